This is an optimization exercise on Yosys and OpenROAD, whose aim is small area, a short achievable clock period and few clock cycles, not a production implementation. Where RTL was checked, it was by simulation tests only, not by an equivalence proof against the original. Order is by start time. A run may have started before the one above it ended, and the first run may already hold edits. Not every run is shown, and edits may drop behaviour that the tests do not exercise. Function not checked in runs 1 to 8, 14, 24 and 30: the RTL went through the layout flow alone. Power and IR drop assume default switching activity.

$ cat flow/design.v
module DivCore(	 
  input         clock,	 
                reset,	 
                io_in_v,	 
  input  [32:0] io_a,	 
                io_b,	 
  output [32:0] io_quot,	 
                io_rem,	 
  output        io_out_v	 
);
  reg  [5:0]  compute_cnt;	 
  reg  [1:0]  state;	 
  reg  [1:0]  casez_tmp;	 
  always_comb begin	 
    casez (state)	 
      2'b00:
        casez_tmp = io_in_v ? 2'h1 : state;	 
      2'b01:
        casez_tmp = compute_cnt == 6'h0 ? 2'h2 : state;	 
      2'b10:
        casez_tmp = 2'h0;	 
      default:
        casez_tmp = state;	 
    endcase	 
  end  
  wire [32:0] a = io_a[32] ? ~io_a + 33'h1 : io_a;	 
  wire [32:0] b = io_b[32] ? ~io_b + 33'h1 : io_b;	 
  wire [32:0] _neg_b_T_1 = ~b + 33'h1;	 
  wire [33:0] neg_b = {_neg_b_T_1[32], _neg_b_T_1};	 
  reg  [32:0] quot_r;	 
  reg  [33:0] rem_r;	 
  wire [33:0] sub_res = rem_r + neg_b;	 
  wire        _GEN = state == 2'h1;	 
  wire        _GEN_0 = state == 2'h0 & io_in_v;	 
  always @(posedge clock) begin	 
    if (reset) begin	 
      compute_cnt <= 6'h0;	 
      state <= 2'h0;	 
    end
    else begin	 
      if (_GEN_0)	 
        compute_cnt <= 6'h21;	 
      else if (_GEN)	 
        compute_cnt <= compute_cnt - 6'h1;	 
      state <= casez_tmp;	 
    end
    if (_GEN) begin	 
      quot_r <= sub_res[33] ? {quot_r[31:0], 1'h0} : {quot_r[31:0], 1'h1};	 
      rem_r <= {sub_res[33] ? rem_r[32:0] : sub_res[32:0], quot_r[32]};	 
    end
    else if (_GEN_0) begin	 
      quot_r <= a;	 
      rem_r <= 34'h0;	 
    end
  end  
  assign io_quot = (io_a[32] ^ io_b[32]) & (|io_b) ? ~quot_r + 33'h1 : quot_r;	 
  assign io_rem = io_a[32] ? ~(rem_r[33:1]) + 33'h1 : rem_r[33:1];	 
  assign io_out_v = state == 2'h2;	 
endmodule
module DivDebug(	 
  input         clock,	 
                reset,	 
                io_v,	 
  input  [31:0] io_a,	 
                io_b,	 
  input  [1:0]  io_op,	 
  output [31:0] io_res,	 
  output        io_res_valid	 
);
  wire [32:0] _div_inst_io_quot;	 
  wire [32:0] _div_inst_io_rem;	 
  DivCore div_inst (	 
    .clock    (clock),
    .reset    (reset),
    .io_in_v  (io_v),
    .io_a     ({~(io_op[0]) & io_a[31], io_a}),	 
    .io_b     ({~(io_op[0]) & io_b[31], io_b}),	 
    .io_quot  (_div_inst_io_quot),
    .io_rem   (_div_inst_io_rem),
    .io_out_v (io_res_valid)
  );	 
  assign io_res = io_op[1] ? _div_inst_io_rem[31:0] : _div_inst_io_quot[31:0];	 
endmodule
$ cat flow/run.sh
#!/bin/bash
# synth_recipe.tcl (not shown) runs the flow's synth.tcl, then flattens the netlist and writes it again
# the make line also repeats each setting of config.mk as NAME=value (left out here)
make -C /OpenROAD-flow-scripts/flow DESIGN_CONFIG=/design/flow/config.mk WORK_HOME=/design/flow/orfs CLKGATE_MAP_FILE= SYNTH_SCRIPT=/design/flow/synth_recipe.tcl finish
$ cat flow/config.mk
export PLATFORM = sky130hd
export DESIGN_NAME = DivDebug
export DESIGN_NICKNAME = DivDebug
export VERILOG_FILES = /design/flow/design.v
export SDC_FILE = /design/flow/constraint.sdc
export NUM_CORES = 4
export LEC_CHECK = 0
export CAP_MARGIN = 20
export CORE_MARGIN = 2
export CORE_UTILIZATION = 40
export SLEW_MARGIN = 20
$ cat flow/constraint.sdc
create_clock -name core_clock -period 6.0 [get_ports {clock}]
set_input_delay 1.2000 -clock core_clock [delete_from_list [all_inputs] [get_ports {clock}]]
set_output_delay 1.2000 -clock core_clock [all_outputs]
set_load 0.01 [all_outputs]
==> results of run 1 <==
==> per-layer routing <==
| layer | wire, um | global-route usage (%) | vias up |
|---|---|---|---|
| li1 | - | - | 4576 |
| met2 | 11100 | 31.9 | 209 |
| met3 | 1090 | 1.70 | 15 |
| met4 | 206 | 4.01 | 0 |
| met1 | 12600 | 30.9 | 4089 |
| met5 | 0 | 0 | - |
==> synth_stat cells (5+ instances only) <==
cell type / instances / area [um^2]
nor4_1: 23 / 144
xnor2_1: 109 / 955
a21oi_1: 90 / 450
o21bai_1: 6 / 45.0
mux2i_1: 31 / 310
a211oi_1: 9 / 67.6
a21o_1: 15 / 113
dfxtp_1: 8 / 160
o31ai_1: 10 / 75.1
o41ai_1: 11 / 96.3
ha_1: 43 / 538
clkbuf_1: 39 / 146
nand3_1: 20 / 100
a311oi_1: 6 / 52.6
edfxtp_1: 67 / 2010
nand3b_1: 5 / 37.5
or3_1: 7 / 43.8
nand2_1: 153 / 574
nor2b_1: 10 / 62.6
o21ai_0: 84 / 420
nor2_1: 108 / 405
buf_2: 10 / 50.1
or2_2: 9 / 56.3
nand4_1: 6 / 37.5
nor3_1: 46 / 230
xor2_1: 67 / 587
and3_1: 11 / 68.8
nand2b_1: 20 / 125
or4_1: 12 / 90.1
a31oi_1: 13 / 81.3
inv_1: 31 / 116
==> how the worst max path moves through the flow <==
| stage | start | to | slack [ns] | cells past startpoint |
|---|---|---|---|---|
| floorplan | io_b[0] | div_inst.rem_r[31]$_SDFFCE_PN0P_ | 0.03 | 22 |
| CTS | io_b[1] | div_inst.rem_r[28]$_SDFFCE_PN0P_ | 0.01 | 25 |
| global route | io_b[3] | div_inst.rem_r[32]$_SDFFCE_PN0P_ | -0.03 | 22 |
| detailed placement | io_b[1] | div_inst.rem_r[31]$_SDFFCE_PN0P_ | -0.43 | 21 |
| finish | io_b[5] | div_inst.rem_r[32]$_SDFFCE_PN0P_ | 0.18 | 23 |
| global placement | io_b[1] | div_inst.rem_r[31]$_SDFFCE_PN0P_ | -0.33 | 21 |
==> state kept, by name, indices dropped and copies added (netlist names) <==
signal and cells:
div_inst.state 2, div_inst.quot_r 33, div_inst.compute_cnt 6, div_inst.rem_r 34
==> area by class of cell <==
type | instances | area [um^2]
Fill cell | 2099 | 9900
Clock inverter | 4 | 26.3
Tap cell | 280 | 350
Inverter | 31 | 116
Clock buffer | 12 | 289
Multi-Input combinational cell | 987 | 6670
Timing Repair Buffer | 265 | 2300
Sequential cell | 75 | 2170
==> stage by stage <==
step           instance area (um^2)  worst slack [ns]  util [%]  hold slack (ns)
6_report                      11900             0.178      54.6            0.511
5_1_grt                       11900           -0.0253      54.6            0.546
4_1_cts                       11600            0.0144      53.0            0.508
3_5_place_dp                  11200            -0.429      51.5            0.502
3_3_place_gp                  11200            -0.333      51.5            0.498
2_1_floorplan                  8910            0.0323         -            0.448
==> power by group through the flow <==
stage | combinational [mW] | clock, mW | sequential (mW)
floorplan | 2.05 | 0 | 1.21
global placement | 2.98 | 0 | 1.33
detailed placement | 3.01 | 0 | 1.34
CTS | 3.03 | 0.563 | 1.34
global route | 3.52 | 0.585 | 1.39
finish | 3.19 | 0.557 | 1.34
==> cell families (layout without fill, tap and decap cells) <==
logic type	Yosys count	in the layout	synth area share [%]
fa+ha+maj	44	44	6.26
compound gates	282	282	19.6
xor+xnor	176	176	17.3
buf+inv	87	312	4.13
simple gates	452	452	24.6
flops	75	75	24.4
mux	33	33	3.74
==> placed cells by master, fill, tap and decap left out, drive strengths merged, types with 5 or more instances in the layout <==
cell type,instances
buf,164
nand2,154
xnor2,109
nor2,109
clkdlybuf4s50,96
a21oi,90
o21ai,84
xor2,67
edfxtp,67
nor3,49
ha,43
inv,33
mux2i,31
nor4,25
nand3,21
nand2b,20
a21o,15
o41ai,14
a31oi,13
clkbuf,13
or4,13
and3,11
or2,10
nor2b,10
o31ai,10
a211oi,9
dfxtp,8
or3,7
nand4,6
a311oi,6
o21bai,6
nand3b,5
and2,5
==> worst min-delay path, delay by kind of cell (launching register included) <==
kind,cells,cell delay (ns)
AO/OA/AOI/OAI,1,0.06
AND/OR/NAND/NOR,1,0.07
flip-flops,1,0.34
==> what timing repair did <==
item | in CTS | in global routing
cloned | 0 | 1
gates resized for setup | 5 | 57
pin swaps | 2 | 16
setup buffers | 0 | 7
endpoints found under the setup margin | 33 | 60
hold endpoints to repair | 0 | 0
==> summary.txt, run 1 <==
- Number of synthesized flops with an enable pin: 67
- Placer Congestion: 0.945
- I/O Buffers: 101
- Post-DP HPWL: slightly below 20 mm
- CP most frequent cell: buf_4
- Mapped Area: 8910 um^2
- First-iteration detailed-routing DRC count: between 300 and 400
- Vias per inst: 5.37
- Final Skew: 0.00749 ns
- Critical path peak fanout: 4
- Outcome: finished clean
- First-pass DRT Iterations: 5
- Static leakage: between 4 and 5 nW
- Fin Setup TNS: 0 ns
- First-pass GRT wire length: roughly 40 mm
- Gr usage total: 20.4%
- Hold crit path type: reg2reg
- Clock buffer depth: 2
- Worst path required time: just over 6 ns
- Slew Viols, Final: 0
- Total Routed Length: 25.0 mm
- Syn_nets: 1262
- Worst-case reg-to-reg path depth: 12
- Antenna-violating nets left: 0
- Critical path arrival: ~6 ns
- Pwr Total: 5.09 mW
- Fin cells: 1654
- CTS Sinks: 75
- # IOs: 102
- Initial Util: 40.8%
- Launching point of the worst reg2reg path: div_inst.rem_r[1]$_SDFFCE_PN0P_
- Clock root cell: clkbuf_16
- Synth-to-Final Area Change: 33.8%
- Hold depth: 2
- Sw Share: 44.0%
- Initial antenna violation count: 0
- Yosys cell types: 68
- Cts bufs inserted: 9
- Reg power frac: 26.4%
- WHS Endpoint: div_inst.state[0]$_SDFFE_PP0P_
- CP Launch Type: primary input
- Reg-to-reg slack, setup: between 2 and 3 ns
- Pint: 2.85 mW
- Ant diodes: 0
- Fin crit share: 97.0%
- Net Sw Power: 2.24 mW
- CTS H-Tree Depth: 3
- Yosys warning count: 1
- GR Overflow Total: 0
- Sequential share of the synthesized area: 24.4%
- Cells after Synth: 1149
- Row count: 54
- Fin nets: 1482
- Largest stage delay, worst path: 0.45 ns
- CTS tree: done
- Max_slew headroom: 36.2%
- Final hold violations: 0
- Largest net degree at the start of global routing: 71
- Final Critical Period: roughly 5.8 ns
- WP buf/inv: 6
- Final setup fails: 0
- Combinational power share: 62.6%
- Core area: 21800 um^2
- Number of global-route vias before repair: 8196
- Slowest CP cell: clkdlybuf4s50_1
- Clock transition at path regs: 0.06 ns
- Post-placement cell count: 1630
- Worst Path Class, Setup: in2reg
- CP endpoint kind: register
- Die area: between 20000 and 25000 um^2
- DRC violations left: 0
- Fraction of layout instances using a drive strength above 1: 18.3%
- Worst slew pin tran: 0.957 ns
- Die X: 153 um
- Die Y: 153 um
- Cell Pwr Density: around 430 nW/um^2
- Fmax: 172 MHz
- Largest delay contributor family on the critical path: simple AND/OR/NAND/NOR gates
- Syn Area/Cell: a little under 8 um^2
- Post-detailed-route wirelength per cell: 15.1 um
- Worst-Skew Late Latency: 0.33 ns
- Synth Register Bits: 75
- Predominant post-synthesis flop cell: edfxtp_1
- Hold_sp: div_inst.state[0]$_SDFFE_PP0P_
- Vias: approximately 8900
- Asr flop ratio synth: 0%
- RR Endpoint: div_inst.rem_r[32]$_SDFFCE_PN0P_
- Cts hold-fix bufs: 0
- Max-cap viol count: 0
- Maximum VDD drop: a little over 0.2 mV
- Crit-path cells: clkdlybuf4s50_1 > buf_6 > or3_4 > o41ai_4 > xnor2_1 > or2_1 > buf_4 > nor4_4 > buf_4 > buf_4 > nand3_2 > nor3_2 > xor2_1 > ha_1 > or2_2 > o31ai_2 > a211oi_2 > nor2_2 > o2bb2ai_2 > a21o_1 > nand2_4 > buf_4 > o41ai_4
- Clock Power Share: between 10% and 20%
==> run 2: changes to the inputs <==
==> flow/design.v (replaced) <==
module DivDebug(
  input         clock,
                reset,
                io_v,
  input  [31:0] io_a,
                io_b,
  input  [1:0]  io_op,
  output [31:0] io_res,
  output        io_res_valid
);
  localparam [2:0] S_IDLE = 3'd0, S_BIAS = 3'd1, S_ALIGN = 3'd2, S_DIV = 3'd3,
                   S_FIX = 3'd4, S_DONE = 3'd5;
  reg [2:0]  state;
  reg [32:0] R;       
  reg [32:0] D;       
  reg [31:0] Q;       
  reg [5:0]  cnt;
  reg        sa;      
  reg        sub;     
  reg        rq;      
  reg        fix;     
  reg        selq;    
  reg        valid;
  wire signd = ~io_op[0];
  wire in_sa = signd & io_a[31];
  wire in_sb = signd & io_b[31];
  wire in_bz = ~|io_b;
  wire [32:0] X = selq ? {1'b1, ~Q} : R;
  wire [32:0] T = X + (D ^ {33{sub}}) + {32'd0, sub};
  wire        acc = T[32] ~^ sa;
  wire        grow = acc & (D[32] ~^ D[31]);
  wire        last = (cnt == 6'd0);
  always @(posedge clock) begin
    if (reset) begin
      state <= S_IDLE;
      valid <= 1'b0;
    end else begin
      valid <= 1'b0;
      case (state)
        S_IDLE: if (io_v) begin
          state <= in_bz ? S_DONE : (in_sa ? S_BIAS : S_ALIGN);
          valid <= in_bz;
        end
        S_BIAS: state <= S_ALIGN;
        S_ALIGN: if (!grow) begin
          if (last) begin
            state <= fix ? S_FIX : S_DONE;
            valid <= ~fix;
          end else state <= S_DIV;
        end
        S_DIV: if (last) begin
          state <= fix ? S_FIX : S_DONE;
          valid <= ~fix;
        end
        S_FIX: begin state <= S_DONE; valid <= 1'b1; end
        default: state <= S_IDLE;
      endcase
    end
  end
  always @(posedge clock) begin
    case (state)
      S_IDLE: begin
        R    <= {in_sa, io_a};
        D    <= in_sa ? {33{1'b1}} : {in_sb, io_b};
        Q    <= {32{in_bz}};
        cnt  <= 6'd0;
        sa   <= in_sa & ~in_bz;
        sub  <= ~in_sa & ~in_sb;
        rq   <= io_op[1];
        fix  <= io_op[1] ? in_sa : (in_sa ^ in_sb);
        selq <= 1'b0;
      end
      S_BIAS: begin
        R   <= T;
        D   <= {in_sb, io_b};
        sub <= in_sb;
      end
      S_ALIGN, S_DIV: begin
        if (grow && state == S_ALIGN) begin
          D   <= {D[31:0], 1'b0};
          cnt <= cnt + 6'd1;
        end else begin
          if (acc) R <= T;
          Q <= {Q[30:0], acc};
          cnt <= cnt - 6'd1;
          if (last && fix) begin
            D    <= {33{1'b1}};
            sub  <= 1'b1;
            selq <= ~rq;
          end else
            D <= {D[32], D[32:1]};
        end
      end
      S_FIX: begin
        if (rq) R <= T; else Q <= T[31:0];
      end
      default: ;
    endcase
  end
  assign io_res = rq ? R[31:0] : Q;
  assign io_res_valid = valid;
endmodule
==> run 2 against run 1 <==
Effect of this change: global-route usage increased by 1.6 points; via count decreased by 17%; synthesized cell count decreased by 21%; register-to-register slack got worse by 2.2 ns; clock skew increased by 0.0017 ns; synthesized area decreased by 5.6%; count of clock-buffer cells in the layout increased by 8; largest cell class unchanged; highest routed layer unchanged.
==> summary.txt, run 2 <==
- RR Endpoint: cnt[4]$_SDFFCE_PP0N_ (was div_inst.rem_r[32]$_SDFFCE_PN0P_)
- Worst-Skew Late Latency: 0.42 ns (was 0.33 ns)
- Max-cap viol count: 0 (unchanged)
- Area contributors post-synth: edfxtp_1 (39%), nand2_1 (5.8%), mux2_2 (5.5%), ha_1 (5.4%), xor2_1 (4.7%) (was edfxtp_1 (23%), xnor2_1 (11%), xor2_1 (6.6%), nand2_1 (6.4%), ha_1 (6.0%))
- Syn Area/Cell: 9.23 um^2 (was 7.75 um^2)
- Met1 GRT Util: 31.7% (was 30.9%)
- WP buf/inv: 3 (was 6)
- Post-synth top cells: nand2_1 (131), edfxtp_1 (109), nor2_1 (92) (was nand2_1 (153), xnor2_1 (109), nor2_1 (108))
- Number of global-route vias before repair: 7157 (was 8196)
- Vias per inst: 5.79 (was 5.37)
- Fin Setup TNS: 0 ns (unchanged)
- Post-CTS setup buffer count: 0 (unchanged)
- Met3 GRT Util: 3.06% (was 1.70%)
- Critical path peak fanout: 38 (was 4)
- Largest net degree at the start of global routing: 67 (was 71)
- Cts hold-fix bufs: 0 (unchanged)
- Launching point of the worst reg2reg path: sub$_DFFE_PP_ (was div_inst.rem_r[1]$_SDFFCE_PN0P_)
- Post-CTS Resized: 0 (was 5)
- Worst path required time: 6.26 ns (was 6.16 ns)
- Gr usage total: 22.1% (was 20.4%)
- Share of the synthesized area in the top cell type: 38.9% (was 22.6%)
- Max_slew headroom: 37.9% (was 36.2%)
- Row count: 53 (was 54)
- Yosys warning count: 1 (unchanged)
- Largest stage delay, worst path: 0.92 ns (was 0.45 ns)
- Ant diodes: 0 (unchanged)
- I/O Buffers: 101 (unchanged)
- Largest registers: D (33), R (33), Q (32) (was div_inst.rem_r (34), div_inst.quot_r (33), div_inst.compute_cnt (6))
- CP endpoint kind: register (unchanged)
- Vias: 7374 (was 8889)
- Fillers: 1985 (was 2099)
- Hold crit path type: reg2reg (unchanged)
- Post-DP HPWL: 16.8 mm (was 19.3 mm)
- CTS Sinks: 113 (was 75)
- Fmax: 188 MHz (was 172 MHz)
- Fraction of layout instances using a drive strength above 1: 10.8% (was 18.3%)
- Cells after Synth: 911 (was 1149)
- Dominant cell type by area after synthesis: edfxtp_1 (unchanged)
- # IOs: 102 (unchanged)
- Placer Congestion: 0.925 (was 0.945)
- GRT busiest layer: met2 (unchanged)
- Final Critical Period: 5.33 ns (was 5.82 ns)
- Predominant post-synthesis flop cell: edfxtp_1 (unchanged)
- Number of synthesized flops with an enable pin: 109 (was 67)
- Most frequent cell after synthesis: nand2_1 (unchanged)
- Final hold violations: 0 (unchanged)
- Synth Register Bits: 113 (was 75)
- Initial antenna violation count: 0 (unchanged)
- Sequential share of the synthesized area: 39.9% (was 24.4%)
- Post-detailed-route wirelength per cell: 18.8 um (was 15.1 um)
- CP Launch Type: register (was primary input)
- Cts bufs inserted: 17 (was 9)
- Clock buffer depth: 2 (unchanged)
- Critical Path Stages: 17 (was 23)
- Die Y: 149 um (was 153 um)
- Antenna-violating nets left: 0 (unchanged)
- Die area: 22200 um^2 (was 23500 um^2)
- PnR worst setup slack: 0.669 ns (was 0.178 ns)
- Synth-to-Final Area Change: 21.9% (was 33.8%)
- Commonest non-fill, non-tap cell in the layout: nand2_1 (was buf_4)
- First-pass DRT Iterations: 5 (unchanged)
- Asr flop ratio synth: 0% (unchanged)
- Largest delay contributor family on the critical path: compound AO/OA/AOI/OAI gates (was simple AND/OR/NAND/NOR gates)
- First-pass GRT wire length: 38.2 mm (was 40.4 mm)
- Mapped Area: 8410 um^2 (was 8910 um^2)
- Met2 usage: 34.6% (was 31.9%)
- DRC violations left: 0 (unchanged)
- CTS tree: done (unchanged)
- Fin crit share: 88.9% (was 97.0%)
- Reg-to-reg slack, setup: 0.67 ns (was 2.86 ns)
- Worst Path Class, Setup: reg2reg (was in2reg)
- First-iteration detailed-routing DRC count: 521 (was 378)
- Yosys cell types: 66 (was 68)
- Final setup fails: 0 (unchanged)
- Worst slew pin tran: 0.928 ns (was 0.957 ns)
- Critical path startpoint: sub$_DFFE_PP_ (was io_b[5])
- Crit-path cells: buf_4 > xor2_1 > ha_1 > a21o_1 > or3_1 > o21ai_2 > a21oi_1 > o21a_1 > a41oi_4 > mux2_4 > inv_2 > ha_1 > inv_1 > or3_1 > nor3_1 > a311oi_1 > o211ai_1 (was clkdlybuf4s50_1 > buf_6 > or3_4 > o41ai_4 > xnor2_1 > or2_1 > buf_4 > nor4_4 > buf_4 > buf_4 > nand3_2 > nor3_2 > xor2_1 > ha_1 > or2_2 > o31ai_2 > a211oi_2 > nor2_2 > o2bb2ai_2 > a21o_1 > nand2_4 > buf_4 > o41ai_4)
- Slowest CP cell: edfxtp_1 (was clkdlybuf4s50_1)
- Pre-CTS WS: 0.690 ns (was -0.429 ns)
- Most frequent cells in the layout: nand2_1 (131), edfxtp_1 (109), clkdlybuf4s50_1 (101), nor2_1 (91), a21oi_1 (75) (was buf_4 (159), nand2_1 (151), xnor2_1 (109), nor2_1 (103), clkdlybuf4s50_1 (96))
- Slew Viols, Final: 0 (unchanged)
- Clock root cell: clkbuf_16 (unchanged)
- Initial Util: 40.4% (was 40.8%)
- Fin nets: 1092 (was 1482)
- Final Skew: 0.00921 ns (was 0.00749 ns)
- GR Overflow Total: 0 (unchanged)
- CTS H-Tree Depth: 4 (was 3)
- RSZ-0062 raised after global routing: false
- Critical path arrival: 5.59 ns (was 5.98 ns)
- Core area: 20800 um^2 (was 21800 um^2)
- Crit path to: cnt[4]$_SDFFCE_PP0N_ (was div_inst.rem_r[32]$_SDFFCE_PN0P_)
- Util after Layout: 49.2% (was 54.6%)
- Die X: 149 um (was 153 um)
- Syn_nets: 1017 (was 1262)
- Outcome: finished clean (unchanged)
- Worst-case reg-to-reg path depth: 17 (was 12)
- Total Routed Length: 23.9 mm (was 25.0 mm)
- Clock transition at path regs: 0.06 ns (about the same)
run 2: layout make-up:
cell class                 count  area [um^2]  share of cell area [%]
tap                          275          344                    3.36
sequential                   113         3350                    32.7
timing repair buffer         118         1150                    11.2
inverter                      14         52.6                   0.513
clock buffer                  20          457                    4.46
clock inverter                12          110                    1.07
multi-input combinational    722         4780                    46.7
run 2: stage by stage:
step                std cells  cell area (um^2)  hold slack, ns
floorplan                 911              8410           0.534
global placement         1242              9680           0.590
detailed placement       1242              9680           0.596
CTS                      1274             10300           0.611
global route             1274             10300           0.633
finish                   1274             10300           0.608
run 2: cell families (layout without fill, tap and decap cells):
kind of cell / count (synthesis) / count (layout) / share of synthesized area [%]
compound gates: 238 / 238 / 19.5
buf+inv: 76 / 164 / 3.91
mux: 47 / 47 / 6.32
flops: 113 / 113 / 39.9
simple gates: 329 / 329 / 17.4
xor+xnor: 71 / 71 / 7.39
fa+ha+maj: 37 / 37 / 5.59
run 2: how the worst min path moves through the flow:
stage,depth (start not counted),to,start
3_5_place_dp,1,Q[15]$_DFFE_PP_,Q[14]$_DFFE_PP_
4_1_cts,1,Q[12]$_DFFE_PP_,Q[11]$_DFFE_PP_
3_3_place_gp,1,Q[12]$_DFFE_PP_,Q[11]$_DFFE_PP_
2_1_floorplan,2,valid$_SDFF_PP0_,fix$_DFFE_PP_
5_1_grt,1,Q[1]$_DFFE_PP_,Q[0]$_DFFE_PP_
6_report,1,Q[15]$_DFFE_PP_,Q[14]$_DFFE_PP_
run 2: layer usage:
layer / routed length [um] / vias to the layer above
met5: 0 / -
met4: 452 / 0
met3: 1460 / 36
met2: 10800 / 251
met1: 11200 / 3530
li1: - / 3557
Power of run 2 is not shown: default switching activity piles up to over one toggle a cycle in this logic, so the estimate is an artifact.
==> run 3: changes to the inputs <==
==> flow/design.v (replaced) <==
module DivDebug(
  input         clock,
                reset,
                io_v,
  input  [31:0] io_a,
                io_b,
  input  [1:0]  io_op,
  output [31:0] io_res,
  output        io_res_valid
);
  localparam [2:0] S_IDLE = 3'd0, S_BIAS = 3'd1, S_ALIGN = 3'd2, S_DIV = 3'd3,
                   S_FIX = 3'd4, S_DONE = 3'd5;
  reg [2:0]  state;
  reg [32:0] R;       
  reg [32:0] Dx;      
  reg [31:0] Q;       
  reg [5:0]  cnt;
  reg        sa;      
  reg        cin;     
  reg        rq;      
  reg        fix;     
  reg        nq;      
  reg        valid;
  wire signd = ~io_op[0];
  wire in_sa = signd & io_a[31];
  wire in_sb = signd & io_b[31];
  wire in_bz = ~|io_b;
  wire in_fix = io_op[1] ? in_sa : (in_sa ^ in_sb);
  wire [32:0] T = R + Dx + {32'd0, cin};
  wire        acc = T[32] ~^ sa;
  wire        grow = acc & (Dx[32] ~^ Dx[31]);
  wire        last = (cnt == 6'd0);
  wire        step = (state == S_DIV) | ((state == S_ALIGN) & ~grow);
  wire [31:0] Qn = {Q[30:0], (acc & step) ^ nq};
  always @(posedge clock) begin
    if (reset) begin
      state <= S_IDLE;
      valid <= 1'b0;
    end else begin
      valid <= 1'b0;
      case (state)
        S_IDLE: if (io_v) begin
          state <= in_bz ? S_DONE : (in_sa ? S_BIAS : S_ALIGN);
          valid <= in_bz;
        end
        S_BIAS: state <= S_ALIGN;
        S_ALIGN, S_DIV: if (step & last) begin
          state <= fix ? S_FIX : S_DONE;
          valid <= ~fix;
        end else if (step) state <= S_DIV;
        S_FIX: begin state <= S_DONE; valid <= 1'b1; end
        default: state <= S_IDLE;
      endcase
    end
  end
  always @(posedge clock) begin
    Q <= Qn;
    case (state)
      S_IDLE: begin
        R   <= {in_sa & ~in_bz, io_a | {32{in_bz & ~io_op[1]}}};
        Dx  <= in_sa ? {33{1'b1}} : ({in_sb, io_b} ^ {33{~in_sb}});
        Q   <= {32{in_fix & ~io_op[1]}};
        cnt <= 6'd0;
        sa  <= in_sa;
        cin <= ~in_sa & ~in_sb;
        rq  <= io_op[1];
        fix <= in_fix;
        nq  <= in_fix & ~io_op[1];
      end
      S_BIAS: begin
        R   <= T;
        Dx  <= {in_sb, io_b} ^ {33{in_sb}};
        cin <= in_sb;
      end
      S_ALIGN, S_DIV: begin
        if (!step) begin
          Dx  <= {Dx[31:0], cin};
          cnt <= cnt + 6'd1;
        end else begin
          cnt <= cnt - 6'd1;
          if (last) begin
            if (rq) begin if (acc) R <= T; end
            else R <= {1'b0, Qn};
            Dx  <= 33'd0;
            cin <= 1'b1;
          end else begin
            if (acc) R <= T;
            Dx <= {Dx[32], Dx[32:1]};
          end
        end
      end
      S_FIX: R <= T;
      default: ;
    endcase
  end
  assign io_res = R[31:0];
  assign io_res_valid = valid;
endmodule
==> run 3 against run 2 <==
Effect of this change: wire length down 6.5%; die area is 6.3% lower; still clean on timing, DRC and antenna; synthesized area shrank 6.5%; synthesized cell count decreased by 7.9%; final cell count down 9.5%; setup slack improved by 1.0 ns; sequential share of layout area increased by 0.19 points; cell area down 11%; register-to-register slack better by 1.0 ns; first-iteration DRC count up 32%; highest routed layer unchanged; global-route usage decreased by 0.63 points.
==> summary.txt, run 3 <==
- Clock buffer depth: 2 (unchanged)
- Critical path peak fanout: 26 (was 38)
- Die X: 144 um (was 149 um)
- Cts hold-fix bufs: 0 (unchanged)
- Sequential share of the synthesized area: 38.3% (was 39.9%)
- Max_slew headroom: 34.0% (was 37.9%)
- DRC violations left: 0 (unchanged)
- CTS tree: done (unchanged)
- Final Critical Period: 4.33 ns (was 5.33 ns)
- Cells after Synth: 839 (was 911)
- Fin nets: 989 (was 1092)
- Worst-case reg-to-reg path depth: 13 (was 17)
- Worst-Skew Late Latency: 0.36 ns (was 0.42 ns)
- Fmax: 231 MHz (was 188 MHz)
- Hold crit path type: reg2reg (unchanged)
- Share of the synthesized area in the top cell type: 29.4% (was 38.9%)
- CP most frequent cell: fa_1
- Cts bufs inserted: 9 (was 17)
- Most frequent cells in the layout: o21ai_0 (111), clkdlybuf4s50_1 (101), nand2_1 (91), edfxtp_1 (77), xnor2_1 (45) (was nand2_1 (131), edfxtp_1 (109), clkdlybuf4s50_1 (101), nor2_1 (91), a21oi_1 (75))
- Clock root cell: clkbuf_16 (unchanged)
- Row count: 51 (was 53)
- Number of synthesized flops with an enable pin: 77 (was 109)
- Worst slew pin tran: 0.990 ns (was 0.928 ns)
- Vias: 6716 (was 7374)
- CP endpoint kind: register (unchanged)
- Antenna-violating nets left: 0 (unchanged)
- Post-placement cell count: 1136 (was 1242)
- Final Skew: 0.00914 ns (was 0.00921 ns)
- # IOs: 102 (unchanged)
- CTS Sinks: 112 (was 113)
- Initial antenna violation count: 0 (unchanged)
- Critical path arrival: 4.57 ns (was 5.59 ns)
- Util after Layout: 47.2% (was 49.2%)
- Synth-to-Final Area Change: 16.4% (was 21.9%)
- Pre-CTS WS: 1.56 ns (was 0.690 ns)
- RSZ-0062 raised after global routing: false (unchanged)
- Slew Viols, Final: 0 (unchanged)
- Seq. cell area: 3010 um^2 (was 3350 um^2)
- PnR worst setup slack: 1.67 ns (was 0.669 ns)
- Post-detailed-route wirelength per cell: 19.4 um (was 18.8 um)
- Final hold violations: 0 (unchanged)
- Commonest non-fill, non-tap cell in the layout: o21ai_0 (was nand2_1)
- Hold depth: 1 (unchanged)
- Placer Congestion: 0.870 (was 0.925)
- First-pass DRT Iterations: 5 (unchanged)
- Number of global-route vias before repair: 6201 (was 7157)
- CP Launch Type: register (unchanged)
- WP buf/inv: 2 (was 3)
- Worst path required time: 6.24 ns (was 6.26 ns)
- Vias per inst: 5.82 (was 5.79)
- CTS H-Tree Depth: 3 (was 4)
- Final setup fails: 0 (unchanged)
- Post-CTS Resized: 0 (unchanged)
- Synth Register Bits: 112 (was 113)
- Total Routed Length: 22.4 mm (was 23.9 mm)
- Largest delay contributor family on the critical path: compound AO/OA/AOI/OAI gates (unchanged)
- Outcome: finished clean (unchanged)
- Post-DP HPWL: 16.4 mm (was 16.8 mm)
- Largest stage delay, worst path: 0.85 ns (was 0.92 ns)
- Fin Setup TNS: 0 ns (unchanged)
- I/O Buffers: 101 (unchanged)
- First-iteration detailed-routing DRC count: 690 (was 521)
- Syn Area/Cell: 9.38 um^2 (was 9.23 um^2)
- Critical Path Stages: 13 (was 17)
- Clock transition at path regs: 0.07 ns (was 0.06 ns)
- Die Y: 144 um (was 149 um)
- Yosys warning count: 1 (unchanged)
- Multi-input gate area in the final layout: 4360 um^2 (was 4780 um^2)
- Predominant post-synthesis flop cell: edfxtp_1 (unchanged)
- Fin cells: 1153 (was 1274)
- Fin crit share: 72.1% (was 88.9%)
- Worst Path Class, Setup: reg2reg (unchanged)
- Largest net degree at the start of global routing: 41 (was 67)
- Largest registers: Dx (33), R (33), Q (31) (was D (33), R (33), Q (32))
- Post-CTS setup buffer count: 0 (unchanged)
- Core area: 19400 um^2 (was 20800 um^2)
- Area contributors post-synth: edfxtp_1 (29%), dfxtp_1 (8.9%), o21ai_0 (7.1%), ha_1 (5.6%), xnor2_1 (5.0%) (was edfxtp_1 (39%), nand2_1 (5.8%), mux2_2 (5.5%), ha_1 (5.4%), xor2_1 (4.7%))
- Yosys cell types: 72 (was 66)
- Die area: 20800 um^2 (was 22200 um^2)
- Asr flop ratio synth: 0% (unchanged)
- Ant diodes: 0 (unchanged)
- Initial Util: 40.6% (was 40.4%)
- Most frequent cell after synthesis: o21ai_0 (was nand2_1)
- First-pass GRT wire length: 34.1 mm (was 38.2 mm)
- Fillers: 1870 (was 1985)
- Post-synth top cells: o21ai_0 (111), nand2_1 (91), edfxtp_1 (77) (was nand2_1 (131), edfxtp_1 (109), nor2_1 (92))
- Gr usage total: 21.4% (was 22.1%)
- Mapped Area: 7870 um^2 (was 8410 um^2)
- Max-cap viol count: 0 (unchanged)
- Slowest CP cell: and2_1 (was edfxtp_1)
- GR Overflow Total: 0 (unchanged)
- Crit-path cells: fa_1 > inv_1 > fa_1 > nor2b_4 > o31a_4 > a221oi_4 > o21ai_4 > a311o_1 > a31oi_4 > and2_1 > buf_4 > a2111o_1 > a21oi_1 (was buf_4 > xor2_1 > ha_1 > a21o_1 > or3_1 > o21ai_2 > a21oi_1 > o21a_1 > a41oi_4 > mux2_4 > inv_2 > ha_1 > inv_1 > or3_1 > nor3_1 > a311oi_1 > o211ai_1)
- Dominant cell type by area after synthesis: edfxtp_1 (unchanged)
- Fraction of layout instances using a drive strength above 1: 6.53% (was 10.8%)
- Syn_nets: 945 (was 1017)
run 3: final timing paths:
kind                                startpoint                    end  slack (ns)
worst max-delay path            R[0]$_DFFE_PP_  state[0]$_SDFFE_PP0P_        1.67
worst min-delay path              Q[4]$_DFF_P_           Q[5]$_DFF_P_        0.45
worst max register to register  R[0]$_DFFE_PP_  state[0]$_SDFFE_PP0P_        1.67
worst min register to register    Q[4]$_DFF_P_           Q[5]$_DFF_P_        0.45
run 3: cell families after synthesis:
logic type / count (synthesis) / synth area share (%)
adders and majority gates: 37 / 6.08
muxes: 7 / 0.922
and+or+nand+nor: 201 / 12.1
AOI/OAI and AO/OA: 319 / 28.0
buffers and inverters: 96 / 6.71
xor gates and xnor gates: 67 / 7.89
DFF: 112 / 38.3
run 3: final cells by class:
type	count	area share [%]
clock buffer	12	2.80
multi-input combinational	631	47.6
clock inverter	4	0.219
tap	265	3.62
sequential	112	32.9
timing repair buffer	116	12.4
inverter	13	0.533
run 3: through the flow:
step	instance area [um^2]	hold slack [ns]
after floorplan	7870	0.426
after global placement	8850	0.439
after detailed placement	8860	0.433
after CTS	9140	0.454
after global routing	9160	0.474
final	9160	0.451
run 3: metal layers:
metal | routed length, um | part of all wire, % | vias to the layer above | track usage, %
met1 | 10500 | 47 | 3216 | 30.7
met3 | 1340 | 6.0 | 17 | 2.32
met5 | 0 | 0 | - | 0
li1 | - | - | 3245 | -
met4 | 248 | 1.1 | 0 | 5.31
met2 | 10300 | 46 | 238 | 34.8
Power of run 3 is not shown: the default activity estimate is doubtful for this run.
==> run 4: changes to the inputs <==
--- a/flow/config.mk
+++ b/flow/config.mk
@@ -8,4 +8,5 @@
 export CAP_MARGIN = 20
 export CORE_MARGIN = 2
 export CORE_UTILIZATION = 40
+export SETUP_SLACK_MARGIN = 3.0
 export SLEW_MARGIN = 20
==> run 4 against run 3 <==
Effect of this change: wire length grew 8.8%; register-to-register slack improved by 0.51 ns; synthesized area unchanged; still clean on timing, DRC and antenna; highest routed layer unchanged; fmax is 14% higher; core utilization is 4.1 points higher.
==> summary.txt, run 4 <==
- Sequential share of the synthesized area: 38.3% (unchanged)
- First-pass GRT wire length: 37.5 mm (was 34.1 mm)
- Core area: 19400 um^2 (unchanged)
- Cells after Synth: 839 (unchanged)
- Worst-Skew Late Latency: 0.37 ns (was 0.36 ns)
- Uppermost layer routed: met4 (unchanged)
- Largest net degree at the start of global routing: 36 (was 41)
- Mapped Area: 7870 um^2 (unchanged)
- Total Routed Length: 24.3 mm (was 22.4 mm)
- M1 wire length: 11.4 mm (was 10.5 mm)
- # IOs: 102 (unchanged)
- Post-DP HPWL: 16.4 mm (about the same)
- Initial antenna violation count: 0 (unchanged)
- Placer Congestion: 0.873 (was 0.870)
- Worst Path Class, Setup: reg2reg (unchanged)
- Final Skew: 0.00943 ns (was 0.00914 ns)
- Fin Setup TNS: 0 ns (unchanged)
- Initial Util: 40.6% (unchanged)
- Critical path arrival: 3.92 ns (was 4.57 ns)
- Final hold violations: 0 (unchanged)
- CTS tree: done (unchanged)
- Clock transition at path regs: 0.08 ns (was 0.07 ns)
- Number of global-route vias before repair: 6588 (was 6201)
- Post-synth top cells: o21ai_0 (111), nand2_1 (91), edfxtp_1 (77) (unchanged)
- Worst path required time: 6.11 ns (was 6.24 ns)
- Synth Register Bits: 112 (unchanged)
- Largest registers: Dx (33), R (33), Q (31) (unchanged)
- I/O Buffers: 101 (unchanged)
- Clock buffer depth: 2 (unchanged)
- First-iteration detailed-routing DRC count: 614 (was 690)
- Gr usage total: 23.7% (was 21.4%)
- Most frequent cells in the layout: o21ai_0 (111), clkdlybuf4s50_1 (101), nand2_1 (88), edfxtp_1 (77), xnor2_1 (44) (was o21ai_0 (111), clkdlybuf4s50_1 (101), nand2_1 (91), edfxtp_1 (77), xnor2_1 (45))
- Clock root cell: clkbuf_16 (unchanged)
- Final Critical Period: 3.81 ns (was 4.33 ns)
- Yosys cell types: 72 (unchanged)
- Die Y: 144 um (unchanged)
- Row count: 51 (unchanged)
- Critical path peak fanout: 6 (was 26)
- CTS H-Tree Depth: 3 (unchanged)
- Die area: 20800 um^2 (unchanged)
- GR Overflow Total: 0 (unchanged)
- Fmax: 262 MHz (was 231 MHz)
- Die X: 144 um (unchanged)
- Antenna-violating nets left: 0 (unchanged)
- Final setup fails: 0 (unchanged)
- CP endpoint kind: register (unchanged)
- DRC violations left: 0 (unchanged)
- Commonest non-fill, non-tap cell in the layout: o21ai_0 (unchanged)
- Outcome: finished clean (unchanged)
- Max-cap viol count: 0 (unchanged)
- Yosys warning count: 1 (unchanged)
- Dominant cell type by area after synthesis: edfxtp_1 (unchanged)
- Fraction of layout instances using a drive strength above 1: 15.0% (was 6.53%)
- Fin crit share: 63.5% (was 72.1%)
- Metal2 WL: 11.0 mm (was 10.3 mm)
- Fin nets: 1035 (was 989)
- CP Launch Type: register (unchanged)
- Worst slew pin tran: 0.978 ns (was 0.990 ns)
- Post-detailed-route wirelength per cell: 20.3 um (was 19.4 um)
- Area contributors post-synth: edfxtp_1 (29%), dfxtp_1 (8.9%), o21ai_0 (7.1%), ha_1 (5.6%), xnor2_1 (5.0%) (unchanged)
- Slew Viols, Final: 0 (unchanged)
- Vias: 6886 (was 6716)
- Predominant post-synthesis flop cell: edfxtp_1 (unchanged)
- First-pass DRT Iterations: 4 (was 5)
- Ant diodes: 0 (unchanged)
- Most frequent cell after synthesis: o21ai_0 (unchanged)
- Metal3 WL: 1.29 mm (was 1.34 mm)
- Share of the synthesized area in the top cell type: 29.4% (unchanged)
- Cts bufs inserted: 9 (unchanged)
- Asr flop ratio synth: 0% (unchanged)
- Synth-to-Final Area Change: 26.6% (was 16.4%)
- Syn Area/Cell: 9.38 um^2 (unchanged)
- Vias per inst: 5.74 (was 5.82)
- Max_slew headroom: 34.6% (was 34.0%)
- Cts hold-fix bufs: 0 (unchanged)
- RSZ-0062 raised after global routing: true (was false)
- Syn_nets: 945 (unchanged)
- Number of synthesized flops with an enable pin: 77 (unchanged)
- Hold crit path type: reg2reg (unchanged)
- CTS Sinks: 112 (unchanged)
==> run 4: changes by cell type in the layout (fill, tap and decap cells not counted), sizes merged <==
| cell | delta |
|---|---|
| bufinv | +1 |
| clkinvlp | +2 |
| inv | +1 |
| clkinv | -2 |
| nor2 | +2 |
| buf | +43 |
| clkbuf | -1 |
==> run 4: logic make-up (layout without fill, tap and decap cells) <==
| kind of cell | count (synthesis) | after routing | synth area share [%] |
|---|---|---|---|
| flip-flops | 112 | 112 | 38.3 |
| AO/OA/AOI/OAI | 319 | 319 | 28.0 |
| AND/OR/NAND/NOR | 201 | 203 | 12.1 |
| XOR/XNOR | 67 | 67 | 7.89 |
| multiplexers | 7 | 7 | 0.922 |
| buffers and inverters | 96 | 189 | 6.71 |
| adder cells (fa/ha/maj) | 37 | 37 | 6.08 |
==> run 4: timing repair <==
item / 4_1_cts / 5_1_grt
pin swaps: 19 / 13
resized for setup: 37 / 27
endpoints found under the setup margin: 141 / 145
gates cloned: 4 / 1
buffers inserted: 37 / 6
==> run 4: area by class of cell <==
cell class              count  area (um^2)
fillers                  1841         9440
multi-input cells         633         4590
well taps                 265          332
inverters                  13         52.6
flip-flops and latches    112         3010
repair buffers            160         1680
clock inverters             6         58.8
clock buffers              10          229
==> run 4: metal layers <==
metal | up-vias | track usage (%)
met3 | 36 | 2.91
met5 | - | 0
met1 | 3287 | 33.9
met4 | 0 | 7.36
met2 | 233 | 37.5
li1 | 3330 | -
==> run 4: critical path: stages, from the launching register on <==
cell and delay (ns):
edfxtp_1 0.43, fa_2 0.43, inv_2 0.06, fa_2 0.23, nor2b_4 0.05, o31a_4 0.30, a221oi_4 0.34, o21ai_4 0.14
buf_4 0.15, buf_6 0.10, buf_6 0.12, a31oi_4 0.19, xnor2_4 0.17, xnor2_4 0.18, buf_6 0.13, buf_6 0.09
buf_12 0.10, nor2_4 0.05, buf_6 0.13, nand2_1 0.07, o2111ai_2 0.09
==> run 4: path summary, 6_finish.rpt <==
path	end	depth (start not counted)	slack, ns	startpoint
setup / recovery	R[24]$_DFFE_PP_	20	2.19	Dx[0]$_DFFE_PP_
hold / removal	Q[24]$_DFF_P_	1	0.45	Q[23]$_DFF_P_
setup reg to reg	R[24]$_DFFE_PP_	20	2.19	Dx[0]$_DFFE_PP_
hold reg to reg	Q[24]$_DFF_P_	1	0.45	Q[23]$_DFF_P_
==> run 4: stage by stage <==
step                      util (%)  hold slack [ns]  cells  setup WS [ns]  cell area (um^2)
after CTS                     50.3            0.455   1192           2.16              9770
after global routing          51.3            0.471   1199           2.01              9960
after detailed placement      45.9            0.436   1135           1.54              8900
final                         51.3            0.449   1199           2.19              9960
after global placement        45.8            0.437   1134           1.64              8890
after floorplan                  -            0.426    839           2.25              7940
Power of run 4 is not shown: the default activity estimate is doubtful for this run.
==> run 5: changes to the inputs <==
==> flow/design.v (replaced) <==
module DivDebug(
  input         clock,
                reset,
                io_v,
  input  [31:0] io_a,
                io_b,
  input  [1:0]  io_op,
  output [31:0] io_res,
  output        io_res_valid
);
  localparam [2:0] S_IDLE = 3'd0, S_ALIGN = 3'd1, S_DIV = 3'd2,
                   S_FIX = 3'd3, S_DONE = 3'd4;
  function automatic [5:0] bitlen(input [31:0] x);
    reg [15:0] y16; reg [7:0] y8; reg [3:0] y4; reg [1:0] y2;
    reg v16, v8, v4, v2;
    begin
      v16 = |x[31:16];  y16 = v16 ? x[31:16] : x[15:0];
      v8  = |y16[15:8]; y8  = v8  ? y16[15:8] : y16[7:0];
      v4  = |y8[7:4];   y4  = v4  ? y8[7:4]   : y8[3:0];
      v2  = |y4[3:2];   y2  = v2  ? y4[3:2]   : y4[1:0];
      bitlen = (|y2) ? {1'b0, v16, v8, v4, v2, y2[1]} + 6'd1 : 6'd0;
    end
  endfunction
  reg [2:0]  state;
  reg [32:0] R;       
  reg [32:0] Dx;      
  reg [31:0] Q;       
  reg [5:0]  cnt;
  reg        sa;      
  reg        cin;     
  reg        rq;      
  reg        fix;     
  reg        nq;      
  reg        valid;
  wire signd = ~io_op[0];
  wire in_sa = signd & io_a[31];
  wire in_sb = signd & io_b[31];
  wire in_bz = ~|io_b;
  wire in_fix = io_op[1] ? in_sa : (in_sa ^ in_sb);
  wire [5:0] la = bitlen(io_a ^ {32{in_sa}}) + {5'd0, in_sa};
  wire [5:0] lb = bitlen(io_b ^ {32{in_sb}});
  wire [6:0] kd = {1'b0, la} - {1'b0, lb};
  wire [5:0] k  = kd[6] ? 6'd0 : kd[5:0];
  wire        sub = ~(sa ^ in_sb);
  wire [32:0] Dsh = {in_sb, io_b} << cnt;
  wire [32:0] T = R + Dx + {32'd0, cin};
  wire        acc = T[32] ~^ sa;
  wire        last = (cnt == 6'd0);
  wire        step = (state == S_DIV);
  wire [31:0] Qn = {Q[30:0], (acc & step) ^ nq};
  always @(posedge clock) begin
    if (reset) begin
      state <= S_IDLE;
      valid <= 1'b0;
    end else begin
      valid <= 1'b0;
      case (state)
        S_IDLE: if (io_v) begin
          state <= in_bz ? S_DONE : S_ALIGN;
          valid <= in_bz;
        end
        S_ALIGN: state <= S_DIV;
        S_DIV: if (last) begin
          state <= fix ? S_FIX : S_DONE;
          valid <= ~fix;
        end
        S_FIX: begin state <= S_DONE; valid <= 1'b1; end
        default: state <= S_IDLE;
      endcase
    end
  end
  always @(posedge clock) begin
    Q <= Qn;
    case (state)
      S_IDLE: begin
        R   <= {in_sa & ~in_bz, io_a | {32{in_bz & ~io_op[1]}}};
        Dx  <= {33{1'b1}};
        Q   <= {32{in_fix & ~io_op[1]}};
        cnt <= k;
        sa  <= in_sa;
        cin <= 1'b0;
        rq  <= io_op[1];
        fix <= in_fix;
        nq  <= in_fix & ~io_op[1];
      end
      S_ALIGN: begin
        if (sa) R <= T;
        Dx  <= Dsh ^ {33{sub}};
        cin <= sub;
      end
      S_DIV: begin
        cnt <= cnt - 6'd1;
        if (last) begin
          if (rq) begin if (acc) R <= T; end
          else R <= {1'b0, Qn};
          Dx  <= 33'd0;
          cin <= 1'b1;
        end else begin
          if (acc) R <= T;
          Dx <= {Dx[32], Dx[32:1]};
        end
      end
      S_FIX: R <= T;
      default: ;
    endcase
  end
  assign io_res = R[31:0];
  assign io_res_valid = valid;
endmodule
--- a/flow/config.mk
+++ b/flow/config.mk
@@ -8,5 +8,4 @@
 export CAP_MARGIN = 20
 export CORE_MARGIN = 2
 export CORE_UTILIZATION = 40
-export SETUP_SLACK_MARGIN = 3.0
 export SLEW_MARGIN = 20
==> run 5 against run 4 <==
Effect of this change: clock skew rose by 0.0011 ns; critical endpoint is now cnt[4]$_DFFE_PP_; count of clock-buffer cells in the layout did not move; setup slack got worse by 1.8 ns; wire length rose by 53%; critical path depth rose by 1; sequential share of layout area fell by 7.2 points.
==> summary.txt, run 5 <==
- Outcome: finished clean (unchanged)
- Cells after Synth: 1349 (was 839)
- Share of the synthesized area in the top cell type: 20.7% (was 29.4%)
- Pre-CTS WS: -0.105 ns (was 1.54 ns)
- Static leakage: approximately 5.2 nW
- Crit-path cells: clkdlybuf4s50_1 > buf_4 > or4_1 > o22ai_1 > o21ai_0 > mux2_2 > o21ai_0 > o21ai_0 > a21boi_0 > ha_1 > inv_1 > o311a_1 > a31o_1 > ha_1 > o21ai_0 > nand2b_1 > a21oi_1 > nor2b_1 > o21ai_1 > buf_4 > o22ai_1 (was fa_2 > inv_2 > fa_2 > nor2b_4 > o31a_4 > a221oi_4 > o21ai_4 > buf_4 > buf_6 > buf_6 > a31oi_4 > xnor2_4 > xnor2_4 > buf_6 > buf_6 > buf_12 > nor2_4 > buf_6 > nand2_1 > o2111ai_2)
- CTS Sinks: 112 (unchanged)
- Antenna-violating nets left: 0 (unchanged)
- Final setup fails: 0 (unchanged)
- Final Skew: 0.0106 ns (was 0.00943 ns)
- Number of global-route vias before repair: 9942 (was 6588)
- Commonest non-fill, non-tap cell in the layout: nand2_1 (was o21ai_0)
- Post-Synth XOR/XNOR Area: 7.88% (was 7.89%)
- Row count: 61 (was 51)
- Final Critical Period: 5.62 ns (was 3.81 ns)
- PnR worst setup slack: 0.378 ns (was 2.19 ns)
- Max_slew headroom: 34.5% (was 34.6%)
- Placer Congestion: 0.971 (was 0.873)
- Fmax: 178 MHz (was 262 MHz)
- Yosys cell types: 92 (was 72)
- Mux cell area share after synthesis: 10.7% (was 0.922%)
- Syn_nets: 1461 (was 945)
- Worst-Skew Late Latency: 0.37 ns (about the same)
- Cts bufs inserted: 9 (unchanged)
- Initial antenna violation count: 0 (unchanged)
- Post-DP HPWL: 28.5 mm (was 16.4 mm)
- Post-synth top cells: nand2_1 (152), o21ai_0 (110), a21oi_1 (106) (was o21ai_0 (111), nand2_1 (91), edfxtp_1 (77))
- CP most frequent cell: o21ai_0 (was buf_6)
- Largest registers: Dx (33), R (33), Q (31) (unchanged)
- Post-synthesis simple-gate area fraction: 16.6% (was 12.1%)
- Cell Pwr Density: 548 nW/um^2
- Hold crit path type: reg2reg (unchanged)
- Mapped Area: 11200 um^2 (was 7870 um^2)
- Worst-case reg-to-reg path depth: 14 (was 20)
- Slew Viols, Final: 0 (unchanged)
- Ant diodes: 0 (unchanged)
- GR Overflow Total: 0 (unchanged)
- CTS H-Tree Depth: 3 (unchanged)
- Sequential share of the synthesized area: 26.9% (was 38.3%)
- Synth Register Bits: 112 (unchanged)
- Die Y: 171 um (was 144 um)
- Maximum VDD drop: 0.447 mV
- Synth-to-Final Area Change: 17.1% (was 26.6%)
- Launching point of the worst reg2reg path: R[0]$_DFFE_PP_ (was Dx[0]$_DFFE_PP_)
- Compound-Gate Fraction of Synth Area: 26.2% (was 28.0%)
- Worst slew pin tran: 0.982 ns (was 0.978 ns)
- Number of synthesized flops with an enable pin: 77 (unchanged)
- Clock transition at path regs: 0.08 ns (about the same)
- Fraction of layout instances using a drive strength above 1: 11.8% (was 15.0%)
- Worst path required time: 6.10 ns (was 6.11 ns)
- CTS tree: done (unchanged)
- Vias per inst: 5.92 (was 5.74)
- Die X: 171 um (was 144 um)
- Largest family of logic cells by synthesized area: compound AO/OA/AOI/OAI gates (unchanged)
- CP endpoint kind: register (unchanged)
- Initial Util: 40.5% (was 40.6%)
- DRC violations left: 0 (unchanged)
- Reg-to-reg slack, setup: 1.29 ns (was 2.19 ns)
- Post-detailed-route wirelength per cell: 20.6 um (was 20.3 um)
- Syn Area/Cell: 8.29 um^2 (was 9.38 um^2)
- Post-synthesis adder-cell area fraction: 5.01% (was 6.08%)
- RR Endpoint: R[31]$_DFFE_PP_ (was R[24]$_DFFE_PP_)
- Area contributors post-synth: edfxtp_1 (21%), dfxtp_1 (6.3%), mux2i_1 (6.2%), xnor2_1 (5.8%), nand2_1 (5.1%) (was edfxtp_1 (29%), dfxtp_1 (8.9%), o21ai_0 (7.1%), ha_1 (5.6%), xnor2_1 (5.0%))
- Final hold violations: 0 (unchanged)
- Most frequent cells in the layout: nand2_1 (152), o21ai_0 (110), a21oi_1 (104), clkdlybuf4s50_1 (100), nor2_1 (93) (was o21ai_0 (111), clkdlybuf4s50_1 (101), nand2_1 (88), edfxtp_1 (77), xnor2_1 (44))
- Pwr Total: 7.18 mW
- Critical path peak fanout: 8 (was 6)
- Hold_sp: Q[12]$_DFF_P_ (was Q[23]$_DFF_P_)
- Total Routed Length: 37.2 mm (was 24.3 mm)
- # IOs: 102 (unchanged)
- Dominant cell type by area after synthesis: edfxtp_1 (unchanged)
- Die area: 29300 um^2 (was 20800 um^2)
- Worst Path Class, Setup: in2reg (was reg2reg)
- Critical path arrival: 5.72 ns (was 3.92 ns)
- Vias: 10700 (was 6886)
- Clock buffer depth: 2 (unchanged)
- Critical path startpoint: io_a[27] (was Dx[0]$_DFFE_PP_)
- Asr flop ratio synth: 0% (unchanged)
- RSZ-0062 raised after global routing: false (was true)
- Largest stage delay, worst path: 0.53 ns (was 0.43 ns)
- Core area: 27600 um^2 (was 19400 um^2)
- Largest net degree at the start of global routing: 43 (was 36)
- First-pass GRT wire length: 57.2 mm (was 37.5 mm)
- Most frequent cell after synthesis: nand2_1 (was o21ai_0)
- First-pass DRT Iterations: 6 (was 4)
- CP Launch Type: primary input (was register)
- Gr usage total: 25.2% (was 23.7%)
- Fin crit share: 93.7% (was 63.5%)
- Hold depth: 1 (unchanged)
- WHS Endpoint: Q[13]$_DFF_P_ (was Q[24]$_DFF_P_)
- Slowest CP cell: clkdlybuf4s50_1 (was edfxtp_1)
- Max-cap viol count: 0 (unchanged)
- First-iteration detailed-routing DRC count: 924 (was 614)
- I/O Buffers: 101 (unchanged)
- Clock root cell: clkbuf_16 (unchanged)
- Predominant post-synthesis flop cell: edfxtp_1 (unchanged)
- Post-CTS setup buffer count: 0 (was 37)
- Yosys warning count: 1 (unchanged)
- Fin nets: 1532 (was 1035)
## run 5: changes by cell type in the layout (fill, tap and decap cells not counted), sizes merged, moves of 13 or more
| cell | delta |
|---|---|
| nand3 | +16 |
| mux2i | +64 |
| mux4 | +15 |
| a21o | +17 |
| xnor2 | +27 |
| buf | +28 |
| a221o | -28 |
| inv | +17 |
| a21oi | +66 |
| nand2 | +61 |
| mux2 | +13 |
| nor2 | +56 |
| a211oi | +19 |
## run 5: final cells by class
type,instances,area [um^2]
Clock buffer,10,229
Clock inverter,6,92.6
Fill cell,2751,14500
Inverter,29,109
Multi-Input combinational cell,1081,7500
Sequential cell,112,3010
Tap cell,378,473
Timing Repair Buffer,187,1670
## run 5: worst max-delay path by stage
| stage | slack, ns | to | cells after the start |
|---|---|---|---|
| after floorplan | 0.29 | cnt[2]$_DFFE_PP_ | 24 |
| after global placement | 0.03 | cnt[5]$_DFFE_PP_ | 23 |
| after detailed placement | -0.11 | cnt[4]$_DFFE_PP_ | 25 |
| after CTS | 0.28 | cnt[4]$_DFFE_PP_ | 25 |
| after global routing | 0.02 | cnt[3]$_DFFE_PP_ | 25 |
| final | 0.38 | cnt[4]$_DFFE_PP_ | 21 |
## run 5: cells by family (layout without fill, tap and decap cells)
kind of cell | count (synthesis) | in the layout
buffers and inverters | 156 | 232
AND/OR/NAND/NOR | 397 | 397
AO/OA/AOI/OAI | 443 | 443
flip-flops | 112 | 112
adder cells (fa/ha/maj) | 43 | 43
XOR/XNOR | 99 | 99
multiplexers | 99 | 99
## run 5: worst max-delay path: cells and delay by family
family / cells / cell delay, ns
AOI/OAI and AO/OA: 11 / 2.05
adders and majority gates: 2 / 0.55
buffers and inverters: 4 / 0.97
muxes: 1 / 0.40
and+or+nand+nor: 3 / 0.55
## run 5: timing repair
item	in CTS	in global routing
resized for setup	0	8
hold endpoints to repair	0	0
setup endpoints to repair	0	6
hold buffers	0	0
## run 5: layer usage
layer  global-route usage, %  routed length [um]  up-vias
li1                        -                   -     5114
met1                    35.7               17100     5167
met2                    40.1               17000      348
met3                    3.91                2200       44
met4                    6.67                 814        0
met5                       0                   0        -
## run 5: per-stage QoR
step / utilization (%) / hold WS, ns / instances / setup TNS, ns / area (um^2)
floorplan: - / 0.421 / 1349 / 0 / 11200
global placement: 46.0 / 0.434 / 1786 / 0 / 12700
detailed placement: 46.0 / 0.437 / 1786 / -0.484 / 12700
CTS: 47.2 / 0.458 / 1802 / 0 / 13000
global route: 47.4 / 0.473 / 1803 / 0 / 13100
finish: 47.4 / 0.456 / 1803 / 0 / 13100
## run 5: where the power goes
group	internal [mW]	switching (mW)	leakage [nW]
clock	0.369	0.304	0.149
sequential	1.18	0.305	1.05
combinational	2.15	2.87	3.97
total	3.70	3.48	5.17
==> run 6: changes to the inputs <==
==> flow/design.v (replaced) <==
module DivDebug(
  input         clock,
                reset,
                io_v,
  input  [31:0] io_a,
                io_b,
  input  [1:0]  io_op,
  output [31:0] io_res,
  output        io_res_valid
);
  localparam [2:0] S_IDLE = 3'd0, S_BIAS = 3'd1, S_ALIGN = 3'd2, S_DIV = 3'd3,
                   S_FIX = 3'd4, S_DONE = 3'd5;
  reg [2:0]  state;
  reg [32:0] R;       
  reg [32:0] Dx;      
  reg [31:0] Q;       
  reg [5:0]  cnt;
  reg        sa;      
  reg        cin;     
  reg        rq;      
  reg        fix;     
  reg        nq;      
  reg        valid;
  wire signd = ~io_op[0];
  wire in_sa = signd & io_a[31];
  wire in_sb = signd & io_b[31];
  wire in_bz = ~|io_b;
  wire in_fix = io_op[1] ? in_sa : (in_sa ^ in_sb);
  wire [32:0] T;
  PrefixAdd33 add_u (.a(R), .b(Dx), .ci(cin), .s(T));
  wire        acc = T[32] ~^ sa;
  wire        grow = acc & (Dx[32] ~^ Dx[31]);
  wire        last = (cnt == 6'd0);
  wire        step = (state == S_DIV) | ((state == S_ALIGN) & ~grow);
  wire [31:0] Qn = {Q[30:0], (acc & step) ^ nq};
  always @(posedge clock) begin
    if (reset) begin
      state <= S_IDLE;
      valid <= 1'b0;
    end else begin
      valid <= 1'b0;
      case (state)
        S_IDLE: if (io_v) begin
          state <= in_bz ? S_DONE : (in_sa ? S_BIAS : S_ALIGN);
          valid <= in_bz;
        end
        S_BIAS: state <= S_ALIGN;
        S_ALIGN, S_DIV: if (step & last) begin
          state <= fix ? S_FIX : S_DONE;
          valid <= ~fix;
        end else if (step) state <= S_DIV;
        S_FIX: begin state <= S_DONE; valid <= 1'b1; end
        default: state <= S_IDLE;
      endcase
    end
  end
  always @(posedge clock) begin
    Q <= Qn;
    case (state)
      S_IDLE: begin
        R   <= {in_sa & ~in_bz, io_a | {32{in_bz & ~io_op[1]}}};
        Dx  <= in_sa ? {33{1'b1}} : ({in_sb, io_b} ^ {33{~in_sb}});
        Q   <= {32{in_fix & ~io_op[1]}};
        cnt <= 6'd0;
        sa  <= in_sa;
        cin <= ~in_sa & ~in_sb;
        rq  <= io_op[1];
        fix <= in_fix;
        nq  <= in_fix & ~io_op[1];
      end
      S_BIAS: begin
        R   <= T;
        Dx  <= {in_sb, io_b} ^ {33{in_sb}};
        cin <= in_sb;
      end
      S_ALIGN, S_DIV: begin
        if (!step) begin
          Dx  <= {Dx[31:0], cin};
          cnt <= cnt + 6'd1;
        end else begin
          cnt <= cnt - 6'd1;
          if (last) begin
            if (rq) begin if (acc) R <= T; end
            else R <= {1'b0, Qn};
            Dx  <= 33'd0;
            cin <= 1'b1;
          end else begin
            if (acc) R <= T;
            Dx <= {Dx[32], Dx[32:1]};
          end
        end
      end
      S_FIX: R <= T;
      default: ;
    endcase
  end
  assign io_res = R[31:0];
  assign io_res_valid = valid;
endmodule
module PrefixAdd33(
  input  [32:0] a,
                b,
  input         ci,
  output [32:0] s
);
  localparam N = 34;    
  wire [N-1:0] p0 = {a ^ b, 1'b0};
  wire [N-1:0] g0 = {a & b, ci};
  wire [N-1:0] g [0:6];
  wire [N-1:0] p [0:6];
  assign g[0] = g0;
  assign p[0] = p0;
  genvar l, i;
  generate
    for (l = 0; l < 6; l = l + 1) begin : lvl
      for (i = 0; i < N; i = i + 1) begin : bit_
        if ((i >> l) & 1) begin : op
          localparam integer J = ((i >> l) << l) - 1;
          assign g[l+1][i] = g[l][i] | (p[l][i] & g[l][J]);
          assign p[l+1][i] = p[l][i] & p[l][J];
        end else begin : pass
          assign g[l+1][i] = g[l][i];
          assign p[l+1][i] = p[l][i];
        end
      end
    end
  endgenerate
  assign s = p0[N-1:1] ^ g[6][N-2:0];
endmodule
--- a/flow/config.mk
+++ b/flow/config.mk
@@ -8,4 +8,5 @@
 export CAP_MARGIN = 20
 export CORE_MARGIN = 2
 export CORE_UTILIZATION = 40
+export SETUP_SLACK_MARGIN = 3.0
 export SLEW_MARGIN = 20
==> run 6 against run 5 <==
Effect of this change: still clean on timing, DRC and antenna; sequential share of layout area up 4.5 points; clock skew up 0.0014 ns; global-route usage up 0.73 points; wire length down 23%; core utilization up 11 points; critical path depth down 2; highest routed layer unchanged.
==> summary.txt, run 6 <==
- Post-synth top cells: o21ai_0 (107), edfxtp_1 (77), xnor2_1 (44) (was nand2_1 (152), o21ai_0 (110), a21oi_1 (106))
- Fmax: 222 MHz (was 178 MHz)
- Critical Path Stages: 19 (was 21)
- Slew Viols, Final: 0 (unchanged)
- Fillers: 1521 (was 2751)
- Worst-Skew Late Latency: 0.37 ns (about the same)
- Vias: 7558 (was 10700)
- First-pass DRT Iterations: 7 (was 6)
- Final setup fails: 0 (unchanged)
- Gr usage total: 26.0% (was 25.2%)
- Fin Setup TNS: 0 ns (unchanged)
- Ant diodes: 0 (unchanged)
- Yosys warning count: 2 (was 1)
- WP buf/inv: 0 (was 4)
- Synth-to-Final Area Change: 43.3% (was 17.1%)
- Launching point of the worst reg2reg path: Dx[4]$_DFFE_PP_ (was R[0]$_DFFE_PP_)
- Util after Layout: 58.5% (was 47.4%)
- Placer Congestion: 0.888 (was 0.971)
- Clock buffer depth: 2 (unchanged)
- Sequential share of the synthesized area: 39.4% (was 26.9%)
- Worst Path Class, Setup: reg2reg (was in2reg)
- # IOs: 102 (unchanged)
- Final Critical Period: 4.50 ns (was 5.62 ns)
- Cts bufs inserted: 9 (unchanged)
- Critical path arrival: 4.59 ns (was 5.72 ns)
- Hold depth: 1 (unchanged)
- Core area: 18700 um^2 (was 27600 um^2)
- Worst-case reg-to-reg path depth: 19 (was 14)
- Syn_nets: 903 (was 1461)
- Worst slew pin tran: 1.24 ns (was 0.982 ns)
- Asr flop ratio synth: 0% (unchanged)
- RR Endpoint: cnt[4]$_SDFFCE_PN0P_ (was R[31]$_DFFE_PP_)
- First-pass GRT wire length: 40.1 mm (was 57.2 mm)
- Total Routed Length: 28.5 mm (was 37.2 mm)
- Outcome: finished clean (unchanged)
- Hold_sp: Q[4]$_DFF_P_ (was Q[12]$_DFF_P_)
- Worst path required time: 6.09 ns (was 6.10 ns)
- Dominant cell type by area after synthesis: edfxtp_1 (unchanged)
- Cells after Synth: 794 (was 1349)
- Hold crit path type: reg2reg (unchanged)
- Final hold violations: 0 (unchanged)
- DRC violations left: 0 (unchanged)
- I/O Buffers: 101 (unchanged)
- First-iteration detailed-routing DRC count: 631 (was 924)
- WHS Endpoint: Q[5]$_DFF_P_ (was Q[13]$_DFF_P_)
- Cts hold-fix bufs: 0 (unchanged)
- Reg-to-reg slack, setup: 1.50 ns (was 1.29 ns)
- Most frequent cells in the layout: clkdlybuf4s50_1 (101), o21ai_0 (100), edfxtp_1 (77), buf_4 (70), buf_6 (45) (was nand2_1 (152), o21ai_0 (110), a21oi_1 (104), clkdlybuf4s50_1 (100), nor2_1 (93))
- Clock transition at path regs: 0.08 ns (about the same)
- Clock root cell: clkbuf_16 (unchanged)
- RSZ-0062 raised after global routing: true (was false)
- Predominant post-synthesis flop cell: edfxtp_1 (unchanged)
- Share of the synthesized area in the top cell type: 30.3% (was 20.7%)
- Initial Util: 40.8% (was 40.5%)
- Fraction of layout instances using a drive strength above 1: 26.4% (was 11.8%)
- Critical path peak fanout: 3 (was 8)
- CTS tree: done (unchanged)
- Number of synthesized flops with an enable pin: 77 (unchanged)
- Post-DP HPWL: 16.9 mm (was 28.5 mm)
- Largest net degree at the start of global routing: 39 (was 43)
- Area contributors post-synth: edfxtp_1 (30%), dfxtp_1 (9.2%), o21ai_0 (7.0%), ha_1 (5.6%), xnor2_1 (5.0%) (was edfxtp_1 (21%), dfxtp_1 (6.3%), mux2i_1 (6.2%), xnor2_1 (5.8%), nand2_1 (5.1%))
- Crit-path cells: ha_4 > o211ai_1 > o211ai_1 > nand3_2 > a21oi_4 > nor2_4 > o311ai_4 > a21oi_2 > fa_2 > xnor3_1 > mux2i_4 > a21oi_4 > xor2_2 > ha_4 > or2_4 > a21oi_2 > o21bai_1 > xnor2_1 > nor2_1 (was clkdlybuf4s50_1 > buf_4 > or4_1 > o22ai_1 > o21ai_0 > mux2_2 > o21ai_0 > o21ai_0 > a21boi_0 > ha_1 > inv_1 > o311a_1 > a31o_1 > ha_1 > o21ai_0 > nand2b_1 > a21oi_1 > nor2b_1 > o21ai_1 > buf_4 > o22ai_1)
- Post-detailed-route wirelength per cell: 23.7 um (was 20.6 um)
- Largest registers: Dx (33), R (33), Q (31) (unchanged)
- Mapped Area: 7640 um^2 (was 11200 um^2)
- Row count: 50 (was 61)
- Die Y: 142 um (was 171 um)
- Vias per inst: 6.29 (was 5.92)
- GR Overflow Total: 0 (unchanged)
- Die X: 142 um (was 171 um)
- CTS H-Tree Depth: 3 (unchanged)
- Largest delay contributor family on the critical path: compound AO/OA/AOI/OAI gates (unchanged)
- CP Launch Type: register (was primary input)
- Max_slew headroom: 16.7% (was 34.5%)
- Most frequent cell after synthesis: o21ai_0 (was nand2_1)
- CP endpoint kind: register (unchanged)
- Slowest CP cell: edfxtp_1 (was clkdlybuf4s50_1)
- Die area: 20200 um^2 (was 29300 um^2)
- Final Skew: 0.0119 ns (was 0.0106 ns)
- Fin nets: 1072 (was 1532)
- Initial antenna violation count: 0 (unchanged)
- CTS Sinks: 112 (unchanged)
- Synth Register Bits: 112 (unchanged)
- Max-cap viol count: 0 (unchanged)
- Antenna-violating nets left: 0 (unchanged)
- Number of global-route vias before repair: 7173 (was 9942)
- Yosys cell types: 70 (was 92)
- Commonest non-fill, non-tap cell in the layout: clkdlybuf4s50_1 (was nand2_1)
- Fin crit share: 75.0% (was 93.7%)
- Largest stage delay, worst path: 0.44 ns (was 0.53 ns)
- Syn Area/Cell: 9.62 um^2 (was 8.29 um^2)
-- run 6: changes by cell type in the layout (fill, tap and decap cells not counted), moves of 16 or more --
cell / delta
nor2_1: -68
nand3_1: -20
o21a_1: -16
a21o_1: -18
a221o_1: +22
mux2i_1: -61
xnor2_1: -31
a211oi_1: -21
a21oi_1: -75
buf_6: +45
nand2_1: -119
ha_1: -17
-- run 6: final cells by class --
cell class / instances / area (um^2) / area share [%]
sequential: 112 / 3010 / 27.5
clock buffer: 10 / 250 / 2.29
clock inverter: 6 / 48.8 / 0.446
timing repair buffer: 238 / 2500 / 22.8
inverter: 21 / 78.8 / 0.720
multi-input combinational: 581 / 4770 / 43.5
tap: 234 / 293 / 2.67
-- run 6: per-stage QoR --
stage,instance area (um^2),cells,setup slack (ns),hold slack (ns)
CTS,10200,1170,1.56,0.464
global placement,8780,1069,1.05,0.441
floorplan,7770,794,1.77,0.426
finish,10900,1202,1.50,0.462
global route,10900,1202,1.34,0.485
detailed placement,8780,1069,0.981,0.442
-- run 6: what timing repair did --
| item | 4_1_cts | 5_1_grt |
|---|---|---|
| pin swaps | 42 | 41 |
| setup endpoints to repair | 144 | 141 |
| buffers inserted | 81 | 24 |
| cloned | 4 | 8 |
| resized for setup | 93 | 78 |
-- run 6: logic make-up after synthesis --
logic type,share of synthesized area (%)
AO/OA/AOI/OAI,28.2
XOR/XNOR,7.06
adder cells (fa/ha/maj),7.14
buffers and inverters,6.89
flip-flops,39.4
multiplexers,1.34
AND/OR/NAND/NOR,9.91
-- run 6: worst max path at each step --
| stage | startpoint | endpoint | slack (ns) |
|---|---|---|---|
| after floorplan | Dx[4]$_DFFE_PP_ | cnt[4]$_SDFFCE_PN0P_ | 1.77 |
| after global placement | Dx[4]$_DFFE_PP_ | cnt[4]$_SDFFCE_PN0P_ | 1.05 |
| after detailed placement | R[4]$_DFFE_PP_ | cnt[4]$_SDFFCE_PN0P_ | 0.98 |
| after CTS | R[15]$_DFFE_PP_ | cnt[4]$_SDFFCE_PN0P_ | 1.56 |
| after global routing | R[4]$_DFFE_PP_ | cnt[4]$_SDFFCE_PN0P_ | 1.34 |
| final | Dx[4]$_DFFE_PP_ | cnt[4]$_SDFFCE_PN0P_ | 1.50 |
-- run 6: per-layer routing --
layer | GRT usage [%] | wire, um
met4 | 8.42 | 810
met5 | 0 | 0
met3 | 4.61 | 2450
met2 | 43.4 | 13800
met1 | 34.2 | 11500
Power of run 6 is not shown: the default activity estimate is doubtful for this run.
==> run 7: changes to the inputs <==
--- a/flow/config.mk
+++ b/flow/config.mk
@@ -8,5 +8,7 @@
 export CAP_MARGIN = 20
 export CORE_MARGIN = 2
 export CORE_UTILIZATION = 40
+export CTS_BUF_LIST = sky130_fd_sc_hd__clkbuf_4 sky130_fd_sc_hd__clkbuf_8
+export CTS_CLUSTER_SIZE = 30
 export SETUP_SLACK_MARGIN = 3.0
 export SLEW_MARGIN = 20
==> run 7 against run 6 <==
Effect of this change: fmax decreased by 1.8%; wire length decreased by 4.9%; global-route usage rose by 0.26 points; largest cell class unchanged; setup slack worse by 0.083 ns; die area did not move; highest routed layer unchanged; sequential share of layout area is 0.19 points higher; critical path type unchanged.
==> summary.txt, run 7 <==
- Antenna-violating nets left: 0 (unchanged)
- Post-synth top cells: o21ai_0 (107), edfxtp_1 (77), xnor2_1 (44) (unchanged)
- Met3 GRT Util: 5.11% (was 4.61%)
- Core area: 18700 um^2 (unchanged)
- CP Launch Type: register (unchanged)
- Initial antenna violation count: 0 (unchanged)
- First-pass GRT wire length: 40.4 mm (was 40.1 mm)
- CP endpoint kind: register (unchanged)
- Yosys cell types: 70 (unchanged)
- Most frequent cells in the layout: clkdlybuf4s50_1 (101), o21ai_0 (100), edfxtp_1 (77), buf_4 (65), buf_6 (57) (was clkdlybuf4s50_1 (101), o21ai_0 (100), edfxtp_1 (77), buf_4 (70), buf_6 (45))
- Sequential share of the synthesized area: 39.4% (unchanged)
- Clock buffer depth: 2 (unchanged)
- Commonest non-fill, non-tap cell in the layout: clkdlybuf4s50_1 (unchanged)
- Die area: 20200 um^2 (unchanged)
- Post-DP HPWL: 16.9 mm (unchanged)
- GRT busiest layer: met2 (unchanged)
- Met2 usage: 43.3% (was 43.4%)
- Worst slew pin tran: 1.21 ns (was 1.24 ns)
- CTS tree: done (unchanged)
- Seq. cell area: 3010 um^2 (unchanged)
- Largest net degree at the start of global routing: 39 (unchanged)
- Final Skew: 0.0139 ns (was 0.0119 ns)
- Dominant cell type by area after synthesis: edfxtp_1 (unchanged)
- Hold crit path type: reg2reg (unchanged)
- Final hold violations: 0 (unchanged)
- Die Y: 142 um (unchanged)
- Most frequent cell after synthesis: o21ai_0 (unchanged)
- Fin nets: 1075 (was 1072)
- Final Critical Period: 4.58 ns (was 4.50 ns)
- Max_slew headroom: 18.4% (was 16.7%)
- Cts bufs inserted: 9 (unchanged)
- Fillers: 1523 (was 1521)
- Gr usage total: 26.2% (was 26.0%)
- Cells after Synth: 794 (unchanged)
- Syn_nets: 903 (unchanged)
- Cts hold-fix bufs: 0 (unchanged)
- Clock transition at path regs: 0.12 ns (was 0.08 ns)
- Fraction of layout instances using a drive strength above 1: 26.3% (was 26.4%)
- Clock root cell: clkbuf_8 (was clkbuf_16)
- Area contributors post-synth: edfxtp_1 (30%), dfxtp_1 (9.2%), o21ai_0 (7.0%), ha_1 (5.6%), xnor2_1 (5.0%) (unchanged)
- Fin Setup TNS: 0 ns (unchanged)
- Mapped Area: 7640 um^2 (unchanged)
- GR Overflow Total: 0 (unchanged)
- Fin crit share: 76.4% (was 75.0%)
- Largest registers: Dx (33), R (33), Q (31) (unchanged)
- Critical path peak fanout: 5 (was 3)
- Max-cap viol count: 0 (unchanged)
- Row count: 50 (unchanged)
- I/O Buffers: 101 (unchanged)
- Asr flop ratio synth: 0% (unchanged)
- Synth-to-Final Area Change: 42.3% (was 43.3%)
- Ant diodes: 0 (unchanged)
- Worst path required time: 6.16 ns (was 6.09 ns)
- RSZ-0062 raised after global routing: true (unchanged)
- Vias: 7463 (was 7558)
- Yosys warning count: 2 (unchanged)
- Number of global-route vias before repair: 7272 (was 7173)
- Critical path arrival: 4.74 ns (was 4.59 ns)
- Outcome: finished clean (unchanged)
- Share of the synthesized area in the top cell type: 30.3% (unchanged)
- First-iteration detailed-routing DRC count: 613 (was 631)
- CTS H-Tree Depth: 3 (unchanged)
- Fmax: 218 MHz (was 222 MHz)
- CTS Sinks: 112 (unchanged)
- Number of synthesized flops with an enable pin: 77 (unchanged)
- Post-detailed-route wirelength per cell: 22.5 um (was 23.7 um)
- Predominant post-synthesis flop cell: edfxtp_1 (unchanged)
- Initial Util: 40.8% (unchanged)
- Final setup fails: 0 (unchanged)
- Placer Congestion: 0.888 (unchanged)
- Slew Viols, Final: 0 (unchanged)
- Syn Area/Cell: 9.62 um^2 (unchanged)
- # IOs: 102 (unchanged)
- Vias per inst: 6.19 (was 6.29)
- Met1 GRT Util: 34.4% (was 34.2%)
- First-pass DRT Iterations: 6 (was 7)
- Synth Register Bits: 112 (unchanged)
- Total Routed Length: 27.1 mm (was 28.5 mm)
- Multi-input gate area in the final layout: 4760 um^2 (was 4770 um^2)
- Die X: 142 um (unchanged)
- Worst Path Class, Setup: reg2reg (unchanged)
- DRC violations left: 0 (unchanged)
- Final Hold Slack: 0.470 ns (was 0.462 ns)
- Worst-Skew Late Latency: 0.41 ns (was 0.37 ns)
-- run 7: cells by family after synthesis --
family / share of synthesized area, %
compound gates: 28.2
xor+xnor: 7.06
fa+ha+maj: 7.14
buf+inv: 6.89
flops: 39.4
mux: 1.34
simple gates: 9.91
-- run 7: worst paths after layout --
check                  startpoint  cells past startpoint          endpoint  slack [ns]
hold reg to reg      Q[4]$_DFF_P_                      1      Q[5]$_DFF_P_        0.47
setup reg to reg  Dx[4]$_DFFE_PP_                     19  Dx[29]$_DFFE_PP_        1.42
setup / recovery  Dx[4]$_DFFE_PP_                     19  Dx[29]$_DFFE_PP_        1.42
hold / removal       Q[4]$_DFF_P_                      1      Q[5]$_DFF_P_        0.47
-- run 7: stage by stage --
stage	cell area [um^2]	std cells	setup WS (ns)	utilization, %
finish	10900	1205	1.42	58.1
global route	10900	1205	1.32	58.1
CTS	10300	1182	1.55	55.2
detailed placement	8780	1069	0.981	46.9
global placement	8780	1069	1.05	46.9
floorplan	7770	794	1.77	-
-- run 7: critical path: stages (launching register included) --
cell	delay [ns]
edfxtp_1	0.46
ha_4	0.31
o211ai_1	0.11
o211ai_1	0.42
nand3_2	0.21
a21oi_4	0.21
nor2_4	0.07
o311ai_4	0.24
a21oi_2	0.10
fa_2	0.37
xnor3_1	0.30
mux2i_4	0.33
buf_6	0.15
and2_4	0.16
buf_6	0.09
buf_6	0.08
nor3_4	0.04
buf_12	0.20
buf_12	0.14
a221o_1	0.34
-- run 7: final cells by class --
class                      instances  share of cell area (%)
clock buffer                       9                    1.14
clock inverter                     7                   0.725
inverter                          21                   0.725
multi-input combinational        581                    43.8
sequential                       112                    27.7
tap                              234                    2.69
timing repair buffer             241                    23.3
-- run 7: metal layers --
metal / vias up / part of all wire, %
met1: 3602 / 41
met4: 0 / 3.0
li1: 3363 / -
met5: - / 0
met3: 70 / 8.0
met2: 428 / 48
-- run 7: what timing repair did --
item                                    CTS  global route
gates resized for setup                 104            75
buffers inserted                         90            23
endpoints found under the setup margin  144           141
cloned                                    7             0
pin swaps                                53            38
Power of run 7 is not shown: the default activity estimate is doubtful for this run.
==> run 8: changes to the inputs <==
--- a/flow/design.v
+++ b/flow/design.v
@@ -30,8 +30,19 @@
   PrefixAdd33 add_u (.a(R), .b(Dx), .ci(cin), .s(T));
   wire        acc = T[32] ~^ sa;
   wire        grow = acc & (Dx[32] ~^ Dx[31]);
-  wire        last = (cnt == 6'd0);
-  wire        step = (state == S_DIV) | ((state == S_ALIGN) & ~grow);
+  wire [7:0]  nzR, nzD;
+  wire [7:0]  zDup;     
+  genvar n;
+  generate
+    for (n = 0; n < 8; n = n + 1) begin : nib
+      assign nzR[n] = R[4*n+3:4*n] != {4{R[32]}};
+      assign nzD[n] = Dx[4*n+3:4*n] != {4{Dx[32]}};
+      assign zDup[n] = ~|nzD[7:n];
+    end
+  endgenerate
+  wire        big = |(nzR[7:1] & zDup[6:0]);
+  wire        last = (state == S_DIV) ? (cnt == 6'd1) : (cnt == 6'd0);
+  wire        step = (state == S_DIV) | ((state == S_ALIGN) & ~grow & ~big);
   wire [31:0] Qn = {Q[30:0], (acc & step) ^ nq};
   always @(posedge clock) begin
     if (reset) begin
@@ -75,10 +86,15 @@
       end
       S_ALIGN, S_DIV: begin
         if (!step) begin
-          Dx  <= {Dx[31:0], cin};
-          cnt <= cnt + 6'd1;
+          if (big) begin
+            Dx  <= {Dx[28:0], {4{cin}}};
+            cnt <= cnt + 6'd4;
+          end else begin
+            Dx  <= {Dx[31:0], cin};
+            cnt <= cnt + 6'd1;
+          end
         end else begin
-          cnt <= cnt - 6'd1;
+          if (state == S_DIV) cnt <= cnt - 6'd1;
           if (last) begin
             if (rq) begin if (acc) R <= T; end
             else R <= {1'b0, Qn};
--- a/flow/config.mk
+++ b/flow/config.mk
@@ -8,7 +8,5 @@
 export CAP_MARGIN = 20
 export CORE_MARGIN = 2
 export CORE_UTILIZATION = 40
-export CTS_BUF_LIST = sky130_fd_sc_hd__clkbuf_4 sky130_fd_sc_hd__clkbuf_8
-export CTS_CLUSTER_SIZE = 30
 export SETUP_SLACK_MARGIN = 3.0
 export SLEW_MARGIN = 20
==> run 8 against run 7 <==
Effect of this change: highest routed layer unchanged; critical endpoint is now Dx[21]$_DFFE_PP_; first-iteration DRC count is 23% higher; register-to-register slack improved by 0.09 ns; critical path type unchanged; die area is 12% higher; critical path depth increased by 1; cell area up 6.1%; fmax is 2.0% higher; synthesized cell count increased by 22%.
==> summary.txt, run 8 <==
- Fin crit share: 74.9% (was 76.4%)
- RSZ-0062 raised after global routing: true (unchanged)
- Fmax: 223 MHz (was 218 MHz)
- Worst path required time: 6.11 ns (was 6.16 ns)
- # IOs: 102 (unchanged)
- Syn Area/Cell: 8.88 um^2 (was 9.62 um^2)
- Hold_sp: Q[8]$_DFF_P_ (was Q[4]$_DFF_P_)
- Max-cap viol count: 0 (unchanged)
- Largest net degree at the start of global routing: 44 (was 39)
- Cells after Synth: 966 (was 794)
- Antenna-violating nets left: 0 (unchanged)
- Cts bufs inserted: 9 (unchanged)
- CTS H-Tree Depth: 3 (unchanged)
- Mapped Area: 8580 um^2 (was 7640 um^2)
- Ant diodes: 0 (unchanged)
- Synth Register Bits: 112 (unchanged)
- Asr flop ratio synth: 0% (unchanged)
- Fillers: 1885 (was 1523)
- Clock root cell: clkbuf_16 (was clkbuf_8)
- CTS Sinks: 112 (unchanged)
- Critical path peak fanout: 8 (was 5)
- Clock buffer depth: 2 (unchanged)
- Post-synth top cells: o21ai_0 (104), nand2_1 (92), edfxtp_1 (77) (was o21ai_0 (107), edfxtp_1 (77), xnor2_1 (44))
- GR Overflow Total: 0 (unchanged)
- Worst-Skew Late Latency: 0.37 ns (was 0.41 ns)
- Post-DP HPWL: 18.9 mm (was 16.9 mm)
- CP endpoint kind: register (unchanged)
- Die area: 22600 um^2 (was 20200 um^2)
- Gr usage total: 26.6% (was 26.2%)
- Total Routed Length: 30.4 mm (was 27.1 mm)
- First-pass GRT wire length: 45.9 mm (was 40.4 mm)
- Final Skew: 0.0119 ns (was 0.0139 ns)
- Core area: 21000 um^2 (was 18700 um^2)
- Outcome: finished clean (unchanged)
- Final Critical Period: 4.49 ns (was 4.58 ns)
- WHS Endpoint: Q[9]$_DFF_P_ (was Q[5]$_DFF_P_)
- Area contributors post-synth: edfxtp_1 (27%), dfxtp_1 (8.2%), o21ai_0 (6.1%), ha_1 (5.3%), xnor2_1 (4.3%) (was edfxtp_1 (30%), dfxtp_1 (9.2%), o21ai_0 (7.0%), ha_1 (5.6%), xnor2_1 (5.0%))
- Vias per inst: 6.05 (was 6.19)
- Worst slew pin tran: 1.06 ns (was 1.21 ns)
- Cts hold-fix bufs: 0 (unchanged)
- Worst-case reg-to-reg path depth: 20 (was 19)
- Vias: 8374 (was 7463)
- Syn_nets: 1077 (was 903)
- Sequential share of the synthesized area: 35.1% (was 39.4%)
- Initial Util: 40.8% (about the same)
- Hold depth: 1 (unchanged)
- CTS tree: done (unchanged)
- Hold crit path type: reg2reg (unchanged)
- Critical path arrival: 4.61 ns (was 4.74 ns)
- Final hold violations: 0 (unchanged)
- I/O Buffers: 101 (unchanged)
- Most frequent cell after synthesis: o21ai_0 (unchanged)
- Reg-to-reg slack, setup: 1.51 ns (was 1.42 ns)
- Metal2 WL: 15.0 mm (was 13.1 mm)
- Dominant cell type by area after synthesis: edfxtp_1 (unchanged)
- Largest registers: Dx (33), R (33), Q (31) (unchanged)
- Max_slew headroom: 28.9% (was 18.4%)
- Synth-to-Final Area Change: 34.6% (was 42.3%)
- Fin Setup TNS: 0 ns (unchanged)
- Initial antenna violation count: 0 (unchanged)
- Die X: 150 um (was 142 um)
- Launching point of the worst reg2reg path: R[2]$_DFFE_PP_ (was Dx[4]$_DFFE_PP_)
- Slew Viols, Final: 0 (unchanged)
- Yosys warning count: 2 (unchanged)
- Most frequent cells in the layout: clkdlybuf4s50_1 (101), o21ai_0 (97), nand2_1 (88), buf_4 (82), edfxtp_1 (77) (was clkdlybuf4s50_1 (101), o21ai_0 (100), edfxtp_1 (77), buf_4 (65), buf_6 (57))
- Metal3 WL: 1.90 mm (was 2.17 mm)
- Die Y: 150 um (was 142 um)
- Predominant post-synthesis flop cell: edfxtp_1 (unchanged)
- First-iteration detailed-routing DRC count: 752 (was 613)
- CP Launch Type: register (unchanged)
- Fin nets: 1214 (was 1075)
- Yosys cell types: 68 (was 70)
- Number of synthesized flops with an enable pin: 77 (unchanged)
- Number of global-route vias before repair: 7981 (was 7272)
- Share of the synthesized area in the top cell type: 27.0% (was 30.3%)
- Final setup fails: 0 (unchanged)
- Commonest non-fill, non-tap cell in the layout: clkdlybuf4s50_1 (unchanged)
- Clock transition at path regs: 0.07 ns (was 0.12 ns)
- M1 wire length: 12.6 mm (was 11.0 mm)
- DRC violations left: 0 (unchanged)
- Fraction of layout instances using a drive strength above 1: 21.0% (was 26.3%)
- Placer Congestion: 0.893 (was 0.888)
- RR Endpoint: Dx[21]$_DFFE_PP_ (was Dx[29]$_DFFE_PP_)
- Post-detailed-route wirelength per cell: 22.0 um (was 22.5 um)
- Uppermost layer routed: met4 (unchanged)
- Row count: 53 (was 50)
- Worst Path Class, Setup: reg2reg (unchanged)
- First-pass DRT Iterations: 6 (unchanged)
-- run 8: what timing repair did --
item / in CTS / in global routing
setup endpoints to repair: 148 / 148
buffers inserted: 72 / 21
hold endpoints to repair: 0 / 0
resized for setup: 87 / 41
pin swaps: 43 / 36
gates cloned: 10 / 1
-- run 8: how the worst max path moves through the flow --
stage	startpoint	end	slack, ns
after floorplan	Dx[12]$_DFFE_PP_	Dx[30]$_DFFE_PP_	1.80
after global placement	Dx[21]$_DFFE_PP_	Dx[31]$_DFFE_PP_	0.96
after detailed placement	Dx[4]$_DFFE_PP_	Dx[30]$_DFFE_PP_	0.88
after CTS	Dx[14]$_DFFE_PP_	Dx[0]$_DFFE_PP_	1.63
after global routing	R[2]$_DFFE_PP_	cnt[5]$_SDFFCE_PN0P_	1.34
final	R[2]$_DFFE_PP_	Dx[21]$_DFFE_PP_	1.51
-- run 8: area by class of cell --
class,count,area (um^2),area share [%]
Multi-Input combinational cell,738,5690,49.3
Sequential cell,112,3010,26.1
Timing Repair Buffer,213,2110,18.3
Tap cell,275,344,2.98
Clock buffer,14,265,2.30
Inverter,29,109,0.943
Clock inverter,2,13.8,0.119
-- run 8: critical path: stages (launching register included) --
cell and delay (ns):
edfxtp_1 0.47, ha_4 0.31, o211ai_1 0.12, o211ai_1 0.25, nand3b_1 0.16, a21bo_2 0.28
a21oi_4 0.18, nor2_4 0.05, a21oi_2 0.18, a21oi_2 0.08, fa_2 0.36, xnor3_2 0.29
xor2_4 0.19, buf_6 0.15, or2_4 0.24, o2111ai_4 0.10, and2_4 0.22, buf_12 0.11
nor2_4 0.04, clkbuf_16 0.21, a211o_1 0.25
-- run 8: through the flow --
stage	std cells	util, %	cell area (um^2)	setup WS (ns)	hold WS (ns)
after floorplan	966	-	8760	1.80	0.426
after global placement	1263	46.2	9700	0.960	0.433
after detailed placement	1263	46.2	9700	0.877	0.438
after CTS	1361	53.1	11200	1.63	0.456
after global routing	1383	54.9	11500	1.34	0.473
final	1383	54.9	11500	1.51	0.455
-- run 8: routing by layer --
| layer | global-route usage (%) | vias to the layer above |
|---|---|---|
| met4 | 8.96 | 0 |
| met1 | 34.4 | 4088 |
| met2 | 45.3 | 329 |
| met5 | 0 | - |
| met3 | 4.33 | 63 |
| li1 | - | 3894 |
-- run 8: kinds of logic after synthesis --
kind of cell / Yosys count / share of synthesized area (%)
AOI/OAI and AO/OA: 349 / 26.7
xor gates and xnor gates: 56 / 5.88
adders and majority gates: 42 / 6.65
buffers and inverters: 122 / 7.12
DFF: 112 / 35.1
muxes: 21 / 2.60
and+or+nand+nor: 264 / 15.9
Power of run 8 is not shown: the default activity estimate is doubtful for this run.
==> run 9: changes to the inputs <==
--- a/flow/design.v
+++ b/flow/design.v
@@ -26,8 +26,8 @@
   wire in_sb = signd & io_b[31];
   wire in_bz = ~|io_b;
   wire in_fix = io_op[1] ? in_sa : (in_sa ^ in_sb);
-  wire [32:0] T;
-  PrefixAdd33 add_u (.a(R), .b(Dx), .ci(cin), .s(T));
+  wire [33:0] T1 = {R, 1'b1} + {Dx, cin};
+  wire [32:0] T = T1[33:1];
   wire        acc = T[32] ~^ sa;
   wire        grow = acc & (Dx[32] ~^ Dx[31]);
   wire [7:0]  nzR, nzD;
@@ -113,33 +113,3 @@
   assign io_res = R[31:0];
   assign io_res_valid = valid;
 endmodule
-module PrefixAdd33(
-  input  [32:0] a,
-                b,
-  input         ci,
-  output [32:0] s
-);
-  localparam N = 34;    
-  wire [N-1:0] p0 = {a ^ b, 1'b0};
-  wire [N-1:0] g0 = {a & b, ci};
-  wire [N-1:0] g [0:6];
-  wire [N-1:0] p [0:6];
-  assign g[0] = g0;
-  assign p[0] = p0;
-  genvar l, i;
-  generate
-    for (l = 0; l < 6; l = l + 1) begin : lvl
-      for (i = 0; i < N; i = i + 1) begin : bit_
-        if ((i >> l) & 1) begin : op
-          localparam integer J = ((i >> l) << l) - 1;
-          assign g[l+1][i] = g[l][i] | (p[l][i] & g[l][J]);
-          assign p[l+1][i] = p[l][i] & p[l][J];
-        end else begin : pass
-          assign g[l+1][i] = g[l][i];
-          assign p[l+1][i] = p[l][i];
-        end
-      end
-    end
-  endgenerate
-  assign s = p0[N-1:1] ^ g[6][N-2:0];
-endmodule
==> run 9 against run 8 <==
Effect of this change: still clean; synthesized area increased by 0.57%; sequential cell count unchanged; sequential share of layout area decreased by 1.4 points; register-to-register slack improved by 1.0 ns; non-clock buffer count increased by 34.
==> summary.txt, run 9 <==
- Placer Congestion: 0.869 (was 0.893)
- Core area: 21100 um^2 (was 21000 um^2)
- Clock buffer depth: 2 (unchanged)
- Largest stage delay, worst path: 0.51 ns (was 0.47 ns)
- Post-synth top cells: edfxtp_1 (77), nand2_1 (76), o21ai_0 (62) (was o21ai_0 (104), nand2_1 (92), edfxtp_1 (77))
- Final Skew: 0.0111 ns (was 0.0119 ns)
- Ant diodes: 0 (unchanged)
- Sequential share of the synthesized area: 34.9% (was 35.1%)
- Die Y: 151 um (was 150 um)
- Worst slew pin tran: 0.982 ns (was 1.06 ns)
- # IOs: 102 (unchanged)
- RSZ-0062 raised after global routing: true (unchanged)
- Slowest CP cell: edfxtp_1 (unchanged)
- Vias per inst: 6.23 (was 6.05)
- Worst path required time: 6.12 ns (was 6.11 ns)
- Met3 GRT Util: 4.40% (was 4.33%)
- Fillers: 1763 (was 1885)
- First-iteration detailed-routing DRC count: 780 (was 752)
- CP most frequent cell: buf_4
- Worst-Skew Late Latency: 0.37 ns (about the same)
- Critical path arrival: 3.57 ns (was 4.61 ns)
- DRC violations left: 0 (unchanged)
- Final setup fails: 0 (unchanged)
- Number of global-route vias before repair: 8012 (was 7981)
- Die area: 22800 um^2 (was 22600 um^2)
- Yosys warning count: 1 (was 2)
- Fmax: 290 MHz (was 223 MHz)
- Worst Path Class, Setup: reg2reg (unchanged)
- Fin crit share: 57.5% (was 74.9%)
- Share of the synthesized area in the top cell type: 26.8% (was 27.0%)
- Syn_nets: 1043 (was 1077)
- Row count: 53 (unchanged)
- GRT busiest layer: met2 (unchanged)
- Final hold violations: 0 (unchanged)
- Synth-to-Final Area Change: 41.6% (was 34.6%)
- CP endpoint kind: register (unchanged)
- WP buf/inv: 3 (unchanged)
- Max_slew headroom: 34.4% (was 28.9%)
- Largest net degree at the start of global routing: 37 (was 44)
- Post-DP HPWL: 18.2 mm (was 18.9 mm)
- GR Overflow Total: 0 (unchanged)
- Util after Layout: 57.9% (was 54.9%)
- Post-detailed-route wirelength per cell: 22.8 um (was 22.0 um)
- Largest registers: Dx (33), R (33), Q (31) (unchanged)
- Predominant post-synthesis flop cell: edfxtp_1 (unchanged)
- Synth Register Bits: 112 (unchanged)
- Clock root cell: clkbuf_16 (unchanged)
- Crit-path cells: ha_4 > and3_4 > nand4_1 > buf_4 > a31o_4 > o211ai_1 > buf_4 > o211ai_4 > o21ai_4 > nor2_4 > clkbuf_16 > a221o_1 (was ha_4 > o211ai_1 > o211ai_1 > nand3b_1 > a21bo_2 > a21oi_4 > nor2_4 > a21oi_2 > a21oi_2 > fa_2 > xnor3_2 > xor2_4 > buf_6 > or2_4 > o2111ai_4 > and2_4 > buf_12 > nor2_4 > clkbuf_16 > a211o_1)
- Yosys cell types: 69 (was 68)
- Critical path peak fanout: 7 (was 8)
- Initial Util: 40.9% (was 40.8%)
- Hold crit path type: reg2reg (unchanged)
- Clock transition at path regs: 0.08 ns (was 0.07 ns)
- Max-cap viol count: 0 (unchanged)
- Fin Setup TNS: 0 ns (unchanged)
- Met2 usage: 42.7% (was 45.3%)
- Mapped Area: 8620 um^2 (was 8580 um^2)
- CP Launch Type: register (unchanged)
- Number of synthesized flops with an enable pin: 77 (unchanged)
- Initial antenna violation count: 0 (unchanged)
- Vias: 8677 (was 8374)
- Met1 GRT Util: 35.4% (was 34.4%)
- Commonest non-fill, non-tap cell in the layout: buf_4 (was clkdlybuf4s50_1)
- Cts bufs inserted: 9 (unchanged)
- CTS tree: done (unchanged)
- CTS Sinks: 112 (unchanged)
- Slew Viols, Final: 0 (unchanged)
- Cells after Synth: 935 (was 966)
- Fin nets: 1221 (was 1214)
- Asr flop ratio synth: 0% (unchanged)
- Fraction of layout instances using a drive strength above 1: 28.2% (was 21.0%)
- Most frequent cell after synthesis: edfxtp_1 (was o21ai_0)
- Most frequent cells in the layout: buf_4 (104), clkdlybuf4s50_1 (101), edfxtp_1 (77), nand2_1 (74), o21ai_0 (56) (was clkdlybuf4s50_1 (101), o21ai_0 (97), nand2_1 (88), buf_4 (82), edfxtp_1 (77))
- Dominant cell type by area after synthesis: edfxtp_1 (unchanged)
- Cts hold-fix bufs: 0 (unchanged)
- Area contributors post-synth: edfxtp_1 (27%), dfxtp_1 (8.1%), ha_1 (5.5%), xnor2_1 (5.5%), a21o_1 (4.4%) (was edfxtp_1 (27%), dfxtp_1 (8.2%), o21ai_0 (6.1%), ha_1 (5.3%), xnor2_1 (4.3%))
- CTS H-Tree Depth: 3 (unchanged)
- I/O Buffers: 101 (unchanged)
- Die X: 151 um (was 150 um)
- Outcome: finished clean (unchanged)
- First-pass DRT Iterations: 6 (unchanged)
- Final Critical Period: 3.45 ns (was 4.49 ns)
- First-pass GRT wire length: 46.0 mm (was 45.9 mm)
- Gr usage total: 26.6% (about the same)
- Total Routed Length: 31.7 mm (was 30.4 mm)
- Syn Area/Cell: 9.22 um^2 (was 8.88 um^2)
- Largest delay contributor family on the critical path: compound AO/OA/AOI/OAI gates (unchanged)
- Antenna-violating nets left: 0 (unchanged)
run 9: through the flow:
step / setup WS (ns) / hold WS, ns / cell area (um^2) / instances
2_1_floorplan: 2.83 / 0.426 / 8720 / 935
3_3_place_gp: 1.94 / 0.434 / 9670 / 1234
3_5_place_dp: 1.91 / 0.434 / 9670 / 1234
4_1_cts: 2.76 / 0.456 / 11500 / 1352
5_1_grt: 2.49 / 0.460 / 12200 / 1393
6_report: 2.55 / 0.453 / 12200 / 1393
run 9: routing by layer:
metal  share of wire [%]  vias up
li1                    -     3950
met1                  41     4233
met3                 7.7       77
met4                 3.5        0
met5                   0        -
met2                  48      417
run 9: worst reg2reg max path, cell delays in order, from the launching register on:
cell and delay [ns]:
edfxtp_1 0.51, ha_4 0.34, and3_4 0.23, nand4_1 0.26
buf_4 0.24, a31o_4 0.24, o211ai_1 0.10, buf_4 0.18
o211ai_4 0.11, o21ai_4 0.29, nor2_4 0.15, clkbuf_16 0.24
a221o_1 0.32
run 9: what timing repair did:
item	CTS	global route
setup endpoints to repair	119	117
gates resized for setup	123	55
pin swaps	59	70
buffers inserted	90	35
gates cloned	12	6
run 9: final timing paths:
check        slack, ns          endpoint  depth (start not counted)              from
min reg2reg       0.45     Q[29]$_DFF_P_                          1     Q[28]$_DFF_P_
max reg2reg       2.55  Dx[29]$_DFFE_PP_                         12  Dx[14]$_DFFE_PP_
min               0.45     Q[29]$_DFF_P_                          1     Q[28]$_DFF_P_
max               2.55  Dx[29]$_DFFE_PP_                         12  Dx[14]$_DFFE_PP_
run 9: cell families (layout without fill, tap and decap cells):
group	after synthesis	after routing	synth area share (%)
and+or+nand+nor	252	260	14.4
AOI/OAI and AO/OA	316	316	25.9
buffers and inverters	103	278	6.51
adders and majority gates	39	39	5.75
xor gates and xnor gates	69	69	7.01
DFF	112	112	34.9
muxes	44	44	5.51
run 9: final cells by class:
cell class	instances	area [um^2]	share of cell area, %
multi-input cells	728	6050	49.5
flip-flops and latches	112	3010	24.7
repair buffers	247	2420	19.9
well taps	275	344	2.82
clock buffers	11	243	1.99
clock inverters	5	78.8	0.646
inverters	15	57.6	0.471
Testbench counts for the RTL of run 9, summed over its fixed seeds: cycles 35,474.
Power of run 9 is not shown: the default activity estimate is doubtful for this run.
==> run 10: changes to the inputs <==
--- a/flow/config.mk
+++ b/flow/config.mk
@@ -5,6 +5,7 @@
 export SDC_FILE = /design/flow/constraint.sdc
 export NUM_CORES = 4
 export LEC_CHECK = 0
+export ABC_AREA = 1
 export CAP_MARGIN = 20
 export CORE_MARGIN = 2
 export CORE_UTILIZATION = 40
==> run 10 against run 9 <==
Effect of this change: setup slack improved by 0.47 ns; clock skew is 0.0044 ns lower; synthesized area is 5.8% higher; hold slack worse by 0.0064 ns; cell area up 0.46%; critical path depth down 1; non-clock buffer count shrank 22; wire length increased by 3.3%; register-to-register slack improved by 0.49 ns; sequential share of layout area down 0.10 points; critical path type is now in2reg; critical endpoint is now Q[5]$_DFF_P_; largest cell class unchanged.
==> summary.txt, run 10 <==
- Placer Congestion: 0.910 (was 0.869)
- Core area: 22500 um^2 (was 21100 um^2)
- GR Overflow Total: 0 (unchanged)
- Most frequent cell after synthesis: nand2_1 (was edfxtp_1)
- Final hold violations: 0 (unchanged)
- Die X: 155 um (was 151 um)
- Predominant post-synthesis flop cell: edfxtp_1 (unchanged)
- Row count: 55 (was 53)
- Worst path required time: 6.24 ns (was 6.12 ns)
- Most frequent cells in the layout: nand2_1 (269), o21ai_0 (121), buf_4 (109), inv_1 (98), nor2_1 (83) (was buf_4 (104), clkdlybuf4s50_1 (101), edfxtp_1 (77), nand2_1 (74), o21ai_0 (56))
- Dominant cell type by area after synthesis: edfxtp_1 (unchanged)
- Final setup fails: 0 (unchanged)
- Slew Viols, Final: 0 (unchanged)
- CP most frequent cell: inv_1 (was buf_4)
- CTS H-Tree Depth: 3 (unchanged)
- Util after Layout: 54.5% (was 57.9%)
- Syn_nets: 1336 (was 1043)
- Fin cells: 1684 (was 1393)
- Antenna-violating nets left: 0 (unchanged)
- Syn Area/Cell: 7.43 um^2 (was 9.22 um^2)
- Outcome: finished clean (unchanged)
- Sequential share of the synthesized area: 33.0% (was 34.9%)
- Synth Register Bits: 112 (unchanged)
- Largest registers: Dx (33), R (33), Q (31) (unchanged)
- First-pass DRT Iterations: 7 (was 6)
- Fraction of layout instances using a drive strength above 1: 19.7% (was 28.2%)
- # IOs: 102 (unchanged)
- Synth-to-Final Area Change: 34.4% (was 41.6%)
- Area contributors post-synth: edfxtp_1 (25%), nand2_1 (12%), dfxtp_1 (7.7%), o21ai_0 (7.0%), ha_1 (5.2%) (was edfxtp_1 (27%), dfxtp_1 (8.1%), ha_1 (5.5%), xnor2_1 (5.5%), a21o_1 (4.4%))
- Final Skew: 0.00674 ns (was 0.0111 ns)
- CTS Sinks: 112 (unchanged)
- Cts bufs inserted: 9 (unchanged)
- Fin crit share: 49.6% (was 57.5%)
- Critical path startpoint: io_a[31] (was Dx[14]$_DFFE_PP_)
- Clock root cell: clkbuf_16 (unchanged)
- Initial antenna violation count: 0 (unchanged)
- Vias: 9405 (was 8677)
- Crit-path cells: clkdlybuf4s50_1 > inv_1 > nor2_4 > buf_8 > inv_1 > ha_1 > nand2_2 > clkinvlp_4 > nand2_8 > buf_4 > o21ai_0 (was ha_4 > and3_4 > nand4_1 > buf_4 > a31o_4 > o211ai_1 > buf_4 > o211ai_4 > o21ai_4 > nor2_4 > clkbuf_16 > a221o_1)
- Share of the synthesized area in the top cell type: 25.3% (was 26.8%)
- Total Routed Length: 32.8 mm (was 31.7 mm)
- Max-cap viol count: 0 (unchanged)
- Launching point of the worst reg2reg path: Dx[16]$_DFFE_PP_ (was Dx[14]$_DFFE_PP_)
- First-iteration detailed-routing DRC count: 832 (was 780)
- Die area: 24000 um^2 (was 22800 um^2)
- CTS tree: done (unchanged)
- DRC violations left: 0 (unchanged)
- Fmax: 336 MHz (was 290 MHz)
- Post-DP HPWL: 21.0 mm (was 18.2 mm)
- Crit path to: Q[5]$_DFF_P_ (was Dx[29]$_DFFE_PP_)
- Reg-to-reg slack, setup: 3.04 ns (was 2.55 ns)
- Asr flop ratio synth: 0% (unchanged)
- Yosys cell types: 53 (was 69)
- Worst-Skew Late Latency: 0.36 ns (was 0.37 ns)
- RR Endpoint: R[0]$_DFFE_PP_ (was Dx[29]$_DFFE_PP_)
- Cts hold-fix bufs: 0 (unchanged)
- Worst slew pin tran: 0.773 ns (was 0.982 ns)
- CP endpoint kind: register (unchanged)
- Mapped Area: 9130 um^2 (was 8620 um^2)
- Largest net degree at the start of global routing: 37 (unchanged)
- Fillers: 2074 (was 1763)
- Critical path arrival: 3.22 ns (was 3.57 ns)
- Die Y: 155 um (was 151 um)
- Max_slew headroom: 48.4% (was 34.4%)
- Number of synthesized flops with an enable pin: 77 (unchanged)
- Cells after Synth: 1228 (was 935)
- CP Launch Type: primary input (was register)
- Post-placement cell count: 1541 (was 1234)
- First-pass GRT wire length: 46.8 mm (was 46.0 mm)
- Post-detailed-route wirelength per cell: 19.5 um (was 22.8 um)
- Critical path peak fanout: 17 (was 7)
- Worst Path Class, Setup: in2reg (was reg2reg)
- Gr usage total: 25.2% (was 26.6%)
- Vias per inst: 5.58 (was 6.23)
- Clock transition at path regs: 0.08 ns (about the same)
- Number of global-route vias before repair: 8424 (was 8012)
- Initial Util: 40.6% (was 40.9%)
- Post-synth top cells: nand2_1 (283), o21ai_0 (128), inv_1 (104) (was edfxtp_1 (77), nand2_1 (76), o21ai_0 (62))
- I/O Buffers: 101 (unchanged)
- Commonest non-fill, non-tap cell in the layout: nand2_1 (was buf_4)
- Hold crit path type: reg2reg (unchanged)
- Worst-case reg-to-reg path depth: 14 (was 12)
- Largest stage delay, worst path: 0.45 ns (was 0.51 ns)
- RSZ-0062 raised after global routing: false (was true)
- Fin nets: 1502 (was 1221)
- Ant diodes: 0 (unchanged)
- Final Hold Slack: 0.447 ns (was 0.453 ns)
- Fin Setup TNS: 0 ns (unchanged)
- Final Critical Period: 2.97 ns (was 3.45 ns)
- Slowest CP cell: clkdlybuf4s50_1 (was edfxtp_1)
- Clock buffer depth: 2 (unchanged)
- Yosys warning count: 1 (unchanged)
==> run 10: worst min-delay path by stage <==
| stage | from | slack (ns) | endpoint | cells past startpoint |
|---|---|---|---|---|
| global placement | Q[5]$_DFF_P_ | 0.43 | Q[6]$_DFF_P_ | 2 |
| detailed placement | Q[26]$_DFF_P_ | 0.43 | Q[27]$_DFF_P_ | 2 |
| global route | Q[22]$_DFF_P_ | 0.47 | Q[23]$_DFF_P_ | 2 |
| finish | Q[12]$_DFF_P_ | 0.45 | Q[13]$_DFF_P_ | 2 |
| floorplan | Q[9]$_DFF_P_ | 0.42 | Q[10]$_DFF_P_ | 2 |
| CTS | Q[12]$_DFF_P_ | 0.45 | Q[13]$_DFF_P_ | 2 |
==> run 10: layout make-up <==
cell class	count	area [um^2]	share of cell area, %
clock buffer	11	275	2.24
timing repair inverter	3	22.5	0.184
multi-input combinational	929	5920	48.2
clock inverter	5	33.8	0.275
tap	285	357	2.91
inverter	114	499	4.07
timing repair buffer	225	2150	17.5
sequential	112	3010	24.6
==> run 10: through the flow <==
step | cell area, um^2 | setup slack [ns]
final | 12300 | 3.03
after global routing | 12300 | 2.92
after floorplan | 9130 | 3.22
after CTS | 11400 | 2.93
after global placement | 10000 | 1.71
after detailed placement | 10000 | 1.77
==> run 10: critical path, delay by kind of cell <==
kind / cells / cell delay, ns
AOI/OAI and AO/OA: 1 / 0.09
and+or+nand+nor: 3 / 0.42
buffers and inverters: 6 / 1.19
adders and majority gates: 1 / 0.32
==> run 10: cells by family (layout without fill, tap and decap cells) <==
logic type / Yosys count / after routing / synth area share (%)
simple gates: 517 / 520 / 25.1
compound gates: 301 / 302 / 19.7
buf+inv: 191 / 358 / 10.2
flops: 112 / 112 / 33.0
xor+xnor: 68 / 68 / 6.53
fa+ha+maj: 39 / 39 / 5.43
==> run 10: repair_timing <==
action,4_1_cts,5_1_grt
gates cloned,4,5
buffers inserted,66,52
endpoints found under the hold margin,0,0
gates resized for setup,66,107
pin swaps,8,46
endpoints found under the setup margin,147,123
==> run 10: per-layer routing <==
layer	share of wire, %	track usage [%]
met5	0	0
met4	3.7	7.72
met3	6.3	4.15
met2	48	43.4
met1	42	32.3
Power of run 10 is not shown: the default activity estimate is doubtful for this run.
==> run 11: changes to the inputs <==
==> flow/flow/run.sh (new file) <==
#!/bin/bash
# The standard layout (standard.sh, unchanged synthesis and steps), with
# plain sky130_fd_sc_hd__buf_1 cells as the port buffers instead of the default.
set -euo pipefail
export BUFFER_PORTS_ARGS="-buffer_cell sky130_fd_sc_hd__buf_1"
bash standard.sh > standard_sh.log 2>&1
==> flow/standard.sh (new file) <==
#!/bin/bash
# synth_recipe.tcl (not shown) runs the flow's synth.tcl, then flattens the netlist and writes it again
# the make line also repeats each setting of config.mk as NAME=value (left out here)
make -C /OpenROAD-flow-scripts/flow DESIGN_CONFIG=/design/flow/config.mk WORK_HOME=/design/flow/orfs CLKGATE_MAP_FILE= SYNTH_SCRIPT=/design/flow/synth_recipe.tcl "${@:-finish}"
--- a/flow/config.mk
+++ b/flow/config.mk
@@ -5,7 +5,6 @@
 export SDC_FILE = /design/flow/constraint.sdc
 export NUM_CORES = 4
 export LEC_CHECK = 0
-export ABC_AREA = 1
 export CAP_MARGIN = 20
 export CORE_MARGIN = 2
 export CORE_UTILIZATION = 40
removed: flow/run.sh
==> run 11 against run 10 <==
Effect of this change: still clean on timing, DRC and antenna; via count fell by 9.0%; wire length fell by 5.2%; final cell count fell by 18%; synthesized cell count fell by 24%; register-to-register slack got worse by 0.39 ns; fmax fell by 11%; clock skew rose by 0.0064 ns; critical endpoint is now Dx[9]$_DFFE_PP_.
==> summary.txt, run 11 <==
- Number of synthesized flops with an enable pin: 77 (unchanged)
- Synth Register Bits: 112 (unchanged)
- Multi-input gate area in the final layout: 6000 um^2 (was 5920 um^2)
- Initial Util: 40.9% (was 40.6%)
- Die Y: 151 um (was 155 um)
- Hold crit path type: reg2reg (unchanged)
- Share of the synthesized area in the top cell type: 26.8% (was 25.3%)
- Post-synth top cells: edfxtp_1 (77), nand2_1 (76), o21ai_0 (62) (was nand2_1 (283), o21ai_0 (128), inv_1 (104))
- Outcome: finished clean (unchanged)
- Initial antenna violation count: 0 (unchanged)
- Yosys cell types: 69 (was 53)
- Syn Area/Cell: 9.22 um^2 (was 7.43 um^2)
- Number of global-route vias before repair: 7903 (was 8424)
- Cts bufs inserted: 9 (unchanged)
- Cells after Synth: 935 (was 1228)
- Slew Viols, Final: 0 (unchanged)
- Most frequent cells in the layout: buf_4 (108), buf_1 (101), edfxtp_1 (77), nand2_1 (74), o21ai_0 (58) (was nand2_1 (269), o21ai_0 (121), buf_4 (109), inv_1 (98), nor2_1 (83))
- Gr usage total: 26.0% (was 25.2%)
- First-pass GRT wire length: 45.2 mm (was 46.8 mm)
- Antenna-violating nets left: 0 (unchanged)
- Vias per inst: 6.18 (was 5.58)
- Cts hold-fix bufs: 0 (unchanged)
- CTS H-Tree Depth: 3 (unchanged)
- First-pass DRT Iterations: 5 (was 7)
- CTS tree: done (unchanged)
- Worst-Skew Late Latency: 0.38 ns (was 0.36 ns)
- Ant diodes: 0 (unchanged)
- Final hold violations: 0 (unchanged)
- Largest net degree at the start of global routing: 37 (unchanged)
- Post-detailed-route wirelength per cell: 22.4 um (was 19.5 um)
- CP endpoint kind: register (unchanged)
- Die area: 22800 um^2 (was 24000 um^2)
- Dominant cell type by area after synthesis: edfxtp_1 (unchanged)
- Fin Setup TNS: 0 ns (unchanged)
- Clock transition at path regs: 0.08 ns (about the same)
- Area contributors post-synth: edfxtp_1 (27%), dfxtp_1 (8.1%), ha_1 (5.5%), xnor2_1 (5.5%), a21o_1 (4.4%) (was edfxtp_1 (25%), nand2_1 (12%), dfxtp_1 (7.7%), o21ai_0 (7.0%), ha_1 (5.2%))
- Worst slew pin tran: 0.990 ns (was 0.773 ns)
- First-iteration detailed-routing DRC count: 821 (was 832)
- Crit-path cells: ha_4 > and4_4 > a211o_1 > o22ai_2 > nand2b_4 > o211ai_1 > buf_4 > o211ai_4 > o21ai_4 > buf_12 > and3_4 > a221o_1 (was clkdlybuf4s50_1 > inv_1 > nor2_4 > buf_8 > inv_1 > ha_1 > nand2_2 > clkinvlp_4 > nand2_8 > buf_4 > o21ai_0)
- Die X: 151 um (was 155 um)
- Yosys warning count: 1 (unchanged)
- Fin crit share: 55.8% (was 49.6%)
- DRC violations left: 0 (unchanged)
- Fmax: 299 MHz (was 336 MHz)
- Largest stage delay, worst path: 0.52 ns (was 0.45 ns)
- Commonest non-fill, non-tap cell in the layout: buf_4 (was nand2_1)
- Most frequent cell after synthesis: edfxtp_1 (was nand2_1)
- Fillers: 1903 (was 2074)
- Clock buffer depth: 2 (unchanged)
- Placer Congestion: 0.843 (was 0.910)
- Final Critical Period: 3.35 ns (was 2.97 ns)
- RSZ-0062 raised after global routing: true (was false)
- Synth-to-Final Area Change: 32.2% (was 34.4%)
- Clock root cell: clkbuf_16 (unchanged)
- Critical path peak fanout: 8 (was 17)
- Largest delay contributor family on the critical path: compound AO/OA/AOI/OAI gates (was buffers and inverters)
- Syn_nets: 1043 (was 1336)
- Vias: 8554 (was 9405)
- Core area: 21100 um^2 (was 22500 um^2)
- Critical path arrival: 3.47 ns (was 3.22 ns)
- Max_slew headroom: 33.9% (was 48.4%)
- Predominant post-synthesis flop cell: edfxtp_1 (unchanged)
- # IOs: 102 (unchanged)
- CP Launch Type: register (was primary input)
- I/O Buffers: 101 (unchanged)
- Post-DP HPWL: 18.4 mm (was 21.0 mm)
- Fin nets: 1213 (was 1502)
- Largest registers: Dx (33), R (33), Q (31) (unchanged)
- Fraction of layout instances using a drive strength above 1: 26.8% (was 19.7%)
- Worst path required time: 6.12 ns (was 6.24 ns)
- Final Skew: 0.0131 ns (was 0.00674 ns)
- Asr flop ratio synth: 0% (unchanged)
- Total Routed Length: 31.1 mm (was 32.8 mm)
- CTS Sinks: 112 (unchanged)
- Worst Path Class, Setup: reg2reg (was in2reg)
- Final setup fails: 0 (unchanged)
- Sequential share of the synthesized area: 34.9% (was 33.0%)
- GR Overflow Total: 0 (unchanged)
- Mapped Area: 8620 um^2 (was 9130 um^2)
- Row count: 53 (was 55)
- Slowest CP cell: edfxtp_1 (was clkdlybuf4s50_1)
- Max-cap viol count: 0 (unchanged)
- WP buf/inv: 2 (was 6)
- Seq. cell area: 3010 um^2 (unchanged)
-- run 11: cell type report --
cell class                 instances  area share, %
multi-input combinational        729           52.6
sequential                       112           26.4
timing repair buffer             238           14.9
tap                              275           3.02
clock buffer                      10           2.19
inverter                          15          0.505
clock inverter                     6          0.351
-- run 11: metal layers --
| metal | vias up | wire (um) | global-route usage [%] |
|---|---|---|---|
| li1 | 3929 | - | - |
| met1 | 4168 | 12900 | 34.5 |
| met2 | 370 | 14400 | 41.7 |
| met3 | 87 | 2120 | 3.95 |
| met4 | 0 | 1620 | 11.9 |
| met5 | - | 0 | 0 |
-- run 11: final timing paths --
kind / slack (ns) / to / startpoint / cells past startpoint
worst max-delay path: 2.65 / Dx[9]$_DFFE_PP_ / Dx[21]$_DFFE_PP_ / 12
worst min-delay path: 0.46 / Q[1]$_DFF_P_ / Q[0]$_DFF_P_ / 1
worst max register to register: 2.65 / Dx[9]$_DFFE_PP_ / Dx[21]$_DFFE_PP_ / 12
worst min register to register: 0.46 / Q[1]$_DFF_P_ / Q[0]$_DFF_P_ / 1
-- run 11: kinds of logic (layout without fill, tap and decap cells) --
| family | Yosys count | after routing | synth area share, % |
|---|---|---|---|
| flip-flops | 112 | 112 | 34.9 |
| AND/OR/NAND/NOR | 252 | 261 | 14.4 |
| AO/OA/AOI/OAI | 316 | 316 | 25.9 |
| adder cells (fa/ha/maj) | 39 | 39 | 5.75 |
| multiplexers | 44 | 44 | 5.51 |
| XOR/XNOR | 69 | 69 | 7.01 |
| buffers and inverters | 103 | 269 | 6.51 |
-- run 11: metrics by stage --
step | cells | setup WS (ns) | cell area [um^2] | hold slack [ns] | utilization, %
finish | 1385 | 2.65 | 11400 | 0.457 | 54.1
floorplan | 935 | 2.83 | 8720 | 0.426 | -
CTS | 1352 | 2.77 | 10800 | 0.461 | 51.2
global placement | 1234 | 1.84 | 9040 | 0.439 | 42.9
global route | 1385 | 2.59 | 11400 | 0.481 | 54.1
detailed placement | 1234 | 1.87 | 9040 | 0.439 | 42.9
-- run 11: timing repair --
action,CTS,global route
buffers inserted,90,25
setup endpoints to repair,147,116
gates resized for setup,98,65
pin swaps,42,40
cloned,12,8
hold endpoints to repair,0,0
Power of run 11 is not shown: the default activity estimate is doubtful for this run.
==> run 12: changes to the inputs <==
--- a/flow/config.mk
+++ b/flow/config.mk
@@ -5,8 +5,9 @@
 export SDC_FILE = /design/flow/constraint.sdc
 export NUM_CORES = 4
 export LEC_CHECK = 0
+export ABC_AREA = 1
 export CAP_MARGIN = 20
 export CORE_MARGIN = 2
 export CORE_UTILIZATION = 40
-export SETUP_SLACK_MARGIN = 3.0
+export SETUP_SLACK_MARGIN = 3.8
 export SLEW_MARGIN = 20
==> run 12 against run 11 <==
Effect of this change: wire length grew 8.4%; first-iteration DRC count down 17%; synthesized cell count is 31% higher; highest routed layer unchanged; via count is 12% higher.
==> summary.txt, run 12 <==
- Most frequent cell after synthesis: nand2_1 (was edfxtp_1)
- Core area: 22500 um^2 (was 21100 um^2)
- Multi-input gate area in the final layout: 6340 um^2 (was 6000 um^2)
- CTS tree: done (unchanged)
- Yosys cell types: 53 (was 69)
- WHS Endpoint: Q[6]$_DFF_P_ (was Q[1]$_DFF_P_)
- Largest registers: Dx (33), R (33), Q (31) (unchanged)
- Cells after Synth: 1228 (was 935)
- Fillers: 2040 (was 1903)
- Commonest non-fill, non-tap cell in the layout: nand2_1 (was buf_4)
- Post-DP HPWL: 21.5 mm (was 18.4 mm)
- Initial Util: 40.6% (was 40.9%)
- Most frequent cells in the layout: nand2_1 (246), buf_4 (109), o21ai_0 (104), inv_1 (93), buf_1 (87) (was buf_4 (108), buf_1 (101), edfxtp_1 (77), nand2_1 (74), o21ai_0 (58))
- Number of synthesized flops with an enable pin: 77 (unchanged)
- Share of the synthesized area in the top cell type: 25.3% (was 26.8%)
- CP Launch Type: register (unchanged)
- Antenna-violating nets left: 0 (unchanged)
- Area contributors post-synth: edfxtp_1 (25%), nand2_1 (12%), dfxtp_1 (7.7%), o21ai_0 (7.0%), ha_1 (5.2%) (was edfxtp_1 (27%), dfxtp_1 (8.1%), ha_1 (5.5%), xnor2_1 (5.5%), a21o_1 (4.4%))
- Die X: 155 um (was 151 um)
- Ant diodes: 0 (unchanged)
- Post-detailed-route wirelength per cell: 19.6 um (was 22.4 um)
- Reg-to-reg slack, setup: 3.23 ns (was 2.65 ns)
- Clock root cell: clkbuf_16 (unchanged)
- Vias: 9599 (was 8554)
- Hold crit path type: reg2reg (unchanged)
- DRC violations left: 0 (unchanged)
- Max_slew headroom: 48.6% (was 33.9%)
- Synth Register Bits: 112 (unchanged)
- Final setup fails: 0 (unchanged)
- Largest net degree at the start of global routing: 37 (unchanged)
- Die Y: 155 um (was 151 um)
- First-pass GRT wire length: 50.5 mm (was 45.2 mm)
- First-iteration detailed-routing DRC count: 681 (was 821)
- Max-cap viol count: 0 (unchanged)
- Post-synth top cells: nand2_1 (283), o21ai_0 (128), inv_1 (104) (was edfxtp_1 (77), nand2_1 (76), o21ai_0 (62))
- I/O Buffers: 101 (unchanged)
- Total Routed Length: 33.7 mm (was 31.1 mm)
- Placer Congestion: 0.933 (was 0.843)
- Fin nets: 1533 (was 1213)
- Worst-Skew Late Latency: 0.37 ns (was 0.38 ns)
- Die area: 24000 um^2 (was 22800 um^2)
- Fin Setup TNS: 0 ns (unchanged)
- Cts bufs inserted: 9 (unchanged)
- Slew Viols, Final: 0 (unchanged)
- Fraction of layout instances using a drive strength above 1: 26.8% (about the same)
- RR Endpoint: R[6]$_DFFE_PP_ (was Dx[9]$_DFFE_PP_)
- Yosys warning count: 1 (unchanged)
- CP endpoint kind: register (unchanged)
- Vias per inst: 5.60 (was 6.18)
- Critical path peak fanout: 17 (was 8)
- Asr flop ratio synth: 0% (unchanged)
- Initial antenna violation count: 0 (unchanged)
- Dominant cell type by area after synthesis: edfxtp_1 (unchanged)
- Final hold violations: 0 (unchanged)
- Worst Path Class, Setup: reg2reg (unchanged)
- CTS Sinks: 112 (unchanged)
- Outcome: finished clean (unchanged)
- Worst-case reg-to-reg path depth: 16 (was 12)
- Number of global-route vias before repair: 9020 (was 7903)
- CTS H-Tree Depth: 3 (unchanged)
- Worst slew pin tran: 0.770 ns (was 0.990 ns)
- Clock buffer depth: 2 (unchanged)
- Predominant post-synthesis flop cell: edfxtp_1 (unchanged)
- Final Critical Period: 2.77 ns (was 3.35 ns)
- Critical path arrival: 2.84 ns (was 3.47 ns)
- Launching point of the worst reg2reg path: Dx[17]$_DFFE_PP_ (was Dx[21]$_DFFE_PP_)
- Hold depth: 2 (was 1)
- Fin crit share: 46.2% (was 55.8%)
- GR Overflow Total: 0 (unchanged)
- # IOs: 102 (unchanged)
- Row count: 55 (was 53)
- RSZ-0062 raised after global routing: true (unchanged)
- Gr usage total: 27.3% (was 26.0%)
- Seq. cell area: 3020 um^2 (was 3010 um^2)
- Final Skew: 0.0124 ns (was 0.0131 ns)
- Syn_nets: 1336 (was 1043)
- Sequential share of the synthesized area: 33.0% (was 34.9%)
- Hold_sp: Q[5]$_DFF_P_ (was Q[0]$_DFF_P_)
- First-pass DRT Iterations: 5 (unchanged)
- Syn Area/Cell: 7.43 um^2 (was 9.22 um^2)
- Worst path required time: 6.07 ns (was 6.12 ns)
- Mapped Area: 9130 um^2 (was 8620 um^2)
- Synth-to-Final Area Change: 35.9% (was 32.2%)
- Clock transition at path regs: 0.08 ns (about the same)
- Fmax: 361 MHz (was 299 MHz)
-- run 12: cell types whose count changed in the layout (fill, tap and decap cells not counted), moves of 25 or more --
cell	delta
nand2_1	+172
xor2_1	+36
xnor2_1	-36
a221o_1	-32
inv_1	+79
o22ai_1	-28
a21o_1	-46
buf_6	+33
nor2_1	+26
o21ai_0	+46
o211ai_1	+25
o21ai_1	+26
-- run 12: routing by layer --
layer  track usage (%)  routed length, um
met5                 0                  0
met4              10.9               1450
met3              4.43               2170
met2              46.1              16200
met1              35.1              13900
-- run 12: logic make-up (layout without fill, tap and decap cells) --
family,count (synthesis),in the layout,synth area share (%)
buf+inv,191,388,10.2
fa+ha+maj,39,39,5.43
xor+xnor,68,68,6.53
compound gates,301,302,19.7
flops,112,112,33.0
simple gates,517,521,25.1
-- run 12: area by class of cell --
type / count / share of cell area (%)
clock buffers: 10 / 1.85
clock inverters: 6 / 0.353
inverters: 114 / 4.42
multi-input cells: 930 / 51.1
flip-flops and latches: 112 / 24.3
well taps: 285 / 2.88
repair buffers: 253 / 14.7
repair inverters: 5 / 0.383
-- run 12: worst max path at each step --
stage	startpoint	to	cells past startpoint
floorplan	Dx[4]$_DFFE_PP_	Dx[2]$_DFFE_PP_	19
global placement	R[32]$_DFFE_PP_	Dx[23]$_DFFE_PP_	13
detailed placement	state[2]$_SDFFE_PP0P_	R[24]$_DFFE_PP_	10
CTS	Dx[1]$_DFFE_PP_	R[17]$_DFFE_PP_	18
global route	Dx[3]$_DFFE_PP_	Dx[23]$_DFFE_PP_	18
finish	Dx[17]$_DFFE_PP_	R[6]$_DFFE_PP_	16
-- run 12: what timing repair did --
item / 4_1_cts / 5_1_grt
endpoints found under the setup margin: 182 / 176
hold buffers: 0 / 0
gates resized for setup: 168 / 94
gates cloned: 10 / 1
endpoints found under the hold margin: 0 / 0
pin swaps: 56 / 43
buffers inserted: 113 / 37
-- run 12: worst max-delay path, cell delays in order (launching register included) --
cell and delay [ns]:
edfxtp_1 0.52, ha_4 0.29, nand2_1 0.08, nand2_1 0.09
nand2_1 0.08, nand2_2 0.07, nand2_2 0.08, nand3_4 0.08
a21oi_4 0.23, nand2_4 0.10, nand2_4 0.07, nand3_4 0.12
nand3_4 0.13, nand3_4 0.12, buf_4 0.18, nand3_4 0.06
buf_12 0.19
-- run 12: through the flow --
stage	util, %	worst slack (ns)	hold slack, ns	cells	instance area, um^2
final	55.1	3.23	0.450	1715	12400
after detailed placement	43.2	2.44	0.432	1538	9720
after CTS	52.2	3.25	0.451	1677	11800
after global placement	43.2	2.55	0.426	1538	9720
after global routing	55.1	3.12	0.467	1715	12400
after floorplan	-	3.54	0.419	1228	9560
Power of run 12 is not shown: the default activity estimate is doubtful for this run.
==> run 13: changes to the inputs <==
--- a/flow/config.mk
+++ b/flow/config.mk
@@ -9,5 +9,5 @@
 export CAP_MARGIN = 20
 export CORE_MARGIN = 2
 export CORE_UTILIZATION = 40
-export SETUP_SLACK_MARGIN = 3.8
+export SETUP_SLACK_MARGIN = 3.3
 export SLEW_MARGIN = 20
==> run 13 against run 12 <==
Effect of this change: non-clock buffer count is 21 lower; global-route usage is 0.12 points higher; die area stayed put; via count is 2.1% higher; synthesized cell count stayed put; cell area is 3.3% lower; critical path type unchanged.
==> summary.txt, run 13 <==
- Util after Layout: 53.3% (was 55.1%)
- Worst slew pin tran: 0.786 ns (was 0.770 ns)
- RR Endpoint: R[11]$_DFFE_PP_ (was R[6]$_DFFE_PP_)
- Most frequent cells in the layout: nand2_1 (249), o21ai_0 (117), buf_4 (104), buf_1 (100), inv_1 (95) (was nand2_1 (246), buf_4 (109), o21ai_0 (104), inv_1 (93), buf_1 (87))
- Critical path startpoint: R[32]$_DFFE_PP_ (was Dx[17]$_DFFE_PP_)
- Yosys cell types: 53 (unchanged)
- Final Skew: 0.00919 ns (was 0.0124 ns)
- First-pass GRT wire length: 50.9 mm (was 50.5 mm)
- First-pass DRT Iterations: 5 (unchanged)
- Sequential share of the synthesized area: 33.0% (unchanged)
- Predominant post-synthesis flop cell: edfxtp_1 (unchanged)
- Met3 GRT Util: 3.54% (was 4.43%)
- Gr usage total: 27.5% (was 27.3%)
- Number of global-route vias before repair: 9157 (was 9020)
- First-iteration detailed-routing DRC count: 993 (was 681)
- Fin cells: 1695 (was 1715)
- CP endpoint kind: register (unchanged)
- Crit path to: R[11]$_DFFE_PP_ (was R[6]$_DFFE_PP_)
- # IOs: 102 (unchanged)
- Die area: 24000 um^2 (unchanged)
- Synth Register Bits: 112 (unchanged)
- Area contributors post-synth: edfxtp_1 (25%), nand2_1 (12%), dfxtp_1 (7.7%), o21ai_0 (7.0%), ha_1 (5.2%) (unchanged)
- Post-placement cell count: 1541 (was 1538)
- Clock transition at path regs: 0.08 ns (about the same)
- CTS H-Tree Depth: 3 (unchanged)
- Ant diodes: 0 (unchanged)
- CTS Sinks: 112 (unchanged)
- Reg-to-reg slack, setup: 3.17 ns (was 3.23 ns)
- Critical path peak fanout: 32 (was 17)
- Met1 GRT Util: 34.4% (was 35.1%)
- Most frequent cell after synthesis: nand2_1 (unchanged)
- Slew Viols, Final: 0 (unchanged)
- Post-DP HPWL: 21.1 mm (was 21.5 mm)
- Worst-case reg-to-reg path depth: 13 (was 16)
- Pre-CTS WS: 2.12 ns (was 2.44 ns)
- Share of the synthesized area in the top cell type: 25.3% (unchanged)
- Final hold violations: 0 (unchanged)
- Asr flop ratio synth: 0% (unchanged)
- PnR worst setup slack: 3.17 ns (was 3.23 ns)
- Syn Area/Cell: 7.43 um^2 (unchanged)
- Syn_nets: 1336 (unchanged)
- Fin crit share: 47.2% (was 46.2%)
- Die Y: 155 um (unchanged)
- Commonest non-fill, non-tap cell in the layout: nand2_1 (unchanged)
- Clock root cell: clkbuf_16 (unchanged)
- Met2 usage: 45.7% (was 46.1%)
- Yosys warning count: 1 (unchanged)
- Dominant cell type by area after synthesis: edfxtp_1 (unchanged)
- Placer Congestion: 0.923 (was 0.933)
- Post-detailed-route wirelength per cell: 20.1 um (was 19.6 um)
- Core area: 22500 um^2 (unchanged)
- Largest net degree at the start of global routing: 34 (was 37)
- GRT busiest layer: met2 (unchanged)
- Synth-to-Final Area Change: 31.5% (was 35.9%)
- CP Launch Type: register (unchanged)
- Worst-Skew Late Latency: 0.37 ns (about the same)
- Largest registers: Dx (33), R (33), Q (31) (unchanged)
- Row count: 55 (unchanged)
- CTS tree: done (unchanged)
- Fin Setup TNS: 0 ns (unchanged)
- Clock buffer depth: 2 (unchanged)
- Launching point of the worst reg2reg path: R[32]$_DFFE_PP_ (was Dx[17]$_DFFE_PP_)
- Final setup fails: 0 (unchanged)
- Worst path required time: 6.08 ns (was 6.07 ns)
- Outcome: finished clean (unchanged)
- I/O Buffers: 101 (unchanged)
- Mapped Area: 9130 um^2 (unchanged)
- Vias: 9798 (was 9599)
- Vias per inst: 5.78 (was 5.60)
- Final Critical Period: 2.83 ns (was 2.77 ns)
- Cells after Synth: 1228 (unchanged)
- DRC violations left: 0 (unchanged)
- Initial Util: 40.6% (unchanged)
- Critical path arrival: 2.92 ns (was 2.84 ns)
- Max_slew headroom: 47.5% (was 48.6%)
- Cts hold-fix bufs: 0 (unchanged)
- Fmax: 353 MHz (was 361 MHz)
- Max-cap viol count: 0 (unchanged)
- GR Overflow Total: 0 (unchanged)
- Initial antenna violation count: 0 (unchanged)
- Fin nets: 1513 (was 1533)
- Antenna-violating nets left: 0 (unchanged)
- Cts bufs inserted: 9 (unchanged)
- Worst Path Class, Setup: reg2reg (unchanged)
- Hold crit path type: reg2reg (unchanged)
- Number of synthesized flops with an enable pin: 77 (unchanged)
- RSZ-0062 raised after global routing: true (unchanged)
- Total Routed Length: 34.1 mm (was 33.7 mm)
- Die X: 155 um (unchanged)
- Post-synth top cells: nand2_1 (283), o21ai_0 (128), inv_1 (104) (unchanged)
- Fraction of layout instances using a drive strength above 1: 24.5% (was 26.8%)
[run 13: cell counts after synthesis]
No cell type changed its count.
[run 13: worst max-delay path: stages, from the launching register on]
cell and delay [ns]:
edfxtp_1 0.47, clkinvlp_4 0.15, buf_12 0.16, nor3_1 0.23
a31oi_1 0.16, nand3_1 0.15, nand2_1 0.10, nor2_4 0.22
nand2_8 0.10, inv_8 0.21, nand3_4 0.18, buf_6 0.18
nand3_4 0.08, buf_12 0.15
[run 13: timing repair]
item | in CTS | in global routing
setup buffers | 113 | 13
gates resized for setup | 136 | 101
pin swaps | 25 | 35
cloned | 11 | 1
endpoints found under the setup margin | 148 | 126
[run 13: stage by stage]
stage | hold slack, ns | cell area [um^2]
after floorplan | 0.419 | 9140
after global placement | 0.423 | 9410
after detailed placement | 0.431 | 9410
after CTS | 0.449 | 11500
after global routing | 0.472 | 12000
final | 0.447 | 12000
[run 13: per-layer routing]
metal / part of all wire (%) / vias up
met2: 47 / 452
li1: - / 4553
met1: 40 / 4670
met4: 6.4 / 0
met5: 0 / -
met3: 6.9 / 123
[run 13: area by class of cell]
class,instances,area (um^2)
repair buffers,232,1560
clock inverters,4,35.0
multi-input cells,931,6200
flip-flops and latches,112,3020
clock buffers,12,256
well taps,285,357
inverters,114,526
repair inverters,5,42.5
fillers,2064,10500
[run 13: worst min-delay path by stage]
stage,start,endpoint,slack [ns],cells past startpoint
floorplan,Q[9]$_DFF_P_,Q[10]$_DFF_P_,0.42,2
global placement,Q[9]$_DFF_P_,Q[10]$_DFF_P_,0.42,2
detailed placement,Q[16]$_DFF_P_,Q[17]$_DFF_P_,0.43,2
CTS,Q[16]$_DFF_P_,Q[17]$_DFF_P_,0.45,2
global route,Q[12]$_DFF_P_,Q[13]$_DFF_P_,0.47,2
finish,Q[17]$_DFF_P_,Q[18]$_DFF_P_,0.45,2
[run 13: cell families (layout without fill, tap and decap cells)]
| family | Yosys count | count (layout) | share of synthesized area, % |
|---|---|---|---|
| AO/OA/AOI/OAI | 301 | 302 | 19.7 |
| XOR/XNOR | 68 | 68 | 6.53 |
| adder cells (fa/ha/maj) | 39 | 39 | 5.43 |
| buffers and inverters | 191 | 367 | 10.2 |
| flip-flops | 112 | 112 | 33.0 |
| AND/OR/NAND/NOR | 517 | 522 | 25.1 |
Power of run 13 is not shown: the default activity estimate is doubtful for this run.
==> run 14: changes to the inputs <==
--- a/flow/design.v
+++ b/flow/design.v
@@ -15,17 +15,18 @@
   reg [32:0] Dx;      
   reg [31:0] Q;       
   reg [5:0]  cnt;
-  reg        sa;      
   reg        cin;     
-  reg        rq;      
-  reg        fix;     
-  reg        nq;      
   reg        valid;
   wire signd = ~io_op[0];
   wire in_sa = signd & io_a[31];
   wire in_sb = signd & io_b[31];
   wire in_bz = ~|io_b;
   wire in_fix = io_op[1] ? in_sa : (in_sa ^ in_sb);
+  wire sa  = in_sa;                
+  wire rq  = io_op[1];             
+  wire fix = in_fix;               
+  wire nq  = in_fix & ~io_op[1];   
+  wire [32:0] Dld = {in_sb, io_b} ^ {33{in_sb ^ (state == S_IDLE)}};
   wire [33:0] T1 = {R, 1'b1} + {Dx, cin};
   wire [32:0] T = T1[33:1];
   wire        acc = T[32] ~^ sa;
@@ -35,8 +36,8 @@
   genvar n;
   generate
     for (n = 0; n < 8; n = n + 1) begin : nib
-      assign nzR[n] = R[4*n+3:4*n] != {4{R[32]}};
-      assign nzD[n] = Dx[4*n+3:4*n] != {4{Dx[32]}};
+      assign nzR[n] = R[32]  ? ~&R[4*n+3:4*n]  : |R[4*n+3:4*n];
+      assign nzD[n] = Dx[32] ? ~&Dx[4*n+3:4*n] : |Dx[4*n+3:4*n];
       assign zDup[n] = ~|nzD[7:n];
     end
   endgenerate
@@ -70,18 +71,14 @@
     case (state)
       S_IDLE: begin
         R   <= {in_sa & ~in_bz, io_a | {32{in_bz & ~io_op[1]}}};
-        Dx  <= in_sa ? {33{1'b1}} : ({in_sb, io_b} ^ {33{~in_sb}});
+        Dx  <= Dld | {33{in_sa}};
         Q   <= {32{in_fix & ~io_op[1]}};
         cnt <= 6'd0;
-        sa  <= in_sa;
         cin <= ~in_sa & ~in_sb;
-        rq  <= io_op[1];
-        fix <= in_fix;
-        nq  <= in_fix & ~io_op[1];
       end
       S_BIAS: begin
         R   <= T;
-        Dx  <= {in_sb, io_b} ^ {33{in_sb}};
+        Dx  <= Dld;
         cin <= in_sb;
       end
       S_ALIGN, S_DIV: begin
@@ -106,8 +103,11 @@
           end
         end
       end
-      S_FIX: R <= T;
-      default: ;
+      S_FIX: begin
+        R  <= T;
+        Dx <= Dld;
+      end
+      default: Dx <= Dld;
     endcase
   end
   assign io_res = R[31:0];
--- a/flow/config.mk
+++ b/flow/config.mk
@@ -9,5 +9,6 @@
 export CAP_MARGIN = 20
 export CORE_MARGIN = 2
 export CORE_UTILIZATION = 40
+export CTS_BUF_LIST = sky130_fd_sc_hd__clkbuf_4 sky130_fd_sc_hd__clkbuf_8
 export SETUP_SLACK_MARGIN = 3.3
 export SLEW_MARGIN = 20
==> run 14 against run 13 <==
Effect of this change: sequential share of layout area decreased by 3.0 points; sequential cell count decreased by 4; first-iteration DRC count decreased by 7.9%.
==> summary.txt, run 14 <==
- Outcome: finished clean (unchanged)
- CP Launch Type: register (unchanged)
- Largest registers: Dx (33), R (33), Q (31) (unchanged)
- Critical path arrival: 2.92 ns (about the same)
- Fraction of layout instances using a drive strength above 1: 25.2% (was 24.5%)
- CP endpoint kind: register (unchanged)
- Vias per inst: 5.75 (was 5.78)
- Share of the synthesized area in the top cell type: 15.5% (was 25.3%)
- Worst slew pin tran: 0.752 ns (was 0.786 ns)
- Asr flop ratio synth: 0% (unchanged)
- CTS tree: done (unchanged)
- Commonest non-fill, non-tap cell in the layout: nand2_1 (unchanged)
- CTS H-Tree Depth: 3 (unchanged)
- Number of synthesized flops with an enable pin: 41 (was 77)
- Fin Setup TNS: 0 ns (unchanged)
- RSZ-0062 raised after global routing: true (unchanged)
- Worst path required time: 6.11 ns (was 6.08 ns)
- First-pass DRT Iterations: 5 (unchanged)
- Area contributors post-synth: dfxtp_1 (16%), edfxtp_1 (14%), nand2_1 (13%), o21ai_0 (8.8%), nand3_1 (5.8%) (was edfxtp_1 (25%), nand2_1 (12%), dfxtp_1 (7.7%), o21ai_0 (7.0%), ha_1 (5.2%))
- Hold_sp: Q[28]$_DFF_P_ (was Q[17]$_DFF_P_)
- Cts hold-fix bufs: 0 (unchanged)
- Final setup fails: 0 (unchanged)
- Dominant cell type by area after synthesis: dfxtp_1 (was edfxtp_1)
- Most frequent cells in the layout: nand2_1 (259), o21ai_0 (123), inv_1 (101), buf_1 (100), buf_4 (75) (was nand2_1 (249), o21ai_0 (117), buf_4 (104), buf_1 (100), inv_1 (95))
- Post-synth top cells: nand2_1 (308), o21ai_0 (152), inv_1 (106) (was nand2_1 (283), o21ai_0 (128), inv_1 (104))
- Post-detailed-route wirelength per cell: 19.9 um (was 20.1 um)
- Antenna-violating nets left: 0 (unchanged)
- Launching point of the worst reg2reg path: R[2]$_DFFE_PP_ (was R[32]$_DFFE_PP_)
- # IOs: 102 (unchanged)
- Die X: 151 um (was 155 um)
- Largest net degree at the start of global routing: 35 (was 34)
- Yosys warning count: 1 (unchanged)
- Hold crit path type: reg2reg (unchanged)
- Ant diodes: 0 (unchanged)
- Fin crit share: 46.8% (was 47.2%)
- Final hold violations: 0 (unchanged)
- Die area: 22800 um^2 (was 24000 um^2)
- Cells after Synth: 1263 (was 1228)
- Max_slew headroom: 49.8% (was 47.5%)
- Initial antenna violation count: 0 (unchanged)
- Vias: 9691 (was 9798)
- Syn_nets: 1371 (was 1336)
- Worst-Skew Late Latency: 0.41 ns (was 0.37 ns)
- First-pass GRT wire length: 48.5 mm (was 50.9 mm)
- Yosys cell types: 47 (was 53)
- I/O Buffers: 101 (unchanged)
- Final Skew: 0.0191 ns (was 0.00919 ns)
- Initial Util: 41.0% (was 40.6%)
- Post-DP HPWL: 21.0 mm (was 21.1 mm)
- Fmax: 356 MHz (was 353 MHz)
- Critical path startpoint: R[2]$_DFFE_PP_ (was R[32]$_DFFE_PP_)
- Clock transition at path regs: 0.12 ns (was 0.08 ns)
- CTS Sinks: 108 (was 112)
- Syn Area/Cell: 6.85 um^2 (was 7.43 um^2)
- Fillers: 1982 (was 2064)
- Synth-to-Final Area Change: 35.4% (was 31.5%)
- Fin nets: 1514 (was 1513)
- Clock buffer depth: 2 (unchanged)
- Most frequent cell after synthesis: nand2_1 (unchanged)
- Die Y: 151 um (was 155 um)
- Final Critical Period: 2.81 ns (was 2.83 ns)
- Cts bufs inserted: 9 (unchanged)
- Sequential share of the synthesized area: 29.7% (was 33.0%)
- DRC violations left: 0 (unchanged)
- Mapped Area: 8650 um^2 (was 9130 um^2)
- First-iteration detailed-routing DRC count: 915 (was 993)
- Clock root cell: clkbuf_8 (was clkbuf_16)
- Number of global-route vias before repair: 8771 (was 9157)
- Max-cap viol count: 0 (unchanged)
- Synth Register Bits: 108 (was 112)
- Gr usage total: 27.9% (was 27.5%)
- Core area: 21100 um^2 (was 22500 um^2)
- Row count: 53 (was 55)
- Placer Congestion: 0.915 (was 0.923)
- Slew Viols, Final: 0 (unchanged)
- Predominant post-synthesis flop cell: dfxtp_1 (was edfxtp_1)
- GR Overflow Total: 0 (unchanged)
- Worst Path Class, Setup: reg2reg (unchanged)
- Total Routed Length: 33.6 mm (was 34.1 mm)
- Critical path peak fanout: 17 (was 32)
[run 14: cell types whose count changed in the layout (fill, tap and decap cells not counted), sizes merged, moves of 12 or more]
cell	before	now
dfxtp	35	67
nand3	54	104
buf	230	203
o2111ai	5	19
o211ai	38	9
nand2	294	314
edfxtp	77	41
nand3b	19	0
o21ai	141	153
[run 14: critical path: stages, from the launching register on]
cell,delay [ns]
edfxtp_1,0.48
ha_4,0.29
nand2_4,0.08
inv_2,0.03
nand2_1,0.05
nand2_1,0.04
nand2_1,0.07
nand3_2,0.12
nand2_2,0.11
nand2_4,0.08
nand2_4,0.12
nand2_4,0.07
nand2_4,0.10
nand3_2,0.07
nand3_2,0.09
nand3_4,0.08
nand2_4,0.15
inv_8,0.04
buf_12,0.14
nand3_4,0.09
buf_12,0.18
[run 14: cell type report]
class	instances	area (um^2)	share of cell area [%]
clock buffers	11	151	1.29
inverters	113	458	3.91
multi-input cells	961	6390	54.6
well taps	275	344	2.94
repair buffers	213	1680	14.4
flip-flops and latches	108	2600	22.2
clock inverters	5	82.6	0.706
[run 14: logic make-up after synthesis]
logic type,after synthesis,synth area share (%)
compound gates,289,19.0
xor+xnor,67,6.79
fa+ha+maj,39,5.73
buf+inv,197,10.7
flops,108,29.7
mux,1,0.116
simple gates,562,27.9
[run 14: per-stage QoR]
step           util, %  worst slack (ns)  std cells  hold slack [ns]  area, um^2
2_1_floorplan        -              3.33       1263            0.419        8720
3_3_place_gp      42.9              1.73       1568            0.434        9050
3_5_place_dp      43.2              1.88       1570            0.436        9110
4_1_cts           50.2              3.27       1663            0.455       10600
5_1_grt           55.5              3.04       1686            0.465       11700
6_report          55.5              3.19       1686            0.440       11700
[run 14: worst paths after layout]
check	end	slack, ns	cells past startpoint
worst max register to register	R[24]$_DFFE_PP_	3.19	20
worst min register to register	Q[29]$_DFF_P_	0.44	2
worst max-delay path	R[24]$_DFFE_PP_	3.19	20
worst min-delay path	Q[29]$_DFF_P_	0.44	2
[run 14: per-layer routing]
metal / GRT usage (%) / vias to the layer above / share of wire [%]
li1: - / 4569 / -
met1: 37.8 / 4603 / 42
met2: 45.0 / 445 / 46
met3: 3.16 / 74 / 7.4
met4: 12.0 / 0 / 4.1
met5: 0 / - / 0
[run 14: repair_timing]
item	CTS	global route
gates cloned	7	8
pin swaps	30	36
setup endpoints to repair	147	136
resized for setup	92	220
endpoints found under the hold margin	0	0
setup buffers	70	15
Power of run 14 is not shown: the default activity estimate is doubtful for this run.
==> run 15: changes to the inputs <==
--- a/flow/design.v
+++ b/flow/design.v
@@ -14,7 +14,7 @@
   reg [32:0] R;       
   reg [32:0] Dx;      
   reg [31:0] Q;       
-  reg [5:0]  cnt;
+  reg [4:0]  cnt;
   reg        cin;     
   reg        valid;
   wire signd = ~io_op[0];
@@ -30,7 +30,7 @@
   wire [33:0] T1 = {R, 1'b1} + {Dx, cin};
   wire [32:0] T = T1[33:1];
   wire        acc = T[32] ~^ sa;
-  wire        grow = acc & (Dx[32] ~^ Dx[31]);
+  wire        grow = acc & (Dx[32] ~^ Dx[31]) & (~(Dx[32] ^ cin) | (Dx[30] ^ cin));
   wire [7:0]  nzR, nzD;
   wire [7:0]  zDup;     
   genvar n;
@@ -42,7 +42,7 @@
     end
   endgenerate
   wire        big = |(nzR[7:1] & zDup[6:0]);
-  wire        last = (state == S_DIV) ? (cnt == 6'd1) : (cnt == 6'd0);
+  wire        last = (state == S_DIV) ? (cnt == 5'd1) : (cnt == 5'd0);
   wire        step = (state == S_DIV) | ((state == S_ALIGN) & ~grow & ~big);
   wire [31:0] Qn = {Q[30:0], (acc & step) ^ nq};
   always @(posedge clock) begin
@@ -73,7 +73,7 @@
         R   <= {in_sa & ~in_bz, io_a | {32{in_bz & ~io_op[1]}}};
         Dx  <= Dld | {33{in_sa}};
         Q   <= {32{in_fix & ~io_op[1]}};
-        cnt <= 6'd0;
+        cnt <= 5'd0;
         cin <= ~in_sa & ~in_sb;
       end
       S_BIAS: begin
@@ -85,13 +85,13 @@
         if (!step) begin
           if (big) begin
             Dx  <= {Dx[28:0], {4{cin}}};
-            cnt <= cnt + 6'd4;
+            cnt <= cnt + 5'd4;
           end else begin
             Dx  <= {Dx[31:0], cin};
-            cnt <= cnt + 6'd1;
+            cnt <= cnt + 5'd1;
           end
         end else begin
-          if (state == S_DIV) cnt <= cnt - 6'd1;
+          if (state == S_DIV) cnt <= cnt - 5'd1;
           if (last) begin
             if (rq) begin if (acc) R <= T; end
             else R <= {1'b0, Qn};
==> run 15 against run 14 <==
Effect of this change: die area decreased by 3.3%; synthesized cell count fell by 6.7%; non-clock buffer count rose by 14; global-route usage increased by 1.6 points; setup slack got worse by 0.077 ns; synthesized area down 3.4%; count of clock-buffer cells in the layout decreased by 1; hold slack got worse by 0.0054 ns.
==> summary.txt, run 15 <==
- Number of global-route vias before repair: 8681 (was 8771)
- Most frequent cell after synthesis: nand2_1 (unchanged)
- Asr flop ratio synth: 0% (unchanged)
- Post-detailed-route wirelength per cell: 20.3 um (was 19.9 um)
- Dominant cell type by area after synthesis: dfxtp_1 (unchanged)
- Gr usage total: 29.4% (was 27.9%)
- Total Routed Length: 32.9 mm (was 33.6 mm)
- # IOs: 102 (unchanged)
- Post-DP HPWL: 21.3 mm (was 21.0 mm)
- Critical path peak fanout: 6 (was 17)
- Largest registers: Dx (33), R (33), Q (31) (unchanged)
- Die X: 149 um (was 151 um)
- Final setup fails: 0 (unchanged)
- CTS tree: done (unchanged)
- CP Launch Type: register (unchanged)
- Die area: 22100 um^2 (was 22800 um^2)
- Vias: 9145 (was 9691)
- Worst-Skew Late Latency: 0.41 ns (about the same)
- WHS Endpoint: Q[9]$_DFF_P_ (was Q[29]$_DFF_P_)
- GR Overflow Total: 0 (unchanged)
- Worst-case reg-to-reg path depth: 16 (was 20)
- I/O Buffers: 101 (unchanged)
- Antenna-violating nets left: 0 (unchanged)
- RR Endpoint: R[19]$_DFFE_PP_ (was R[24]$_DFFE_PP_)
- Hold depth: 2 (unchanged)
- Clock transition at path regs: 0.12 ns (about the same)
- Worst Path Class, Setup: reg2reg (unchanged)
- Largest stage delay, worst path: 0.50 ns (was 0.48 ns)
- Number of synthesized flops with an enable pin: 40 (was 41)
- Worst slew pin tran: 0.775 ns (was 0.752 ns)
- Hold_sp: Q[8]$_DFF_P_ (was Q[28]$_DFF_P_)
- Worst path required time: 6.15 ns (was 6.11 ns)
- Synth Register Bits: 107 (was 108)
- Cts hold-fix bufs: 0 (unchanged)
- Clock root cell: clkbuf_8 (unchanged)
- Core area: 20400 um^2 (was 21100 um^2)
- Vias per inst: 5.63 (was 5.75)
- First-pass GRT wire length: 49.7 mm (was 48.5 mm)
- CTS Sinks: 107 (was 108)
- Reg-to-reg slack, setup: 3.11 ns (was 3.19 ns)
- Most frequent cells in the layout: nand2_1 (246), o21ai_0 (110), buf_1 (101), buf_4 (94), inv_1 (93) (was nand2_1 (259), o21ai_0 (123), inv_1 (101), buf_1 (100), buf_4 (75))
- Cells after Synth: 1178 (was 1263)
- Mapped Area: 8360 um^2 (was 8650 um^2)
- Critical path arrival: 3.04 ns (was 2.92 ns)
- Die Y: 149 um (was 151 um)
- Placer Congestion: 0.909 (was 0.915)
- Critical path startpoint: R[21]$_DFFE_PP_ (was R[2]$_DFFE_PP_)
- Launching point of the worst reg2reg path: R[21]$_DFFE_PP_ (was R[2]$_DFFE_PP_)
- Largest net degree at the start of global routing: 35 (unchanged)
- Syn_nets: 1286 (was 1371)
- CTS H-Tree Depth: 3 (unchanged)
- Max_slew headroom: 48.3% (was 49.8%)
- Cts bufs inserted: 9 (unchanged)
- Sequential share of the synthesized area: 30.4% (was 29.7%)
- Predominant post-synthesis flop cell: dfxtp_1 (unchanged)
- CP endpoint kind: register (unchanged)
- Area contributors post-synth: dfxtp_1 (16%), edfxtp_1 (14%), nand2_1 (12%), o21ai_0 (7.4%), ha_1 (5.7%) (was dfxtp_1 (16%), edfxtp_1 (14%), nand2_1 (13%), o21ai_0 (8.8%), nand3_1 (5.8%))
- Util after Layout: 54.2% (was 55.5%)
- Yosys cell types: 52 (was 47)
- Final Skew: 0.0199 ns (was 0.0191 ns)
- Syn Area/Cell: 7.09 um^2 (was 6.85 um^2)
- Post-synth top cells: nand2_1 (266), o21ai_0 (124), inv_1 (104) (was nand2_1 (308), o21ai_0 (152), inv_1 (106))
- First-pass DRT Iterations: 7 (was 5)
- Yosys warning count: 1 (unchanged)
- Row count: 52 (was 53)
- DRC violations left: 0 (unchanged)
- Hold crit path type: reg2reg (unchanged)
- Outcome: finished clean (unchanged)
- Fraction of layout instances using a drive strength above 1: 23.4% (was 25.2%)
- Fmax: 346 MHz (was 356 MHz)
- Slowest CP cell: edfxtp_1 (unchanged)
- Fin crit share: 48.1% (was 46.8%)
- Share of the synthesized area in the top cell type: 16.1% (was 15.5%)
- Clock buffer depth: 2 (unchanged)
- Initial Util: 41.0% (about the same)
- Commonest non-fill, non-tap cell in the layout: nand2_1 (unchanged)
- Fin nets: 1456 (was 1514)
- First-iteration detailed-routing DRC count: 899 (was 915)
- Final Critical Period: 2.89 ns (was 2.81 ns)
- Crit-path cells: ha_4 > a21o_1 > a21oi_2 > nand2_2 > a21oi_4 > buf_6 > nand3_4 > nand3_4 > nand2_8 > buf_12 > nand2_8 > inv_12 > nor2_8 > a21oi_1 > o21ai_1 > nand2_1 (was ha_4 > nand2_4 > inv_2 > nand2_1 > nand2_1 > nand2_1 > nand3_2 > nand2_2 > nand2_4 > nand2_4 > nand2_4 > nand2_4 > nand3_2 > nand3_2 > nand3_4 > nand2_4 > inv_8 > buf_12 > nand3_4 > buf_12)
- Max-cap viol count: 0 (unchanged)
- Fin Setup TNS: 0 ns (unchanged)
- Slew Viols, Final: 0 (unchanged)
- Synth-to-Final Area Change: 32.0% (was 35.4%)
- Initial antenna violation count: 0 (unchanged)
- Final Hold Slack: 0.435 ns (was 0.440 ns)
- Final hold violations: 0 (unchanged)
- Ant diodes: 0 (unchanged)
- RSZ-0062 raised after global routing: true (unchanged)
==> run 15: cell types whose count changed after synthesis, sizes merged, moves of 8 or more <==
cell	delta
nand2	-36
nand3b	+12
o22ai	+8
xor2	-15
o21ai	-18
nor2	+12
o2111ai	-8
o211ai	+20
nand3	-52
==> run 15: critical path: cells and delay by family, from the launching register on <==
| family | cells | cell delay (ns) |
|---|---|---|
| AO/OA/AOI/OAI | 5 | 0.81 |
| AND/OR/NAND/NOR | 7 | 0.73 |
| flip-flops | 1 | 0.50 |
| adder cells (fa/ha/maj) | 1 | 0.27 |
| buffers and inverters | 3 | 0.33 |
==> run 15: per-layer routing <==
metal	vias up	global-route usage (%)	wire, um
met2	377	47.4	15200
met5	-	0	0
met1	4353	39.7	14100
li1	4334	-	-
met4	0	11.7	1410
met3	81	4.51	2180
==> run 15: area by class of cell <==
class / count / area [um^2]
multi-input combinational: 887 / 5810
clock buffer: 10 / 138
timing repair buffer: 227 / 1580
timing repair inverter: 1 / 5.00
sequential: 107 / 2560
fill: 1909 / 9330
inverter: 115 / 492
clock inverter: 6 / 111
tap: 270 / 338
==> run 15: cell families after synthesis <==
logic type	after synthesis	synth area share, %
and+or+nand+nor	497	26.4
AOI/OAI and AO/OA	285	20.0
buffers and inverters	189	10.9
DFF	107	30.4
xor gates and xnor gates	59	6.18
adders and majority gates	39	5.93
muxes	2	0.240
==> run 15: how the worst max path moves through the flow <==
stage,to,depth (start not counted)
final,R[19]$_DFFE_PP_,16
after CTS,R[19]$_DFFE_PP_,19
after detailed placement,R[17]$_DFFE_PP_,12
after global placement,R[17]$_DFFE_PP_,12
after global routing,R[19]$_DFFE_PP_,17
after floorplan,R[0]$_DFFE_PP_,17
==> run 15: metrics by stage <==
stage	area (um^2)	setup WS (ns)	instances
detailed placement	8990	2.28	1484
floorplan	8680	3.28	1178
finish	11000	3.11	1623
CTS	10600	3.18	1610
global route	11000	3.03	1623
global placement	8990	2.32	1484
==> run 15: repair_timing <==
action	in CTS	in global routing
buffers inserted	101	12
gates cloned	9	1
setup endpoints to repair	145	144
gates resized for setup	106	82
pin swaps	11	21
Testbench counts for the RTL of run 15, summed over its fixed seeds: cycles 35,308.
Power of run 15 is not shown: the default activity estimate is doubtful for this run.
==> run 16: changes to the inputs <==
--- a/flow/config.mk
+++ b/flow/config.mk
@@ -9,6 +9,7 @@
 export CAP_MARGIN = 20
 export CORE_MARGIN = 2
 export CORE_UTILIZATION = 40
-export CTS_BUF_LIST = sky130_fd_sc_hd__clkbuf_4 sky130_fd_sc_hd__clkbuf_8
+export CTS_BUF_LIST = sky130_fd_sc_hd__clkbuf_8
 export SETUP_SLACK_MARGIN = 3.3
 export SLEW_MARGIN = 20
+export TNS_END_PERCENT = 5
==> run 16 against run 15 <==
Effect of this change: fmax grew 1.6%; synthesized area did not move; critical path type unchanged; die area stayed put; highest routed layer unchanged; setup slack better by 0.045 ns; critical path depth decreased by 1.
==> summary.txt, run 16 <==
- Outcome: finished clean (unchanged)
- CTS tree: done (unchanged)
- Critical path arrival: 3.00 ns (was 3.04 ns)
- CP endpoint kind: register (unchanged)
- Max-cap viol count: 0 (unchanged)
- Final hold violations: 0 (unchanged)
- Hold crit path type: reg2reg (unchanged)
- PnR worst setup slack: 3.16 ns (was 3.11 ns)
- Reg-to-reg slack, setup: 3.16 ns (was 3.11 ns)
- Hold depth: 2 (unchanged)
- Gr usage total: 26.6% (was 29.4%)
- Worst path required time: 6.15 ns (about the same)
- Final Critical Period: 2.84 ns (was 2.89 ns)
- Die X: 149 um (unchanged)
- Share of the synthesized area in the top cell type: 16.1% (unchanged)
- Max_slew headroom: 51.7% (was 48.3%)
- Fin nets: 1440 (was 1456)
- Slew Viols, Final: 0 (unchanged)
- Worst slew pin tran: 0.718 ns (was 0.775 ns)
- Fraction of layout instances using a drive strength above 1: 21.4% (was 23.4%)
- Vias: 8966 (was 9145)
- Yosys cell types: 52 (unchanged)
- Row count: 52 (unchanged)
- Synth Register Bits: 107 (unchanged)
- Synth-to-Final Area Change: 27.1% (was 32.0%)
- Post-synth top cells: nand2_1 (266), o21ai_0 (124), inv_1 (104) (unchanged)
- Final setup fails: 0 (unchanged)
- Die Y: 149 um (unchanged)
- Clock buffer depth: 2 (unchanged)
- Syn Area/Cell: 7.09 um^2 (unchanged)
- Largest net degree at the start of global routing: 51 (was 35)
- Fin Setup TNS: 0 ns (unchanged)
- Cts hold-fix bufs: 0 (unchanged)
- Ant diodes: 0 (unchanged)
- Area contributors post-synth: dfxtp_1 (16%), edfxtp_1 (14%), nand2_1 (12%), o21ai_0 (7.4%), ha_1 (5.7%) (unchanged)
- Vias per inst: 5.58 (was 5.63)
- Syn_nets: 1286 (unchanged)
- Final Skew: 0.0250 ns (was 0.0199 ns)
- Yosys warning count: 1 (unchanged)
- Post-detailed-route wirelength per cell: 19.4 um (was 20.3 um)
- Post-placement cell count: 1483 (was 1484)
- Die area: 22100 um^2 (unchanged)
- Clock transition at path regs: 0.12 ns (about the same)
- Largest registers: Dx (33), R (33), Q (31) (unchanged)
- Dominant cell type by area after synthesis: dfxtp_1 (unchanged)
- Cells after Synth: 1178 (unchanged)
- Fin cells: 1607 (was 1623)
- Number of synthesized flops with an enable pin: 40 (unchanged)
- Number of global-route vias before repair: 8017 (was 8681)
- Initial antenna violation count: 0 (unchanged)
- Core area: 20400 um^2 (unchanged)
- Fin crit share: 47.4% (was 48.1%)
- Asr flop ratio synth: 0% (unchanged)
- CP Launch Type: register (unchanged)
- Most frequent cells in the layout: nand2_1 (252), o21ai_0 (114), buf_1 (100), inv_1 (97), buf_4 (96) (was nand2_1 (246), o21ai_0 (110), buf_1 (101), buf_4 (94), inv_1 (93))
- First-pass GRT wire length: 45.2 mm (was 49.7 mm)
- Initial Util: 41.0% (unchanged)
- Multi-input gate area in the final layout: 5690 um^2 (was 5810 um^2)
- Worst Path Class, Setup: reg2reg (unchanged)
- CTS H-Tree Depth: 3 (unchanged)
- Placer Congestion: 0.924 (was 0.909)
- RR Endpoint: R[9]$_DFFE_PP_ (was R[19]$_DFFE_PP_)
- First-iteration detailed-routing DRC count: 793 (was 899)
- GR Overflow Total: 0 (unchanged)
- Fmax: 352 MHz (was 346 MHz)
- Antenna-violating nets left: 0 (unchanged)
- Cts bufs inserted: 9 (unchanged)
- Worst-Skew Late Latency: 0.41 ns (about the same)
- Sequential share of the synthesized area: 30.4% (unchanged)
- CTS Sinks: 107 (unchanged)
- I/O Buffers: 101 (unchanged)
- Post-DP HPWL: 21.4 mm (was 21.3 mm)
- Commonest non-fill, non-tap cell in the layout: nand2_1 (unchanged)
- Predominant post-synthesis flop cell: dfxtp_1 (unchanged)
- First-pass DRT Iterations: 5 (was 7)
- Critical path peak fanout: 17 (was 6)
- Mapped Area: 8360 um^2 (unchanged)
- WHS Endpoint: Q[15]$_DFF_P_ (was Q[9]$_DFF_P_)
- Pre-CTS WS: 2.26 ns (was 2.28 ns)
- Launching point of the worst reg2reg path: R[23]$_DFFE_PP_ (was R[21]$_DFFE_PP_)
- Hold_sp: Q[14]$_DFF_P_ (was Q[8]$_DFF_P_)
- DRC violations left: 0 (unchanged)
- Worst-case reg-to-reg path depth: 15 (was 16)
- Fillers: 1988 (was 1909)
- RSZ-0062 raised after global routing: true (unchanged)
- # IOs: 102 (unchanged)
- Most frequent cell after synthesis: nand2_1 (unchanged)
- Clock root cell: clkbuf_8 (unchanged)
- Seq. cell area: 2570 um^2 (was 2560 um^2)
- Total Routed Length: 31.1 mm (was 32.9 mm)
-- run 16: how the worst max path moves through the flow --
stage / startpoint / endpoint / slack (ns) / depth (start not counted)
4_1_cts: cin$_DFFE_PP_ / R[19]$_DFFE_PP_ / 2.99 / 12
2_1_floorplan: R[7]$_DFFE_PP_ / R[0]$_DFFE_PP_ / 3.28 / 18
5_1_grt: R[1]$_DFFE_PP_ / R[22]$_DFFE_PP_ / 2.96 / 15
3_3_place_gp: io_b[26] / R[21]$_DFFE_PP_ / 2.32 / 12
6_report: R[23]$_DFFE_PP_ / R[9]$_DFFE_PP_ / 3.16 / 15
3_5_place_dp: io_b[12] / R[12]$_DFFE_PP_ / 2.26 / 11
-- run 16: worst max-delay path: stages (launching register included) --
cell      delay [ns]
edfxtp_1        0.51
ha_4            0.28
a21o_1          0.18
a21oi_2         0.14
nand2_2         0.10
a21oi_4         0.24
nand2_2         0.09
nand2_2         0.11
nand3_4         0.11
nand2_8         0.16
nand2_8         0.08
nand2_8         0.14
nand2_8         0.09
clkinv_8        0.08
nand3_4         0.06
buf_12          0.17
-- run 16: stage by stage --
stage	hold WS, ns	instance area (um^2)	utilization [%]
final	0.446	10600	52.2
after global routing	0.468	10600	52.2
after CTS	0.448	9610	47.2
after detailed placement	0.431	8980	44.1
after global placement	0.428	8980	44.1
after floorplan	0.419	8670	-
-- run 16: kinds of logic after synthesis --
logic type      share of synthesized area, %
flops                                   30.4
buf+inv                                 10.9
mux                                    0.240
fa+ha+maj                               5.93
simple gates                            26.4
xor+xnor                                6.18
compound gates                          20.0
-- run 16: cell type report --
type / count / area share [%]
Multi-Input combinational cell: 887 / 53.6
Sequential cell: 107 / 24.2
Timing Repair Buffer: 211 / 12.4
Inverter: 115 / 4.52
Tap cell: 270 / 3.18
Clock buffer: 9 / 1.17
Clock inverter: 7 / 0.872
Timing Repair inverter: 1 / 0.0471
-- run 16: per-layer routing --
layer  wire [um]  GRT usage (%)  vias to the layer above  share of wire (%)
met1       13300           36.2                     4213                 43
met5           0              0                        -                  0
li1            -              -                     4303                  -
met4        1110           9.19                        0                3.6
met3        2240           3.28                       68                7.2
met2       14500           43.7                      382                 47
-- run 16: repair_timing --
item,CTS,global route
endpoints found under the hold margin,0,0
setup buffers,39,61
resized for setup,23,121
pin swaps,4,35
setup endpoints to repair,146,146
cloned,3,5
Power of run 16 is not shown: the default activity estimate is doubtful for this run.
==> run 17: changes to the inputs <==
--- a/flow/config.mk
+++ b/flow/config.mk
@@ -9,7 +9,6 @@
 export CAP_MARGIN = 20
 export CORE_MARGIN = 2
 export CORE_UTILIZATION = 40
-export CTS_BUF_LIST = sky130_fd_sc_hd__clkbuf_8
 export SETUP_SLACK_MARGIN = 3.3
 export SLEW_MARGIN = 20
-export TNS_END_PERCENT = 5
+export TNS_END_PERCENT = 0
==> run 17 against run 16 <==
Effect of this change: still clean; register-to-register slack lost 0.02 ns; synthesized cell count unchanged; sequential cell count did not move; final cell count up 0.19%; first-iteration DRC count is 11% higher; cell area grew 0.16%; wire length is 0.24% lower; clock skew is 0.0069 ns lower; non-clock buffer count grew 2; hold slack better by 0.0012 ns; critical path type unchanged; critical endpoint is now R[7]$_DFFE_PP_; highest routed layer unchanged.
==> summary.txt, run 17 <==
- Syn_nets: 1286 (unchanged)
- # IOs: 102 (unchanged)
- CTS H-Tree Depth: 3 (unchanged)
- Max-cap viol count: 0 (unchanged)
- Clock transition at path regs: 0.07 ns (was 0.12 ns)
- Number of synthesized flops with an enable pin: 40 (unchanged)
- Launching point of the worst reg2reg path: R[9]$_DFFE_PP_ (was R[23]$_DFFE_PP_)
- Final setup fails: 0 (unchanged)
- Max_slew headroom: 52.4% (was 51.7%)
- Util after Layout: 52.2% (about the same)
- Largest family of logic cells by synthesized area: simple AND/OR/NAND/NOR gates (unchanged)
- RR Endpoint: R[7]$_DFFE_PP_ (was R[9]$_DFFE_PP_)
- Placed inst area: 8980 um^2 (unchanged)
- Largest net degree at the start of global routing: 51 (unchanged)
- First-pass GRT wire length: 44.1 mm (was 45.2 mm)
- Area contributors post-synth: dfxtp_1 (16%), edfxtp_1 (14%), nand2_1 (12%), o21ai_0 (7.4%), ha_1 (5.7%) (unchanged)
- Critical path peak fanout: 9 (was 17)
- Most frequent cells in the layout: nand2_1 (255), o21ai_0 (116), buf_1 (101), buf_4 (100), inv_1 (97) (was nand2_1 (252), o21ai_0 (114), buf_1 (100), inv_1 (97), buf_4 (96))
- Fin Setup TNS: 0 ns (unchanged)
- Post-synthesis adder-cell area fraction: 5.93% (unchanged)
- Die X: 149 um (unchanged)
- Dominant cell type by area after synthesis: dfxtp_1 (unchanged)
- Die area: 22100 um^2 (unchanged)
- Fraction of layout instances using a drive strength above 1: 20.1% (was 21.4%)
- DRC violations left: 0 (unchanged)
- CP Launch Type: register (unchanged)
- I/O Buffers: 101 (unchanged)
- Vias per inst: 5.54 (was 5.58)
- Asr flop ratio synth: 0% (unchanged)
- Die Y: 149 um (unchanged)
- Cells after Synth: 1178 (unchanged)
- First-pass DRT Iterations: 5 (unchanged)
- Core area: 20400 um^2 (unchanged)
- Slew Viols, Final: 0 (unchanged)
- Final Skew: 0.0181 ns (was 0.0250 ns)
- Total Routed Length: 31.0 mm (was 31.1 mm)
- Synth-to-Final Area Change: 27.3% (was 27.1%)
- Yosys cell types: 52 (unchanged)
- Post-DP HPWL: 21.4 mm (unchanged)
- Initial Util: 41.0% (unchanged)
- Post-detailed-route wirelength per cell: 19.3 um (was 19.4 um)
- Antenna-violating nets left: 0 (unchanged)
- Clock buffer depth: 2 (unchanged)
- Worst Path Class, Setup: reg2reg (unchanged)
- Fin cells: 1610 (was 1607)
- WHS Endpoint: Q[14]$_DFF_P_ (was Q[15]$_DFF_P_)
- Hold crit path type: reg2reg (unchanged)
- Hold_sp: Q[13]$_DFF_P_ (was Q[14]$_DFF_P_)
- Share of the synthesized area in the top cell type: 16.1% (unchanged)
- Largest registers: Dx (33), R (33), Q (31) (unchanged)
- Commonest non-fill, non-tap cell in the layout: nand2_1 (unchanged)
- Post-synthesis simple-gate area fraction: 26.4% (unchanged)
- Worst path required time: 6.09 ns (was 6.15 ns)
- Synth Register Bits: 107 (unchanged)
- Clock root cell: clkbuf_16 (was clkbuf_8)
- Gr usage total: 25.8% (was 26.6%)
- Predominant post-synthesis flop cell: dfxtp_1 (unchanged)
- Row count: 52 (unchanged)
- Post-Synth XOR/XNOR Area: 6.18% (unchanged)
- Fin nets: 1443 (was 1440)
- Post-placement cell count: 1483 (unchanged)
- Sequential share of the synthesized area: 30.4% (unchanged)
- Mapped Area: 8360 um^2 (unchanged)
- Hold depth: 2 (unchanged)
- First-iteration detailed-routing DRC count: 879 (was 793)
- Final Instance Area: 10600 um^2 (about the same)
- CTS tree: done (unchanged)
- Fmax: 349 MHz (was 352 MHz)
- Worst-Skew Late Latency: 0.37 ns (was 0.41 ns)
- CP endpoint kind: register (unchanged)
- Yosys warning count: 1 (unchanged)
- Vias: 8926 (was 8966)
- Worst-case reg-to-reg path depth: 17 (was 15)
- Compound-Gate Fraction of Synth Area: 20.0% (unchanged)
- RSZ-0062 raised after global routing: true (unchanged)
- Number of global-route vias before repair: 7938 (was 8017)
- Initial antenna violation count: 0 (unchanged)
- Ant diodes: 0 (unchanged)
- CTS Sinks: 107 (unchanged)
- Cts bufs inserted: 9 (unchanged)
- Most frequent cell after synthesis: nand2_1 (unchanged)
- Syn Area/Cell: 7.09 um^2 (unchanged)
- Placer Congestion: 0.924 (unchanged)
- Post-synth top cells: nand2_1 (266), o21ai_0 (124), inv_1 (104) (unchanged)
- Final hold violations: 0 (unchanged)
- Critical path arrival: 2.96 ns (was 3.00 ns)
- Mux cell area share after synthesis: 0.240% (unchanged)
- Reg-to-reg slack, setup: 3.13 ns (was 3.16 ns)
- Worst slew pin tran: 0.707 ns (was 0.718 ns)
- Fin crit share: 47.8% (was 47.4%)
- GR Overflow Total: 0 (unchanged)
- Outcome: finished clean (unchanged)
- Final Critical Period: 2.87 ns (was 2.84 ns)
-- run 17: cell counts after synthesis --
No cell type changed its count.
-- run 17: logic make-up (layout without fill, tap and decap cells) --
group | after synthesis | count (layout)
and+or+nand+nor | 497 | 503
xor gates and xnor gates | 59 | 59
buffers and inverters | 189 | 345
adders and majority gates | 39 | 39
muxes | 2 | 2
DFF | 107 | 107
AOI/OAI and AO/OA | 285 | 285
-- run 17: cell type report --
class | count | area, um^2
repair inverters | 1 | 5.00
clock inverters | 6 | 88.8
fillers | 1984 | 9730
inverters | 115 | 465
repair buffers | 213 | 1330
multi-input cells | 888 | 5630
clock buffers | 10 | 229
flip-flops and latches | 107 | 2560
well taps | 270 | 338
-- run 17: worst max-delay path: stages, from the launching register on --
cell       delay (ns)
edfxtp_1         0.49
ha_4             0.33
nand2_1          0.07
inv_2            0.07
nand3_2          0.09
nor3_2           0.19
nand2_2          0.09
nand2_4          0.10
nand2_4          0.08
nand2_2          0.09
nand2_2          0.08
nand3_4          0.11
nand2_8          0.10
nand2_4          0.11
inv_4            0.10
nor2_8           0.18
buf_4            0.18
o2111ai_1        0.12
-- run 17: how the worst max path moves through the flow --
stage | from | to | slack [ns] | depth (start not counted)
2_1_floorplan | R[7]$_DFFE_PP_ | R[0]$_DFFE_PP_ | 3.28 | 18
4_1_cts | Dx[3]$_DFF_P_ | R[9]$_DFFE_PP_ | 2.94 | 18
6_report | R[9]$_DFFE_PP_ | R[7]$_DFFE_PP_ | 3.13 | 17
5_1_grt | R[17]$_DFFE_PP_ | R[31]$_DFFE_PP_ | 3.04 | 16
3_3_place_gp | io_b[26] | R[21]$_DFFE_PP_ | 2.32 | 12
3_5_place_dp | io_b[12] | R[12]$_DFFE_PP_ | 2.26 | 11
-- run 17: timing repair --
item                                    4_1_cts  5_1_grt
gates resized for setup                      10      101
pin swaps                                     2       31
setup buffers                                19       83
endpoints found under the hold margin         0        0
hold buffers                                  0        0
endpoints found under the setup margin      146      146
gates cloned                                  2        7
-- run 17: per-stage QoR --
step | hold WS [ns] | worst slack (ns)
floorplan | 0.419 | 3.28
global placement | 0.428 | 2.32
detailed placement | 0.431 | 2.26
CTS | 0.446 | 2.94
global route | 0.464 | 3.04
finish | 0.447 | 3.13
-- run 17: layer usage --
metal | share of wire [%] | vias up | track usage [%]
li1 | - | 4312 | -
met2 | 47 | 355 | 42.6
met5 | 0 | - | 0
met3 | 6.6 | 51 | 3.01
met1 | 43 | 4208 | 35.4
met4 | 2.8 | 0 | 8.24
Power of run 17 is not shown: the default activity estimate is doubtful for this run.
==> run 18: changes to the inputs <==
--- a/flow/config.mk
+++ b/flow/config.mk
@@ -11,4 +11,4 @@
 export CORE_UTILIZATION = 40
 export SETUP_SLACK_MARGIN = 3.3
 export SLEW_MARGIN = 20
-export TNS_END_PERCENT = 0
+export TNS_END_PERCENT = 5
==> run 18 against run 17 <==
Effect of this change: still clean on timing, DRC and antenna; die area is the same; fmax shrank 1.5%; synthesized cell count is the same; count of clock-buffer cells in the layout is the same; critical path depth shrank 5; global-route usage grew 1.8 points; first-iteration DRC count shrank 7.5%; critical endpoint is now R[24]$_DFFE_PP_; largest cell class unchanged.
==> summary.txt, run 18 <==
- Worst-Skew Late Latency: 0.37 ns (about the same)
- Initial antenna violation count: 0 (unchanged)
- First-pass DRT Iterations: 5 (unchanged)
- Yosys warning count: 1 (unchanged)
- Row count: 52 (unchanged)
- RSZ-0062 raised after global routing: true (unchanged)
- Die area: 22100 um^2 (unchanged)
- Placer Congestion: 0.924 (unchanged)
- Die X: 149 um (unchanged)
- Clock root cell: clkbuf_16 (unchanged)
- CP endpoint kind: register (unchanged)
- Synth Register Bits: 107 (unchanged)
- Worst-case reg-to-reg path depth: 12 (was 17)
- Initial Util: 41.0% (unchanged)
- Area contributors post-synth: dfxtp_1 (16%), edfxtp_1 (14%), nand2_1 (12%), o21ai_0 (7.4%), ha_1 (5.7%) (unchanged)
- Syn Area/Cell: 7.09 um^2 (unchanged)
- Number of global-route vias before repair: 8369 (was 7938)
- Die Y: 149 um (unchanged)
- CTS tree: done (unchanged)
- Slew Viols, Final: 0 (unchanged)
- Fin crit share: 48.5% (was 47.8%)
- I/O Buffers: 101 (unchanged)
- Cts bufs inserted: 9 (unchanged)
- CP Launch Type: register (unchanged)
- CTS H-Tree Depth: 3 (unchanged)
- Predominant post-synthesis flop cell: dfxtp_1 (unchanged)
- Antenna-violating nets left: 0 (unchanged)
- Hold crit path type: reg2reg (unchanged)
- Post-detailed-route wirelength per cell: 19.7 um (was 19.3 um)
- Number of synthesized flops with an enable pin: 40 (unchanged)
- Clock buffer depth: 2 (unchanged)
- Final setup fails: 0 (unchanged)
- Core area: 20400 um^2 (unchanged)
- Worst Path Class, Setup: reg2reg (unchanged)
- Most frequent cells in the layout: nand2_1 (252), o21ai_0 (115), buf_1 (101), inv_1 (99), nor2_1 (87) (was nand2_1 (255), o21ai_0 (116), buf_1 (101), buf_4 (100), inv_1 (97))
- Fin Setup TNS: 0 ns (unchanged)
- CTS Sinks: 107 (unchanged)
- Final Skew: 0.0175 ns (was 0.0181 ns)
- Most frequent cell after synthesis: nand2_1 (unchanged)
- Vias per inst: 5.58 (was 5.54)
- Syn_nets: 1286 (unchanged)
- Max-cap viol count: 0 (unchanged)
- Commonest non-fill, non-tap cell in the layout: nand2_1 (unchanged)
- Fmax: 344 MHz (was 349 MHz)
- Gr usage total: 27.6% (was 25.8%)
- Fillers: 1965 (was 1984)
- Asr flop ratio synth: 0% (unchanged)
- Outcome: finished clean (unchanged)
- First-pass GRT wire length: 47.0 mm (was 44.1 mm)
- Ant diodes: 0 (unchanged)
- Mapped Area: 8360 um^2 (unchanged)
- Max_slew headroom: 56.6% (was 52.4%)
- First-iteration detailed-routing DRC count: 813 (was 879)
- Largest net degree at the start of global routing: 34 (was 51)
- Worst slew pin tran: 0.652 ns (was 0.707 ns)
- Largest registers: Dx (33), R (33), Q (31) (unchanged)
- Worst path required time: 6.20 ns (was 6.09 ns)
- Final hold violations: 0 (unchanged)
- Hold depth: 2 (unchanged)
- GR Overflow Total: 0 (unchanged)
- Final Critical Period: 2.91 ns (was 2.87 ns)
- Cells after Synth: 1178 (unchanged)
- Vias: 8916 (was 8926)
- Share of the synthesized area in the top cell type: 16.1% (unchanged)
- Post-DP HPWL: 21.4 mm (unchanged)
- Total Routed Length: 31.5 mm (was 31.0 mm)
- Critical path peak fanout: 10 (was 9)
- Yosys cell types: 52 (unchanged)
- Synth-to-Final Area Change: 26.8% (was 27.3%)
- Dominant cell type by area after synthesis: dfxtp_1 (unchanged)
- # IOs: 102 (unchanged)
- Critical path arrival: 3.11 ns (was 2.96 ns)
- Cts hold-fix bufs: 0 (unchanged)
- Clock transition at path regs: 0.08 ns (was 0.07 ns)
- Post-synth top cells: nand2_1 (266), o21ai_0 (124), inv_1 (104) (unchanged)
- Sequential share of the synthesized area: 30.4% (unchanged)
- Fin nets: 1430 (was 1443)
- Fraction of layout instances using a drive strength above 1: 19.4% (was 20.1%)
- DRC violations left: 0 (unchanged)
run 18: cell count changes in the layout (fill, tap and decap cells not counted), moves of 3 or more:
cell     previous run  this run
dfxtp_1            55        51
buf_4             100        82
nand2_1           255       252
dfxtp_2            12        16
run 18: metal layers:
| metal | global-route usage [%] | wire (um) | share of wire [%] | up-vias |
|---|---|---|---|---|
| met1 | 36.7 | 13300 | 42 | 4179 |
| met5 | 0 | 0 | 0 | - |
| li1 | - | - | - | 4280 |
| met2 | 44.9 | 14500 | 46 | 387 |
| met4 | 11.5 | 1290 | 4.1 | 0 |
| met3 | 4.17 | 2380 | 7.6 | 70 |
run 18: through the flow:
step	cells	util (%)	cell area (um^2)	hold WS, ns	worst slack (ns)
floorplan	1178	-	8670	0.419	3.28
global placement	1483	44.1	8980	0.428	2.32
detailed placement	1483	44.1	8980	0.431	2.26
CTS	1565	49.9	10200	0.446	2.95
global route	1597	52.0	10600	0.464	2.99
finish	1597	52.0	10600	0.440	3.09
run 18: final cells by class:
type	instances	area (um^2)	share of cell area [%]
timing repair buffer	202	1340	12.7
multi-input combinational	886	5560	52.5
inverter	115	464	4.38
clock inverter	6	88.8	0.839
tap	270	338	3.19
timing repair inverter	1	5.00	0.0472
clock buffer	10	229	2.16
sequential	107	2560	24.2
run 18: final timing paths:
| check | start | end | slack, ns |
|---|---|---|---|
| setup / recovery | R[21]$_DFFE_PP_ | R[24]$_DFFE_PP_ | 3.09 |
| hold / removal | Q[14]$_DFF_P_ | Q[15]$_DFF_P_ | 0.44 |
| setup reg to reg | R[21]$_DFFE_PP_ | R[24]$_DFFE_PP_ | 3.09 |
| hold reg to reg | Q[14]$_DFF_P_ | Q[15]$_DFF_P_ | 0.44 |
run 18: kinds of logic (layout without fill, tap and decap cells):
| family | Yosys count | count (layout) | share of synthesized area [%] |
|---|---|---|---|
| AOI/OAI and AO/OA | 285 | 285 | 20.0 |
| xor gates and xnor gates | 59 | 59 | 6.18 |
| adders and majority gates | 39 | 39 | 5.93 |
| buffers and inverters | 189 | 334 | 10.9 |
| DFF | 107 | 107 | 30.4 |
| muxes | 2 | 2 | 0.240 |
| and+or+nand+nor | 497 | 501 | 26.4 |
run 18: worst max-delay path, cell delays in order, from the launching register on:
cell and delay (ns):
edfxtp_1 0.47, ha_4 0.27, a21o_1 0.18, a21oi_2 0.16
nand2_2 0.11, a21oi_4 0.25, nand3_2 0.16, nand3_4 0.16
nand2_8 0.08, buf_4 0.15, nor2_4 0.33, inv_1 0.17
o221ai_1 0.23
run 18: what timing repair did:
item | CTS | global route
endpoints found under the hold margin | 0 | 0
buffers inserted | 61 | 27
setup endpoints to repair | 146 | 146
gates resized for setup | 62 | 49
pin swaps | 15 | 16
gates cloned | 5 | 5
Power of run 18 is not shown: the default activity estimate is doubtful for this run.
==> run 19: changes to the inputs <==
--- a/flow/design.v
+++ b/flow/design.v
@@ -24,8 +24,8 @@
   wire in_fix = io_op[1] ? in_sa : (in_sa ^ in_sb);
   wire sa  = in_sa;                
   wire rq  = io_op[1];             
-  wire fix = in_fix;               
-  wire nq  = in_fix & ~io_op[1];   
+  wire fix = in_fix & ~in_bz;      
+  wire nq  = fix & ~io_op[1];      
   wire [32:0] Dld = {in_sb, io_b} ^ {33{in_sb ^ (state == S_IDLE)}};
   wire [33:0] T1 = {R, 1'b1} + {Dx, cin};
   wire [32:0] T = T1[33:1];
@@ -53,8 +53,7 @@
       valid <= 1'b0;
       case (state)
         S_IDLE: if (io_v) begin
-          state <= in_bz ? S_DONE : (in_sa ? S_BIAS : S_ALIGN);
-          valid <= in_bz;
+          state <= in_bz ? S_DIV : (in_sa ? S_BIAS : S_ALIGN);
         end
         S_BIAS: state <= S_ALIGN;
         S_ALIGN, S_DIV: if (step & last) begin
@@ -70,11 +69,11 @@
     Q <= Qn;
     case (state)
       S_IDLE: begin
-        R   <= {in_sa & ~in_bz, io_a | {32{in_bz & ~io_op[1]}}};
+        R   <= {in_sa, io_a};
         Dx  <= Dld | {33{in_sa}};
-        Q   <= {32{in_fix & ~io_op[1]}};
-        cnt <= 5'd0;
-        cin <= ~in_sa & ~in_sb;
+        Q   <= {32{nq | in_bz}};
+        cnt <= {4'd0, in_bz};
+        cin <= (~in_sa & ~in_sb) | in_bz;
       end
       S_BIAS: begin
         R   <= T;
==> run 19 against run 18 <==
Effect of this change: largest cell class unchanged; via count down 4.8%; highest routed layer unchanged; setup slack better by 0.011 ns; non-clock buffer count rose by 11; critical endpoint is now R[15]$_DFFE_PP_; fmax increased by 0.40%; die area decreased by 2.7%.
==> summary.txt, run 19 <==
- Fraction of layout instances using a drive strength above 1: 22.8% (was 19.4%)
- Area contributors post-synth: dfxtp_1 (17%), edfxtp_1 (15%), nand2_1 (9.2%), o21ai_0 (7.1%), ha_1 (5.9%) (was dfxtp_1 (16%), edfxtp_1 (14%), nand2_1 (12%), o21ai_0 (7.4%), ha_1 (5.7%))
- DRC violations left: 0 (unchanged)
- Slowest CP cell: edfxtp_1 (unchanged)
- Clock transition at path regs: 0.08 ns (about the same)
- Fmax: 345 MHz (was 344 MHz)
- Initial Util: 40.4% (was 41.0%)
- Final Instance Area: 10600 um^2 (about the same)
- CTS Sinks: 107 (unchanged)
- Commonest non-fill, non-tap cell in the layout: nand2_1 (unchanged)
- Sequential share of the synthesized area: 31.3% (was 30.4%)
- Synth-to-Final Area Change: 30.4% (was 26.8%)
- Most frequent cells in the layout: nand2_1 (177), o21ai_0 (112), inv_1 (107), buf_4 (102), buf_1 (101) (was nand2_1 (252), o21ai_0 (115), buf_1 (101), inv_1 (99), nor2_1 (87))
- Launching point of the worst reg2reg path: R[3]$_DFFE_PP_ (was R[21]$_DFFE_PP_)
- Cts bufs inserted: 9 (unchanged)
- Fillers: 1883 (was 1965)
- CP endpoint kind: register (unchanged)
- CP Launch Type: register (unchanged)
- Predominant post-synthesis flop cell: dfxtp_1 (unchanged)
- Crit-path cells: ha_4 > nand2_1 > inv_1 > nand2_2 > nand2_2 > nand2_2 > nand3_2 > nand2_2 > nand2_4 > nand2_4 > nand2_4 > nand2_4 > nand3_4 > nand2_8 > buf_4 > nor2_4 > buf_12 > a221oi_1 > o21ai_0 (was ha_4 > a21o_1 > a21oi_2 > nand2_2 > a21oi_4 > nand3_2 > nand3_4 > nand2_8 > buf_4 > nor2_4 > inv_1 > o221ai_1)
- Final setup fails: 0 (unchanged)
- Synth Register Bits: 107 (unchanged)
- Row count: 52 (unchanged)
- Share of the synthesized area in the top cell type: 16.5% (was 16.1%)
- Max-cap viol count: 0 (unchanged)
- Worst Path Class, Setup: reg2reg (unchanged)
- First-iteration detailed-routing DRC count: 743 (was 813)
- Cts hold-fix bufs: 0 (unchanged)
- RR Endpoint: R[15]$_DFFE_PP_ (was R[24]$_DFFE_PP_)
- Final Critical Period: 2.90 ns (was 2.91 ns)
- Cells after Synth: 1102 (was 1178)
- Dominant cell type by area after synthesis: dfxtp_1 (unchanged)
- Worst-Skew Late Latency: 0.37 ns (about the same)
- Fin crit share: 48.3% (was 48.5%)
- Ant diodes: 0 (unchanged)
- Worst-case reg-to-reg path depth: 19 (was 12)
- Core area: 20100 um^2 (was 20400 um^2)
- Die area: 21500 um^2 (was 22100 um^2)
- Multi-input gate area in the final layout: 5600 um^2 (was 5560 um^2)
- Syn Area/Cell: 7.37 um^2 (was 7.09 um^2)
- Placed inst area: 8620 um^2 (was 8980 um^2)
- Yosys cell types: 56 (was 52)
- Number of global-route vias before repair: 7449 (was 8369)
- Vias per inst: 5.52 (was 5.58)
- Post-synth top cells: nand2_1 (199), o21ai_0 (116), inv_1 (110) (was nand2_1 (266), o21ai_0 (124), inv_1 (104))
- CTS tree: done (unchanged)
- Initial antenna violation count: 0 (unchanged)
- Critical path peak fanout: 11 (was 10)
- WHS Endpoint: Q[9]$_DFF_P_ (was Q[15]$_DFF_P_)
- Gr usage total: 24.3% (was 27.6%)
- Number of synthesized flops with an enable pin: 40 (unchanged)
- Reg-to-reg slack, setup: 3.10 ns (was 3.09 ns)
- Critical path arrival: 2.99 ns (was 3.11 ns)
- Largest stage delay, worst path: 0.45 ns (was 0.47 ns)
- Fin Setup TNS: 0 ns (unchanged)
- Worst path required time: 6.10 ns (was 6.20 ns)
- Post-detailed-route wirelength per cell: 18.5 um (was 19.7 um)
- Clock root cell: clkbuf_16 (unchanged)
- Total Routed Length: 28.5 mm (was 31.5 mm)
- Hold depth: 2 (unchanged)
- Die X: 147 um (was 149 um)
- Fin nets: 1370 (was 1430)
- Outcome: finished clean (unchanged)
- # IOs: 102 (unchanged)
- First-pass DRT Iterations: 6 (was 5)
- Syn_nets: 1210 (was 1286)
- Die Y: 147 um (was 149 um)
- Max_slew headroom: 48.8% (was 56.6%)
- First-pass GRT wire length: 40.7 mm (was 47.0 mm)
- GR Overflow Total: 0 (unchanged)
- RSZ-0062 raised after global routing: true (unchanged)
- Hold_sp: Q[8]$_DFF_P_ (was Q[14]$_DFF_P_)
- Mapped Area: 8130 um^2 (was 8360 um^2)
- Seq. cell area: 2550 um^2 (was 2560 um^2)
- CTS H-Tree Depth: 3 (unchanged)
- Most frequent cell after synthesis: nand2_1 (unchanged)
- Largest registers: Dx (33), R (33), Q (31) (unchanged)
- Slew Viols, Final: 0 (unchanged)
- Asr flop ratio synth: 0% (unchanged)
- Util after Layout: 52.7% (was 52.0%)
- Final Skew: 0.0136 ns (was 0.0175 ns)
- Vias: 8485 (was 8916)
- Placer Congestion: 0.956 (was 0.924)
- Post-DP HPWL: 18.8 mm (was 21.4 mm)
- Worst slew pin tran: 0.767 ns (was 0.652 ns)
- Hold crit path type: reg2reg (unchanged)
- Final hold violations: 0 (unchanged)
- I/O Buffers: 101 (unchanged)
- Yosys warning count: 1 (unchanged)
- Clock buffer depth: 2 (unchanged)
- Largest net degree at the start of global routing: 33 (was 34)
- Antenna-violating nets left: 0 (unchanged)
-- run 19: cell type report --
cell class	count	share of cell area [%]
multi-input combinational	812	52.9
clock inverter	7	0.638
clock buffer	9	2.13
timing repair inverter	1	0.0708
sequential	107	24.1
inverter	118	4.49
tap	270	3.19
timing repair buffer	213	12.5
-- run 19: metrics by stage --
stage,setup slack [ns],hold WS [ns],cells
3_5_place_dp,2.40,0.437,1406
2_1_floorplan,3.31,0.427,1102
4_1_cts,3.11,0.453,1462
5_1_grt,3.01,0.480,1537
6_report,3.10,0.461,1537
3_3_place_gp,2.27,0.439,1406
-- run 19: worst max path at each step --
stage	cells past startpoint	from	slack [ns]	endpoint
2_1_floorplan	11	io_op[0]	3.31	R[0]$_DFFE_PP_
3_3_place_gp	7	io_b[23]	2.27	Q[18]$_DFF_P_
3_5_place_dp	6	io_op[1]	2.40	R[3]$_DFFE_PP_
4_1_cts	10	cnt[0]$_DFFE_PP_	3.11	R[3]$_DFFE_PP_
5_1_grt	20	R[3]$_DFFE_PP_	3.01	R[7]$_DFFE_PP_
6_report	19	R[3]$_DFFE_PP_	3.10	R[15]$_DFFE_PP_
-- run 19: timing repair --
action,in CTS,in global routing
gates resized for setup,28,114
setup buffers,35,70
pin swaps,7,44
endpoints found under the setup margin,144,144
gates cloned,5,5
-- run 19: cells by family after synthesis --
group / count (synthesis) / share of synthesized area [%]
and+or+nand+nor: 416 / 22.9
AOI/OAI and AO/OA: 283 / 21.7
buffers and inverters: 191 / 10.8
DFF: 107 / 31.3
xor gates and xnor gates: 64 / 6.90
adders and majority gates: 39 / 6.10
muxes: 2 / 0.246
-- run 19: worst max-delay path, delay by kind of cell, from the launching register on --
family,cells,cell delay [ns]
DFF,1,0.45
adders and majority gates,1,0.29
and+or+nand+nor,13,1.11
AOI/OAI and AO/OA,2,0.38
buffers and inverters,3,0.35
-- run 19: per-layer routing --
| layer | share of wire (%) | track usage (%) | up-vias |
|---|---|---|---|
| met1 | 43 | 32.0 | 4011 |
| met4 | 3.5 | 10.0 | 0 |
| li1 | - | - | 4122 |
| met3 | 5.6 | 3.75 | 55 |
| met2 | 47 | 39.8 | 297 |
| met5 | 0 | 0 | - |
Testbench counts for the RTL of run 19, summed over its fixed seeds: cycles 35,497.
Power of run 19 is not shown: the default activity estimate is doubtful for this run.
==> run 20: changes to the inputs <==
--- a/flow/design.v
+++ b/flow/design.v
@@ -24,8 +24,8 @@
   wire in_fix = io_op[1] ? in_sa : (in_sa ^ in_sb);
   wire sa  = in_sa;                
   wire rq  = io_op[1];             
-  wire fix = in_fix & ~in_bz;      
-  wire nq  = fix & ~io_op[1];      
+  wire fix = in_fix;               
+  wire nq  = in_fix & ~io_op[1];   
   wire [32:0] Dld = {in_sb, io_b} ^ {33{in_sb ^ (state == S_IDLE)}};
   wire [33:0] T1 = {R, 1'b1} + {Dx, cin};
   wire [32:0] T = T1[33:1];
@@ -53,7 +53,8 @@
       valid <= 1'b0;
       case (state)
         S_IDLE: if (io_v) begin
-          state <= in_bz ? S_DIV : (in_sa ? S_BIAS : S_ALIGN);
+          state <= in_bz ? S_DONE : (in_sa ? S_BIAS : S_ALIGN);
+          valid <= in_bz;
         end
         S_BIAS: state <= S_ALIGN;
         S_ALIGN, S_DIV: if (step & last) begin
@@ -69,11 +70,11 @@
     Q <= Qn;
     case (state)
       S_IDLE: begin
-        R   <= {in_sa, io_a};
+        R   <= {in_sa & ~in_bz, io_a | {32{in_bz & ~io_op[1]}}};
         Dx  <= Dld | {33{in_sa}};
-        Q   <= {32{nq | in_bz}};
-        cnt <= {4'd0, in_bz};
-        cin <= (~in_sa & ~in_sb) | in_bz;
+        Q   <= {32{in_fix & ~io_op[1]}};
+        cnt <= 5'd0;
+        cin <= ~in_sa & ~in_sb;
       end
       S_BIAS: begin
         R   <= T;
--- a/flow/config.mk
+++ b/flow/config.mk
@@ -5,7 +5,7 @@
 export SDC_FILE = /design/flow/constraint.sdc
 export NUM_CORES = 4
 export LEC_CHECK = 0
-export ABC_AREA = 1
+export ABC_AREA = 0
 export CAP_MARGIN = 20
 export CORE_MARGIN = 2
 export CORE_UTILIZATION = 40
==> run 20 against run 19 <==
Effect of this change: wire length decreased by 7.1%; sequential cell count unchanged; fmax decreased by 11%; synthesized area about the same; first-iteration DRC count decreased by 26%; cell area decreased by 7.1%; critical path depth decreased by 5; final cell count decreased by 13%; largest cell class unchanged; highest routed layer unchanged.
==> summary.txt, run 20 <==
- Asr flop ratio synth: 0% (unchanged)
- Seq. cell area: 2550 um^2 (about the same)
- PnR worst setup slack: 2.76 ns (was 3.10 ns)
- Predominant post-synthesis flop cell: dfxtp_1 (unchanged)
- Final Hold Slack: 0.452 ns (was 0.461 ns)
- Critical path peak fanout: 8 (was 11)
- Row count: 52 (unchanged)
- Max-cap viol count: 0 (unchanged)
- Launching point of the worst reg2reg path: R[0]$_DFFE_PP_ (was R[3]$_DFFE_PP_)
- Core area: 20100 um^2 (unchanged)
- Largest net degree at the start of global routing: 40 (was 33)
- Vias per inst: 5.87 (was 5.52)
- Synth-to-Final Area Change: 21.2% (was 30.4%)
- CTS Sinks: 107 (unchanged)
- Cts bufs inserted: 9 (unchanged)
- Pre-CTS WS: 1.75 ns (was 2.40 ns)
- Final Skew: 0.00897 ns (was 0.0136 ns)
- Clock transition at path regs: 0.08 ns (about the same)
- Multi-input gate area in the final layout: 5440 um^2 (was 5600 um^2)
- First-pass DRT Iterations: 5 (was 6)
- DRC violations left: 0 (unchanged)
- CP Launch Type: register (unchanged)
- Post-synth top cells: nand2_1 (109), dfxtp_1 (67), o21ai_0 (61) (was nand2_1 (199), o21ai_0 (116), inv_1 (110))
- Final hold violations: 0 (unchanged)
- RSZ-0062 raised after global routing: true (unchanged)
- CP endpoint kind: register (unchanged)
- WHS Endpoint: Q[23]$_DFF_P_ (was Q[9]$_DFF_P_)
- Yosys cell types: 65 (was 56)
- Total Routed Length: 26.4 mm (was 28.5 mm)
- Hold crit path type: reg2reg (unchanged)
- Clock root cell: clkbuf_16 (unchanged)
- Final Critical Period: 3.24 ns (was 2.90 ns)
- Syn Area/Cell: 8.52 um^2 (was 7.37 um^2)
- Final setup fails: 0 (unchanged)
- Fin cells: 1334 (was 1537)
- I/O Buffers: 101 (unchanged)
- Cells after Synth: 953 (was 1102)
- CTS tree: done (unchanged)
- Outcome: finished clean (unchanged)
- Fraction of layout instances using a drive strength above 1: 18.2% (was 22.8%)
- Worst-case reg-to-reg path depth: 14 (was 19)
- Number of synthesized flops with an enable pin: 40 (unchanged)
- Die area: 21500 um^2 (about the same)
- Post-placement cell count: 1250 (was 1406)
- Hold depth: 1 (was 2)
- Max_slew headroom: 55.8% (was 48.8%)
- Cts hold-fix bufs: 0 (unchanged)
- Most frequent cell after synthesis: nand2_1 (unchanged)
- Share of the synthesized area in the top cell type: 16.5% (about the same)
- Gr usage total: 24.2% (was 24.3%)
- Reg-to-reg slack, setup: 2.76 ns (was 3.10 ns)
- # IOs: 102 (unchanged)
- Critical path arrival: 3.33 ns (was 2.99 ns)
- Fin Setup TNS: 0 ns (unchanged)
- Commonest non-fill, non-tap cell in the layout: nand2_1 (unchanged)
- Hold_sp: Q[22]$_DFF_P_ (was Q[8]$_DFF_P_)
- Initial Util: 40.4% (about the same)
- CTS H-Tree Depth: 3 (unchanged)
- Number of global-route vias before repair: 7393 (was 7449)
- Synth Register Bits: 107 (unchanged)
- First-iteration detailed-routing DRC count: 548 (was 743)
- Die Y: 146 um (was 147 um)
- Dominant cell type by area after synthesis: dfxtp_1 (unchanged)
- Clock buffer depth: 2 (unchanged)
- Placer Congestion: 0.881 (was 0.956)
- Worst Path Class, Setup: reg2reg (unchanged)
- Die X: 146 um (was 147 um)
- Yosys warning count: 1 (unchanged)
- Post-detailed-route wirelength per cell: 19.8 um (was 18.5 um)
- Worst-Skew Late Latency: 0.37 ns (about the same)
- Largest registers: Dx (33), R (33), Q (31) (unchanged)
- Worst slew pin tran: 0.661 ns (was 0.767 ns)
- First-pass GRT wire length: 41.2 mm (was 40.7 mm)
- RR Endpoint: R[16]$_DFFE_PP_ (was R[15]$_DFFE_PP_)
- Mapped Area: 8120 um^2 (was 8130 um^2)
- Vias: 7824 (was 8485)
- Initial antenna violation count: 1 (was 0)
- Slew Viols, Final: 0 (unchanged)
- GR Overflow Total: 0 (unchanged)
- Post-DP HPWL: 17.8 mm (was 18.8 mm)
- Fin crit share: 54.0% (was 48.3%)
- Most frequent cells in the layout: nand2_1 (108), buf_1 (101), buf_4 (67), dfxtp_1 (62), o21ai_0 (58) (was nand2_1 (177), o21ai_0 (112), inv_1 (107), buf_4 (102), buf_1 (101))
- Worst path required time: 6.09 ns (was 6.10 ns)
- Antenna-violating nets left: 0 (unchanged)
- Fin nets: 1167 (was 1370)
- Fillers: 1921 (was 1883)
- Area contributors post-synth: dfxtp_1 (17%), edfxtp_1 (15%), ha_1 (5.9%), nand2_1 (5.0%), a21o_1 (4.2%) (was dfxtp_1 (17%), edfxtp_1 (15%), nand2_1 (9.2%), o21ai_0 (7.1%), ha_1 (5.9%))
- Ant diodes: 0 (unchanged)
- Fmax: 309 MHz (was 345 MHz)
- Syn_nets: 1061 (was 1210)
- Sequential share of the synthesized area: 31.3% (about the same)
run 20: changes by cell type after synthesis, sizes merged, moves of 22 or more:
cell,delta
nand2,-104
inv,-106
a21o,+42
clkbuf,+28
mux2,+29
o2111ai,+22
nor2,-55
o21ai,-54
run 20: cell families after synthesis:
| group | after synthesis | synth area share, % |
|---|---|---|
| muxes | 52 | 7.09 |
| adders and majority gates | 39 | 6.10 |
| buffers and inverters | 104 | 6.53 |
| xor gates and xnor gates | 67 | 7.23 |
| AOI/OAI and AO/OA | 303 | 24.9 |
| and+or+nand+nor | 281 | 16.8 |
| DFF | 107 | 31.3 |
run 20: per-stage QoR:
| stage | utilization [%] | instance area, um^2 |
|---|---|---|
| floorplan | - | 8160 |
| global placement | 42.5 | 8540 |
| detailed placement | 42.5 | 8540 |
| CTS | 47.3 | 9520 |
| global route | 48.9 | 9840 |
| finish | 48.9 | 9840 |
run 20: worst max-delay path by stage:
stage	start	endpoint	depth (start not counted)
after floorplan	R[15]$_DFFE_PP_	R[0]$_DFFE_PP_	12
after global placement	R[32]$_DFFE_PP_	R[27]$_DFFE_PP_	12
after detailed placement	R[32]$_DFFE_PP_	R[27]$_DFFE_PP_	12
after CTS	R[0]$_DFFE_PP_	R[19]$_DFFE_PP_	12
after global routing	R[9]$_DFFE_PP_	R[29]$_DFFE_PP_	12
final	R[0]$_DFFE_PP_	R[16]$_DFFE_PP_	14
run 20: layout make-up:
type	instances	area share (%)
multi-input cells	743	55.2
flip-flops and latches	107	25.9
repair buffers	185	11.9
well taps	270	3.43
clock buffers	10	2.54
inverters	13	0.496
clock inverters	6	0.470
run 20: worst max-delay path, cell delays in order, from the launching register on:
cell and delay, ns:
edfxtp_1 0.46, ha_1 0.33, a21oi_1 0.18, nand4b_1 0.16, a21oi_1 0.11, o21ai_2 0.23, a311oi_2 0.17, buf_4 0.19
o21ai_4 0.20, a21oi_4 0.08, or2_4 0.25, buf_12 0.13, o22ai_4 0.15, buf_6 0.17, buf_16 0.14
run 20: layer usage:
| layer | wire length (um) | track usage, % | part of all wire, % |
|---|---|---|---|
| met5 | 0 | 0 | 0 |
| met2 | 12500 | 39.9 | 47 |
| met4 | 817 | 9.37 | 3.1 |
| met1 | 11900 | 32.1 | 45 |
| met3 | 1300 | 3.66 | 4.9 |
run 20: what timing repair did:
| item | CTS | global route |
|---|---|---|
| resized for setup | 61 | 33 |
| buffers inserted | 41 | 21 |
| endpoints found under the setup margin | 116 | 120 |
| gates cloned | 5 | 0 |
| pin swaps | 20 | 18 |
Testbench counts for the RTL of run 20, summed over its fixed seeds: cycles 35,308.
Power of run 20 is not shown: the default activity estimate is doubtful for this run.
==> run 21: changes to the inputs <==
--- a/flow/config.mk
+++ b/flow/config.mk
@@ -5,10 +5,10 @@
 export SDC_FILE = /design/flow/constraint.sdc
 export NUM_CORES = 4
 export LEC_CHECK = 0
-export ABC_AREA = 0
+export ABC_AREA = 1
 export CAP_MARGIN = 20
 export CORE_MARGIN = 2
 export CORE_UTILIZATION = 40
-export SETUP_SLACK_MARGIN = 3.3
+export SETUP_SLACK_MARGIN = 3.6
 export SLEW_MARGIN = 20
 export TNS_END_PERCENT = 5
==> run 21 against run 20 <==
Effect of this change: final cell count up 19%; hold slack worse by 0.012 ns; sequential share of layout area down 1.4 points; still clean; register-to-register slack better by 0.38 ns.
==> summary.txt, run 21 <==
- Cells after Synth: 1178 (was 953)
- Synth Register Bits: 107 (unchanged)
- Predominant post-synthesis flop cell: dfxtp_1 (unchanged)
- PnR worst setup slack: 3.14 ns (was 2.76 ns)
- Cts bufs inserted: 9 (unchanged)
- GR Overflow Total: 0 (unchanged)
- Placer Congestion: 0.909 (was 0.881)
- Compound-Gate Fraction of Synth Area: 20.0% (was 24.9%)
- Worst Path Class, Setup: reg2reg (unchanged)
- Fraction of layout instances using a drive strength above 1: 18.2% (about the same)
- Max_slew headroom: 55.8% (about the same)
- CP most frequent cell: buf_4 (was a21oi_1)
- First-iteration detailed-routing DRC count: 670 (was 548)
- Initial Util: 41.0% (was 40.4%)
- Total Routed Length: 30.9 mm (was 26.4 mm)
- Row count: 52 (unchanged)
- Asr flop ratio synth: 0% (unchanged)
- CTS Sinks: 107 (unchanged)
- RSZ-0062 raised after global routing: true (unchanged)
- Fin crit share: 47.6% (was 54.0%)
- Post-synthesis adder-cell area fraction: 5.93% (was 6.10%)
- Commonest non-fill, non-tap cell in the layout: nand2_1 (unchanged)
- Post-detailed-route wirelength per cell: 19.5 um (was 19.8 um)
- Mux cell area share after synthesis: 0.240% (was 7.09%)
- Max-cap viol count: 0 (unchanged)
- Util after Layout: 51.3% (was 48.9%)
- Post-Synth XOR/XNOR Area: 6.18% (was 7.23%)
- Final Critical Period: 2.86 ns (was 3.24 ns)
- Die Y: 149 um (was 146 um)
- CP Launch Type: register (unchanged)
- Antenna-violating nets left: 0 (unchanged)
- Clock buffer depth: 2 (unchanged)
- Most frequent cells in the layout: nand2_1 (259), o21ai_0 (113), buf_1 (100), inv_1 (95), nor2_1 (88) (was nand2_1 (108), buf_1 (101), buf_4 (67), dfxtp_1 (62), o21ai_0 (58))
- Post-synth top cells: nand2_1 (266), o21ai_0 (124), inv_1 (104) (was nand2_1 (109), dfxtp_1 (67), o21ai_0 (61))
- Worst slew pin tran: 0.656 ns (was 0.661 ns)
- Number of synthesized flops with an enable pin: 40 (unchanged)
- Core area: 20400 um^2 (was 20100 um^2)
- Yosys warning count: 1 (unchanged)
- Fmax: 350 MHz (was 309 MHz)
- Clock root cell: clkbuf_16 (unchanged)
- Final setup fails: 0 (unchanged)
- Largest family of logic cells by synthesized area: simple AND/OR/NAND/NOR gates (was compound AO/OA/AOI/OAI gates)
- Outcome: finished clean (unchanged)
- Critical path peak fanout: 11 (was 8)
- Mapped Area: 8360 um^2 (was 8120 um^2)
- Fin nets: 1420 (was 1167)
- Hold crit path type: reg2reg (unchanged)
- Syn_nets: 1286 (was 1061)
- Most frequent cell after synthesis: nand2_1 (unchanged)
- CP endpoint kind: register (unchanged)
- Vias per inst: 5.60 (was 5.87)
- Vias: 8899 (was 7824)
- I/O Buffers: 101 (unchanged)
- Largest net degree at the start of global routing: 51 (was 40)
- Post-placement cell count: 1484 (was 1250)
- Worst-Skew Late Latency: 0.36 ns (was 0.37 ns)
- Final hold violations: 0 (unchanged)
- Worst path required time: 6.11 ns (was 6.09 ns)
- # IOs: 102 (unchanged)
- Area contributors post-synth: dfxtp_1 (16%), edfxtp_1 (14%), nand2_1 (12%), o21ai_0 (7.4%), ha_1 (5.7%) (was dfxtp_1 (17%), edfxtp_1 (15%), ha_1 (5.9%), nand2_1 (5.0%), a21o_1 (4.2%))
- Fin cells: 1588 (was 1334)
- Pre-CTS WS: 2.28 ns (was 1.75 ns)
- Largest registers: Dx (33), R (33), Q (31) (unchanged)
- Die area: 22100 um^2 (was 21500 um^2)
- First-pass DRT Iterations: 6 (was 5)
- Slew Viols, Final: 0 (unchanged)
- Post-DP HPWL: 21.3 mm (was 17.8 mm)
- Largest stage delay, worst path: 0.51 ns (was 0.46 ns)
- Yosys cell types: 52 (was 65)
- First-pass GRT wire length: 46.7 mm (was 41.2 mm)
- Sequential share of the synthesized area: 30.4% (was 31.3%)
- Number of global-route vias before repair: 8157 (was 7393)
- WP buf/inv: 3 (was 4)
- Share of the synthesized area in the top cell type: 16.1% (was 16.5%)
- Fin Setup TNS: 0 ns (unchanged)
- DRC violations left: 0 (unchanged)
- Synth-to-Final Area Change: 25.0% (was 21.2%)
- Gr usage total: 27.4% (was 24.2%)
- Fillers: 1975 (was 1921)
- Slowest CP cell: edfxtp_1 (unchanged)
- Syn Area/Cell: 7.09 um^2 (was 8.52 um^2)
- CTS H-Tree Depth: 3 (unchanged)
- Dominant cell type by area after synthesis: dfxtp_1 (unchanged)
- Critical path arrival: 2.97 ns (was 3.33 ns)
- CTS tree: done (unchanged)
- Clock transition at path regs: 0.08 ns (about the same)
- Cts hold-fix bufs: 0 (unchanged)
- Final Skew: 0.0140 ns (was 0.00897 ns)
- Largest delay contributor family on the critical path: compound AO/OA/AOI/OAI gates (unchanged)
- Die X: 149 um (was 146 um)
- Post-synthesis simple-gate area fraction: 26.4% (was 16.8%)
- Crit-path cells: ha_4 > a21o_1 > a21oi_2 > nand2_2 > a21oi_4 > nand2_4 > nand2_1 > nand3_4 > nand2_8 > buf_4 > nor2_4 > buf_12 > buf_4 > a21oi_1 > o21ai_1 (was ha_1 > a21oi_1 > nand4b_1 > a21oi_1 > o21ai_2 > a311oi_2 > buf_4 > o21ai_4 > a21oi_4 > or2_4 > buf_12 > o22ai_4 > buf_6 > buf_16)
- Initial antenna violation count: 1 (unchanged)
## run 21: cell count changes in the layout (fill, tap and decap cells not counted), sizes merged, moves of 15 or more
cell | before | now
o211ai | 9 | 29
a21o | 45 | 3
mux2 | 29 | 0
a32oi | 19 | 0
nor2 | 42 | 107
inv | 14 | 110
nand2 | 109 | 278
nand3 | 37 | 52
and3 | 17 | 0
mux2i | 23 | 2
o21ai | 78 | 135
## run 21: cells by family (layout without fill, tap and decap cells)
family,count (synthesis),after routing
muxes,2,2
AOI/OAI and AO/OA,285,285
adders and majority gates,39,39
DFF,107,107
and+or+nand+nor,497,501
buffers and inverters,189,324
other,0,1
xor gates and xnor gates,59,59
## run 21: final timing paths
kind | depth (start not counted) | startpoint | slack, ns | end
worst min register to register | 2 | Q[8]$_DFF_P_ | 0.44 | Q[9]$_DFF_P_
worst min-delay path | 2 | Q[8]$_DFF_P_ | 0.44 | Q[9]$_DFF_P_
worst max-delay path | 15 | R[21]$_DFFE_PP_ | 3.14 | R[25]$_DFFE_PP_
worst max register to register | 15 | R[21]$_DFFE_PP_ | 3.14 | R[25]$_DFFE_PP_
## run 21: layout make-up
type	count	area, um^2	share of cell area, %
repair inverters	1	5.00	0.0479
flip-flops and latches	107	2560	24.5
inverters	115	472	4.52
multi-input cells	886	5580	53.4
clock inverters	5	81.3	0.779
diodes	1	2.50	0.0240
repair buffers	192	1140	10.9
well taps	270	338	3.23
clock buffers	11	264	2.53
## run 21: metal layers
| metal | GRT usage (%) | wire, um | up-vias |
|---|---|---|---|
| met4 | 9.62 | 1080 | 0 |
| met3 | 4.11 | 1890 | 56 |
| li1 | - | - | 4270 |
| met2 | 44.3 | 14400 | 344 |
| met5 | 0 | 0 | - |
| met1 | 37.5 | 13600 | 4229 |
## run 21: worst register-to-register path, delay by kind of cell (launching register included)
family | cells | cell delay (ns)
flip-flops | 1 | 0.51
AND/OR/NAND/NOR | 6 | 0.56
adder cells (fa/ha/maj) | 1 | 0.28
buffers and inverters | 3 | 0.44
AO/OA/AOI/OAI | 5 | 0.85
## run 21: per-stage QoR
step	hold slack, ns	area [um^2]
2_1_floorplan	0.419	8680
3_3_place_gp	0.425	8990
3_5_place_dp	0.433	8990
4_1_cts	0.443	9970
5_1_grt	0.466	10400
6_report	0.440	10400
## run 21: repair_timing
action,in CTS,in global routing
pin swaps,10,17
setup endpoints to repair,146,152
gates cloned,5,1
gates resized for setup,46,54
setup buffers,51,30
Power of run 21 is not shown: the default activity estimate is doubtful for this run.
==> run 22: changes to the inputs <==
--- a/flow/config.mk
+++ b/flow/config.mk
@@ -5,10 +5,10 @@
 export SDC_FILE = /design/flow/constraint.sdc
 export NUM_CORES = 4
 export LEC_CHECK = 0
-export ABC_AREA = 1
+export ABC_AREA = 0
 export CAP_MARGIN = 20
 export CORE_MARGIN = 2
 export CORE_UTILIZATION = 40
-export SETUP_SLACK_MARGIN = 3.6
+export SETUP_SLACK_MARGIN = 4.0
 export SLEW_MARGIN = 20
 export TNS_END_PERCENT = 5
==> run 22 against run 21 <==
Effect of this change: clock skew down 0.0055 ns; global-route usage fell by 3.2 points; cell area fell by 5.8%; via count fell by 12%; setup slack worse by 0.35 ns; still clean on timing, DRC and antenna; critical path depth decreased by 1; register-to-register slack worse by 0.35 ns; fmax decreased by 11%; synthesized cell count decreased by 19%; final cell count decreased by 16%; first-iteration DRC count decreased by 15%.
==> summary.txt, run 22 <==
- Outcome: finished clean (unchanged)
- Predominant post-synthesis flop cell: dfxtp_1 (unchanged)
- Final Critical Period: 3.21 ns (was 2.86 ns)
- Core area: 20100 um^2 (was 20400 um^2)
- DRC violations left: 0 (unchanged)
- Most frequent cells in the layout: nand2_1 (108), buf_1 (101), buf_4 (67), dfxtp_1 (62), o21ai_0 (58) (was nand2_1 (259), o21ai_0 (113), buf_1 (100), inv_1 (95), nor2_1 (88))
- Final setup fails: 0 (unchanged)
- RR Endpoint: R[16]$_DFFE_PP_ (was R[25]$_DFFE_PP_)
- Number of global-route vias before repair: 7393 (was 8157)
- Yosys warning count: 1 (unchanged)
- Worst slew pin tran: 0.654 ns (was 0.656 ns)
- Launching point of the worst reg2reg path: R[20]$_DFFE_PP_ (was R[21]$_DFFE_PP_)
- Worst path required time: 6.09 ns (was 6.11 ns)
- Largest net degree at the start of global routing: 40 (was 51)
- # IOs: 102 (unchanged)
- Fin crit share: 53.5% (was 47.6%)
- Fin Setup TNS: 0 ns (unchanged)
- Worst-Skew Late Latency: 0.37 ns (was 0.36 ns)
- Share of the synthesized area in the top cell type: 16.5% (was 16.1%)
- Post-detailed-route wirelength per cell: 19.8 um (was 19.5 um)
- Reg-to-reg slack, setup: 2.79 ns (was 3.14 ns)
- Clock buffer depth: 2 (unchanged)
- Post-synthesis adder-cell area fraction: 6.10% (was 5.93%)
- First-iteration detailed-routing DRC count: 570 (was 670)
- Post-synthesis simple-gate area fraction: 16.8% (was 26.4%)
- Yosys cell types: 65 (was 52)
- Post-synth top cells: nand2_1 (109), dfxtp_1 (67), o21ai_0 (61) (was nand2_1 (266), o21ai_0 (124), inv_1 (104))
- Asr flop ratio synth: 0% (unchanged)
- Final hold violations: 0 (unchanged)
- Clock transition at path regs: 0.08 ns (about the same)
- Final Skew: 0.00847 ns (was 0.0140 ns)
- Worst-case reg-to-reg path depth: 14 (was 15)
- Vias per inst: 5.87 (was 5.60)
- I/O Buffers: 101 (unchanged)
- Antenna-violating nets left: 0 (unchanged)
- Cells after Synth: 953 (was 1178)
- First-pass DRT Iterations: 5 (was 6)
- Die Y: 146 um (was 149 um)
- Number of synthesized flops with an enable pin: 40 (unchanged)
- CP Launch Type: register (unchanged)
- Fraction of layout instances using a drive strength above 1: 18.2% (about the same)
- Largest registers: Dx (33), R (33), Q (31) (unchanged)
- Cts bufs inserted: 9 (unchanged)
- Max-cap viol count: 0 (unchanged)
- Vias: 7832 (was 8899)
- CTS H-Tree Depth: 3 (unchanged)
- Most frequent cell after synthesis: nand2_1 (unchanged)
- WHS Endpoint: Q[23]$_DFF_P_ (was Q[9]$_DFF_P_)
- Hold depth: 1 (was 2)
- Synth Register Bits: 107 (unchanged)
- Commonest non-fill, non-tap cell in the layout: nand2_1 (unchanged)
- Critical path arrival: 3.30 ns (was 2.97 ns)
- Worst Path Class, Setup: reg2reg (unchanged)
- Post-DP HPWL: 17.8 mm (was 21.3 mm)
- Initial antenna violation count: 1 (unchanged)
- Initial Util: 40.4% (was 41.0%)
- Gr usage total: 24.2% (was 27.4%)
- Ant diodes: 0 (was 1)
- Sequential share of the synthesized area: 31.3% (was 30.4%)
- Dominant cell type by area after synthesis: dfxtp_1 (unchanged)
- Row count: 52 (unchanged)
- Area contributors post-synth: dfxtp_1 (17%), edfxtp_1 (15%), ha_1 (5.9%), nand2_1 (5.0%), a21o_1 (4.2%) (was dfxtp_1 (16%), edfxtp_1 (14%), nand2_1 (12%), o21ai_0 (7.4%), ha_1 (5.7%))
- Die area: 21500 um^2 (was 22100 um^2)
- Max_slew headroom: 56.2% (was 55.8%)
- Largest family of logic cells by synthesized area: compound AO/OA/AOI/OAI gates (was simple AND/OR/NAND/NOR gates)
- Critical path peak fanout: 8 (was 11)
- CTS tree: done (unchanged)
- Synth-to-Final Area Change: 21.2% (was 25.0%)
- Hold crit path type: reg2reg (unchanged)
- Fin nets: 1167 (was 1420)
- Syn Area/Cell: 8.52 um^2 (was 7.09 um^2)
- Mapped Area: 8120 um^2 (was 8360 um^2)
- Mux cell area share after synthesis: 7.09% (was 0.240%)
- CP endpoint kind: register (unchanged)
- Post-Synth XOR/XNOR Area: 7.23% (was 6.18%)
- Die X: 146 um (was 149 um)
- GR Overflow Total: 0 (unchanged)
- Hold_sp: Q[22]$_DFF_P_ (was Q[8]$_DFF_P_)
- Clock root cell: clkbuf_16 (unchanged)
- Critical path startpoint: R[20]$_DFFE_PP_ (was R[21]$_DFFE_PP_)
- Slew Viols, Final: 0 (unchanged)
- Placer Congestion: 0.881 (was 0.909)
- CTS Sinks: 107 (unchanged)
- Total Routed Length: 26.4 mm (was 30.9 mm)
- Compound-Gate Fraction of Synth Area: 24.9% (was 20.0%)
- Syn_nets: 1061 (was 1286)
- RSZ-0062 raised after global routing: true (unchanged)
- First-pass GRT wire length: 41.2 mm (was 46.7 mm)
- Fmax: 311 MHz (was 350 MHz)
[run 22: cells by family after synthesis]
logic type	Yosys count
AND/OR/NAND/NOR	281
multiplexers	52
adder cells (fa/ha/maj)	39
XOR/XNOR	67
flip-flops	107
buffers and inverters	104
AO/OA/AOI/OAI	303
[run 22: metrics by stage]
| stage | hold WS (ns) | cell area [um^2] | cells | setup slack (ns) | util (%) |
|---|---|---|---|---|---|
| after detailed placement | 0.436 | 8540 | 1250 | 1.75 | 42.5 |
| after global placement | 0.434 | 8540 | 1250 | 1.84 | 42.5 |
| after global routing | 0.465 | 9840 | 1334 | 2.61 | 48.9 |
| final | 0.451 | 9840 | 1334 | 2.79 | 48.9 |
| after floorplan | 0.426 | 8160 | 953 | 2.49 | - |
| after CTS | 0.454 | 9520 | 1312 | 2.78 | 47.3 |
[run 22: worst max path at each step]
stage	end	slack, ns	cells past startpoint
after global routing	R[29]$_DFFE_PP_	2.61	12
after CTS	R[19]$_DFFE_PP_	2.78	12
final	R[16]$_DFFE_PP_	2.79	14
after global placement	R[27]$_DFFE_PP_	1.84	12
after floorplan	R[0]$_DFFE_PP_	2.49	12
after detailed placement	R[27]$_DFFE_PP_	1.75	12
[run 22: final cells by class]
class / count / area (um^2)
Multi-Input combinational cell: 743 / 5440
Clock buffer: 10 / 250
Timing Repair Buffer: 185 / 1170
Tap cell: 270 / 338
Clock inverter: 6 / 46.3
Sequential cell: 107 / 2550
Inverter: 13 / 48.8
Fill cell: 1921 / 10300
[run 22: timing repair]
item	in CTS	in global routing
pin swaps	20	18
endpoints found under the setup margin	180	180
cloned	5	0
hold buffers	0	0
resized for setup	61	33
buffers inserted	41	21
[run 22: routing by layer]
metal  GRT usage [%]  share of wire, %
met1            32.1                44
met2            39.9                47
met3            3.66               5.5
met4            9.37               3.1
met5               0                 0
[run 22: worst max-delay path, cell delays in order (launching register included)]
cell and delay [ns]:
edfxtp_1 0.49, buf_4 0.19, or4_1 0.46, nor2_1 0.14, a31oi_2 0.07, a311oi_2 0.29
nor2_2 0.09, o21ai_4 0.17, buf_12 0.12, nor2_4 0.03, or2_4 0.28, buf_12 0.13
o22ai_4 0.15, buf_6 0.17, buf_16 0.14
Power of run 22 is not shown: the default activity estimate is doubtful for this run.
==> run 23: changes to the inputs <==
==> flow/config.mk (replaced) <==
export PLATFORM = sky130hd
export DESIGN_NAME = DivDebug
export DESIGN_NICKNAME = DivDebug
export VERILOG_FILES = /design/flow/design.v
export SDC_FILE = /design/flow/constraint.sdc
export NUM_CORES = 4
export LEC_CHECK = 0
export ABC_AREA = 1
export CAP_MARGIN = 5
export CORE_MARGIN = 2
export CORE_UTILIZATION = 40
export SETUP_SLACK_MARGIN = 3.6
export SLEW_MARGIN = 5
export TNS_END_PERCENT = 5
==> run 23 against run 22 <==
Effect of this change: final cell count is 19% higher; count of clock-buffer cells in the layout is 1 higher; fmax is 12% higher; sequential cell count stayed put; via count is 14% higher; largest cell class unchanged; setup slack better by 0.35 ns; critical endpoint is now R[25]$_DFFE_PP_; register-to-register slack better by 0.35 ns; critical path depth is 1 higher; hold slack worse by 0.011 ns; sequential share of layout area is 1.4 points lower.
==> summary.txt, run 23 <==
- Final setup fails: 0 (unchanged)
- Critical path peak fanout: 11 (was 8)
- Synth Register Bits: 107 (unchanged)
- CP Launch Type: register (unchanged)
- Critical path arrival: 2.97 ns (was 3.30 ns)
- Yosys warning count: 1 (unchanged)
- Most frequent cell after synthesis: nand2_1 (unchanged)
- Max-cap viol count: 0 (unchanged)
- Dominant cell type by area after synthesis: dfxtp_1 (unchanged)
- Worst-Skew Late Latency: 0.36 ns (was 0.37 ns)
- Predominant post-synthesis flop cell: dfxtp_1 (unchanged)
- Sequential share of the synthesized area: 30.4% (was 31.3%)
- Share of the synthesized area in the top cell type: 16.1% (was 16.5%)
- Slew Viols, Final: 0 (unchanged)
- Mapped Area: 8360 um^2 (was 8120 um^2)
- Fin Setup TNS: 0 ns (unchanged)
- Worst path required time: 6.11 ns (was 6.09 ns)
- First-pass DRT Iterations: 6 (was 5)
- Reg-to-reg slack, setup: 3.14 ns (was 2.79 ns)
- Crit-path cells: ha_4 > a21o_1 > a21oi_2 > nand2_2 > a21oi_4 > nand2_4 > nand2_1 > nand3_4 > nand2_8 > buf_4 > nor2_4 > buf_12 > buf_4 > a21oi_1 > o21ai_1 (was buf_4 > or4_1 > nor2_1 > a31oi_2 > a311oi_2 > nor2_2 > o21ai_4 > buf_12 > nor2_4 > or2_4 > buf_12 > o22ai_4 > buf_6 > buf_16)
- Total Routed Length: 30.9 mm (was 26.4 mm)
- RSZ-0062 raised after global routing: true (unchanged)
- Fin crit share: 47.6% (was 53.5%)
- Most frequent cells in the layout: nand2_1 (259), o21ai_0 (113), buf_1 (100), inv_1 (95), nor2_1 (88) (was nand2_1 (108), buf_1 (101), buf_4 (67), dfxtp_1 (62), o21ai_0 (58))
- Initial antenna violation count: 1 (unchanged)
- Die area: 22100 um^2 (was 21500 um^2)
- Hold depth: 2 (was 1)
- Clock buffer depth: 2 (unchanged)
- Yosys cell types: 52 (was 65)
- Fmax: 350 MHz (was 311 MHz)
- First-iteration detailed-routing DRC count: 670 (was 570)
- Vias: 8899 (was 7832)
- Largest net degree at the start of global routing: 51 (was 40)
- Worst slew pin tran: 0.656 ns (was 0.654 ns)
- CP endpoint kind: register (unchanged)
- CP most frequent cell: buf_4 (was buf_12)
- First-pass GRT wire length: 46.7 mm (was 41.2 mm)
- Clock transition at path regs: 0.08 ns (about the same)
- Die X: 149 um (was 146 um)
- Row count: 52 (unchanged)
- Post-DP HPWL: 21.3 mm (was 17.8 mm)
- Cts hold-fix bufs: 0 (unchanged)
- Max_slew headroom: 55.8% (was 56.2%)
- Cts bufs inserted: 9 (unchanged)
- CTS Sinks: 107 (unchanged)
- Largest stage delay, worst path: 0.51 ns (was 0.49 ns)
- Slowest CP cell: edfxtp_1 (unchanged)
- Vias per inst: 5.60 (was 5.87)
- Outcome: finished clean (unchanged)
- DRC violations left: 0 (unchanged)
- CTS tree: done (unchanged)
- Fraction of layout instances using a drive strength above 1: 18.2% (about the same)
- Post-detailed-route wirelength per cell: 19.5 um (was 19.8 um)
- Gr usage total: 27.4% (was 24.2%)
- Post-synth top cells: nand2_1 (266), o21ai_0 (124), inv_1 (104) (was nand2_1 (109), dfxtp_1 (67), o21ai_0 (61))
- Cells after Synth: 1178 (was 953)
- Final Skew: 0.0140 ns (was 0.00847 ns)
- Fillers: 1975 (was 1921)
- Number of synthesized flops with an enable pin: 40 (unchanged)
- Worst-case reg-to-reg path depth: 15 (was 14)
- Final Critical Period: 2.86 ns (was 3.21 ns)
- CTS H-Tree Depth: 3 (unchanged)
- Placer Congestion: 0.909 (was 0.881)
- Largest delay contributor family on the critical path: compound AO/OA/AOI/OAI gates (was simple AND/OR/NAND/NOR gates)
- Final hold violations: 0 (unchanged)
- Die Y: 149 um (was 146 um)
- Synth-to-Final Area Change: 25.0% (was 21.2%)
- Largest registers: Dx (33), R (33), Q (31) (unchanged)
- # IOs: 102 (unchanged)
- Number of global-route vias before repair: 8157 (was 7393)
- Worst Path Class, Setup: reg2reg (unchanged)
- I/O Buffers: 101 (unchanged)
- Initial Util: 41.0% (was 40.4%)
- WHS Endpoint: Q[9]$_DFF_P_ (was Q[23]$_DFF_P_)
- RR Endpoint: R[25]$_DFFE_PP_ (was R[16]$_DFFE_PP_)
- WP buf/inv: 3 (was 5)
- Launching point of the worst reg2reg path: R[21]$_DFFE_PP_ (was R[20]$_DFFE_PP_)
- Core area: 20400 um^2 (was 20100 um^2)
- Area contributors post-synth: dfxtp_1 (16%), edfxtp_1 (14%), nand2_1 (12%), o21ai_0 (7.4%), ha_1 (5.7%) (was dfxtp_1 (17%), edfxtp_1 (15%), ha_1 (5.9%), nand2_1 (5.0%), a21o_1 (4.2%))
- Asr flop ratio synth: 0% (unchanged)
- GR Overflow Total: 0 (unchanged)
- Clock root cell: clkbuf_16 (unchanged)
- Fin nets: 1420 (was 1167)
- Syn Area/Cell: 7.09 um^2 (was 8.52 um^2)
- Syn_nets: 1286 (was 1061)
- Hold_sp: Q[8]$_DFF_P_ (was Q[22]$_DFF_P_)
- Antenna-violating nets left: 0 (unchanged)
- Commonest non-fill, non-tap cell in the layout: nand2_1 (unchanged)
- Hold crit path type: reg2reg (unchanged)
run 23: changes by cell type after synthesis, moves of 21 or more:
cell	previous run	this run
mux2_2	21	0
o21ai_0	61	124
a21o_1	45	3
clkbuf_1	52	22
mux2i_1	23	2
nand2_1	109	266
nor2_1	39	98
inv_1	12	104
run 23: cells by family (layout without fill, tap and decap cells):
kind of cell	after synthesis	count (layout)	synth area share (%)
and+or+nand+nor	497	501	26.4
AOI/OAI and AO/OA	285	285	20.0
adders and majority gates	39	39	5.93
xor gates and xnor gates	59	59	6.18
other	0	1	0
muxes	2	2	0.240
DFF	107	107	30.4
buffers and inverters	189	324	10.9
run 23: area by class of cell:
| type | instances | area [um^2] | area share, % |
|---|---|---|---|
| clock buffer | 11 | 264 | 2.53 |
| timing repair inverter | 1 | 5.00 | 0.0479 |
| sequential | 107 | 2560 | 24.5 |
| multi-input combinational | 886 | 5580 | 53.4 |
| tap | 270 | 338 | 3.23 |
| inverter | 115 | 472 | 4.52 |
| antenna | 1 | 2.50 | 0.0240 |
| timing repair buffer | 192 | 1140 | 10.9 |
| clock inverter | 5 | 81.3 | 0.779 |
run 23: tightest hold or removal path, stage by stage (launching register included):
cell and delay, ns:
dfxtp_1 0.31, nand2_1 0.06, nand2_1 0.04
run 23: layer usage:
layer	routed length [um]	track usage, %	share of wire (%)	up-vias
met2	14400	44.3	47	344
met3	1890	4.11	6.1	56
li1	-	-	-	4270
met4	1080	9.62	3.5	0
met1	13600	37.5	44	4229
met5	0	0	0	-
run 23: timing repair:
action | CTS | global route
gates resized for setup | 46 | 54
buffers inserted | 51 | 30
pin swaps | 10 | 17
setup endpoints to repair | 146 | 152
gates cloned | 5 | 1
run 23: how the worst max path moves through the flow:
stage,from,endpoint,slack (ns),cells past startpoint
CTS,R[9]$_DFFE_PP_,R[22]$_DFFE_PP_,3.16,18
global route,R[25]$_DFFE_PP_,R[24]$_DFFE_PP_,3.05,16
global placement,io_b[25],R[17]$_DFFE_PP_,2.32,12
finish,R[21]$_DFFE_PP_,R[25]$_DFFE_PP_,3.14,15
detailed placement,io_b[31],R[17]$_DFFE_PP_,2.28,12
floorplan,R[7]$_DFFE_PP_,R[0]$_DFFE_PP_,3.28,17
run 23: per-stage QoR:
stage          utilization, %  hold WS, ns  worst slack, ns  instances  area [um^2]
2_1_floorplan               -        0.419             3.28       1178         8680
3_3_place_gp             44.2        0.425             2.32       1484         8990
3_5_place_dp             44.2        0.433             2.28       1484         8990
4_1_cts                  49.0        0.443             3.16       1556         9970
5_1_grt                  51.3        0.466             3.05       1587        10400
6_report                 51.3        0.440             3.14       1588        10400
Power of run 23 is not shown: the default activity estimate is doubtful for this run.
==> run 24: changes to the inputs <==
==> flow/design.v (replaced) <==
module DivDebug(
  input         clock,
                reset,
                io_v,
  input  [31:0] io_a,
                io_b,
  input  [1:0]  io_op,
  output [31:0] io_res,
  output        io_res_valid
);
  localparam [2:0] S_IDLE = 3'd0, S_BIAS = 3'd1, S_ALIGN = 3'd2, S_DIV = 3'd3,
                   S_FIX = 3'd4, S_DONE = 3'd5;
  reg [2:0]  state;
  reg [31:0] R;       
  reg [31:0] Dx;      
  reg [31:0] Q;       
  reg [4:0]  cnt;
  reg        cin;     
  reg        valid;
  wire sa  = ~io_op[0] & io_a[31];     
  wire sb  = ~io_op[0] & io_b[31];     
  wire bz  = ~|io_b;                   
  wire rq  = io_op[1];                 
  wire fix = rq ? sa : (sa ^ sb);      
  wire nq  = fix & ~rq;                
  wire inloop = (state == S_ALIGN) | (state == S_DIV);
  wire rs = sa;
  wire ds = (state == S_BIAS) | (inloop & ~sa);
  wire [31:0] Dld = io_b ^ {32{sb ^ (state == S_IDLE)}};
  wire [33:0] T1 = {rs, R, 1'b1} + {ds, Dx, cin};
  wire [32:0] T = T1[33:1];
  wire        acc = T[32] ~^ sa;
  wire        grow = acc & (ds ~^ Dx[31]) & (~(ds ^ cin) | (Dx[30] ^ cin));
  wire [7:0]  nzR, nzD;
  wire [7:0]  zDup;     
  genvar n;
  generate
    for (n = 0; n < 8; n = n + 1) begin : nib
      assign nzR[n] = rs ? ~&R[4*n+3:4*n]  : |R[4*n+3:4*n];
      assign nzD[n] = ds ? ~&Dx[4*n+3:4*n] : |Dx[4*n+3:4*n];
      assign zDup[n] = ~|nzD[7:n];
    end
  endgenerate
  wire        big = |(nzR[7:1] & zDup[6:0]);
  wire        last = (state == S_DIV) ? (cnt == 5'd1) : (cnt == 5'd0);
  wire        step = (state == S_DIV) | ((state == S_ALIGN) & ~grow & ~big);
  wire [31:0] Qn = {Q[30:0], (acc & step) ^ nq};
  always @(posedge clock) begin
    if (reset) begin
      state <= S_IDLE;
      valid <= 1'b0;
    end else begin
      valid <= 1'b0;
      case (state)
        S_IDLE: if (io_v) begin
          state <= bz ? S_DONE : (sa ? S_BIAS : S_ALIGN);
          valid <= bz;
        end
        S_BIAS: state <= S_ALIGN;
        S_ALIGN, S_DIV: if (step & last) begin
          state <= fix ? S_FIX : S_DONE;
          valid <= ~fix;
        end else if (step) state <= S_DIV;
        S_FIX: begin state <= S_DONE; valid <= 1'b1; end
        default: state <= S_IDLE;
      endcase
    end
  end
  always @(posedge clock) begin
    Q <= Qn;
    case (state)
      S_IDLE: begin
        R   <= io_a | {32{bz & ~rq}};
        Dx  <= Dld | {32{sa}};
        Q   <= {32{nq}};
        cnt <= 5'd0;
        cin <= ~sa & ~sb;
      end
      S_BIAS: begin
        R   <= T[31:0];
        Dx  <= Dld;
        cin <= sb;
      end
      S_ALIGN, S_DIV: begin
        if (!step) begin
          if (big) begin
            Dx  <= {Dx[27:0], {4{cin}}};
            cnt <= cnt + 5'd4;
          end else begin
            Dx  <= {Dx[30:0], cin};
            cnt <= cnt + 5'd1;
          end
        end else begin
          if (state == S_DIV) cnt <= cnt - 5'd1;
          if (last) begin
            if (rq) begin if (acc) R <= T[31:0]; end
            else R <= Qn;
            Dx  <= 32'd0;
            cin <= 1'b1;
          end else begin
            if (acc) R <= T[31:0];
            Dx <= {ds, Dx[31:1]};
          end
        end
      end
      S_FIX: begin
        R  <= T[31:0];
        Dx <= Dld;
      end
      default: Dx <= Dld;
    endcase
  end
  assign io_res = R;
  assign io_res_valid = valid;
endmodule
--- a/flow/config.mk
+++ b/flow/config.mk
@@ -6,9 +6,9 @@
 export NUM_CORES = 4
 export LEC_CHECK = 0
 export ABC_AREA = 1
-export CAP_MARGIN = 5
+export CAP_MARGIN = 20
 export CORE_MARGIN = 2
 export CORE_UTILIZATION = 40
 export SETUP_SLACK_MARGIN = 3.6
-export SLEW_MARGIN = 5
+export SLEW_MARGIN = 20
 export TNS_END_PERCENT = 5
==> run 24 against run 23 <==
Effect of this change: global-route usage is 1.5 points higher; final cell count grew 8.8%; die area rose by 2.2%; first-iteration DRC count increased by 40%.
==> summary.txt, run 24 <==
- Outcome: finished clean (unchanged)
- # IOs: 102 (unchanged)
- Placer Congestion: 0.926 (was 0.909)
- Syn Area/Cell: 6.61 um^2 (was 7.09 um^2)
- Commonest non-fill, non-tap cell in the layout: nand2_1 (unchanged)
- Critical path peak fanout: 8 (was 11)
- Asr flop ratio synth: 0% (unchanged)
- Slew Viols, Final: 0 (unchanged)
- CTS H-Tree Depth: 3 (unchanged)
- First-pass GRT wire length: 49.7 mm (was 46.7 mm)
- Cts hold-fix bufs: 0 (unchanged)
- Antenna-violating nets left: 0 (unchanged)
- Post-detailed-route wirelength per cell: 19.6 um (was 19.5 um)
- Dominant cell type by area after synthesis: dfxtp_1 (unchanged)
- I/O Buffers: 101 (unchanged)
- Worst slew pin tran: 0.887 ns (was 0.656 ns)
- First-pass DRT Iterations: 5 (was 6)
- Met2 usage: 43.2% (was 44.3%)
- Final setup fails: 0 (unchanged)
- RSZ-0062 raised after global routing: true (unchanged)
- Fillers: 2113 (was 1975)
- Core area: 21000 um^2 (was 20400 um^2)
- CTS Sinks: 105 (was 107)
- Max_slew headroom: 40.9% (was 55.8%)
- Fraction of layout instances using a drive strength above 1: 19.4% (was 18.2%)
- Largest net degree at the start of global routing: 71 (was 51)
- Final Critical Period: 2.99 ns (was 2.86 ns)
- Initial antenna violation count: 0 (was 1)
- Final Skew: 0.0105 ns (was 0.0140 ns)
- Most frequent cell after synthesis: nand2_1 (unchanged)
- Slowest CP cell: nor2_4 (was edfxtp_1)
- Synth Register Bits: 105 (was 107)
- Post-DP HPWL: 22.0 mm (was 21.3 mm)
- Total Routed Length: 33.8 mm (was 30.9 mm)
- CP Launch Type: primary input (was register)
- Critical path arrival: 3.12 ns (was 2.97 ns)
- CP most frequent cell: nand2_4 (was buf_4)
- CTS tree: done (unchanged)
- Yosys warning count: 1 (unchanged)
- Clock buffer depth: 2 (unchanged)
- Die Y: 150 um (was 149 um)
- Worst-Skew Late Latency: 0.37 ns (was 0.36 ns)
- Fin nets: 1555 (was 1420)
- Cts bufs inserted: 9 (unchanged)
- Met1 GRT Util: 42.7% (was 37.5%)
- Sequential share of the synthesized area: 29.1% (was 30.4%)
- Fmax: 335 MHz (was 350 MHz)
- Syn_nets: 1400 (was 1286)
- Number of global-route vias before repair: 8640 (was 8157)
- Clock root cell: clkbuf_16 (unchanged)
- GR Overflow Total: 0 (unchanged)
- Crit-path cells: buf_12 > inv_12 > nand2_8 > nand2_8 > nand2_8 > nand2_4 > nand2_4 > nand2_2 > nor2_4 > nand3_1 > nand2_2 > nor2_4 > nand2_4 > nor2_4 > nand2_4 > nand2_8 > nand2_4 > nand2_4 > nand3_2 > nand3_2 > nand2_1 (was ha_4 > a21o_1 > a21oi_2 > nand2_2 > a21oi_4 > nand2_4 > nand2_1 > nand3_4 > nand2_8 > buf_4 > nor2_4 > buf_12 > buf_4 > a21oi_1 > o21ai_1)
- Met3 GRT Util: 4.45% (was 4.11%)
- Most frequent cells in the layout: nand2_1 (307), o21ai_0 (166), inv_1 (105), buf_1 (99) (was nand2_1 (259), o21ai_0 (113), buf_1 (100), inv_1 (95), nor2_1 (88))
- CP endpoint kind: register (unchanged)
- First-iteration detailed-routing DRC count: 936 (was 670)
- Share of the synthesized area in the top cell type: 15.7% (was 16.1%)
- Clock transition at path regs: 0.08 ns (about the same)
- Row count: 53 (was 52)
- Gr usage total: 29.0% (was 27.4%)
- Fin Setup TNS: 0 ns (unchanged)
- Predominant post-synthesis flop cell: dfxtp_1 (unchanged)
- Post-synth top cells: nand2_1 (348), o21ai_0 (172), inv_1 (108) (was nand2_1 (266), o21ai_0 (124), inv_1 (104))
- Hold crit path type: reg2reg (unchanged)
- Cells after Synth: 1292 (was 1178)
- Util after Layout: 53.5% (was 51.3%)
- Yosys cell types: 43 (was 52)
- GRT busiest layer: met2 (unchanged)
- Final hold violations: 0 (unchanged)
- Number of synthesized flops with an enable pin: 38 (was 40)
- Ant diodes: 0 (was 1)
- Mapped Area: 8540 um^2 (was 8360 um^2)
- Initial Util: 40.6% (was 41.0%)
- Max-cap viol count: 0 (unchanged)
- Largest registers: Dx (32), R (32), Q (31) (was Dx (33), R (33), Q (31))
- Fin crit share: 49.8% (was 47.6%)
- Vias: 9805 (was 8899)
- Worst path required time: 6.13 ns (was 6.11 ns)
- Die X: 150 um (was 149 um)
- Vias per inst: 5.68 (was 5.60)
- DRC violations left: 0 (unchanged)
- Largest stage delay, worst path: 0.17 ns (was 0.51 ns)
- Area contributors post-synth: dfxtp_1 (16%), nand2_1 (15%), edfxtp_1 (13%), o21ai_0 (10%), ha_1 (5.6%) (was dfxtp_1 (16%), edfxtp_1 (14%), nand2_1 (12%), o21ai_0 (7.4%), ha_1 (5.7%))
- Worst Path Class, Setup: in2reg (was reg2reg)
- Synth-to-Final Area Change: 31.6% (was 25.0%)
- Die area: 22500 um^2 (was 22100 um^2)
[run 24: cell types whose count changed after synthesis, moves of 11 or more]
cell,before,now
nand3_1,47,86
o211ai_1,29,40
o21ai_1,10,25
nor2_1,98,81
nand2_1,266,348
clkbuf_1,22,33
o21ai_0,124,172
buf_4,34,5
[run 24: final timing paths]
check	cells after the start	slack (ns)	to	start
min	2	0.46	Q[30]$_DFF_P_	Q[29]$_DFF_P_
min reg2reg	2	0.46	Q[30]$_DFF_P_	Q[29]$_DFF_P_
max reg2reg	14	3.02	R[7]$_DFFE_PP_	R[30]$_DFFE_PP_
max	21	3.01	R[0]$_DFFE_PP_	io_op[0]
[run 24: layout make-up]
cell class	count	area [um^2]	share of cell area (%)
clock buffers	9	225	2.00
clock inverters	7	58.8	0.523
inverters	116	473	4.21
multi-input cells	1018	6350	56.5
flip-flops and latches	105	2490	22.2
well taps	275	344	3.06
repair buffers	193	1260	11.3
repair inverters	4	27.5	0.245
[run 24: cell families (layout without fill, tap and decap cells)]
group | count (synthesis) | in the layout | share of synthesized area, %
mux | 2 | 2 | 0.234
compound gates | 335 | 335 | 21.9
simple gates | 580 | 587 | 29.0
xor+xnor | 55 | 55 | 5.64
fa+ha+maj | 39 | 39 | 5.80
buf+inv | 176 | 329 | 8.32
flops | 105 | 105 | 29.1
[run 24: worst max-delay path, delay by kind of cell]
kind | cells | cell delay (ns)
buffers and inverters | 2 | 0.17
and+or+nand+nor | 19 | 1.74
[run 24: what timing repair did]
action	CTS	global route
gates resized for setup	87	124
gates cloned	8	4
setup endpoints to repair	142	152
pin swaps	26	46
endpoints found under the hold margin	0	0
buffers inserted	46	38
[run 24: metrics by stage]
step	instances	cell area, um^2	hold slack (ns)	setup slack [ns]
2_1_floorplan	1292	8600	0.422	2.89
3_3_place_gp	1615	9110	0.435	1.75
3_5_place_dp	1615	9110	0.443	1.73
4_1_cts	1685	10300	0.455	3.03
5_1_grt	1727	11200	0.475	2.90
6_report	1727	11200	0.457	3.01
[run 24: layer usage]
layer  routed length, um  vias up
met5                   0        -
met4                 822        0
met3                2850       49
li1                    -     4708
met2               14900      439
met1               15200     4609
Power of run 24 is not shown: default switching activity piles up to over one toggle a cycle in this logic, so the estimate is an artifact.
==> run 25: changes to the inputs <==
==> flow/design.v: back to that of run 15 <==
--- a/flow/config.mk
+++ b/flow/config.mk
@@ -9,6 +9,6 @@
 export CAP_MARGIN = 20
 export CORE_MARGIN = 2
 export CORE_UTILIZATION = 40
-export SETUP_SLACK_MARGIN = 3.6
+export SETUP_SLACK_MARGIN = 3.9
 export SLEW_MARGIN = 20
 export TNS_END_PERCENT = 5
==> run 25 against run 24 <==
Effect of this change: core utilization decreased by 2.2 points; global-route usage decreased by 1.5 points; sequential cell count increased by 2; setup slack improved by 0.13 ns; critical endpoint is now R[25]$_DFFE_PP_; via count decreased by 9.2%; first-iteration DRC count decreased by 28%; still clean on timing, DRC and antenna; die area decreased by 2.1%; sequential share of layout area increased by 2.3 points; critical path type is now reg2reg; final cell count decreased by 8.0%; clock skew increased by 0.0035 ns.
==> summary.txt, run 25 <==
- Worst slew pin tran: 0.656 ns (was 0.887 ns)
- Commonest non-fill, non-tap cell in the layout: nand2_1 (unchanged)
- Max-cap viol count: 0 (unchanged)
- Post-DP HPWL: 21.3 mm (was 22.0 mm)
- Total Routed Length: 30.9 mm (was 33.8 mm)
- Critical Path Stages: 15 (was 21)
- Initial antenna violation count: 1 (was 0)
- Critical path startpoint: R[21]$_DFFE_PP_ (was io_op[0])
- Asr flop ratio synth: 0% (unchanged)
- Worst-case reg-to-reg path depth: 15 (was 14)
- Worst path required time: 6.11 ns (was 6.13 ns)
- WP buf/inv: 3 (was 2)
- Clock root cell: clkbuf_16 (unchanged)
- Crit-path cells: ha_4 > a21o_1 > a21oi_2 > nand2_2 > a21oi_4 > nand2_4 > nand2_1 > nand3_4 > nand2_8 > buf_4 > nor2_4 > buf_12 > buf_4 > a21oi_1 > o21ai_1 (was buf_12 > inv_12 > nand2_8 > nand2_8 > nand2_8 > nand2_4 > nand2_4 > nand2_2 > nor2_4 > nand3_1 > nand2_2 > nor2_4 > nand2_4 > nor2_4 > nand2_4 > nand2_8 > nand2_4 > nand2_4 > nand3_2 > nand3_2 > nand2_1)
- Syn_nets: 1286 (was 1400)
- Most frequent cells in the layout: nand2_1 (259), o21ai_0 (113), buf_1 (100), inv_1 (95), nor2_1 (88) (was nand2_1 (307), o21ai_0 (166), inv_1 (105), buf_1 (99))
- Clock buffer depth: 2 (unchanged)
- Syn Area/Cell: 7.09 um^2 (was 6.61 um^2)
- Gr usage total: 27.4% (was 29.0%)
- Reg-to-reg slack, setup: 3.14 ns (was 3.02 ns)
- Crit path to: R[25]$_DFFE_PP_ (was R[0]$_DFFE_PP_)
- CTS tree: done (unchanged)
- Slowest CP cell: edfxtp_1 (was nor2_4)
- Largest stage delay, worst path: 0.51 ns (was 0.17 ns)
- Critical path arrival: 2.97 ns (was 3.12 ns)
- Fin Setup TNS: 0 ns (unchanged)
- RSZ-0062 raised after global routing: true (unchanged)
- CTS Sinks: 107 (was 105)
- CP Launch Type: register (was primary input)
- Largest net degree at the start of global routing: 51 (was 71)
- Fin crit share: 47.6% (was 49.8%)
- Die X: 149 um (was 150 um)
- # IOs: 102 (unchanged)
- Initial Util: 41.0% (was 40.6%)
- Cts bufs inserted: 9 (unchanged)
- Uppermost layer routed: met4 (unchanged)
- Post-detailed-route wirelength per cell: 19.5 um (was 19.6 um)
- Antenna-violating nets left: 0 (unchanged)
- Vias per inst: 5.60 (was 5.68)
- Die Y: 149 um (was 150 um)
- Synth Register Bits: 107 (was 105)
- First-pass GRT wire length: 46.7 mm (was 49.7 mm)
- CTS H-Tree Depth: 3 (unchanged)
- Metal2 WL: 14.4 mm (was 14.9 mm)
- Predominant post-synthesis flop cell: dfxtp_1 (unchanged)
- Dominant cell type by area after synthesis: dfxtp_1 (unchanged)
- Core area: 20400 um^2 (was 21000 um^2)
- I/O Buffers: 101 (unchanged)
- Final Skew: 0.0140 ns (was 0.0105 ns)
- Seq. cell area: 2560 um^2 (was 2490 um^2)
- Outcome: finished clean (unchanged)
- Vias: 8899 (was 9805)
- Number of global-route vias before repair: 8157 (was 8640)
- First-pass DRT Iterations: 6 (was 5)
- M1 wire length: 13.6 mm (was 15.2 mm)
- First-iteration detailed-routing DRC count: 670 (was 936)
- Final hold violations: 0 (unchanged)
- Worst-Skew Late Latency: 0.36 ns (was 0.37 ns)
- Largest registers: Dx (33), R (33), Q (31) (was Dx (32), R (32), Q (31))
- CP most frequent cell: buf_4 (was nand2_4)
- Most frequent cell after synthesis: nand2_1 (unchanged)
- Die area: 22100 um^2 (was 22500 um^2)
- Clock transition at path regs: 0.08 ns (about the same)
- Share of the synthesized area in the top cell type: 16.1% (was 15.7%)
- DRC violations left: 0 (unchanged)
- Sequential share of the synthesized area: 30.4% (was 29.1%)
- Multi-input gate area in the final layout: 5580 um^2 (was 6350 um^2)
- Worst Path Class, Setup: reg2reg (was in2reg)
- Yosys warning count: 1 (unchanged)
- Mapped Area: 8360 um^2 (was 8540 um^2)
- Fraction of layout instances using a drive strength above 1: 18.2% (was 19.4%)
- GR Overflow Total: 0 (unchanged)
- Row count: 52 (was 53)
- Area contributors post-synth: dfxtp_1 (16%), edfxtp_1 (14%), nand2_1 (12%), o21ai_0 (7.4%), ha_1 (5.7%) (was dfxtp_1 (16%), nand2_1 (15%), edfxtp_1 (13%), o21ai_0 (10%), ha_1 (5.6%))
- Final setup fails: 0 (unchanged)
- Critical path peak fanout: 11 (was 8)
- Fin nets: 1420 (was 1555)
- Number of synthesized flops with an enable pin: 40 (was 38)
- Metal3 WL: 1.89 mm (was 2.85 mm)
- Yosys cell types: 52 (was 43)
- Max_slew headroom: 55.8% (was 40.9%)
- Hold crit path type: reg2reg (unchanged)
- Placer Congestion: 0.909 (was 0.926)
- Fillers: 1975 (was 2113)
- Largest delay contributor family on the critical path: compound AO/OA/AOI/OAI gates (was simple AND/OR/NAND/NOR gates)
- RR Endpoint: R[25]$_DFFE_PP_ (was R[7]$_DFFE_PP_)
- CP endpoint kind: register (unchanged)
- Slew Viols, Final: 0 (unchanged)
- Post-synth top cells: nand2_1 (266), o21ai_0 (124), inv_1 (104) (was nand2_1 (348), o21ai_0 (172), inv_1 (108))
- Synth-to-Final Area Change: 25.0% (was 31.6%)
- Fmax: 350 MHz (was 335 MHz)
- Final Critical Period: 2.86 ns (was 2.99 ns)
- Cells after Synth: 1178 (was 1292)
- Launching point of the worst reg2reg path: R[21]$_DFFE_PP_ (was R[30]$_DFFE_PP_)
[run 25: cell count changes in the layout (fill, tap and decap cells not counted), moves of 13 or more]
cell and change:
nand2_1 -48, nor2_1 +26, nand3_1 -31, o21ai_0 -53
a21oi_1 +13, nand2_2 -18, nand2_4 -18
[run 25: kinds of logic (layout without fill, tap and decap cells)]
| family | after synthesis | in the layout | share of synthesized area, % |
|---|---|---|---|
| AO/OA/AOI/OAI | 285 | 285 | 20.0 |
| XOR/XNOR | 59 | 59 | 6.18 |
| adder cells (fa/ha/maj) | 39 | 39 | 5.93 |
| buffers and inverters | 189 | 324 | 10.9 |
| flip-flops | 107 | 107 | 30.4 |
| multiplexers | 2 | 2 | 0.240 |
| other | 0 | 1 | 0 |
| AND/OR/NAND/NOR | 497 | 501 | 26.4 |
[run 25: metal layers]
metal / global-route usage [%] / vias up
li1: - / 4270
met5: 0 / -
met1: 37.5 / 4229
met2: 44.3 / 344
met3: 4.11 / 56
met4: 9.62 / 0
[run 25: worst register-to-register path, delay by kind of cell (launching register included)]
family	cells	cell delay, ns
AOI/OAI and AO/OA	5	0.85
and+or+nand+nor	6	0.56
DFF	1	0.51
buffers and inverters	3	0.44
adders and majority gates	1	0.28
[run 25: worst min-delay path by stage]
stage | from | end | slack, ns | cells after the start
after CTS | Q[8]$_DFF_P_ | Q[9]$_DFF_P_ | 0.44 | 2
final | Q[8]$_DFF_P_ | Q[9]$_DFF_P_ | 0.44 | 2
after global placement | Q[12]$_DFF_P_ | Q[13]$_DFF_P_ | 0.43 | 2
after global routing | Q[8]$_DFF_P_ | Q[9]$_DFF_P_ | 0.47 | 2
after detailed placement | Q[14]$_DFF_P_ | Q[15]$_DFF_P_ | 0.43 | 2
after floorplan | Q[0]$_DFF_P_ | Q[1]$_DFF_P_ | 0.42 | 2
[run 25: through the flow]
step                setup WS, ns  hold slack, ns  area, um^2  std cells  util [%]
floorplan                   3.28           0.419        8680       1178         -
global placement            2.32           0.425        8990       1484      44.2
detailed placement          2.28           0.433        8990       1484      44.2
CTS                         3.16           0.443        9970       1556      49.0
global route                3.05           0.466       10400       1587      51.3
finish                      3.14           0.440       10400       1588      51.3
[run 25: timing repair]
action / 4_1_cts / 5_1_grt
cloned: 5 / 1
gates resized for setup: 46 / 54
pin swaps: 10 / 17
setup buffers: 51 / 30
hold buffers: 0 / 0
endpoints found under the setup margin: 178 / 179
[run 25: final cells by class]
cell class / count / area share [%]
timing repair buffer: 192 / 10.9
tap: 270 / 3.23
sequential: 107 / 24.5
antenna: 1 / 0.0240
clock buffer: 11 / 2.53
inverter: 115 / 4.52
multi-input combinational: 886 / 53.4
timing repair inverter: 1 / 0.0479
clock inverter: 5 / 0.779
Testbench counts for the RTL of run 25, summed over its fixed seeds: cycles 35,308.
Power of run 25 is not shown: the default activity estimate is doubtful for this run.
==> run 26: changes to the inputs <==
--- a/flow/config.mk
+++ b/flow/config.mk
@@ -9,6 +9,8 @@
 export CAP_MARGIN = 20
 export CORE_MARGIN = 2
 export CORE_UTILIZATION = 40
-export SETUP_SLACK_MARGIN = 3.9
+export CTS_BUF_LIST = sky130_fd_sc_hd__clkbuf_8
+export CTS_CLUSTER_SIZE = 10
+export SETUP_SLACK_MARGIN = 3.6
 export SLEW_MARGIN = 20
 export TNS_END_PERCENT = 5
==> run 26 against run 25 <==
Effect of this change: die area stayed put; global-route usage is 1.3 points higher; non-clock buffer count is 27 higher; sequential share of layout area is 0.80 points lower; critical path depth stayed put; synthesized cell count stayed put; via count is 1.6% higher; setup slack worse by 0.016 ns; final cell count is 1.8% higher; largest cell class unchanged.
==> summary.txt, run 26 <==
- Outcome: finished clean (unchanged)
- Critical path arrival: 3.04 ns (was 2.97 ns)
- Final Critical Period: 2.87 ns (was 2.86 ns)
- Fillers: 1932 (was 1975)
- Total Routed Length: 32.3 mm (was 30.9 mm)
- CP endpoint kind: register (unchanged)
- Clock buffer depth: 2 (unchanged)
- Max_slew headroom: 55.5% (was 55.8%)
- Row count: 52 (unchanged)
- Worst Path Class, Setup: reg2reg (unchanged)
- Final setup fails: 0 (unchanged)
- Syn Area/Cell: 7.09 um^2 (unchanged)
- Fmax: 348 MHz (was 350 MHz)
- Most frequent cells in the layout: nand2_1 (251), o21ai_0 (115), buf_1 (101), buf_4 (101), inv_1 (95) (was nand2_1 (259), o21ai_0 (113), buf_1 (100), inv_1 (95), nor2_1 (88))
- Die area: 22100 um^2 (unchanged)
- Ant diodes: 0 (was 1)
- Worst-Skew Late Latency: 0.40 ns (was 0.36 ns)
- Dominant cell type by area after synthesis: dfxtp_1 (unchanged)
- Initial antenna violation count: 0 (was 1)
- Pre-CTS WS: 2.28 ns (unchanged)
- Post-detailed-route wirelength per cell: 20.0 um (was 19.5 um)
- Multi-input gate area in the final layout: 5690 um^2 (was 5580 um^2)
- Synth Register Bits: 107 (unchanged)
- Syn_nets: 1286 (unchanged)
- Area contributors post-synth: dfxtp_1 (16%), edfxtp_1 (14%), nand2_1 (12%), o21ai_0 (7.4%), ha_1 (5.7%) (unchanged)
- Yosys cell types: 52 (unchanged)
- DRC violations left: 0 (unchanged)
- Vias: 9040 (was 8899)
- First-iteration detailed-routing DRC count: 815 (was 670)
- CTS Sinks: 107 (unchanged)
- Placer Congestion: 0.909 (unchanged)
- Initial Util: 41.0% (unchanged)
- Yosys warning count: 1 (unchanged)
- Hold crit path type: reg2reg (unchanged)
- Die X: 149 um (unchanged)
- Share of the synthesized area in the top cell type: 16.1% (unchanged)
- First-pass DRT Iterations: 8 (was 6)
- Largest registers: Dx (33), R (33), Q (31) (unchanged)
- Gr usage total: 28.7% (was 27.4%)
- Cells after Synth: 1178 (unchanged)
- Fin crit share: 47.9% (was 47.6%)
- Asr flop ratio synth: 0% (unchanged)
- Worst slew pin tran: 0.664 ns (was 0.656 ns)
- # IOs: 102 (unchanged)
- Synth-to-Final Area Change: 29.4% (was 25.0%)
- CTS H-Tree Depth: 3 (unchanged)
- Antenna-violating nets left: 0 (unchanged)
- Sequential share of the synthesized area: 30.4% (unchanged)
- Predominant post-synthesis flop cell: dfxtp_1 (unchanged)
- Fin Setup TNS: 0 ns (unchanged)
- Fraction of layout instances using a drive strength above 1: 21.9% (was 18.2%)
- Worst path required time: 6.17 ns (was 6.11 ns)
- Placed inst area: 8990 um^2 (unchanged)
- Core area: 20400 um^2 (unchanged)
- GR Overflow Total: 0 (unchanged)
- Final Skew: 0.0149 ns (was 0.0140 ns)
- Number of global-route vias before repair: 8474 (was 8157)
- Vias per inst: 5.59 (was 5.60)
- Post-synth top cells: nand2_1 (266), o21ai_0 (124), inv_1 (104) (unchanged)
- Number of synthesized flops with an enable pin: 40 (unchanged)
- Fin nets: 1449 (was 1420)
- Final Instance Area: 10800 um^2 (was 10400 um^2)
- Final hold violations: 0 (unchanged)
- Seq. cell area: 2560 um^2 (about the same)
- CTS tree: done (unchanged)
- Largest net degree at the start of global routing: 35 (was 51)
- Cts hold-fix bufs: 0 (unchanged)
- Cts bufs inserted: 9 (unchanged)
- Commonest non-fill, non-tap cell in the layout: nand2_1 (unchanged)
- Die Y: 149 um (unchanged)
- I/O Buffers: 101 (unchanged)
- PnR worst setup slack: 3.13 ns (was 3.14 ns)
- Clock transition at path regs: 0.12 ns (was 0.08 ns)
- Post-DP HPWL: 21.3 mm (unchanged)
- Most frequent cell after synthesis: nand2_1 (unchanged)
- CP Launch Type: register (unchanged)
- Clock root cell: clkbuf_8 (was clkbuf_16)
- Max-cap viol count: 0 (unchanged)
- Slew Viols, Final: 0 (unchanged)
- Util after Layout: 53.1% (was 51.3%)
- RSZ-0062 raised after global routing: true (unchanged)
- Critical path peak fanout: 6 (was 11)
- First-pass GRT wire length: 48.7 mm (was 46.7 mm)
- Mapped Area: 8360 um^2 (unchanged)
[run 26: cell counts after synthesis]
No cell type changed its count.
[run 26: final timing paths]
| path | slack, ns | to | depth (start not counted) | startpoint |
|---|---|---|---|---|
| setup reg to reg | 3.13 | R[31]$_DFFE_PP_ | 15 | R[23]$_DFFE_PP_ |
| setup / recovery | 3.13 | R[31]$_DFFE_PP_ | 15 | R[23]$_DFFE_PP_ |
| hold reg to reg | 0.44 | Q[9]$_DFF_P_ | 2 | Q[8]$_DFF_P_ |
| hold / removal | 0.44 | Q[9]$_DFF_P_ | 2 | Q[8]$_DFF_P_ |
[run 26: cells by family (layout without fill, tap and decap cells)]
group	Yosys count	count (layout)	synth area share, %
multiplexers	2	2	0.240
adder cells (fa/ha/maj)	39	39	5.93
AND/OR/NAND/NOR	497	501	26.4
AO/OA/AOI/OAI	285	285	20.0
flip-flops	107	107	30.4
XOR/XNOR	59	59	6.18
buffers and inverters	189	353	10.9
[run 26: repair_timing]
| action | CTS | global route |
|---|---|---|
| setup endpoints to repair | 146 | 168 |
| pin swaps | 25 | 33 |
| setup buffers | 84 | 21 |
| gates cloned | 8 | 3 |
| resized for setup | 75 | 63 |
[run 26: final cells by class]
class	count	share of cell area [%]
multi-input combinational	886	52.6
tap	270	3.12
clock buffer	10	1.27
timing repair inverter	3	0.208
timing repair buffer	219	13.6
inverter	115	4.49
sequential	107	23.7
clock inverter	6	1.03
[run 26: metrics by stage]
| step | hold WS [ns] | cells |
|---|---|---|
| 2_1_floorplan | 0.419 | 1178 |
| 3_3_place_gp | 0.425 | 1484 |
| 3_5_place_dp | 0.433 | 1484 |
| 4_1_cts | 0.443 | 1592 |
| 5_1_grt | 0.465 | 1616 |
| 6_report | 0.438 | 1616 |
[run 26: layer usage]
metal  up-vias  track usage, %  share of wire, %
li1       4319               -                 -
met1      4304            38.9                43
met2       356            46.0                46
met5         -               0                 0
met4         0            11.0               3.4
met3        61            4.79               7.1
[run 26: worst max-delay path: stages (launching register included)]
cell and delay [ns]:
edfxtp_1 0.49, ha_4 0.30, a21o_1 0.18, a21oi_2 0.16, nand2_2 0.11, a21oi_4 0.27, nand2_4 0.10, nand2_4 0.07
nand3_4 0.10, nand2_8 0.11, buf_12 0.13, nor2_4 0.05, buf_12 0.14, buf_12 0.13, a221oi_2 0.23, nand2_1 0.07
Power of run 26 is not shown: the default activity estimate is doubtful for this run.
==> run 27: changes to the inputs <==
--- a/flow/config.mk
+++ b/flow/config.mk
@@ -9,8 +9,7 @@
 export CAP_MARGIN = 20
 export CORE_MARGIN = 2
 export CORE_UTILIZATION = 40
-export CTS_BUF_LIST = sky130_fd_sc_hd__clkbuf_8
-export CTS_CLUSTER_SIZE = 10
+export GPL_ROUTABILITY_DRIVEN = 0
 export SETUP_SLACK_MARGIN = 3.6
 export SLEW_MARGIN = 20
 export TNS_END_PERCENT = 5
==> run 27 against run 26 <==
Effect of this change: still clean; first-iteration DRC count is 1.7% higher; sequential cell count stayed put; critical path depth stayed put; setup slack better by 0.019 ns; core utilization is 0.27 points higher; synthesized area stayed put; via count is 0.35% lower; count of clock-buffer cells in the layout is 1 lower; die area stayed put; synthesized cell count stayed put; wire length is 0.70% lower; clock skew is 0.0011 ns lower; critical endpoint is now R[16]$_DFFE_PP_; highest routed layer is now met5.
==> summary.txt, run 27 <==
- Worst-Skew Late Latency: 0.37 ns (was 0.40 ns)
- CTS Sinks: 107 (unchanged)
- First-pass GRT wire length: 48.4 mm (was 48.7 mm)
- Fmax: 350 MHz (was 348 MHz)
- Synth Register Bits: 107 (unchanged)
- CTS tree: done (unchanged)
- Yosys warning count: 1 (unchanged)
- Critical path peak fanout: 8 (was 6)
- Number of global-route vias before repair: 8488 (was 8474)
- RSZ-0062 raised after global routing: true (unchanged)
- Clock transition at path regs: 0.08 ns (was 0.12 ns)
- Hold_sp: Q[28]$_DFF_P_ (was Q[8]$_DFF_P_)
- Pre-CTS WS: 2.23 ns (was 2.28 ns)
- Die X: 149 um (unchanged)
- Fin crit share: 47.6% (was 47.9%)
- CTS H-Tree Depth: 3 (unchanged)
- Critical path startpoint: R[20]$_DFFE_PP_ (was R[23]$_DFFE_PP_)
- Largest registers: Dx (33), R (33), Q (31) (unchanged)
- Largest stage delay, worst path: 0.50 ns (was 0.49 ns)
- Clock buffer depth: 2 (unchanged)
- Die area: 22100 um^2 (unchanged)
- Row count: 52 (unchanged)
- Cts bufs inserted: 9 (unchanged)
- I/O Buffers: 101 (unchanged)
- Mapped Area: 8360 um^2 (unchanged)
- Number of synthesized flops with an enable pin: 40 (unchanged)
- Final setup fails: 0 (unchanged)
- CP Launch Type: register (unchanged)
- CP most frequent cell: nand2_4 (was buf_12)
- First-iteration detailed-routing DRC count: 829 (was 815)
- WP buf/inv: 2 (was 3)
- Cells after Synth: 1178 (unchanged)
- Total Routed Length: 32.1 mm (was 32.3 mm)
- Largest family of logic cells by synthesized area: simple AND/OR/NAND/NOR gates (unchanged)
- Worst-case reg-to-reg path depth: 15 (unchanged)
- Max-cap viol count: 0 (unchanged)
- DRC violations left: 0 (unchanged)
- Worst path required time: 6.13 ns (was 6.17 ns)
- Post-Synth XOR/XNOR Area: 6.18% (unchanged)
- Antenna-violating nets left: 0 (unchanged)
- Final Critical Period: 2.85 ns (was 2.87 ns)
- Initial Util: 41.0% (unchanged)
- Compound-Gate Fraction of Synth Area: 20.0% (unchanged)
- Final hold violations: 0 (unchanged)
- Asr flop ratio synth: 0% (unchanged)
- # IOs: 102 (unchanged)
- Fin nets: 1449 (unchanged)
- Sequential share of the synthesized area: 30.4% (unchanged)
- Critical path arrival: 2.98 ns (was 3.04 ns)
- Post-DP HPWL: 21.1 mm (was 21.3 mm)
- Predominant post-synthesis flop cell: dfxtp_1 (unchanged)
- Fin Setup TNS: 0 ns (unchanged)
- Core area: 20400 um^2 (unchanged)
- Hold crit path type: reg2reg (unchanged)
- Final Skew: 0.0137 ns (was 0.0149 ns)
- Ant diodes: 0 (unchanged)
- Area contributors post-synth: dfxtp_1 (16%), edfxtp_1 (14%), nand2_1 (12%), o21ai_0 (7.4%), ha_1 (5.7%) (unchanged)
- Post-detailed-route wirelength per cell: 19.8 um (was 20.0 um)
- Max_slew headroom: 58.8% (was 55.5%)
- Fraction of layout instances using a drive strength above 1: 21.6% (was 21.9%)
- Post-synth top cells: nand2_1 (266), o21ai_0 (124), inv_1 (104) (unchanged)
- Critical Path Stages: 15 (unchanged)
- PnR worst setup slack: 3.15 ns (was 3.13 ns)
- Outcome: finished clean (unchanged)
- Slowest CP cell: edfxtp_1 (unchanged)
- Mux cell area share after synthesis: 0.240% (unchanged)
- Final Hold Slack: 0.446 ns (was 0.438 ns)
- Vias: 9008 (was 9040)
- Share of the synthesized area in the top cell type: 16.1% (unchanged)
- CP endpoint kind: register (unchanged)
- Largest delay contributor family on the critical path: simple AND/OR/NAND/NOR gates (was compound AO/OA/AOI/OAI gates)
- GR Overflow Total: 0 (unchanged)
- Most frequent cell after synthesis: nand2_1 (unchanged)
- Fin cells: 1616 (unchanged)
- Initial antenna violation count: 1 (was 0)
- Launching point of the worst reg2reg path: R[20]$_DFFE_PP_ (was R[23]$_DFFE_PP_)
- Gr usage total: 28.8% (was 28.7%)
- First-pass DRT Iterations: 6 (was 8)
- Yosys cell types: 52 (unchanged)
- Synth-to-Final Area Change: 30.1% (was 29.4%)
- Commonest non-fill, non-tap cell in the layout: nand2_1 (unchanged)
- Worst Path Class, Setup: reg2reg (unchanged)
- Vias per inst: 5.57 (was 5.59)
- Dominant cell type by area after synthesis: dfxtp_1 (unchanged)
- Clock root cell: clkbuf_16 (was clkbuf_8)
- Die Y: 149 um (unchanged)
- Worst slew pin tran: 0.615 ns (was 0.664 ns)
- Syn_nets: 1286 (unchanged)
- Post-synthesis simple-gate area fraction: 26.4% (unchanged)
- Post-synthesis adder-cell area fraction: 5.93% (unchanged)
- Largest net degree at the start of global routing: 35 (unchanged)
- Slew Viols, Final: 0 (unchanged)
- Crit-path cells: ha_4 > a21o_1 > a21oi_2 > nand2_2 > a21oi_4 > nand2_4 > nand2_4 > nand3_4 > nand2_8 > nand2_4 > nand2_4 > nand2_8 > inv_8 > nand3_4 > buf_16 (was ha_4 > a21o_1 > a21oi_2 > nand2_2 > a21oi_4 > nand2_4 > nand2_4 > nand3_4 > nand2_8 > buf_12 > nor2_4 > buf_12 > buf_12 > a221oi_2 > nand2_1)
- Syn Area/Cell: 7.09 um^2 (unchanged)
- Post-placement cell count: 1483 (was 1484)
- Hold depth: 2 (unchanged)
- Most frequent cells in the layout: nand2_1 (253), o21ai_0 (115), buf_1 (100), buf_4 (96), inv_1 (95) (was nand2_1 (251), o21ai_0 (115), buf_1 (101), buf_4 (101), inv_1 (95))
-- run 27: cell counts after synthesis --
No cell type changed its count.
-- run 27: routing by layer --
| layer | routed length, um | track usage (%) | up-vias |
|---|---|---|---|
| met5 | 10 | 0 | - |
| met1 | 13600 | 38.3 | 4222 |
| met2 | 14900 | 46.8 | 361 |
| met3 | 2310 | 4.57 | 85 |
| met4 | 1300 | 11.5 | 2 |
| li1 | - | - | 4338 |
-- run 27: metrics by stage --
step,area [um^2],utilization (%)
3_3_place_gp,8990,44.1
3_5_place_dp,8990,44.1
2_1_floorplan,8680,-
5_1_grt,10900,53.4
4_1_cts,10400,51.1
6_report,10900,53.4
-- run 27: worst paths after layout --
| path | slack (ns) | to |
|---|---|---|
| worst max-delay path | 3.15 | R[16]$_DFFE_PP_ |
| worst min-delay path | 0.45 | Q[29]$_DFF_P_ |
| worst max register to register | 3.15 | R[16]$_DFFE_PP_ |
| worst min register to register | 0.45 | Q[29]$_DFF_P_ |
-- run 27: worst min-delay path, delay by kind of cell, from the launching register on --
kind | cells | cell delay (ns)
and+or+nand+nor | 2 | 0.09
DFF | 1 | 0.32
-- run 27: final cells by class --
cell class              instances  area, um^2
clock buffers                   9         225
inverters                     115         488
clock inverters                 7        97.6
multi-input cells             886        5640
well taps                     270         338
repair inverters                2        13.8
fillers                      1948        9500
repair buffers                220        1500
flip-flops and latches        107        2570
-- run 27: cell families after synthesis --
logic type	after synthesis
XOR/XNOR	59
multiplexers	2
AO/OA/AOI/OAI	285
AND/OR/NAND/NOR	497
buffers and inverters	189
adder cells (fa/ha/maj)	39
flip-flops	107
-- run 27: what timing repair did --
action                                 in CTS  in global routing
setup endpoints to repair                 146                157
gates resized for setup                    89                 55
pin swaps                                  27                 29
gates cloned                                8                  3
endpoints found under the hold margin       0                  0
hold buffers                                0                  0
setup buffers                              80                 26
Power of run 27 is not shown: the default activity estimate is doubtful for this run.
==> run 28: changes to the inputs <==
--- a/flow/design.v
+++ b/flow/design.v
@@ -24,8 +24,8 @@
   wire in_fix = io_op[1] ? in_sa : (in_sa ^ in_sb);
   wire sa  = in_sa;                
   wire rq  = io_op[1];             
-  wire fix = in_fix;               
-  wire nq  = in_fix & ~io_op[1];   
+  wire fix = in_fix & ~in_bz;      
+  wire nq  = fix & ~io_op[1];      
   wire [32:0] Dld = {in_sb, io_b} ^ {33{in_sb ^ (state == S_IDLE)}};
   wire [33:0] T1 = {R, 1'b1} + {Dx, cin};
   wire [32:0] T = T1[33:1];
@@ -53,8 +53,7 @@
       valid <= 1'b0;
       case (state)
         S_IDLE: if (io_v) begin
-          state <= in_bz ? S_DONE : (in_sa ? S_BIAS : S_ALIGN);
-          valid <= in_bz;
+          state <= in_bz ? S_DIV : (in_sa ? S_BIAS : S_ALIGN);
         end
         S_BIAS: state <= S_ALIGN;
         S_ALIGN, S_DIV: if (step & last) begin
@@ -70,11 +69,11 @@
     Q <= Qn;
     case (state)
       S_IDLE: begin
-        R   <= {in_sa & ~in_bz, io_a | {32{in_bz & ~io_op[1]}}};
+        R   <= {in_sa, io_a};
         Dx  <= Dld | {33{in_sa}};
-        Q   <= {32{in_fix & ~io_op[1]}};
-        cnt <= 5'd0;
-        cin <= ~in_sa & ~in_sb;
+        Q   <= {32{nq | in_bz}};
+        cnt <= {4'd0, in_bz};
+        cin <= (~in_sa & ~in_sb) | in_bz;
       end
       S_BIAS: begin
         R   <= T;
--- a/flow/config.mk
+++ b/flow/config.mk
@@ -9,7 +9,6 @@
 export CAP_MARGIN = 20
 export CORE_MARGIN = 2
 export CORE_UTILIZATION = 40
-export GPL_ROUTABILITY_DRIVEN = 0
 export SETUP_SLACK_MARGIN = 3.6
 export SLEW_MARGIN = 20
 export TNS_END_PERCENT = 5
==> run 28 against run 27 <==
Effect of this change: register-to-register slack gained 0.04 ns; die area shrank 2.7%; wire length shrank 9.9%; first-iteration DRC count shrank 1.3%; via count shrank 7.2%; still clean on timing, DRC and antenna; synthesized cell count shrank 6.5%; fmax grew 1.4%; sequential share of layout area grew 0.97 points; critical path type unchanged; highest routed layer is now met4; final cell count shrank 6.4%.
==> summary.txt, run 28 <==
- Outcome: finished clean (unchanged)
- First-pass DRT Iterations: 5 (was 6)
- Gr usage total: 26.2% (was 28.8%)
- Die Y: 147 um (was 149 um)
- Final setup fails: 0 (unchanged)
- Fin crit share: 46.9% (was 47.6%)
- # IOs: 102 (unchanged)
- Antenna-violating nets left: 0 (unchanged)
- Max-cap viol count: 0 (unchanged)
- Predominant post-synthesis flop cell: dfxtp_1 (unchanged)
- Critical path arrival: 2.94 ns (was 2.98 ns)
- Util after Layout: 51.7% (was 53.4%)
- Reg-to-reg slack, setup: 3.18 ns (was 3.15 ns)
- Largest stage delay, worst path: 0.48 ns (was 0.50 ns)
- Largest registers: Dx (33), R (33), Q (31) (unchanged)
- Worst-Skew Late Latency: 0.37 ns (about the same)
- Slew Viols, Final: 0 (unchanged)
- Crit path to: R[0]$_DFFE_PP_ (was R[16]$_DFFE_PP_)
- Placer Congestion: ~0.95
- Asr flop ratio synth: 0% (unchanged)
- Final Hold Slack: 0.457 ns (was 0.446 ns)
- Vias: 8357 (was 9008)
- Critical path peak fanout: 11 (was 8)
- Post-detailed-route wirelength per cell: 19.1 um (was 19.8 um)
- Critical Path Stages: 16 (was 15)
- Largest delay contributor family on the critical path: simple AND/OR/NAND/NOR gates (unchanged)
- Post-synth top cells: nand2_1 (199), o21ai_0 (116), inv_1 (110) (was nand2_1 (266), o21ai_0 (124), inv_1 (104))
- Fin Setup TNS: 0 ns (unchanged)
- Clock buffer depth: 2 (unchanged)
- Sequential share of the synthesized area: 31.3% (was 30.4%)
- Synth-to-Final Area Change: 28.0% (was 30.1%)
- CP endpoint kind: register (unchanged)
- Most frequent cell after synthesis: nand2_1 (unchanged)
- Worst path required time: 6.13 ns (about the same)
- Fraction of layout instances using a drive strength above 1: 21.4% (was 21.6%)
- Post-synthesis simple-gate area fraction: 22.9% (was 26.4%)
- Crit-path cells: buf_4 > buf_4 > nor4_4 > a21oi_1 > nand3_1 > nand2_1 > nor2_4 > nand2_8 > nor2_4 > nand2_8 > nand2_8 > buf_4 > nand2_2 > xnor2_2 > nand2_1 > nand2_1 (was ha_4 > a21o_1 > a21oi_2 > nand2_2 > a21oi_4 > nand2_4 > nand2_4 > nand3_4 > nand2_8 > nand2_4 > nand2_4 > nand2_8 > inv_8 > nand3_4 > buf_16)
- Cells after Synth: 1102 (was 1178)
- CTS H-Tree Depth: 3 (unchanged)
- Final Skew: 0.0145 ns (was 0.0137 ns)
- Clock transition at path regs: 0.07 ns (was 0.08 ns)
- Initial Util: 40.4% (was 41.0%)
- CTS Sinks: 107 (unchanged)
- Compound-Gate Fraction of Synth Area: 21.7% (was 20.0%)
- RR Endpoint: R[0]$_DFFE_PP_ (was R[16]$_DFFE_PP_)
- Cts hold-fix bufs: 0 (unchanged)
- Mux cell area share after synthesis: 0.246% (was 0.240%)
- GR Overflow Total: 0 (unchanged)
- CP Launch Type: register (unchanged)
- RSZ-0062 raised after global routing: true (unchanged)
- Synth Register Bits: 107 (unchanged)
- First-pass GRT wire length: 43.7 mm (was 48.4 mm)
- Die area: 21500 um^2 (was 22100 um^2)
- Row count: 52 (unchanged)
- Die X: 147 um (was 149 um)
- I/O Buffers: 101 (unchanged)
- Worst-case reg-to-reg path depth: 16 (was 15)
- Post-DP HPWL: 19.6 mm (was 21.1 mm)
- Commonest non-fill, non-tap cell in the layout: nand2_1 (unchanged)
- Share of the synthesized area in the top cell type: 16.5% (was 16.1%)
- Area contributors post-synth: dfxtp_1 (17%), edfxtp_1 (15%), nand2_1 (9.2%), o21ai_0 (7.1%), ha_1 (5.9%) (was dfxtp_1 (16%), edfxtp_1 (14%), nand2_1 (12%), o21ai_0 (7.4%), ha_1 (5.7%))
- Post-synthesis adder-cell area fraction: 6.10% (was 5.93%)
- Cts bufs inserted: 9 (unchanged)
- Most frequent cells in the layout: nand2_1 (183), o21ai_0 (111), inv_1 (104), buf_1 (101), buf_4 (80) (was nand2_1 (253), o21ai_0 (115), buf_1 (100), buf_4 (96), inv_1 (95))
- Initial antenna violation count: 0 (was 1)
- Launching point of the worst reg2reg path: R[7]$_DFFE_PP_ (was R[20]$_DFFE_PP_)
- Final Critical Period: 2.82 ns (was 2.85 ns)
- Max_slew headroom: 44.3% (was 58.8%)
- Dominant cell type by area after synthesis: dfxtp_1 (unchanged)
- Yosys warning count: 1 (unchanged)
- Largest net degree at the start of global routing: 33 (was 35)
- Fmax: 355 MHz (was 350 MHz)
- CTS tree: done (unchanged)
- Total Routed Length: 28.9 mm (was 32.1 mm)
- Final hold violations: 0 (unchanged)
- Syn Area/Cell: 7.37 um^2 (was 7.09 um^2)
- Fillers: 1981 (was 1948)
- Worst slew pin tran: 0.834 ns (was 0.615 ns)
- Mapped Area: 8130 um^2 (was 8360 um^2)
- Post-Synth XOR/XNOR Area: 6.90% (was 6.18%)
- Fin nets: 1346 (was 1449)
- Ant diodes: 0 (unchanged)
- Worst Path Class, Setup: reg2reg (unchanged)
- Core area: 20100 um^2 (was 20400 um^2)
- Hold crit path type: reg2reg (unchanged)
- Syn_nets: 1210 (was 1286)
- First-iteration detailed-routing DRC count: 818 (was 829)
- Slowest CP cell: edfxtp_1 (unchanged)
- Number of synthesized flops with an enable pin: 40 (unchanged)
- Critical path startpoint: R[7]$_DFFE_PP_ (was R[20]$_DFFE_PP_)
- Yosys cell types: 56 (was 52)
- Largest family of logic cells by synthesized area: simple AND/OR/NAND/NOR gates (unchanged)
- DRC violations left: 0 (unchanged)
- Vias per inst: 5.52 (was 5.57)
- WP buf/inv: 3 (was 2)
- Number of global-route vias before repair: 7940 (was 8488)
- Clock root cell: clkbuf_16 (unchanged)
[run 28: cell count changes in the layout (fill, tap and decap cells not counted), sizes merged, moves of 8 or more]
cell | before | now
o2111ai | 11 | 3
a221oi | 4 | 19
a21oi | 71 | 52
buf | 218 | 190
o221ai | 3 | 22
nor2 | 107 | 97
xnor2 | 19 | 27
nand2 | 278 | 216
[run 28: cell type report]
cell class | count | area (um^2) | area share, %
multi-input cells | 809 | 5560 | 53.4
repair buffers | 191 | 1150 | 11.0
inverters | 118 | 464 | 4.46
repair inverters | 2 | 10.0 | 0.0962
clock buffers | 13 | 303 | 2.91
well taps | 270 | 338 | 3.25
flip-flops and latches | 107 | 2560 | 24.6
clock inverters | 3 | 22.5 | 0.216
[run 28: worst reg2reg max path, delay by kind of cell (launching register included)]
| family | cells | cell delay (ns) |
|---|---|---|
| buffers and inverters | 3 | 0.47 |
| flip-flops | 1 | 0.48 |
| AND/OR/NAND/NOR | 11 | 1.34 |
| XOR/XNOR | 1 | 0.14 |
| AO/OA/AOI/OAI | 1 | 0.14 |
[run 28: layer usage]
| metal | vias up | GRT usage, % | share of wire (%) |
|---|---|---|---|
| met2 | 280 | 43.8 | 48 |
| met5 | - | 0 | 0 |
| li1 | 4067 | - | - |
| met3 | 67 | 3.88 | 5.1 |
| met1 | 3943 | 32.9 | 43 |
| met4 | 0 | 13.4 | 4.5 |
[run 28: cell families after synthesis]
family | count (synthesis)
multiplexers | 2
buffers and inverters | 191
AO/OA/AOI/OAI | 283
adder cells (fa/ha/maj) | 39
AND/OR/NAND/NOR | 416
XOR/XNOR | 64
flip-flops | 107
[run 28: what timing repair did]
| item | CTS | global route |
|---|---|---|
| cloned | 9 | 1 |
| gates resized for setup | 82 | 37 |
| setup buffers | 65 | 14 |
| pin swaps | 27 | 24 |
| endpoints found under the setup margin | 145 | 153 |
[run 28: worst min path at each step]
stage,cells after the start,start,to
detailed placement,2,Q[8]$_DFF_P_,Q[9]$_DFF_P_
floorplan,2,Q[1]$_DFF_P_,Q[2]$_DFF_P_
global placement,2,Q[22]$_DFF_P_,Q[23]$_DFF_P_
CTS,2,Q[22]$_DFF_P_,Q[23]$_DFF_P_
global route,2,Q[8]$_DFF_P_,Q[9]$_DFF_P_
finish,2,Q[2]$_DFF_P_,Q[3]$_DFF_P_
[run 28: metrics by stage]
stage                     cell area [um^2]  setup slack, ns  cells
after floorplan                       8440             3.33   1102
after global placement                8780             2.59   1408
after detailed placement              8780             2.54   1408
after CTS                            10100             3.24   1498
after global routing                 10400             3.04   1513
final                                10400             3.18   1513
Testbench counts for the RTL of run 28, summed over its fixed seeds: cycles 35,497.
Power of run 28 is not shown: the default activity estimate is doubtful for this run.
==> run 29: changes to the inputs <==
==> flow/run.sh (new file) <==
#!/bin/bash
# synth_recipe.tcl (not shown) runs the flow's synth.tcl, then flattens the netlist and writes it again
# the make line also repeats each setting of config.mk as NAME=value (left out here)
make -C /OpenROAD-flow-scripts/flow DESIGN_CONFIG=/design/flow/config.mk WORK_HOME=/design/flow/orfs CLKGATE_MAP_FILE= SYNTH_SCRIPT=/design/flow/synth_recipe.tcl finish
removed: flow/flow/run.sh
removed: flow/standard.sh
==> run 29 against run 28 <==
Effect of this change: critical endpoint is now io_res[14]; die area stayed put; critical path type is now reg2out; fmax is 0.51% lower; still clean; synthesized area is the same; register-to-register slack better by 0.03 ns; hold slack better by 0.0042 ns.
==> summary.txt, run 29 <==
- Outcome: finished clean (unchanged)
- Initial Util: 40.4% (unchanged)
- Sequential share of the synthesized area: 31.3% (unchanged)
- Final Critical Period: 2.83 ns (was 2.82 ns)
- Fin crit share: 47.2% (was 46.9%)
- Cells after Synth: 1102 (unchanged)
- DRC violations left: 0 (unchanged)
- Fin nets: 1365 (was 1346)
- Number of global-route vias before repair: 8201 (was 7940)
- Yosys cell types: 56 (unchanged)
- Placed inst area: 9410 um^2 (was 8780 um^2)
- Syn Area/Cell: 7.37 um^2 (unchanged)
- Cts bufs inserted: 9 (unchanged)
- Vias per inst: 5.59 (was 5.52)
- Critical path arrival: 1.63 ns (was 2.94 ns)
- Die Y: 147 um (unchanged)
- First-pass GRT wire length: 45.2 mm (was 43.7 mm)
- Cts hold-fix bufs: 0 (unchanged)
- Fmax: 353 MHz (was 355 MHz)
- Row count: 52 (unchanged)
- Area contributors post-synth: dfxtp_1 (17%), edfxtp_1 (15%), nand2_1 (9.2%), o21ai_0 (7.1%), ha_1 (5.9%) (unchanged)
- Worst slew pin tran: 0.750 ns (was 0.834 ns)
- Vias: 8573 (was 8357)
- Placer Congestion: 0.917 (was 0.951)
- RSZ-0062 raised after global routing: true (unchanged)
- Fillers: 1904 (was 1981)
- Yosys warning count: 1 (unchanged)
- Largest registers: Dx (33), R (33), Q (31) (unchanged)
- Largest net degree at the start of global routing: 33 (unchanged)
- Number of synthesized flops with an enable pin: 40 (unchanged)
- CP endpoint kind: output port (was register)
- Critical path peak fanout: 4 (was 11)
- Asr flop ratio synth: 0% (unchanged)
- Slew Viols, Final: 0 (unchanged)
- Synth Register Bits: 107 (unchanged)
- Multi-input gate area in the final layout: 5640 um^2 (was 5560 um^2)
- Final Hold Slack: 0.461 ns (was 0.457 ns)
- Total Routed Length: 29.9 mm (was 28.9 mm)
- First-iteration detailed-routing DRC count: 755 (was 818)
- Largest stage delay, worst path: 0.48 ns (about the same)
- Syn_nets: 1210 (unchanged)
- CTS Sinks: 107 (unchanged)
- Worst Path Class, Setup: reg2out (was reg2reg)
- Synth-to-Final Area Change: 40.2% (was 28.0%)
- Final hold violations: 0 (unchanged)
- Dominant cell type by area after synthesis: dfxtp_1 (unchanged)
- Die X: 147 um (unchanged)
- GR Overflow Total: 0 (unchanged)
- Final Instance Area: 11400 um^2 (was 10400 um^2)
- Post-detailed-route wirelength per cell: 19.5 um (was 19.1 um)
- Predominant post-synthesis flop cell: dfxtp_1 (unchanged)
- Worst path required time: 4.80 ns (was 6.13 ns)
- Fraction of layout instances using a drive strength above 1: 23.6% (was 21.4%)
- Post-synth top cells: nand2_1 (199), o21ai_0 (116), inv_1 (110) (unchanged)
- Final Skew: 0.00560 ns (was 0.0145 ns)
- Commonest non-fill, non-tap cell in the layout: nand2_1 (unchanged)
- Slowest CP cell: edfxtp_1 (unchanged)
- Gr usage total: 27.1% (was 26.2%)
- Mapped Area: 8130 um^2 (unchanged)
- Crit-path cells: buf_4 > buf_4 > clkdlybuf4s50_1 (was buf_4 > buf_4 > nor4_4 > a21oi_1 > nand3_1 > nand2_1 > nor2_4 > nand2_8 > nor2_4 > nand2_8 > nand2_8 > buf_4 > nand2_2 > xnor2_2 > nand2_1 > nand2_1)
- Final setup fails: 0 (unchanged)
- Clock transition at path regs: 0.07 ns (about the same)
- First-pass DRT Iterations: 5 (unchanged)
- Post-DP HPWL: 19.3 mm (was 19.6 mm)
- Fin Setup TNS: 0 ns (unchanged)
- Worst-Skew Late Latency: 0.37 ns (about the same)
- CP most frequent cell: buf_4
- CTS tree: done (unchanged)
- Hold crit path type: reg2reg (unchanged)
- Antenna-violating nets left: 0 (unchanged)
- Seq. cell area: 2560 um^2 (about the same)
- Share of the synthesized area in the top cell type: 16.5% (unchanged)
- I/O Buffers: 101 (unchanged)
- Initial antenna violation count: 0 (unchanged)
- Clock root cell: clkbuf_16 (unchanged)
- Most frequent cells in the layout: nand2_1 (173), o21ai_0 (113), inv_1 (102), buf_4 (82) (was nand2_1 (183), o21ai_0 (111), inv_1 (104), buf_1 (101), buf_4 (80))
- Core area: 20100 um^2 (unchanged)
- Clock buffer depth: 2 (unchanged)
- # IOs: 102 (unchanged)
- Most frequent cell after synthesis: nand2_1 (unchanged)
- Max_slew headroom: 50.0% (was 44.3%)
- CP Launch Type: register (unchanged)
- CTS H-Tree Depth: 3 (unchanged)
- Die area: 21500 um^2 (unchanged)
- Max-cap viol count: 0 (unchanged)
==> run 29: cell counts after synthesis <==
No cell type changed its count.
==> run 29: final timing paths <==
| check | from | slack, ns | cells past startpoint | to |
|---|---|---|---|---|
| worst min-delay path | Q[21]$_DFF_P_ | 0.46 | 2 | Q[22]$_DFF_P_ |
| worst max-delay path | R[14]$_DFFE_PP_ | 3.17 | 3 | io_res[14] |
| worst min register to register | Q[21]$_DFF_P_ | 0.46 | 2 | Q[22]$_DFF_P_ |
| worst max register to register | R[8]$_DFFE_PP_ | 3.21 | 14 | R[7]$_DFFE_PP_ |
==> run 29: what timing repair did <==
item	4_1_cts	5_1_grt
endpoints found under the hold margin	0	0
buffers inserted	82	11
gates resized for setup	138	38
endpoints found under the setup margin	180	180
pin swaps	47	21
cloned	12	4
==> run 29: kinds of logic after synthesis <==
kind of cell	after synthesis	share of synthesized area, %
adder cells (fa/ha/maj)	39	6.10
buffers and inverters	191	10.8
AO/OA/AOI/OAI	283	21.7
flip-flops	107	31.3
multiplexers	2	0.246
AND/OR/NAND/NOR	416	22.9
XOR/XNOR	64	6.90
==> run 29: area by class of cell <==
class                   count  share of cell area [%]
diodes                      1                  0.0220
clock buffers               9                    1.98
clock inverters             7                   0.582
inverters                 118                    4.25
multi-input cells         811                    49.5
flip-flops and latches    107                    22.5
well taps                 270                    2.97
repair buffers            207                    18.1
repair inverters            3                   0.165
==> run 29: critical path, delay by kind of cell, from the launching register on <==
kind	cells	cell delay, ns
buffers and inverters	3	0.79
DFF	1	0.48
==> run 29: routing by layer <==
layer | part of all wire, % | vias to the layer above | global-route usage [%]
met5 | 0 | - | 0
met4 | 4.9 | 0 | 13.4
met3 | 7.0 | 80 | 4.81
met2 | 46 | 327 | 43.7
met1 | 42 | 4049 | 35.2
li1 | - | 4117 | -
==> run 29: metrics by stage <==
step | worst slack [ns] | std cells | utilization, %
after floorplan | 3.33 | 1102 | -
after global placement | 2.37 | 1407 | 46.8
after detailed placement | 2.24 | 1407 | 46.8
after CTS | 3.28 | 1517 | 55.1
after global routing | 3.11 | 1532 | 56.7
final | 3.17 | 1533 | 56.7
Power of run 29 is not shown: the default activity estimate is doubtful for this run.
==> run 30: changes to the inputs <==
--- a/flow/design.v
+++ b/flow/design.v
@@ -24,13 +24,14 @@
   wire in_fix = io_op[1] ? in_sa : (in_sa ^ in_sb);
   wire sa  = in_sa;                
   wire rq  = io_op[1];             
-  wire fix = in_fix & ~in_bz;      
-  wire nq  = fix & ~io_op[1];      
-  wire [32:0] Dld = {in_sb, io_b} ^ {33{in_sb ^ (state == S_IDLE)}};
+  wire sub = ~(in_sa ^ in_sb);     
+  wire addb = in_sa & ~in_sb;      
+  wire nq  = (in_sa ^ in_sb) & ~io_op[1] & ~in_bz;   
+  wire [32:0] Dld = {in_sb, io_b} ^ {33{sub}};
   wire [33:0] T1 = {R, 1'b1} + {Dx, cin};
   wire [32:0] T = T1[33:1];
   wire        acc = T[32] ~^ sa;
-  wire        grow = acc & (Dx[32] ~^ Dx[31]) & (~(Dx[32] ^ cin) | (Dx[30] ^ cin));
+  wire        grow = acc & (Dx[32] ~^ Dx[31]) & (~(Dx[32] ^ sub) | (Dx[30] ^ sub));
   wire [7:0]  nzR, nzD;
   wire [7:0]  zDup;     
   genvar n;
@@ -45,6 +46,7 @@
   wire        last = (state == S_DIV) ? (cnt == 5'd1) : (cnt == 5'd0);
   wire        step = (state == S_DIV) | ((state == S_ALIGN) & ~grow & ~big);
   wire [31:0] Qn = {Q[30:0], (acc & step) ^ nq};
+  wire fix = (rq ? (in_sa & (~in_sb | cin | (acc & step))) : (in_sa ^ in_sb)) & ~in_bz;
   always @(posedge clock) begin
     if (reset) begin
       state <= S_IDLE;
@@ -53,7 +55,7 @@
       valid <= 1'b0;
       case (state)
         S_IDLE: if (io_v) begin
-          state <= in_bz ? S_DIV : (in_sa ? S_BIAS : S_ALIGN);
+          state <= in_bz ? S_DIV : (addb ? S_BIAS : S_ALIGN);
         end
         S_BIAS: state <= S_ALIGN;
         S_ALIGN, S_DIV: if (step & last) begin
@@ -70,7 +72,7 @@
     case (state)
       S_IDLE: begin
         R   <= {in_sa, io_a};
-        Dx  <= Dld | {33{in_sa}};
+        Dx  <= Dld | {33{addb}};
         Q   <= {32{nq | in_bz}};
         cnt <= {4'd0, in_bz};
         cin <= (~in_sa & ~in_sb) | in_bz;
@@ -78,15 +80,15 @@
       S_BIAS: begin
         R   <= T;
         Dx  <= Dld;
-        cin <= in_sb;
+        cin <= 1'b0;
       end
       S_ALIGN, S_DIV: begin
         if (!step) begin
           if (big) begin
-            Dx  <= {Dx[28:0], {4{cin}}};
+            Dx  <= {Dx[28:0], {4{sub}}};
             cnt <= cnt + 5'd4;
           end else begin
-            Dx  <= {Dx[31:0], cin};
+            Dx  <= {Dx[31:0], sub};
             cnt <= cnt + 5'd1;
           end
         end else begin
@@ -97,7 +99,10 @@
             Dx  <= 33'd0;
             cin <= 1'b1;
           end else begin
-            if (acc) R <= T;
+            if (acc) begin
+              R   <= T;
+              cin <= sub;
+            end
             Dx <= {Dx[32], Dx[32:1]};
           end
         end
==> flow/flow/run.sh (new file) <==
#!/bin/bash
# The standard layout (standard.sh, unchanged synthesis and steps), with
# plain sky130_fd_sc_hd__buf_1 cells as the port buffers instead of the default.
set -euo pipefail
export BUFFER_PORTS_ARGS="-buffer_cell sky130_fd_sc_hd__buf_1"
bash standard.sh > standard_sh.log 2>&1
==> flow/standard.sh (new file) <==
#!/bin/bash
# synth_recipe.tcl (not shown) runs the flow's synth.tcl, then flattens the netlist and writes it again
# the make line also repeats each setting of config.mk as NAME=value (left out here)
make -C /OpenROAD-flow-scripts/flow DESIGN_CONFIG=/design/flow/config.mk WORK_HOME=/design/flow/orfs CLKGATE_MAP_FILE= SYNTH_SCRIPT=/design/flow/synth_recipe.tcl "${@:-finish}"
removed: flow/run.sh
==> run 30 against run 29 <==
Effect of this change: via count grew 2.4%; critical endpoint is now R[24]$_DFFE_PP_; non-clock buffer count increased by 12; hold slack worse by 0.00078 ns; register-to-register slack got worse by 0.14 ns; fmax down 3.3%; critical path depth rose by 17; largest cell class unchanged; synthesized area up 1.1%; cell area shrank 5.3%; die area is 1.0% higher; final cell count rose by 2.4%.
==> summary.txt, run 30 <==
- Cells after Synth: 1134 (was 1102)
- GRT busiest layer: met2 (unchanged)
- Initial antenna violation count: 0 (unchanged)
- Antenna-violating nets left: 0 (unchanged)
- Syn Area/Cell: 7.24 um^2 (was 7.37 um^2)
- Number of synthesized flops with an enable pin: 40 (unchanged)
- Placed inst area: 8620 um^2 (was 9410 um^2)
- Worst path required time: 6.10 ns (was 4.80 ns)
- Hold crit path type: reg2reg (unchanged)
- Worst Path Class, Setup: reg2reg (was reg2out)
- Multi-input gate area in the final layout: 5570 um^2 (was 5640 um^2)
- First-iteration detailed-routing DRC count: 684 (was 755)
- Mapped Area: 8210 um^2 (was 8130 um^2)
- Placer Congestion: 0.926 (was 0.917)
- Synth Register Bits: 107 (unchanged)
- Met1 GRT Util: 35.7% (was 35.2%)
- CP endpoint kind: register (was output port)
- Slowest CP cell: edfxtp_1 (unchanged)
- Vias per inst: 5.59 (about the same)
- Fin crit share: 48.8% (was 47.2%)
- First-pass GRT wire length: 45.1 mm (was 45.2 mm)
- Post-detailed-route wirelength per cell: 19.2 um (was 19.5 um)
- Clock buffer depth: 2 (unchanged)
- Post-synth top cells: nand2_1 (221), inv_1 (125), nor2_1 (92) (was nand2_1 (199), o21ai_0 (116), inv_1 (110))
- Sequential share of the synthesized area: 31.0% (was 31.3%)
- Predominant post-synthesis flop cell: dfxtp_1 (unchanged)
- Dominant cell type by area after synthesis: dfxtp_1 (unchanged)
- DRC violations left: 0 (unchanged)
- Slew Viols, Final: 0 (unchanged)
- Outcome: finished clean (unchanged)
- Final setup fails: 0 (unchanged)
- Area contributors post-synth: dfxtp_1 (16%), edfxtp_1 (15%), nand2_1 (10%), ha_1 (6.1%), inv_1 (5.7%) (was dfxtp_1 (17%), edfxtp_1 (15%), nand2_1 (9.2%), o21ai_0 (7.1%), ha_1 (5.9%))
- Met2 usage: 44.0% (was 43.7%)
- Fillers: 1987 (was 1904)
- Largest delay contributor family on the critical path: simple AND/OR/NAND/NOR gates (was buffers and inverters)
- Critical path peak fanout: 5 (was 4)
- Ant diodes: 0 (was 1)
- Final Skew: 0.00710 ns (was 0.00560 ns)
- Vias: 8775 (was 8573)
- Final Critical Period: 2.93 ns (was 2.83 ns)
- Total Routed Length: 30.2 mm (was 29.9 mm)
- Synth-to-Final Area Change: 31.4% (was 40.2%)
- Syn_nets: 1244 (was 1210)
- Met3 GRT Util: 4.16% (was 4.81%)
- Largest net degree at the start of global routing: 33 (unchanged)
- Core area: 20200 um^2 (was 20100 um^2)
- Largest registers: Dx (33), R (33), Q (31) (unchanged)
- Seq. cell area: 2560 um^2 (about the same)
- Most frequent cell after synthesis: nand2_1 (unchanged)
- Most frequent cells in the layout: nand2_1 (208), inv_1 (119), buf_4 (103), buf_1 (98), nor2_1 (81) (was nand2_1 (173), o21ai_0 (113), inv_1 (102), buf_4 (82))
- Number of global-route vias before repair: 8163 (was 8201)
- Initial Util: 40.7% (was 40.4%)
- WP buf/inv: 3 (unchanged)
- Fmax: 342 MHz (was 353 MHz)
- Die Y: 147 um (about the same)
- Gr usage total: 26.8% (was 27.1%)
- Share of the synthesized area in the top cell type: 16.3% (was 16.5%)
- Commonest non-fill, non-tap cell in the layout: nand2_1 (unchanged)
- Final hold violations: 0 (unchanged)
- CTS tree: done (unchanged)
- RSZ-0062 raised after global routing: true (unchanged)
- Worst slew pin tran: 0.727 ns (was 0.750 ns)
- Post-DP HPWL: 19.5 mm (was 19.3 mm)
- Clock root cell: clkbuf_16 (unchanged)
- Clock transition at path regs: 0.08 ns (was 0.07 ns)
- Row count: 52 (unchanged)
- CP most frequent cell: nand2_4 (was buf_4)
- Final Instance Area: 10800 um^2 (was 11400 um^2)
- Asr flop ratio synth: 0% (unchanged)
- Fin Setup TNS: 0 ns (unchanged)
- CTS Sinks: 107 (unchanged)
- Fin nets: 1405 (was 1365)
- Yosys cell types: 52 (was 56)
- Worst-Skew Late Latency: 0.37 ns (about the same)
- Critical path arrival: 3.02 ns (was 1.63 ns)
- Cts bufs inserted: 9 (unchanged)
- Max-cap viol count: 0 (unchanged)
- Fraction of layout instances using a drive strength above 1: 23.2% (was 23.6%)
- Max_slew headroom: 51.5% (was 50.0%)
- I/O Buffers: 101 (unchanged)
- Die area: 21700 um^2 (was 21500 um^2)
- Die X: 147 um (about the same)
- CTS H-Tree Depth: 3 (unchanged)
- Largest stage delay, worst path: 0.48 ns (about the same)
- # IOs: 102 (unchanged)
- Yosys warning count: 1 (unchanged)
- Cts hold-fix bufs: 0 (unchanged)
- CP Launch Type: register (unchanged)
- Crit-path cells: ha_4 > nand2_4 > nor2_4 > nand3_2 > nand3_4 > nand2_2 > nand2_2 > nand2_4 > nand2_4 > nand2_4 > nand3_4 > nand2_8 > nand2_4 > nand2_4 > nand2_8 > nor2_8 > a21oi_4 > buf_6 > buf_6 > clkbuf_16 (was buf_4 > buf_4 > clkdlybuf4s50_1)
- First-pass DRT Iterations: 7 (was 5)
- GR Overflow Total: 0 (unchanged)
==> run 30: cell count changes after synthesis, moves of 6 or more <==
cell | before | now
a21oi_1 | 51 | 57
inv_1 | 110 | 125
nand2_1 | 199 | 221
nand3_1 | 41 | 69
nand3b_1 | 10 | 2
nor2_2 | 7 | 1
o2111ai_1 | 3 | 32
o21ai_0 | 116 | 81
o21ai_1 | 15 | 7
o221ai_1 | 22 | 6
or2_2 | 6 | 17
xor2_1 | 37 | 28
==> run 30: path summary, 6_finish.rpt <==
kind	to	slack [ns]	cells past startpoint	startpoint
hold / removal	Q[21]$_DFF_P_	0.46	2	Q[20]$_DFF_P_
setup / recovery	R[24]$_DFFE_PP_	3.07	20	R[7]$_DFFE_PP_
hold reg to reg	Q[21]$_DFF_P_	0.46	2	Q[20]$_DFF_P_
setup reg to reg	R[24]$_DFFE_PP_	3.07	20	R[7]$_DFFE_PP_
==> run 30: final cells by class <==
| type | instances | area share (%) |
|---|---|---|
| Timing Repair inverter | 3 | 0.197 |
| Tap cell | 270 | 3.13 |
| Clock buffer | 9 | 2.09 |
| Inverter | 133 | 5.01 |
| Multi-Input combinational cell | 822 | 51.6 |
| Clock inverter | 7 | 0.568 |
| Timing Repair Buffer | 219 | 13.6 |
| Sequential cell | 107 | 23.8 |
==> run 30: what timing repair did <==
item	CTS	global route
setup endpoints to repair	147	150
pin swaps	31	28
gates resized for setup	117	53
setup buffers	82	22
cloned	9	2
==> run 30: worst register-to-register path, stage by stage (launching register included) <==
cell and delay [ns]:
edfxtp_1 0.48, ha_4 0.34, nand2_4 0.06, nor2_4 0.12, nand3_2 0.10, nand3_4 0.12
nand2_2 0.06, nand2_2 0.09, nand2_4 0.09, nand2_4 0.09, nand2_4 0.05, nand3_4 0.12
nand2_8 0.08, nand2_4 0.07, nand2_4 0.06, nand2_8 0.10, nor2_8 0.05, a21oi_4 0.16
buf_6 0.14, buf_6 0.12, clkbuf_16 0.14
==> run 30: cells by family after synthesis <==
| logic type | Yosys count | share of synthesized area, % |
|---|---|---|
| adders and majority gates | 41 | 6.34 |
| xor gates and xnor gates | 50 | 5.33 |
| and+or+nand+nor | 463 | 25.2 |
| DFF | 107 | 31.0 |
| AOI/OAI and AO/OA | 261 | 20.3 |
| muxes | 4 | 0.488 |
| buffers and inverters | 208 | 11.3 |
==> run 30: routing by layer <==
| layer | up-vias | wire length, um |
|---|---|---|
| li1 | 4214 | - |
| met1 | 4166 | 13200 |
| met2 | 332 | 13900 |
| met3 | 63 | 1830 |
| met4 | 0 | 1240 |
| met5 | - | 0 |
==> run 30: through the flow <==
step / utilization [%] / worst slack, ns / instances / hold WS [ns]
2_1_floorplan: - / 2.75 / 1134 / 0.427
3_3_place_gp: 42.7 / 1.93 / 1439 / 0.450
6_report: 53.5 / 3.07 / 1570 / 0.460
4_1_cts: 51.5 / 3.16 / 1546 / 0.461
3_5_place_dp: 42.7 / 1.85 / 1439 / 0.439
5_1_grt: 53.5 / 2.98 / 1570 / 0.485
Power of run 30 is not shown: the default activity estimate is doubtful for this run.
==> run 31: changes to the inputs <==
==> flow/design.v: back to that of run 19 <==
--- a/flow/config.mk
+++ b/flow/config.mk
@@ -8,7 +8,7 @@
 export ABC_AREA = 1
 export CAP_MARGIN = 20
 export CORE_MARGIN = 2
-export CORE_UTILIZATION = 40
+export CORE_UTILIZATION = 60
 export SETUP_SLACK_MARGIN = 3.6
 export SLEW_MARGIN = 20
 export TNS_END_PERCENT = 5
==> run 31 against run 30 <==
Effect of this change: critical path type unchanged; highest routed layer unchanged; sequential cell count unchanged; synthesized cell count is 2.8% lower; hold slack worse by 0.021 ns; global-route usage grew 12 points.
==> summary.txt, run 31 <==
- Outcome: finished clean (unchanged)
- Max-cap viol count: 0 (unchanged)
- Max_slew headroom: 43.4% (was 51.5%)
- Synth Register Bits: 107 (unchanged)
- Sequential share of the synthesized area: 31.3% (was 31.0%)
- Critical path startpoint: state[1]$_SDFFE_PP0P_ (was R[7]$_DFFE_PP_)
- Predominant post-synthesis flop cell: dfxtp_1 (unchanged)
- # IOs: 102 (unchanged)
- Critical path peak fanout: 27 (was 5)
- Final setup fails: 0 (unchanged)
- Worst path required time: 6.08 ns (was 6.10 ns)
- Most frequent cell after synthesis: nand2_1 (unchanged)
- Synth-to-Final Area Change: 28.7% (was 31.4%)
- Fin Setup TNS: 0 ns (unchanged)
- Hold_sp: Q[2]$_DFF_P_ (was Q[20]$_DFF_P_)
- Asr flop ratio synth: 0% (unchanged)
- Clock buffer depth: 2 (unchanged)
- Number of global-route vias before repair: 8198 (was 8163)
- Initial antenna violation count: 0 (unchanged)
- Worst Path Class, Setup: reg2reg (unchanged)
- Row count: 42 (was 52)
- Fraction of layout instances using a drive strength above 1: 21.9% (was 23.2%)
- Placer Congestion: 0.989 (was 0.926)
- Post-detailed-route wirelength per cell: 20.9 um (was 19.2 um)
- Ant diodes: 0 (unchanged)
- Cells after Synth: 1102 (was 1134)
- CTS tree: done (unchanged)
- First-iteration detailed-routing DRC count: 1035 (was 684)
- Final Critical Period: 2.90 ns (was 2.93 ns)
- Fin crit share: 48.4% (was 48.8%)
- Clock transition at path regs: 0.10 ns (was 0.08 ns)
- Share of the synthesized area in the top cell type: 16.5% (was 16.3%)
- Yosys cell types: 56 (was 52)
- First-pass DRT Iterations: 6 (was 7)
- Syn_nets: 1210 (was 1244)
- CP Launch Type: register (unchanged)
- Number of synthesized flops with an enable pin: 40 (unchanged)
- Vias per inst: 6.28 (was 5.59)
- Cts bufs inserted: 9 (unchanged)
- Critical path arrival: 2.99 ns (was 3.02 ns)
- Largest net degree at the start of global routing: 43 (was 33)
- CP endpoint kind: register (unchanged)
- DRC violations left: 0 (unchanged)
- Hold crit path type: reg2reg (unchanged)
- Cts hold-fix bufs: 0 (unchanged)
- Gr usage total: 38.4% (was 26.8%)
- CTS Sinks: 107 (unchanged)
- Core area: 13200 um^2 (was 20200 um^2)
- Final hold violations: 0 (unchanged)
- Worst slew pin tran: 0.846 ns (was 0.727 ns)
- Post-DP HPWL: 18.4 mm (was 19.5 mm)
- Worst-Skew Late Latency: 0.38 ns (was 0.37 ns)
- Clock root cell: clkbuf_16 (unchanged)
- Slew Viols, Final: 0 (unchanged)
- Vias: 8993 (was 8775)
- Commonest non-fill, non-tap cell in the layout: nand2_1 (unchanged)
- Fin nets: 1358 (was 1405)
- First-pass GRT wire length: 42.9 mm (was 45.1 mm)
- Die Y: 120 um (was 147 um)
- Yosys warning count: 1 (unchanged)
- Launching point of the worst reg2reg path: state[1]$_SDFFE_PP0P_ (was R[7]$_DFFE_PP_)
- CTS H-Tree Depth: 3 (unchanged)
- Final Skew: 0.0201 ns (was 0.00710 ns)
- Largest registers: Dx (33), R (33), Q (31) (unchanged)
- Syn Area/Cell: 7.37 um^2 (was 7.24 um^2)
- Total Routed Length: 29.9 mm (was 30.2 mm)
- Initial Util: 61.4% (was 40.7%)
- Mapped Area: 8130 um^2 (was 8210 um^2)
- Die X: 120 um (was 147 um)
- Area contributors post-synth: dfxtp_1 (17%), edfxtp_1 (15%), nand2_1 (9.2%), o21ai_0 (7.1%), ha_1 (5.9%) (was dfxtp_1 (16%), edfxtp_1 (15%), nand2_1 (10%), ha_1 (6.1%), inv_1 (5.7%))
- RSZ-0062 raised after global routing: true (unchanged)
- Dominant cell type by area after synthesis: dfxtp_1 (unchanged)
- Antenna-violating nets left: 0 (unchanged)
- GR Overflow Total: 0 (unchanged)
- I/O Buffers: 101 (unchanged)
- Fmax: 345 MHz (was 342 MHz)
- Most frequent cells in the layout: nand2_1 (182), o21ai_0 (110), inv_1 (105), buf_1 (101), buf_4 (84) (was nand2_1 (208), inv_1 (119), buf_4 (103), buf_1 (98), nor2_1 (81))
- Die area: 14500 um^2 (was 21700 um^2)
- Post-synth top cells: nand2_1 (199), o21ai_0 (116), inv_1 (110) (was nand2_1 (221), inv_1 (125), nor2_1 (92))
==> run 31: cell count changes after synthesis, sizes merged, moves of 4 or more <==
cell	change
or2	-11
nand3b	+8
nand2	-17
a21oi	-7
o221ai	+16
xnor2	+5
xor2	+9
inv	-14
o21ai	+43
a31oi	-4
nand3	-28
o2111ai	-29
==> run 31: final timing paths <==
path / to / slack [ns] / cells past startpoint
max: R[24]$_DFFE_PP_ / 3.10 / 11
min reg2reg: Q[3]$_DFF_P_ / 0.44 / 2
max reg2reg: R[24]$_DFFE_PP_ / 3.10 / 11
min: Q[3]$_DFF_P_ / 0.44 / 2
==> run 31: final cells by class <==
| class | count | area (um^2) |
|---|---|---|
| fill | 962 | 2780 |
| multi-input combinational | 814 | 5640 |
| clock inverter | 7 | 93.8 |
| clock buffer | 9 | 225 |
| tap | 176 | 220 |
| sequential | 107 | 2550 |
| timing repair buffer | 198 | 1240 |
| timing repair inverter | 2 | 12.5 |
| inverter | 118 | 479 |
==> run 31: cells by family after synthesis <==
kind of cell               synth area share (%)
and+or+nand+nor                            22.9
AOI/OAI and AO/OA                          21.7
buffers and inverters                      10.8
DFF                                        31.3
xor gates and xnor gates                   6.90
adders and majority gates                  6.10
muxes                                     0.246
==> run 31: metrics by stage <==
step	std cells	hold WS, ns	worst slack [ns]	instance area (um^2)	utilization [%]
2_1_floorplan	1102	0.427	3.33	8440	-
3_3_place_gp	1310	0.436	2.35	8640	65.2
3_5_place_dp	1310	0.443	2.34	8640	65.2
4_1_cts	1397	0.450	3.14	9880	74.6
5_1_grt	1431	0.478	2.95	10500	79.0
6_report	1431	0.439	3.10	10500	79.0
==> run 31: layer usage <==
metal  wire, um  track usage (%)  up-vias
met5          0                0        -
met4       1810             19.3        0
met3       3180             7.64      150
met2      13600             62.0      607
met1      11300             48.9     4115
li1           -                -     4121
==> run 31: critical path: stages (launching register included) <==
cell,delay (ns)
dfxtp_1,0.39
inv_1,0.09
nor2_1,0.17
inv_1,0.35
nor2_2,0.56
inv_1,0.18
nor2_4,0.22
nand2_8,0.10
nand2_8,0.14
clkinv_8,0.09
nand3_4,0.12
clkbuf_16,0.19
==> run 31: timing repair <==
item,in CTS,in global routing
buffers inserted,63,28
endpoints found under the setup margin,146,158
pin swaps,18,26
cloned,8,6
gates resized for setup,69,58
Testbench counts for the RTL of run 31, summed over its fixed seeds: cycles 35,497.
Power of run 31 is not shown: the default activity estimate is doubtful for this run.
==> run 32: changes to the inputs <==
--- a/flow/config.mk
+++ b/flow/config.mk
@@ -8,7 +8,7 @@
 export ABC_AREA = 1
 export CAP_MARGIN = 20
 export CORE_MARGIN = 2
-export CORE_UTILIZATION = 60
+export CORE_UTILIZATION = 50
 export SETUP_SLACK_MARGIN = 3.6
 export SLEW_MARGIN = 20
 export TNS_END_PERCENT = 5
==> run 32 against run 31 <==
Effect of this change: still clean on timing, DRC and antenna; setup slack better by 0.14 ns; register-to-register slack gained 0.14 ns; die area grew 19%; final cell count is 2.1% higher; cell area fell by 2.1%; wire length is 5.8% lower; first-iteration DRC count decreased by 46%; hold slack improved by 0.022 ns; via count decreased by 6.6%; sequential share of layout area rose by 0.56 points; clock skew fell by 0.0089 ns; sequential cell count is the same; largest cell class unchanged.
==> summary.txt, run 32 <==
- Predominant post-synthesis flop cell: dfxtp_1 (unchanged)
- Sequential share of the synthesized area: 31.3% (unchanged)
- Critical path peak fanout: 6 (was 27)
- Largest net degree at the start of global routing: 33 (was 43)
- First-iteration detailed-routing DRC count: 563 (was 1035)
- Worst path required time: 6.29 ns (was 6.08 ns)
- I/O Buffers: 101 (unchanged)
- CTS tree: done (unchanged)
- Number of global-route vias before repair: 7971 (was 8198)
- RR Endpoint: Dx[2]$_DFF_P_ (was R[24]$_DFFE_PP_)
- Crit-path cells: ha_4 > nand2_4 > inv_2 > a21oi_2 > nand3_4 > nand2_4 > nand2_4 > nand2_4 > nand2_4 > nand2_2 > nand3_4 > nand2_8 > nand2_8 > nand2_8 > nand2_8 > buf_6 > buf_4 > nor2_4 > nand2_2 > o211ai_2 (was inv_1 > nor2_1 > inv_1 > nor2_2 > inv_1 > nor2_4 > nand2_8 > nand2_8 > clkinv_8 > nand3_4 > clkbuf_16)
- Largest registers: Dx (33), R (33), Q (31) (unchanged)
- Fillers: 1454 (was 962)
- Hold crit path type: reg2reg (unchanged)
- Slowest CP cell: edfxtp_1 (was nor2_2)
- Asr flop ratio synth: 0% (unchanged)
- Final setup fails: 0 (unchanged)
- Vias: 8403 (was 8993)
- Share of the synthesized area in the top cell type: 16.5% (unchanged)
- Mapped Area: 8130 um^2 (unchanged)
- Post-DP HPWL: 19.0 mm (was 18.4 mm)
- Worst slew pin tran: 0.867 ns (was 0.846 ns)
- CP endpoint kind: register (unchanged)
- Final Skew: 0.0112 ns (was 0.0201 ns)
- Max_slew headroom: 42.1% (was 43.4%)
- Fraction of layout instances using a drive strength above 1: 20.2% (was 21.9%)
- Number of synthesized flops with an enable pin: 40 (unchanged)
- Synth-to-Final Area Change: 26.1% (was 28.7%)
- Placer Congestion: 0.923 (was 0.989)
- Commonest non-fill, non-tap cell in the layout: nand2_1 (unchanged)
- Max-cap viol count: 0 (unchanged)
- Critical path startpoint: R[7]$_DFFE_PP_ (was state[1]$_SDFFE_PP0P_)
- Final hold violations: 0 (unchanged)
- Ant diodes: 0 (unchanged)
- Critical Path Stages: 20 (was 11)
- Clock transition at path regs: 0.08 ns (was 0.10 ns)
- Outcome: finished clean (unchanged)
- Initial Util: 51.1% (was 61.4%)
- Vias per inst: 5.75 (was 6.28)
- Worst Path Class, Setup: reg2reg (unchanged)
- WP buf/inv: 3 (was 5)
- Slew Viols, Final: 0 (unchanged)
- Most frequent cells in the layout: nand2_1 (185), o21ai_0 (111), inv_1 (104), buf_1 (101), buf_4 (81) (was nand2_1 (182), o21ai_0 (110), inv_1 (105), buf_1 (101), buf_4 (84))
- Cts bufs inserted: 9 (unchanged)
- Area contributors post-synth: dfxtp_1 (17%), edfxtp_1 (15%), nand2_1 (9.2%), o21ai_0 (7.1%), ha_1 (5.9%) (unchanged)
- CTS H-Tree Depth: 3 (unchanged)
- Die Y: 131 um (was 120 um)
- CP Launch Type: register (unchanged)
- RSZ-0062 raised after global routing: true (unchanged)
- Syn Area/Cell: 7.37 um^2 (unchanged)
- Cells after Synth: 1102 (unchanged)
- Total Routed Length: 28.2 mm (was 29.9 mm)
- # IOs: 102 (unchanged)
- Reg-to-reg slack, setup: 3.24 ns (was 3.10 ns)
- Yosys warning count: 1 (unchanged)
- GR Overflow Total: 0 (unchanged)
- Final Critical Period: 2.76 ns (was 2.90 ns)
- Die X: 131 um (was 120 um)
- Cts hold-fix bufs: 0 (unchanged)
- Die area: 17300 um^2 (was 14500 um^2)
- Core area: 15900 um^2 (was 13200 um^2)
- Critical path arrival: 3.05 ns (was 2.99 ns)
- Antenna-violating nets left: 0 (unchanged)
- Row count: 46 (was 42)
- DRC violations left: 0 (unchanged)
- First-pass GRT wire length: 43.2 mm (was 42.9 mm)
- Launching point of the worst reg2reg path: R[7]$_DFFE_PP_ (was state[1]$_SDFFE_PP0P_)
- Dominant cell type by area after synthesis: dfxtp_1 (unchanged)
- Clock root cell: clkbuf_16 (unchanged)
- Fin crit share: 46.0% (was 48.4%)
- Fmax: 362 MHz (was 345 MHz)
- Post-synth top cells: nand2_1 (199), o21ai_0 (116), inv_1 (110) (unchanged)
- Fin nets: 1348 (was 1358)
- Crit path to: Dx[2]$_DFF_P_ (was R[24]$_DFFE_PP_)
- CP most frequent cell: nand2_4 (was inv_1)
- Post-detailed-route wirelength per cell: 19.3 um (was 20.9 um)
- Syn_nets: 1210 (unchanged)
- Multi-input gate area in the final layout: 5500 um^2 (was 5640 um^2)
- Clock buffer depth: 2 (unchanged)
- Most frequent cell after synthesis: nand2_1 (unchanged)
- Yosys cell types: 56 (unchanged)
- Worst-case reg-to-reg path depth: 20 (was 11)
- Fin Setup TNS: 0 ns (unchanged)
- First-pass DRT Iterations: 8 (was 6)
- Initial antenna violation count: 0 (unchanged)
- Synth Register Bits: 107 (unchanged)
- Largest delay contributor family on the critical path: simple AND/OR/NAND/NOR gates (unchanged)
- Worst-Skew Late Latency: 0.36 ns (was 0.38 ns)
- Largest stage delay, worst path: 0.48 ns (was 0.56 ns)
- Gr usage total: 31.8% (was 38.4%)
- CTS Sinks: 107 (unchanged)
- Seq. cell area: 2550 um^2 (about the same)
run 32: cell counts after synthesis:
No cell type changed its count.
run 32: cells by family (layout without fill, tap and decap cells):
logic type / Yosys count / after routing / synth area share (%)
flip-flops: 107 / 107 / 31.3
adder cells (fa/ha/maj): 39 / 39 / 6.10
buffers and inverters: 191 / 328 / 10.8
AND/OR/NAND/NOR: 416 / 421 / 22.9
AO/OA/AOI/OAI: 283 / 284 / 21.7
multiplexers: 2 / 2 / 0.246
XOR/XNOR: 64 / 64 / 6.90
run 32: worst min-delay path by stage:
stage	from	endpoint	cells after the start
after global placement	Q[2]$_DFF_P_	Q[3]$_DFF_P_	2
after detailed placement	Q[22]$_DFF_P_	Q[23]$_DFF_P_	2
final	Q[22]$_DFF_P_	Q[23]$_DFF_P_	2
after floorplan	Q[1]$_DFF_P_	Q[2]$_DFF_P_	2
after global routing	Q[21]$_DFF_P_	Q[22]$_DFF_P_	2
after CTS	Q[22]$_DFF_P_	Q[23]$_DFF_P_	2
run 32: what timing repair did:
action | CTS | global route
buffers inserted | 60 | 22
setup endpoints to repair | 145 | 150
pin swaps | 18 | 27
cloned | 7 | 2
gates resized for setup | 60 | 43
run 32: final cells by class:
| cell class | count | area share (%) |
|---|---|---|
| Tap cell | 216 | 2.64 |
| Sequential cell | 107 | 24.9 |
| Clock inverter | 7 | 0.721 |
| Timing Repair Buffer | 191 | 11.1 |
| Clock buffer | 9 | 2.20 |
| Inverter | 118 | 4.54 |
| Multi-Input combinational cell | 810 | 53.7 |
| Timing Repair inverter | 3 | 0.147 |
run 32: tightest hold or removal path, delay by kind of cell (launching register included):
kind	cells	cell delay, ns
DFF	1	0.32
and+or+nand+nor	2	0.10
run 32: routing by layer:
layer  vias to the layer above  global-route usage (%)  part of all wire (%)
li1                       4081                       -                     -
met1                      3955                    42.7                    44
met2                       330                    53.1                    47
met3                        37                    4.94                   6.7
met4                         0                    9.24                   2.3
met5                         -                       0                     0
run 32: per-stage QoR:
step | hold WS, ns | setup WS (ns) | instances | instance area (um^2) | utilization, %
2_1_floorplan | 0.427 | 3.33 | 1102 | 8440 | -
3_3_place_gp | 0.451 | 2.15 | 1354 | 8720 | 54.9
4_1_cts | 0.461 | 3.21 | 1437 | 9860 | 62.1
5_1_grt | 0.482 | 3.12 | 1461 | 10200 | 64.5
6_report | 0.462 | 3.24 | 1461 | 10200 | 64.5
3_5_place_dp | 0.448 | 2.39 | 1354 | 8720 | 54.9
Power of run 32 is not shown: the default activity estimate is doubtful for this run.

[static timing again, ports no longer ideal]
The flow's constraints put no driver on any port. The routed layouts listed below were extracted and timed again, unchanged, in two steps. Step 1: set_driving_cell puts a clkbuf_16 on clock and a buf_2 on each other input, an assumption about the parent block. Step 2 times the ports against the registers' clock, not the clock port: input delays grow and output delays shrink by t, the midpoint of the rising clock arrivals with the driver on. a / b / c = ideal / step 1 / step 2; a / b = the first two.
run | t, ns | setup slack, ns | worst hold slack (ns) | worst setup path after step 2 | worst slew at a driven data input, ns
run 1 | 0.372 | 0.178 / 0.195 / -0.177 | 0.511 / 0.511 / 0.511 | input to register | 0.04
run 2 | 0.465 | 0.669 / 0.669 / 0.669 | 0.608 / 0.608 / 0.608 | register to register | 0.04
run 3 | 0.400 | 1.673 / 1.673 / 1.673 | 0.451 / 0.451 / 0.451 | register to register | 0.04
run 4 | 0.410 | 2.188 / 2.188 / 2.188 | 0.449 / 0.449 / 0.449 | register to register | 0.05
run 5 | 0.407 | 0.378 / 0.397 / -0.010 | 0.456 / 0.456 / 0.456 | input to register | 0.04
run 6 | 0.403 | 1.501 / 1.501 / 1.501 | 0.462 / 0.462 / 0.462 | register to register | 0.04
run 7 | 0.438 | 1.418 / 1.418 / 1.418 | 0.470 / 0.470 / 0.470 | register to register | 0.04
run 8 | 0.410 | 1.507 / 1.507 / 1.507 | 0.455 / 0.455 / 0.455 | register to register | 0.04
run 9 | 0.408 | 2.553 / 2.553 / 2.407 | 0.453 / 0.453 / 0.453 | input to register | 0.04
run 10 | 0.403 | 3.025 / 3.039 / 2.640 | 0.447 / 0.447 / 0.447 | input to register | 0.04
run 11 | 0.413 | 2.653 / 2.653 / 2.592 | 0.457 / 0.457 / 0.457 | input to register | 0.04
run 12 | 0.410 | 3.227 / 3.227 / 2.955 | 0.450 / 0.450 / 0.450 | input to register | 0.03
run 13 | 0.413 | 3.167 / 3.167 / 2.923 | 0.447 / 0.447 / 0.447 | input to register | 0.04
run 14 | 0.445 | 3.189 / 3.189 / 2.820 | 0.440 / 0.440 / 0.440 | input to register | 0.04
run 15 | 0.445 | 3.112 / 3.112 / 2.859 | 0.435 / 0.435 / 0.435 | input to register | 0.04
run 16 | 0.439 | 3.157 / 3.157 / 2.824 | 0.446 / 0.446 / 0.446 | input to register | 0.04
run 17 | 0.407 | 3.135 / 3.135 / 2.795 | 0.447 / 0.447 / 0.447 | input to register | 0.04
run 18 | 0.407 | 3.092 / 3.092 / 2.770 | 0.440 / 0.440 / 0.440 | input to register | 0.04
run 19 | 0.411 | 3.103 / 3.103 / 2.807 | 0.461 / 0.461 / 0.461 | input to register | 0.03
run 20 | 0.411 | 2.761 / 2.761 / 2.525 | 0.452 / 0.452 / 0.452 | input to register | 0.03
run 21 | 0.403 | 3.142 / 3.142 / 2.808 | 0.440 / 0.440 / 0.440 | input to register | 0.04
run 22 | 0.411 | 2.788 / 2.788 / 2.530 | 0.451 / 0.451 / 0.451 | input to register | 0.03
run 23 | 0.403 | 3.142 / 3.142 / 2.808 | 0.440 / 0.440 / 0.440 | input to register | 0.04
run 24 | 0.406 | 3.010 / 2.997 / 2.590 | 0.457 / 0.457 / 0.457 | input to register | 0.08
run 25 | 0.403 | 3.142 / 3.142 / 2.808 | 0.440 / 0.440 / 0.440 | input to register | 0.04
run 26 | 0.439 | 3.126 / 3.126 / 2.818 | 0.438 / 0.438 / 0.438 | input to register | 0.04
run 27 | 0.411 | 3.145 / 3.145 / 2.869 | 0.446 / 0.446 / 0.446 | input to register | 0.04
run 28 | 0.407 | 3.185 / 3.185 / 2.940 | 0.457 / 0.457 / 0.457 | input to register | 0.04
run 29 | 0.407 | 3.170 / 3.128 / 2.844 | 0.461 / 0.461 / 0.461 | input to register | 0.04
run 30 | 0.414 | 3.074 / 3.074 / 2.717 | 0.460 / 0.460 / 0.460 | input to register | 0.05
run 31 | 0.414 | 3.099 / 3.099 / 2.776 | 0.439 / 0.439 / 0.439 | input to register | 0.08
run 32 | 0.404 | 3.239 / 3.239 / 2.901 | 0.462 / 0.462 / 0.462 | input to register | 0.04
With both steps, setup timing fails in run 1 and run 5, where it was met with ideal ports. For run 24, which loses most, drivers alone change the setup slack by -0.013 ns; drivers and shift together by -0.420 ns.
